Context: an optimization exercise on an open-source flow, tuned for small area and a short achievable clock period. The choices shown serve that exercise and are no tape-out recipe.
Where RTL was checked, it was by simulation tests only, not by an equivalence proof against the original.
Runs are listed by start time; runs that overlapped did not see each other's results, and the first one shown may already differ from the original design.
The series may have gaps, and a smaller design here may also do less where the tests do not look.
For runs 5 to 10, 14, 15, 17, 19 to 21 and 26, only the layout was checked, not whether the RTL still works.

==> config.mk <==
export PLATFORM = sky130hd
export DESIGN_NAME = fir_direct_nom
export DESIGN_NICKNAME = fir_direct_nom
export VERILOG_FILES = /design/flow/design.v
export SDC_FILE = /design/flow/constraint.sdc
export NUM_CORES = 4
export LEC_CHECK = 0
export CAP_MARGIN = 20
export CORE_MARGIN = 2
export CORE_UTILIZATION = 40
export SLEW_MARGIN = 20
==> design.v <==
module mult #(
    parameter DATA_WIDTH      = 6,
    parameter TAP_COEFF_WIDTH = 6
)(
    input  signed [DATA_WIDTH-1:0]      in,
    output signed [DATA_WIDTH-1:0]      out,
    input  signed [TAP_COEFF_WIDTH-1:0] tap_coeff
);
logic signed [TAP_COEFF_WIDTH + DATA_WIDTH - 2 : 0] mult_out;  
assign mult_out = ($signed(in) * $signed(tap_coeff));
assign out = $signed(mult_out[TAP_COEFF_WIDTH + DATA_WIDTH - 2 : TAP_COEFF_WIDTH - 1]);
endmodule
module add_sat #(
    parameter DATA_WIDTH = 6,
    parameter NUM_TAPS   = 2
)(
    input         [NUM_TAPS-1:0][DATA_WIDTH-1:0] in,
    output signed [DATA_WIDTH-1:0] out
);
localparam PAD_WIDTH = $clog2(NUM_TAPS);
logic signed [PAD_WIDTH+DATA_WIDTH-1:0] sum;
logic signed [DATA_WIDTH-1:0] sum_sat;
always @(*) begin
	sum = '0;
	for (integer i=0; i<NUM_TAPS; i+=1) begin
		sum += $signed(in[i]);
	end  
end  
always @(*) begin
	if      (sum >= $signed(  'b1 << (DATA_WIDTH-1)))  sum_sat = $signed(~('b1 << (DATA_WIDTH-1)));
	else if (sum <  $signed(-('b1 << (DATA_WIDTH-1)))) sum_sat = $signed(  'b1 << (DATA_WIDTH-1) );
	else                                               sum_sat = $signed(sum[DATA_WIDTH-1:0]);
end  
assign out = sum_sat;
endmodule
module fir_direct_nom #(
    parameter DATA_WIDTH      = 5,
    parameter TAP_COEFF_WIDTH = 5,
    parameter NUM_TAPS        = 50
)(
    input                               clk,
    input                               rst,
    input  signed [DATA_WIDTH-1:0]      in,
    output signed [DATA_WIDTH-1:0]      out,
    input  [NUM_TAPS*TAP_COEFF_WIDTH-1:0] tap_coeffs
);
logic [NUM_TAPS-1:0][DATA_WIDTH-1:0] in_flopped;
logic [NUM_TAPS-1:0][DATA_WIDTH-1:0] mult_out;
logic signed [DATA_WIDTH-1:0] out_pre_flopped, out_flopped;
logic [NUM_TAPS-1:0][TAP_COEFF_WIDTH-1:0] tap_coeffs_flopped;
always @ (posedge clk or posedge rst) begin
    if (rst) begin
        out_flopped <= '0;
        for (integer i=0; i<NUM_TAPS; i+=1) begin
            tap_coeffs_flopped[i] <= '0;
            in_flopped[i]         <= '0;
        end  
    end  
    else begin
        in_flopped[0]         <= in;
        out_flopped           <= out_pre_flopped;
        tap_coeffs_flopped[0] <= tap_coeffs[0 +: TAP_COEFF_WIDTH];
        for (integer i=1; i<NUM_TAPS; i+=1) begin
            tap_coeffs_flopped[i] <= tap_coeffs[TAP_COEFF_WIDTH*i +: TAP_COEFF_WIDTH];
            in_flopped[i]         <= in_flopped[i-1];
        end  
    end  
end  
assign out = out_flopped;
genvar i;
for (i=0; i<NUM_TAPS; i=i+1) begin: mult
    mult #(
        .DATA_WIDTH(DATA_WIDTH),
        .TAP_COEFF_WIDTH(TAP_COEFF_WIDTH)
    ) mult (
        .in(in_flopped[i]),
        .out(mult_out[i]),
        .tap_coeff(tap_coeffs_flopped[i])
    );
end  
add_sat #(
    .DATA_WIDTH(DATA_WIDTH),
    .NUM_TAPS(NUM_TAPS)
) add_sat (
    .in(mult_out),
    .out(out_pre_flopped)
);
endmodule
==> constraint.sdc <==
create_clock -name core_clock -period 12.0 [get_ports {clk}]
set_input_delay 2.4000 -clock core_clock [delete_from_list [all_inputs] [get_ports {clk}]]
set_output_delay 2.4000 -clock core_clock [all_outputs]
set_load 0.01 [all_outputs]
==> run.sh <==
#!/bin/bash
# synth_recipe.tcl (not shown) runs the flow's synth.tcl, then flattens the netlist and writes it again
# the make line also repeats each setting of config.mk as NAME=value (left out here)
make -C /OpenROAD-flow-scripts/flow DESIGN_CONFIG=/design/flow/config.mk WORK_HOME=/design/flow/orfs CLKGATE_MAP_FILE= SYNTH_SCRIPT=/design/flow/synth_recipe.tcl finish
==> qor.csv, run 1 <==
metric;value;unit
final-layout fill cell count;13400;
gpl congestion;0.848;
TNS Setup;0;ns
Syn Std Cell Area;0.0575;mm^2
slew margin rel.;39.9;%
initial antenna violation count;1;
CP Max Fanout;6;
Die ar.;0.147;mm^2
total CTS buffers;70;
post-layout net count;7524;
1st-pass router iterations;7;
worst hold path class;reg -> reg;
# Post-CTS Setup Buffers;0;
H-tree depth;3;
TritonCTS clock tree;done;
root buf cell;clkbuf_16;
Max Fclk;87.2;MHz
largest net degree at the start of global routing;147;
I/O pin cnt;262;
WHS Path Cells;0;
Clock Skews;0.0314;ns
Ys Warns;2;
initial drt markers;1519;
Port Buf Inserts;261;
max-slew violation count;0;
Setup Crit Path Kind;reg -> reg;
min Tclk post-route;11.47;ns
sequential area share after synthesis;22.0;%
critical path's most frequent cell;fa_1;
CTS clk-pin slew, worst paths;0.06;ns
placed cells;7530;
register bit total from synthesis;505;
core outline area;0.143;mm^2
reg-to-reg slack, setup;0.53;ns
Cells after Synth;5361;
deepest clock path buffer count;3;
Vias/cell;4.72;
final core utilization;45.5;%
WP data required;12.56;ns
asr flop ratio synth;100;%
Non-Filler Instances;7659;
first-pass GRT wire length;211000;um
hpwl dp;106000;um
ranking of synthesized cells by area;fa_1, dfrtp_1, ha_1;
latest clock arrival within the worst-skew pair;0.67;ns
ratio of cells with drive above 1 in the final layout;2.59;%
Total Routing Usage GR;18.3;%
GR Overflow Total;0;
CP Launch Type;register;
Critical R2R Capture;out_flopped[2];
die height;383;um
post-synth top area cell;fa_1;
period utilization;95.6;%
r2r worst-path depth;34;
post-synth top area share;35.7;%
Top Family by Delay on Critical Path;adder cells;
final hold vios;0;
initial core utilization;40.2;%
Most used DFF post-synth;dfrtp_1;
Max-cap violations;0;
unrepaired setup endpoints after global routing;no;
Setup violations, final;0;
Net Count, Synth;7186;
Slowest cell on crit path;o311ai_1;
slowest stage delay, CP;0.68;ns
Mean Syn Cell Area;10.7;um^2
post-CTS sizing;0;
hold_buf cts;0;
number of synthesized flops with an enable pin;0;
vias in the first global route;39800;
pre-CTS setup slack;0.542;ns
Crit. End Element;register;
Setup WS post-layout;0.528;ns
DRT Wirelength;126000;um
status;timing/DRC/antenna clean;
most frequent cells in the layout;inv_1, fa_1, nand2_1;
Die X;383;um
clk sink count;505;
crit path DAT;12.03;ns
cell row count;139;
synth unique cells;48;
Final ANT Viol Nets;0;
Crit Reg-Reg Startpoint;in_flopped[3];
HP Start;in_flopped[240];
Residual DRC;0;
Worst-Margin Slew;0.901;ns
CP bufs+invs;7;
leading cell type in the layout, fill and taps excluded;inv_1;
Hold Path End;in_flopped[245];
post-detailed-route wirelength per cell;16.4;um
Layout area overhead;13.2;%
routed vias;36100;
[state kept, by name (all words and copies together) (netlist names)]
register / count
in_flopped: 250
tap_coeffs_flopped: 250
out_flopped: 5
[worst max path at each step]
stage	from	endpoint	slack (ns)	depth (start not counted)
2_1_floorplan	in_flopped[8]	out_flopped[0]	1.19	39
3_3_place_gp	in_flopped[8]	out_flopped[2]	0.69	39
3_5_place_dp	in_flopped[8]	out_flopped[2]	0.54	38
4_1_cts	in_flopped[8]	out_flopped[2]	0.53	39
5_1_grt	in_flopped[9]	out_flopped[2]	0.03	38
6_report	in_flopped[3]	out_flopped[2]	0.53	34
[area by class of cell]
cell class / instances / area (um^2) / area share (%)
repair buffers: 267 / 2680 / 4.12
inverters: 1098 / 4130 / 6.34
well taps: 1903 / 2380 / 3.66
flip-flops and latches: 505 / 12600 / 19.4
diodes: 1 / 2.50 / 0.00384
clock inverters: 43 / 588 / 0.903
clock buffers: 85 / 1920 / 2.95
multi-input cells: 3757 / 40800 / 62.6
[synthesized netlist by cell type (2+ instances only)]
cell / number
a211oi_1: 4
a21o_1: 89
a21oi_1: 157
a31o_2: 2
a41o_1: 10
and2_1: 396
and3b_1: 13
and4_1: 2
and4b_1: 2
dfrtp_1: 505
fa_1: 1025
ha_1: 543
inv_1: 1098
mux2_2: 3
mux2i_1: 2
nand2_1: 562
nand2b_1: 186
nand3_1: 12
nand4_1: 34
nor2_1: 48
nor2b_1: 10
nor3_1: 2
nor4_1: 4
o21ai_0: 103
o21bai_1: 3
or2_2: 3
xnor2_1: 427
xnor2_2: 2
xor2_1: 95
[routing by layer]
layer  track usage, %  up-vias  wire [um]
li1                 -    16900          -
met1             24.3    18600      54900
met2             30.5      523      61800
met3             2.73      161       4770
met4             5.93        0       4070
met5                0        -          0
[cell families (layout without fill, tap and decap cells)]
kind of cell | count (synthesis) | in the layout | synth area share (%)
adders and majority gates | 1568 | 1568 | 47.5
and+or+nand+nor | 1282 | 1282 | 11.4
buffers and inverters | 1099 | 1493 | 7.17
xor gates and xnor gates | 524 | 524 | 8.00
DFF | 505 | 505 | 22.0
AOI/OAI and AO/OA | 378 | 378 | 3.90
muxes | 5 | 5 | 0.0935
other | 0 | 1 | 0
[stage by stage]
| stage | area [um^2] | hold slack [ns] |
|---|---|---|
| final | 65100 | 0.443 |
| after global routing | 65100 | 0.458 |
| after CTS | 65100 | 0.437 |
| after detailed placement | 62600 | 0.429 |
| after global placement | 62600 | 0.424 |
| after floorplan | 57500 | 0.384 |
Power of run 1 is not shown: default switching activity piles up to over one toggle a cycle in this logic, so the estimate is an artifact.
--- run 2: outline of the changes from run 1 ---
design.v: 88 -> 7082 lines; modules unchanged: 0
  fir_direct_nom: edited, 53 -> 7082 lines, shown in part
  removed: mult, add_sat
==> module fir_direct_nom, changes in run 2, first 94 of 7133 lines <==
@@ -1,53 +1,7082 @@
-module fir_direct_nom #(
-    parameter DATA_WIDTH      = 5,
-    parameter TAP_COEFF_WIDTH = 5,
-    parameter NUM_TAPS        = 50
-)(
-    input                               clk,
-    input                               rst,
-    input  signed [DATA_WIDTH-1:0]      in,
-    output signed [DATA_WIDTH-1:0]      out,
-    input  [NUM_TAPS*TAP_COEFF_WIDTH-1:0] tap_coeffs
+module fir_direct_nom (
+    input              clk,
+    input              rst,
+    input  signed [4:0] in,
+    output signed [4:0] out,
+    input  [249:0]     tap_coeffs
 );
-logic [NUM_TAPS-1:0][DATA_WIDTH-1:0] in_flopped;
-logic [NUM_TAPS-1:0][DATA_WIDTH-1:0] mult_out;
-logic signed [DATA_WIDTH-1:0] out_pre_flopped, out_flopped;
-logic [NUM_TAPS-1:0][TAP_COEFF_WIDTH-1:0] tap_coeffs_flopped;
-always @ (posedge clk or posedge rst) begin
-    if (rst) begin
-        out_flopped <= '0;
-        for (integer i=0; i<NUM_TAPS; i+=1) begin
-            tap_coeffs_flopped[i] <= '0;
-            in_flopped[i]         <= '0;
-        end  
-    end  
+logic [48:0][4:0] sr;
+logic vld;   
+logic [110:0] ra, ra_d;
+logic [10:0] sum_a, sum_b, sum;
+wire n1;
+wire n2;
+wire n3;
+wire n4;
+wire n5;
+wire n6;
+wire n7;
+wire n8;
+wire n9;
+wire n10;
+wire n11;
+wire n12;
+wire n13;
+wire n14;
+wire n15;
+wire n16;
+wire n17;
+wire n18;
+wire n19;
+wire n20;
+wire n21;
+wire n22;
+wire n23;
+wire n24;
+wire n25;
+wire n26;
+wire n27;
+wire n28;
+wire n29;
+wire n30;
+wire n31;
+wire n32;
+wire n33;
+wire n34;
+wire n35;
+wire n36;
+wire n37;
+wire n38;
+wire n39;
+wire n40;
+wire n41;
+wire n42;
+wire n43;
+wire n44;
+wire n45;
+wire n46;
+wire n47;
+wire n48;
+wire n49;
+wire n50;
+wire n51;
+wire n52;
+wire n53;
+wire n54;
+wire n55;
+wire n56;
+wire n57;
+wire n58;
+wire n59;
+wire n60;
==> qor.csv, run 2 <==
metric;value;unit;change
status;timing/DRC/antenna clean;;unchanged
post-detailed-route wirelength per cell;26.2;um;was 16.4 um
Final ANT Viol Nets;0;;unchanged
worst hold path class;reg -> reg;;unchanged
most frequent cells in the layout;fa_1, inv_1, and2_1;;was inv_1, fa_1, nand2_1
# Post-CTS Setup Buffers;0;;unchanged
post-layout net count;5353;;was 7,524
asr flop ratio synth;100;%;unchanged
max-slew violation count;0;;unchanged
Net Count, Synth;5040;;was 7,186
CP Launch Type;input port;;was register
ranking of synthesized cells by area;fa_1, dfrtp_1, and2_1;;was fa_1, dfrtp_1, ha_1
Port Buf Inserts;261;;unchanged
routed vias;27500;;was 36,100
CP Max Fanout;6;;unchanged
Max-cap violations;0;;unchanged
initial core utilization;40.4;%;was 40.2%
clk sink count;367;;was 505
Layout area overhead;14.4;%;was 13.2%
min Tclk post-route;6.21;ns;was 11.47 ns
crit path DAT;6.79;ns;was 12.03 ns
1st-pass router iterations;7;;unchanged
Vias/cell;5.05;;was 4.72
deepest clock path buffer count;3;;unchanged
period utilization;51.8;%;was 95.6%
synth unique cells;35;;was 48
post-CTS sizing;0;;unchanged
hold_buf cts;0;;unchanged
initial antenna violation count;23;;was 1
post-synth top area share;51.5;%;was 35.7%
register area;0.00918;mm^2;was 0.0126 mm^2
Syn Std Cell Area;0.0419;mm^2;was 0.0575 mm^2
slew margin rel.;34.9;%;was 39.9%
unrepaired setup endpoints after global routing;no;;unchanged
DRT Wirelength;143000;um;was 126,000 um
number of synthesized flops with an enable pin;0;;unchanged
register bit total from synthesis;367;;was 505
leading cell type in the layout, fill and taps excluded;fa_1;;was inv_1
Max Fclk;161;MHz;was 87.2 MHz
Cells after Synth;3690;;was 5,361
H-tree depth;2;;was 3
final-layout fill cell count;9649;;was 13,400
Residual DRC;0;;unchanged
Top reg by flops;sr;;
Mean Syn Cell Area;11.4;um^2;was 10.7 um^2
cell row count;118;;was 139
Worst-Margin Slew;0.976;ns;was 0.901 ns
Crit. End Element;register;;unchanged
post-synth top area cell;fa_1;;unchanged
Die X;328;um;was 383 um
vias in the first global route;30800;;was 39,800
total CTS buffers;48;;was 70
Setup violations, final;0;;unchanged
Clock Skews;0.0286;ns;was 0.0314 ns
WP data required;12.57;ns;was 12.56 ns
multi-input logic area;0.0296;mm^2;was 0.0408 mm^2
Ys Warns;1;;was 2
sequential area share after synthesis;21.9;%;was 22.0%
Die ar.;0.107;mm^2;was 0.147 mm^2
initial drt markers;2397;;was 1,519
TritonCTS clock tree;done;;unchanged
largest net degree at the start of global routing;150;;was 147
max reg flops;245;;
Synth top cells by count;fa_1, inv_1, and2_1;;was inv_1, fa_1, nand2_1
final hold vios;0;;unchanged
root buf cell;clkbuf_16;;unchanged
die height;328;um;was 383 um
gpl congestion;1.00;;was 0.848
Setup Crit Path Kind;in -> reg;;was reg -> reg
CTS clk-pin slew, worst paths;0.06;ns;about the same
hpwl dp;124000;um;was 106,000 um
I/O pin cnt;262;;unchanged
most common cell in the netlist;fa_1;;was inv_1
ratio of cells with drive above 1 in the final layout;2.11;%;was 2.59%
Top Registers;sr (245), ra (111), sum_q (11);;was in_flopped (250), tap_coeffs_flopped (250), out_flopped (5)
latest clock arrival within the worst-skew pair;0.64;ns;was 0.67 ns
GR Overflow Total;0;;unchanged
first-pass GRT wire length;212000;um;was 211,000 um
Total Routing Usage GR;27.7;%;was 18.3%
core outline area;0.104;mm^2;was 0.143 mm^2
TNS Setup;0;ns;unchanged
Most used DFF post-synth;dfrtp_1;;unchanged
run 2: cell types whose count changed after synthesis, moves of 46 or more:
cell      previous run  this run
a21o_1              89         5
a21oi_1            157         4
and2_1             396       718
and3_1               0        46
dfrtp_1            505       367
fa_1              1025      1079
ha_1               543        14
inv_1             1098       822
nand2_1            562       398
nand2b_1           186         0
nor4_1               4        95
o21ai_0            103         1
xnor2_1            427         8
xor2_1              95         3
run 2: layout make-up:
cell class                 instances  share of cell area [%]
clock buffer                      66                    2.88
tap                             1380                    3.60
antenna                           15                  0.0782
clock inverter                    19                   0.563
multi-input combinational       2499                    61.8
inverter                         822                    6.44
timing repair buffer             265                    5.53
sequential                       367                    19.1
run 2: kinds of logic after synthesis:
logic type      after synthesis  synth area share, %
simple gates               1375                 18.2
fa+ha+maj                  1093                 51.9
buf+inv                     824                 7.39
flops                       367                 21.9
compound gates               18                0.325
xor+xnor                     11                0.230
mux                           2               0.0477
run 2: worst paths after layout:
kind,from,to,slack (ns),cells past startpoint
max,tap_coeffs[198],ra[31],5.79,10
min,sr[159],sr[164],0.46,0
max reg2reg,ra[79],sum_q[9],7.05,13
min reg2reg,sr[159],sr[164],0.46,0
max in group asynchronous,rst,sr[124],7.51,4
min in group asynchronous,rst,sr[240],2.22,2
run 2: critical path, cell delays in order:
cell and delay [ns]:
clkdlybuf4s50_1 0.52, and2_1 0.21, fa_1 0.54, inv_1 0.05
fa_1 0.43, nor4bb_1 0.48, fa_1 0.59, fa_1 0.54
fa_1 0.49, fa_1 0.54
run 2: per-layer routing:
layer	track usage, %	up-vias	wire length (um)
met5	0	-	107
met4	14.5	16	8930
met3	4.72	312	9460
met2	44.0	995	67400
met1	36.6	14700	56600
li1	-	11400	-
run 2: per-stage QoR:
stage | instance area, um^2 | hold WS (ns) | util [%] | worst slack [ns] | std cells
detailed placement | 46300 | 0.444 | 44.6 | 5.03 | 5333
floorplan | 41900 | 0.403 | - | 4.68 | 3690
global placement | 46300 | 0.446 | 44.6 | 5.04 | 5333
CTS | 48000 | 0.449 | 46.2 | 5.71 | 5418
finish | 48000 | 0.459 | 46.2 | 5.79 | 5433
global route | 48000 | 0.472 | 46.2 | 5.53 | 5432
Power of run 2 is not shown: the default activity estimate is doubtful for this run.
## Run 3: large edit since run 2, in outline
design.v: 7082 -> 6115 lines; modules unchanged: 0
  fa: new, 9 lines
  fir_direct_nom: edited, 7082 -> 6106 lines, shown in part
==> module fa as of run 3 <==
module fa (
    input  a,
    input  b,
    input  c,
    output s,
    output co
);
assign {co, s} = a + b + c;
endmodule
==> module fir_direct_nom, changes in run 3, first 80 of 5783 lines <==
@@ -5,10 +5,11 @@
     output signed [4:0] out,
     input  [249:0]     tap_coeffs
 );
-logic [48:0][4:0] sr;
-logic vld;   
-logic [110:0] ra, ra_d;
-logic [10:0] sum_a, sum_b, sum;
+logic [48:0][4:0] sr;     
+logic [133:0] ra, ra_d;  
+logic [10:0] sum_q;     
+logic v1, v2;              
+wire [10:0] sum_a, sum_b, sum;
 wire n1;
 wire n2;
 wire n3;
@@ -3481,3602 +3482,2625 @@
 wire n3470;
 wire n3471;
 wire n3472;
-assign n1 = in[0] & in[1] & tap_coeffs[0] & tap_coeffs[1];
-assign n2 = in[0] & tap_coeffs[2];
-assign n3 = in[1] & tap_coeffs[1];
-assign n4 = in[2] & tap_coeffs[0];
-assign n5 = in[0] & tap_coeffs[3];
-assign n6 = in[1] & tap_coeffs[2];
-assign n7 = in[2] & tap_coeffs[1];
-assign n8 = in[3] & tap_coeffs[0];
-assign n9 = (n2 & n3) | (n4 & (n2 ^ n3));
-assign n10 = n2 ^ n3 ^ n4;
-assign n11 = n1 & n10;
-assign n12 = (n5 & n6) | (n7 & (n5 ^ n6));
-assign n13 = n5 ^ n6 ^ n7;
-assign n14 = (n8 & n9) | (n13 & (n8 ^ n9));
-assign n15 = n8 ^ n9 ^ n13;
-assign n16 = n11 & n15;
+wire n3473;
+wire n3474;
+wire n3475;
+wire n3476;
+wire n3477;
+wire n3478;
+wire n3479;
+wire n3480;
+wire n3481;
+wire n3482;
+wire n3483;
+wire n3484;
+wire n3485;
+wire n3486;
+wire n3487;
+wire n3488;
+wire n3489;
+wire n3490;
+wire n3491;
+wire n3492;
+wire n3493;
+wire n3494;
+wire n3495;
+wire n3496;
+wire n3497;
+wire n3498;
+wire n3499;
+wire n3500;
+wire n3501;
+wire n3502;
+wire n3503;
+wire n3504;
+wire n3505;
+wire n3506;
+wire n3507;
+wire n3508;
+wire n3509;
+assign n1 = ~(in[0] & in[1] & tap_coeffs[0] & tap_coeffs[1]);
+assign n2 = ~(in[0] & tap_coeffs[2]);
+assign n3 = ~(in[1] & tap_coeffs[1]);
+assign n4 = ~(in[2] & tap_coeffs[0]);
+assign n5 = ~(in[0] & tap_coeffs[3]);
+assign n6 = ~(in[1] & tap_coeffs[2]);
+assign n7 = ~(in[2] & tap_coeffs[1]);
--- a/config.mk
+++ b/config.mk
@@ -9,3 +9,5 @@
 export CORE_MARGIN = 2
 export CORE_UTILIZATION = 40
 export SLEW_MARGIN = 20
+export SYNTH_HIERARCHICAL = 1
+export SYNTH_MINIMUM_KEEP_SIZE = 0
==> qor.csv, run 3 <==
metric;value;unit;change
core outline area;0.0918;mm^2;was 0.104 mm^2
number of synthesized flops with an enable pin;0;;unchanged
sequential area share after synthesis;24.4;%;was 21.9%
Synth top cells by count;nand2_1, fa_1, dfrtp_1;;was fa_1, inv_1, and2_1
Ys Warns;7;;was 1
Die ar.;0.0954;mm^2;was 0.107 mm^2
final-layout fill cell count;8335;;was 9,649
root buf cell;clkbuf_16;;unchanged
slew margin rel.;41.8;%;was 34.9%
post-synth top area cell;fa_1;;unchanged
max-slew violation count;0;;unchanged
WP data required;12.49;ns;was 12.57 ns
Setup Crit Path Kind;in -> reg;;unchanged
worst hold path class;reg -> reg;;unchanged
Slowest cell on crit path;fa_1;;unchanged
post-route cell area;0.0431;mm^2;was 0.0480 mm^2
deepest clock path buffer count;3;;unchanged
Non-Filler Instances;4567;;was 5,433
TritonCTS clock tree;done;;unchanged
Total Routing Usage GR;28.8;%;was 27.7%
CP Max Fanout;7;;was 6
1st-pass router iterations;7;;unchanged
vias in the first global route;28000;;was 30,800
crit path DAT;6.37;ns;was 6.79 ns
CTS clk-pin slew, worst paths;0.06;ns;about the same
register bit total from synthesis;392;;was 367
Cells after Synth;2968;;was 3,690
Area after DPL;0.0413;mm^2;was 0.0463 mm^2
Syn Std Cell Area;0.0372;mm^2;was 0.0419 mm^2
Setup violations, final;0;;unchanged
multi-input logic area;0.0278;mm^2;was 0.0296 mm^2
unrepaired setup endpoints after global routing;no;;unchanged
asr flop ratio synth;63.0;%;was 100%
post-layout net count;4634;;was 5,353
Net Count, Synth;4319;;was 5,040
CP Launch Type;input port;;unchanged
ratio of cells with drive above 1 in the final layout;2.77;%;was 2.11%
total CTS buffers;50;;was 48
Mean Syn Cell Area;12.5;um^2;was 11.4 um^2
Most used DFF post-synth;dfrtp_1;;unchanged
latest clock arrival within the worst-skew pair;0.63;ns;was 0.64 ns
post-detailed-route wirelength per cell;28.6;um;was 26.2 um
max reg flops;245;;unchanged
Port Buf Inserts;261;;unchanged
Final ANT Viol Nets;0;;unchanged
status;timing/DRC/antenna clean;;unchanged
Max-cap violations;0;;unchanged
CP Cell Sequence;clkdlybuf4s50_1 -> nor4_1 -> nand4_1 -> fa_1 -> fa_1 -> fa_1 -> fa_1 -> fa_1;;was clkdlybuf4s50_1 -> and2_1 -> fa_1 -> inv_1 -> fa_1 -> nor4bb_1 -> fa_1 -> fa_1 -> fa_1 -> fa_1
Top reg by flops;sr;;unchanged
GR Overflow Total;0;;unchanged
Worst-Margin Slew;0.874;ns;was 0.976 ns
initial core utilization;40.5;%;was 40.4%
first-pass GRT wire length;193000;um;was 212,000 um
post-CTS sizing;0;;unchanged
post-synth top area share;58.2;%;was 51.5%
Die X;309;um;was 328 um
placed cells;4474;;was 5,333
I/O pin cnt;262;;unchanged
die height;309;um;was 328 um
Crit. End Element;register;;unchanged
leading cell type in the layout, fill and taps excluded;nand2_1;;was fa_1
H-tree depth;2;;unchanged
routed vias;25300;;was 27,500
Top Registers;sr (245), ra (134), sum_q (11);;was sr (245), ra (111), sum_q (11)
Residual DRC;0;;unchanged
synth unique cells;39;;was 35
min Tclk post-route;5.88;ns;was 6.21 ns
Layout area overhead;15.9;%;was 14.4%
# Post-CTS Setup Buffers;0;;unchanged
initial antenna violation count;1;;was 23
initial drt markers;2776;;was 2,397
hpwl dp;115000;um;was 124,000 um
Clock Skews;0.0299;ns;was 0.0286 ns
gpl congestion;1.01;;was 1.00
Vias/cell;5.54;;was 5.05
ranking of synthesized cells by area;fa_1, dfrtp_1, nand2_1;;was fa_1, dfrtp_1, and2_1
cell row count;111;;was 118
largest net degree at the start of global routing;69;;was 150
hold_buf cts;0;;unchanged
most frequent cells in the layout;nand2_1, fa_1, clkdlybuf4s50_1;;was fa_1, inv_1, and2_1
DRT Wirelength;131000;um;was 143,000 um
critical path's most frequent cell;fa_1;;unchanged
Max Fclk;170;MHz;was 161 MHz
clk sink count;392;;was 367
final hold vios;0;;unchanged
most common cell in the netlist;nand2_1;;was fa_1
period utilization;49.0;%;was 51.8%
register area;0.00908;mm^2;was 0.00918 mm^2
slowest stage delay, CP;0.73;ns;was 0.59 ns
TNS Setup;0;ns;unchanged
==> run 3: cell count changes in the layout (fill, tap and decap cells not counted), moves of 10 or more <==
cell     change
nor3b_1     -10
and3_1      -45
and2_1     -716
diode_2     -14
nand2_1    +762
dfxtp_1    +145
dfrtp_1    -120
inv_1      -757
nor4_1      +56
nand4_1     +16
nand3_1     -13
nor2b_1     -33
==> run 3: cell type report <==
cell class	instances	area share, %
antenna	1	0.00581
clock inverter	15	0.383
timing repair buffer	264	6.12
clock buffer	77	3.62
sequential	392	21.1
tap	1243	3.61
inverter	65	0.584
multi-input combinational	2510	64.6
==> run 3: logic make-up (layout without fill, tap and decap cells) <==
kind of cell | after synthesis | after routing | share of synthesized area, %
and+or+nand+nor | 1381 | 1381 | 15.5
adders and majority gates | 1094 | 1094 | 58.7
DFF | 392 | 392 | 24.4
buffers and inverters | 66 | 421 | 0.687
AOI/OAI and AO/OA | 24 | 24 | 0.512
xor gates and xnor gates | 9 | 9 | 0.212
other | 1 | 2 | 0.0101
muxes | 1 | 1 | 0.0269
==> run 3: Yosys stat by module, one instance, submodules excluded <==
module          cell area (um^2)  flip-flops and latches  copies in the design  cells inside
fir_direct_nom             15500                     392                     1          1888
fa                          20.0                       0                  1080             1
==> run 3: path summary, 6_finish.rpt <==
path	from	to	slack, ns	cells after the start
max in group asynchronous	rst	sr[179]	7.78	4
min in group asynchronous	rst	sr[46]	2.19	2
worst min register to register	v1	v2	0.35	0
worst max register to register	ra[53]	sum_q[9]	6.82	15
worst max-delay path	in[2]	ra[109]	6.12	8
worst min-delay path	v1	v2	0.35	0
==> run 3: routing by layer <==
| layer | vias up | share of wire (%) | GRT usage [%] |
|---|---|---|---|
| met3 | 227 | 8.7 | 5.02 |
| met4 | 0 | 4.5 | 11.0 |
| li1 | 10000 | - | - |
| met1 | 13700 | 39 | 39.3 |
| met2 | 1315 | 48 | 46.2 |
| met5 | - | 0 | 0 |
==> run 3: metrics by stage <==
step                      hold slack [ns]  utilization, %  setup WS (ns)
after floorplan                     0.331               -           2.81
after global placement              0.333            45.0           5.50
after detailed placement            0.337            45.0           5.49
after CTS                           0.350            46.9           6.14
after global routing                0.367            46.9           6.01
final                               0.348            46.9           6.12
==> run 3: critical path, delay by kind of cell <==
| family | cells | cell delay (ns) |
|---|---|---|
| adder cells (fa/ha/maj) | 5 | 2.86 |
| buffers and inverters | 1 | 0.57 |
| AND/OR/NAND/NOR | 2 | 0.54 |
Power of run 3 is not shown: default switching activity piles up to over one toggle a cycle in this logic, so the estimate is an artifact.
==> run 4, diff against run 3 <==
==> flow/run.sh (new file) <==
#!/bin/bash
# Standard ORFS layout; only the port buffers are plain buf cells instead of
# the default delay buffers.
set -e
export BUFFER_PORTS_ARGS="-buffer_cell sky130_fd_sc_hd__buf_2"
bash standard.sh > standard.log 2>&1
==> standard.sh (new file) <==
#!/bin/bash
# synth_recipe.tcl (not shown) runs the flow's synth.tcl, then flattens the netlist and writes it again
# the make line also repeats each setting of config.mk as NAME=value (left out here)
make -C /OpenROAD-flow-scripts/flow DESIGN_CONFIG=/design/flow/config.mk WORK_HOME=/design/flow/orfs CLKGATE_MAP_FILE= SYNTH_SCRIPT=/design/flow/synth_recipe.tcl "${@:-finish}"
removed: run.sh
==> qor.csv, run 4 <==
metric;value;unit;change
die height;309;um;unchanged
root buf cell;clkbuf_16;;unchanged
deepest clock path buffer count;3;;unchanged
Max-cap violations;0;;unchanged
core outline area;0.0918;mm^2;unchanged
max reg flops;245;;unchanged
Worst-Margin Slew;0.890;ns;was 0.874 ns
critical path's most frequent cell;fa_1;;unchanged
clk sink count;392;;unchanged
ratio of cells with drive above 1 in the final layout;10.5;%;was 2.77%
CTS clk-pin slew, worst paths;0.06;ns;about the same
CP Launch Type;input port;;unchanged
crit path DAT;5.91;ns;was 6.37 ns
Most used DFF post-synth;dfrtp_1;;unchanged
sequential area share after synthesis;24.4;%;unchanged
leading cell type in the layout, fill and taps excluded;nand2_1;;unchanged
multi-input logic area;0.0278;mm^2;unchanged
1st-pass router iterations;5;;was 7
gpl congestion;1.00;;was 1.01
first-pass GRT wire length;193000;um;about the same
post-CTS sizing;0;;unchanged
Vias/cell;5.54;;about the same
Total Routing Usage GR;28.7;%;was 28.8%
post-synth top area cell;fa_1;;unchanged
Layout area overhead;12.1;%;was 15.9%
total CTS buffers;48;;was 50
CP Max Fanout;6;;was 7
Top Family by Delay on Critical Path;adder cells;;unchanged
CP bufs+invs;1;;unchanged
TNS Setup;0;ns;unchanged
Final ANT Viol Nets;0;;unchanged
slowest stage delay, CP;0.64;ns;was 0.73 ns
post-layout net count;4632;;was 4,634
max-slew violation count;0;;unchanged
Slowest cell on crit path;nor4_1;;was fa_1
post-synth top area share;58.2;%;unchanged
hold_buf cts;0;;unchanged
slew margin rel.;40.7;%;was 41.8%
Cells after Synth;2968;;unchanged
Crit. End Element;register;;unchanged
# Post-CTS Setup Buffers;0;;unchanged
routed vias;25300;;about the same
Net Count, Synth;4319;;unchanged
DRT Wirelength;130000;um;was 131,000 um
final-layout fill cell count;8429;;was 8,335
Top Registers;sr (245), ra (134), sum_q (11);;unchanged
Ys Warns;7;;unchanged
I/O pin cnt;262;;unchanged
number of synthesized flops with an enable pin;0;;unchanged
Max Fclk;184;MHz;was 170 MHz
Clock Skews;0.0166;ns;was 0.0299 ns
register area;0.00908;mm^2;unchanged
CP Cell Sequence;buf_2 -> nand2_1 -> fa_1 -> fa_1 -> nor4_1 -> fa_1 -> fa_1 -> fa_1;;was clkdlybuf4s50_1 -> nor4_1 -> nand4_1 -> fa_1 -> fa_1 -> fa_1 -> fa_1 -> fa_1
Syn Std Cell Area;0.0372;mm^2;unchanged
cell row count;111;;unchanged
H-tree depth;2;;unchanged
Port Buf Inserts;261;;unchanged
WP data required;12.49;ns;about the same
Setup Crit Path Kind;in -> reg;;unchanged
asr flop ratio synth;63.0;%;unchanged
min Tclk post-route;5.42;ns;was 5.88 ns
post-detailed-route wirelength per cell;28.6;um;about the same
Mean Syn Cell Area;12.5;um^2;unchanged
vias in the first global route;28400;;was 28,000
GR Overflow Total;0;;unchanged
Synth top cells by count;nand2_1, fa_1, dfrtp_1;;unchanged
most common cell in the netlist;nand2_1;;unchanged
Die X;309;um;unchanged
final hold vios;0;;unchanged
status;timing/DRC/antenna clean;;unchanged
most frequent cells in the layout;nand2_1, fa_1, buf_2;;was nand2_1, fa_1, clkdlybuf4s50_1
initial drt markers;2677;;was 2,776
Residual DRC;0;;unchanged
period utilization;45.2;%;was 49.0%
initial antenna violation count;3;;was 1
register bit total from synthesis;392;;unchanged
synth unique cells;39;;unchanged
initial core utilization;40.5;%;unchanged
largest net degree at the start of global routing;68;;was 69
TritonCTS clock tree;done;;unchanged
Top reg by flops;sr;;unchanged
hpwl dp;114000;um;was 115,000 um
unrepaired setup endpoints after global routing;no;;unchanged
Setup violations, final;0;;unchanged
Die ar.;0.0954;mm^2;unchanged
latest clock arrival within the worst-skew pair;0.62;ns;was 0.63 ns
ranking of synthesized cells by area;fa_1, dfrtp_1, nand2_1;;unchanged
worst hold path class;reg -> reg;;unchanged
run 4: cell counts after synthesis:
No cell type changed its count.
run 4: cell type report:
class	count	area share (%)
Sequential cell	392	21.8
Inverter	65	0.604
Tap cell	1243	3.73
Antenna cell	3	0.0180
Clock inverter	18	0.360
Timing Repair Buffer	264	3.19
Clock buffer	69	3.52
Multi-Input combinational cell	2510	66.8
run 4: worst reg2reg max path, delay by kind of cell, from the launching register on:
| family | cells | cell delay [ns] |
|---|---|---|
| buffers and inverters | 2 | 0.09 |
| DFF | 1 | 0.32 |
| xor gates and xnor gates | 1 | 0.13 |
| and+or+nand+nor | 2 | 0.29 |
| adders and majority gates | 8 | 3.82 |
| AOI/OAI and AO/OA | 1 | 0.35 |
run 4: stage by stage:
step | area, um^2 | hold slack (ns) | cells | util, % | setup WS, ns
after detailed placement | 40000 | 0.343 | 4474 | 43.6 | 5.99
after global placement | 40000 | 0.333 | 4474 | 43.6 | 6.02
after floorplan | 37200 | 0.331 | 2968 | - | 2.81
after CTS | 41700 | 0.357 | 4561 | 45.4 | 6.64
after global routing | 41700 | 0.359 | 4563 | 45.4 | 6.52
final | 41700 | 0.353 | 4564 | 45.4 | 6.58
run 4: worst paths after layout:
| kind | from | end | slack [ns] | depth (start not counted) |
|---|---|---|---|---|
| worst max-delay path | tap_coeffs[118] | ra[4] | 6.58 | 8 |
| worst min-delay path | v1 | v2 | 0.35 | 0 |
| worst max register to register | ra[57] | sum_q[9] | 6.89 | 14 |
| worst min register to register | v1 | v2 | 0.35 | 0 |
| max in group asynchronous | rst | sr[151] | 8.22 | 4 |
| min in group asynchronous | rst | sr[45] | 1.82 | 2 |
run 4: cells by family after synthesis:
kind of cell    Yosys count  share of synthesized area [%]
xor+xnor                  9                          0.212
other cells               1                         0.0101
flops                   392                           24.4
mux                       1                         0.0269
simple gates           1381                           15.5
fa+ha+maj              1094                           58.7
compound gates           24                          0.512
buf+inv                  66                          0.687
run 4: modules after synthesis, one instance, submodules excluded:
module | copies in the design | cells
fir_direct_nom | 1 | 1888
fa | 1080 | 1
run 4: routing by layer:
metal	share of wire [%]	global-route usage, %	wire length, um	up-vias
met4	5.5	13.1	7210	0
met3	7.7	4.87	10000	252
met1	39	38.7	50900	13800
li1	-	-	-	10000
met5	0	0	0	-
met2	48	46.0	62300	1236
Power of run 4 is left out for the same reason.
## Run 5: large edit since run 4, in outline
design.v: 6115 -> 6149 lines; modules unchanged: 1
  fir_direct_nom: edited, 6106 -> 6140 lines, shown in part
==> module fir_direct_nom, changes in run 5, first 40 of 1896 lines <==
@@ -6,7 +6,7 @@
     input  [249:0]     tap_coeffs
 );
 logic [48:0][4:0] sr;     
-logic [133:0] ra, ra_d;  
+logic [159:0] ra, ra_d;  
 logic [10:0] sum_q;     
 logic v1, v2;              
 wire [10:0] sum_a, sum_b, sum;
@@ -3519,6 +3519,10 @@
 wire n3507;
 wire n3508;
 wire n3509;
+wire n3510;
+wire n3511;
+wire n3512;
+wire n3513;
 assign n1 = ~(in[0] & in[1] & tap_coeffs[0] & tap_coeffs[1]);
 assign n2 = ~(in[0] & tap_coeffs[2]);
 assign n3 = ~(in[1] & tap_coeffs[1]);
@@ -5164,926 +5168,956 @@
 fa u_n1985 (.a(n1955), .b(n1957), .c(n1959), .s(n1985), .co(n1986));
 fa u_n1987 (.a(n1949), .b(n1965), .c(n1967), .s(n1987), .co(n1988));
 fa u_n1989 (.a(n1961), .b(n1963), .c(n1969), .s(n1989), .co(n1990));
-fa u_n1991 (.a(n1973), .b(n1975), .c(n1977), .s(n1991), .co(n1992));
-assign n1993 = ~n1971;
-fa u_n1994 (.a(n1993), .b(n1979), .c(n1981), .s(n1994), .co(n1995));
-fa u_n1996 (.a(n19), .b(n28), .c(n51), .s(n1996), .co(n1997));
-fa u_n1998 (.a(n60), .b(n83), .c(n92), .s(n1998), .co(n1999));
-fa u_n2000 (.a(n115), .b(n124), .c(n147), .s(n2000), .co(n2001));
-fa u_n2002 (.a(n156), .b(n179), .c(n188), .s(n2002), .co(n2003));
-fa u_n2004 (.a(n211), .b(n220), .c(n243), .s(n2004), .co(n2005));
-fa u_n2006 (.a(n252), .b(n275), .c(n284), .s(n2006), .co(n2007));
-fa u_n2008 (.a(n307), .b(n316), .c(n339), .s(n2008), .co(n2009));
-fa u_n2010 (.a(n348), .b(n371), .c(n380), .s(n2010), .co(n2011));
-fa u_n2012 (.a(n403), .b(n412), .c(n435), .s(n2012), .co(n2013));
-fa u_n2014 (.a(n444), .b(n467), .c(n476), .s(n2014), .co(n2015));
-fa u_n2016 (.a(n499), .b(n508), .c(n531), .s(n2016), .co(n2017));
-fa u_n2018 (.a(n540), .b(n563), .c(n572), .s(n2018), .co(n2019));
-fa u_n2020 (.a(n595), .b(n604), .c(n627), .s(n2020), .co(n2021));
==> qor.csv, run 5 <==
metric;value;unit;change
DRT Wirelength;132000;um;was 130,000 um
post-synth top area share;57.4;%;was 58.2%
Clock Skews;0.0240;ns;was 0.0166 ns
hold slack final;0.351;ns;was 0.353 ns
Final ANT Viol Nets;0;;unchanged
Mean Syn Cell Area;12.6;um^2;was 12.5 um^2
most frequent cells in the layout;nand2_1, fa_1, buf_2;;unchanged
HP Start;v1;;unchanged
number of synthesized flops with an enable pin;0;;unchanged
H-tree depth;2;;unchanged
ratio of cells with drive above 1 in the final layout;10.6;%;was 10.5%
CP Launch Type;register;;was input port
max reg flops;245;;unchanged
Die X;311;um;was 309 um
register bit total from synthesis;418;;was 392
Worst-Margin Slew;0.874;ns;was 0.890 ns
# Post-CTS Setup Buffers;0;;unchanged
GR Overflow Total;0;;unchanged
final hold vios;0;;unchanged
asr flop ratio synth;59.1;%;was 63.0%
CP Max Fanout;5;;was 6
Top reg by flops;sr;;unchanged
Syn Std Cell Area;0.0377;mm^2;was 0.0372 mm^2
post-CTS sizing;0;;unchanged
sequential area share after synthesis;25.5;%;was 24.4%
die height;311;um;was 309 um
Net Count, Synth;4352;;was 4,319
TritonCTS clock tree;done;;unchanged
TNS Setup;0;ns;unchanged
Top Registers;sr (245), ra (160), sum_q (11);;was sr (245), ra (134), sum_q (11)
worst hold path class;reg -> reg;;unchanged
cell row count;112;;was 111
first-pass GRT wire length;195000;um;was 193,000 um
Max-cap violations;0;;unchanged
Port Buf Inserts;261;;unchanged
post-synth top area cell;fa_1;;unchanged
Non-Filler Instances;4618;;was 4,564
gpl congestion;1.00;;about the same
hold_buf cts;0;;unchanged
placed cells;4518;;was 4,474
unrepaired setup endpoints after global routing;no;;unchanged
Setup violations, final;0;;unchanged
register area;0.00960;mm^2;was 0.00908 mm^2
post-layout net count;4669;;was 4,632
Setup Crit Path Kind;reg -> reg;;was in -> reg
met2 usage;45.6;%;was 46.0%
crit path DAT;5.97;ns;was 5.91 ns
CTS clk-pin slew, worst paths;0.06;ns;about the same
Synth top cells by count;nand2_1, fa_1, dfrtp_1;;unchanged
Crit. End Element;register;;unchanged
CP Launch Point;ra[96];;was tap_coeffs[118]
core outline area;0.0933;mm^2;was 0.0918 mm^2
I/O pin cnt;262;;unchanged
1st-pass router iterations;7;;was 5
ranking of synthesized cells by area;fa_1, dfrtp_1, nand2_1;;unchanged
Layout area overhead;12.2;%;was 12.1%
vias in the first global route;28300;;was 28,400
Total Routing Usage GR;28.1;%;was 28.7%
initial antenna violation count;9;;was 3
min Tclk post-route;5.47;ns;was 5.42 ns
post-detailed-route wirelength per cell;28.5;um;was 28.6 um
max-slew violation count;0;;unchanged
latest clock arrival within the worst-skew pair;0.63;ns;was 0.62 ns
Most used DFF post-synth;dfrtp_1;;unchanged
Residual DRC;0;;unchanged
Die ar.;0.0967;mm^2;was 0.0954 mm^2
most common cell in the netlist;nand2_1;;unchanged
WP data required;12.51;ns;was 12.49 ns
initial drt markers;2901;;was 2,677
Top Usage Layer GRT;met2;;unchanged
Ys Warns;7;;unchanged
slew margin rel.;41.7;%;was 40.7%
met3 GRT Util;5.17;%;was 4.87%
routed vias;25400;;was 25,300
deepest clock path buffer count;3;;unchanged
multi-input logic area;0.0278;mm^2;about the same
largest net degree at the start of global routing;65;;was 68
Cells after Synth;3001;;was 2,968
clk sink count;418;;was 392
Max Fclk;183;MHz;was 184 MHz
Vias/cell;5.49;;was 5.54
final-layout fill cell count;8676;;was 8,429
period utilization;45.6;%;was 45.2%
met1 GRT Util;37.4;%;was 38.7%
total CTS buffers;52;;was 48
status;timing/DRC/antenna clean;;unchanged
root buf cell;clkbuf_16;;unchanged
initial core utilization;40.4;%;was 40.5%
leading cell type in the layout, fill and taps excluded;nand2_1;;unchanged
synth unique cells;35;;was 39
hpwl dp;115000;um;was 114,000 um
Crit Reg-Reg Startpoint;ra[96];;was ra[57]
## run 5: cells by family (layout without fill, tap and decap cells)
logic type                 Yosys count  count (layout)  synth area share, %
buffers and inverters               76             435                0.777
xor gates and xnor gates             8               8                0.186
and+or+nand+nor                   1379            1379                 15.2
AOI/OAI and AO/OA                   24              24                0.501
muxes                                1               1               0.0398
other                                1               5              0.00995
DFF                                418             418                 25.5
adders and majority gates         1094            1094                 57.8
## run 5: per-module statistics from Yosys (local to each module, per instance)
module | times used | area (um^2)
fa | 1080 | 20.0
fir_direct_nom | 1 | 16100
## run 5: final timing paths
kind | depth (start not counted) | end | slack (ns)
worst max-delay path | 13 | sum_q[10] | 6.53
worst min-delay path | 0 | v2 | 0.35
worst max register to register | 13 | sum_q[10] | 6.53
worst min register to register | 0 | v2 | 0.35
max in group asynchronous | 4 | sr[121] | 8.10
min in group asynchronous | 2 | sr[35] | 1.83
## run 5: final cells by class
class	instances	share of cell area, %
multi-input cells	2507	65.7
clock inverters	20	0.317
flip-flops and latches	418	22.7
repair buffers	264	3.14
inverters	75	0.684
clock buffers	76	3.70
well taps	1254	3.71
diodes	4	0.0237
## run 5: worst max-delay path, stage by stage, from the launching register on
cell	delay [ns]
dfxtp_1	0.32
fa_1	0.49
fa_1	0.44
fa_1	0.46
fa_1	0.50
inv_1	0.06
fa_1	0.39
fa_1	0.49
fa_1	0.41
fa_1	0.39
xnor2_1	0.69
nor3_1	0.10
mux2_4	0.29
a211oi_2	0.32
## run 5: layer usage
| layer | vias up | wire length, um |
|---|---|---|
| met4 | 2 | 6530 |
| met1 | 13800 | 50200 |
| met3 | 219 | 10900 |
| li1 | 10100 | - |
| met2 | 1257 | 63900 |
| met5 | - | 13 |
## run 5: per-stage QoR
| stage | setup WS, ns | area [um^2] | utilization [%] |
|---|---|---|---|
| after global placement | 6.28 | 40600 | 43.5 |
| after CTS | 6.62 | 42300 | 45.3 |
| final | 6.53 | 42300 | 45.3 |
| after floorplan | 2.81 | 37700 | - |
| after global routing | 6.37 | 42300 | 45.3 |
| after detailed placement | 6.27 | 40600 | 43.5 |
Power of run 5 is left out for the same reason.
==> run 6, diff against run 5 <==
==> flow/run.sh (replaced) <==
#!/bin/bash
# Standard ORFS layout with plain buf_2 port buffers; timing repair aims at
# a setup slack margin so the resizer works on the critical paths.
set -e
export BUFFER_PORTS_ARGS="-buffer_cell sky130_fd_sc_hd__buf_2"
export SETUP_SLACK_MARGIN=${MARGIN:-6.9}
bash standard.sh > standard.log 2>&1
==> qor.csv, run 6 <==
metric;value;unit;change
first-pass GRT wire length;199000;um;was 195,000 um
complex-gate fraction of the synthesized area;0.501;%;unchanged
Residual DRC;0;;unchanged
unrepaired setup endpoints after global routing;yes;;was no
Cells after Synth;3001;;unchanged
CP Launch Type;register;;unchanged
Net Count, Synth;4352;;unchanged
gpl congestion;0.994;;was 1.00
1st-pass router iterations;7;;unchanged
CP Max Fanout;6;;was 5
most common cell in the netlist;nand2_1;;unchanged
Die X;311;um;unchanged
cell row count;112;;unchanged
Non-Filler Instances;4623;;was 4,618
crit path DAT;5.58;ns;was 5.97 ns
final hold vios;0;;unchanged
Critical R2R Capture;sum_q[10];;unchanged
HP Start;v1;;unchanged
WP data required;12.52;ns;was 12.51 ns
post-synth top area share;57.4;%;unchanged
leading cell type in the layout, fill and taps excluded;nand2_1;;unchanged
Clock Skews;0.0347;ns;was 0.0240 ns
WHS Path Cells;0;;unchanged
pre-CTS setup slack;6.35;ns;was 6.27 ns
die height;311;um;unchanged
max-slew violation count;0;;unchanged
Ys Warns;7;;unchanged
Setup violations, final;0;;unchanged
min Tclk post-route;5.06;ns;was 5.47 ns
placed cells;4519;;was 4,518
GR Overflow Total;0;;unchanged
Setup Crit Path Kind;reg -> reg;;unchanged
initial core utilization;40.4;%;unchanged
reg-to-reg slack, setup;6.94;ns;was 6.53 ns
Top reg by flops;sr;;unchanged
core outline area;0.0933;mm^2;unchanged
Final ANT Viol Nets;0;;unchanged
total CTS buffers;53;;was 52
Max Fclk;198;MHz;was 183 MHz
Max-cap violations;0;;unchanged
Die ar.;0.0967;mm^2;unchanged
DRT Wirelength;135000;um;was 132,000 um
adder-cell area share of the yosys netlist;57.8;%;unchanged
post-synthesis simple-gate area fraction;15.2;%;unchanged
final-layout fill cell count;8696;;was 8,676
Vias/cell;5.50;;was 5.49
Mean Syn Cell Area;12.6;um^2;unchanged
Synth top cells by count;nand2_1, fa_1, dfrtp_1;;unchanged
TritonCTS clock tree;done;;unchanged
multi-input logic area;0.0279;mm^2;was 0.0278 mm^2
I/O pin cnt;262;;unchanged
slew margin rel.;47.8;%;was 41.7%
Crit. End Element;register;;unchanged
r2r worst-path depth;13;;unchanged
H-tree depth;2;;unchanged
Top Registers;sr (245), ra (160), sum_q (11);;unchanged
CTS clk-pin slew, worst paths;0.06;ns;about the same
period utilization;42.2;%;was 45.6%
Layout area overhead;13.0;%;was 12.2%
register bit total from synthesis;418;;unchanged
status;timing/DRC/antenna clean;;unchanged
TNS Setup;0;ns;unchanged
Port Buf Inserts;261;;unchanged
worst hold path class;reg -> reg;;unchanged
latest clock arrival within the worst-skew pair;0.64;ns;was 0.63 ns
Most used DFF post-synth;dfrtp_1;;unchanged
largest net degree at the start of global routing;73;;was 65
root buf cell;clkbuf_16;;unchanged
max reg flops;245;;unchanged
Setup WS post-layout;6.94;ns;was 6.53 ns
deepest clock path buffer count;3;;unchanged
Total Routing Usage GR;28.8;%;was 28.1%
post-layout net count;4674;;was 4,669
largest family of logic cells by synthesized area;adder cells;;unchanged
post-synth top area cell;fa_1;;unchanged
asr flop ratio synth;59.1;%;unchanged
most frequent cells in the layout;nand2_1, fa_1, buf_2;;unchanged
number of synthesized flops with an enable pin;0;;unchanged
synth unique cells;35;;unchanged
post-synthesis mux area share;0.0398;%;unchanged
clk sink count;418;;unchanged
Crit Reg-Reg Startpoint;ra[122];;was ra[96]
initial drt markers;2755;;was 2,901
hold_buf cts;0;;unchanged
Synth Area in XOR/XNOR;0.186;%;unchanged
sequential area share after synthesis;25.5;%;unchanged
register area;0.00961;mm^2;was 0.00960 mm^2
hpwl dp;118000;um;was 115,000 um
post-detailed-route wirelength per cell;29.2;um;was 28.5 um
Syn Std Cell Area;0.0377;mm^2;unchanged
vias in the first global route;28300;;about the same
ranking of synthesized cells by area;fa_1, dfrtp_1, nand2_1;;unchanged
initial antenna violation count;7;;was 9
ratio of cells with drive above 1 in the final layout;11.8;%;was 10.6%
Hold Path End;v2;;unchanged
routed vias;25400;;about the same
Worst-Margin Slew;0.783;ns;was 0.874 ns
run 6: metal layers:
metal | vias up | global-route usage [%] | part of all wire (%)
li1 | 10100 | - | -
met1 | 13800 | 38.9 | 39
met2 | 1258 | 47.9 | 49
met3 | 215 | 4.62 | 7.6
met4 | 10 | 9.46 | 3.9
met5 | - | 0 | 0.041
run 6: area by class of cell:
| cell class | count | share of cell area, % |
|---|---|---|
| repair buffers | 268 | 3.24 |
| clock inverters | 23 | 0.620 |
| inverters | 75 | 0.670 |
| well taps | 1254 | 3.68 |
| clock buffers | 77 | 3.76 |
| multi-input cells | 2507 | 65.5 |
| flip-flops and latches | 418 | 22.6 |
| diodes | 1 | 0.00588 |
run 6: how the worst max path moves through the flow:
stage | slack, ns | from | depth (start not counted) | to
floorplan | 6.35 | rst | 1 | sr[0]
global placement | 6.37 | tap_coeffs[215] | 8 | ra[154]
detailed placement | 6.35 | tap_coeffs[185] | 8 | ra[154]
CTS | 6.90 | ra[95] | 13 | sum_q[10]
global route | 6.85 | ra[122] | 13 | sum_q[10]
finish | 6.94 | ra[122] | 13 | sum_q[10]
run 6: timing repair:
item / CTS / global route
setup buffers: 1 / 1
endpoints found under the hold margin: 0 / 0
pin swaps: 3 / 4
setup endpoints to repair: 2 / 4
resized for setup: 11 / 10
run 6: metrics by stage:
step	hold WS (ns)	util, %	area (um^2)
after floorplan	0.331	-	37700
after detailed placement	0.350	43.5	40600
after CTS	0.358	45.6	42500
after global routing	0.360	45.6	42600
after global placement	0.348	43.5	40600
final	0.361	45.6	42600
run 6: worst max-delay path: stages, from the launching register on:
cell and delay (ns):
dfxtp_1 0.32, fa_1 0.59, fa_2 0.46, fa_2 0.53, inv_1 0.08, fa_1 0.53
fa_1 0.43, fa_1 0.40, fa_1 0.51, inv_1 0.04, ha_2 0.40, nand3_2 0.13
a41o_2 0.30, a211oi_2 0.22
run 6: logic make-up after synthesis:
family | count (synthesis)
other | 1
AO/OA/AOI/OAI | 24
multiplexers | 1
buffers and inverters | 76
XOR/XNOR | 8
flip-flops | 418
AND/OR/NAND/NOR | 1379
adder cells (fa/ha/maj) | 1094
run 6: Yosys stat by module, one instance, submodules excluded:
module          cells  copies in the design
fir_direct_nom   1921                     1
fa                  1                  1080
Power of run 6 is left out for the same reason.
==> run 7, diff against run 6 <==
==> flow/run.sh (replaced) <==
#!/bin/bash
# Standard ORFS layout with plain buf_2 port buffers; timing repair aims at
# a setup slack margin so the resizer works on the critical paths.
set -e
export BUFFER_PORTS_ARGS="-buffer_cell sky130_fd_sc_hd__buf_2"
export SETUP_SLACK_MARGIN=7.4
bash standard.sh > standard.log 2>&1
==> qor.csv, run 7 <==
metric;value;unit;change
status;timing/DRC/antenna clean;;unchanged
Port Buf Inserts;261;;unchanged
total CTS buffers;52;;was 53
period utilization;42.0;%;was 42.2%
Crit Reg-Reg Startpoint;ra[126];;was ra[122]
most frequent cells in the layout;fa_2, nand2_1, nand2_2;;was nand2_1, fa_1, buf_2
Worst-Margin Slew;0.918;ns;was 0.783 ns
Layout area overhead;30.4;%;was 13.0%
ratio of cells with drive above 1 in the final layout;51.7;%;was 11.8%
Final ANT Viol Nets;0;;unchanged
largest net degree at the start of global routing;64;;was 73
DRT Wirelength;147000;um;was 135,000 um
Critical R2R Capture;sum_q[10];;unchanged
leading cell type in the layout, fill and taps excluded;fa_2;;was nand2_1
Die ar.;0.0967;mm^2;unchanged
routed vias;25800;;was 25,400
initial drt markers;2310;;was 2,755
slew margin rel.;38.8;%;was 47.8%
register bit total from synthesis;418;;unchanged
TritonCTS clock tree;done;;unchanged
hold_buf cts;0;;unchanged
Clock Skews;0.0302;ns;was 0.0347 ns
I/O pin cnt;262;;unchanged
TNS Setup;0;ns;unchanged
crit path DAT;5.58;ns;about the same
max-slew violation count;0;;unchanged
clk sink count;418;;unchanged
Vias/cell;5.55;;was 5.50
Crit. End Element;register;;unchanged
Residual DRC;0;;unchanged
most common cell in the netlist;nand2_1;;unchanged
post-synth top area share;57.4;%;unchanged
critical path endpoint;sum_q[10];;unchanged
initial core utilization;40.4;%;unchanged
Top reg by flops;sr;;unchanged
gpl congestion;1.03;;was 0.994
HP Start;v1;;unchanged
asr flop ratio synth;59.1;%;unchanged
Max-cap violations;0;;unchanged
root buf cell;clkbuf_16;;unchanged
reg-to-reg slack, setup;6.96;ns;was 6.94 ns
cell row count;112;;unchanged
WP data required;12.54;ns;was 12.52 ns
1st-pass router iterations;7;;unchanged
Syn Std Cell Area;0.0377;mm^2;unchanged
post-detailed-route wirelength per cell;31.6;um;was 29.2 um
H-tree depth;2;;unchanged
unrepaired setup endpoints after global routing;yes;;unchanged
Most used DFF post-synth;dfrtp_1;;unchanged
latest clock arrival within the worst-skew pair;0.64;ns;about the same
Top Registers;sr (245), ra (160), sum_q (11);;unchanged
ranking of synthesized cells by area;fa_1, dfrtp_1, nand2_1;;unchanged
Ys Warns;7;;unchanged
Non-Filler Instances;4639;;was 4,623
CTS clk-pin slew, worst paths;0.06;ns;about the same
deepest clock path buffer count;3;;unchanged
post-layout net count;4689;;was 4,674
vias in the first global route;28800;;was 28,300
number of synthesized flops with an enable pin;0;;unchanged
max reg flops;245;;unchanged
min Tclk post-route;5.04;ns;was 5.06 ns
placed cells;4519;;unchanged
CP Launch Type;register;;unchanged
Die X;311;um;unchanged
Setup violations, final;0;;unchanged
first-pass GRT wire length;210000;um;was 199,000 um
initial antenna violation count;5;;was 7
GR Overflow Total;0;;unchanged
sequential area share after synthesis;25.5;%;unchanged
Synth top cells by count;nand2_1, fa_1, dfrtp_1;;unchanged
final hold vios;0;;unchanged
synth unique cells;35;;unchanged
Max Fclk;198;MHz;about the same
post-synth top area cell;fa_1;;unchanged
Mean Syn Cell Area;12.6;um^2;unchanged
die height;311;um;unchanged
hpwl dp;128000;um;was 118,000 um
Cells after Synth;3001;;unchanged
r2r worst-path depth;14;;was 13
Net Count, Synth;4352;;unchanged
CP Launch Point;ra[126];;was ra[122]
CP Max Fanout;6;;unchanged
worst hold path class;reg -> reg;;unchanged
Setup Crit Path Kind;reg -> reg;;unchanged
core outline area;0.0933;mm^2;unchanged
Total Routing Usage GR;31.1;%;was 28.8%
==> run 7: cell counts after synthesis <==
No cell type changed its count.
==> run 7: final cells by class <==
type / instances / area [um^2]
Sequential cell: 418 / 9610
Tap cell: 1254 / 1570
Timing Repair Buffer: 284 / 3130
Inverter: 75 / 285
Antenna cell: 3 / 7.51
Multi-Input combinational cell: 2507 / 32700
Fill cell: 7847 / 44200
Clock inverter: 25 / 319
Clock buffer: 73 / 1500
==> run 7: cell families after synthesis <==
group	after synthesis	synth area share [%]
XOR/XNOR	8	0.186
flip-flops	418	25.5
AO/OA/AOI/OAI	24	0.501
multiplexers	1	0.0398
other	1	0.00995
buffers and inverters	76	0.777
adder cells (fa/ha/maj)	1094	57.8
AND/OR/NAND/NOR	1379	15.2
==> run 7: worst min-delay path by stage <==
stage | cells past startpoint | to | slack, ns
3_5_place_dp | 0 | v2 | 0.35
3_3_place_gp | 0 | v2 | 0.33
4_1_cts | 0 | v2 | 0.36
2_1_floorplan | 0 | v2 | 0.33
5_1_grt | 0 | v2 | 0.38
6_report | 0 | v2 | 0.37
==> run 7: metal layers <==
| layer | wire (um) | GRT usage (%) | vias to the layer above |
|---|---|---|---|
| li1 | - | - | 10200 |
| met1 | 56100 | 40.9 | 14100 |
| met2 | 69000 | 49.2 | 1201 |
| met3 | 13000 | 7.72 | 254 |
| met4 | 8520 | 13.8 | 6 |
| met5 | 42 | 0 | - |
==> run 7: Yosys stat by module, one instance, submodules excluded <==
module / flip-flops and latches / cells inside / area, um^2 / times used
fa: 0 / 1 / 20.0 / 1080
fir_direct_nom: 418 / 1921 / 16100 / 1
==> run 7: critical path, stage by stage (launching register included) <==
cell and delay, ns:
dfxtp_1 0.38, fa_1 0.47, fa_2 0.36, fa_1 0.55, fa_2 0.48, fa_2 0.40
fa_1 0.61, inv_1 0.09, fa_1 0.50, inv_1 0.07, ha_4 0.31, nand3_2 0.11
and3_1 0.15, mux2_4 0.26, a211oi_2 0.18
==> run 7: timing repair <==
item,in CTS,in global routing
setup buffers,9,10
setup endpoints to repair,83,51
pin swaps,389,313
hold endpoints to repair,0,0
gates resized for setup,723,344
==> run 7: through the flow <==
step                      setup WS [ns]  hold WS, ns  area, um^2  util [%]
after floorplan                    6.35        0.331       40700         -
after global placement             6.34        0.334       43600      46.8
after detailed placement           6.33        0.346       43600      46.8
after CTS                          7.00        0.364       47800      51.2
after global routing               6.92        0.379       49100      52.6
final                              6.96        0.370       49100      52.7
Power of run 7 is left out for the same reason.
==> run 8, diff against run 7 <==
==> flow/run.sh (replaced) <==
#!/bin/bash
# Standard ORFS layout with plain buf_2 port buffers; timing repair aims at
# a setup slack margin so the resizer works on the critical paths.
set -e
export BUFFER_PORTS_ARGS="-buffer_cell sky130_fd_sc_hd__buf_2"
export SETUP_SLACK_MARGIN=7.9
bash standard.sh > standard.log 2>&1
==> qor.csv, run 8 <==
metric;value;unit;change
status;timing/DRC/antenna clean;;unchanged
routed vias;25800;;about the same
GR Overflow Total;0;;unchanged
Setup WS post-layout;7.03;ns;was 6.96 ns
cell row count;112;;unchanged
post-synth top area cell;fa_1;;unchanged
Highest Signal Layer;met5;;unchanged
most common cell in the netlist;nand2_1;;unchanged
deepest clock path buffer count;3;;unchanged
max reg flops;245;;unchanged
Max-cap violations;0;;unchanged
TNS Setup;0;ns;unchanged
Non-Filler Instances;4663;;was 4,639
CP Max Fanout;4;;was 6
Most used DFF post-synth;dfrtp_1;;unchanged
latest clock arrival within the worst-skew pair;0.65;ns;was 0.64 ns
hold_buf cts;0;;unchanged
H-tree depth;2;;unchanged
total CTS buffers;54;;was 52
largest net degree at the start of global routing;129;;was 64
leading cell type in the layout, fill and taps excluded;fa_2;;unchanged
die height;311;um;unchanged
ratio of cells with drive above 1 in the final layout;55.5;%;was 51.7%
core outline area;0.0933;mm^2;unchanged
1st-pass router iterations;7;;unchanged
Total Routing Usage GR;31.4;%;was 31.1%
clk sink count;418;;unchanged
TritonCTS clock tree;done;;unchanged
initial antenna violation count;10;;was 5
WL met1;55200;um;was 56,100 um
slew margin rel.;37.1;%;was 38.8%
register bit total from synthesis;418;;unchanged
Residual DRC;0;;unchanged
Layout area overhead;33.5;%;was 30.4%
WP data required;12.56;ns;was 12.54 ns
worst hold path class;reg -> reg;;unchanged
I/O pin cnt;262;;unchanged
Mean Syn Cell Area;12.6;um^2;unchanged
Vias/cell;5.54;;was 5.55
Max Fclk;201;MHz;was 198 MHz
Die X;311;um;unchanged
DRT Wirelength;147000;um;about the same
crit path DAT;5.52;ns;was 5.58 ns
Crit. End Element;register;;unchanged
first-pass GRT wire length;213000;um;was 210,000 um
Syn Std Cell Area;0.0377;mm^2;unchanged
placed cells;4518;;was 4,519
gpl congestion;1.04;;was 1.03
Top reg by flops;sr;;unchanged
Port Buf Inserts;261;;unchanged
post-layout net count;4713;;was 4,689
post-synth top area share;57.4;%;unchanged
Setup violations, final;0;;unchanged
hpwl dp;128000;um;about the same
root buf cell;clkbuf_16;;unchanged
Worst-Margin Slew;0.943;ns;was 0.918 ns
period utilization;41.4;%;was 42.0%
min Tclk post-route;4.97;ns;was 5.04 ns
most frequent cells in the layout;fa_2, nand2_1, nand2_2;;unchanged
unrepaired setup endpoints after global routing;yes;;unchanged
met2 WL;69100;um;was 69,000 um
number of synthesized flops with an enable pin;0;;unchanged
asr flop ratio synth;59.1;%;unchanged
vias in the first global route;29600;;was 28,800
CP Launch Type;register;;unchanged
final hold vios;0;;unchanged
initial drt markers;2313;;was 2,310
Setup Crit Path Kind;reg -> reg;;unchanged
Cells after Synth;3001;;unchanged
Net Count, Synth;4352;;unchanged
post-detailed-route wirelength per cell;31.6;um;about the same
CTS clk-pin slew, worst paths;0.06;ns;about the same
Ys Warns;7;;unchanged
sequential area share after synthesis;25.5;%;unchanged
pre-CTS setup slack;6.28;ns;was 6.33 ns
ranking of synthesized cells by area;fa_1, dfrtp_1, nand2_1;;unchanged
Die ar.;0.0967;mm^2;unchanged
routed length on met3;13500;um;was 13,000 um
reg-to-reg slack, setup;7.03;ns;was 6.96 ns
Clock Skews;0.0306;ns;was 0.0302 ns
Top Registers;sr (245), ra (160), sum_q (11);;unchanged
max-slew violation count;0;;unchanged
Final ANT Viol Nets;0;;unchanged
synth unique cells;35;;unchanged
Synth top cells by count;nand2_1, fa_1, dfrtp_1;;unchanged
initial core utilization;40.4;%;unchanged
run 8: path summary, 6_finish.rpt:
kind / from / end / cells after the start
max: ra[123] / sum_q[10] / 13
min: v1 / v2 / 0
max reg2reg: ra[123] / sum_q[10] / 13
min reg2reg: v1 / v2 / 0
max in group asynchronous: rst / sr[225] / 4
min in group asynchronous: rst / sr[0] / 3
run 8: critical path, stage by stage (launching register included):
cell and delay (ns):
dfxtp_2 0.32, fa_1 0.57, fa_2 0.45, fa_1 0.54
inv_2 0.05, fa_1 0.53, fa_2 0.46, fa_2 0.56
inv_2 0.04, fa_2 0.56, nand3_2 0.10, o211ai_4 0.21
mux2_4 0.32, a211oi_2 0.18
run 8: cell families after synthesis:
family	Yosys count	synth area share, %
AO/OA/AOI/OAI	24	0.501
XOR/XNOR	8	0.186
adder cells (fa/ha/maj)	1094	57.8
buffers and inverters	76	0.777
flip-flops	418	25.5
multiplexers	1	0.0398
other	1	0.00995
AND/OR/NAND/NOR	1379	15.2
run 8: final cells by class:
type | instances | area [um^2]
Fill cell | 7781 | 43000
Clock inverter | 15 | 164
Sequential cell | 418 | 9610
Clock buffer | 82 | 1700
Multi-Input combinational cell | 2507 | 33300
Inverter | 75 | 289
Tap cell | 1254 | 1570
Antenna cell | 6 | 15.0
Timing Repair Buffer | 306 | 3660
run 8: Yosys stat by module, one instance, submodules excluded:
module          cells  cell area, um^2  flops+latches
fir_direct_nom   1921            16100            418
fa                  1             20.0              0
run 8: per-layer routing:
layer,vias to the layer above,GRT usage [%]
met5,-,0
met4,8,15.5
met3,326,8.36
met2,1201,49.7
met1,14100,40.1
li1,10300,-
run 8: repair_timing:
item	CTS	global route
endpoints found under the setup margin	171	169
cloned	0	0
pin swaps	484	298
resized for setup	903	282
setup buffers	20	22
run 8: stage by stage:
stage	hold WS, ns	instance area, um^2	util [%]
finish	0.347	50300	53.9
global route	0.354	50300	53.9
CTS	0.349	49100	52.6
detailed placement	0.335	44200	47.4
global placement	0.334	44200	47.4
floorplan	0.331	41300	-
Power of run 8 is left out for the same reason.
==> run 9, diff against run 8 <==
==> flow/run.sh (replaced) <==
#!/bin/bash
# ORFS layout (standard.sh) in three calls:
#  1. synthesis to placement as standard, with plain buf_2 port buffers;
#  2. CTS and 3. routing to finish, with timing repair aimed at a setup
#     slack margin and at the worst paths only.
set -e
export BUFFER_PORTS_ARGS="-buffer_cell sky130_fd_sc_hd__buf_2"
bash standard.sh synth floorplan place > standard_place.log 2>&1
export SETUP_SLACK_MARGIN=7.4
export TNS_END_PERCENT=0
bash standard.sh cts > standard_cts.log 2>&1
bash standard.sh > standard_finish.log 2>&1
==> qor.csv, run 9 <==
metric;value;unit;change
CP Max Fanout;6;;was 4
Mean Syn Cell Area;12.6;um^2;unchanged
number of synthesized flops with an enable pin;0;;unchanged
Max Fclk;198;MHz;was 201 MHz
Max-cap violations;0;;unchanged
hpwl dp;115000;um;was 128,000 um
cell row count;112;;unchanged
Top Family by Delay on Critical Path;adder cells;;unchanged
initial core utilization;40.4;%;unchanged
I/O pin cnt;262;;unchanged
worst hold path class;reg -> reg;;unchanged
Cells after Synth;3001;;unchanged
Total Routing Usage GR;28.2;%;was 31.4%
CTS clk-pin slew, worst paths;0.06;ns;about the same
leading cell type in the layout, fill and taps excluded;nand2_1;;was fa_2
H-tree depth;2;;unchanged
Die X;311;um;unchanged
Most used DFF post-synth;dfrtp_1;;unchanged
core outline area;0.0933;mm^2;unchanged
largest net degree at the start of global routing;65;;was 129
Die ar.;0.0967;mm^2;unchanged
Setup violations, final;0;;unchanged
total CTS buffers;52;;was 54
slew margin rel.;41.3;%;was 37.1%
period utilization;42.1;%;was 41.4%
sequential area share after synthesis;25.5;%;unchanged
Critical R2R Capture;sum_q[8];;was sum_q[10]
Vias/cell;5.51;;was 5.54
post-detailed-route wirelength per cell;28.5;um;was 31.6 um
latest clock arrival within the worst-skew pair;0.63;ns;was 0.65 ns
1st-pass router iterations;5;;was 7
Layout area overhead;12.7;%;was 33.5%
post-layout net count;4673;;was 4,713
placed cells;4518;;unchanged
CP Launch Type;input port;;was register
most frequent cells in the layout;nand2_1, fa_1, buf_2;;was fa_2, nand2_1, nand2_2
first-pass GRT wire length;195000;um;was 213,000 um
post-synth top area cell;fa_1;;unchanged
register bit total from synthesis;418;;unchanged
slowest stage delay, CP;0.76;ns;was 0.57 ns
HP Start;v1;;unchanged
post-synth top area share;57.4;%;unchanged
max-slew violation count;0;;unchanged
Net Count, Synth;4352;;unchanged
Clock Skews;0.0211;ns;was 0.0306 ns
unrepaired setup endpoints after global routing;yes;;unchanged
GR Overflow Total;0;;unchanged
Top reg by flops;sr;;unchanged
vias in the first global route;28400;;was 29,600
initial antenna violation count;9;;was 10
Setup Crit Path Kind;in -> reg;;was reg -> reg
Final ANT Viol Nets;0;;unchanged
Crit. End Element;register;;unchanged
ranking of synthesized cells by area;fa_1, dfrtp_1, nand2_1;;unchanged
DRT Wirelength;132000;um;was 147,000 um
die height;311;um;unchanged
Residual DRC;0;;unchanged
Synth top cells by count;nand2_1, fa_1, dfrtp_1;;unchanged
Non-Filler Instances;4623;;was 4,663
CP bufs+invs;1;;was 2
WHS Path Cells;0;;unchanged
Worst-Margin Slew;0.881;ns;was 0.943 ns
most common cell in the netlist;nand2_1;;unchanged
root buf cell;clkbuf_16;;unchanged
clk sink count;418;;unchanged
Ys Warns;7;;unchanged
Syn Std Cell Area;0.0377;mm^2;unchanged
Slowest cell on crit path;fa_1;;unchanged
status;timing/DRC/antenna clean;;unchanged
hold_buf cts;0;;unchanged
r2r worst-path depth;13;;unchanged
TritonCTS clock tree;done;;unchanged
initial drt markers;2765;;was 2,313
final core utilization;45.5;%;was 53.9%
asr flop ratio synth;59.1;%;unchanged
reg-to-reg slack, setup;6.96;ns;was 7.03 ns
CP Cell Sequence;buf_2 -> nand2_1 -> fa_1 -> fa_1 -> fa_1 -> fa_1 -> fa_1;;was fa_1 -> fa_2 -> fa_1 -> inv_2 -> fa_1 -> fa_2 -> fa_2 -> inv_2 -> fa_2 -> nand3_2 -> o211ai_4 -> mux2_4 -> a211oi_2
TNS Setup;0;ns;unchanged
synth unique cells;35;;unchanged
Hold Path End;v2;;unchanged
min Tclk post-route;5.06;ns;was 4.97 ns
ratio of cells with drive above 1 in the final layout;11.6;%;was 55.5%
max reg flops;245;;unchanged
Top Registers;sr (245), ra (160), sum_q (11);;unchanged
WP data required;12.50;ns;was 12.56 ns
routed vias;25500;;was 25,800
crit path DAT;5.55;ns;was 5.52 ns
Crit Reg-Reg Startpoint;ra[68];;was ra[123]
final hold vios;0;;unchanged
critical path's most frequent cell;fa_1;;was fa_2
deepest clock path buffer count;3;;unchanged
Port Buf Inserts;261;;unchanged
gpl congestion;1.00;;was 1.04
## run 9: logic make-up (layout without fill, tap and decap cells)
logic type	Yosys count	count (layout)	synth area share [%]
and+or+nand+nor	1379	1379	15.2
DFF	418	418	25.5
adders and majority gates	1094	1094	57.8
AOI/OAI and AO/OA	24	24	0.501
buffers and inverters	76	439	0.777
muxes	1	1	0.0398
other	1	6	0.00995
xor gates and xnor gates	8	8	0.186
## run 9: metal layers
metal | up-vias | share of wire [%] | global-route usage (%) | routed length, um
met4 | 4 | 5.3 | 12.3 | 6990
met3 | 251 | 7.9 | 4.92 | 10400
met1 | 13800 | 39 | 37.7 | 51000
met5 | - | 0.024 | 0 | 32
li1 | 10100 | - | - | -
met2 | 1281 | 48 | 45.5 | 63500
## run 9: area by class of cell
type                            instances  area [um^2]
Multi-Input combinational cell       2507        27900
Clock inverter                         20          134
Timing Repair Buffer                  268         1360
Sequential cell                       418         9610
Clock buffer                           76         1570
Tap cell                             1254         1570
Fill cell                            8658        50900
Antenna cell                            5         12.5
Inverter                               75          289
## run 9: worst max-delay path by stage
stage / to / depth (start not counted) / slack (ns) / start
6_report: ra[28] / 7 / 6.94 / tap_coeffs[3]
5_1_grt: sum_q[10] / 14 / 6.84 / ra[68]
4_1_cts: sum_q[10] / 13 / 7.00 / ra[123]
3_5_place_dp: ra[154] / 8 / 6.27 / tap_coeffs[180]
3_3_place_gp: ra[154] / 8 / 6.28 / in[0]
2_1_floorplan: sr[0] / 1 / 2.81 / rst
## run 9: stage by stage
| step | area, um^2 | worst slack, ns | hold WS [ns] |
|---|---|---|---|
| after global routing | 42500 | 6.84 | 0.374 |
| after CTS | 42400 | 7.00 | 0.354 |
| after detailed placement | 40600 | 6.27 | 0.342 |
| after global placement | 40600 | 6.28 | 0.337 |
| after floorplan | 37700 | 2.81 | 0.331 |
| final | 42500 | 6.94 | 0.351 |
## run 9: repair_timing
item	4_1_cts	5_1_grt
buffers inserted	4	0
setup endpoints to repair	144	150
resized for setup	22	15
pin swaps	8	12
## run 9: per-module statistics from Yosys (local to each module, per instance)
module,copies in the design,area [um^2],cells,flops+latches
fa,1080,20.0,1,0
fir_direct_nom,1,16100,1921,418
Power of run 9 is left out for the same reason.
==> run 10, diff against run 9 <==
--- a/config.mk
+++ b/config.mk
@@ -8,6 +8,9 @@
 export CAP_MARGIN = 20
 export CORE_MARGIN = 2
 export CORE_UTILIZATION = 40
+export CTS_BUF_LIST = sky130_fd_sc_hd__clkbuf_4 sky130_fd_sc_hd__clkbuf_8
+export CTS_CLUSTER_DIAMETER = 60
+export CTS_CLUSTER_SIZE = 20
 export SLEW_MARGIN = 20
 export SYNTH_HIERARCHICAL = 1
 export SYNTH_MINIMUM_KEEP_SIZE = 0
==> qor.csv, run 10 <==
metric;value;unit;change
WP data required;12.60;ns;was 12.50 ns
most common cell in the netlist;nand2_1;;unchanged
Final ANT Viol Nets;0;;unchanged
slowest stage delay, CP;0.59;ns;was 0.76 ns
hpwl dp;115000;um;unchanged
Slowest cell on crit path;fa_2;;was fa_1
min Tclk post-route;5.09;ns;was 5.06 ns
I/O pin cnt;262;;unchanged
met2 usage;45.6;%;was 45.5%
Layout area overhead;11.3;%;was 12.7%
Hold Path End;v2;;unchanged
sequential area share after synthesis;25.5;%;unchanged
HP Start;v1;;unchanged
slew margin rel.;42.2;%;was 41.3%
Non-Filler Instances;4618;;was 4,623
Clock Skews;0.0455;ns;was 0.0211 ns
register area;0.00960;mm^2;was 0.00961 mm^2
r2r worst-path depth;13;;unchanged
hold_buf cts;0;;unchanged
period utilization;42.5;%;was 42.1%
initial core utilization;40.4;%;unchanged
Critical R2R Capture;sum_q[10];;was sum_q[8]
worst hold path class;reg -> reg;;unchanged
gpl congestion;1.00;;unchanged
CP Launch Type;register;;was input port
post-route cell area;0.0419;mm^2;was 0.0425 mm^2
post-synth top area share;57.4;%;unchanged
clk sink count;418;;unchanged
cell row count;112;;unchanged
Top Usage Layer GRT;met2;;unchanged
leading cell type in the layout, fill and taps excluded;nand2_1;;unchanged
routed vias;25400;;was 25,500
Mean Syn Cell Area;12.6;um^2;unchanged
die height;311;um;unchanged
Setup violations, final;0;;unchanged
initial drt markers;2662;;was 2,765
1st-pass router iterations;5;;unchanged
Vias/cell;5.51;;about the same
core outline area;0.0933;mm^2;unchanged
crit path DAT;5.70;ns;was 5.55 ns
most frequent cells in the layout;nand2_1, fa_1, buf_2;;unchanged
CP Max Fanout;5;;was 6
TritonCTS clock tree;done;;unchanged
Residual DRC;0;;unchanged
Die ar.;0.0967;mm^2;unchanged
Port Buf Inserts;261;;unchanged
Crit. End Element;register;;unchanged
deepest clock path buffer count;3;;unchanged
WHS Path Cells;0;;unchanged
Ys Warns;7;;unchanged
register bit total from synthesis;418;;unchanged
DRT Wirelength;131000;um;was 132,000 um
vias in the first global route;28200;;was 28,400
Max-cap violations;0;;unchanged
Synth top cells by count;nand2_1, fa_1, dfrtp_1;;unchanged
initial antenna violation count;7;;was 9
final hold vios;0;;unchanged
critical path's most frequent cell;fa_1;;unchanged
H-tree depth;2;;unchanged
GR Overflow Total;0;;unchanged
met1 GRT Util;37.4;%;was 37.7%
reg-to-reg slack, setup;6.91;ns;was 6.96 ns
Total Routing Usage GR;28.1;%;was 28.2%
Top Registers;sr (245), ra (160), sum_q (11);;unchanged
Setup Crit Path Kind;reg -> reg;;was in -> reg
Cells after Synth;3001;;unchanged
Max Fclk;196;MHz;was 198 MHz
number of synthesized flops with an enable pin;0;;unchanged
hold slack final;0.356;ns;was 0.351 ns
latest clock arrival within the worst-skew pair;0.72;ns;was 0.63 ns
Crit Reg-Reg Startpoint;ra[123];;was ra[68]
total CTS buffers;49;;was 52
Die X;311;um;unchanged
post-detailed-route wirelength per cell;28.5;um;about the same
Syn Std Cell Area;0.0377;mm^2;unchanged
synth unique cells;35;;unchanged
max reg flops;245;;unchanged
post-layout net count;4669;;was 4,673
Worst-Margin Slew;0.867;ns;was 0.881 ns
ranking of synthesized cells by area;fa_1, dfrtp_1, nand2_1;;unchanged
final-layout fill cell count;8734;;was 8,658
TNS Setup;0;ns;unchanged
asr flop ratio synth;59.1;%;unchanged
CP Cell Sequence;fa_1 -> fa_2 -> fa_2 -> inv_1 -> fa_1 -> fa_1 -> fa_1 -> inv_1 -> fa_2 -> nand3_1 -> o211ai_2 -> mux2_4 -> a211oi_4;;was buf_2 -> nand2_1 -> fa_1 -> fa_1 -> fa_1 -> fa_1 -> fa_1
met3 GRT Util;5.16;%;was 4.92%
unrepaired setup endpoints after global routing;yes;;unchanged
placed cells;4518;;unchanged
Top reg by flops;sr;;unchanged
CTS clk-pin slew, worst paths;0.10;ns;was 0.06 ns
largest net degree at the start of global routing;65;;unchanged
first-pass GRT wire length;194000;um;was 195,000 um
status;timing/DRC/antenna clean;;unchanged
max-slew violation count;0;;unchanged
Net Count, Synth;4352;;unchanged
root buf cell;clkbuf_8;;was clkbuf_16
Most used DFF post-synth;dfrtp_1;;unchanged
ratio of cells with drive above 1 in the final layout;11.6;%;about the same
multi-input logic area;0.0279;mm^2;about the same
Area after DPL;0.0406;mm^2;unchanged
post-synth top area cell;fa_1;;unchanged
run 10: cell counts after synthesis:
No cell type changed its count.
run 10: layout make-up:
type                            instances  share of cell area (%)
Clock inverter                         36                    1.04
Inverter                               75                   0.689
Tap cell                             1254                    3.74
Sequential cell                       418                    22.9
Clock buffer                           56                    1.82
Timing Repair Buffer                  267                    3.22
Antenna cell                            5                  0.0298
Multi-Input combinational cell       2507                    66.6
run 10: layer usage:
layer	wire, um	up-vias
met1	50500	13900
met4	6500	2
met2	63800	1201
met5	13	-
li1	-	10100
met3	10700	218
run 10: metrics by stage:
stage                     util, %  setup WS (ns)
after floorplan                 -           2.81
after global placement       43.5           6.28
after detailed placement     43.5           6.27
after CTS                    44.9           6.96
after global routing         44.9           6.85
final                        44.9           6.91
run 10: kinds of logic (layout without fill, tap and decap cells):
kind of cell / after synthesis / count (layout) / share of synthesized area, %
fa+ha+maj: 1094 / 1094 / 57.8
simple gates: 1379 / 1379 / 15.2
xor+xnor: 8 / 8 / 0.186
compound gates: 24 / 24 / 0.501
buf+inv: 76 / 434 / 0.777
other cells: 1 / 6 / 0.00995
flops: 418 / 418 / 25.5
mux: 1 / 1 / 0.0398
run 10: timing repair:
item	CTS	global route
cloned	0	0
resized for setup	18	11
pin swaps	5	11
endpoints found under the setup margin	107	144
buffers inserted	3	0
run 10: modules after synthesis, one instance, submodules excluded:
module          cells inside  flip-flops and latches  times used
fa                         1                       0        1080
fir_direct_nom          1921                     418           1
run 10: worst max-delay path by stage:
stage | startpoint | to | slack (ns)
2_1_floorplan | rst | sr[0] | 2.81
3_3_place_gp | in[0] | ra[154] | 6.28
3_5_place_dp | tap_coeffs[180] | ra[154] | 6.27
4_1_cts | ra[123] | sum_q[10] | 6.96
5_1_grt | ra[68] | sum_q[10] | 6.85
6_report | ra[123] | sum_q[10] | 6.91
run 10: critical path: cells and delay by family (launching register included):
kind	cells	cell delay, ns
buf+inv	2	0.11
fa+ha+maj	7	3.64
flops	1	0.33
compound gates	2	0.48
simple gates	1	0.11
mux	1	0.33
Power of run 10 is left out for the same reason.
--- run 11: outline of the changes from run 10 ---
design.v: 6149 -> 5968 lines; modules unchanged: 1
  fir_direct_nom: edited, 6140 -> 5959 lines, shown in part
==> module fir_direct_nom as of run 11, first 157 of 5959 lines <==
module fir_direct_nom (
    input              clk,
    input              rst,
    input  signed [4:0] in,
    output signed [4:0] out,
    input  [249:0]     tap_coeffs
);
logic [48:0][4:0] sr;     
logic [129:0] ra, ra_d;  
logic [10:0] sum_q;     
logic v1, v2;              
wire [10:0] sum_a, sum_b, sum;
wire n1;
wire n2;
wire n3;
wire n4;
wire n5;
wire n6;
wire n7;
wire n8;
wire n9;
wire n10;
wire n11;
wire n12;
wire n13;
wire n14;
wire n15;
wire n16;
wire n17;
wire n18;
wire n19;
wire n20;
wire n21;
wire n22;
wire n23;
wire n24;
wire n25;
wire n26;
wire n27;
wire n28;
wire n29;
wire n30;
wire n31;
wire n32;
wire n33;
wire n34;
wire n35;
wire n36;
wire n37;
wire n38;
wire n39;
wire n40;
wire n41;
wire n42;
wire n43;
wire n44;
wire n45;
wire n46;
wire n47;
wire n48;
wire n49;
wire n50;
wire n51;
wire n52;
wire n53;
wire n54;
wire n55;
wire n56;
wire n57;
wire n58;
wire n59;
wire n60;
wire n61;
wire n62;
wire n63;
wire n64;
wire n65;
wire n66;
wire n67;
wire n68;
wire n69;
wire n70;
wire n71;
wire n72;
wire n73;
wire n74;
wire n75;
wire n76;
wire n77;
wire n78;
wire n79;
wire n80;
wire n81;
wire n82;
wire n83;
wire n84;
wire n85;
wire n86;
wire n87;
wire n88;
wire n89;
wire n90;
wire n91;
wire n92;
wire n93;
wire n94;
wire n95;
wire n96;
wire n97;
wire n98;
wire n99;
wire n100;
wire n101;
wire n102;
wire n103;
wire n104;
wire n105;
wire n106;
wire n107;
wire n108;
wire n109;
wire n110;
wire n111;
wire n112;
wire n113;
wire n114;
wire n115;
wire n116;
wire n117;
wire n118;
wire n119;
wire n120;
wire n121;
wire n122;
wire n123;
wire n124;
wire n125;
wire n126;
wire n127;
wire n128;
wire n129;
wire n130;
wire n131;
wire n132;
wire n133;
wire n134;
wire n135;
wire n136;
wire n137;
wire n138;
wire n139;
wire n140;
wire n141;
wire n142;
wire n143;
wire n144;
wire n145;
--- a/config.mk
+++ b/config.mk
@@ -8,7 +8,7 @@
 export CAP_MARGIN = 20
 export CORE_MARGIN = 2
 export CORE_UTILIZATION = 40
-export CTS_BUF_LIST = sky130_fd_sc_hd__clkbuf_4 sky130_fd_sc_hd__clkbuf_8
+export CTS_BUF_LIST = sky130_fd_sc_hd__clkbuf_8
 export CTS_CLUSTER_DIAMETER = 60
 export CTS_CLUSTER_SIZE = 20
 export SLEW_MARGIN = 20
==> qor.csv, run 11 <==
metric;value;unit;change
initial antenna violation count;4;;was 7
post-synth top area cell;fa_1;;unchanged
complex-gate fraction of the synthesized area;1.91;%;was 0.501%
register area;0.00900;mm^2;was 0.00960 mm^2
most common cell in the netlist;fa_1;;was nand2_1
post-layout net count;4514;;was 4,669
ranking of synthesized cells by area;fa_1, dfrtp_1, nand2_1;;unchanged
most frequent cells in the layout;fa_1, nand2_1, buf_2;;was nand2_1, fa_1, buf_2
CP Launch Type;input port;;was register
GR Overflow Total;0;;unchanged
hold slack final;0.362;ns;was 0.356 ns
Max Fclk;190;MHz;was 196 MHz
unrepaired setup endpoints after global routing;yes;;unchanged
TNS Setup;0;ns;unchanged
I/O pin cnt;262;;unchanged
latest clock arrival within the worst-skew pair;0.70;ns;was 0.72 ns
asr flop ratio synth;63.7;%;was 59.1%
Top reg by flops;sr;;unchanged
final hold vios;0;;unchanged
core outline area;0.0901;mm^2;was 0.0933 mm^2
Synth Area in XOR/XNOR;0.192;%;was 0.186%
first-pass GRT wire length;185000;um;was 194,000 um
DRT Wirelength;126000;um;was 131,000 um
Max-cap violations;0;;unchanged
sequential area share after synthesis;24.7;%;was 25.5%
Cells after Synth;2900;;was 3,001
Residual DRC;0;;unchanged
deepest clock path buffer count;3;;unchanged
worst hold path class;reg -> reg;;unchanged
CTS clk-pin slew, worst paths;0.09;ns;was 0.10 ns
TritonCTS clock tree;done;;unchanged
Clock Skews;0.0367;ns;was 0.0455 ns
post-synthesis mux area share;0.0275;%;was 0.0398%
Worst-Margin Slew;0.925;ns;was 0.867 ns
status;timing/DRC/antenna clean;;unchanged
Layout area overhead;11.7;%;was 11.3%
cell row count;110;;was 112
Critical R2R Capture;sum_q[10];;unchanged
clk sink count;388;;was 418
post-detailed-route wirelength per cell;28.4;um;was 28.5 um
r2r worst-path depth;12;;was 13
multi-input logic area;0.0274;mm^2;was 0.0279 mm^2
Most used DFF post-synth;dfrtp_1;;unchanged
CP Max Fanout;5;;unchanged
Crit Reg-Reg Startpoint;ra[55];;was ra[123]
initial drt markers;2551;;was 2,662
total CTS buffers;45;;was 49
root buf cell;clkbuf_8;;unchanged
Final ANT Viol Nets;0;;unchanged
adder-cell area share of the yosys netlist;57.0;%;was 57.8%
number of synthesized flops with an enable pin;0;;unchanged
Setup violations, final;0;;unchanged
post-synth top area share;56.7;%;was 57.4%
register bit total from synthesis;388;;was 418
period utilization;44.0;%;was 42.5%
Vias/cell;5.58;;was 5.51
routed vias;24700;;was 25,400
leading cell type in the layout, fill and taps excluded;fa_1;;was nand2_1
WP data required;12.57;ns;was 12.60 ns
Crit. End Element;register;;unchanged
Port Buf Inserts;261;;unchanged
min Tclk post-route;5.28;ns;was 5.09 ns
Synth top cells by count;fa_1, nand2_1, dfrtp_1;;was nand2_1, fa_1, dfrtp_1
post-synthesis simple-gate area fraction;15.5;%;was 15.2%
max reg flops;245;;unchanged
largest net degree at the start of global routing;68;;was 65
crit path DAT;5.84;ns;was 5.70 ns
synth unique cells;35;;unchanged
slew margin rel.;38.3;%;was 42.2%
Die X;306;um;was 311 um
Syn Std Cell Area;0.0364;mm^2;was 0.0377 mm^2
vias in the first global route;27400;;was 28,200
1st-pass router iterations;7;;was 5
hpwl dp;110000;um;was 115,000 um
ratio of cells with drive above 1 in the final layout;12.3;%;was 11.6%
Mean Syn Cell Area;12.6;um^2;about the same
initial core utilization;40.4;%;about the same
Setup Crit Path Kind;in -> reg;;was reg -> reg
WHS Path Cells;0;;unchanged
hold_buf cts;0;;unchanged
Net Count, Synth;4199;;was 4,352
reg-to-reg slack, setup;6.84;ns;was 6.91 ns
max-slew violation count;0;;unchanged
Ys Warns;7;;unchanged
largest family of logic cells by synthesized area;adder cells;;unchanged
CP Launch Point;tap_coeffs[125];;was ra[123]
gpl congestion;1.00;;about the same
die height;306;um;was 311 um
Top Registers;sr (245), ra (130), sum_q (11);;was sr (245), ra (160), sum_q (11)
Die ar.;0.0935;mm^2;was 0.0967 mm^2
H-tree depth;2;;unchanged
critical path endpoint;ra[94];;was sum_q[10]
Total Routing Usage GR;27.8;%;was 28.1%
final-layout fill cell count;8275;;was 8,734
==> run 11: layout make-up <==
| type | instances | share of cell area (%) |
|---|---|---|
| inverter | 59 | 0.563 |
| tap | 1176 | 3.62 |
| clock inverter | 30 | 0.886 |
| clock buffer | 54 | 1.83 |
| timing repair buffer | 269 | 3.49 |
| antenna | 2 | 0.0123 |
| sequential | 388 | 22.1 |
| multi-input combinational | 2452 | 67.5 |
==> run 11: cell families (layout without fill, tap and decap cells) <==
family,Yosys count,count (layout)
XOR/XNOR,8,8
AO/OA/AOI/OAI,126,126
adder cells (fa/ha/maj),1042,1042
buffers and inverters,60,412
AND/OR/NAND/NOR,1274,1274
multiplexers,1,1
other,1,3
flip-flops,388,388
==> run 11: per-layer routing <==
metal / global-route usage, % / vias to the layer above / wire length [um]
met1: 35.8 / 13400 / 47600
met3: 6.21 / 210 / 10500
met4: 10.5 / 2 / 5540
li1: - / 9971 / -
met5: 0 / - / 13
met2: 46.1 / 1134 / 62100
==> run 11: worst min-delay path by stage <==
stage               start  endpoint  slack [ns]
global route           v1        v2        0.38
global placement       v1        v2        0.33
floorplan              v1        v2        0.33
CTS                    v1        v2        0.37
detailed placement     v1        v2        0.35
finish                 v1        v2        0.36
==> run 11: repair_timing <==
action                     4_1_cts  5_1_grt
buffers inserted                 5        0
pin swaps                       23       27
gates cloned                     0        0
gates resized for setup         32       39
setup endpoints to repair      122      133
==> run 11: critical path: stages <==
cell	delay [ns]
buf_2	0.15
nor4_4	0.27
and4_4	0.27
nand3b_1	0.12
fa_1	0.45
fa_2	0.69
fa_2	0.53
fa_1	0.55
fa_1	0.41
==> run 11: through the flow <==
stage / cell area (um^2) / setup WS, ns / utilization (%) / cells
after global routing: 40700 / 6.67 / 45.1 / 4430
final: 40700 / 6.72 / 45.1 / 4430
after floorplan: 36400 / 2.81 / - / 2900
after global placement: 39200 / 5.82 / 43.5 / 4339
after detailed placement: 39200 / 5.85 / 43.5 / 4339
after CTS: 40500 / 6.78 / 44.9 / 4428
==> run 11: Yosys stat by module, one instance, submodules excluded <==
module	flops+latches	cells	copies in the design
fir_direct_nom	388	1869	1
fa	0	1	1031
Power of run 11 is left out for the same reason.
==> run 12, diff against run 11 <==
--- a/config.mk
+++ b/config.mk
@@ -8,9 +8,9 @@
 export CAP_MARGIN = 20
 export CORE_MARGIN = 2
 export CORE_UTILIZATION = 40
-export CTS_BUF_LIST = sky130_fd_sc_hd__clkbuf_8
-export CTS_CLUSTER_DIAMETER = 60
-export CTS_CLUSTER_SIZE = 20
+export CTS_BUF_LIST = sky130_fd_sc_hd__clkbuf_4 sky130_fd_sc_hd__clkbuf_8
+export CTS_CLUSTER_DIAMETER = 50
+export CTS_CLUSTER_SIZE = 16
 export SLEW_MARGIN = 20
 export SYNTH_HIERARCHICAL = 1
 export SYNTH_MINIMUM_KEEP_SIZE = 0
==> qor.csv, run 12 <==
metric;value;unit;change
core outline area;0.0901;mm^2;unchanged
DRT Wirelength;127000;um;was 126,000 um
Final ANT Viol Nets;0;;unchanged
hold_buf cts;0;;unchanged
max-slew violation count;0;;unchanged
WP data required;12.61;ns;was 12.57 ns
Syn Std Cell Area;0.0364;mm^2;unchanged
synth unique cells;35;;unchanged
Vias/cell;5.56;;was 5.58
ratio of cells with drive above 1 in the final layout;14.7;%;was 12.3%
die height;306;um;unchanged
Top reg by flops;sr;;unchanged
register bit total from synthesis;388;;unchanged
CP Launch Type;input port;;unchanged
initial drt markers;2343;;was 2,551
post-layout net count;4533;;was 4,514
Mean Syn Cell Area;12.6;um^2;unchanged
Layout area overhead;13.7;%;was 11.7%
TNS Setup;0;ns;unchanged
Worst-Margin Slew;0.921;ns;was 0.925 ns
Ys Warns;7;;unchanged
clk sink count;388;;unchanged
post-route cell area;0.0414;mm^2;was 0.0407 mm^2
crit path DAT;5.85;ns;was 5.84 ns
Setup Crit Path Kind;in -> reg;;unchanged
sequential area share after synthesis;24.7;%;unchanged
ranking of synthesized cells by area;fa_1, dfrtp_1, nand2_1;;unchanged
first-pass GRT wire length;186000;um;was 185,000 um
post-synth top area share;56.7;%;unchanged
gpl congestion;1.00;;unchanged
initial antenna violation count;5;;was 4
unrepaired setup endpoints after global routing;yes;;unchanged
Crit. End Element;register;;unchanged
reg-to-reg slack, setup;6.87;ns;was 6.84 ns
Cells after Synth;2900;;unchanged
hpwl dp;110000;um;unchanged
final hold vios;0;;unchanged
number of synthesized flops with an enable pin;0;;unchanged
total CTS buffers;57;;was 45
latest clock arrival within the worst-skew pair;0.74;ns;was 0.70 ns
Slowest cell on crit path;fa_2;;unchanged
vias in the first global route;27500;;was 27,400
period utilization;43.6;%;was 44.0%
hold slack final;0.361;ns;was 0.362 ns
leading cell type in the layout, fill and taps excluded;nand2_1;;was fa_1
post-synth top area cell;fa_1;;unchanged
CP Max Fanout;6;;was 5
most common cell in the netlist;fa_1;;unchanged
Synth top cells by count;fa_1, nand2_1, dfrtp_1;;unchanged
Total Routing Usage GR;27.9;%;was 27.8%
Max-cap violations;0;;unchanged
most frequent cells in the layout;nand2_1, fa_1, dfrtp_1;;was fa_1, nand2_1, buf_2
CTS clk-pin slew, worst paths;0.08;ns;was 0.09 ns
critical path's most frequent cell;fa_2;;was fa_1
largest net degree at the start of global routing;68;;unchanged
max reg flops;245;;unchanged
CP Cell Sequence;buf_2 -> nor4_1 -> and4_1 -> nand3b_1 -> fa_2 -> fa_2 -> fa_2 -> fa_1 -> fa_1;;was buf_2 -> nor4_4 -> and4_4 -> nand3b_1 -> fa_1 -> fa_2 -> fa_2 -> fa_1 -> fa_1
worst hold path class;reg -> reg;;unchanged
Residual DRC;0;;unchanged
slew margin rel.;38.6;%;was 38.3%
asr flop ratio synth;63.7;%;unchanged
Most used DFF post-synth;dfrtp_1;;unchanged
initial core utilization;40.4;%;unchanged
Top Registers;sr (245), ra (130), sum_q (11);;unchanged
I/O pin cnt;262;;unchanged
TritonCTS clock tree;done;;unchanged
GR Overflow Total;0;;unchanged
min Tclk post-route;5.24;ns;was 5.28 ns
status;timing/DRC/antenna clean;;unchanged
Clock Skews;0.0402;ns;was 0.0367 ns
Die ar.;0.0935;mm^2;unchanged
1st-pass router iterations;6;;was 7
post-detailed-route wirelength per cell;28.4;um;about the same
slowest stage delay, CP;0.66;ns;was 0.69 ns
Area after DPL;0.0392;mm^2;unchanged
cell row count;110;;unchanged
Net Count, Synth;4199;;unchanged
Die X;306;um;unchanged
root buf cell;clkbuf_8;;unchanged
Setup violations, final;0;;unchanged
Port Buf Inserts;261;;unchanged
routed vias;24800;;was 24,700
Max Fclk;191;MHz;was 190 MHz
deepest clock path buffer count;3;;unchanged
H-tree depth;2;;unchanged
==> run 12: cell counts after synthesis <==
Identical to the previous run, type by type.
==> run 12: per-module statistics from Yosys (local to each module, per instance) <==
module | copies in the design | flops+latches
fir_direct_nom | 1 | 388
fa | 1031 | 0
==> run 12: final cells by class <==
type / count / area, um^2
multi-input cells: 2452 / 27700
clock inverters: 42 / 514
repair buffers: 276 / 1590
flip-flops and latches: 388 / 9000
well taps: 1176 / 1470
inverters: 59 / 229
clock buffers: 65 / 857
diodes: 2 / 5.00
fillers: 8174 / 48700
==> run 12: final timing paths <==
kind | startpoint | endpoint | cells after the start
max | tap_coeffs[143] | ra[94] | 9
min in group asynchronous | rst | sr[43] | 2
min reg2reg | v1 | v2 | 0
min | v1 | v2 | 0
max in group asynchronous | rst | sr[134] | 4
max reg2reg | ra[55] | sum_q[10] | 13
==> run 12: cells by family after synthesis <==
group / after synthesis / share of synthesized area, %
AOI/OAI and AO/OA: 126 / 1.91
xor gates and xnor gates: 8 / 0.192
adders and majority gates: 1042 / 57.0
buffers and inverters: 60 / 0.622
DFF: 388 / 24.7
muxes: 1 / 0.0275
other: 1 / 0.0103
and+or+nand+nor: 1274 / 15.5
==> run 12: critical path, delay by kind of cell <==
| kind | cells | cell delay (ns) |
|---|---|---|
| fa+ha+maj | 5 | 2.65 |
| simple gates | 3 | 0.62 |
| buf+inv | 1 | 0.15 |
==> run 12: stage by stage <==
| stage | std cells | utilization (%) | worst slack [ns] |
|---|---|---|---|
| after floorplan | 2900 | - | 2.81 |
| after global placement | 4339 | 43.5 | 5.82 |
| after detailed placement | 4339 | 43.5 | 5.85 |
| after CTS | 4451 | 45.2 | 6.83 |
| after global routing | 4460 | 45.9 | 6.73 |
| final | 4460 | 45.9 | 6.76 |
==> run 12: layer usage <==
metal / routed length, um / track usage, % / vias up
li1: - / - / 10000
met3: 9830 / 6.06 / 242
met4: 6050 / 11.4 / 4
met2: 62100 / 46.0 / 1085
met5: 23 / 0 / -
met1: 48500 / 35.9 / 13400
==> run 12: repair_timing <==
action / CTS / global route
endpoints found under the hold margin: 0 / 0
setup buffers: 5 / 7
setup endpoints to repair: 118 / 133
pin swaps: 23 / 88
gates resized for setup: 41 / 140
Power of run 12 is left out for the same reason.
==> run 13, diff against run 12 <==
==> config.mk (replaced) <==
export PLATFORM = sky130hd
export DESIGN_NAME = fir_direct_nom
export DESIGN_NICKNAME = fir_direct_nom
export VERILOG_FILES = /design/flow/design.v
export SDC_FILE = /design/flow/constraint.sdc
export NUM_CORES = 4
export LEC_CHECK = 0
export CAP_MARGIN = 20
export CORE_MARGIN = 2
export CORE_UTILIZATION = 65
export CTS_BUF_LIST = sky130_fd_sc_hd__clkbuf_8
export CTS_CLUSTER_DIAMETER = 60
export CTS_CLUSTER_SIZE = 20
export SLEW_MARGIN = 20
export SYNTH_HIERARCHICAL = 1
export SYNTH_MINIMUM_KEEP_SIZE = 0
==> qor.csv, run 13 <==
metric;value;unit;change
TNS Setup;0;ns;unchanged
worst hold path class;reg -> reg;;unchanged
post-detailed-route wirelength per cell;30.1;um;was 28.4 um
Vias/cell;6.47;;was 5.56
die height;241;um;was 306 um
max reg flops;245;;unchanged
number of synthesized flops with an enable pin;0;;unchanged
Die X;241;um;was 306 um
latest clock arrival within the worst-skew pair;0.70;ns;was 0.74 ns
most frequent cells in the layout;nand2_1, fa_1, dfrtp_1;;unchanged
Setup WS post-layout;6.79;ns;was 6.76 ns
Cells after Synth;2900;;unchanged
TritonCTS clock tree;done;;unchanged
cell row count;86;;was 110
post-synth top area cell;fa_1;;unchanged
core outline area;0.0553;mm^2;was 0.0901 mm^2
sequential area share after synthesis;24.7;%;unchanged
hold_buf cts;0;;unchanged
Syn Std Cell Area;0.0364;mm^2;unchanged
period utilization;43.4;%;was 43.6%
vias in the first global route;27700;;was 27,500
Total Routing Usage GR;44.5;%;was 27.9%
GR Overflow Total;0;;unchanged
CP Max Fanout;5;;was 6
Net Count, Synth;4199;;unchanged
Max-cap violations;0;;unchanged
register bit total from synthesis;388;;unchanged
initial core utilization;65.9;%;was 40.4%
post-layout net count;4509;;was 4,533
Top Family by Delay on Critical Path;adder cells;;unchanged
reg-to-reg slack, setup;6.88;ns;was 6.87 ns
Port Buf Inserts;261;;unchanged
gpl congestion;1.05;;was 1.00
total CTS buffers;43;;was 57
CP Launch Type;input port;;unchanged
pre-CTS setup slack;5.88;ns;was 5.85 ns
ratio of cells with drive above 1 in the final layout;14.6;%;was 14.7%
Residual DRC;0;;unchanged
hpwl dp;105000;um;was 110,000 um
deepest clock path buffer count;3;;unchanged
Critical R2R Capture;sum_q[10];;unchanged
slew margin rel.;32.4;%;was 38.6%
Hold Path End;v2;;unchanged
Layout area overhead;10.9;%;was 13.7%
Die ar.;0.0580;mm^2;was 0.0935 mm^2
Non-Filler Instances;3993;;was 4,460
Clock Skews;0.0603;ns;was 0.0402 ns
final hold vios;0;;unchanged
Slowest cell on crit path;fa_2;;unchanged
WHS Path Cells;0;;unchanged
Crit. End Element;register;;unchanged
1st-pass router iterations;6;;unchanged
Top Registers;sr (245), ra (130), sum_q (11);;unchanged
CTS clk-pin slew, worst paths;0.12;ns;was 0.08 ns
unrepaired setup endpoints after global routing;yes;;unchanged
largest net degree at the start of global routing;72;;was 68
clk sink count;388;;unchanged
initial antenna violation count;3;;was 5
Crit Reg-Reg Startpoint;ra[84];;was ra[55]
H-tree depth;2;;unchanged
root buf cell;clkbuf_8;;unchanged
DRT Wirelength;120000;um;was 127,000 um
HP Start;v1;;unchanged
I/O pin cnt;262;;unchanged
status;timing/DRC/antenna clean;;unchanged
initial drt markers;3475;;was 2,343
Setup Crit Path Kind;in -> reg;;unchanged
placed cells;3911;;was 4,339
min Tclk post-route;5.21;ns;was 5.24 ns
Setup violations, final;0;;unchanged
max-slew violation count;0;;unchanged
Top reg by flops;sr;;unchanged
Ys Warns;7;;unchanged
r2r worst-path depth;13;;unchanged
Worst-Margin Slew;1.01;ns;was 0.921 ns
CP bufs+invs;1;;unchanged
routed vias;25800;;was 24,800
Mean Syn Cell Area;12.6;um^2;unchanged
synth unique cells;35;;unchanged
crit path DAT;5.80;ns;was 5.85 ns
Synth top cells by count;fa_1, nand2_1, dfrtp_1;;unchanged
asr flop ratio synth;63.7;%;unchanged
Max Fclk;192;MHz;was 191 MHz
Most used DFF post-synth;dfrtp_1;;unchanged
critical path's most frequent cell;fa_1;;was fa_2
WP data required;12.60;ns;was 12.61 ns
first-pass GRT wire length;179000;um;was 186,000 um
slowest stage delay, CP;0.69;ns;was 0.66 ns
most common cell in the netlist;fa_1;;unchanged
ranking of synthesized cells by area;fa_1, dfrtp_1, nand2_1;;unchanged
CP Cell Sequence;buf_2 -> nor4_1 -> and4_1 -> nand3b_1 -> fa_1 -> fa_2 -> fa_2 -> fa_1 -> fa_1;;was buf_2 -> nor4_1 -> and4_1 -> nand3b_1 -> fa_2 -> fa_2 -> fa_2 -> fa_1 -> fa_1
post-synth top area share;56.7;%;unchanged
leading cell type in the layout, fill and taps excluded;nand2_1;;unchanged
Final ANT Viol Nets;0;;unchanged
## run 13: cell counts after synthesis
Identical to the previous run, type by type.
## run 13: kinds of logic after synthesis
kind of cell / count (synthesis) / synth area share (%)
flip-flops: 388 / 24.7
other: 1 / 0.0103
multiplexers: 1 / 0.0275
buffers and inverters: 60 / 0.622
adder cells (fa/ha/maj): 1042 / 57.0
XOR/XNOR: 8 / 0.192
AND/OR/NAND/NOR: 1274 / 15.5
AO/OA/AOI/OAI: 126 / 1.91
## run 13: worst reg2reg max path: stages, from the launching register on
cell	delay, ns
dfxtp_1	0.36
fa_1	0.57
fa_1	0.43
fa_1	0.52
fa_1	0.47
fa_1	0.39
fa_1	0.50
fa_1	0.55
inv_1	0.06
ha_2	0.40
and3_4	0.23
a2111oi_1	0.05
a211oi_1	0.25
o311ai_0	0.18
## run 13: Yosys stat by module (local to each module, per instance)
module / area [um^2] / copies in the design / flip-flops and latches / cells inside
fir_direct_nom: 15800 / 1 / 388 / 1869
fa: 20.0 / 1031 / 0 / 1
## run 13: layer usage
layer	track usage [%]	routed length, um
met5	0	13
met4	22.0	7590
met3	9.24	13300
met2	69.2	56500
met1	61.2	43000
## run 13: stage by stage
stage | hold WS, ns | area [um^2] | util, %
final | 0.370 | 40400 | 73.0
after global routing | 0.379 | 40400 | 73.0
after CTS | 0.374 | 40300 | 72.9
after detailed placement | 0.346 | 38700 | 70.0
after global placement | 0.336 | 38700 | 70.0
after floorplan | 0.331 | 36400 | -
## run 13: area by class of cell
cell class / instances / area [um^2]
Clock buffer: 46 / 633
Clock inverter: 32 / 398
Fill cell: 3827 / 14900
Antenna cell: 2 / 5.00
Inverter: 59 / 229
Timing Repair Buffer: 266 / 1450
Tap cell: 748 / 936
Multi-Input combinational cell: 2452 / 27700
Sequential cell: 388 / 9000
## run 13: timing repair
| item | CTS | global route |
|---|---|---|
| pin swaps | 95 | 14 |
| setup endpoints to repair | 130 | 133 |
| gates resized for setup | 155 | 15 |
| buffers inserted | 2 | 0 |
## run 13: how the worst max path moves through the flow
| stage | end | from | slack (ns) | cells past startpoint |
|---|---|---|---|---|
| 6_report | ra[94] | tap_coeffs[80] | 6.79 | 9 |
| 3_3_place_gp | ra[85] | in[0] | 5.93 | 9 |
| 5_1_grt | ra[94] | tap_coeffs[80] | 6.73 | 9 |
| 4_1_cts | ra[94] | tap_coeffs[97] | 6.87 | 9 |
| 2_1_floorplan | sr[0] | rst | 2.81 | 1 |
| 3_5_place_dp | ra[85] | in[2] | 5.88 | 9 |
Power of run 13 is left out for the same reason.
## Run 14: large edit since run 13, in outline
design.v: 5968 -> 6015 lines; modules unchanged: 1
  fir_direct_nom: edited, 5959 -> 6006 lines, shown in part
==> module fir_direct_nom, changes in run 14, first 42 of 1445 lines <==
@@ -6,8 +6,9 @@
     input  [249:0]     tap_coeffs
 );
 logic [48:0][4:0] sr;     
-logic [129:0] ra, ra_d;  
-logic [10:0] sum_q;     
+logic [152:0] ra, ra_d;  
+logic [5:0] lo_q;         
+logic [5:0] x_q, g_q, o_q;  
 logic v1, v2;              
 wire [10:0] sum_a, sum_b, sum;
 wire n1;
@@ -3423,6 +3424,11 @@
 wire n3411;
 wire n3412;
 wire n3413;
+wire n3414;
+wire n3415;
+wire n3416;
+wire n3417;
+wire n3418;
 assign n1 = ~(in[0] & in[1] & tap_coeffs[0] & tap_coeffs[1]);
 assign n2 = ~(in[0] & tap_coeffs[2]);
 assign n3 = ~(in[1] & tap_coeffs[1]);
@@ -5252,410 +5258,386 @@
 fa u_n2353 (.a(n1972), .b(n2311), .c(n2313), .s(n2353), .co(n2354));
 fa u_n2355 (.a(n2315), .b(n2317), .c(n2319), .s(n2355), .co(n2356));
 fa u_n2357 (.a(n2307), .b(n2309), .c(n2323), .s(n2357), .co(n2358));
-fa u_n2359 (.a(n1974), .b(n1976), .c(n1978), .s(n2359), .co(n2360));
-fa u_n2361 (.a(n1980), .b(n1982), .c(n2327), .s(n2361), .co(n2362));
-fa u_n2363 (.a(n2329), .b(n2331), .c(n2333), .s(n2363), .co(n2364));
-fa u_n2365 (.a(n2321), .b(n2325), .c(n1984), .s(n2365), .co(n2366));
-fa u_n2367 (.a(n23), .b(n30), .c(n55), .s(n2367), .co(n2368));
-fa u_n2369 (.a(n62), .b(n87), .c(n94), .s(n2369), .co(n2370));
-fa u_n2371 (.a(n119), .b(n126), .c(n151), .s(n2371), .co(n2372));
-fa u_n2373 (.a(n158), .b(n183), .c(n190), .s(n2373), .co(n2374));
-fa u_n2375 (.a(n215), .b(n222), .c(n247), .s(n2375), .co(n2376));
-fa u_n2377 (.a(n254), .b(n279), .c(n286), .s(n2377), .co(n2378));
-fa u_n2379 (.a(n311), .b(n318), .c(n343), .s(n2379), .co(n2380));
-fa u_n2381 (.a(n350), .b(n375), .c(n382), .s(n2381), .co(n2382));
-fa u_n2383 (.a(n407), .b(n414), .c(n439), .s(n2383), .co(n2384));
-fa u_n2385 (.a(n446), .b(n471), .c(n478), .s(n2385), .co(n2386));
--- a/config.mk
+++ b/config.mk
@@ -7,10 +7,7 @@
 export LEC_CHECK = 0
 export CAP_MARGIN = 20
 export CORE_MARGIN = 2
-export CORE_UTILIZATION = 65
-export CTS_BUF_LIST = sky130_fd_sc_hd__clkbuf_8
-export CTS_CLUSTER_DIAMETER = 60
-export CTS_CLUSTER_SIZE = 20
+export CORE_UTILIZATION = 40
 export SLEW_MARGIN = 20
 export SYNTH_HIERARCHICAL = 1
 export SYNTH_MINIMUM_KEEP_SIZE = 0
==> qor.csv, run 14 <==
metric;value;unit;change
final-layout fill cell count;8417;;was 3,827
Port Buf Inserts;261;;unchanged
die height;308;um;was 241 um
I/O pin cnt;262;;unchanged
deepest clock path buffer count;3;;unchanged
vias in the first global route;27500;;was 27,700
CP Launch Type;input port;;unchanged
Cells after Synth;2930;;was 2,900
1st-pass router iterations;6;;unchanged
register bit total from synthesis;418;;was 388
Clock Skews;0.0184;ns;was 0.0603 ns
slew margin rel.;41.9;%;was 32.4%
sequential area share after synthesis;25.9;%;was 24.7%
TNS Setup;0;ns;unchanged
max-slew violation count;0;;unchanged
HP Start;v1;;unchanged
CTS clk-pin slew, worst paths;0.06;ns;was 0.12 ns
routed length on met3;10200;um;was 13,300 um
Critical R2R Capture;x_q[5];;was sum_q[10]
hpwl dp;111000;um;was 105,000 um
post-layout net count;4556;;was 4,509
Top reg by flops;sr;;unchanged
clk sink count;418;;was 388
hold slack final;0.359;ns;was 0.370 ns
DRT Wirelength;127000;um;was 120,000 um
Max Fclk;192;MHz;about the same
WL met1;48700;um;was 43,000 um
ratio of cells with drive above 1 in the final layout;13.4;%;was 14.6%
asr flop ratio synth;59.1;%;was 63.7%
latest clock arrival within the worst-skew pair;0.62;ns;was 0.70 ns
Crit Reg-Reg Startpoint;ra[98];;was ra[84]
H-tree depth;2;;unchanged
leading cell type in the layout, fill and taps excluded;nand2_1;;unchanged
min Tclk post-route;5.21;ns;about the same
Setup violations, final;0;;unchanged
post-synth top area cell;fa_1;;unchanged
Total Routing Usage GR;27.8;%;was 44.5%
worst hold path class;reg -> reg;;unchanged
Worst-Margin Slew;0.871;ns;was 1.01 ns
largest net degree at the start of global routing;65;;was 72
Hold Path End;v2;;unchanged
number of synthesized flops with an enable pin;0;;unchanged
most frequent cells in the layout;nand2_1, fa_1, buf_2;;was nand2_1, fa_1, dfrtp_1
Die X;308;um;was 241 um
Ys Warns;7;;unchanged
status;timing/DRC/antenna clean;;unchanged
Final ANT Viol Nets;0;;unchanged
Crit. End Element;register;;unchanged
Net Count, Synth;4233;;was 4,199
Layout area overhead;13.9;%;was 10.9%
cell row count;111;;was 86
Residual DRC;0;;unchanged
initial core utilization;40.4;%;was 65.9%
post-detailed-route wirelength per cell;28.3;um;was 30.1 um
unrepaired setup endpoints after global routing;yes;;unchanged
reg-to-reg slack, setup;7.45;ns;was 6.88 ns
WP data required;12.49;ns;was 12.60 ns
initial drt markers;2527;;was 3,475
Highest Signal Layer;met5;;unchanged
ranking of synthesized cells by area;fa_1, dfrtp_1, nand2_1;;unchanged
CP Max Fanout;5;;unchanged
max reg flops;245;;unchanged
Most used DFF post-synth;dfrtp_1;;unchanged
Syn Std Cell Area;0.0370;mm^2;was 0.0364 mm^2
Die ar.;0.0950;mm^2;was 0.0580 mm^2
crit path DAT;5.70;ns;was 5.80 ns
final hold vios;0;;unchanged
WHS Path Cells;0;;unchanged
core outline area;0.0917;mm^2;was 0.0553 mm^2
met2 WL;61600;um;was 56,500 um
initial antenna violation count;8;;was 3
synth unique cells;30;;was 35
Vias/cell;5.57;;was 6.47
gpl congestion;0.974;;was 1.05
Max-cap violations;0;;unchanged
Top Registers;sr (245), ra (153), lo_q (6);;was sr (245), ra (130), sum_q (11)
most common cell in the netlist;fa_1;;unchanged
routed vias;25000;;was 25,800
total CTS buffers;54;;was 43
Mean Syn Cell Area;12.6;um^2;about the same
post-synth top area share;55.8;%;was 56.7%
CP Launch Point;tap_coeffs[165];;was tap_coeffs[80]
Synth top cells by count;fa_1, nand2_1, dfrtp_1;;unchanged
root buf cell;clkbuf_16;;was clkbuf_8
TritonCTS clock tree;done;;unchanged
GR Overflow Total;0;;unchanged
Setup Crit Path Kind;in -> reg;;unchanged
first-pass GRT wire length;188000;um;was 179,000 um
r2r worst-path depth;9;;was 13
period utilization;43.4;%;about the same
[run 14: cell types whose count changed after synthesis, moves of 2 or more]
cell / change
and2_1: -2
inv_1: +13
nor2_1: -5
a21o_1: -3
a211oi_1: -2
ha_1: +4
nand3_1: +6
xor2_1: +3
dfxtp_1: +30
a31oi_1: -2
o21bai_1: -5
a21boi_0: -4
o221ai_1: +4
nand2_1: -2
[run 14: kinds of logic after synthesis]
group / share of synthesized area, %
compound gates: 1.64
xor+xnor: 0.260
fa+ha+maj: 56.3
buf+inv: 0.740
flops: 25.9
other cells: 0.0101
simple gates: 15.1
[run 14: repair_timing]
action                                  in CTS  in global routing
hold buffers                                 0                  0
resized for setup                           43                 53
endpoints found under the setup margin     143                146
pin swaps                                   36                 63
buffers inserted                             1                  3
[run 14: final cells by class]
type / count / area (um^2) / area share, %
multi-input combinational: 2439 / 27500 / 65.3
sequential: 418 / 9600 / 22.8
clock buffer: 76 / 1610 / 3.81
tap: 1186 / 1480 / 3.52
timing repair buffer: 268 / 1370 / 3.26
inverter: 72 / 278 / 0.659
clock inverter: 24 / 255 / 0.605
antenna: 6 / 15.0 / 0.0356
[run 14: how the worst max path moves through the flow]
stage	to	slack, ns	cells after the start
final	ra[135]	6.79	9
after CTS	ra[135]	6.84	9
after detailed placement	ra[134]	5.92	9
after floorplan	sr[0]	2.81	1
after global placement	ra[118]	5.92	9
after global routing	ra[118]	6.72	9
[run 14: per-module statistics from Yosys (local to each module, per instance)]
module,flip-flops and latches,copies in the design,cells inside
fa,0,1031,1
fir_direct_nom,418,1,1899
[run 14: per-stage QoR]
step / std cells / area [um^2] / utilization (%) / worst slack [ns]
4_1_cts: 4480 / 41900 / 45.7 / 6.84
3_3_place_gp: 4379 / 39800 / 43.5 / 5.92
3_5_place_dp: 4379 / 39800 / 43.5 / 5.92
6_report: 4489 / 42200 / 46.0 / 6.79
2_1_floorplan: 2930 / 37000 / - / 2.81
5_1_grt: 4487 / 42200 / 46.0 / 6.72
[run 14: layer usage]
layer | vias up | global-route usage, %
li1 | 10100 | -
met1 | 13400 | 36.8
met2 | 1226 | 45.4
met3 | 249 | 5.14
met4 | 4 | 11.2
met5 | - | 0
[run 14: worst max-delay path: stages]
cell      delay (ns)
buf_2           0.14
nor4_4          0.26
and4_1          0.27
nand3b_1        0.16
fa_2            0.48
fa_2            0.71
fa_2            0.47
fa_2            0.37
fa_1            0.44
Power of run 14 is not shown: the default activity estimate is doubtful for this run.
==> run 15, diff against run 14 <==
--- a/config.mk
+++ b/config.mk
@@ -7,7 +7,10 @@
 export LEC_CHECK = 0
 export CAP_MARGIN = 20
 export CORE_MARGIN = 2
-export CORE_UTILIZATION = 40
+export CORE_UTILIZATION = 60
+export CTS_BUF_LIST = sky130_fd_sc_hd__clkbuf_8
+export CTS_CLUSTER_DIAMETER = 40
+export CTS_CLUSTER_SIZE = 12
 export SLEW_MARGIN = 20
 export SYNTH_HIERARCHICAL = 1
 export SYNTH_MINIMUM_KEEP_SIZE = 0
==> qor.csv, run 15 <==
metric;value;unit;change
sequential area share after synthesis;25.9;%;unchanged
Vias/cell;6.21;;was 5.57
Critical R2R Capture;x_q[1];;was x_q[5]
Top Family by Delay on Critical Path;adder cells;;unchanged
routed vias;25700;;was 25,000
CP Max Fanout;5;;unchanged
die height;252;um;was 308 um
r2r worst-path depth;11;;was 9
HP Start;v1;;unchanged
Most used DFF post-synth;dfrtp_1;;unchanged
max reg flops;245;;unchanged
min Tclk post-route;5.13;ns;was 5.21 ns
status;timing/DRC/antenna clean;;unchanged
Ys Warns;7;;unchanged
number of synthesized flops with an enable pin;0;;unchanged
latest clock arrival within the worst-skew pair;0.71;ns;was 0.62 ns
GR Overflow Total;0;;unchanged
cell row count;91;;was 111
Total Routing Usage GR;42.1;%;was 27.8%
WHS Path Cells;0;;unchanged
most common cell in the netlist;fa_1;;unchanged
core outline area;0.0614;mm^2;was 0.0917 mm^2
initial core utilization;60.3;%;was 40.4%
TNS Setup;0;ns;unchanged
worst hold path class;reg -> reg;;unchanged
hold_buf cts;0;;unchanged
Final ANT Viol Nets;0;;unchanged
post-layout net count;4581;;was 4,556
leading cell type in the layout, fill and taps excluded;nand2_1;;unchanged
post-detailed-route wirelength per cell;30.4;um;was 28.3 um
Max Fclk;195;MHz;was 192 MHz
Residual DRC;0;;unchanged
Worst-Margin Slew;1.00;ns;was 0.871 ns
final-layout fill cell count;4509;;was 8,417
TritonCTS clock tree;done;;unchanged
clk sink count;418;;unchanged
Port Buf Inserts;261;;unchanged
largest net degree at the start of global routing;108;;was 65
Cells after Synth;2930;;unchanged
Die ar.;0.0637;mm^2;was 0.0950 mm^2
DRT Wirelength;126000;um;was 127,000 um
Syn Std Cell Area;0.0370;mm^2;unchanged
Clock Skews;0.0457;ns;was 0.0184 ns
reg-to-reg slack, setup;7.61;ns;was 7.45 ns
CP bufs+invs;1;;unchanged
gpl congestion;1.02;;was 0.974
vias in the first global route;28300;;was 27,500
initial antenna violation count;4;;was 8
Hold Path End;v2;;unchanged
max-slew violation count;0;;unchanged
I/O pin cnt;262;;unchanged
CP Cell Sequence;buf_2 -> nor4_1 -> and4_1 -> nand3b_1 -> fa_2 -> fa_2 -> fa_1 -> fa_1 -> fa_1;;was buf_2 -> nor4_4 -> and4_1 -> nand3b_1 -> fa_2 -> fa_2 -> fa_2 -> fa_2 -> fa_1
Setup violations, final;0;;unchanged
Slowest cell on crit path;fa_1;;was fa_2
hold slack final;0.362;ns;was 0.359 ns
register bit total from synthesis;418;;unchanged
unrepaired setup endpoints after global routing;yes;;unchanged
final hold vios;0;;unchanged
Max-cap violations;0;;unchanged
H-tree depth;3;;was 2
Die X;252;um;was 308 um
first-pass GRT wire length;188000;um;about the same
WP data required;12.58;ns;was 12.49 ns
ratio of cells with drive above 1 in the final layout;14.1;%;was 13.4%
hpwl dp;108000;um;was 111,000 um
CP Launch Type;input port;;unchanged
Setup Crit Path Kind;in -> reg;;unchanged
root buf cell;clkbuf_8;;was clkbuf_16
Top Registers;sr (245), ra (153), lo_q (6);;unchanged
critical path's most frequent cell;fa_1;;was fa_2
period utilization;42.8;%;was 43.4%
CTS clk-pin slew, worst paths;0.07;ns;was 0.06 ns
Crit Reg-Reg Startpoint;ra[38];;was ra[98]
Layout area overhead;12.2;%;was 13.9%
total CTS buffers;82;;was 54
CP Depth;9;;unchanged
1st-pass router iterations;9;;was 6
synth unique cells;30;;unchanged
Crit. End Element;register;;unchanged
Net Count, Synth;4233;;unchanged
deepest clock path buffer count;3;;unchanged
initial drt markers;3050;;was 2,527
crit path DAT;5.72;ns;was 5.70 ns
ranking of synthesized cells by area;fa_1, dfrtp_1, nand2_1;;unchanged
post-synth top area share;55.8;%;unchanged
Top reg by flops;sr;;unchanged
most frequent cells in the layout;nand2_1, fa_1, buf_2;;unchanged
post-synth top area cell;fa_1;;unchanged
slew margin rel.;33.4;%;was 41.9%
asr flop ratio synth;59.1;%;unchanged
Synth top cells by count;fa_1, nand2_1, dfrtp_1;;unchanged
slowest stage delay, CP;0.59;ns;was 0.71 ns
Mean Syn Cell Area;12.6;um^2;unchanged
[run 15: how the worst max path moves through the flow]
stage | from | to | slack (ns)
2_1_floorplan | rst | sr[0] | 2.81
3_3_place_gp | tap_coeffs[155] | ra[118] | 6.06
3_5_place_dp | tap_coeffs[65] | ra[118] | 5.99
4_1_cts | tap_coeffs[180] | ra[135] | 6.94
5_1_grt | tap_coeffs[173] | ra[135] | 6.78
6_report | tap_coeffs[210] | ra[135] | 6.87
[run 15: cell type report]
type | count | area (um^2) | share of cell area (%)
multi-input cells | 2439 | 27400 | 65.9
flip-flops and latches | 418 | 9600 | 23.1
repair buffers | 265 | 1360 | 3.27
clock buffers | 92 | 1270 | 3.05
well taps | 790 | 988 | 2.38
clock inverters | 59 | 643 | 1.55
inverters | 72 | 278 | 0.669
diodes | 3 | 7.51 | 0.0181
[run 15: stage by stage]
| stage | setup WS (ns) | area [um^2] | utilization, % | std cells |
|---|---|---|---|---|
| after global routing | 6.78 | 41500 | 67.7 | 4138 |
| after global placement | 6.06 | 39300 | 64.1 | 3982 |
| after floorplan | 2.81 | 37000 | - | 2930 |
| after detailed placement | 5.99 | 39300 | 64.1 | 3982 |
| final | 6.87 | 41500 | 67.7 | 4138 |
| after CTS | 6.94 | 41500 | 67.5 | 4133 |
[run 15: what timing repair did]
| item | CTS | global route |
|---|---|---|
| buffers inserted | 0 | 2 |
| setup endpoints to repair | 124 | 144 |
| gates resized for setup | 57 | 10 |
| pin swaps | 50 | 12 |
[run 15: per-layer routing]
| layer | share of wire, % | track usage (%) | up-vias |
|---|---|---|---|
| met2 | 48 | 65.9 | 1693 |
| met5 | 0 | 0 | - |
| met4 | 4.7 | 17.2 | 0 |
| met1 | 37 | 59.6 | 13600 |
| met3 | 9.9 | 7.70 | 273 |
| li1 | - | - | 10200 |
[run 15: kinds of logic after synthesis]
logic type | synth area share, %
xor+xnor | 0.260
other cells | 0.0101
simple gates | 15.1
compound gates | 1.64
flops | 25.9
fa+ha+maj | 56.3
buf+inv | 0.740
[run 15: Yosys stat by module (local to each module, per instance)]
module	area, um^2	flops+latches
fir_direct_nom	16400	418
fa	20.0	0
Power of run 15 is not shown: the default activity estimate is doubtful for this run.
==> run 16, diff against run 15 <==
--- a/design.v
+++ b/design.v
@@ -15,7 +15,7 @@
     input  [249:0]     tap_coeffs
 );
 logic [48:0][4:0] sr;     
-logic [152:0] ra, ra_d;  
+logic [160:0] ra, ra_d;  
 logic [5:0] lo_q;         
 logic [5:0] x_q, g_q, o_q;  
 logic v1, v2;              
@@ -3434,10 +3434,6 @@
 wire n3412;
 wire n3413;
 wire n3414;
-wire n3415;
-wire n3416;
-wire n3417;
-wire n3418;
 assign n1 = ~(in[0] & in[1] & tap_coeffs[0] & tap_coeffs[1]);
 assign n2 = ~(in[0] & tap_coeffs[2]);
 assign n3 = ~(in[1] & tap_coeffs[1]);
@@ -5475,24 +5471,24 @@
 fa u_n2764 (.a(n2450), .b(n2452), .c(n2454), .s(n2764), .co(n2765));
 assign n2766 = ~n2424;
 fa u_n2767 (.a(n2456), .b(n2459), .c(n2766), .s(n2767), .co(n2768));
-fa u_n2769 (.a(n2668), .b(n2670), .c(n2672), .s(n2769), .co(n2770));
-fa u_n2771 (.a(n2674), .b(n2676), .c(n2678), .s(n2771), .co(n2772));
-fa u_n2773 (.a(n2680), .b(n2682), .c(n2684), .s(n2773), .co(n2774));
-fa u_n2775 (.a(n2686), .b(n2688), .c(n2690), .s(n2775), .co(n2776));
-fa u_n2777 (.a(n2692), .b(n2694), .c(n2696), .s(n2777), .co(n2778));
-fa u_n2779 (.a(n2698), .b(n2700), .c(n2702), .s(n2779), .co(n2780));
-fa u_n2781 (.a(n2704), .b(n2706), .c(n2708), .s(n2781), .co(n2782));
-fa u_n2783 (.a(n2710), .b(n2712), .c(n2714), .s(n2783), .co(n2784));
-fa u_n2785 (.a(n2716), .b(n2718), .c(n2720), .s(n2785), .co(n2786));
-fa u_n2787 (.a(n2722), .b(n2724), .c(n2726), .s(n2787), .co(n2788));
-fa u_n2789 (.a(n2728), .b(n2730), .c(n2732), .s(n2789), .co(n2790));
-fa u_n2791 (.a(n2461), .b(n2463), .c(n2465), .s(n2791), .co(n2792));
-fa u_n2793 (.a(n2467), .b(n2469), .c(n2471), .s(n2793), .co(n2794));
-fa u_n2795 (.a(n2473), .b(n2475), .c(n2477), .s(n2795), .co(n2796));
-fa u_n2797 (.a(n2483), .b(n2485), .c(n2487), .s(n2797), .co(n2798));
-fa u_n2799 (.a(n2489), .b(n2491), .c(n2493), .s(n2799), .co(n2800));
-fa u_n2801 (.a(n2495), .b(n2497), .c(n2499), .s(n2801), .co(n2802));
-fa u_n2803 (.a(n2479), .b(n2481), .c(n2505), .s(n2803), .co(n2804));
+fa u_n2769 (.a(n2461), .b(n2463), .c(n2465), .s(n2769), .co(n2770));
+fa u_n2771 (.a(n2467), .b(n2469), .c(n2471), .s(n2771), .co(n2772));
+fa u_n2773 (.a(n2473), .b(n2475), .c(n2477), .s(n2773), .co(n2774));
+fa u_n2775 (.a(n2483), .b(n2485), .c(n2487), .s(n2775), .co(n2776));
+fa u_n2777 (.a(n2489), .b(n2491), .c(n2493), .s(n2777), .co(n2778));
+fa u_n2779 (.a(n2495), .b(n2497), .c(n2499), .s(n2779), .co(n2780));
+fa u_n2781 (.a(n2479), .b(n2481), .c(n2668), .s(n2781), .co(n2782));
+fa u_n2783 (.a(n2670), .b(n2672), .c(n2674), .s(n2783), .co(n2784));
+fa u_n2785 (.a(n2676), .b(n2678), .c(n2680), .s(n2785), .co(n2786));
+fa u_n2787 (.a(n2682), .b(n2684), .c(n2686), .s(n2787), .co(n2788));
+fa u_n2789 (.a(n2688), .b(n2690), .c(n2692), .s(n2789), .co(n2790));
+fa u_n2791 (.a(n2694), .b(n2696), .c(n2698), .s(n2791), .co(n2792));
+fa u_n2793 (.a(n2700), .b(n2702), .c(n2704), .s(n2793), .co(n2794));
+fa u_n2795 (.a(n2706), .b(n2708), .c(n2710), .s(n2795), .co(n2796));
+fa u_n2797 (.a(n2712), .b(n2714), .c(n2716), .s(n2797), .co(n2798));
+fa u_n2799 (.a(n2718), .b(n2720), .c(n2722), .s(n2799), .co(n2800));
+fa u_n2801 (.a(n2724), .b(n2726), .c(n2728), .s(n2801), .co(n2802));
+fa u_n2803 (.a(n2730), .b(n2732), .c(n2505), .s(n2803), .co(n2804));
 fa u_n2805 (.a(n2507), .b(n2509), .c(n2511), .s(n2805), .co(n2806));
 fa u_n2807 (.a(n2513), .b(n2515), .c(n2517), .s(n2807), .co(n2808));
 fa u_n2809 (.a(n2519), .b(n2521), .c(n2523), .s(n2809), .co(n2810));
@@ -5504,40 +5500,40 @@
 fa u_n2821 (.a(n2529), .b(n2531), .c(n2533), .s(n2821), .co(n2822));
 fa u_n2823 (.a(n2535), .b(n2756), .c(n2758), .s(n2823), .co(n2824));
 fa u_n2825 (.a(n2760), .b(n2762), .c(n2764), .s(n2825), .co(n2826));
-fa u_n2827 (.a(n2769), .b(n2771), .c(n2773), .s(n2827), .co(n2828));
-fa u_n2829 (.a(n2775), .b(n2777), .c(n2779), .s(n2829), .co(n2830));
-fa u_n2831 (.a(n2781), .b(n2783), .c(n2785), .s(n2831), .co(n2832));
-fa u_n2833 (.a(n2787), .b(n2789), .c(n2537), .s(n2833), .co(n2834));
-fa u_n2835 (.a(n2767), .b(n2543), .c(n2545), .s(n2835), .co(n2836));
-fa u_n2837 (.a(n2547), .b(n2549), .c(n2551), .s(n2837), .co(n2838));
-fa u_n2839 (.a(n2539), .b(n2541), .c(n2555), .s(n2839), .co(n2840));
-fa u_n2841 (.a(n2557), .b(n2559), .c(n2561), .s(n2841), .co(n2842));
-fa u_n2843 (.a(n2563), .b(n2565), .c(n2567), .s(n2843), .co(n2844));
-fa u_n2845 (.a(n2569), .b(n2791), .c(n2793), .s(n2845), .co(n2846));
-fa u_n2847 (.a(n2553), .b(n2571), .c(n2573), .s(n2847), .co(n2848));
-fa u_n2849 (.a(n2575), .b(n2577), .c(n2579), .s(n2849), .co(n2850));
-fa u_n2851 (.a(n2581), .b(n2583), .c(n2797), .s(n2851), .co(n2852));
-fa u_n2853 (.a(n2795), .b(n2585), .c(n2587), .s(n2853), .co(n2854));
+fa u_n2827 (.a(n2537), .b(n2539), .c(n2541), .s(n2827), .co(n2828));
+fa u_n2829 (.a(n2767), .b(n2543), .c(n2545), .s(n2829), .co(n2830));
+fa u_n2831 (.a(n2547), .b(n2549), .c(n2551), .s(n2831), .co(n2832));
+fa u_n2833 (.a(n2555), .b(n2557), .c(n2559), .s(n2833), .co(n2834));
+fa u_n2835 (.a(n2561), .b(n2563), .c(n2565), .s(n2835), .co(n2836));
+fa u_n2837 (.a(n2567), .b(n2569), .c(n2769), .s(n2837), .co(n2838));
+fa u_n2839 (.a(n2553), .b(n2571), .c(n2573), .s(n2839), .co(n2840));
+fa u_n2841 (.a(n2575), .b(n2577), .c(n2579), .s(n2841), .co(n2842));
+fa u_n2843 (.a(n2581), .b(n2583), .c(n2775), .s(n2843), .co(n2844));
+fa u_n2845 (.a(n2771), .b(n2773), .c(n2781), .s(n2845), .co(n2846));
+fa u_n2847 (.a(n2783), .b(n2785), .c(n2787), .s(n2847), .co(n2848));
+fa u_n2849 (.a(n2789), .b(n2791), .c(n2793), .s(n2849), .co(n2850));
+fa u_n2851 (.a(n2795), .b(n2797), .c(n2799), .s(n2851), .co(n2852));
+fa u_n2853 (.a(n2801), .b(n2585), .c(n2587), .s(n2853), .co(n2854));
 fa u_n2855 (.a(n2589), .b(n2803), .c(n2805), .s(n2855), .co(n2856));
 fa u_n2857 (.a(n2807), .b(n2809), .c(n2811), .s(n2857), .co(n2858));
 fa u_n2859 (.a(n2813), .b(n2815), .c(n2817), .s(n2859), .co(n2860));
-fa u_n2861 (.a(n2799), .b(n2801), .c(n2591), .s(n2861), .co(n2862));
+fa u_n2861 (.a(n2777), .b(n2779), .c(n2591), .s(n2861), .co(n2862));
 fa u_n2863 (.a(n2593), .b(n2819), .c(n2821), .s(n2863), .co(n2864));
 assign n2865 = ~n2823;
 assign n2866 = ~n2825;
 fa u_n2867 (.a(n2865), .b(n2866), .c(n2596), .s(n2867), .co(n2868));
-fa u_n2869 (.a(n2827), .b(n2829), .c(n2831), .s(n2869), .co(n2870));
-fa u_n2871 (.a(n2600), .b(n2602), .c(n2604), .s(n2871), .co(n2872));
-fa u_n2873 (.a(n2598), .b(n2606), .c(n2608), .s(n2873), .co(n2874));
-fa u_n2875 (.a(n2610), .b(n2612), .c(n2614), .s(n2875), .co(n2876));
-fa u_n2877 (.a(n2616), .b(n2835), .c(n2837), .s(n2877), .co(n2878));
-fa u_n2879 (.a(n2833), .b(n2618), .c(n2620), .s(n2879), .co(n2880));
-fa u_n2881 (.a(n2622), .b(n2624), .c(n2839), .s(n2881), .co(n2882));
-fa u_n2883 (.a(n2841), .b(n2843), .c(n2845), .s(n2883), .co(n2884));
-fa u_n2885 (.a(n2626), .b(n2628), .c(n2630), .s(n2885), .co(n2886));
-fa u_n2887 (.a(n2632), .b(n2847), .c(n2849), .s(n2887), .co(n2888));
+fa u_n2869 (.a(n2600), .b(n2602), .c(n2604), .s(n2869), .co(n2870));
+fa u_n2871 (.a(n2598), .b(n2606), .c(n2608), .s(n2871), .co(n2872));
+fa u_n2873 (.a(n2610), .b(n2612), .c(n2614), .s(n2873), .co(n2874));
+fa u_n2875 (.a(n2616), .b(n2829), .c(n2831), .s(n2875), .co(n2876));
+fa u_n2877 (.a(n2827), .b(n2618), .c(n2620), .s(n2877), .co(n2878));
+fa u_n2879 (.a(n2622), .b(n2624), .c(n2833), .s(n2879), .co(n2880));
+fa u_n2881 (.a(n2626), .b(n2628), .c(n2630), .s(n2881), .co(n2882));
+fa u_n2883 (.a(n2632), .b(n2839), .c(n2841), .s(n2883), .co(n2884));
+fa u_n2885 (.a(n2835), .b(n2837), .c(n2845), .s(n2885), .co(n2886));
+fa u_n2887 (.a(n2847), .b(n2849), .c(n2851), .s(n2887), .co(n2888));
 fa u_n2889 (.a(n2634), .b(n2853), .c(n2855), .s(n2889), .co(n2890));
-fa u_n2891 (.a(n2851), .b(n2861), .c(n2863), .s(n2891), .co(n2892));
+fa u_n2891 (.a(n2843), .b(n2861), .c(n2863), .s(n2891), .co(n2892));
 fa u_n2893 (.a(n2857), .b(n2859), .c(n2867), .s(n2893), .co(n2894));
 fa u_n2895 (.a(n32), .b(n64), .c(n96), .s(n2895), .co(n2896));
 fa u_n2897 (.a(n128), .b(n160), .c(n192), .s(n2897), .co(n2898));
@@ -5566,87 +5562,79 @@
 fa u_n2943 (.a(n2717), .b(n2719), .c(n2721), .s(n2943), .co(n2944));
 fa u_n2945 (.a(n2723), .b(n2725), .c(n2727), .s(n2945), .co(n2946));
 fa u_n2947 (.a(n2729), .b(n2731), .c(n2733), .s(n2947), .co(n2948));
-fa u_n2949 (.a(n1568), .b(n1600), .c(n2895), .s(n2949), .co(n2950));
-fa u_n2951 (.a(n2897), .b(n2899), .c(n2901), .s(n2951), .co(n2952));
-fa u_n2953 (.a(n2903), .b(n2905), .c(n2907), .s(n2953), .co(n2954));
-fa u_n2955 (.a(n2909), .b(n2911), .c(n2913), .s(n2955), .co(n2956));
-fa u_n2957 (.a(n2915), .b(n2917), .c(n2919), .s(n2957), .co(n2958));
-fa u_n2959 (.a(n2921), .b(n2923), .c(n2925), .s(n2959), .co(n2960));
-fa u_n2961 (.a(n2735), .b(n2737), .c(n2739), .s(n2961), .co(n2962));
-fa u_n2963 (.a(n2741), .b(n2743), .c(n2745), .s(n2963), .co(n2964));
-fa u_n2965 (.a(n2747), .b(n2749), .c(n2751), .s(n2965), .co(n2966));
-fa u_n2967 (.a(n2757), .b(n2759), .c(n2761), .s(n2967), .co(n2968));
-fa u_n2969 (.a(n2763), .b(n2765), .c(n2768), .s(n2969), .co(n2970));
+fa u_n2949 (.a(n2735), .b(n2737), .c(n2739), .s(n2949), .co(n2950));
+fa u_n2951 (.a(n2741), .b(n2743), .c(n2745), .s(n2951), .co(n2952));
+fa u_n2953 (.a(n2747), .b(n2749), .c(n2751), .s(n2953), .co(n2954));
+fa u_n2955 (.a(n1568), .b(n1600), .c(n2757), .s(n2955), .co(n2956));
+fa u_n2957 (.a(n2759), .b(n2761), .c(n2763), .s(n2957), .co(n2958));
+fa u_n2959 (.a(n2765), .b(n2768), .c(n2895), .s(n2959), .co(n2960));
+fa u_n2961 (.a(n2897), .b(n2899), .c(n2901), .s(n2961), .co(n2962));
+fa u_n2963 (.a(n2903), .b(n2905), .c(n2907), .s(n2963), .co(n2964));
+fa u_n2965 (.a(n2909), .b(n2911), .c(n2913), .s(n2965), .co(n2966));
+fa u_n2967 (.a(n2915), .b(n2917), .c(n2919), .s(n2967), .co(n2968));
+fa u_n2969 (.a(n2921), .b(n2923), .c(n2925), .s(n2969), .co(n2970));
 fa u_n2971 (.a(n2753), .b(n2755), .c(n2770), .s(n2971), .co(n2972));
-fa u_n2973 (.a(n2772), .b(n2774), .c(n2776), .s(n2973), .co(n2974));
-fa u_n2975 (.a(n2778), .b(n2780), .c(n2782), .s(n2975), .co(n2976));
+fa u_n2973 (.a(n2776), .b(n2778), .c(n2780), .s(n2973), .co(n2974));
+fa u_n2975 (.a(n2772), .b(n2774), .c(n2782), .s(n2975), .co(n2976));
 fa u_n2977 (.a(n2784), .b(n2786), .c(n2788), .s(n2977), .co(n2978));
-fa u_n2979 (.a(n2790), .b(n2927), .c(n2929), .s(n2979), .co(n2980));
-fa u_n2981 (.a(n2931), .b(n2933), .c(n2935), .s(n2981), .co(n2982));
-fa u_n2983 (.a(n2937), .b(n2939), .c(n2941), .s(n2983), .co(n2984));
-fa u_n2985 (.a(n2943), .b(n2945), .c(n2947), .s(n2985), .co(n2986));
-fa u_n2987 (.a(n2949), .b(n2951), .c(n2953), .s(n2987), .co(n2988));
-fa u_n2989 (.a(n2955), .b(n2957), .c(n2959), .s(n2989), .co(n2990));
-fa u_n2991 (.a(n2792), .b(n2794), .c(n2796), .s(n2991), .co(n2992));
-fa u_n2993 (.a(n2798), .b(n2800), .c(n2802), .s(n2993), .co(n2994));
-fa u_n2995 (.a(n2804), .b(n2806), .c(n2808), .s(n2995), .co(n2996));
-fa u_n2997 (.a(n2810), .b(n2812), .c(n2814), .s(n2997), .co(n2998));
-fa u_n2999 (.a(n2816), .b(n2818), .c(n2961), .s(n2999), .co(n3000));
-fa u_n3001 (.a(n2820), .b(n2822), .c(n2824), .s(n3001), .co(n3002));
-fa u_n3003 (.a(n2826), .b(n2967), .c(n2969), .s(n3003), .co(n3004));
-fa u_n3005 (.a(n2963), .b(n2965), .c(n2828), .s(n3005), .co(n3006));
-fa u_n3007 (.a(n2830), .b(n2832), .c(n2971), .s(n3007), .co(n3008));
-fa u_n3009 (.a(n2973), .b(n2975), .c(n2977), .s(n3009), .co(n3010));
-fa u_n3011 (.a(n2979), .b(n2981), .c(n2983), .s(n3011), .co(n3012));
-fa u_n3013 (.a(n2987), .b(n2989), .c(n2836), .s(n3013), .co(n3014));
-fa u_n3015 (.a(n2985), .b(n2834), .c(n2840), .s(n3015), .co(n3016));
-fa u_n3017 (.a(n2842), .b(n2844), .c(n2846), .s(n3017), .co(n3018));
-fa u_n3019 (.a(n2838), .b(n2848), .c(n2850), .s(n3019), .co(n3020));
-fa u_n3021 (.a(n2991), .b(n2854), .c(n2856), .s(n3021), .co(n3022));
-fa u_n3023 (.a(n2858), .b(n2860), .c(n2995), .s(n3023), .co(n3024));
-fa u_n3025 (.a(n2852), .b(n2993), .c(n2862), .s(n3025), .co(n3026));
-fa u_n3027 (.a(n2997), .b(n2999), .c(n2868), .s(n3027), .co(n3028));
-fa u_n3029 (.a(n2864), .b(n3001), .c(n3003), .s(n3029), .co(n3030));
-fa u_n3031 (.a(n2870), .b(n3005), .c(n3007), .s(n3031), .co(n3032));
-fa u_n3033 (.a(n2896), .b(n2898), .c(n2900), .s(n3033), .co(n3034));
-fa u_n3035 (.a(n2902), .b(n2904), .c(n2906), .s(n3035), .co(n3036));
-fa u_n3037 (.a(n2908), .b(n2910), .c(n2912), .s(n3037), .co(n3038));
-fa u_n3039 (.a(n2914), .b(n2916), .c(n2918), .s(n3039), .co(n3040));
-fa u_n3041 (.a(n2920), .b(n2922), .c(n2924), .s(n3041), .co(n3042));
-fa u_n3043 (.a(n2928), .b(n2930), .c(n2932), .s(n3043), .co(n3044));
-fa u_n3045 (.a(n2934), .b(n2936), .c(n2938), .s(n3045), .co(n3046));
-fa u_n3047 (.a(n2940), .b(n2942), .c(n2944), .s(n3047), .co(n3048));
-fa u_n3049 (.a(n2926), .b(n2950), .c(n2952), .s(n3049), .co(n3050));
-fa u_n3051 (.a(n2954), .b(n2956), .c(n2958), .s(n3051), .co(n3052));
-fa u_n3053 (.a(n2960), .b(n3033), .c(n3035), .s(n3053), .co(n3054));
-fa u_n3055 (.a(n3037), .b(n3039), .c(n3041), .s(n3055), .co(n3056));
-fa u_n3057 (.a(n2946), .b(n2948), .c(n2962), .s(n3057), .co(n3058));
-assign n3059 = ~n2968;
-fa u_n3060 (.a(n2964), .b(n2966), .c(n3059), .s(n3060), .co(n3061));
-fa u_n3062 (.a(n2972), .b(n2974), .c(n2976), .s(n3062), .co(n3063));
-fa u_n3064 (.a(n2978), .b(n2980), .c(n2982), .s(n3064), .co(n3065));
-fa u_n3066 (.a(n2984), .b(n2986), .c(n3043), .s(n3066), .co(n3067));
-fa u_n3068 (.a(n2970), .b(n2988), .c(n2990), .s(n3068), .co(n3069));
-fa u_n3070 (.a(n3049), .b(n3051), .c(n3053), .s(n3070), .co(n3071));
-fa u_n3072 (.a(n3045), .b(n3047), .c(n2992), .s(n3072), .co(n3073));
-fa u_n3074 (.a(n2996), .b(n2998), .c(n3000), .s(n3074), .co(n3075));
-fa u_n3076 (.a(n3055), .b(n2994), .c(n3002), .s(n3076), .co(n3077));
-assign n3078 = ~n3057;
-assign n3079 = ~n3060;
-fa u_n3080 (.a(n3078), .b(n3004), .c(n3079), .s(n3080), .co(n3081));
-fa u_n3082 (.a(n3006), .b(n3008), .c(n3010), .s(n3082), .co(n3083));
-fa u_n3084 (.a(n3012), .b(n3062), .c(n3064), .s(n3084), .co(n3085));
-fa u_n3086 (.a(n3068), .b(n3070), .c(n3014), .s(n3086), .co(n3087));
-fa u_n3088 (.a(n3034), .b(n3036), .c(n3038), .s(n3088), .co(n3089));
-fa u_n3090 (.a(n3044), .b(n3046), .c(n3048), .s(n3090), .co(n3091));
-fa u_n3092 (.a(n3040), .b(n3042), .c(n3050), .s(n3092), .co(n3093));
-fa u_n3094 (.a(n3052), .b(n3054), .c(n3056), .s(n3094), .co(n3095));
-assign n3096 = ~n3088;
-fa u_n3097 (.a(n3096), .b(n3058), .c(n3061), .s(n3097), .co(n3098));
-fa u_n3099 (.a(n3063), .b(n3065), .c(n3067), .s(n3099), .co(n3100));
-fa u_n3101 (.a(n3069), .b(n3071), .c(n3092), .s(n3101), .co(n3102));
-fa u_n3103 (.a(n3090), .b(n3073), .c(n3075), .s(n3103), .co(n3104));
-fa u_n3105 (.a(n3089), .b(n3093), .c(n3095), .s(n3105), .co(n3106));
+fa u_n2979 (.a(n2790), .b(n2792), .c(n2794), .s(n2979), .co(n2980));
+fa u_n2981 (.a(n2796), .b(n2798), .c(n2800), .s(n2981), .co(n2982));
+fa u_n2983 (.a(n2802), .b(n2927), .c(n2929), .s(n2983), .co(n2984));
+fa u_n2985 (.a(n2931), .b(n2933), .c(n2935), .s(n2985), .co(n2986));
+fa u_n2987 (.a(n2937), .b(n2939), .c(n2941), .s(n2987), .co(n2988));
+fa u_n2989 (.a(n2943), .b(n2945), .c(n2947), .s(n2989), .co(n2990));
+fa u_n2991 (.a(n2804), .b(n2806), .c(n2808), .s(n2991), .co(n2992));
+fa u_n2993 (.a(n2810), .b(n2812), .c(n2814), .s(n2993), .co(n2994));
+fa u_n2995 (.a(n2816), .b(n2818), .c(n2949), .s(n2995), .co(n2996));
+fa u_n2997 (.a(n2820), .b(n2822), .c(n2824), .s(n2997), .co(n2998));
+fa u_n2999 (.a(n2826), .b(n2955), .c(n2957), .s(n2999), .co(n3000));
+fa u_n3001 (.a(n2959), .b(n2961), .c(n2963), .s(n3001), .co(n3002));
+fa u_n3003 (.a(n2965), .b(n2967), .c(n2969), .s(n3003), .co(n3004));
+fa u_n3005 (.a(n2951), .b(n2953), .c(n2828), .s(n3005), .co(n3006));
+fa u_n3007 (.a(n2834), .b(n2836), .c(n2838), .s(n3007), .co(n3008));
+fa u_n3009 (.a(n2830), .b(n2832), .c(n2840), .s(n3009), .co(n3010));
+fa u_n3011 (.a(n2842), .b(n2844), .c(n2973), .s(n3011), .co(n3012));
+fa u_n3013 (.a(n2971), .b(n2846), .c(n2848), .s(n3013), .co(n3014));
+fa u_n3015 (.a(n2850), .b(n2852), .c(n2975), .s(n3015), .co(n3016));
+fa u_n3017 (.a(n2977), .b(n2979), .c(n2981), .s(n3017), .co(n3018));
+fa u_n3019 (.a(n2983), .b(n2985), .c(n2987), .s(n3019), .co(n3020));
+fa u_n3021 (.a(n2989), .b(n2854), .c(n2856), .s(n3021), .co(n3022));
+fa u_n3023 (.a(n2858), .b(n2860), .c(n2991), .s(n3023), .co(n3024));
+fa u_n3025 (.a(n2862), .b(n2864), .c(n2997), .s(n3025), .co(n3026));
+fa u_n3027 (.a(n2993), .b(n2995), .c(n2868), .s(n3027), .co(n3028));
+fa u_n3029 (.a(n2999), .b(n3001), .c(n3003), .s(n3029), .co(n3030));
+fa u_n3031 (.a(n2896), .b(n2898), .c(n2900), .s(n3031), .co(n3032));
+fa u_n3033 (.a(n2902), .b(n2904), .c(n2906), .s(n3033), .co(n3034));
+fa u_n3035 (.a(n2908), .b(n2910), .c(n2912), .s(n3035), .co(n3036));
+fa u_n3037 (.a(n2914), .b(n2916), .c(n2918), .s(n3037), .co(n3038));
+fa u_n3039 (.a(n2920), .b(n2922), .c(n2924), .s(n3039), .co(n3040));
+fa u_n3041 (.a(n2928), .b(n2930), .c(n2932), .s(n3041), .co(n3042));
+fa u_n3043 (.a(n2934), .b(n2936), .c(n2938), .s(n3043), .co(n3044));
+fa u_n3045 (.a(n2940), .b(n2942), .c(n2944), .s(n3045), .co(n3046));
+fa u_n3047 (.a(n2946), .b(n2948), .c(n2950), .s(n3047), .co(n3048));
+fa u_n3049 (.a(n2926), .b(n2956), .c(n2958), .s(n3049), .co(n3050));
+fa u_n3051 (.a(n2960), .b(n2962), .c(n2964), .s(n3051), .co(n3052));
+fa u_n3053 (.a(n2966), .b(n2968), .c(n2970), .s(n3053), .co(n3054));
+fa u_n3055 (.a(n3031), .b(n3033), .c(n3035), .s(n3055), .co(n3056));
+assign n3057 = ~n2952;
+assign n3058 = ~n2954;
+fa u_n3059 (.a(n3057), .b(n3058), .c(n3037), .s(n3059), .co(n3060));
+fa u_n3061 (.a(n2972), .b(n2976), .c(n2978), .s(n3061), .co(n3062));
+fa u_n3063 (.a(n2980), .b(n2982), .c(n2984), .s(n3063), .co(n3064));
+fa u_n3065 (.a(n2986), .b(n2988), .c(n2990), .s(n3065), .co(n3066));
+fa u_n3067 (.a(n3041), .b(n3043), .c(n3045), .s(n3067), .co(n3068));
+fa u_n3069 (.a(n2992), .b(n2994), .c(n2996), .s(n3069), .co(n3070));
+fa u_n3071 (.a(n3039), .b(n2974), .c(n2998), .s(n3071), .co(n3072));
+fa u_n3073 (.a(n3000), .b(n3049), .c(n3002), .s(n3073), .co(n3074));
+fa u_n3075 (.a(n3004), .b(n3051), .c(n3053), .s(n3075), .co(n3076));
+assign n3077 = ~n3047;
+fa u_n3078 (.a(n3077), .b(n3055), .c(n3059), .s(n3078), .co(n3079));
+fa u_n3080 (.a(n3032), .b(n3034), .c(n3036), .s(n3080), .co(n3081));
+fa u_n3082 (.a(n3042), .b(n3044), .c(n3046), .s(n3082), .co(n3083));
+fa u_n3084 (.a(n3038), .b(n3040), .c(n3050), .s(n3084), .co(n3085));
+fa u_n3086 (.a(n3052), .b(n3054), .c(n3056), .s(n3086), .co(n3087));
+assign n3088 = ~n3048;
+fa u_n3089 (.a(n3088), .b(n3060), .c(n3080), .s(n3089), .co(n3090));
 assign ra_d[0] = n1971;
 assign ra_d[1] = n1973;
 assign ra_d[2] = n1975;
@@ -5715,24 +5703,24 @@
 assign ra_d[65] = n2662;
 assign ra_d[66] = n2666;
 assign ra_d[67] = n2637;
-assign ra_d[68] = n2869;
-assign ra_d[69] = n2639;
-assign ra_d[70] = n2641;
-assign ra_d[71] = n2643;
-assign ra_d[72] = n2645;
-assign ra_d[73] = n2647;
-assign ra_d[74] = n2649;
-assign ra_d[75] = n2651;
-assign ra_d[76] = n2653;
-assign ra_d[77] = n2655;
+assign ra_d[68] = n2639;
+assign ra_d[69] = n2641;
+assign ra_d[70] = n2643;
+assign ra_d[71] = n2645;
+assign ra_d[72] = n2647;
+assign ra_d[73] = n2649;
+assign ra_d[74] = n2651;
+assign ra_d[75] = n2653;
+assign ra_d[76] = n2655;
+assign ra_d[77] = n2869;
 assign ra_d[78] = n2871;
 assign ra_d[79] = n2873;
 assign ra_d[80] = n2875;
-assign ra_d[81] = n2877;
-assign ra_d[82] = n2657;
-assign ra_d[83] = n2659;
-assign ra_d[84] = n2661;
-assign ra_d[85] = n2663;
+assign ra_d[81] = n2657;
+assign ra_d[82] = n2659;
+assign ra_d[83] = n2661;
+assign ra_d[84] = n2663;
+assign ra_d[85] = n2877;
 assign ra_d[86] = n2879;
 assign ra_d[87] = n2881;
 assign ra_d[88] = n2883;
@@ -5742,244 +5730,256 @@
 assign ra_d[92] = n2891;
 assign ra_d[93] = n2667;
 assign ra_d[94] = n2893;
-assign ra_d[95] = n3009;
-assign ra_d[96] = n3011;
-assign ra_d[97] = n2872;
-assign ra_d[98] = n2874;
-assign ra_d[99] = n2876;
+assign ra_d[95] = n2870;
+assign ra_d[96] = n2872;
+assign ra_d[97] = n2874;
+assign ra_d[98] = n2876;
+assign ra_d[99] = n3005;
 assign ra_d[100] = n2878;
-assign ra_d[101] = n3013;
-assign ra_d[102] = n2880;
-assign ra_d[103] = n2882;
-assign ra_d[104] = n2884;
-assign ra_d[105] = n2886;
-assign ra_d[106] = n2888;
-assign ra_d[107] = n3015;
-assign ra_d[108] = n3017;
-assign ra_d[109] = n3019;
-assign ra_d[110] = n2890;
-assign ra_d[111] = n2892;
-assign ra_d[112] = n3021;
-assign ra_d[113] = n3023;
-assign ra_d[114] = n3025;
-assign ra_d[115] = n2894;
-assign ra_d[116] = n3027;
-assign ra_d[117] = n3029;
-assign ra_d[118] = n3031;
-assign ra_d[119] = n3066;
-assign ra_d[120] = n3016;
-assign ra_d[121] = n3018;
-assign ra_d[122] = n3020;
-assign ra_d[123] = n3072;
-assign ra_d[124] = n3022;
-assign ra_d[125] = n3024;
-assign ra_d[126] = n3026;
-assign ra_d[127] = n3074;
-assign ra_d[128] = n3076;
-assign ra_d[129] = n3028;
-assign ra_d[130] = n3030;
-assign ra_d[131] = n3080;
-assign ra_d[132] = n3032;
-assign ra_d[133] = n3082;
-assign ra_d[134] = n3084;
-assign ra_d[135] = n3086;
-assign ra_d[136] = n3094;
-assign ra_d[137] = n3077;
-assign ra_d[138] = n3097;
-assign ra_d[139] = n3081;
-assign ra_d[140] = n3083;
-assign ra_d[141] = n3085;
-assign ra_d[142] = n3099;
-assign ra_d[143] = n3101;
-assign ra_d[144] = n3087;
-assign ra_d[145] = n3103;
-assign ra_d[146] = n3091;
-assign ra_d[147] = n3098;
-assign ra_d[148] = n3100;
-assign ra_d[149] = n3102;
-assign ra_d[150] = n3105;
-assign ra_d[151] = n3104;
-assign ra_d[152] = n3106;
-fa u_n3107 (.a(ra[1]), .b(ra[2]), .c(ra[3]), .s(n3107), .co(n3108));
-fa u_n3109 (.a(ra[4]), .b(ra[5]), .c(ra[8]), .s(n3109), .co(n3110));
-fa u_n3111 (.a(ra[0]), .b(ra[6]), .c(ra[7]), .s(n3111), .co(n3112));
-assign n3113 = ~ra[9];
-fa u_n3114 (.a(n3113), .b(n3107), .c(n3109), .s(n3114), .co(n3115));
-fa u_n3116 (.a(ra[12]), .b(ra[13]), .c(ra[14]), .s(n3116), .co(n3117));
-fa u_n3118 (.a(ra[15]), .b(ra[16]), .c(ra[17]), .s(n3118), .co(n3119));
-fa u_n3120 (.a(ra[18]), .b(ra[19]), .c(ra[20]), .s(n3120), .co(n3121));
-fa u_n3122 (.a(ra[21]), .b(ra[29]), .c(ra[31]), .s(n3122), .co(n3123));
-fa u_n3124 (.a(ra[10]), .b(ra[11]), .c(ra[22]), .s(n3124), .co(n3125));
-fa u_n3126 (.a(ra[23]), .b(ra[24]), .c(ra[25]), .s(n3126), .co(n3127));
-fa u_n3128 (.a(ra[26]), .b(ra[27]), .c(ra[28]), .s(n3128), .co(n3129));
-fa u_n3130 (.a(ra[30]), .b(ra[33]), .c(ra[34]), .s(n3130), .co(n3131));
-assign n3132 = ~ra[35];
-fa u_n3133 (.a(ra[32]), .b(ra[36]), .c(n3132), .s(n3133), .co(n3134));
-fa u_n3135 (.a(n3108), .b(n3110), .c(n3116), .s(n3135), .co(n3136));
-fa u_n3137 (.a(n3118), .b(n3120), .c(n3122), .s(n3137), .co(n3138));
-fa u_n3139 (.a(n3112), .b(n3124), .c(n3126), .s(n3139), .co(n3140));
-assign n3141 = ~n3128;
-assign n3142 = ~n3130;
-fa u_n3143 (.a(n3141), .b(n3142), .c(n3133), .s(n3143), .co(n3144));
-fa u_n3145 (.a(n3115), .b(n3135), .c(n3137), .s(n3145), .co(n3146));
-assign n3147 = ~n3139;
-fa u_n3148 (.a(n3143), .b(n3147), .c(n3145), .s(n3148), .co(n3149));
-fa u_n3150 (.a(ra[37]), .b(ra[38]), .c(ra[39]), .s(n3150), .co(n3151));
-fa u_n3152 (.a(ra[40]), .b(ra[41]), .c(ra[50]), .s(n3152), .co(n3153));
-fa u_n3154 (.a(ra[51]), .b(ra[55]), .c(ra[56]), .s(n3154), .co(n3155));
-fa u_n3156 (.a(ra[61]), .b(ra[62]), .c(ra[63]), .s(n3156), .co(n3157));
-fa u_n3158 (.a(ra[42]), .b(ra[43]), .c(ra[44]), .s(n3158), .co(n3159));
-fa u_n3160 (.a(ra[45]), .b(ra[46]), .c(ra[47]), .s(n3160), .co(n3161));
-fa u_n3162 (.a(ra[48]), .b(ra[49]), .c(ra[52]), .s(n3162), .co(n3163));
-fa u_n3164 (.a(ra[53]), .b(ra[54]), .c(ra[57]), .s(n3164), .co(n3165));
-fa u_n3166 (.a(ra[58]), .b(ra[59]), .c(ra[60]), .s(n3166), .co(n3167));
-fa u_n3168 (.a(ra[64]), .b(ra[65]), .c(ra[66]), .s(n3168), .co(n3169));
-assign n3170 = ~(n3117 ^ n3119);
-assign n3171 = n3117 | n3119;
-fa u_n3172 (.a(n3125), .b(n3127), .c(n3129), .s(n3172), .co(n3173));
-fa u_n3174 (.a(n3121), .b(n3123), .c(n3134), .s(n3174), .co(n3175));
-fa u_n3176 (.a(n3150), .b(n3152), .c(n3154), .s(n3176), .co(n3177));
-fa u_n3178 (.a(n3131), .b(n3158), .c(n3160), .s(n3178), .co(n3179));
-fa u_n3180 (.a(n3162), .b(n3164), .c(n3166), .s(n3180), .co(n3181));
-fa u_n3182 (.a(n3156), .b(n3136), .c(n3138), .s(n3182), .co(n3183));
-fa u_n3184 (.a(n3168), .b(n3140), .c(n3172), .s(n3184), .co(n3185));
-fa u_n3186 (.a(n3170), .b(n3144), .c(n3174), .s(n3186), .co(n3187));
-assign n3188 = ~n3176;
-fa u_n3189 (.a(n3178), .b(n3180), .c(n3188), .s(n3189), .co(n3190));
-fa u_n3191 (.a(n3146), .b(n3182), .c(n3186), .s(n3191), .co(n3192));
-assign n3193 = ~n3184;
-assign n3194 = ~n3189;
-fa u_n3195 (.a(n3193), .b(n3194), .c(n3149), .s(n3195), .co(n3196));
-fa u_n3197 (.a(ra[68]), .b(ra[72]), .c(ra[73]), .s(n3197), .co(n3198));
-fa u_n3199 (.a(ra[78]), .b(ra[82]), .c(ra[83]), .s(n3199), .co(n3200));
-fa u_n3201 (.a(ra[86]), .b(ra[87]), .c(ra[88]), .s(n3201), .co(n3202));
-fa u_n3203 (.a(ra[67]), .b(ra[69]), .c(ra[70]), .s(n3203), .co(n3204));
-fa u_n3205 (.a(ra[71]), .b(ra[74]), .c(ra[75]), .s(n3205), .co(n3206));
-fa u_n3207 (.a(ra[76]), .b(ra[77]), .c(ra[79]), .s(n3207), .co(n3208));
-fa u_n3209 (.a(ra[80]), .b(ra[81]), .c(ra[84]), .s(n3209), .co(n3210));
-fa u_n3211 (.a(ra[85]), .b(ra[89]), .c(ra[90]), .s(n3211), .co(n3212));
-assign n3213 = ~ra[91];
-fa u_n3214 (.a(ra[92]), .b(ra[93]), .c(n3213), .s(n3214), .co(n3215));
-fa u_n3216 (.a(ra[94]), .b(n3151), .c(n3153), .s(n3216), .co(n3217));
-fa u_n3218 (.a(n3159), .b(n3161), .c(n3163), .s(n3218), .co(n3219));
-fa u_n3220 (.a(n3165), .b(n3167), .c(n3169), .s(n3220), .co(n3221));
-fa u_n3222 (.a(n3155), .b(n3157), .c(n3197), .s(n3222), .co(n3223));
-fa u_n3224 (.a(n3203), .b(n3205), .c(n3207), .s(n3224), .co(n3225));
-fa u_n3226 (.a(n3209), .b(n3211), .c(n3214), .s(n3226), .co(n3227));
-fa u_n3228 (.a(n3199), .b(n3201), .c(n3171), .s(n3228), .co(n3229));
-fa u_n3230 (.a(n3175), .b(n3177), .c(n3216), .s(n3230), .co(n3231));
-fa u_n3232 (.a(n3173), .b(n3179), .c(n3181), .s(n3232), .co(n3233));
-fa u_n3234 (.a(n3218), .b(n3220), .c(n3224), .s(n3234), .co(n3235));
-fa u_n3236 (.a(n3222), .b(n3183), .c(n3228), .s(n3236), .co(n3237));
-fa u_n3238 (.a(n3226), .b(n3185), .c(n3232), .s(n3238), .co(n3239));
-assign n3240 = ~n3187;
-assign n3241 = ~n3230;
-fa u_n3242 (.a(n3240), .b(n3241), .c(n3190), .s(n3242), .co(n3243));
-fa u_n3244 (.a(n3234), .b(n3238), .c(n3242), .s(n3244), .co(n3245));
-fa u_n3246 (.a(n3236), .b(n3192), .c(n3196), .s(n3246), .co(n3247));
-fa u_n3248 (.a(ra[95]), .b(ra[96]), .c(ra[97]), .s(n3248), .co(n3249));
-fa u_n3250 (.a(ra[102]), .b(ra[103]), .c(ra[104]), .s(n3250), .co(n3251));
-fa u_n3252 (.a(ra[107]), .b(ra[108]), .c(ra[110]), .s(n3252), .co(n3253));
-fa u_n3254 (.a(ra[112]), .b(ra[113]), .c(ra[115]), .s(n3254), .co(n3255));
-fa u_n3256 (.a(ra[98]), .b(ra[99]), .c(ra[100]), .s(n3256), .co(n3257));
-fa u_n3258 (.a(ra[101]), .b(ra[105]), .c(ra[106]), .s(n3258), .co(n3259));
-fa u_n3260 (.a(ra[109]), .b(ra[111]), .c(ra[114]), .s(n3260), .co(n3261));
-assign n3262 = ~ra[117];
-fa u_n3263 (.a(ra[116]), .b(ra[118]), .c(n3262), .s(n3263), .co(n3264));
-fa u_n3265 (.a(n3198), .b(n3200), .c(n3202), .s(n3265), .co(n3266));
-fa u_n3267 (.a(n3204), .b(n3206), .c(n3208), .s(n3267), .co(n3268));
-fa u_n3269 (.a(n3210), .b(n3212), .c(n3215), .s(n3269), .co(n3270));
-fa u_n3271 (.a(n3248), .b(n3250), .c(n3252), .s(n3271), .co(n3272));
-fa u_n3273 (.a(n3256), .b(n3258), .c(n3260), .s(n3273), .co(n3274));
-fa u_n3275 (.a(n3254), .b(n3263), .c(n3217), .s(n3275), .co(n3276));
-fa u_n3277 (.a(n3219), .b(n3221), .c(n3225), .s(n3277), .co(n3278));
-fa u_n3279 (.a(n3267), .b(n3227), .c(n3269), .s(n3279), .co(n3280));
-fa u_n3281 (.a(n3223), .b(n3265), .c(n3271), .s(n3281), .co(n3282));
-fa u_n3283 (.a(n3229), .b(n3231), .c(n3275), .s(n3283), .co(n3284));
-fa u_n3285 (.a(n3273), .b(n3233), .c(n3235), .s(n3285), .co(n3286));
-assign n3287 = ~n3277;
-assign n3288 = ~n3279;
-fa u_n3289 (.a(n3287), .b(n3281), .c(n3288), .s(n3289), .co(n3290));
-fa u_n3291 (.a(n3239), .b(n3243), .c(n3285), .s(n3291), .co(n3292));
-fa u_n3293 (.a(n3237), .b(n3283), .c(n3289), .s(n3293), .co(n3294));
-assign n3295 = ~n3245;
-assign n3296 = ~n3291;
-fa u_n3297 (.a(n3295), .b(n3296), .c(n3293), .s(n3297), .co(n3298));
-fa u_n3299 (.a(ra[119]), .b(ra[120]), .c(ra[121]), .s(n3299), .co(n3300));
-fa u_n3301 (.a(ra[123]), .b(ra[124]), .c(ra[125]), .s(n3301), .co(n3302));
-fa u_n3303 (.a(ra[127]), .b(ra[129]), .c(ra[132]), .s(n3303), .co(n3304));
-assign n3305 = ~(ra[133] ^ ra[134]);
-assign n3306 = ra[133] | ra[134];
-fa u_n3307 (.a(ra[122]), .b(ra[126]), .c(ra[128]), .s(n3307), .co(n3308));
-fa u_n3309 (.a(ra[130]), .b(ra[131]), .c(ra[135]), .s(n3309), .co(n3310));
-fa u_n3311 (.a(n3249), .b(n3251), .c(n3253), .s(n3311), .co(n3312));
-fa u_n3313 (.a(n3257), .b(n3259), .c(n3261), .s(n3313), .co(n3314));
-fa u_n3315 (.a(n3255), .b(n3264), .c(n3299), .s(n3315), .co(n3316));
-fa u_n3317 (.a(n3301), .b(n3303), .c(n3305), .s(n3317), .co(n3318));
-fa u_n3319 (.a(n3307), .b(n3309), .c(n3268), .s(n3319), .co(n3320));
-fa u_n3321 (.a(n3266), .b(n3272), .c(n3311), .s(n3321), .co(n3322));
-fa u_n3323 (.a(n3270), .b(n3274), .c(n3313), .s(n3323), .co(n3324));
-fa u_n3325 (.a(n3315), .b(n3317), .c(n3276), .s(n3325), .co(n3326));
-fa u_n3327 (.a(n3278), .b(n3319), .c(n3280), .s(n3327), .co(n3328));
-assign n3329 = ~n3323;
-fa u_n3330 (.a(n3282), .b(n3321), .c(n3329), .s(n3330), .co(n3331));
-assign n3332 = ~n3284;
-assign n3333 = ~n3325;
-fa u_n3334 (.a(n3332), .b(n3333), .c(n3286), .s(n3334), .co(n3335));
-assign n3336 = ~n3327;
-fa u_n3337 (.a(n3336), .b(n3290), .c(n3330), .s(n3337), .co(n3338));
-assign n3339 = ~n3292;
-assign n3340 = ~n3334;
-fa u_n3341 (.a(n3339), .b(n3340), .c(n3294), .s(n3341), .co(n3342));
-fa u_n3343 (.a(n3337), .b(n3298), .c(n3341), .s(n3343), .co(n3344));
-fa u_n3345 (.a(ra[138]), .b(ra[140]), .c(ra[141]), .s(n3345), .co(n3346));
-fa u_n3347 (.a(ra[136]), .b(ra[137]), .c(ra[139]), .s(n3347), .co(n3348));
-assign n3349 = ~ra[142];
-fa u_n3350 (.a(ra[143]), .b(ra[144]), .c(n3349), .s(n3350), .co(n3351));
-fa u_n3352 (.a(ra[145]), .b(n3300), .c(n3302), .s(n3352), .co(n3353));
-fa u_n3354 (.a(n3304), .b(n3306), .c(n3345), .s(n3354), .co(n3355));
-fa u_n3356 (.a(n3308), .b(n3310), .c(n3347), .s(n3356), .co(n3357));
-fa u_n3358 (.a(n3312), .b(n3316), .c(n3318), .s(n3358), .co(n3359));
-fa u_n3360 (.a(n3350), .b(n3314), .c(n3356), .s(n3360), .co(n3361));
-fa u_n3362 (.a(n3352), .b(n3354), .c(n3322), .s(n3362), .co(n3363));
-fa u_n3364 (.a(n3320), .b(n3324), .c(n3360), .s(n3364), .co(n3365));
-fa u_n3366 (.a(n3358), .b(n3326), .c(n3362), .s(n3366), .co(n3367));
-assign n3368 = ~n3331;
-fa u_n3369 (.a(n3328), .b(n3368), .c(n3364), .s(n3369), .co(n3370));
-assign n3371 = ~n3335;
-fa u_n3372 (.a(n3371), .b(n3366), .c(n3338), .s(n3372), .co(n3373));
-assign n3374 = ~n3369;
-fa u_n3375 (.a(n3374), .b(n3342), .c(n3372), .s(n3375), .co(n3376));
-fa u_n3377 (.a(ra[146]), .b(ra[147]), .c(ra[148]), .s(n3377), .co(n3378));
-assign n3379 = ~ra[151];
-fa u_n3380 (.a(ra[149]), .b(ra[150]), .c(n3379), .s(n3380), .co(n3381));
-fa u_n3382 (.a(n3348), .b(n3351), .c(n3380), .s(n3382), .co(n3383));
-fa u_n3384 (.a(n3346), .b(n3377), .c(n3353), .s(n3384), .co(n3385));
-assign n3386 = ~n3355;
-fa u_n3387 (.a(n3357), .b(n3386), .c(n3382), .s(n3387), .co(n3388));
-assign n3389 = ~n3359;
-assign n3390 = ~n3384;
-fa u_n3391 (.a(n3389), .b(n3390), .c(n3361), .s(n3391), .co(n3392));
-fa u_n3393 (.a(n3387), .b(n3365), .c(n3391), .s(n3393), .co(n3394));
-assign n3395 = ~n3363;
-assign n3396 = ~n3367;
-fa u_n3397 (.a(n3395), .b(n3396), .c(n3370), .s(n3397), .co(n3398));
-assign n3399 = ~n3373;
-fa u_n3400 (.a(n3393), .b(n3399), .c(n3397), .s(n3400), .co(n3401));
-assign n3402 = ~n3378;
-fa u_n3403 (.a(ra[152]), .b(n3402), .c(n3381), .s(n3403), .co(n3404));
-assign n3405 = ~n3383;
-assign n3406 = ~n3403;
-fa u_n3407 (.a(n3405), .b(n3406), .c(n3385), .s(n3407), .co(n3408));
-assign n3409 = ~n3407;
-fa u_n3410 (.a(n3388), .b(n3409), .c(n3392), .s(n3410), .co(n3411));
-fa u_n3412 (.a(n3394), .b(n3410), .c(n3398), .s(n3412), .co(n3413));
-assign n3414 = ~(~n3404 ^ n3408);
-assign n3415 = ~n3404 | n3408;
-assign n3416 = ~n3414;
-fa u_n3417 (.a(n3416), .b(n3411), .c(n3413), .s(n3417), .co(n3418));
-assign sum_a = {n3415, ~n3417, ~n3401, n3376, n3344, n3343, n3247, ~n3244, n3191, n3148, ~n3111};
-assign sum_b = {~n3418, 1'b0, ~n3412, ~n3400, n3375, 1'b0, n3297, n3246, n3195, 1'b0, n3114};
+assign ra_d[101] = n2880;
+assign ra_d[102] = n2882;
+assign ra_d[103] = n2884;
+assign ra_d[104] = n3007;
+assign ra_d[105] = n3009;
+assign ra_d[106] = n3011;
+assign ra_d[107] = n2886;
+assign ra_d[108] = n2888;
+assign ra_d[109] = n3013;
+assign ra_d[110] = n3015;
+assign ra_d[111] = n3017;
+assign ra_d[112] = n3019;
+assign ra_d[113] = n2890;
+assign ra_d[114] = n2892;
+assign ra_d[115] = n3021;
+assign ra_d[116] = n3023;
+assign ra_d[117] = n3025;
+assign ra_d[118] = n2894;
+assign ra_d[119] = n3027;
+assign ra_d[120] = n3029;
+assign ra_d[121] = n3006;
+assign ra_d[122] = n3008;
+assign ra_d[123] = n3010;
+assign ra_d[124] = n3012;
+assign ra_d[125] = n3014;
+assign ra_d[126] = n3016;
+assign ra_d[127] = n3018;
+assign ra_d[128] = n3020;
+assign ra_d[129] = n3061;
+assign ra_d[130] = n3063;
+assign ra_d[131] = n3065;
+assign ra_d[132] = n3067;
+assign ra_d[133] = n3022;
+assign ra_d[134] = n3024;
+assign ra_d[135] = n3026;
+assign ra_d[136] = n3069;
+assign ra_d[137] = n3071;
+assign ra_d[138] = n3028;
+assign ra_d[139] = n3030;
+assign ra_d[140] = n3073;
+assign ra_d[141] = n3075;
+assign ra_d[142] = n3078;
+assign ra_d[143] = n3062;
+assign ra_d[144] = n3064;
+assign ra_d[145] = n3066;
+assign ra_d[146] = n3068;
+assign ra_d[147] = n3082;
+assign ra_d[148] = n3070;
+assign ra_d[149] = n3072;
+assign ra_d[150] = n3084;
+assign ra_d[151] = n3074;
+assign ra_d[152] = n3076;
+assign ra_d[153] = n3079;
+assign ra_d[154] = n3086;
+assign ra_d[155] = n3089;
+assign ra_d[156] = n3081;
+assign ra_d[157] = n3083;
+assign ra_d[158] = n3085;
+assign ra_d[159] = n3087;
+assign ra_d[160] = n3090;
+fa u_n3091 (.a(ra[1]), .b(ra[2]), .c(ra[3]), .s(n3091), .co(n3092));
+fa u_n3093 (.a(ra[4]), .b(ra[5]), .c(ra[8]), .s(n3093), .co(n3094));
+fa u_n3095 (.a(ra[0]), .b(ra[6]), .c(ra[7]), .s(n3095), .co(n3096));
+assign n3097 = ~ra[9];
+fa u_n3098 (.a(n3097), .b(n3091), .c(n3093), .s(n3098), .co(n3099));
+fa u_n3100 (.a(ra[12]), .b(ra[13]), .c(ra[14]), .s(n3100), .co(n3101));
+fa u_n3102 (.a(ra[15]), .b(ra[16]), .c(ra[17]), .s(n3102), .co(n3103));
+fa u_n3104 (.a(ra[18]), .b(ra[19]), .c(ra[20]), .s(n3104), .co(n3105));
+fa u_n3106 (.a(ra[21]), .b(ra[29]), .c(ra[31]), .s(n3106), .co(n3107));
+fa u_n3108 (.a(ra[10]), .b(ra[11]), .c(ra[22]), .s(n3108), .co(n3109));
+fa u_n3110 (.a(ra[23]), .b(ra[24]), .c(ra[25]), .s(n3110), .co(n3111));
+fa u_n3112 (.a(ra[26]), .b(ra[27]), .c(ra[28]), .s(n3112), .co(n3113));
+fa u_n3114 (.a(ra[30]), .b(ra[33]), .c(ra[34]), .s(n3114), .co(n3115));
+assign n3116 = ~ra[35];
+fa u_n3117 (.a(ra[32]), .b(ra[36]), .c(n3116), .s(n3117), .co(n3118));
+fa u_n3119 (.a(n3092), .b(n3094), .c(n3100), .s(n3119), .co(n3120));
+fa u_n3121 (.a(n3102), .b(n3104), .c(n3106), .s(n3121), .co(n3122));
+fa u_n3123 (.a(n3096), .b(n3108), .c(n3110), .s(n3123), .co(n3124));
+assign n3125 = ~n3112;
+assign n3126 = ~n3114;
+fa u_n3127 (.a(n3125), .b(n3126), .c(n3117), .s(n3127), .co(n3128));
+fa u_n3129 (.a(n3099), .b(n3119), .c(n3121), .s(n3129), .co(n3130));
+assign n3131 = ~n3123;
+fa u_n3132 (.a(n3127), .b(n3131), .c(n3129), .s(n3132), .co(n3133));
+fa u_n3134 (.a(ra[37]), .b(ra[38]), .c(ra[39]), .s(n3134), .co(n3135));
+fa u_n3136 (.a(ra[40]), .b(ra[41]), .c(ra[50]), .s(n3136), .co(n3137));
+fa u_n3138 (.a(ra[51]), .b(ra[55]), .c(ra[56]), .s(n3138), .co(n3139));
+fa u_n3140 (.a(ra[61]), .b(ra[62]), .c(ra[63]), .s(n3140), .co(n3141));
+fa u_n3142 (.a(ra[42]), .b(ra[43]), .c(ra[44]), .s(n3142), .co(n3143));
+fa u_n3144 (.a(ra[45]), .b(ra[46]), .c(ra[47]), .s(n3144), .co(n3145));
+fa u_n3146 (.a(ra[48]), .b(ra[49]), .c(ra[52]), .s(n3146), .co(n3147));
+fa u_n3148 (.a(ra[53]), .b(ra[54]), .c(ra[57]), .s(n3148), .co(n3149));
+fa u_n3150 (.a(ra[58]), .b(ra[59]), .c(ra[60]), .s(n3150), .co(n3151));
+fa u_n3152 (.a(ra[64]), .b(ra[65]), .c(ra[66]), .s(n3152), .co(n3153));
+assign n3154 = ~(n3101 ^ n3103);
+assign n3155 = n3101 | n3103;
+fa u_n3156 (.a(n3109), .b(n3111), .c(n3113), .s(n3156), .co(n3157));
+fa u_n3158 (.a(n3105), .b(n3107), .c(n3118), .s(n3158), .co(n3159));
+fa u_n3160 (.a(n3134), .b(n3136), .c(n3138), .s(n3160), .co(n3161));
+fa u_n3162 (.a(n3115), .b(n3142), .c(n3144), .s(n3162), .co(n3163));
+fa u_n3164 (.a(n3146), .b(n3148), .c(n3150), .s(n3164), .co(n3165));
+fa u_n3166 (.a(n3140), .b(n3120), .c(n3122), .s(n3166), .co(n3167));
+fa u_n3168 (.a(n3152), .b(n3124), .c(n3156), .s(n3168), .co(n3169));
+fa u_n3170 (.a(n3154), .b(n3128), .c(n3158), .s(n3170), .co(n3171));
+assign n3172 = ~n3160;
+fa u_n3173 (.a(n3162), .b(n3164), .c(n3172), .s(n3173), .co(n3174));
+fa u_n3175 (.a(n3130), .b(n3166), .c(n3170), .s(n3175), .co(n3176));
+assign n3177 = ~n3168;
+assign n3178 = ~n3173;
+fa u_n3179 (.a(n3177), .b(n3178), .c(n3133), .s(n3179), .co(n3180));
+fa u_n3181 (.a(ra[71]), .b(ra[72]), .c(ra[77]), .s(n3181), .co(n3182));
+fa u_n3183 (.a(ra[81]), .b(ra[82]), .c(ra[85]), .s(n3183), .co(n3184));
+fa u_n3185 (.a(ra[86]), .b(ra[89]), .c(ra[90]), .s(n3185), .co(n3186));
+fa u_n3187 (.a(ra[67]), .b(ra[68]), .c(ra[69]), .s(n3187), .co(n3188));
+fa u_n3189 (.a(ra[70]), .b(ra[73]), .c(ra[74]), .s(n3189), .co(n3190));
+fa u_n3191 (.a(ra[75]), .b(ra[76]), .c(ra[78]), .s(n3191), .co(n3192));
+fa u_n3193 (.a(ra[79]), .b(ra[80]), .c(ra[83]), .s(n3193), .co(n3194));
+fa u_n3195 (.a(ra[84]), .b(ra[87]), .c(ra[88]), .s(n3195), .co(n3196));
+assign n3197 = ~ra[91];
+fa u_n3198 (.a(ra[92]), .b(ra[93]), .c(n3197), .s(n3198), .co(n3199));
+fa u_n3200 (.a(ra[94]), .b(n3135), .c(n3137), .s(n3200), .co(n3201));
+fa u_n3202 (.a(n3143), .b(n3145), .c(n3147), .s(n3202), .co(n3203));
+fa u_n3204 (.a(n3149), .b(n3151), .c(n3153), .s(n3204), .co(n3205));
+fa u_n3206 (.a(n3139), .b(n3141), .c(n3181), .s(n3206), .co(n3207));
+fa u_n3208 (.a(n3187), .b(n3189), .c(n3191), .s(n3208), .co(n3209));
+fa u_n3210 (.a(n3193), .b(n3195), .c(n3198), .s(n3210), .co(n3211));
+fa u_n3212 (.a(n3183), .b(n3185), .c(n3155), .s(n3212), .co(n3213));
+fa u_n3214 (.a(n3159), .b(n3161), .c(n3200), .s(n3214), .co(n3215));
+fa u_n3216 (.a(n3157), .b(n3163), .c(n3165), .s(n3216), .co(n3217));
+fa u_n3218 (.a(n3202), .b(n3204), .c(n3208), .s(n3218), .co(n3219));
+fa u_n3220 (.a(n3206), .b(n3167), .c(n3212), .s(n3220), .co(n3221));
+fa u_n3222 (.a(n3210), .b(n3169), .c(n3216), .s(n3222), .co(n3223));
+assign n3224 = ~n3171;
+assign n3225 = ~n3214;
+fa u_n3226 (.a(n3224), .b(n3225), .c(n3174), .s(n3226), .co(n3227));
+fa u_n3228 (.a(n3218), .b(n3222), .c(n3226), .s(n3228), .co(n3229));
+fa u_n3230 (.a(n3220), .b(n3176), .c(n3180), .s(n3230), .co(n3231));
+fa u_n3232 (.a(ra[95]), .b(ra[99]), .c(ra[100]), .s(n3232), .co(n3233));
+fa u_n3234 (.a(ra[101]), .b(ra[104]), .c(ra[107]), .s(n3234), .co(n3235));
+fa u_n3236 (.a(ra[108]), .b(ra[109]), .c(ra[110]), .s(n3236), .co(n3237));
+fa u_n3238 (.a(ra[111]), .b(ra[112]), .c(ra[113]), .s(n3238), .co(n3239));
+fa u_n3240 (.a(ra[115]), .b(ra[116]), .c(ra[118]), .s(n3240), .co(n3241));
+fa u_n3242 (.a(ra[96]), .b(ra[97]), .c(ra[98]), .s(n3242), .co(n3243));
+fa u_n3244 (.a(ra[102]), .b(ra[103]), .c(ra[105]), .s(n3244), .co(n3245));
+fa u_n3246 (.a(ra[106]), .b(ra[114]), .c(ra[117]), .s(n3246), .co(n3247));
+fa u_n3248 (.a(ra[119]), .b(n3182), .c(n3184), .s(n3248), .co(n3249));
+fa u_n3250 (.a(ra[120]), .b(n3188), .c(n3190), .s(n3250), .co(n3251));
+fa u_n3252 (.a(n3192), .b(n3194), .c(n3196), .s(n3252), .co(n3253));
+fa u_n3254 (.a(n3186), .b(n3232), .c(n3234), .s(n3254), .co(n3255));
+fa u_n3256 (.a(n3236), .b(n3238), .c(n3240), .s(n3256), .co(n3257));
+fa u_n3258 (.a(n3199), .b(n3242), .c(n3244), .s(n3258), .co(n3259));
+fa u_n3260 (.a(n3246), .b(n3203), .c(n3205), .s(n3260), .co(n3261));
+fa u_n3262 (.a(n3201), .b(n3207), .c(n3248), .s(n3262), .co(n3263));
+fa u_n3264 (.a(n3209), .b(n3250), .c(n3252), .s(n3264), .co(n3265));
+assign n3266 = ~n3211;
+fa u_n3267 (.a(n3254), .b(n3256), .c(n3266), .s(n3267), .co(n3268));
+fa u_n3269 (.a(n3258), .b(n3217), .c(n3260), .s(n3269), .co(n3270));
+fa u_n3271 (.a(n3213), .b(n3215), .c(n3262), .s(n3271), .co(n3272));
+assign n3273 = ~n3219;
+assign n3274 = ~n3264;
+fa u_n3275 (.a(n3273), .b(n3274), .c(n3267), .s(n3275), .co(n3276));
+fa u_n3277 (.a(n3223), .b(n3269), .c(n3227), .s(n3277), .co(n3278));
+fa u_n3279 (.a(n3221), .b(n3271), .c(n3275), .s(n3279), .co(n3280));
+assign n3281 = ~n3229;
+assign n3282 = ~n3277;
+fa u_n3283 (.a(n3281), .b(n3282), .c(n3279), .s(n3283), .co(n3284));
+fa u_n3285 (.a(ra[121]), .b(ra[122]), .c(ra[125]), .s(n3285), .co(n3286));
+fa u_n3287 (.a(ra[126]), .b(ra[127]), .c(ra[128]), .s(n3287), .co(n3288));
+fa u_n3289 (.a(ra[129]), .b(ra[130]), .c(ra[131]), .s(n3289), .co(n3290));
+fa u_n3291 (.a(ra[132]), .b(ra[133]), .c(ra[134]), .s(n3291), .co(n3292));
+assign n3293 = ~(ra[136] ^ ra[138]);
+assign n3294 = ra[136] | ra[138];
+fa u_n3295 (.a(ra[123]), .b(ra[124]), .c(ra[135]), .s(n3295), .co(n3296));
+fa u_n3297 (.a(ra[137]), .b(ra[139]), .c(ra[140]), .s(n3297), .co(n3298));
+fa u_n3299 (.a(n3233), .b(n3235), .c(n3237), .s(n3299), .co(n3300));
+fa u_n3301 (.a(ra[141]), .b(ra[142]), .c(n3243), .s(n3301), .co(n3302));
+fa u_n3303 (.a(n3239), .b(n3241), .c(n3285), .s(n3303), .co(n3304));
+fa u_n3305 (.a(n3287), .b(n3289), .c(n3291), .s(n3305), .co(n3306));
+fa u_n3307 (.a(n3245), .b(n3247), .c(n3295), .s(n3307), .co(n3308));
+fa u_n3309 (.a(n3297), .b(n3251), .c(n3253), .s(n3309), .co(n3310));
+fa u_n3311 (.a(n3293), .b(n3249), .c(n3255), .s(n3311), .co(n3312));
+fa u_n3313 (.a(n3257), .b(n3299), .c(n3303), .s(n3313), .co(n3314));
+fa u_n3315 (.a(n3259), .b(n3301), .c(n3307), .s(n3315), .co(n3316));
+fa u_n3317 (.a(n3261), .b(n3265), .c(n3309), .s(n3317), .co(n3318));
+fa u_n3319 (.a(n3305), .b(n3263), .c(n3311), .s(n3319), .co(n3320));
+assign n3321 = ~n3315;
+fa u_n3322 (.a(n3268), .b(n3313), .c(n3321), .s(n3322), .co(n3323));
+assign n3324 = ~n3272;
+fa u_n3325 (.a(n3270), .b(n3317), .c(n3324), .s(n3325), .co(n3326));
+fa u_n3327 (.a(n3319), .b(n3276), .c(n3322), .s(n3327), .co(n3328));
+assign n3329 = ~n3278;
+assign n3330 = ~n3325;
+fa u_n3331 (.a(n3329), .b(n3280), .c(n3330), .s(n3331), .co(n3332));
+fa u_n3333 (.a(n3327), .b(n3284), .c(n3331), .s(n3333), .co(n3334));
+fa u_n3335 (.a(ra[143]), .b(ra[144]), .c(ra[145]), .s(n3335), .co(n3336));
+fa u_n3337 (.a(ra[146]), .b(ra[147]), .c(ra[148]), .s(n3337), .co(n3338));
+fa u_n3339 (.a(ra[149]), .b(ra[150]), .c(ra[151]), .s(n3339), .co(n3340));
+fa u_n3341 (.a(ra[152]), .b(ra[153]), .c(ra[154]), .s(n3341), .co(n3342));
+fa u_n3343 (.a(n3286), .b(n3288), .c(n3290), .s(n3343), .co(n3344));
+fa u_n3345 (.a(ra[155]), .b(n3296), .c(n3298), .s(n3345), .co(n3346));
+fa u_n3347 (.a(n3292), .b(n3294), .c(n3335), .s(n3347), .co(n3348));
+assign n3349 = ~n3337;
+fa u_n3350 (.a(n3339), .b(n3341), .c(n3349), .s(n3350), .co(n3351));
+fa u_n3352 (.a(n3300), .b(n3304), .c(n3306), .s(n3352), .co(n3353));
+fa u_n3354 (.a(n3302), .b(n3308), .c(n3345), .s(n3354), .co(n3355));
+assign n3356 = ~n3343;
+assign n3357 = ~n3347;
+fa u_n3358 (.a(n3356), .b(n3350), .c(n3357), .s(n3358), .co(n3359));
+fa u_n3360 (.a(n3312), .b(n3314), .c(n3352), .s(n3360), .co(n3361));
+fa u_n3362 (.a(n3310), .b(n3316), .c(n3354), .s(n3362), .co(n3363));
+fa u_n3364 (.a(n3358), .b(n3318), .c(n3362), .s(n3364), .co(n3365));
+fa u_n3366 (.a(n3320), .b(n3360), .c(n3323), .s(n3366), .co(n3367));
+assign n3368 = ~n3326;
+assign n3369 = ~n3364;
+fa u_n3370 (.a(n3368), .b(n3369), .c(n3328), .s(n3370), .co(n3371));
+fa u_n3372 (.a(n3366), .b(n3332), .c(n3370), .s(n3372), .co(n3373));
+fa u_n3374 (.a(ra[156]), .b(ra[158]), .c(ra[159]), .s(n3374), .co(n3375));
+fa u_n3376 (.a(ra[157]), .b(n3336), .c(n3338), .s(n3376), .co(n3377));
+fa u_n3378 (.a(ra[160]), .b(n3340), .c(n3342), .s(n3378), .co(n3379));
+fa u_n3380 (.a(n3344), .b(n3348), .c(n3376), .s(n3380), .co(n3381));
+fa u_n3382 (.a(n3374), .b(n3346), .c(n3378), .s(n3382), .co(n3383));
+fa u_n3384 (.a(n3351), .b(n3355), .c(n3382), .s(n3384), .co(n3385));
+assign n3386 = ~n3353;
+assign n3387 = ~n3380;
+fa u_n3388 (.a(n3386), .b(n3387), .c(n3359), .s(n3388), .co(n3389));
+fa u_n3390 (.a(n3363), .b(n3384), .c(n3388), .s(n3390), .co(n3391));
+assign n3392 = ~n3365;
+fa u_n3393 (.a(n3361), .b(n3392), .c(n3367), .s(n3393), .co(n3394));
+assign n3395 = ~n3390;
+fa u_n3396 (.a(n3395), .b(n3371), .c(n3393), .s(n3396), .co(n3397));
+assign n3398 = ~n3377;
+fa u_n3399 (.a(n3375), .b(n3379), .c(n3398), .s(n3399), .co(n3400));
+assign n3401 = ~n3381;
+fa u_n3402 (.a(n3383), .b(n3401), .c(n3399), .s(n3402), .co(n3403));
+fa u_n3404 (.a(n3385), .b(n3389), .c(n3402), .s(n3404), .co(n3405));
+assign n3406 = ~n3391;
+assign n3407 = ~n3404;
+fa u_n3408 (.a(n3406), .b(n3407), .c(n3394), .s(n3408), .co(n3409));
+assign n3410 = ~(~n3400 ^ ~n3403);
+assign n3411 = ~n3400 | ~n3403;
+assign n3412 = ~n3405;
+fa u_n3413 (.a(n3410), .b(n3412), .c(n3409), .s(n3413), .co(n3414));
+assign sum_a = {n3411, n3413, n3397, n3373, n3334, n3333, n3231, ~n3228, n3175, n3132, ~n3095};
+assign sum_b = {n3414, 1'b0, n3408, n3396, n3372, 1'b0, n3283, n3230, n3179, 1'b0, n3098};
 assign sum = {6'b0, {1'b0, sum_a[4:0]} + {1'b0, sum_b[4:0]}};
 always @(posedge clk or posedge rst) begin
     if (rst) begin
--- a/config.mk
+++ b/config.mk
@@ -7,10 +7,7 @@
 export LEC_CHECK = 0
 export CAP_MARGIN = 20
 export CORE_MARGIN = 2
-export CORE_UTILIZATION = 60
-export CTS_BUF_LIST = sky130_fd_sc_hd__clkbuf_8
-export CTS_CLUSTER_DIAMETER = 40
-export CTS_CLUSTER_SIZE = 12
+export CORE_UTILIZATION = 40
 export SLEW_MARGIN = 20
 export SYNTH_HIERARCHICAL = 1
 export SYNTH_MINIMUM_KEEP_SIZE = 0
==> qor.csv, run 16 <==
metric;value;unit;change
worst hold path class;reg -> reg;;unchanged
Total Routing Usage GR;28.2;%;was 42.1%
leading cell type in the layout, fill and taps excluded;nand2_1;;unchanged
I/O pin cnt;262;;unchanged
die height;309;um;was 252 um
Ys Warns;7;;unchanged
Vias/cell;5.53;;was 6.21
number of synthesized flops with an enable pin;0;;unchanged
Setup violations, final;0;;unchanged
1st-pass router iterations;6;;was 9
asr flop ratio synth;58.0;%;was 59.1%
register bit total from synthesis;426;;was 418
post-layout net count;4564;;was 4,581
first-pass GRT wire length;191000;um;was 188,000 um
core outline area;0.0919;mm^2;was 0.0614 mm^2
unrepaired setup endpoints after global routing;yes;;unchanged
Max Fclk;206;MHz;was 195 MHz
Final ANT Viol Nets;0;;unchanged
WP data required;12.50;ns;was 12.58 ns
Top reg by flops;sr;;unchanged
vias in the first global route;27600;;was 28,300
largest net degree at the start of global routing;68;;was 108
initial core utilization;40.4;%;was 60.3%
post-synth top area cell;fa_1;;unchanged
reg-to-reg slack, setup;7.61;ns;about the same
root buf cell;clkbuf_16;;was clkbuf_8
most common cell in the netlist;fa_1;;unchanged
initial drt markers;2374;;was 3,050
TNS Setup;0;ns;unchanged
Area after DPL;0.0401;mm^2;was 0.0393 mm^2
Synth top cells by count;fa_1, nand2_1, dfrtp_1;;unchanged
GR Overflow Total;0;;unchanged
H-tree depth;2;;was 3
crit path DAT;5.36;ns;was 5.72 ns
Max-cap violations;0;;unchanged
status;timing/DRC/antenna clean;;unchanged
min Tclk post-route;4.86;ns;was 5.13 ns
Top Registers;sr (245), ra (161), lo_q (6);;was sr (245), ra (153), lo_q (6)
post-synth top area share;55.5;%;was 55.8%
Mean Syn Cell Area;12.7;um^2;was 12.6 um^2
CTS clk-pin slew, worst paths;0.06;ns;was 0.07 ns
final core utilization;46.9;%;was 67.7%
hpwl dp;112000;um;was 108,000 um
Crit. End Element;register;;unchanged
Port Buf Inserts;261;;unchanged
DRT Wirelength;130000;um;was 126,000 um
Clock Skews;0.0454;ns;was 0.0457 ns
latest clock arrival within the worst-skew pair;0.64;ns;was 0.71 ns
gpl congestion;1.04;;was 1.02
Die ar.;0.0954;mm^2;was 0.0637 mm^2
Die X;309;um;was 252 um
Most used DFF post-synth;dfrtp_1;;unchanged
Net Count, Synth;4237;;was 4,233
post-route cell area;0.0431;mm^2;was 0.0415 mm^2
cell row count;111;;was 91
TritonCTS clock tree;done;;unchanged
ratio of cells with drive above 1 in the final layout;18.8;%;was 14.1%
total CTS buffers;53;;was 82
clk sink count;426;;was 418
period utilization;40.5;%;was 42.8%
most frequent cells in the layout;nand2_1, fa_1, dfrtp_1;;was nand2_1, fa_1, buf_2
slew margin rel.;40.4;%;was 33.4%
Layout area overhead;16.0;%;was 12.2%
initial antenna violation count;4;;unchanged
sequential area share after synthesis;26.3;%;was 25.9%
ranking of synthesized cells by area;fa_1, dfrtp_1, nand2_1;;unchanged
CP Max Fanout;5;;unchanged
final hold vios;0;;unchanged
synth unique cells;30;;unchanged
Syn Std Cell Area;0.0372;mm^2;was 0.0370 mm^2
max-slew violation count;0;;unchanged
Cells after Synth;2934;;was 2,930
routed vias;25200;;was 25,700
CP Launch Type;input port;;unchanged
deepest clock path buffer count;3;;unchanged
Worst-Margin Slew;0.894;ns;was 1.00 ns
Residual DRC;0;;unchanged
Setup Crit Path Kind;in -> reg;;unchanged
post-detailed-route wirelength per cell;28.5;um;was 30.4 um
max reg flops;245;;unchanged
## run 16: final timing paths
| path | startpoint | endpoint | depth (start not counted) |
|---|---|---|---|
| min in group asynchronous | rst | sr[35] | 2 |
| max reg2reg | ra[113] | x_q[5] | 9 |
| min reg2reg | v1 | v2 | 0 |
| max in group asynchronous | rst | sr[151] | 4 |
| max | tap_coeffs[136] | ra[90] | 8 |
| min | v1 | v2 | 0 |
## run 16: final cells by class
cell class,instances,area [um^2]
Sequential cell,426,9760
Clock buffer,78,1570
Fill cell,8355,48800
Antenna cell,3,7.51
Timing Repair Buffer,273,1660
Clock inverter,20,191
Tap cell,1243,1560
Multi-Input combinational cell,2439,28100
Inverter,68,263
## run 16: kinds of logic after synthesis
group           synth area share (%)
simple gates                    15.1
fa+ha+maj                       56.0
flops                           26.3
compound gates                  1.64
buf+inv                        0.697
xor+xnor                       0.259
other cells                   0.0101
## run 16: metrics by stage
step	hold slack, ns	worst slack, ns	instances
2_1_floorplan	0.331	2.81	2934
3_3_place_gp	0.334	6.23	4440
3_5_place_dp	0.338	6.26	4440
4_1_cts	0.351	7.24	4544
5_1_grt	0.363	7.14	4548
6_report	0.349	7.14	4550
## run 16: per-module statistics from Yosys (local to each module, per instance)
module | cells | area (um^2)
fir_direct_nom | 1903 | 16500
fa | 1 | 20.0
## run 16: worst max-delay path, stage by stage
cell and delay (ns):
buf_2 0.16, nor4_4 0.21, and4_1 0.29, a21oi_2 0.06
fa_1 0.61, fa_2 0.51, fa_2 0.67, fa_2 0.45
## run 16: layer usage
layer | up-vias | GRT usage [%] | wire length (um)
met5 | - | 0 | 0
met1 | 13700 | 38.4 | 50900
met3 | 233 | 4.25 | 9410
met2 | 1167 | 46.1 | 63100
li1 | 10100 | - | -
met4 | 0 | 11.0 | 6150
## run 16: timing repair
item / CTS / global route
endpoints found under the setup margin: 139 / 145
gates resized for setup: 218 / 156
pin swaps: 111 / 115
hold buffers: 0 / 0
buffers inserted: 6 / 3
Power of run 16 is not shown: the default activity estimate is doubtful for this run.
==> run 17, diff against run 16 <==
--- a/design.v
+++ b/design.v
@@ -3434,6 +3434,29 @@
 wire n3412;
 wire n3413;
 wire n3414;
+wire n3415;
+wire n3416;
+wire n3417;
+wire n3418;
+wire n3419;
+wire n3420;
+wire n3421;
+wire n3422;
+wire n3423;
+wire n3424;
+wire n3425;
+wire n3426;
+wire n3427;
+wire n3428;
+wire n3429;
+wire n3430;
+wire n3431;
+wire n3432;
+wire n3433;
+wire n3434;
+wire n3435;
+wire n3436;
+wire n3437;
 assign n1 = ~(in[0] & in[1] & tap_coeffs[0] & tap_coeffs[1]);
 assign n2 = ~(in[0] & tap_coeffs[2]);
 assign n3 = ~(in[1] & tap_coeffs[1]);
@@ -5796,190 +5819,215 @@
 assign ra_d[158] = n3085;
 assign ra_d[159] = n3087;
 assign ra_d[160] = n3090;
-fa u_n3091 (.a(ra[1]), .b(ra[2]), .c(ra[3]), .s(n3091), .co(n3092));
-fa u_n3093 (.a(ra[4]), .b(ra[5]), .c(ra[8]), .s(n3093), .co(n3094));
-fa u_n3095 (.a(ra[0]), .b(ra[6]), .c(ra[7]), .s(n3095), .co(n3096));
-assign n3097 = ~ra[9];
-fa u_n3098 (.a(n3097), .b(n3091), .c(n3093), .s(n3098), .co(n3099));
-fa u_n3100 (.a(ra[12]), .b(ra[13]), .c(ra[14]), .s(n3100), .co(n3101));
-fa u_n3102 (.a(ra[15]), .b(ra[16]), .c(ra[17]), .s(n3102), .co(n3103));
-fa u_n3104 (.a(ra[18]), .b(ra[19]), .c(ra[20]), .s(n3104), .co(n3105));
-fa u_n3106 (.a(ra[21]), .b(ra[29]), .c(ra[31]), .s(n3106), .co(n3107));
-fa u_n3108 (.a(ra[10]), .b(ra[11]), .c(ra[22]), .s(n3108), .co(n3109));
-fa u_n3110 (.a(ra[23]), .b(ra[24]), .c(ra[25]), .s(n3110), .co(n3111));
-fa u_n3112 (.a(ra[26]), .b(ra[27]), .c(ra[28]), .s(n3112), .co(n3113));
-fa u_n3114 (.a(ra[30]), .b(ra[33]), .c(ra[34]), .s(n3114), .co(n3115));
-assign n3116 = ~ra[35];
-fa u_n3117 (.a(ra[32]), .b(ra[36]), .c(n3116), .s(n3117), .co(n3118));
-fa u_n3119 (.a(n3092), .b(n3094), .c(n3100), .s(n3119), .co(n3120));
-fa u_n3121 (.a(n3102), .b(n3104), .c(n3106), .s(n3121), .co(n3122));
-fa u_n3123 (.a(n3096), .b(n3108), .c(n3110), .s(n3123), .co(n3124));
-assign n3125 = ~n3112;
-assign n3126 = ~n3114;
-fa u_n3127 (.a(n3125), .b(n3126), .c(n3117), .s(n3127), .co(n3128));
-fa u_n3129 (.a(n3099), .b(n3119), .c(n3121), .s(n3129), .co(n3130));
-assign n3131 = ~n3123;
-fa u_n3132 (.a(n3127), .b(n3131), .c(n3129), .s(n3132), .co(n3133));
-fa u_n3134 (.a(ra[37]), .b(ra[38]), .c(ra[39]), .s(n3134), .co(n3135));
-fa u_n3136 (.a(ra[40]), .b(ra[41]), .c(ra[50]), .s(n3136), .co(n3137));
-fa u_n3138 (.a(ra[51]), .b(ra[55]), .c(ra[56]), .s(n3138), .co(n3139));
-fa u_n3140 (.a(ra[61]), .b(ra[62]), .c(ra[63]), .s(n3140), .co(n3141));
-fa u_n3142 (.a(ra[42]), .b(ra[43]), .c(ra[44]), .s(n3142), .co(n3143));
-fa u_n3144 (.a(ra[45]), .b(ra[46]), .c(ra[47]), .s(n3144), .co(n3145));
-fa u_n3146 (.a(ra[48]), .b(ra[49]), .c(ra[52]), .s(n3146), .co(n3147));
-fa u_n3148 (.a(ra[53]), .b(ra[54]), .c(ra[57]), .s(n3148), .co(n3149));
-fa u_n3150 (.a(ra[58]), .b(ra[59]), .c(ra[60]), .s(n3150), .co(n3151));
-fa u_n3152 (.a(ra[64]), .b(ra[65]), .c(ra[66]), .s(n3152), .co(n3153));
-assign n3154 = ~(n3101 ^ n3103);
-assign n3155 = n3101 | n3103;
-fa u_n3156 (.a(n3109), .b(n3111), .c(n3113), .s(n3156), .co(n3157));
-fa u_n3158 (.a(n3105), .b(n3107), .c(n3118), .s(n3158), .co(n3159));
-fa u_n3160 (.a(n3134), .b(n3136), .c(n3138), .s(n3160), .co(n3161));
-fa u_n3162 (.a(n3115), .b(n3142), .c(n3144), .s(n3162), .co(n3163));
-fa u_n3164 (.a(n3146), .b(n3148), .c(n3150), .s(n3164), .co(n3165));
-fa u_n3166 (.a(n3140), .b(n3120), .c(n3122), .s(n3166), .co(n3167));
-fa u_n3168 (.a(n3152), .b(n3124), .c(n3156), .s(n3168), .co(n3169));
-fa u_n3170 (.a(n3154), .b(n3128), .c(n3158), .s(n3170), .co(n3171));
-assign n3172 = ~n3160;
-fa u_n3173 (.a(n3162), .b(n3164), .c(n3172), .s(n3173), .co(n3174));
-fa u_n3175 (.a(n3130), .b(n3166), .c(n3170), .s(n3175), .co(n3176));
-assign n3177 = ~n3168;
-assign n3178 = ~n3173;
-fa u_n3179 (.a(n3177), .b(n3178), .c(n3133), .s(n3179), .co(n3180));
-fa u_n3181 (.a(ra[71]), .b(ra[72]), .c(ra[77]), .s(n3181), .co(n3182));
-fa u_n3183 (.a(ra[81]), .b(ra[82]), .c(ra[85]), .s(n3183), .co(n3184));
-fa u_n3185 (.a(ra[86]), .b(ra[89]), .c(ra[90]), .s(n3185), .co(n3186));
-fa u_n3187 (.a(ra[67]), .b(ra[68]), .c(ra[69]), .s(n3187), .co(n3188));
-fa u_n3189 (.a(ra[70]), .b(ra[73]), .c(ra[74]), .s(n3189), .co(n3190));
-fa u_n3191 (.a(ra[75]), .b(ra[76]), .c(ra[78]), .s(n3191), .co(n3192));
-fa u_n3193 (.a(ra[79]), .b(ra[80]), .c(ra[83]), .s(n3193), .co(n3194));
-fa u_n3195 (.a(ra[84]), .b(ra[87]), .c(ra[88]), .s(n3195), .co(n3196));
-assign n3197 = ~ra[91];
-fa u_n3198 (.a(ra[92]), .b(ra[93]), .c(n3197), .s(n3198), .co(n3199));
-fa u_n3200 (.a(ra[94]), .b(n3135), .c(n3137), .s(n3200), .co(n3201));
-fa u_n3202 (.a(n3143), .b(n3145), .c(n3147), .s(n3202), .co(n3203));
-fa u_n3204 (.a(n3149), .b(n3151), .c(n3153), .s(n3204), .co(n3205));
-fa u_n3206 (.a(n3139), .b(n3141), .c(n3181), .s(n3206), .co(n3207));
-fa u_n3208 (.a(n3187), .b(n3189), .c(n3191), .s(n3208), .co(n3209));
-fa u_n3210 (.a(n3193), .b(n3195), .c(n3198), .s(n3210), .co(n3211));
-fa u_n3212 (.a(n3183), .b(n3185), .c(n3155), .s(n3212), .co(n3213));
-fa u_n3214 (.a(n3159), .b(n3161), .c(n3200), .s(n3214), .co(n3215));
-fa u_n3216 (.a(n3157), .b(n3163), .c(n3165), .s(n3216), .co(n3217));
-fa u_n3218 (.a(n3202), .b(n3204), .c(n3208), .s(n3218), .co(n3219));
-fa u_n3220 (.a(n3206), .b(n3167), .c(n3212), .s(n3220), .co(n3221));
-fa u_n3222 (.a(n3210), .b(n3169), .c(n3216), .s(n3222), .co(n3223));
-assign n3224 = ~n3171;
-assign n3225 = ~n3214;
-fa u_n3226 (.a(n3224), .b(n3225), .c(n3174), .s(n3226), .co(n3227));
-fa u_n3228 (.a(n3218), .b(n3222), .c(n3226), .s(n3228), .co(n3229));
-fa u_n3230 (.a(n3220), .b(n3176), .c(n3180), .s(n3230), .co(n3231));
-fa u_n3232 (.a(ra[95]), .b(ra[99]), .c(ra[100]), .s(n3232), .co(n3233));
-fa u_n3234 (.a(ra[101]), .b(ra[104]), .c(ra[107]), .s(n3234), .co(n3235));
-fa u_n3236 (.a(ra[108]), .b(ra[109]), .c(ra[110]), .s(n3236), .co(n3237));
-fa u_n3238 (.a(ra[111]), .b(ra[112]), .c(ra[113]), .s(n3238), .co(n3239));
-fa u_n3240 (.a(ra[115]), .b(ra[116]), .c(ra[118]), .s(n3240), .co(n3241));
-fa u_n3242 (.a(ra[96]), .b(ra[97]), .c(ra[98]), .s(n3242), .co(n3243));
-fa u_n3244 (.a(ra[102]), .b(ra[103]), .c(ra[105]), .s(n3244), .co(n3245));
-fa u_n3246 (.a(ra[106]), .b(ra[114]), .c(ra[117]), .s(n3246), .co(n3247));
-fa u_n3248 (.a(ra[119]), .b(n3182), .c(n3184), .s(n3248), .co(n3249));
-fa u_n3250 (.a(ra[120]), .b(n3188), .c(n3190), .s(n3250), .co(n3251));
-fa u_n3252 (.a(n3192), .b(n3194), .c(n3196), .s(n3252), .co(n3253));
-fa u_n3254 (.a(n3186), .b(n3232), .c(n3234), .s(n3254), .co(n3255));
-fa u_n3256 (.a(n3236), .b(n3238), .c(n3240), .s(n3256), .co(n3257));
-fa u_n3258 (.a(n3199), .b(n3242), .c(n3244), .s(n3258), .co(n3259));
-fa u_n3260 (.a(n3246), .b(n3203), .c(n3205), .s(n3260), .co(n3261));
-fa u_n3262 (.a(n3201), .b(n3207), .c(n3248), .s(n3262), .co(n3263));
-fa u_n3264 (.a(n3209), .b(n3250), .c(n3252), .s(n3264), .co(n3265));
-assign n3266 = ~n3211;
-fa u_n3267 (.a(n3254), .b(n3256), .c(n3266), .s(n3267), .co(n3268));
-fa u_n3269 (.a(n3258), .b(n3217), .c(n3260), .s(n3269), .co(n3270));
-fa u_n3271 (.a(n3213), .b(n3215), .c(n3262), .s(n3271), .co(n3272));
-assign n3273 = ~n3219;
-assign n3274 = ~n3264;
-fa u_n3275 (.a(n3273), .b(n3274), .c(n3267), .s(n3275), .co(n3276));
-fa u_n3277 (.a(n3223), .b(n3269), .c(n3227), .s(n3277), .co(n3278));
-fa u_n3279 (.a(n3221), .b(n3271), .c(n3275), .s(n3279), .co(n3280));
-assign n3281 = ~n3229;
-assign n3282 = ~n3277;
-fa u_n3283 (.a(n3281), .b(n3282), .c(n3279), .s(n3283), .co(n3284));
-fa u_n3285 (.a(ra[121]), .b(ra[122]), .c(ra[125]), .s(n3285), .co(n3286));
-fa u_n3287 (.a(ra[126]), .b(ra[127]), .c(ra[128]), .s(n3287), .co(n3288));
-fa u_n3289 (.a(ra[129]), .b(ra[130]), .c(ra[131]), .s(n3289), .co(n3290));
-fa u_n3291 (.a(ra[132]), .b(ra[133]), .c(ra[134]), .s(n3291), .co(n3292));
-assign n3293 = ~(ra[136] ^ ra[138]);
-assign n3294 = ra[136] | ra[138];
-fa u_n3295 (.a(ra[123]), .b(ra[124]), .c(ra[135]), .s(n3295), .co(n3296));
-fa u_n3297 (.a(ra[137]), .b(ra[139]), .c(ra[140]), .s(n3297), .co(n3298));
-fa u_n3299 (.a(n3233), .b(n3235), .c(n3237), .s(n3299), .co(n3300));
-fa u_n3301 (.a(ra[141]), .b(ra[142]), .c(n3243), .s(n3301), .co(n3302));
-fa u_n3303 (.a(n3239), .b(n3241), .c(n3285), .s(n3303), .co(n3304));
-fa u_n3305 (.a(n3287), .b(n3289), .c(n3291), .s(n3305), .co(n3306));
-fa u_n3307 (.a(n3245), .b(n3247), .c(n3295), .s(n3307), .co(n3308));
-fa u_n3309 (.a(n3297), .b(n3251), .c(n3253), .s(n3309), .co(n3310));
-fa u_n3311 (.a(n3293), .b(n3249), .c(n3255), .s(n3311), .co(n3312));
-fa u_n3313 (.a(n3257), .b(n3299), .c(n3303), .s(n3313), .co(n3314));
-fa u_n3315 (.a(n3259), .b(n3301), .c(n3307), .s(n3315), .co(n3316));
-fa u_n3317 (.a(n3261), .b(n3265), .c(n3309), .s(n3317), .co(n3318));
-fa u_n3319 (.a(n3305), .b(n3263), .c(n3311), .s(n3319), .co(n3320));
-assign n3321 = ~n3315;
-fa u_n3322 (.a(n3268), .b(n3313), .c(n3321), .s(n3322), .co(n3323));
-assign n3324 = ~n3272;
-fa u_n3325 (.a(n3270), .b(n3317), .c(n3324), .s(n3325), .co(n3326));
-fa u_n3327 (.a(n3319), .b(n3276), .c(n3322), .s(n3327), .co(n3328));
-assign n3329 = ~n3278;
-assign n3330 = ~n3325;
-fa u_n3331 (.a(n3329), .b(n3280), .c(n3330), .s(n3331), .co(n3332));
-fa u_n3333 (.a(n3327), .b(n3284), .c(n3331), .s(n3333), .co(n3334));
-fa u_n3335 (.a(ra[143]), .b(ra[144]), .c(ra[145]), .s(n3335), .co(n3336));
-fa u_n3337 (.a(ra[146]), .b(ra[147]), .c(ra[148]), .s(n3337), .co(n3338));
-fa u_n3339 (.a(ra[149]), .b(ra[150]), .c(ra[151]), .s(n3339), .co(n3340));
-fa u_n3341 (.a(ra[152]), .b(ra[153]), .c(ra[154]), .s(n3341), .co(n3342));
-fa u_n3343 (.a(n3286), .b(n3288), .c(n3290), .s(n3343), .co(n3344));
-fa u_n3345 (.a(ra[155]), .b(n3296), .c(n3298), .s(n3345), .co(n3346));
-fa u_n3347 (.a(n3292), .b(n3294), .c(n3335), .s(n3347), .co(n3348));
-assign n3349 = ~n3337;
-fa u_n3350 (.a(n3339), .b(n3341), .c(n3349), .s(n3350), .co(n3351));
-fa u_n3352 (.a(n3300), .b(n3304), .c(n3306), .s(n3352), .co(n3353));
-fa u_n3354 (.a(n3302), .b(n3308), .c(n3345), .s(n3354), .co(n3355));
-assign n3356 = ~n3343;
-assign n3357 = ~n3347;
-fa u_n3358 (.a(n3356), .b(n3350), .c(n3357), .s(n3358), .co(n3359));
-fa u_n3360 (.a(n3312), .b(n3314), .c(n3352), .s(n3360), .co(n3361));
-fa u_n3362 (.a(n3310), .b(n3316), .c(n3354), .s(n3362), .co(n3363));
-fa u_n3364 (.a(n3358), .b(n3318), .c(n3362), .s(n3364), .co(n3365));
-fa u_n3366 (.a(n3320), .b(n3360), .c(n3323), .s(n3366), .co(n3367));
-assign n3368 = ~n3326;
-assign n3369 = ~n3364;
-fa u_n3370 (.a(n3368), .b(n3369), .c(n3328), .s(n3370), .co(n3371));
-fa u_n3372 (.a(n3366), .b(n3332), .c(n3370), .s(n3372), .co(n3373));
-fa u_n3374 (.a(ra[156]), .b(ra[158]), .c(ra[159]), .s(n3374), .co(n3375));
-fa u_n3376 (.a(ra[157]), .b(n3336), .c(n3338), .s(n3376), .co(n3377));
-fa u_n3378 (.a(ra[160]), .b(n3340), .c(n3342), .s(n3378), .co(n3379));
-fa u_n3380 (.a(n3344), .b(n3348), .c(n3376), .s(n3380), .co(n3381));
-fa u_n3382 (.a(n3374), .b(n3346), .c(n3378), .s(n3382), .co(n3383));
-fa u_n3384 (.a(n3351), .b(n3355), .c(n3382), .s(n3384), .co(n3385));
-assign n3386 = ~n3353;
-assign n3387 = ~n3380;
-fa u_n3388 (.a(n3386), .b(n3387), .c(n3359), .s(n3388), .co(n3389));
-fa u_n3390 (.a(n3363), .b(n3384), .c(n3388), .s(n3390), .co(n3391));
-assign n3392 = ~n3365;
-fa u_n3393 (.a(n3361), .b(n3392), .c(n3367), .s(n3393), .co(n3394));
-assign n3395 = ~n3390;
-fa u_n3396 (.a(n3395), .b(n3371), .c(n3393), .s(n3396), .co(n3397));
-assign n3398 = ~n3377;
-fa u_n3399 (.a(n3375), .b(n3379), .c(n3398), .s(n3399), .co(n3400));
-assign n3401 = ~n3381;
-fa u_n3402 (.a(n3383), .b(n3401), .c(n3399), .s(n3402), .co(n3403));
-fa u_n3404 (.a(n3385), .b(n3389), .c(n3402), .s(n3404), .co(n3405));
-assign n3406 = ~n3391;
-assign n3407 = ~n3404;
-fa u_n3408 (.a(n3406), .b(n3407), .c(n3394), .s(n3408), .co(n3409));
-assign n3410 = ~(~n3400 ^ ~n3403);
-assign n3411 = ~n3400 | ~n3403;
-assign n3412 = ~n3405;
-fa u_n3413 (.a(n3410), .b(n3412), .c(n3409), .s(n3413), .co(n3414));
-assign sum_a = {n3411, n3413, n3397, n3373, n3334, n3333, n3231, ~n3228, n3175, n3132, ~n3095};
-assign sum_b = {n3414, 1'b0, n3408, n3396, n3372, 1'b0, n3283, n3230, n3179, 1'b0, n3098};
+fa u_n3091 (.a(ra[37]), .b(ra[38]), .c(ra[39]), .s(n3091), .co(n3092));
+assign n3093 = ra[40] ^ ra[41];
+assign n3094 = ra[40] & ra[41];
+fa u_n3095 (.a(ra[71]), .b(ra[72]), .c(ra[77]), .s(n3095), .co(n3096));
+fa u_n3097 (.a(ra[12]), .b(ra[13]), .c(ra[14]), .s(n3097), .co(n3098));
+fa u_n3099 (.a(ra[15]), .b(ra[16]), .c(ra[17]), .s(n3099), .co(n3100));
+fa u_n3101 (.a(ra[18]), .b(ra[19]), .c(ra[20]), .s(n3101), .co(n3102));
+fa u_n3103 (.a(ra[21]), .b(ra[29]), .c(ra[31]), .s(n3103), .co(n3104));
+fa u_n3105 (.a(ra[50]), .b(ra[51]), .c(ra[55]), .s(n3105), .co(n3106));
+fa u_n3107 (.a(ra[56]), .b(ra[61]), .c(ra[62]), .s(n3107), .co(n3108));
+fa u_n3109 (.a(ra[42]), .b(ra[43]), .c(ra[44]), .s(n3109), .co(n3110));
+fa u_n3111 (.a(ra[45]), .b(ra[46]), .c(ra[47]), .s(n3111), .co(n3112));
+fa u_n3113 (.a(ra[48]), .b(ra[49]), .c(ra[52]), .s(n3113), .co(n3114));
+fa u_n3115 (.a(ra[53]), .b(ra[54]), .c(ra[57]), .s(n3115), .co(n3116));
+assign n3117 = ~ra[58] ^ ~ra[59];
+assign n3118 = ~ra[58] & ~ra[59];
+fa u_n3119 (.a(ra[81]), .b(ra[82]), .c(ra[85]), .s(n3119), .co(n3120));
+fa u_n3121 (.a(ra[86]), .b(ra[89]), .c(ra[90]), .s(n3121), .co(n3122));
+fa u_n3123 (.a(ra[67]), .b(ra[68]), .c(ra[69]), .s(n3123), .co(n3124));
+fa u_n3125 (.a(ra[70]), .b(ra[73]), .c(ra[74]), .s(n3125), .co(n3126));
+fa u_n3127 (.a(ra[75]), .b(ra[76]), .c(ra[78]), .s(n3127), .co(n3128));
+fa u_n3129 (.a(ra[79]), .b(ra[80]), .c(ra[83]), .s(n3129), .co(n3130));
+fa u_n3131 (.a(ra[84]), .b(ra[87]), .c(ra[88]), .s(n3131), .co(n3132));
+assign n3133 = ~ra[91];
+fa u_n3134 (.a(ra[92]), .b(ra[93]), .c(n3133), .s(n3134), .co(n3135));
+fa u_n3136 (.a(ra[95]), .b(ra[99]), .c(ra[100]), .s(n3136), .co(n3137));
+fa u_n3138 (.a(ra[101]), .b(ra[104]), .c(ra[107]), .s(n3138), .co(n3139));
+fa u_n3140 (.a(ra[108]), .b(ra[109]), .c(ra[110]), .s(n3140), .co(n3141));
+fa u_n3142 (.a(ra[111]), .b(ra[112]), .c(ra[113]), .s(n3142), .co(n3143));
+fa u_n3144 (.a(ra[115]), .b(ra[116]), .c(ra[118]), .s(n3144), .co(n3145));
+fa u_n3146 (.a(ra[96]), .b(ra[97]), .c(ra[98]), .s(n3146), .co(n3147));
+fa u_n3148 (.a(ra[102]), .b(ra[103]), .c(ra[105]), .s(n3148), .co(n3149));
+fa u_n3150 (.a(ra[106]), .b(ra[114]), .c(ra[117]), .s(n3150), .co(n3151));
+fa u_n3152 (.a(ra[121]), .b(ra[122]), .c(ra[125]), .s(n3152), .co(n3153));
+fa u_n3154 (.a(ra[126]), .b(ra[127]), .c(ra[128]), .s(n3154), .co(n3155));
+fa u_n3156 (.a(ra[129]), .b(ra[130]), .c(ra[131]), .s(n3156), .co(n3157));
+fa u_n3158 (.a(ra[132]), .b(ra[133]), .c(ra[134]), .s(n3158), .co(n3159));
+assign n3160 = ~(ra[136] ^ ra[138]);
+assign n3161 = ra[136] | ra[138];
+fa u_n3162 (.a(ra[123]), .b(ra[124]), .c(ra[135]), .s(n3162), .co(n3163));
+fa u_n3164 (.a(ra[10]), .b(ra[11]), .c(ra[22]), .s(n3164), .co(n3165));
+fa u_n3166 (.a(ra[23]), .b(ra[24]), .c(ra[25]), .s(n3166), .co(n3167));
+fa u_n3168 (.a(ra[26]), .b(ra[27]), .c(ra[28]), .s(n3168), .co(n3169));
+fa u_n3170 (.a(ra[60]), .b(ra[64]), .c(ra[65]), .s(n3170), .co(n3171));
+assign n3172 = ~(ra[63] ^ ~ra[66]);
+assign n3173 = ra[63] | ~ra[66];
+fa u_n3174 (.a(n3117), .b(n3093), .c(n3098), .s(n3174), .co(n3175));
+fa u_n3176 (.a(n3100), .b(n3102), .c(n3104), .s(n3176), .co(n3177));
+assign n3178 = n3105 ^ n3107;
+assign n3179 = n3105 & n3107;
+fa u_n3180 (.a(ra[94]), .b(n3118), .c(n3094), .s(n3180), .co(n3181));
+fa u_n3182 (.a(n3106), .b(n3108), .c(n3092), .s(n3182), .co(n3183));
+fa u_n3184 (.a(n3110), .b(n3112), .c(n3114), .s(n3184), .co(n3185));
+fa u_n3186 (.a(n3119), .b(n3121), .c(n3095), .s(n3186), .co(n3187));
+fa u_n3188 (.a(n3116), .b(n3123), .c(n3125), .s(n3188), .co(n3189));
+assign n3190 = ~n3127 ^ ~n3129;
+assign n3191 = ~n3127 & ~n3129;
+fa u_n3192 (.a(ra[119]), .b(n3120), .c(n3122), .s(n3192), .co(n3193));
+fa u_n3194 (.a(ra[120]), .b(n3124), .c(n3126), .s(n3194), .co(n3195));
+fa u_n3196 (.a(n3128), .b(n3130), .c(n3132), .s(n3196), .co(n3197));
+fa u_n3198 (.a(n3096), .b(n3136), .c(n3138), .s(n3198), .co(n3199));
+fa u_n3200 (.a(n3140), .b(n3142), .c(n3144), .s(n3200), .co(n3201));
+fa u_n3202 (.a(n3135), .b(n3146), .c(n3148), .s(n3202), .co(n3203));
+fa u_n3204 (.a(ra[137]), .b(ra[139]), .c(ra[140]), .s(n3204), .co(n3205));
+fa u_n3206 (.a(n3137), .b(n3139), .c(n3141), .s(n3206), .co(n3207));
+fa u_n3208 (.a(ra[141]), .b(ra[142]), .c(n3147), .s(n3208), .co(n3209));
+fa u_n3210 (.a(n3143), .b(n3145), .c(n3152), .s(n3210), .co(n3211));
+fa u_n3212 (.a(n3154), .b(n3156), .c(n3158), .s(n3212), .co(n3213));
+fa u_n3214 (.a(n3149), .b(n3151), .c(n3162), .s(n3214), .co(n3215));
+fa u_n3216 (.a(ra[143]), .b(ra[144]), .c(ra[145]), .s(n3216), .co(n3217));
+fa u_n3218 (.a(ra[146]), .b(ra[147]), .c(ra[148]), .s(n3218), .co(n3219));
+fa u_n3220 (.a(ra[149]), .b(ra[150]), .c(ra[151]), .s(n3220), .co(n3221));
+fa u_n3222 (.a(ra[152]), .b(ra[153]), .c(ra[154]), .s(n3222), .co(n3223));
+fa u_n3224 (.a(n3153), .b(n3155), .c(n3157), .s(n3224), .co(n3225));
+assign n3226 = ~ra[155];
+fa u_n3227 (.a(n3226), .b(n3159), .c(n3161), .s(n3227), .co(n3228));
+assign n3229 = ~ra[0] ^ ra[1];
+assign n3230 = ~ra[0] & ra[1];
+fa u_n3231 (.a(ra[30]), .b(ra[33]), .c(ra[34]), .s(n3231), .co(n3232));
+assign n3233 = ~ra[35];
+fa u_n3234 (.a(ra[32]), .b(ra[36]), .c(n3233), .s(n3234), .co(n3235));
+assign n3236 = ~n3164 ^ ~n3166;
+assign n3237 = ~n3164 & ~n3166;
+fa u_n3238 (.a(n3165), .b(n3167), .c(n3169), .s(n3238), .co(n3239));
+fa u_n3240 (.a(n3170), .b(n3109), .c(n3111), .s(n3240), .co(n3241));
+assign n3242 = ~n3172;
+fa u_n3243 (.a(n3113), .b(n3115), .c(n3242), .s(n3243), .co(n3244));
+assign n3245 = n3091 ^ n3178;
+assign n3246 = n3091 & n3178;
+fa u_n3247 (.a(n3171), .b(n3131), .c(n3134), .s(n3247), .co(n3248));
+fa u_n3249 (.a(n3173), .b(n3179), .c(n3180), .s(n3249), .co(n3250));
+fa u_n3251 (.a(n3190), .b(n3175), .c(n3177), .s(n3251), .co(n3252));
+assign n3253 = ~n3184;
+fa u_n3254 (.a(n3182), .b(n3253), .c(n3186), .s(n3254), .co(n3255));
+assign n3256 = ~n3150;
+fa u_n3257 (.a(n3256), .b(n3181), .c(n3191), .s(n3257), .co(n3258));
+fa u_n3259 (.a(n3183), .b(n3187), .c(n3192), .s(n3259), .co(n3260));
+fa u_n3261 (.a(n3185), .b(n3189), .c(n3194), .s(n3261), .co(n3262));
+assign n3263 = ~n3196;
+fa u_n3264 (.a(n3263), .b(n3198), .c(n3200), .s(n3264), .co(n3265));
+fa u_n3266 (.a(n3204), .b(n3195), .c(n3197), .s(n3266), .co(n3267));
+fa u_n3268 (.a(n3160), .b(n3193), .c(n3199), .s(n3268), .co(n3269));
+fa u_n3270 (.a(n3201), .b(n3206), .c(n3210), .s(n3270), .co(n3271));
+fa u_n3272 (.a(n3203), .b(n3208), .c(n3214), .s(n3272), .co(n3273));
+fa u_n3274 (.a(n3205), .b(n3163), .c(n3220), .s(n3274), .co(n3275));
+assign n3276 = ~n3222;
+fa u_n3277 (.a(n3216), .b(n3218), .c(n3276), .s(n3277), .co(n3278));
+fa u_n3279 (.a(n3207), .b(n3211), .c(n3213), .s(n3279), .co(n3280));
+assign n3281 = ~n3224;
+fa u_n3282 (.a(n3209), .b(n3215), .c(n3281), .s(n3282), .co(n3283));
+fa u_n3284 (.a(ra[156]), .b(ra[158]), .c(ra[159]), .s(n3284), .co(n3285));
+fa u_n3286 (.a(ra[157]), .b(n3217), .c(n3219), .s(n3286), .co(n3287));
+fa u_n3288 (.a(ra[160]), .b(n3221), .c(n3223), .s(n3288), .co(n3289));
+fa u_n3290 (.a(ra[2]), .b(ra[3]), .c(ra[4]), .s(n3290), .co(n3291));
+assign n3292 = ra[5] ^ ~ra[6];
+assign n3293 = ra[5] & ~ra[6];
+fa u_n3294 (.a(n3230), .b(n3097), .c(n3099), .s(n3294), .co(n3295));
+fa u_n3296 (.a(n3101), .b(n3103), .c(n3234), .s(n3296), .co(n3297));
+assign n3298 = ~n3231 ^ ~n3168;
+assign n3299 = ~n3231 & ~n3168;
+assign n3300 = ~n3232;
+fa u_n3301 (.a(n3300), .b(n3235), .c(n3237), .s(n3301), .co(n3302));
+assign n3303 = ~n3238;
+fa u_n3304 (.a(n3174), .b(n3176), .c(n3303), .s(n3304), .co(n3305));
+assign n3306 = ~n3240;
+assign n3307 = ~n3243;
+fa u_n3308 (.a(n3306), .b(n3245), .c(n3307), .s(n3308), .co(n3309));
+fa u_n3310 (.a(n3239), .b(n3241), .c(n3244), .s(n3310), .co(n3311));
+assign n3312 = ~n3188;
+assign n3313 = ~n3247;
+fa u_n3314 (.a(n3312), .b(n3246), .c(n3313), .s(n3314), .co(n3315));
+fa u_n3316 (.a(n3249), .b(n3251), .c(n3254), .s(n3316), .co(n3317));
+assign n3318 = ~n3248;
+assign n3319 = ~n3202;
+fa u_n3320 (.a(n3318), .b(n3319), .c(n3250), .s(n3320), .co(n3321));
+fa u_n3322 (.a(n3257), .b(n3252), .c(n3255), .s(n3322), .co(n3323));
+assign n3324 = ~n3261;
+fa u_n3325 (.a(n3259), .b(n3324), .c(n3264), .s(n3325), .co(n3326));
+fa u_n3327 (.a(n3212), .b(n3258), .c(n3260), .s(n3327), .co(n3328));
+fa u_n3329 (.a(n3265), .b(n3268), .c(n3270), .s(n3329), .co(n3330));
+fa u_n3331 (.a(n3262), .b(n3266), .c(n3272), .s(n3331), .co(n3332));
+assign n3333 = ~n3274;
+fa u_n3334 (.a(n3227), .b(n3277), .c(n3333), .s(n3334), .co(n3335));
+fa u_n3336 (.a(n3269), .b(n3271), .c(n3279), .s(n3336), .co(n3337));
+fa u_n3338 (.a(n3267), .b(n3273), .c(n3282), .s(n3338), .co(n3339));
+fa u_n3340 (.a(n3225), .b(n3228), .c(n3286), .s(n3340), .co(n3341));
+fa u_n3342 (.a(n3284), .b(n3275), .c(n3288), .s(n3342), .co(n3343));
+assign n3344 = ~n3278;
+assign n3345 = ~n3280;
+fa u_n3346 (.a(n3344), .b(n3283), .c(n3345), .s(n3346), .co(n3347));
+assign n3348 = ~ra[8];
+fa u_n3349 (.a(ra[7]), .b(ra[9]), .c(n3348), .s(n3349), .co(n3350));
+fa u_n3351 (.a(n3293), .b(n3291), .c(n3298), .s(n3351), .co(n3352));
+assign n3353 = n3236 ^ n3294;
+assign n3354 = n3236 & n3294;
+fa u_n3355 (.a(n3299), .b(n3295), .c(n3297), .s(n3355), .co(n3356));
+fa u_n3357 (.a(n3301), .b(n3304), .c(n3308), .s(n3357), .co(n3358));
+fa u_n3359 (.a(n3302), .b(n3305), .c(n3309), .s(n3359), .co(n3360));
+assign n3361 = ~n3310;
+fa u_n3362 (.a(n3361), .b(n3314), .c(n3316), .s(n3362), .co(n3363));
+assign n3364 = ~n3311;
+fa u_n3365 (.a(n3364), .b(n3315), .c(n3320), .s(n3365), .co(n3366));
+fa u_n3367 (.a(n3317), .b(n3322), .c(n3325), .s(n3367), .co(n3368));
+fa u_n3369 (.a(n3321), .b(n3323), .c(n3327), .s(n3369), .co(n3370));
+assign n3371 = ~n3331;
+fa u_n3372 (.a(n3326), .b(n3329), .c(n3371), .s(n3372), .co(n3373));
+fa u_n3374 (.a(n3334), .b(n3328), .c(n3330), .s(n3374), .co(n3375));
+assign n3376 = ~n3336;
+fa u_n3377 (.a(n3332), .b(n3338), .c(n3376), .s(n3377), .co(n3378));
+assign n3379 = ~n3342;
+fa u_n3380 (.a(n3340), .b(n3379), .c(n3335), .s(n3380), .co(n3381));
+assign n3382 = ~n3337;
+fa u_n3383 (.a(n3339), .b(n3382), .c(n3346), .s(n3383), .co(n3384));
+assign n3385 = ~n3287;
+fa u_n3386 (.a(n3285), .b(n3289), .c(n3385), .s(n3386), .co(n3387));
+assign n3388 = ~n3341;
+fa u_n3389 (.a(n3343), .b(n3388), .c(n3347), .s(n3389), .co(n3390));
+assign n3391 = n3292 ^ n3229;
+assign n3392 = n3292 & n3229;
+fa u_n3393 (.a(n3296), .b(n3351), .c(n3353), .s(n3393), .co(n3394));
+fa u_n3395 (.a(n3352), .b(n3354), .c(n3355), .s(n3395), .co(n3396));
+fa u_n3397 (.a(n3356), .b(n3358), .c(n3359), .s(n3397), .co(n3398));
+fa u_n3399 (.a(n3360), .b(n3365), .c(n3363), .s(n3399), .co(n3400));
+fa u_n3401 (.a(n3366), .b(n3369), .c(n3368), .s(n3401), .co(n3402));
+fa u_n3403 (.a(n3370), .b(n3374), .c(n3373), .s(n3403), .co(n3404));
+assign n3405 = ~n3380;
+assign n3406 = ~n3375;
+fa u_n3407 (.a(n3405), .b(n3406), .c(n3378), .s(n3407), .co(n3408));
+fa u_n3409 (.a(n3386), .b(n3384), .c(n3389), .s(n3409), .co(n3410));
+assign n3411 = 1'b1 ^ ~n3387;
+assign n3412 = 1'b1 & ~n3387;
+assign n3413 = n3290 ^ ~n3349;
+assign n3414 = n3290 & ~n3349;
+assign n3415 = ~n3350;
+fa u_n3416 (.a(n3415), .b(n3392), .c(n3393), .s(n3416), .co(n3417));
+fa u_n3418 (.a(n3394), .b(n3395), .c(n3357), .s(n3418), .co(n3419));
+fa u_n3420 (.a(n3396), .b(n3362), .c(n3397), .s(n3420), .co(n3421));
+fa u_n3422 (.a(n3398), .b(n3367), .c(n3399), .s(n3422), .co(n3423));
+fa u_n3424 (.a(n3372), .b(n3400), .c(n3401), .s(n3424), .co(n3425));
+assign n3426 = ~n3377;
+fa u_n3427 (.a(n3426), .b(n3402), .c(n3403), .s(n3427), .co(n3428));
+assign n3429 = ~n3404;
+fa u_n3430 (.a(n3383), .b(n3407), .c(n3429), .s(n3430), .co(n3431));
+assign n3432 = ~n3381;
+fa u_n3433 (.a(n3432), .b(n3408), .c(n3409), .s(n3433), .co(n3434));
+assign n3435 = ~n3411;
+fa u_n3436 (.a(n3435), .b(n3390), .c(n3410), .s(n3436), .co(n3437));
+assign sum_a = {n3412, ~n3434, ~n3433, n3428, n3425, n3423, n3421, n3419, n3417, n3414, n3391};
+assign sum_b = {~n3437, ~n3436, ~n3431, ~n3430, n3427, n3424, n3422, n3420, n3418, n3416, n3413};
 assign sum = {6'b0, {1'b0, sum_a[4:0]} + {1'b0, sum_b[4:0]}};
 always @(posedge clk or posedge rst) begin
     if (rst) begin
==> qor.csv, run 17 <==
metric;value;unit;change
register area;0.00985;mm^2;was 0.00976 mm^2
Setup Crit Path Kind;in -> reg;;unchanged
Max Fclk;204;MHz;was 206 MHz
multi-input logic area;0.0281;mm^2;about the same
period utilization;40.8;%;was 40.5%
post-synth top area share;54.8;%;was 55.5%
1st-pass router iterations;7;;was 6
Non-Filler Instances;4605;;was 4,550
WHS Path Cells;0;;unchanged
final hold vios;0;;unchanged
max-slew violation count;0;;unchanged
DRT Wirelength;132000;um;was 130,000 um
ratio of cells with drive above 1 in the final layout;15.7;%;was 18.8%
post-detailed-route wirelength per cell;28.6;um;was 28.5 um
Ys Warns;7;;unchanged
leading cell type in the layout, fill and taps excluded;nand2_1;;unchanged
synth unique cells;32;;was 30
Crit. End Element;register;;unchanged
CP Launch Type;input port;;unchanged
Setup violations, final;0;;unchanged
status;timing/DRC/antenna clean;;unchanged
most common cell in the netlist;fa_1;;unchanged
Die ar.;0.0965;mm^2;was 0.0954 mm^2
Top reg by flops;sr;;unchanged
Setup WS post-layout;7.11;ns;was 7.14 ns
Total Routing Usage GR;28.1;%;was 28.2%
initial core utilization;40.3;%;was 40.4%
H-tree depth;2;;unchanged
Residual DRC;0;;unchanged
CTS clk-pin slew, worst paths;0.06;ns;about the same
Net Count, Synth;4303;;was 4,237
initial antenna violation count;4;;unchanged
largest net degree at the start of global routing;71;;was 68
root buf cell;clkbuf_16;;unchanged
min Tclk post-route;4.89;ns;was 4.86 ns
core outline area;0.0933;mm^2;was 0.0919 mm^2
clk sink count;430;;was 426
Final ANT Viol Nets;0;;unchanged
vias in the first global route;28200;;was 27,600
r2r worst-path depth;9;;unchanged
TNS Setup;0;ns;unchanged
die height;311;um;was 309 um
Port Buf Inserts;261;;unchanged
Worst-Margin Slew;0.973;ns;was 0.894 ns
post-synth top area cell;fa_1;;unchanged
Mean Syn Cell Area;12.6;um^2;was 12.7 um^2
Top Registers;sr (245), ra (161);;was sr (245), ra (161), lo_q (6)
initial drt markers;2523;;was 2,374
placed cells;4502;;was 4,440
hpwl dp;114000;um;was 112,000 um
total CTS buffers;52;;was 53
Max-cap violations;0;;unchanged
CP Max Fanout;5;;unchanged
post-layout net count;4623;;was 4,564
CP Cell Sequence;buf_4 -> nor4_1 -> and4_2 -> a21oi_2 -> fa_1 -> fa_1 -> fa_2 -> fa_2;;was buf_2 -> nor4_4 -> and4_1 -> a21oi_2 -> fa_1 -> fa_2 -> fa_2 -> fa_2
GR Overflow Total;0;;unchanged
worst hold path class;reg -> reg;;unchanged
slowest stage delay, CP;0.73;ns;was 0.67 ns
deepest clock path buffer count;3;;unchanged
most frequent cells in the layout;nand2_1, fa_1, dfrtp_1;;unchanged
I/O pin cnt;262;;unchanged
TritonCTS clock tree;done;;unchanged
Syn Std Cell Area;0.0376;mm^2;was 0.0372 mm^2
gpl congestion;0.973;;was 1.04
sequential area share after synthesis;26.2;%;was 26.3%
routed vias;25400;;was 25,200
Most used DFF post-synth;dfrtp_1;;unchanged
Cells after Synth;2986;;was 2,934
unrepaired setup endpoints after global routing;yes;;unchanged
asr flop ratio synth;57.4;%;was 58.0%
latest clock arrival within the worst-skew pair;0.62;ns;was 0.64 ns
cell row count;112;;was 111
WP data required;12.49;ns;was 12.50 ns
Clock Skews;0.0213;ns;was 0.0454 ns
Slowest cell on crit path;fa_2;;unchanged
Layout area overhead;14.7;%;was 16.0%
Synth top cells by count;fa_1, nand2_1, dfrtp_1;;unchanged
pre-CTS setup slack;6.31;ns;was 6.26 ns
first-pass GRT wire length;195000;um;was 191,000 um
slew margin rel.;35.1;%;was 40.4%
max reg flops;245;;unchanged
number of synthesized flops with an enable pin;0;;unchanged
ranking of synthesized cells by area;fa_1, dfrtp_1, nand2_1;;unchanged
register bit total from synthesis;430;;was 426
Vias/cell;5.52;;was 5.53
Die X;311;um;was 309 um
crit path DAT;5.38;ns;was 5.36 ns
final-layout fill cell count;8588;;was 8,355
==> run 17: cell types whose count changed after synthesis, moves of 2 or more <==
cell,previous run,this run
inv_1,68,86
ha_1,15,30
nand3b_1,50,58
nand3_1,6,1
xnor2_1,6,11
a21oi_1,103,107
dfxtp_1,179,183
nor2_1,0,4
a21o_1,1,3
xor2_1,5,3
==> run 17: timing repair <==
action | CTS | global route
setup buffers | 2 | 2
hold endpoints to repair | 0 | 0
pin swaps | 77 | 56
hold buffers | 0 | 0
cloned | 0 | 0
gates resized for setup | 157 | 80
setup endpoints to repair | 138 | 151
==> run 17: cell type report <==
class	count	share of cell area [%]
antenna	3	0.0174
timing repair buffer	268	3.48
sequential	430	22.8
tap	1254	3.64
clock inverter	22	0.479
clock buffer	74	3.69
multi-input combinational	2468	65.1
inverter	86	0.766
==> run 17: worst paths after layout <==
kind / start / endpoint / slack, ns
setup / recovery: tap_coeffs[71] / ra[90] / 7.11
hold / removal: v1 / v2 / 0.35
setup reg to reg: ra[90] / lo_q[5] / 7.51
hold reg to reg: v1 / v2 / 0.35
max in group asynchronous: rst / sr[161] / 8.10
min in group asynchronous: rst / sr[35] / 1.78
==> run 17: cell families (layout without fill, tap and decap cells) <==
group / count (synthesis) / in the layout / share of synthesized area, %
AOI/OAI and AO/OA: 120 / 120 / 1.74
xor gates and xnor gates: 14 / 14 / 0.326
adders and majority gates: 1060 / 1060 / 55.8
buffers and inverters: 88 / 450 / 0.891
DFF: 430 / 430 / 26.2
other: 1 / 4 / 0.00997
and+or+nand+nor: 1273 / 1273 / 15.1
==> run 17: stage by stage <==
step / area, um^2 / hold slack, ns / util, %
final: 43100 / 0.350 / 46.2
after global routing: 43100 / 0.361 / 46.2
after CTS: 42800 / 0.352 / 45.9
after detailed placement: 40500 / 0.337 / 43.4
after global placement: 40500 / 0.333 / 43.4
after floorplan: 37600 / 0.331 / -
==> run 17: metal layers <==
metal / part of all wire [%] / up-vias / GRT usage (%)
met4: 4.5 / 0 / 10.5
met2: 49 / 1114 / 46.2
met1: 39 / 13800 / 37.4
met5: 0 / - / 0
met3: 7.4 / 239 / 5.13
li1: - / 10300 / -
==> run 17: modules after synthesis (local to each module, per instance) <==
module / cells / times used
fa: 1 / 1029
fir_direct_nom: 1957 / 1
==> run 17: worst max-delay path: cells and delay by family <==
family / cells / cell delay [ns]
AO/OA/AOI/OAI: 1 / 0.05
buffers and inverters: 1 / 0.14
AND/OR/NAND/NOR: 2 / 0.51
adder cells (fa/ha/maj): 4 / 2.28
Power of run 17 is not shown: the default activity estimate is doubtful for this run.
==> run 18, diff against run 17 <==
==> design.v: back to that of run 16 <==
--- a/config.mk
+++ b/config.mk
@@ -8,6 +8,9 @@
 export CAP_MARGIN = 20
 export CORE_MARGIN = 2
 export CORE_UTILIZATION = 40
+export CTS_BUF_LIST = sky130_fd_sc_hd__clkbuf_8
+export CTS_CLUSTER_DIAMETER = 50
+export CTS_CLUSTER_SIZE = 16
 export SLEW_MARGIN = 20
 export SYNTH_HIERARCHICAL = 1
 export SYNTH_MINIMUM_KEEP_SIZE = 0
==> qor.csv, run 18 <==
metric;value;unit;change
largest family of logic cells by synthesized area;adder cells;;unchanged
most frequent cells in the layout;nand2_1, fa_1, buf_2;;was nand2_1, fa_1, dfrtp_1
synth unique cells;30;;was 32
CP Launch Type;input port;;unchanged
most common cell in the netlist;fa_1;;unchanged
slew margin rel.;39.6;%;was 35.1%
crit path DAT;5.38;ns;about the same
Most used DFF post-synth;dfrtp_1;;unchanged
Worst-Margin Slew;0.906;ns;was 0.973 ns
Vias/cell;5.49;;was 5.52
Non-Filler Instances;4574;;was 4,605
final-layout fill cell count;8512;;was 8,588
cell row count;111;;was 112
root buf cell;clkbuf_8;;was clkbuf_16
Ys Warns;7;;unchanged
Top reg by flops;sr;;unchanged
I/O pin cnt;262;;unchanged
Crit Reg-Reg Startpoint;ra[111];;was ra[90]
register bit total from synthesis;426;;was 430
initial core utilization;40.4;%;was 40.3%
Max Fclk;208;MHz;was 204 MHz
post-layout net count;4578;;was 4,623
Setup Crit Path Kind;in -> reg;;unchanged
final hold vios;0;;unchanged
Top Family by Delay on Critical Path;adder cells;;unchanged
ranking of synthesized cells by area;fa_1, dfrtp_1, nand2_1;;unchanged
Port Buf Inserts;261;;unchanged
vias in the first global route;27600;;was 28,200
Residual DRC;0;;unchanged
Synth top cells by count;fa_1, nand2_1, dfrtp_1;;unchanged
GR Overflow Total;0;;unchanged
sequential area share after synthesis;26.3;%;was 26.2%
Clock Skews;0.0535;ns;was 0.0213 ns
HP Start;v1;;unchanged
H-tree depth;3;;was 2
CTS clk-pin slew, worst paths;0.07;ns;was 0.06 ns
Total Routing Usage GR;28.2;%;was 28.1%
Slowest cell on crit path;fa_2;;unchanged
clk sink count;426;;was 430
complex-gate fraction of the synthesized area;1.64;%;was 1.74%
number of synthesized flops with an enable pin;0;;unchanged
post-synthesis mux area share;0;%;unchanged
leading cell type in the layout, fill and taps excluded;nand2_1;;unchanged
CP Launch Point;tap_coeffs[120];;was tap_coeffs[71]
Net Count, Synth;4237;;was 4,303
placed cells;4440;;was 4,502
min Tclk post-route;4.82;ns;was 4.89 ns
register area;0.00977;mm^2;was 0.00985 mm^2
max-slew violation count;0;;unchanged
largest net degree at the start of global routing;68;;was 71
multi-input logic area;0.0276;mm^2;was 0.0281 mm^2
post-detailed-route wirelength per cell;28.2;um;was 28.6 um
Layout area overhead;13.6;%;was 14.7%
post-synthesis simple-gate area fraction;15.1;%;about the same
final core utilization;45.9;%;was 46.2%
routed vias;25100;;was 25,400
max reg flops;245;;unchanged
period utilization;40.1;%;was 40.8%
TritonCTS clock tree;done;;unchanged
TNS Setup;0;ns;unchanged
CP Cell Sequence;buf_2 -> nor4_1 -> and4_1 -> a21oi_1 -> fa_1 -> fa_1 -> fa_2 -> fa_2;;was buf_4 -> nor4_1 -> and4_2 -> a21oi_2 -> fa_1 -> fa_1 -> fa_2 -> fa_2
CP Max Fanout;5;;unchanged
die height;309;um;was 311 um
hpwl dp;112000;um;was 114,000 um
hold slack final;0.358;ns;was 0.350 ns
slowest stage delay, CP;0.64;ns;was 0.73 ns
deepest clock path buffer count;3;;unchanged
reg-to-reg slack, setup;7.66;ns;was 7.51 ns
Setup violations, final;0;;unchanged
initial antenna violation count;5;;was 4
Die ar.;0.0954;mm^2;was 0.0965 mm^2
1st-pass router iterations;7;;unchanged
unrepaired setup endpoints after global routing;yes;;unchanged
initial drt markers;2567;;was 2,523
Crit. End Element;register;;unchanged
Synth Area in XOR/XNOR;0.259;%;was 0.326%
ratio of cells with drive above 1 in the final layout;15.1;%;was 15.7%
Final ANT Viol Nets;0;;unchanged
Syn Std Cell Area;0.0372;mm^2;was 0.0376 mm^2
core outline area;0.0919;mm^2;was 0.0933 mm^2
WP data required;12.57;ns;was 12.49 ns
Top Registers;sr (245), ra (161), lo_q (6);;was sr (245), ra (161)
Cells after Synth;2934;;was 2,986
post-synth top area share;55.5;%;was 54.8%
adder-cell area share of the yosys netlist;56.0;%;was 55.8%
Mean Syn Cell Area;12.7;um^2;was 12.6 um^2
Die X;309;um;was 311 um
CP bufs+invs;1;;unchanged
DRT Wirelength;129000;um;was 132,000 um
asr flop ratio synth;58.0;%;was 57.4%
gpl congestion;1.04;;was 0.973
latest clock arrival within the worst-skew pair;0.72;ns;was 0.62 ns
Max-cap violations;0;;unchanged
worst hold path class;reg -> reg;;unchanged
total CTS buffers;69;;was 52
status;timing/DRC/antenna clean;;unchanged
post-synth top area cell;fa_1;;unchanged
first-pass GRT wire length;190000;um;was 195,000 um
run 18: cell count changes after synthesis, sizes merged, moves of 2 or more:
| cell | before | now |
|---|---|---|
| inv | 86 | 68 |
| ha | 30 | 15 |
| nand3b | 58 | 50 |
| nand3 | 1 | 6 |
| xnor2 | 11 | 6 |
| a21oi | 107 | 103 |
| dfxtp | 183 | 179 |
| nor2 | 4 | 0 |
| a21o | 3 | 1 |
| xor2 | 3 | 5 |
run 18: worst register-to-register path, cell delays in order, from the launching register on:
cell and delay, ns:
dfxtp_1 0.35, fa_1 0.58, fa_1 0.48, fa_1 0.48, fa_1 0.48, fa_1 0.40
fa_1 0.40, fa_1 0.39, fa_1 0.39, xnor2_1 0.28
run 18: kinds of logic after synthesis:
group                      after synthesis
AOI/OAI and AO/OA                      114
other                                    1
buffers and inverters                   69
and+or+nand+nor                       1267
xor gates and xnor gates                11
adders and majority gates             1046
DFF                                    426
run 18: cell type report:
class / count / area share (%)
multi-input cells: 2439 / 65.4
inverters: 68 / 0.622
flip-flops and latches: 426 / 23.1
diodes: 3 / 0.0178
clock buffers: 77 / 2.51
clock inverters: 47 / 1.20
well taps: 1243 / 3.68
repair buffers: 271 / 3.45
run 18: layer usage:
layer | share of wire (%) | routed length, um | GRT usage [%]
met3 | 7.9 | 10200 | 5.23
met2 | 49 | 62700 | 45.9
met1 | 39 | 50400 | 37.8
met5 | 0 | 0 | 0
met4 | 4.5 | 5760 | 11.0
run 18: metrics by stage:
step	instance area [um^2]	worst slack [ns]
2_1_floorplan	37200	2.81
3_3_place_gp	40100	6.23
3_5_place_dp	40100	6.26
4_1_cts	41800	7.25
5_1_grt	42200	7.16
6_report	42200	7.18
run 18: worst paths after layout:
check,to,depth (start not counted)
setup / recovery,ra[90],8
hold / removal,v2,0
setup reg to reg,x_q[5],9
hold reg to reg,v2,0
max in group asynchronous,sr[153],4
min in group asynchronous,sr[35],2
run 18: repair_timing:
action / CTS / global route
hold buffers: 0 / 0
endpoints found under the setup margin: 117 / 143
gates resized for setup: 49 / 104
setup buffers: 4 / 3
pin swaps: 21 / 44
run 18: modules after synthesis (local to each module, per instance):
module | copies in the design | cell area [um^2]
fir_direct_nom | 1 | 16500
fa | 1031 | 20.0
Power of run 18 is not shown: the default activity estimate is doubtful for this run.
--- run 19: outline of the changes from run 18 ---
design.v: 6015 -> 6022 lines; modules unchanged: 1
  fir_direct_nom: edited, 6006 -> 6013 lines, shown in part
==> module fir_direct_nom, changes in run 19, first 43 of 1866 lines <==
@@ -6,7 +6,7 @@
     input  [249:0]     tap_coeffs
 );
 logic [48:0][4:0] sr;     
-logic [160:0] ra, ra_d;  
+logic [183:0] ra, ra_d;  
 logic [5:0] lo_q;         
 logic [5:0] x_q, g_q, o_q;  
 logic v1, v2;              
@@ -3417,14 +3417,6 @@
 wire n3404;
 wire n3405;
 wire n3406;
-wire n3407;
-wire n3408;
-wire n3409;
-wire n3410;
-wire n3411;
-wire n3412;
-wire n3413;
-wire n3414;
 assign n1 = ~(in[0] & in[1] & tap_coeffs[0] & tap_coeffs[1]);
 assign n2 = ~(in[0] & tap_coeffs[2]);
 assign n3 = ~(in[1] & tap_coeffs[1]);
@@ -5061,916 +5053,931 @@
 fa u_n1967 (.a(n1901), .b(n1903), .c(n1905), .s(n1967), .co(n1968));
 fa u_n1969 (.a(n1897), .b(n1907), .c(n1909), .s(n1969), .co(n1970));
 fa u_n1971 (.a(n1911), .b(n1913), .c(n1915), .s(n1971), .co(n1972));
-fa u_n1973 (.a(n1919), .b(n1921), .c(n1923), .s(n1973), .co(n1974));
-fa u_n1975 (.a(n1925), .b(n1927), .c(n1929), .s(n1975), .co(n1976));
-fa u_n1977 (.a(n1931), .b(n1933), .c(n1935), .s(n1977), .co(n1978));
-fa u_n1979 (.a(n1937), .b(n1939), .c(n1941), .s(n1979), .co(n1980));
-fa u_n1981 (.a(n1943), .b(n1945), .c(n1947), .s(n1981), .co(n1982));
-fa u_n1983 (.a(n1917), .b(n1951), .c(n1953), .s(n1983), .co(n1984));
-fa u_n1985 (.a(n1955), .b(n1957), .c(n1959), .s(n1985), .co(n1986));
-fa u_n1987 (.a(n1949), .b(n1965), .c(n1967), .s(n1987), .co(n1988));
-fa u_n1989 (.a(n1961), .b(n1963), .c(n1969), .s(n1989), .co(n1990));
-fa u_n1991 (.a(n20), .b(n29), .c(n52), .s(n1991), .co(n1992));
-fa u_n1993 (.a(n61), .b(n84), .c(n93), .s(n1993), .co(n1994));
-fa u_n1995 (.a(n116), .b(n125), .c(n148), .s(n1995), .co(n1996));
-fa u_n1997 (.a(n157), .b(n180), .c(n189), .s(n1997), .co(n1998));
-fa u_n1999 (.a(n212), .b(n221), .c(n244), .s(n1999), .co(n2000));
-fa u_n2001 (.a(n253), .b(n276), .c(n285), .s(n2001), .co(n2002));
==> qor.csv, run 19 <==
metric;value;unit;change
slew margin rel.;40.6;%;was 39.6%
core outline area;0.0932;mm^2;was 0.0919 mm^2
cell row count;112;;was 111
met1 GRT Util;35.2;%;was 37.8%
Vias/cell;5.45;;was 5.49
most frequent cells in the layout;fa_1, nand2_1, buf_2;;was nand2_1, fa_1, buf_2
clk sink count;449;;was 426
root buf cell;clkbuf_8;;unchanged
final-layout fill cell count;8561;;was 8,512
GR Overflow Total;0;;unchanged
Ys Warns;7;;unchanged
largest net degree at the start of global routing;69;;was 68
I/O pin cnt;262;;unchanged
Setup violations, final;0;;unchanged
Residual DRC;0;;unchanged
hold_buf cts;0;;unchanged
Top Registers;sr (245), ra (184), lo_q (6);;was sr (245), ra (161), lo_q (6)
initial drt markers;2263;;was 2,567
Setup Crit Path Kind;in -> reg;;unchanged
latest clock arrival within the worst-skew pair;0.74;ns;was 0.72 ns
H-tree depth;3;;unchanged
min Tclk post-route;4.83;ns;was 4.82 ns
unrepaired setup endpoints after global routing;yes;;unchanged
period utilization;40.2;%;was 40.1%
worst hold path class;reg -> reg;;unchanged
vias in the first global route;28100;;was 27,600
ranking of synthesized cells by area;fa_1, dfrtp_1, dfxtp_1;;was fa_1, dfrtp_1, nand2_1
gpl congestion;1.04;;about the same
complex-gate fraction of the synthesized area;1.62;%;was 1.64%
adder-cell area share of the yosys netlist;55.4;%;was 56.0%
CP Launch Type;input port;;unchanged
Total Routing Usage GR;27.4;%;was 28.2%
Syn Std Cell Area;0.0376;mm^2;was 0.0372 mm^2
CP Max Fanout;6;;was 5
Cells after Synth;2951;;was 2,934
post-synth top area cell;fa_1;;unchanged
WP data required;12.56;ns;was 12.57 ns
Worst-Margin Slew;0.891;ns;was 0.906 ns
initial antenna violation count;6;;was 5
total CTS buffers;69;;unchanged
post-synthesis simple-gate area fraction;14.9;%;was 15.1%
number of synthesized flops with an enable pin;0;;unchanged
Layout area overhead;12.6;%;was 13.6%
met2 usage;44.4;%;was 45.9%
Port Buf Inserts;261;;unchanged
leading cell type in the layout, fill and taps excluded;fa_1;;was nand2_1
Max-cap violations;0;;unchanged
initial core utilization;40.4;%;about the same
most common cell in the netlist;fa_1;;unchanged
post-synth top area share;54.9;%;was 55.5%
ratio of cells with drive above 1 in the final layout;12.4;%;was 15.1%
register bit total from synthesis;449;;was 426
Mean Syn Cell Area;12.7;um^2;about the same
Crit Reg-Reg Startpoint;ra[69];;was ra[111]
Die X;311;um;was 309 um
CTS clk-pin slew, worst paths;0.07;ns;about the same
status;timing/DRC/antenna clean;;unchanged
Top Usage Layer GRT;met2;;unchanged
CP Launch Point;tap_coeffs[202];;was tap_coeffs[120]
Max Fclk;207;MHz;was 208 MHz
die height;311;um;was 309 um
post-synthesis mux area share;0;%;unchanged
Most used DFF post-synth;dfrtp_1;;unchanged
final hold vios;0;;unchanged
Final ANT Viol Nets;0;;unchanged
final core utilization;45.4;%;was 45.9%
sequential area share after synthesis;27.2;%;was 26.3%
deepest clock path buffer count;3;;unchanged
max-slew violation count;0;;unchanged
Synth top cells by count;fa_1, nand2_1, dfrtp_1;;unchanged
hpwl dp;112000;um;about the same
synth unique cells;30;;unchanged
post-detailed-route wirelength per cell;27.9;um;was 28.2 um
Critical R2R Capture;x_q[1];;was x_q[5]
Synth Area in XOR/XNOR;0.256;%;was 0.259%
TNS Setup;0;ns;unchanged
TritonCTS clock tree;done;;unchanged
first-pass GRT wire length;190000;um;about the same
DRT Wirelength;128000;um;was 129,000 um
Net Count, Synth;4254;;was 4,237
routed vias;25100;;about the same
largest family of logic cells by synthesized area;adder cells;;unchanged
crit path DAT;5.39;ns;was 5.38 ns
Die ar.;0.0965;mm^2;was 0.0954 mm^2
max reg flops;245;;unchanged
post-layout net count;4591;;was 4,578
met3 GRT Util;6.45;%;was 5.23%
Clock Skews;0.0817;ns;was 0.0535 ns
1st-pass router iterations;6;;was 7
r2r worst-path depth;11;;was 9
critical path endpoint;ra[119];;was ra[90]
asr flop ratio synth;55.0;%;was 58.0%
Top reg by flops;sr;;unchanged
Crit. End Element;register;;unchanged
reg-to-reg slack, setup;7.32;ns;was 7.66 ns
-- run 19: changes by cell type after synthesis, sizes merged --
cell / change
dfxtp: +23
inv: -6
xnor2: -1
xor2: +1
-- run 19: worst min path at each step --
stage               startpoint  endpoint  depth (start not counted)
finish                      v1        v2                          0
global route                v1        v2                          0
CTS                         v1        v2                          0
detailed placement          v1        v2                          0
global placement            v1        v2                          0
floorplan                   v1        v2                          0
-- run 19: timing repair --
| item | in CTS | in global routing |
|---|---|---|
| pin swaps | 5 | 1 |
| cloned | 0 | 0 |
| buffers inserted | 3 | 0 |
| resized for setup | 20 | 12 |
| setup endpoints to repair | 60 | 104 |
-- run 19: cell families (layout without fill, tap and decap cells) --
kind of cell,Yosys count,count (layout)
DFF,449,449
xor gates and xnor gates,11,11
other,1,4
AOI/OAI and AO/OA,114,114
adders and majority gates,1046,1046
buffers and inverters,63,453
and+or+nand+nor,1267,1267
-- run 19: cell type report --
cell class                 count  area [um^2]  area share, %
antenna                        3         7.51         0.0177
clock buffer                  79         1090           2.57
timing repair buffer         267         1360           3.22
tap                         1254         1570           3.71
inverter                      62          240          0.568
multi-input combinational   2439        27300           64.5
clock inverter                45          527           1.24
sequential                   449        10200           24.2
-- run 19: worst max-delay path, cell delays in order --
cell,delay (ns)
buf_2,0.15
nand2_1,0.11
fa_1,0.53
fa_1,0.57
fa_1,0.51
fa_1,0.65
fa_1,0.45
-- run 19: Yosys stat by module, one instance, submodules excluded --
module,area [um^2],copies in the design,cells,flip-flops and latches
fir_direct_nom,17000,1,1920,449
fa,20.0,1031,1,0
-- run 19: metal layers --
| layer | up-vias | share of wire, % |
|---|---|---|
| li1 | 10200 | - |
| met1 | 13400 | 38 |
| met2 | 1195 | 48 |
| met3 | 229 | 8.5 |
| met4 | 4 | 4.9 |
| met5 | - | 0.016 |
-- run 19: metrics by stage --
step | cells | hold WS [ns] | area, um^2 | setup WS (ns)
after floorplan | 2951 | 0.331 | 37600 | 2.81
after global placement | 4468 | 0.338 | 40500 | 6.40
after detailed placement | 4468 | 0.340 | 40500 | 6.41
after CTS | 4595 | 0.366 | 42300 | 7.20
after global routing | 4598 | 0.383 | 42300 | 7.15
final | 4598 | 0.360 | 42300 | 7.17
Power of run 19 is not shown: default switching activity piles up to over one toggle a cycle in this logic, so the estimate is an artifact.
==> run 20, diff against run 19 <==
--- a/design.v
+++ b/design.v
@@ -17,7 +17,10 @@
 logic [48:0][4:0] sr;     
 logic [183:0] ra, ra_d;  
 logic [5:0] lo_q;         
-logic [5:0] x_q, g_q, o_q;  
+logic x0_q;                
+logic [5:1] ez_q, eo_q;  
+logic sg0_q, sg1_q;        
+wire [5:0] xh, gh, oh;
 logic v1, v2;              
 wire [10:0] sum_a, sum_b, sum;
 wire n1;
@@ -5988,6 +5991,17 @@
 assign sum_a = {n3403, ~n3405, ~n3400, ~n3368, ~n3367, ~n3327, ~n3274, n3165, n3160, n3110, ~n3065};
 assign sum_b = {~n3406, 1'b0, ~n3391, ~n3390, ~n3328, 1'b0, ~n3278, ~n3224, n3164, 1'b0, n3068};
 assign sum = {6'b0, {1'b0, sum_a[4:0]} + {1'b0, sum_b[4:0]}};
+wire [5:0] hs0 = sum_a[10:5] + sum_b[10:5];
+wire [5:0] hs1 = sum_a[10:5] + sum_b[10:5] + 1'b1;
+assign xh = sum_a[10:5] ^ sum_b[10:5];
+assign gh = sum_a[10:5] & sum_b[10:5];
+assign oh = sum_a[10:5] | sum_b[10:5];
+wire [5:0] cg;   
+assign cg[0] = 1'b0;
+genvar gi;
+for (gi = 1; gi < 6; gi = gi + 1) begin : g_cg
+    assign cg[gi] = gh[gi-1] | (xh[gi-1] & cg[gi-1]);
+end
 always @(posedge clk or posedge rst) begin
     if (rst) begin
         sr <= '0;
@@ -6002,19 +6016,15 @@
 always @(posedge clk) begin
     ra <= ra_d;
     lo_q <= sum[5:0];
-    x_q <= sum_a[10:5] ^ sum_b[10:5];
-    g_q <= sum_a[10:5] & sum_b[10:5];
-    o_q <= sum_a[10:5] | sum_b[10:5];
-end
-wire hz = (x_q[0] == lo_q[5]) && (x_q[5:1] == o_q[4:0]);
-wire ho = (x_q[0] != lo_q[5]) && (&(x_q[5:1] ^ g_q[4:0]));
-wire [6:0] c;   
-assign c[0] = lo_q[5];
-genvar gi;
-for (gi = 0; gi < 6; gi = gi + 1) begin : g_c
-    assign c[gi+1] = g_q[gi] | (x_q[gi] & c[gi]);
+    x0_q <= xh[0];
+    ez_q <= xh[5:1] ~^ oh[4:0];
+    eo_q <= xh[5:1] ^ gh[4:0];
+    sg0_q <= hs0[5];
+    sg1_q <= hs1[5];
 end
-wire sgn = x_q[5] ^ c[5];
+wire hz = (&ez_q) && (x0_q == lo_q[5]);
+wire ho = (&eo_q) && (x0_q != lo_q[5]);
+wire sgn = lo_q[5] ? sg1_q : sg0_q;
 wire lz = ~|lo_q[4:4];
 wire lo1 = &lo_q[4:4];
 wire inr = (hz && lz) || (ho && lo1);
==> qor.csv, run 20 <==
metric;value;unit;change
initial core utilization;40.3;%;was 40.4%
root buf cell;clkbuf_8;;unchanged
Vias/cell;5.44;;was 5.45
final hold vios;0;;unchanged
Ys Warns;7;;unchanged
Mean Syn Cell Area;12.8;um^2;was 12.7 um^2
GR Overflow Total;0;;unchanged
Crit. End Element;register;;unchanged
ratio of cells with drive above 1 in the final layout;13.5;%;was 12.4%
largest net degree at the start of global routing;68;;was 69
TNS Setup;0;ns;unchanged
post-layout net count;4590;;was 4,591
CP Max Fanout;2;;was 6
Top Registers;sr (245), ra (184), lo_q (6);;unchanged
max reg flops;245;;unchanged
number of synthesized flops with an enable pin;0;;unchanged
Syn Std Cell Area;0.0376;mm^2;about the same
slew margin rel.;41.0;%;was 40.6%
Setup violations, final;0;;unchanged
I/O pin cnt;262;;unchanged
Residual DRC;0;;unchanged
Slowest cell on crit path;fa_1;;unchanged
deepest clock path buffer count;3;;unchanged
1st-pass router iterations;5;;was 6
CTS clk-pin slew, worst paths;0.08;ns;was 0.07 ns
latest clock arrival within the worst-skew pair;0.74;ns;about the same
post-synth top area share;54.9;%;about the same
Final ANT Viol Nets;0;;unchanged
critical path's most frequent cell;fa_1;;unchanged
register bit total from synthesis;450;;was 449
reg-to-reg slack, setup;6.77;ns;was 7.32 ns
post-detailed-route wirelength per cell;28.1;um;was 27.9 um
DRT Wirelength;129000;um;was 128,000 um
Net Count, Synth;4251;;was 4,254
Top reg by flops;sr;;unchanged
Max Fclk;191;MHz;was 207 MHz
slowest stage delay, CP;0.56;ns;was 0.65 ns
hpwl dp;113000;um;was 112,000 um
cell row count;112;;unchanged
first-pass GRT wire length;191000;um;was 190,000 um
Total Routing Usage GR;27.7;%;was 27.4%
core outline area;0.0933;mm^2;was 0.0932 mm^2
CP Launch Type;register;;was input port
CP Cell Sequence;fa_2 -> fa_1 -> fa_1 -> fa_1 -> inv_1 -> fa_1 -> fa_2 -> fa_1 -> inv_2 -> ha_4 -> fa_2 -> nand2_1 -> nor4_2 -> xor2_1;;was buf_2 -> nand2_1 -> fa_1 -> fa_1 -> fa_1 -> fa_1 -> fa_1
Most used DFF post-synth;dfrtp_1;;unchanged
most frequent cells in the layout;nand2_1, fa_1, buf_2;;was fa_1, nand2_1, buf_2
ranking of synthesized cells by area;fa_1, dfrtp_1, dfxtp_1;;unchanged
unrepaired setup endpoints after global routing;yes;;unchanged
status;timing/DRC/antenna clean;;unchanged
min Tclk post-route;5.23;ns;was 4.83 ns
worst hold path class;reg -> reg;;unchanged
leading cell type in the layout, fill and taps excluded;nand2_1;;was fa_1
sequential area share after synthesis;27.2;%;about the same
asr flop ratio synth;54.9;%;was 55.0%
# Post-CTS Setup Buffers;0;;was 3
Max-cap violations;0;;unchanged
TritonCTS clock tree;done;;unchanged
routed vias;25000;;was 25,100
initial drt markers;2274;;was 2,263
synth unique cells;27;;was 30
Synth top cells by count;fa_1, nand2_1, dfrtp_1;;unchanged
most common cell in the netlist;fa_1;;unchanged
Layout area overhead;12.6;%;about the same
Worst-Margin Slew;0.885;ns;was 0.891 ns
H-tree depth;3;;unchanged
Port Buf Inserts;261;;unchanged
total CTS buffers;73;;was 69
Die X;311;um;about the same
max-slew violation count;0;;unchanged
clk sink count;450;;was 449
period utilization;43.6;%;was 40.2%
Setup Crit Path Kind;reg -> reg;;was in -> reg
WP data required;12.65;ns;was 12.56 ns
Cells after Synth;2946;;was 2,951
gpl congestion;0.981;;was 1.04
initial antenna violation count;10;;was 6
vias in the first global route;28100;;about the same
Die ar.;0.0966;mm^2;was 0.0965 mm^2
Clock Skews;0.0777;ns;was 0.0817 ns
post-synth top area cell;fa_1;;unchanged
crit path DAT;5.88;ns;was 5.39 ns
die height;311;um;about the same
run 20: cell types whose count changed after synthesis, sizes merged, moves of 4 or more:
cell	change
a21o	+4
inv	-4
o221ai	-4
nand3	-6
run 20: cell families (layout without fill, tap and decap cells):
logic type               after synthesis  after routing  share of synthesized area, %
buffers and inverters                 58            455                         0.578
other                                  1              9                       0.00996
AO/OA/AOI/OAI                        112            112                          1.55
XOR/XNOR                              14             14                         0.326
AND/OR/NAND/NOR                     1262           1262                          14.9
adder cells (fa/ha/maj)             1048           1048                          55.4
flip-flops                           450            450                          27.2
multiplexers                           1              1                        0.0266
run 20: final timing paths:
path	start	end	depth (start not counted)
min reg2reg	v1	v2	0
min	v1	v2	0
max reg2reg	ra[154]	sg1_q	14
max	ra[154]	sg1_q	14
min in group asynchronous	rst	sr[38]	2
max in group asynchronous	rst	sr[170]	4
run 20: metrics by stage:
step | util [%] | cell area, um^2 | setup WS [ns] | instances | hold WS, ns
final | 45.4 | 42400 | 6.77 | 4605 | 0.356
after global routing | 45.4 | 42400 | 6.63 | 4601 | 0.371
after CTS | 45.4 | 42300 | 6.78 | 4597 | 0.363
after detailed placement | 43.4 | 40500 | 6.34 | 4464 | 0.336
after global placement | 43.4 | 40500 | 6.37 | 4464 | 0.335
after floorplan | - | 37600 | 2.81 | 2946 | 0.331
run 20: cell type report:
cell class | count | area (um^2)
clock inverters | 52 | 578
clock buffers | 81 | 1110
multi-input cells | 2438 | 27300
well taps | 1254 | 1570
repair buffers | 264 | 1330
flip-flops and latches | 450 | 10300
inverters | 58 | 225
diodes | 8 | 20.0
fillers | 8615 | 50900
run 20: Yosys stat by module, one instance, submodules excluded:
module | cells | flops+latches | area (um^2)
fa | 1 | 0 | 20.0
fir_direct_nom | 1915 | 450 | 17000
run 20: repair_timing:
item                       in CTS  in global routing
hold buffers                    0                  0
setup endpoints to repair      77                105
gates cloned                    0                  0
pin swaps                      20                 11
resized for setup              39                 18
run 20: critical path: cells and delay by family (launching register included):
kind                       cells  cell delay (ns)
xor gates and xnor gates       1             0.15
adders and majority gates      9             4.18
buffers and inverters          2             0.13
DFF                            1             0.37
and+or+nand+nor                2             0.33
run 20: layer usage:
layer	up-vias	track usage [%]	share of wire, %
li1	10200	-	-
met1	13600	36.0	39
met2	1065	45.5	49
met3	239	5.76	7.3
met4	8	11.4	4.6
met5	-	0	0.047
Power of run 20 is left out for the same reason.
==> run 21, diff against run 20 <==
--- a/design.v
+++ b/design.v
@@ -17,10 +17,7 @@
 logic [48:0][4:0] sr;     
 logic [183:0] ra, ra_d;  
 logic [5:0] lo_q;         
-logic x0_q;                
-logic [5:1] ez_q, eo_q;  
-logic sg0_q, sg1_q;        
-wire [5:0] xh, gh, oh;
+logic [5:0] x_q, g_q, o_q;  
 logic v1, v2;              
 wire [10:0] sum_a, sum_b, sum;
 wire n1;
@@ -5991,17 +5988,6 @@
 assign sum_a = {n3403, ~n3405, ~n3400, ~n3368, ~n3367, ~n3327, ~n3274, n3165, n3160, n3110, ~n3065};
 assign sum_b = {~n3406, 1'b0, ~n3391, ~n3390, ~n3328, 1'b0, ~n3278, ~n3224, n3164, 1'b0, n3068};
 assign sum = {6'b0, {1'b0, sum_a[4:0]} + {1'b0, sum_b[4:0]}};
-wire [5:0] hs0 = sum_a[10:5] + sum_b[10:5];
-wire [5:0] hs1 = sum_a[10:5] + sum_b[10:5] + 1'b1;
-assign xh = sum_a[10:5] ^ sum_b[10:5];
-assign gh = sum_a[10:5] & sum_b[10:5];
-assign oh = sum_a[10:5] | sum_b[10:5];
-wire [5:0] cg;   
-assign cg[0] = 1'b0;
-genvar gi;
-for (gi = 1; gi < 6; gi = gi + 1) begin : g_cg
-    assign cg[gi] = gh[gi-1] | (xh[gi-1] & cg[gi-1]);
-end
 always @(posedge clk or posedge rst) begin
     if (rst) begin
         sr <= '0;
@@ -6016,15 +6002,19 @@
 always @(posedge clk) begin
     ra <= ra_d;
     lo_q <= sum[5:0];
-    x0_q <= xh[0];
-    ez_q <= xh[5:1] ~^ oh[4:0];
-    eo_q <= xh[5:1] ^ gh[4:0];
-    sg0_q <= hs0[5];
-    sg1_q <= hs1[5];
+    x_q <= sum_a[10:5] ^ sum_b[10:5];
+    g_q <= sum_a[10:5] & sum_b[10:5];
+    o_q <= sum_a[10:5] | sum_b[10:5];
+end
+wire hz = (x_q[0] == lo_q[5]) && (x_q[5:1] == o_q[4:0]);
+wire ho = (x_q[0] != lo_q[5]) && (&(x_q[5:1] ^ g_q[4:0]));
+wire [6:0] c;   
+assign c[0] = lo_q[5];
+genvar gi;
+for (gi = 0; gi < 6; gi = gi + 1) begin : g_c
+    assign c[gi+1] = g_q[gi] | (x_q[gi] & c[gi]);
 end
-wire hz = (&ez_q) && (x0_q == lo_q[5]);
-wire ho = (&eo_q) && (x0_q != lo_q[5]);
-wire sgn = lo_q[5] ? sg1_q : sg0_q;
+wire sgn = x_q[5] ^ c[5];
 wire lz = ~|lo_q[4:4];
 wire lo1 = &lo_q[4:4];
 wire inr = (hz && lz) || (ho && lo1);
--- a/flow/run.sh
+++ b/flow/run.sh
@@ -6,7 +6,7 @@
 set -e
 export BUFFER_PORTS_ARGS="-buffer_cell sky130_fd_sc_hd__buf_2"
 bash standard.sh synth floorplan place > standard_place.log 2>&1
-export SETUP_SLACK_MARGIN=7.4
+export SETUP_SLACK_MARGIN=7.7
 export TNS_END_PERCENT=0
 bash standard.sh cts > standard_cts.log 2>&1
 bash standard.sh > standard_finish.log 2>&1
==> qor.csv, run 21 <==
metric;value;unit;change
status;timing/DRC/antenna clean;;unchanged
Setup violations, final;0;;unchanged
Mean Syn Cell Area;12.7;um^2;was 12.8 um^2
Total Routing Usage GR;27.4;%;was 27.7%
adder-cell area share of the yosys netlist;55.4;%;about the same
final-layout fill cell count;8561;;was 8,615
final hold vios;0;;unchanged
Crit. End Element;register;;unchanged
core outline area;0.0932;mm^2;was 0.0933 mm^2
Hold Path End;v2;;unchanged
Layout area overhead;12.6;%;about the same
CP Cell Sequence;buf_2 -> nand2_1 -> fa_1 -> fa_1 -> fa_1 -> fa_1 -> fa_1;;was fa_2 -> fa_1 -> fa_1 -> fa_1 -> inv_1 -> fa_1 -> fa_2 -> fa_1 -> inv_2 -> ha_4 -> fa_2 -> nand2_1 -> nor4_2 -> xor2_1
post-synthesis simple-gate area fraction;14.9;%;about the same
Synth Area in XOR/XNOR;0.256;%;was 0.326%
vias in the first global route;28100;;about the same
r2r worst-path depth;11;;was 14
initial drt markers;2263;;was 2,274
post-layout net count;4591;;was 4,590
total CTS buffers;69;;was 73
Top Usage Layer GRT;met2;;unchanged
die height;311;um;about the same
post-synthesis mux area share;0;%;was 0.0266%
Cells after Synth;2951;;was 2,946
complex-gate fraction of the synthesized area;1.62;%;was 1.55%
register bit total from synthesis;449;;was 450
Clock Skews;0.0817;ns;was 0.0777 ns
Syn Std Cell Area;0.0376;mm^2;about the same
Max-cap violations;0;;unchanged
sequential area share after synthesis;27.2;%;about the same
routed vias;25100;;was 25,000
Final ANT Viol Nets;0;;unchanged
DRT Wirelength;128000;um;was 129,000 um
asr flop ratio synth;55.0;%;was 54.9%
critical path's most frequent cell;fa_1;;unchanged
most frequent cells in the layout;fa_1, nand2_1, buf_2;;was nand2_1, fa_1, buf_2
largest family of logic cells by synthesized area;adder cells;;unchanged
largest net degree at the start of global routing;69;;was 68
ratio of cells with drive above 1 in the final layout;12.4;%;was 13.5%
synth unique cells;30;;was 27
WP data required;12.56;ns;was 12.65 ns
unrepaired setup endpoints after global routing;yes;;unchanged
Setup Crit Path Kind;in -> reg;;was reg -> reg
Slowest cell on crit path;fa_1;;unchanged
WHS Path Cells;0;;unchanged
Synth top cells by count;fa_1, nand2_1, dfrtp_1;;unchanged
HP Start;v1;;unchanged
clk sink count;449;;was 450
cell row count;112;;unchanged
post-detailed-route wirelength per cell;27.9;um;was 28.1 um
Top Registers;sr (245), ra (184), lo_q (6);;unchanged
number of synthesized flops with an enable pin;0;;unchanged
crit path DAT;5.39;ns;was 5.88 ns
met1 GRT Util;35.2;%;was 36.0%
I/O pin cnt;262;;unchanged
CTS clk-pin slew, worst paths;0.07;ns;was 0.08 ns
slew margin rel.;40.6;%;was 41.0%
CP Launch Type;input port;;was register
first-pass GRT wire length;190000;um;was 191,000 um
ranking of synthesized cells by area;fa_1, dfrtp_1, dfxtp_1;;unchanged
leading cell type in the layout, fill and taps excluded;fa_1;;was nand2_1
hpwl dp;112000;um;was 113,000 um
Max Fclk;207;MHz;was 191 MHz
post-synth top area cell;fa_1;;unchanged
Critical R2R Capture;x_q[1];;was sg1_q
period utilization;40.2;%;was 43.6%
initial antenna violation count;6;;was 10
Vias/cell;5.45;;was 5.44
Crit Reg-Reg Startpoint;ra[69];;was ra[154]
gpl congestion;1.04;;was 0.981
Most used DFF post-synth;dfrtp_1;;unchanged
Residual DRC;0;;unchanged
slowest stage delay, CP;0.65;ns;was 0.56 ns
GR Overflow Total;0;;unchanged
H-tree depth;3;;unchanged
Top reg by flops;sr;;unchanged
most common cell in the netlist;fa_1;;unchanged
root buf cell;clkbuf_8;;unchanged
initial core utilization;40.4;%;was 40.3%
latest clock arrival within the worst-skew pair;0.74;ns;about the same
Die X;311;um;about the same
CP Max Fanout;6;;was 2
TritonCTS clock tree;done;;unchanged
1st-pass router iterations;6;;was 5
min Tclk post-route;4.83;ns;was 5.23 ns
Worst-Margin Slew;0.891;ns;was 0.885 ns
post-synth top area share;54.9;%;about the same
met2 usage;44.4;%;was 45.5%
reg-to-reg slack, setup;7.32;ns;was 6.77 ns
met3 GRT Util;6.45;%;was 5.76%
TNS Setup;0;ns;unchanged
worst hold path class;reg -> reg;;unchanged
max-slew violation count;0;;unchanged
Port Buf Inserts;261;;unchanged
Ys Warns;7;;unchanged
Net Count, Synth;4254;;was 4,251
Die ar.;0.0965;mm^2;was 0.0966 mm^2
deepest clock path buffer count;3;;unchanged
max reg flops;245;;unchanged
run 21: worst max-delay path by stage:
stage                         start       to  slack [ns]  cells after the start
CTS                          o_q[0]   out[0]        7.20                      7
floorplan                       rst    sr[0]        2.81                      1
finish              tap_coeffs[202]  ra[119]        7.17                      7
detailed placement    tap_coeffs[5]  ra[139]        6.41                      8
global placement      tap_coeffs[5]  ra[151]        6.40                      8
global route                 o_q[0]   out[0]        7.15                      8
run 21: critical path: cells and delay by family:
family	cells	cell delay [ns]
adders and majority gates	5	2.71
buffers and inverters	1	0.15
and+or+nand+nor	1	0.11
run 21: cell families after synthesis:
kind of cell | after synthesis
simple gates | 1267
fa+ha+maj | 1046
flops | 449
compound gates | 114
buf+inv | 63
xor+xnor | 11
other cells | 1
run 21: cell type report:
type	count	area [um^2]	share of cell area [%]
Tap cell	1254	1570	3.71
Clock buffer	79	1090	2.57
Clock inverter	45	527	1.24
Sequential cell	449	10200	24.2
Multi-Input combinational cell	2439	27300	64.5
Timing Repair Buffer	267	1360	3.22
Antenna cell	3	7.51	0.0177
Inverter	62	240	0.568
run 21: metrics by stage:
stage / worst slack (ns) / std cells / util (%) / area, um^2 / hold WS [ns]
floorplan: 2.81 / 2951 / - / 37600 / 0.331
global placement: 6.40 / 4468 / 43.5 / 40500 / 0.338
detailed placement: 6.41 / 4468 / 43.5 / 40500 / 0.340
CTS: 7.20 / 4595 / 45.4 / 42300 / 0.366
global route: 7.15 / 4598 / 45.4 / 42300 / 0.383
finish: 7.17 / 4598 / 45.4 / 42300 / 0.360
run 21: timing repair:
item,4_1_cts,5_1_grt
gates cloned,0,0
setup buffers,3,0
gates resized for setup,20,12
pin swaps,5,1
hold buffers,0,0
setup endpoints to repair,130,151
run 21: modules after synthesis, one instance, submodules excluded:
module / cells / area, um^2 / copies in the design
fa: 1 / 20.0 / 1031
fir_direct_nom: 1920 / 17000 / 1
run 21: routing by layer:
layer | vias up | share of wire, %
li1 | 10200 | -
met1 | 13400 | 38
met2 | 1195 | 48
met3 | 229 | 8.5
met4 | 4 | 4.9
met5 | - | 0.016
Power of run 21 is left out for the same reason.
--- run 22: outline of the changes from run 21 ---
design.v: 6022 -> 6015 lines; modules unchanged: 1
  fir_direct_nom: edited, 6013 -> 6006 lines, shown in part
==> module fir_direct_nom, changes in run 22, first 46 of 1907 lines <==
@@ -6,9 +6,9 @@
     input  [249:0]     tap_coeffs
 );
 logic [48:0][4:0] sr;     
-logic [183:0] ra, ra_d;  
-logic [5:0] lo_q;         
-logic [5:0] x_q, g_q, o_q;  
+logic [160:0] ra, ra_d;  
+logic [6:0] lo_q;         
+logic [4:0] x_q, g_q, o_q;  
 logic v1, v2;              
 wire [10:0] sum_a, sum_b, sum;
 wire n1;
@@ -3417,6 +3417,14 @@
 wire n3404;
 wire n3405;
 wire n3406;
+wire n3407;
+wire n3408;
+wire n3409;
+wire n3410;
+wire n3411;
+wire n3412;
+wire n3413;
+wire n3414;
 assign n1 = ~(in[0] & in[1] & tap_coeffs[0] & tap_coeffs[1]);
 assign n2 = ~(in[0] & tap_coeffs[2]);
 assign n3 = ~(in[1] & tap_coeffs[1]);
@@ -5053,932 +5061,917 @@
 fa u_n1967 (.a(n1901), .b(n1903), .c(n1905), .s(n1967), .co(n1968));
 fa u_n1969 (.a(n1897), .b(n1907), .c(n1909), .s(n1969), .co(n1970));
 fa u_n1971 (.a(n1911), .b(n1913), .c(n1915), .s(n1971), .co(n1972));
-fa u_n1973 (.a(n20), .b(n29), .c(n52), .s(n1973), .co(n1974));
-fa u_n1975 (.a(n61), .b(n84), .c(n93), .s(n1975), .co(n1976));
-fa u_n1977 (.a(n116), .b(n125), .c(n148), .s(n1977), .co(n1978));
-fa u_n1979 (.a(n157), .b(n180), .c(n189), .s(n1979), .co(n1980));
-fa u_n1981 (.a(n212), .b(n221), .c(n244), .s(n1981), .co(n1982));
-fa u_n1983 (.a(n253), .b(n276), .c(n285), .s(n1983), .co(n1984));
-fa u_n1985 (.a(n308), .b(n317), .c(n340), .s(n1985), .co(n1986));
-fa u_n1987 (.a(n349), .b(n372), .c(n381), .s(n1987), .co(n1988));
-fa u_n1989 (.a(n404), .b(n413), .c(n436), .s(n1989), .co(n1990));
-fa u_n1991 (.a(n445), .b(n468), .c(n477), .s(n1991), .co(n1992));
-fa u_n1993 (.a(n500), .b(n509), .c(n532), .s(n1993), .co(n1994));
-fa u_n1995 (.a(n541), .b(n564), .c(n573), .s(n1995), .co(n1996));
-fa u_n1997 (.a(n596), .b(n605), .c(n628), .s(n1997), .co(n1998));
-fa u_n1999 (.a(n637), .b(n660), .c(n669), .s(n1999), .co(n2000));
--- a/flow/run.sh
+++ b/flow/run.sh
@@ -6,7 +6,7 @@
 set -e
 export BUFFER_PORTS_ARGS="-buffer_cell sky130_fd_sc_hd__buf_2"
 bash standard.sh synth floorplan place > standard_place.log 2>&1
-export SETUP_SLACK_MARGIN=7.7
+export SETUP_SLACK_MARGIN=7.4
 export TNS_END_PERCENT=0
 bash standard.sh cts > standard_cts.log 2>&1
 bash standard.sh > standard_finish.log 2>&1
==> qor.csv, run 22 <==
metric;value;unit;change
unrepaired setup endpoints after global routing;yes;;unchanged
Residual DRC;0;;unchanged
adder-cell area share of the yosys netlist;56.0;%;was 55.4%
Layout area overhead;12.4;%;was 12.6%
min Tclk post-route;4.87;ns;was 4.83 ns
Setup WS post-layout;7.13;ns;was 7.17 ns
WL met1;49400;um;was 49,100 um
ratio of cells with drive above 1 in the final layout;12.5;%;was 12.4%
Die ar.;0.0954;mm^2;was 0.0965 mm^2
max-slew violation count;0;;unchanged
cell row count;111;;was 112
core outline area;0.0919;mm^2;was 0.0932 mm^2
worst hold path class;reg -> reg;;unchanged
register bit total from synthesis;426;;was 449
H-tree depth;3;;unchanged
Cells after Synth;2935;;was 2,951
CP Max Fanout;6;;unchanged
status;timing/DRC/antenna clean;;unchanged
first-pass GRT wire length;190000;um;about the same
latest clock arrival within the worst-skew pair;0.71;ns;was 0.74 ns
Clock Skews;0.0486;ns;was 0.0817 ns
period utilization;40.6;%;was 40.2%
leading cell type in the layout, fill and taps excluded;fa_1;;unchanged
I/O pin cnt;262;;unchanged
asr flop ratio synth;58.0;%;was 55.0%
post-synthesis simple-gate area fraction;15.1;%;was 14.9%
post-layout net count;4572;;was 4,591
root buf cell;clkbuf_8;;unchanged
Highest Signal Layer;met4;;was met5
routed vias;25200;;was 25,100
number of synthesized flops with an enable pin;0;;unchanged
CP Launch Type;input port;;unchanged
synth unique cells;32;;was 30
gpl congestion;0.999;;was 1.04
Mean Syn Cell Area;12.7;um^2;about the same
# Post-CTS Setup Buffers;0;;was 3
Syn Std Cell Area;0.0372;mm^2;was 0.0376 mm^2
Vias/cell;5.51;;was 5.45
post-synth top area cell;fa_1;;unchanged
Crit. End Element;register;;unchanged
most frequent cells in the layout;fa_1, nand2_1, buf_2;;unchanged
DRT Wirelength;128000;um;about the same
Most used DFF post-synth;dfrtp_1;;unchanged
Max-cap violations;0;;unchanged
multi-input logic area;0.0272;mm^2;was 0.0273 mm^2
pre-CTS setup slack;6.27;ns;was 6.41 ns
Ys Warns;7;;unchanged
CTS clk-pin slew, worst paths;0.08;ns;was 0.07 ns
most common cell in the netlist;fa_1;;unchanged
die height;309;um;was 311 um
crit path DAT;5.51;ns;was 5.39 ns
Synth Area in XOR/XNOR;0.236;%;was 0.256%
total CTS buffers;69;;unchanged
TNS Setup;0;ns;unchanged
Setup violations, final;0;;unchanged
Final ANT Viol Nets;0;;unchanged
Net Count, Synth;4238;;was 4,254
post-synth top area share;55.5;%;was 54.9%
initial drt markers;2564;;was 2,263
deepest clock path buffer count;3;;unchanged
post-detailed-route wirelength per cell;28.1;um;was 27.9 um
Max Fclk;205;MHz;was 207 MHz
GR Overflow Total;0;;unchanged
1st-pass router iterations;5;;was 6
clk sink count;426;;was 449
TritonCTS clock tree;done;;unchanged
Top reg by flops;sr;;unchanged
slew margin rel.;38.4;%;was 40.6%
vias in the first global route;28000;;was 28,100
post-synthesis mux area share;0.108;%;was 0%
Total Routing Usage GR;28.1;%;was 27.4%
WP data required;12.64;ns;was 12.56 ns
sequential area share after synthesis;26.3;%;was 27.2%
routed length on met3;10900;um;about the same
final-layout fill cell count;8585;;was 8,561
max reg flops;245;;unchanged
Synth top cells by count;fa_1, nand2_1, dfrtp_1;;unchanged
Setup Crit Path Kind;in -> reg;;unchanged
largest family of logic cells by synthesized area;adder cells;;unchanged
ranking of synthesized cells by area;fa_1, dfrtp_1, nand2_1;;was fa_1, dfrtp_1, dfxtp_1
Die X;309;um;was 311 um
hpwl dp;112000;um;about the same
register area;0.00977;mm^2;was 0.0102 mm^2
initial core utilization;40.4;%;about the same
Port Buf Inserts;261;;unchanged
initial antenna violation count;6;;unchanged
met2 WL;62000;um;was 62,100 um
largest net degree at the start of global routing;113;;was 69
complex-gate fraction of the synthesized area;1.62;%;about the same
Top Registers;sr (245), ra (161), lo_q (7);;was sr (245), ra (184), lo_q (6)
final hold vios;0;;unchanged
Worst-Margin Slew;0.924;ns;was 0.891 ns
## run 22: routing by layer
layer / GRT usage [%] / vias to the layer above
li1: - / 10100
met1: 37.3 / 13700
met2: 45.9 / 1182
met3: 5.12 / 232
met4: 11.6 / 0
met5: 0 / -
## run 22: metrics by stage
step | instances | util, % | hold slack [ns] | area, um^2
final | 4573 | 45.4 | 0.355 | 41800
after global routing | 4570 | 45.4 | 0.370 | 41800
after CTS | 4568 | 45.4 | 0.355 | 41700
after detailed placement | 4441 | 43.6 | 0.345 | 40100
after global placement | 4441 | 43.6 | 0.334 | 40100
after floorplan | 2935 | - | 0.331 | 37200
## run 22: cell families (layout without fill, tap and decap cells)
| family | Yosys count | after routing |
|---|---|---|
| AO/OA/AOI/OAI | 114 | 114 |
| XOR/XNOR | 10 | 10 |
| adder cells (fa/ha/maj) | 1046 | 1046 |
| buffers and inverters | 68 | 458 |
| flip-flops | 426 | 426 |
| multiplexers | 4 | 4 |
| other | 1 | 6 |
| AND/OR/NAND/NOR | 1266 | 1266 |
## run 22: area by class of cell
type	count	share of cell area [%]
clock inverters	53	1.39
repair buffers	263	3.23
multi-input cells	2441	65.2
flip-flops and latches	426	23.4
well taps	1243	3.72
clock buffers	74	2.44
inverters	68	0.629
diodes	5	0.0299
## run 22: per-module statistics from Yosys, one instance, submodules excluded
module	cell area, um^2	flops+latches	times used
fir_direct_nom	16500	426	1
fa	20.0	0	1031
## run 22: repair_timing
item,4_1_cts,5_1_grt
hold buffers,0,0
resized for setup,12,29
pin swaps,5,15
endpoints found under the setup margin,108,142
## run 22: path summary, 6_finish.rpt
kind | from | slack [ns] | depth (start not counted) | to
max in group asynchronous | rst | 8.58 | 3 | sr[154]
worst max register to register | ra[115] | 7.44 | 9 | x_q[4]
worst max-delay path | tap_coeffs[34] | 7.13 | 8 | ra[66]
worst min register to register | v1 | 0.36 | 0 | v2
worst min-delay path | v1 | 0.36 | 0 | v2
min in group asynchronous | rst | 1.87 | 2 | sr[30]
## run 22: worst max-delay path, cell delays in order
cell      delay (ns)
clkbuf_4        0.14
nand2_1         0.08
fa_1            0.54
fa_2            0.64
fa_2            0.51
fa_1            0.62
inv_2           0.05
fa_2            0.51
Power of run 22 is not shown: the default activity estimate is doubtful for this run.
==> run 23, diff against run 22 <==
--- a/design.v
+++ b/design.v
@@ -16,8 +16,8 @@
 );
 logic [48:0][4:0] sr;     
 logic [160:0] ra, ra_d;  
-logic [6:0] lo_q;         
-logic [4:0] x_q, g_q, o_q;  
+logic [5:0] lo_q;         
+logic [5:0] x_q, g_q, o_q;  
 logic v1, v2;              
 wire [10:0] sum_a, sum_b, sum;
 wire n1;
@@ -5980,7 +5980,7 @@
 fa u_n3413 (.a(n3410), .b(n3412), .c(n3409), .s(n3413), .co(n3414));
 assign sum_a = {n3411, n3413, n3397, n3373, n3334, n3333, n3231, ~n3228, n3175, n3132, ~n3095};
 assign sum_b = {n3414, 1'b0, n3408, n3396, n3372, 1'b0, n3283, n3230, n3179, 1'b0, n3098};
-assign sum = {5'b0, {1'b0, sum_a[5:0]} + {1'b0, sum_b[5:0]}};
+assign sum = {6'b0, {1'b0, sum_a[4:0]} + {1'b0, sum_b[4:0]}};
 always @(posedge clk or posedge rst) begin
     if (rst) begin
         sr <= '0;
@@ -5994,22 +5994,22 @@
 end
 always @(posedge clk) begin
     ra <= ra_d;
-    lo_q <= sum[6:0];
-    x_q <= sum_a[10:6] ^ sum_b[10:6];
-    g_q <= sum_a[10:6] & sum_b[10:6];
-    o_q <= sum_a[10:6] | sum_b[10:6];
+    lo_q <= sum[5:0];
+    x_q <= sum_a[10:5] ^ sum_b[10:5];
+    g_q <= sum_a[10:5] & sum_b[10:5];
+    o_q <= sum_a[10:5] | sum_b[10:5];
 end
-wire hz = (x_q[0] == lo_q[6]) && (x_q[4:1] == o_q[3:0]);
-wire ho = (x_q[0] != lo_q[6]) && (&(x_q[4:1] ^ g_q[3:0]));
-wire [5:0] c;   
-assign c[0] = lo_q[6];
+wire hz = (x_q[0] == lo_q[5]) && (x_q[5:1] == o_q[4:0]);
+wire ho = (x_q[0] != lo_q[5]) && (&(x_q[5:1] ^ g_q[4:0]));
+wire [6:0] c;   
+assign c[0] = lo_q[5];
 genvar gi;
-for (gi = 0; gi < 5; gi = gi + 1) begin : g_c
+for (gi = 0; gi < 6; gi = gi + 1) begin : g_c
     assign c[gi+1] = g_q[gi] | (x_q[gi] & c[gi]);
 end
-wire sgn = x_q[4] ^ c[4];
-wire lz = ~|lo_q[5:4];
-wire lo1 = &lo_q[5:4];
+wire sgn = x_q[5] ^ c[5];
+wire lz = ~|lo_q[4:4];
+wire lo1 = &lo_q[4:4];
 wire inr = (hz && lz) || (ho && lo1);
 assign out = !v2 ? 5'sd0 : inr ? lo_q[4:0] : sgn ? -5'sd16 : 5'sd15;
 endmodule
--- a/flow/run.sh
+++ b/flow/run.sh
@@ -7,6 +7,6 @@
 export BUFFER_PORTS_ARGS="-buffer_cell sky130_fd_sc_hd__buf_2"
 bash standard.sh synth floorplan place > standard_place.log 2>&1
 export SETUP_SLACK_MARGIN=7.4
-export TNS_END_PERCENT=0
+export TNS_END_PERCENT=100
 bash standard.sh cts > standard_cts.log 2>&1
 bash standard.sh > standard_finish.log 2>&1
==> qor.csv, run 23 <==
metric;value;unit;change
WHS Path Cells;0;;unchanged
initial core utilization;40.4;%;about the same
CP Launch Point;tap_coeffs[141];;was tap_coeffs[34]
period utilization;40.0;%;was 40.6%
post-layout net count;4590;;was 4,572
cell row count;111;;unchanged
WP data required;12.56;ns;was 12.64 ns
Setup Crit Path Kind;in -> reg;;unchanged
leading cell type in the layout, fill and taps excluded;nand2_1;;was fa_1
Die X;309;um;about the same
largest family of logic cells by synthesized area;adder cells;;unchanged
Syn Std Cell Area;0.0372;mm^2;about the same
post-detailed-route wirelength per cell;28.5;um;was 28.1 um
clk sink count;426;;unchanged
Clock Skews;0.0504;ns;was 0.0486 ns
post-synth top area share;55.5;%;about the same
synth unique cells;30;;was 32
initial antenna violation count;1;;was 6
die height;309;um;about the same
Port Buf Inserts;261;;unchanged
max-slew violation count;0;;unchanged
placed cells;4440;;was 4,441
Max-cap violations;0;;unchanged
root buf cell;clkbuf_8;;unchanged
most common cell in the netlist;fa_1;;unchanged
CTS clk-pin slew, worst paths;0.07;ns;was 0.08 ns
final core utilization;49.6;%;was 45.4%
Net Count, Synth;4237;;was 4,238
Max Fclk;209;MHz;was 205 MHz
Synth Area in XOR/XNOR;0.259;%;was 0.236%
max reg flops;245;;unchanged
Crit. End Element;register;;unchanged
vias in the first global route;27800;;was 28,000
Worst-Margin Slew;0.907;ns;was 0.924 ns
Top reg by flops;sr;;unchanged
unrepaired setup endpoints after global routing;yes;;unchanged
critical path's most frequent cell;fa_2;;unchanged
sequential area share after synthesis;26.3;%;about the same
register bit total from synthesis;426;;unchanged
slew margin rel.;39.6;%;was 38.4%
Most used DFF post-synth;dfrtp_1;;unchanged
CP Launch Type;input port;;unchanged
Cells after Synth;2934;;was 2,935
ratio of cells with drive above 1 in the final layout;35.7;%;was 12.5%
post-synthesis simple-gate area fraction;15.1;%;about the same
Synth top cells by count;fa_1, nand2_1, dfrtp_1;;unchanged
hold_buf cts;0;;unchanged
most frequent cells in the layout;nand2_1, fa_1, fa_2;;was fa_1, nand2_1, buf_2
core outline area;0.0919;mm^2;unchanged
adder-cell area share of the yosys netlist;56.0;%;about the same
number of synthesized flops with an enable pin;0;;unchanged
Setup violations, final;0;;unchanged
CP Max Fanout;5;;was 6
crit path DAT;5.35;ns;was 5.51 ns
Top Registers;sr (245), ra (161), lo_q (6);;was sr (245), ra (161), lo_q (7)
Die ar.;0.0954;mm^2;about the same
gpl congestion;1.04;;was 0.999
Critical R2R Capture;x_q[5];;was x_q[4]
1st-pass router iterations;5;;unchanged
status;timing/DRC/antenna clean;;unchanged
DRT Wirelength;131000;um;was 128,000 um
slowest stage delay, CP;0.66;ns;was 0.64 ns
complex-gate fraction of the synthesized area;1.64;%;was 1.62%
Final ANT Viol Nets;0;;unchanged
largest net degree at the start of global routing;68;;was 113
H-tree depth;3;;unchanged
Total Routing Usage GR;28.4;%;was 28.1%
post-synthesis mux area share;0;%;was 0.108%
min Tclk post-route;4.80;ns;was 4.87 ns
CP bufs+invs;1;;was 2
GR Overflow Total;0;;unchanged
latest clock arrival within the worst-skew pair;0.71;ns;about the same
Vias/cell;5.52;;was 5.51
worst hold path class;reg -> reg;;unchanged
Crit Reg-Reg Startpoint;ra[111];;was ra[115]
asr flop ratio synth;58.0;%;unchanged
deepest clock path buffer count;3;;unchanged
total CTS buffers;69;;unchanged
CP Cell Sequence;buf_6 -> nor4_4 -> and4_4 -> a21oi_2 -> fa_2 -> fa_2 -> fa_2 -> fa_2;;was clkbuf_4 -> nand2_1 -> fa_1 -> fa_2 -> fa_2 -> fa_1 -> inv_2 -> fa_2
Non-Filler Instances;4584;;was 4,573
reg-to-reg slack, setup;7.62;ns;was 7.44 ns
ranking of synthesized cells by area;fa_1, dfrtp_1, nand2_1;;unchanged
TNS Setup;0;ns;unchanged
CP Depth;8;;unchanged
Top Family by Delay on Critical Path;adder cells;;unchanged
critical path endpoint;ra[90];;was ra[66]
Layout area overhead;22.7;%;was 12.4%
routed vias;25300;;was 25,200
Slowest cell on crit path;fa_2;;unchanged
Residual DRC;0;;unchanged
I/O pin cnt;262;;unchanged
Mean Syn Cell Area;12.7;um^2;about the same
HP Start;v1;;unchanged
r2r worst-path depth;9;;unchanged
final-layout fill cell count;8094;;was 8,585
TritonCTS clock tree;done;;unchanged
first-pass GRT wire length;191000;um;was 190,000 um
initial drt markers;2352;;was 2,564
post-synth top area cell;fa_1;;unchanged
Ys Warns;7;;unchanged
final hold vios;0;;unchanged
hpwl dp;112000;um;about the same
==> run 23: final cells by class <==
class | instances | area, um^2 | share of cell area [%]
Clock buffer | 77 | 1060 | 2.32
Tap cell | 1243 | 1560 | 3.41
Clock inverter | 47 | 507 | 1.11
Multi-Input combinational cell | 2439 | 30000 | 65.7
Sequential cell | 426 | 9770 | 21.4
Timing Repair Buffer | 283 | 2470 | 5.43
Antenna cell | 1 | 2.50 | 0.00549
Inverter | 68 | 263 | 0.576
==> run 23: kinds of logic after synthesis <==
logic type | count (synthesis)
flops | 426
fa+ha+maj | 1046
compound gates | 114
simple gates | 1267
buf+inv | 69
xor+xnor | 11
other cells | 1
==> run 23: through the flow <==
stage	worst slack, ns	instance area (um^2)	hold WS [ns]
2_1_floorplan	2.81	37200	0.331
3_3_place_gp	6.23	40100	0.334
3_5_place_dp	6.26	40100	0.338
4_1_cts	7.30	43500	0.360
5_1_grt	7.20	45600	0.376
6_report	7.20	45600	0.358
==> run 23: routing by layer <==
layer	share of wire (%)	global-route usage [%]	vias up	wire length, um
met3	7.7	4.99	270	10100
met4	5.3	11.8	0	6900
met5	0	0	-	0
li1	-	-	10200	-
met1	39	38.0	13700	50500
met2	48	46.1	1165	63300
==> run 23: worst min-delay path by stage <==
stage                     endpoint  slack [ns]
after global routing            v2        0.38
after CTS                       v2        0.36
final                           v2        0.36
after global placement          v2        0.33
after detailed placement        v2        0.34
after floorplan                 v2        0.33
==> run 23: modules after synthesis (local to each module, per instance) <==
module / cells inside / cell area [um^2] / flip-flops and latches
fa: 1 / 20.0 / 0
fir_direct_nom: 1903 / 16500 / 426
==> run 23: timing repair <==
item / CTS / global route
gates resized for setup: 567 / 676
endpoints found under the setup margin: 117 / 104
buffers inserted: 14 / 5
pin swaps: 296 / 368
Power of run 23 is not shown: the default activity estimate is doubtful for this run.
==> run 24, diff against run 23 <==
--- a/flow/run.sh
+++ b/flow/run.sh
@@ -7,6 +7,6 @@
 export BUFFER_PORTS_ARGS="-buffer_cell sky130_fd_sc_hd__buf_2"
 bash standard.sh synth floorplan place > standard_place.log 2>&1
 export SETUP_SLACK_MARGIN=7.4
-export TNS_END_PERCENT=100
+export TNS_END_PERCENT=0
 bash standard.sh cts > standard_cts.log 2>&1
 bash standard.sh > standard_finish.log 2>&1
--- a/config.mk
+++ b/config.mk
@@ -7,7 +7,7 @@
 export LEC_CHECK = 0
 export CAP_MARGIN = 20
 export CORE_MARGIN = 2
-export CORE_UTILIZATION = 40
+export CORE_UTILIZATION = 55
 export CTS_BUF_LIST = sky130_fd_sc_hd__clkbuf_8
 export CTS_CLUSTER_DIAMETER = 50
 export CTS_CLUSTER_SIZE = 16
==> qor.csv, run 24 <==
metric;value;unit;change
status;timing/DRC/antenna clean;;unchanged
Worst-Margin Slew;0.993;ns;was 0.907 ns
number of synthesized flops with an enable pin;0;;unchanged
CP bufs+invs;1;;unchanged
Vias/cell;6.05;;was 5.52
CP Launch Type;input port;;unchanged
max-slew violation count;0;;unchanged
latest clock arrival within the worst-skew pair;0.70;ns;was 0.71 ns
vias in the first global route;28600;;was 27,800
Die X;264;um;was 309 um
ratio of cells with drive above 1 in the final layout;22.7;%;was 35.7%
Max-cap violations;0;;unchanged
DRT Wirelength;129000;um;was 131,000 um
Port Buf Inserts;261;;unchanged
Top reg by flops;sr;;unchanged
Syn Std Cell Area;0.0372;mm^2;unchanged
Ys Warns;7;;unchanged
post-detailed-route wirelength per cell;30.8;um;was 28.5 um
post-layout net count;4575;;was 4,590
routed vias;25400;;was 25,300
Synth top cells by count;fa_1, nand2_1, dfrtp_1;;unchanged
critical path's most frequent cell;fa_1;;was fa_2
Net Count, Synth;4237;;unchanged
worst hold path class;reg -> reg;;unchanged
Residual DRC;0;;unchanged
slew margin rel.;33.8;%;was 39.6%
first-pass GRT wire length;191000;um;about the same
period utilization;39.9;%;was 40.0%
Crit. End Element;register;;unchanged
Non-Filler Instances;4198;;was 4,584
asr flop ratio synth;58.0;%;unchanged
TNS Setup;0;ns;unchanged
synth unique cells;30;;unchanged
max reg flops;245;;unchanged
Total Routing Usage GR;39.0;%;was 28.4%
initial core utilization;55.4;%;was 40.4%
post-synth top area share;55.5;%;unchanged
final hold vios;0;;unchanged
min Tclk post-route;4.79;ns;was 4.80 ns
Top Family by Delay on Critical Path;adder cells;;unchanged
CTS clk-pin slew, worst paths;0.10;ns;was 0.07 ns
hpwl dp;111000;um;was 112,000 um
Top Registers;sr (245), ra (161), lo_q (6);;unchanged
total CTS buffers;67;;was 69
final-layout fill cell count;5236;;was 8,094
cell row count;95;;was 111
CP Cell Sequence;buf_2 -> nand2_1 -> fa_1 -> fa_1 -> fa_2 -> fa_1 -> fa_1;;was buf_6 -> nor4_4 -> and4_4 -> a21oi_2 -> fa_2 -> fa_2 -> fa_2 -> fa_2
Most used DFF post-synth;dfrtp_1;;unchanged
Setup violations, final;0;;unchanged
gpl congestion;1.03;;was 1.04
most frequent cells in the layout;nand2_1, fa_1, dfrtp_1;;was nand2_1, fa_1, fa_2
Layout area overhead;15.2;%;was 22.7%
Die ar.;0.0697;mm^2;was 0.0954 mm^2
Clock Skews;0.0533;ns;was 0.0504 ns
slowest stage delay, CP;0.65;ns;was 0.66 ns
most common cell in the netlist;fa_1;;unchanged
TritonCTS clock tree;done;;unchanged
1st-pass router iterations;6;;was 5
Setup Crit Path Kind;in -> reg;;unchanged
die height;264;um;was 309 um
Mean Syn Cell Area;12.7;um^2;unchanged
ranking of synthesized cells by area;fa_1, dfrtp_1, nand2_1;;unchanged
clk sink count;426;;unchanged
GR Overflow Total;0;;unchanged
initial drt markers;2526;;was 2,352
H-tree depth;3;;unchanged
Final ANT Viol Nets;0;;unchanged
sequential area share after synthesis;26.3;%;unchanged
Max Fclk;209;MHz;about the same
leading cell type in the layout, fill and taps excluded;nand2_1;;unchanged
placed cells;4070;;was 4,440
largest net degree at the start of global routing;71;;was 68
crit path DAT;5.35;ns;about the same
unrepaired setup endpoints after global routing;yes;;unchanged
I/O pin cnt;262;;unchanged
register bit total from synthesis;426;;unchanged
core outline area;0.0670;mm^2;was 0.0919 mm^2
Slowest cell on crit path;fa_2;;unchanged
post-synth top area cell;fa_1;;unchanged
CP Max Fanout;6;;was 5
Cells after Synth;2934;;unchanged
WP data required;12.56;ns;about the same
root buf cell;clkbuf_8;;unchanged
deepest clock path buffer count;3;;unchanged
initial antenna violation count;2;;was 1
## run 24: cell types whose count changed in the layout (fill, tap and decap cells not counted), sizes merged
cell and change:
bufinv -1, inv +8, clkinvlp -3, clkbuf -15, clkinv -5
## run 24: worst paths after layout
kind | from | to | slack [ns] | cells past startpoint
setup / recovery | tap_coeffs[232] | ra[94] | 7.21 | 7
hold / removal | v1 | v2 | 0.36 | 0
setup reg to reg | ra[95] | x_q[5] | 7.32 | 9
hold reg to reg | v1 | v2 | 0.36 | 0
max in group asynchronous | rst | sr[182] | 8.10 | 4
min in group asynchronous | rst | sr[30] | 1.74 | 2
## run 24: area by class of cell
class	instances	area, um^2	share of cell area (%)
inverters	68	263	0.614
clock buffers	75	1030	2.41
well taps	873	1090	2.55
clock inverters	46	449	1.05
repair buffers	270	1750	4.08
multi-input cells	2439	28500	66.5
flip-flops and latches	426	9770	22.8
diodes	1	2.50	0.00584
## run 24: timing repair
item,CTS,global route
setup buffers,5,1
resized for setup,337,202
hold buffers,0,0
pin swaps,200,159
setup endpoints to repair,131,128
## run 24: cells by family after synthesis
group,count (synthesis),synth area share (%)
AOI/OAI and AO/OA,114,1.64
xor gates and xnor gates,11,0.259
adders and majority gates,1046,56.0
buffers and inverters,69,0.697
DFF,426,26.3
other,1,0.0101
and+or+nand+nor,1267,15.1
## run 24: Yosys stat by module (local to each module, per instance)
module          cells  times used
fa                  1        1031
fir_direct_nom   1903           1
## run 24: metal layers
metal  GRT usage (%)  up-vias  routed length, um
li1                -    10100                  -
met3            9.62      270              11900
met5               0        -                  0
met2            62.5     1314              62000
met4            15.0        0               6300
met1            52.1    13700              49200
## run 24: stage by stage
step	setup WS [ns]	hold slack, ns	area (um^2)	util, %
after floorplan	2.81	0.331	37200	-
after global placement	6.33	0.338	39600	59.1
after detailed placement	6.33	0.342	39600	59.1
after CTS	7.31	0.364	42100	62.8
after global routing	7.20	0.377	42800	63.9
final	7.21	0.361	42800	63.9
Power of run 24 is not shown: the default activity estimate is doubtful for this run.
==> run 25, diff against run 24 <==
--- a/config.mk
+++ b/config.mk
@@ -7,10 +7,11 @@
 export LEC_CHECK = 0
 export CAP_MARGIN = 20
 export CORE_MARGIN = 2
-export CORE_UTILIZATION = 55
+export CORE_UTILIZATION = 40
 export CTS_BUF_LIST = sky130_fd_sc_hd__clkbuf_8
 export CTS_CLUSTER_DIAMETER = 50
 export CTS_CLUSTER_SIZE = 16
+export PLACE_DENSITY = 0.7
 export SLEW_MARGIN = 20
 export SYNTH_HIERARCHICAL = 1
 export SYNTH_MINIMUM_KEEP_SIZE = 0
==> qor.csv, run 25 <==
metric;value;unit;change
status;timing/DRC/antenna clean;;unchanged
sequential area share after synthesis;26.3;%;unchanged
root buf cell;clkbuf_8;;unchanged
CP Max Fanout;6;;unchanged
final hold vios;0;;unchanged
Top reg by flops;sr;;unchanged
post-detailed-route wirelength per cell;28.0;um;was 30.8 um
max-slew violation count;0;;unchanged
Final ANT Viol Nets;0;;unchanged
initial antenna violation count;8;;was 2
Non-Filler Instances;4571;;was 4,198
first-pass GRT wire length;189000;um;was 191,000 um
GR Overflow Total;0;;unchanged
CTS clk-pin slew, worst paths;0.09;ns;was 0.10 ns
Top Registers;sr (245), ra (161), lo_q (6);;unchanged
Setup WS post-layout;7.23;ns;was 7.21 ns
Port Buf Inserts;261;;unchanged
slew margin rel.;35.0;%;was 33.8%
ratio of cells with drive above 1 in the final layout;17.9;%;was 22.7%
hold_buf cts;0;;unchanged
post-layout net count;4574;;was 4,575
1st-pass router iterations;6;;unchanged
Total Routing Usage GR;27.8;%;was 39.0%
leading cell type in the layout, fill and taps excluded;nand2_1;;unchanged
Max Fclk;210;MHz;was 209 MHz
Ys Warns;7;;unchanged
pre-CTS setup slack;6.35;ns;was 6.33 ns
vias in the first global route;28200;;was 28,600
hpwl dp;110000;um;was 111,000 um
TNS Setup;0;ns;unchanged
core outline area;0.0919;mm^2;was 0.0670 mm^2
met2 usage;45.1;%;was 62.5%
Top Usage Layer GRT;met2;;unchanged
latest clock arrival within the worst-skew pair;0.72;ns;was 0.70 ns
period utilization;39.7;%;was 39.9%
post-synth top area share;55.5;%;unchanged
H-tree depth;3;;unchanged
Clock Skews;0.0335;ns;was 0.0533 ns
initial core utilization;40.4;%;was 55.4%
Net Count, Synth;4237;;unchanged
worst hold path class;reg -> reg;;unchanged
placed cells;4439;;was 4,070
Synth top cells by count;fa_1, nand2_1, dfrtp_1;;unchanged
Worst-Margin Slew;0.975;ns;was 0.993 ns
routed vias;26000;;was 25,400
initial drt markers;3374;;was 2,526
Die ar.;0.0954;mm^2;was 0.0697 mm^2
Die X;309;um;was 264 um
min Tclk post-route;4.77;ns;was 4.79 ns
DRT Wirelength;128000;um;was 129,000 um
unrepaired setup endpoints after global routing;yes;;unchanged
Crit. End Element;register;;unchanged
Vias/cell;5.68;;was 6.05
largest net degree at the start of global routing;113;;was 71
synth unique cells;30;;unchanged
Mean Syn Cell Area;12.7;um^2;unchanged
cell row count;111;;was 95
met3 GRT Util;5.89;%;was 9.62%
met1 GRT Util;35.9;%;was 52.1%
TritonCTS clock tree;done;;unchanged
register bit total from synthesis;426;;unchanged
gpl congestion;1.08;;was 1.03
ranking of synthesized cells by area;fa_1, dfrtp_1, nand2_1;;unchanged
deepest clock path buffer count;3;;unchanged
die height;309;um;was 264 um
total CTS buffers;66;;was 67
crit path DAT;5.34;ns;was 5.35 ns
post-synth top area cell;fa_1;;unchanged
number of synthesized flops with an enable pin;0;;unchanged
Syn Std Cell Area;0.0372;mm^2;unchanged
Layout area overhead;14.8;%;was 15.2%
Residual DRC;0;;unchanged
asr flop ratio synth;58.0;%;unchanged
CP Launch Type;input port;;unchanged
Max-cap violations;0;;unchanged
most frequent cells in the layout;nand2_1, fa_1, dfrtp_1;;unchanged
most common cell in the netlist;fa_1;;unchanged
Setup violations, final;0;;unchanged
WP data required;12.57;ns;was 12.56 ns
Cells after Synth;2934;;unchanged
max reg flops;245;;unchanged
Setup Crit Path Kind;in -> reg;;unchanged
I/O pin cnt;262;;unchanged
Most used DFF post-synth;dfrtp_1;;unchanged
clk sink count;426;;unchanged
[run 25: cell types whose count changed in the layout (fill, tap and decap cells not counted), moves of 14 or more]
cell     previous run  this run
a21oi_2            17         3
a21oi_1            81       100
fa_1              808       915
nor4_2             37        20
nor4_1            100       128
buf_4              61        39
buf_2             166       195
fa_2              223       116
and4_1             32        47
[run 25: final timing paths]
path,startpoint,end,slack (ns),cells after the start
max,tap_coeffs[62],ra[66],7.23,8
min,v1,v2,0.36,0
max reg2reg,ra[93],x_q[5],7.53,10
min reg2reg,v1,v2,0.36,0
max in group asynchronous,rst,sr[128],8.55,3
min in group asynchronous,rst,sr[18],1.89,2
[run 25: critical path, stage by stage]
cell and delay (ns):
buf_6 0.10, nand2_2 0.06, fa_1 0.51, fa_1 0.62, fa_2 0.55, fa_1 0.60
inv_2 0.05, fa_1 0.45
[run 25: what timing repair did]
action	4_1_cts	5_1_grt
setup buffers	5	2
resized for setup	182	140
hold endpoints to repair	0	0
endpoints found under the setup margin	109	136
pin swaps	72	88
[run 25: stage by stage]
step	hold WS, ns	utilization, %	instance area, um^2
final	0.365	46.4	42700
after global routing	0.384	46.4	42700
after CTS	0.370	45.9	42200
after detailed placement	0.343	43.6	40000
after global placement	0.338	43.6	40000
after floorplan	0.331	-	37200
[run 25: layout make-up]
class / count / area, um^2
fillers: 8295 / 49300
diodes: 4 / 10.0
well taps: 1243 / 1560
inverters: 68 / 263
clock inverters: 48 / 549
multi-input cells: 2439 / 27800
repair buffers: 270 / 1700
flip-flops and latches: 426 / 9770
clock buffers: 73 / 1000
[run 25: modules after synthesis (local to each module, per instance)]
module          times used  cells inside
fa                    1031             1
fir_direct_nom           1          1903
[run 25: per-layer routing]
layer / vias to the layer above / part of all wire, %
met4: 6 / 5.8
met5: - / 0.028
li1: 10100 / -
met1: 13900 / 36
met2: 1610 / 48
met3: 352 / 9.7
[run 25: cell families (layout without fill, tap and decap cells)]
group | Yosys count | after routing | synth area share [%]
adders and majority gates | 1046 | 1046 | 56.0
other | 1 | 5 | 0.0101
DFF | 426 | 426 | 26.3
AOI/OAI and AO/OA | 114 | 114 | 1.64
and+or+nand+nor | 1267 | 1267 | 15.1
xor gates and xnor gates | 11 | 11 | 0.259
buffers and inverters | 69 | 459 | 0.697
Power of run 25 is not shown: the default activity estimate is doubtful for this run.
==> run 26, diff against run 25 <==
--- a/design.v
+++ b/design.v
@@ -3433,7 +3433,6 @@
 wire n3411;
 wire n3412;
 wire n3413;
-wire n3414;
 assign n1 = ~(in[0] & in[1] & tap_coeffs[0] & tap_coeffs[1]);
 assign n2 = ~(in[0] & tap_coeffs[2]);
 assign n3 = ~(in[1] & tap_coeffs[1]);
@@ -5470,25 +5469,25 @@
 fa u_n2762 (.a(n2444), .b(n2446), .c(n2448), .s(n2762), .co(n2763));
 fa u_n2764 (.a(n2450), .b(n2452), .c(n2454), .s(n2764), .co(n2765));
 assign n2766 = ~n2424;
-fa u_n2767 (.a(n2456), .b(n2459), .c(n2766), .s(n2767), .co(n2768));
-fa u_n2769 (.a(n2461), .b(n2463), .c(n2465), .s(n2769), .co(n2770));
-fa u_n2771 (.a(n2467), .b(n2469), .c(n2471), .s(n2771), .co(n2772));
-fa u_n2773 (.a(n2473), .b(n2475), .c(n2477), .s(n2773), .co(n2774));
-fa u_n2775 (.a(n2483), .b(n2485), .c(n2487), .s(n2775), .co(n2776));
-fa u_n2777 (.a(n2489), .b(n2491), .c(n2493), .s(n2777), .co(n2778));
-fa u_n2779 (.a(n2495), .b(n2497), .c(n2499), .s(n2779), .co(n2780));
-fa u_n2781 (.a(n2479), .b(n2481), .c(n2668), .s(n2781), .co(n2782));
-fa u_n2783 (.a(n2670), .b(n2672), .c(n2674), .s(n2783), .co(n2784));
-fa u_n2785 (.a(n2676), .b(n2678), .c(n2680), .s(n2785), .co(n2786));
-fa u_n2787 (.a(n2682), .b(n2684), .c(n2686), .s(n2787), .co(n2788));
-fa u_n2789 (.a(n2688), .b(n2690), .c(n2692), .s(n2789), .co(n2790));
-fa u_n2791 (.a(n2694), .b(n2696), .c(n2698), .s(n2791), .co(n2792));
-fa u_n2793 (.a(n2700), .b(n2702), .c(n2704), .s(n2793), .co(n2794));
-fa u_n2795 (.a(n2706), .b(n2708), .c(n2710), .s(n2795), .co(n2796));
-fa u_n2797 (.a(n2712), .b(n2714), .c(n2716), .s(n2797), .co(n2798));
-fa u_n2799 (.a(n2718), .b(n2720), .c(n2722), .s(n2799), .co(n2800));
-fa u_n2801 (.a(n2724), .b(n2726), .c(n2728), .s(n2801), .co(n2802));
-fa u_n2803 (.a(n2730), .b(n2732), .c(n2505), .s(n2803), .co(n2804));
+fa u_n2767 (.a(n2456), .b(n2766), .c(n2459), .s(n2767), .co(n2768));
+fa u_n2769 (.a(n2668), .b(n2670), .c(n2672), .s(n2769), .co(n2770));
+fa u_n2771 (.a(n2674), .b(n2676), .c(n2678), .s(n2771), .co(n2772));
+fa u_n2773 (.a(n2680), .b(n2682), .c(n2684), .s(n2773), .co(n2774));
+fa u_n2775 (.a(n2686), .b(n2688), .c(n2690), .s(n2775), .co(n2776));
+fa u_n2777 (.a(n2692), .b(n2694), .c(n2696), .s(n2777), .co(n2778));
+fa u_n2779 (.a(n2698), .b(n2700), .c(n2702), .s(n2779), .co(n2780));
+fa u_n2781 (.a(n2704), .b(n2706), .c(n2708), .s(n2781), .co(n2782));
+fa u_n2783 (.a(n2710), .b(n2712), .c(n2714), .s(n2783), .co(n2784));
+fa u_n2785 (.a(n2716), .b(n2718), .c(n2720), .s(n2785), .co(n2786));
+fa u_n2787 (.a(n2722), .b(n2724), .c(n2726), .s(n2787), .co(n2788));
+fa u_n2789 (.a(n2728), .b(n2730), .c(n2732), .s(n2789), .co(n2790));
+fa u_n2791 (.a(n2461), .b(n2463), .c(n2465), .s(n2791), .co(n2792));
+fa u_n2793 (.a(n2467), .b(n2469), .c(n2471), .s(n2793), .co(n2794));
+fa u_n2795 (.a(n2473), .b(n2475), .c(n2477), .s(n2795), .co(n2796));
+fa u_n2797 (.a(n2483), .b(n2485), .c(n2487), .s(n2797), .co(n2798));
+fa u_n2799 (.a(n2489), .b(n2491), .c(n2493), .s(n2799), .co(n2800));
+fa u_n2801 (.a(n2495), .b(n2497), .c(n2499), .s(n2801), .co(n2802));
+fa u_n2803 (.a(n2479), .b(n2481), .c(n2505), .s(n2803), .co(n2804));
 fa u_n2805 (.a(n2507), .b(n2509), .c(n2511), .s(n2805), .co(n2806));
 fa u_n2807 (.a(n2513), .b(n2515), .c(n2517), .s(n2807), .co(n2808));
 fa u_n2809 (.a(n2519), .b(n2521), .c(n2523), .s(n2809), .co(n2810));
@@ -5503,21 +5502,21 @@
 fa u_n2827 (.a(n2537), .b(n2539), .c(n2541), .s(n2827), .co(n2828));
 fa u_n2829 (.a(n2767), .b(n2543), .c(n2545), .s(n2829), .co(n2830));
 fa u_n2831 (.a(n2547), .b(n2549), .c(n2551), .s(n2831), .co(n2832));
-fa u_n2833 (.a(n2555), .b(n2557), .c(n2559), .s(n2833), .co(n2834));
-fa u_n2835 (.a(n2561), .b(n2563), .c(n2565), .s(n2835), .co(n2836));
-fa u_n2837 (.a(n2567), .b(n2569), .c(n2769), .s(n2837), .co(n2838));
-fa u_n2839 (.a(n2553), .b(n2571), .c(n2573), .s(n2839), .co(n2840));
-fa u_n2841 (.a(n2575), .b(n2577), .c(n2579), .s(n2841), .co(n2842));
-fa u_n2843 (.a(n2581), .b(n2583), .c(n2775), .s(n2843), .co(n2844));
-fa u_n2845 (.a(n2771), .b(n2773), .c(n2781), .s(n2845), .co(n2846));
-fa u_n2847 (.a(n2783), .b(n2785), .c(n2787), .s(n2847), .co(n2848));
-fa u_n2849 (.a(n2789), .b(n2791), .c(n2793), .s(n2849), .co(n2850));
-fa u_n2851 (.a(n2795), .b(n2797), .c(n2799), .s(n2851), .co(n2852));
-fa u_n2853 (.a(n2801), .b(n2585), .c(n2587), .s(n2853), .co(n2854));
+fa u_n2833 (.a(n2769), .b(n2771), .c(n2773), .s(n2833), .co(n2834));
+fa u_n2835 (.a(n2775), .b(n2777), .c(n2779), .s(n2835), .co(n2836));
+fa u_n2837 (.a(n2781), .b(n2783), .c(n2785), .s(n2837), .co(n2838));
+fa u_n2839 (.a(n2787), .b(n2789), .c(n2555), .s(n2839), .co(n2840));
+fa u_n2841 (.a(n2557), .b(n2559), .c(n2561), .s(n2841), .co(n2842));
+fa u_n2843 (.a(n2563), .b(n2565), .c(n2567), .s(n2843), .co(n2844));
+fa u_n2845 (.a(n2569), .b(n2791), .c(n2793), .s(n2845), .co(n2846));
+fa u_n2847 (.a(n2553), .b(n2571), .c(n2573), .s(n2847), .co(n2848));
+fa u_n2849 (.a(n2575), .b(n2577), .c(n2579), .s(n2849), .co(n2850));
+fa u_n2851 (.a(n2581), .b(n2583), .c(n2797), .s(n2851), .co(n2852));
+fa u_n2853 (.a(n2795), .b(n2585), .c(n2587), .s(n2853), .co(n2854));
 fa u_n2855 (.a(n2589), .b(n2803), .c(n2805), .s(n2855), .co(n2856));
 fa u_n2857 (.a(n2807), .b(n2809), .c(n2811), .s(n2857), .co(n2858));
 fa u_n2859 (.a(n2813), .b(n2815), .c(n2817), .s(n2859), .co(n2860));
-fa u_n2861 (.a(n2777), .b(n2779), .c(n2591), .s(n2861), .co(n2862));
+fa u_n2861 (.a(n2799), .b(n2801), .c(n2591), .s(n2861), .co(n2862));
 fa u_n2863 (.a(n2593), .b(n2819), .c(n2821), .s(n2863), .co(n2864));
 assign n2865 = ~n2823;
 assign n2866 = ~n2825;
@@ -5526,14 +5525,14 @@
 fa u_n2871 (.a(n2598), .b(n2606), .c(n2608), .s(n2871), .co(n2872));
 fa u_n2873 (.a(n2610), .b(n2612), .c(n2614), .s(n2873), .co(n2874));
 fa u_n2875 (.a(n2616), .b(n2829), .c(n2831), .s(n2875), .co(n2876));
-fa u_n2877 (.a(n2827), .b(n2618), .c(n2620), .s(n2877), .co(n2878));
-fa u_n2879 (.a(n2622), .b(n2624), .c(n2833), .s(n2879), .co(n2880));
-fa u_n2881 (.a(n2626), .b(n2628), .c(n2630), .s(n2881), .co(n2882));
-fa u_n2883 (.a(n2632), .b(n2839), .c(n2841), .s(n2883), .co(n2884));
-fa u_n2885 (.a(n2835), .b(n2837), .c(n2845), .s(n2885), .co(n2886));
-fa u_n2887 (.a(n2847), .b(n2849), .c(n2851), .s(n2887), .co(n2888));
+fa u_n2877 (.a(n2827), .b(n2833), .c(n2835), .s(n2877), .co(n2878));
+fa u_n2879 (.a(n2837), .b(n2618), .c(n2620), .s(n2879), .co(n2880));
+fa u_n2881 (.a(n2622), .b(n2624), .c(n2839), .s(n2881), .co(n2882));
+fa u_n2883 (.a(n2841), .b(n2843), .c(n2845), .s(n2883), .co(n2884));
+fa u_n2885 (.a(n2626), .b(n2628), .c(n2630), .s(n2885), .co(n2886));
+fa u_n2887 (.a(n2632), .b(n2847), .c(n2849), .s(n2887), .co(n2888));
 fa u_n2889 (.a(n2634), .b(n2853), .c(n2855), .s(n2889), .co(n2890));
-fa u_n2891 (.a(n2843), .b(n2861), .c(n2863), .s(n2891), .co(n2892));
+fa u_n2891 (.a(n2851), .b(n2861), .c(n2863), .s(n2891), .co(n2892));
 fa u_n2893 (.a(n2857), .b(n2859), .c(n2867), .s(n2893), .co(n2894));
 fa u_n2895 (.a(n32), .b(n64), .c(n96), .s(n2895), .co(n2896));
 fa u_n2897 (.a(n128), .b(n160), .c(n192), .s(n2897), .co(n2898));
@@ -5562,47 +5561,47 @@
 fa u_n2943 (.a(n2717), .b(n2719), .c(n2721), .s(n2943), .co(n2944));
 fa u_n2945 (.a(n2723), .b(n2725), .c(n2727), .s(n2945), .co(n2946));
 fa u_n2947 (.a(n2729), .b(n2731), .c(n2733), .s(n2947), .co(n2948));
-fa u_n2949 (.a(n2735), .b(n2737), .c(n2739), .s(n2949), .co(n2950));
-fa u_n2951 (.a(n2741), .b(n2743), .c(n2745), .s(n2951), .co(n2952));
-fa u_n2953 (.a(n2747), .b(n2749), .c(n2751), .s(n2953), .co(n2954));
-fa u_n2955 (.a(n1568), .b(n1600), .c(n2757), .s(n2955), .co(n2956));
-fa u_n2957 (.a(n2759), .b(n2761), .c(n2763), .s(n2957), .co(n2958));
-fa u_n2959 (.a(n2765), .b(n2768), .c(n2895), .s(n2959), .co(n2960));
-fa u_n2961 (.a(n2897), .b(n2899), .c(n2901), .s(n2961), .co(n2962));
-fa u_n2963 (.a(n2903), .b(n2905), .c(n2907), .s(n2963), .co(n2964));
-fa u_n2965 (.a(n2909), .b(n2911), .c(n2913), .s(n2965), .co(n2966));
-fa u_n2967 (.a(n2915), .b(n2917), .c(n2919), .s(n2967), .co(n2968));
-fa u_n2969 (.a(n2921), .b(n2923), .c(n2925), .s(n2969), .co(n2970));
+fa u_n2949 (.a(n1568), .b(n1600), .c(n2895), .s(n2949), .co(n2950));
+fa u_n2951 (.a(n2897), .b(n2899), .c(n2901), .s(n2951), .co(n2952));
+fa u_n2953 (.a(n2903), .b(n2905), .c(n2907), .s(n2953), .co(n2954));
+fa u_n2955 (.a(n2909), .b(n2911), .c(n2913), .s(n2955), .co(n2956));
+fa u_n2957 (.a(n2915), .b(n2917), .c(n2919), .s(n2957), .co(n2958));
+fa u_n2959 (.a(n2921), .b(n2923), .c(n2925), .s(n2959), .co(n2960));
+fa u_n2961 (.a(n2735), .b(n2737), .c(n2739), .s(n2961), .co(n2962));
+fa u_n2963 (.a(n2741), .b(n2743), .c(n2745), .s(n2963), .co(n2964));
+fa u_n2965 (.a(n2747), .b(n2749), .c(n2751), .s(n2965), .co(n2966));
+fa u_n2967 (.a(n2757), .b(n2759), .c(n2761), .s(n2967), .co(n2968));
+fa u_n2969 (.a(n2763), .b(n2765), .c(n2768), .s(n2969), .co(n2970));
 fa u_n2971 (.a(n2753), .b(n2755), .c(n2770), .s(n2971), .co(n2972));
-fa u_n2973 (.a(n2776), .b(n2778), .c(n2780), .s(n2973), .co(n2974));
-fa u_n2975 (.a(n2772), .b(n2774), .c(n2782), .s(n2975), .co(n2976));
+fa u_n2973 (.a(n2772), .b(n2774), .c(n2776), .s(n2973), .co(n2974));
+fa u_n2975 (.a(n2778), .b(n2780), .c(n2782), .s(n2975), .co(n2976));
 fa u_n2977 (.a(n2784), .b(n2786), .c(n2788), .s(n2977), .co(n2978));
-fa u_n2979 (.a(n2790), .b(n2792), .c(n2794), .s(n2979), .co(n2980));
-fa u_n2981 (.a(n2796), .b(n2798), .c(n2800), .s(n2981), .co(n2982));
-fa u_n2983 (.a(n2802), .b(n2927), .c(n2929), .s(n2983), .co(n2984));
-fa u_n2985 (.a(n2931), .b(n2933), .c(n2935), .s(n2985), .co(n2986));
-fa u_n2987 (.a(n2937), .b(n2939), .c(n2941), .s(n2987), .co(n2988));
-fa u_n2989 (.a(n2943), .b(n2945), .c(n2947), .s(n2989), .co(n2990));
-fa u_n2991 (.a(n2804), .b(n2806), .c(n2808), .s(n2991), .co(n2992));
-fa u_n2993 (.a(n2810), .b(n2812), .c(n2814), .s(n2993), .co(n2994));
-fa u_n2995 (.a(n2816), .b(n2818), .c(n2949), .s(n2995), .co(n2996));
-fa u_n2997 (.a(n2820), .b(n2822), .c(n2824), .s(n2997), .co(n2998));
-fa u_n2999 (.a(n2826), .b(n2955), .c(n2957), .s(n2999), .co(n3000));
-fa u_n3001 (.a(n2959), .b(n2961), .c(n2963), .s(n3001), .co(n3002));
-fa u_n3003 (.a(n2965), .b(n2967), .c(n2969), .s(n3003), .co(n3004));
-fa u_n3005 (.a(n2951), .b(n2953), .c(n2828), .s(n3005), .co(n3006));
+fa u_n2979 (.a(n2790), .b(n2927), .c(n2929), .s(n2979), .co(n2980));
+fa u_n2981 (.a(n2931), .b(n2933), .c(n2935), .s(n2981), .co(n2982));
+fa u_n2983 (.a(n2937), .b(n2939), .c(n2941), .s(n2983), .co(n2984));
+fa u_n2985 (.a(n2943), .b(n2945), .c(n2947), .s(n2985), .co(n2986));
+fa u_n2987 (.a(n2792), .b(n2794), .c(n2796), .s(n2987), .co(n2988));
+fa u_n2989 (.a(n2798), .b(n2800), .c(n2802), .s(n2989), .co(n2990));
+fa u_n2991 (.a(n2949), .b(n2951), .c(n2953), .s(n2991), .co(n2992));
+fa u_n2993 (.a(n2955), .b(n2957), .c(n2959), .s(n2993), .co(n2994));
+fa u_n2995 (.a(n2804), .b(n2806), .c(n2808), .s(n2995), .co(n2996));
+fa u_n2997 (.a(n2810), .b(n2812), .c(n2814), .s(n2997), .co(n2998));
+fa u_n2999 (.a(n2816), .b(n2818), .c(n2961), .s(n2999), .co(n3000));
+fa u_n3001 (.a(n2820), .b(n2822), .c(n2824), .s(n3001), .co(n3002));
+fa u_n3003 (.a(n2826), .b(n2967), .c(n2969), .s(n3003), .co(n3004));
+fa u_n3005 (.a(n2963), .b(n2965), .c(n2828), .s(n3005), .co(n3006));
 fa u_n3007 (.a(n2834), .b(n2836), .c(n2838), .s(n3007), .co(n3008));
-fa u_n3009 (.a(n2830), .b(n2832), .c(n2840), .s(n3009), .co(n3010));
-fa u_n3011 (.a(n2842), .b(n2844), .c(n2973), .s(n3011), .co(n3012));
-fa u_n3013 (.a(n2971), .b(n2846), .c(n2848), .s(n3013), .co(n3014));
-fa u_n3015 (.a(n2850), .b(n2852), .c(n2975), .s(n3015), .co(n3016));
-fa u_n3017 (.a(n2977), .b(n2979), .c(n2981), .s(n3017), .co(n3018));
-fa u_n3019 (.a(n2983), .b(n2985), .c(n2987), .s(n3019), .co(n3020));
-fa u_n3021 (.a(n2989), .b(n2854), .c(n2856), .s(n3021), .co(n3022));
-fa u_n3023 (.a(n2858), .b(n2860), .c(n2991), .s(n3023), .co(n3024));
-fa u_n3025 (.a(n2862), .b(n2864), .c(n2997), .s(n3025), .co(n3026));
-fa u_n3027 (.a(n2993), .b(n2995), .c(n2868), .s(n3027), .co(n3028));
-fa u_n3029 (.a(n2999), .b(n3001), .c(n3003), .s(n3029), .co(n3030));
+fa u_n3009 (.a(n2971), .b(n2973), .c(n2975), .s(n3009), .co(n3010));
+fa u_n3011 (.a(n2977), .b(n2979), .c(n2981), .s(n3011), .co(n3012));
+fa u_n3013 (.a(n2983), .b(n2985), .c(n2840), .s(n3013), .co(n3014));
+fa u_n3015 (.a(n2842), .b(n2844), .c(n2846), .s(n3015), .co(n3016));
+fa u_n3017 (.a(n2830), .b(n2832), .c(n2848), .s(n3017), .co(n3018));
+fa u_n3019 (.a(n2850), .b(n2852), .c(n2989), .s(n3019), .co(n3020));
+fa u_n3021 (.a(n2987), .b(n2854), .c(n2856), .s(n3021), .co(n3022));
+fa u_n3023 (.a(n2858), .b(n2860), .c(n2995), .s(n3023), .co(n3024));
+fa u_n3025 (.a(n2991), .b(n2993), .c(n2862), .s(n3025), .co(n3026));
+fa u_n3027 (.a(n2997), .b(n2999), .c(n2868), .s(n3027), .co(n3028));
+fa u_n3029 (.a(n2864), .b(n3001), .c(n3003), .s(n3029), .co(n3030));
 fa u_n3031 (.a(n2896), .b(n2898), .c(n2900), .s(n3031), .co(n3032));
 fa u_n3033 (.a(n2902), .b(n2904), .c(n2906), .s(n3033), .co(n3034));
 fa u_n3035 (.a(n2908), .b(n2910), .c(n2912), .s(n3035), .co(n3036));
@@ -5611,30 +5610,29 @@
 fa u_n3041 (.a(n2928), .b(n2930), .c(n2932), .s(n3041), .co(n3042));
 fa u_n3043 (.a(n2934), .b(n2936), .c(n2938), .s(n3043), .co(n3044));
 fa u_n3045 (.a(n2940), .b(n2942), .c(n2944), .s(n3045), .co(n3046));
-fa u_n3047 (.a(n2946), .b(n2948), .c(n2950), .s(n3047), .co(n3048));
-fa u_n3049 (.a(n2926), .b(n2956), .c(n2958), .s(n3049), .co(n3050));
-fa u_n3051 (.a(n2960), .b(n2962), .c(n2964), .s(n3051), .co(n3052));
-fa u_n3053 (.a(n2966), .b(n2968), .c(n2970), .s(n3053), .co(n3054));
-fa u_n3055 (.a(n3031), .b(n3033), .c(n3035), .s(n3055), .co(n3056));
-assign n3057 = ~n2952;
-assign n3058 = ~n2954;
-fa u_n3059 (.a(n3057), .b(n3058), .c(n3037), .s(n3059), .co(n3060));
-fa u_n3061 (.a(n2972), .b(n2976), .c(n2978), .s(n3061), .co(n3062));
-fa u_n3063 (.a(n2980), .b(n2982), .c(n2984), .s(n3063), .co(n3064));
-fa u_n3065 (.a(n2986), .b(n2988), .c(n2990), .s(n3065), .co(n3066));
-fa u_n3067 (.a(n3041), .b(n3043), .c(n3045), .s(n3067), .co(n3068));
-fa u_n3069 (.a(n2992), .b(n2994), .c(n2996), .s(n3069), .co(n3070));
-fa u_n3071 (.a(n3039), .b(n2974), .c(n2998), .s(n3071), .co(n3072));
-fa u_n3073 (.a(n3000), .b(n3049), .c(n3002), .s(n3073), .co(n3074));
-fa u_n3075 (.a(n3004), .b(n3051), .c(n3053), .s(n3075), .co(n3076));
-assign n3077 = ~n3047;
-fa u_n3078 (.a(n3077), .b(n3055), .c(n3059), .s(n3078), .co(n3079));
-fa u_n3080 (.a(n3032), .b(n3034), .c(n3036), .s(n3080), .co(n3081));
-fa u_n3082 (.a(n3042), .b(n3044), .c(n3046), .s(n3082), .co(n3083));
-fa u_n3084 (.a(n3038), .b(n3040), .c(n3050), .s(n3084), .co(n3085));
-fa u_n3086 (.a(n3052), .b(n3054), .c(n3056), .s(n3086), .co(n3087));
-assign n3088 = ~n3048;
-fa u_n3089 (.a(n3088), .b(n3060), .c(n3080), .s(n3089), .co(n3090));
+fa u_n3047 (.a(n2926), .b(n2950), .c(n2952), .s(n3047), .co(n3048));
+fa u_n3049 (.a(n2954), .b(n2956), .c(n2958), .s(n3049), .co(n3050));
+fa u_n3051 (.a(n2960), .b(n3031), .c(n3033), .s(n3051), .co(n3052));
+fa u_n3053 (.a(n3035), .b(n3037), .c(n3039), .s(n3053), .co(n3054));
+fa u_n3055 (.a(n2946), .b(n2948), .c(n2962), .s(n3055), .co(n3056));
+assign n3057 = ~n2968;
+fa u_n3058 (.a(n2964), .b(n2966), .c(n3057), .s(n3058), .co(n3059));
+fa u_n3060 (.a(n2972), .b(n2974), .c(n2976), .s(n3060), .co(n3061));
+fa u_n3062 (.a(n2978), .b(n2980), .c(n2982), .s(n3062), .co(n3063));
+fa u_n3064 (.a(n2984), .b(n2986), .c(n3041), .s(n3064), .co(n3065));
+fa u_n3066 (.a(n3043), .b(n3045), .c(n2988), .s(n3066), .co(n3067));
+fa u_n3068 (.a(n2970), .b(n2990), .c(n2992), .s(n3068), .co(n3069));
+fa u_n3070 (.a(n2994), .b(n3047), .c(n3049), .s(n3070), .co(n3071));
+fa u_n3072 (.a(n2996), .b(n2998), .c(n3000), .s(n3072), .co(n3073));
+fa u_n3074 (.a(n3051), .b(n3053), .c(n3002), .s(n3074), .co(n3075));
+assign n3076 = ~n3004;
+fa u_n3077 (.a(n3055), .b(n3058), .c(n3076), .s(n3077), .co(n3078));
+fa u_n3079 (.a(n3032), .b(n3034), .c(n3036), .s(n3079), .co(n3080));
+fa u_n3081 (.a(n3042), .b(n3044), .c(n3046), .s(n3081), .co(n3082));
+fa u_n3083 (.a(n3038), .b(n3040), .c(n3048), .s(n3083), .co(n3084));
+fa u_n3085 (.a(n3050), .b(n3052), .c(n3054), .s(n3085), .co(n3086));
+assign n3087 = ~n3079;
+fa u_n3088 (.a(n3056), .b(n3087), .c(n3059), .s(n3088), .co(n3089));
 assign ra_d[0] = n1971;
 assign ra_d[1] = n1973;
 assign ra_d[2] = n1975;
@@ -5716,11 +5714,11 @@
 assign ra_d[78] = n2871;
 assign ra_d[79] = n2873;
 assign ra_d[80] = n2875;
-assign ra_d[81] = n2657;
-assign ra_d[82] = n2659;
-assign ra_d[83] = n2661;
-assign ra_d[84] = n2663;
-assign ra_d[85] = n2877;
+assign ra_d[81] = n2877;
+assign ra_d[82] = n2657;
+assign ra_d[83] = n2659;
+assign ra_d[84] = n2661;
+assign ra_d[85] = n2663;
 assign ra_d[86] = n2879;
 assign ra_d[87] = n2881;
 assign ra_d[88] = n2883;
@@ -5736,12 +5734,12 @@
 assign ra_d[98] = n2876;
 assign ra_d[99] = n3005;
 assign ra_d[100] = n2878;
-assign ra_d[101] = n2880;
-assign ra_d[102] = n2882;
-assign ra_d[103] = n2884;
-assign ra_d[104] = n3007;
-assign ra_d[105] = n3009;
-assign ra_d[106] = n3011;
+assign ra_d[101] = n3007;
+assign ra_d[102] = n3009;
+assign ra_d[103] = n3011;
+assign ra_d[104] = n2880;
+assign ra_d[105] = n2882;
+assign ra_d[106] = n2884;
 assign ra_d[107] = n2886;
 assign ra_d[108] = n2888;
 assign ra_d[109] = n3013;
@@ -5760,226 +5758,226 @@
 assign ra_d[122] = n3008;
 assign ra_d[123] = n3010;
 assign ra_d[124] = n3012;
-assign ra_d[125] = n3014;
-assign ra_d[126] = n3016;
-assign ra_d[127] = n3018;
-assign ra_d[128] = n3020;
-assign ra_d[129] = n3061;
-assign ra_d[130] = n3063;
-assign ra_d[131] = n3065;
-assign ra_d[132] = n3067;
-assign ra_d[133] = n3022;
-assign ra_d[134] = n3024;
-assign ra_d[135] = n3026;
-assign ra_d[136] = n3069;
-assign ra_d[137] = n3071;
-assign ra_d[138] = n3028;
-assign ra_d[139] = n3030;
-assign ra_d[140] = n3073;
-assign ra_d[141] = n3075;
-assign ra_d[142] = n3078;
-assign ra_d[143] = n3062;
-assign ra_d[144] = n3064;
-assign ra_d[145] = n3066;
-assign ra_d[146] = n3068;
-assign ra_d[147] = n3082;
-assign ra_d[148] = n3070;
-assign ra_d[149] = n3072;
-assign ra_d[150] = n3084;
-assign ra_d[151] = n3074;
-assign ra_d[152] = n3076;
-assign ra_d[153] = n3079;
-assign ra_d[154] = n3086;
-assign ra_d[155] = n3089;
-assign ra_d[156] = n3081;
-assign ra_d[157] = n3083;
-assign ra_d[158] = n3085;
-assign ra_d[159] = n3087;
-assign ra_d[160] = n3090;
-fa u_n3091 (.a(ra[1]), .b(ra[2]), .c(ra[3]), .s(n3091), .co(n3092));
-fa u_n3093 (.a(ra[4]), .b(ra[5]), .c(ra[8]), .s(n3093), .co(n3094));
-fa u_n3095 (.a(ra[0]), .b(ra[6]), .c(ra[7]), .s(n3095), .co(n3096));
-assign n3097 = ~ra[9];
-fa u_n3098 (.a(n3097), .b(n3091), .c(n3093), .s(n3098), .co(n3099));
-fa u_n3100 (.a(ra[12]), .b(ra[13]), .c(ra[14]), .s(n3100), .co(n3101));
-fa u_n3102 (.a(ra[15]), .b(ra[16]), .c(ra[17]), .s(n3102), .co(n3103));
-fa u_n3104 (.a(ra[18]), .b(ra[19]), .c(ra[20]), .s(n3104), .co(n3105));
-fa u_n3106 (.a(ra[21]), .b(ra[29]), .c(ra[31]), .s(n3106), .co(n3107));
-fa u_n3108 (.a(ra[10]), .b(ra[11]), .c(ra[22]), .s(n3108), .co(n3109));
-fa u_n3110 (.a(ra[23]), .b(ra[24]), .c(ra[25]), .s(n3110), .co(n3111));
-fa u_n3112 (.a(ra[26]), .b(ra[27]), .c(ra[28]), .s(n3112), .co(n3113));
-fa u_n3114 (.a(ra[30]), .b(ra[33]), .c(ra[34]), .s(n3114), .co(n3115));
-assign n3116 = ~ra[35];
-fa u_n3117 (.a(ra[32]), .b(ra[36]), .c(n3116), .s(n3117), .co(n3118));
-fa u_n3119 (.a(n3092), .b(n3094), .c(n3100), .s(n3119), .co(n3120));
-fa u_n3121 (.a(n3102), .b(n3104), .c(n3106), .s(n3121), .co(n3122));
-fa u_n3123 (.a(n3096), .b(n3108), .c(n3110), .s(n3123), .co(n3124));
-assign n3125 = ~n3112;
-assign n3126 = ~n3114;
-fa u_n3127 (.a(n3125), .b(n3126), .c(n3117), .s(n3127), .co(n3128));
-fa u_n3129 (.a(n3099), .b(n3119), .c(n3121), .s(n3129), .co(n3130));
-assign n3131 = ~n3123;
-fa u_n3132 (.a(n3127), .b(n3131), .c(n3129), .s(n3132), .co(n3133));
-fa u_n3134 (.a(ra[37]), .b(ra[38]), .c(ra[39]), .s(n3134), .co(n3135));
-fa u_n3136 (.a(ra[40]), .b(ra[41]), .c(ra[50]), .s(n3136), .co(n3137));
-fa u_n3138 (.a(ra[51]), .b(ra[55]), .c(ra[56]), .s(n3138), .co(n3139));
-fa u_n3140 (.a(ra[61]), .b(ra[62]), .c(ra[63]), .s(n3140), .co(n3141));
-fa u_n3142 (.a(ra[42]), .b(ra[43]), .c(ra[44]), .s(n3142), .co(n3143));
-fa u_n3144 (.a(ra[45]), .b(ra[46]), .c(ra[47]), .s(n3144), .co(n3145));
-fa u_n3146 (.a(ra[48]), .b(ra[49]), .c(ra[52]), .s(n3146), .co(n3147));
-fa u_n3148 (.a(ra[53]), .b(ra[54]), .c(ra[57]), .s(n3148), .co(n3149));
-fa u_n3150 (.a(ra[58]), .b(ra[59]), .c(ra[60]), .s(n3150), .co(n3151));
-fa u_n3152 (.a(ra[64]), .b(ra[65]), .c(ra[66]), .s(n3152), .co(n3153));
-assign n3154 = ~(n3101 ^ n3103);
-assign n3155 = n3101 | n3103;
-fa u_n3156 (.a(n3109), .b(n3111), .c(n3113), .s(n3156), .co(n3157));
-fa u_n3158 (.a(n3105), .b(n3107), .c(n3118), .s(n3158), .co(n3159));
-fa u_n3160 (.a(n3134), .b(n3136), .c(n3138), .s(n3160), .co(n3161));
-fa u_n3162 (.a(n3115), .b(n3142), .c(n3144), .s(n3162), .co(n3163));
-fa u_n3164 (.a(n3146), .b(n3148), .c(n3150), .s(n3164), .co(n3165));
-fa u_n3166 (.a(n3140), .b(n3120), .c(n3122), .s(n3166), .co(n3167));
-fa u_n3168 (.a(n3152), .b(n3124), .c(n3156), .s(n3168), .co(n3169));
-fa u_n3170 (.a(n3154), .b(n3128), .c(n3158), .s(n3170), .co(n3171));
-assign n3172 = ~n3160;
-fa u_n3173 (.a(n3162), .b(n3164), .c(n3172), .s(n3173), .co(n3174));
-fa u_n3175 (.a(n3130), .b(n3166), .c(n3170), .s(n3175), .co(n3176));
-assign n3177 = ~n3168;
-assign n3178 = ~n3173;
-fa u_n3179 (.a(n3177), .b(n3178), .c(n3133), .s(n3179), .co(n3180));
-fa u_n3181 (.a(ra[71]), .b(ra[72]), .c(ra[77]), .s(n3181), .co(n3182));
-fa u_n3183 (.a(ra[81]), .b(ra[82]), .c(ra[85]), .s(n3183), .co(n3184));
-fa u_n3185 (.a(ra[86]), .b(ra[89]), .c(ra[90]), .s(n3185), .co(n3186));
-fa u_n3187 (.a(ra[67]), .b(ra[68]), .c(ra[69]), .s(n3187), .co(n3188));
-fa u_n3189 (.a(ra[70]), .b(ra[73]), .c(ra[74]), .s(n3189), .co(n3190));
-fa u_n3191 (.a(ra[75]), .b(ra[76]), .c(ra[78]), .s(n3191), .co(n3192));
-fa u_n3193 (.a(ra[79]), .b(ra[80]), .c(ra[83]), .s(n3193), .co(n3194));
-fa u_n3195 (.a(ra[84]), .b(ra[87]), .c(ra[88]), .s(n3195), .co(n3196));
-assign n3197 = ~ra[91];
-fa u_n3198 (.a(ra[92]), .b(ra[93]), .c(n3197), .s(n3198), .co(n3199));
-fa u_n3200 (.a(ra[94]), .b(n3135), .c(n3137), .s(n3200), .co(n3201));
-fa u_n3202 (.a(n3143), .b(n3145), .c(n3147), .s(n3202), .co(n3203));
-fa u_n3204 (.a(n3149), .b(n3151), .c(n3153), .s(n3204), .co(n3205));
-fa u_n3206 (.a(n3139), .b(n3141), .c(n3181), .s(n3206), .co(n3207));
-fa u_n3208 (.a(n3187), .b(n3189), .c(n3191), .s(n3208), .co(n3209));
-fa u_n3210 (.a(n3193), .b(n3195), .c(n3198), .s(n3210), .co(n3211));
-fa u_n3212 (.a(n3183), .b(n3185), .c(n3155), .s(n3212), .co(n3213));
-fa u_n3214 (.a(n3159), .b(n3161), .c(n3200), .s(n3214), .co(n3215));
-fa u_n3216 (.a(n3157), .b(n3163), .c(n3165), .s(n3216), .co(n3217));
-fa u_n3218 (.a(n3202), .b(n3204), .c(n3208), .s(n3218), .co(n3219));
-fa u_n3220 (.a(n3206), .b(n3167), .c(n3212), .s(n3220), .co(n3221));
-fa u_n3222 (.a(n3210), .b(n3169), .c(n3216), .s(n3222), .co(n3223));
-assign n3224 = ~n3171;
-assign n3225 = ~n3214;
-fa u_n3226 (.a(n3224), .b(n3225), .c(n3174), .s(n3226), .co(n3227));
-fa u_n3228 (.a(n3218), .b(n3222), .c(n3226), .s(n3228), .co(n3229));
-fa u_n3230 (.a(n3220), .b(n3176), .c(n3180), .s(n3230), .co(n3231));
-fa u_n3232 (.a(ra[95]), .b(ra[99]), .c(ra[100]), .s(n3232), .co(n3233));
-fa u_n3234 (.a(ra[101]), .b(ra[104]), .c(ra[107]), .s(n3234), .co(n3235));
-fa u_n3236 (.a(ra[108]), .b(ra[109]), .c(ra[110]), .s(n3236), .co(n3237));
-fa u_n3238 (.a(ra[111]), .b(ra[112]), .c(ra[113]), .s(n3238), .co(n3239));
-fa u_n3240 (.a(ra[115]), .b(ra[116]), .c(ra[118]), .s(n3240), .co(n3241));
-fa u_n3242 (.a(ra[96]), .b(ra[97]), .c(ra[98]), .s(n3242), .co(n3243));
-fa u_n3244 (.a(ra[102]), .b(ra[103]), .c(ra[105]), .s(n3244), .co(n3245));
-fa u_n3246 (.a(ra[106]), .b(ra[114]), .c(ra[117]), .s(n3246), .co(n3247));
-fa u_n3248 (.a(ra[119]), .b(n3182), .c(n3184), .s(n3248), .co(n3249));
-fa u_n3250 (.a(ra[120]), .b(n3188), .c(n3190), .s(n3250), .co(n3251));
-fa u_n3252 (.a(n3192), .b(n3194), .c(n3196), .s(n3252), .co(n3253));
-fa u_n3254 (.a(n3186), .b(n3232), .c(n3234), .s(n3254), .co(n3255));
-fa u_n3256 (.a(n3236), .b(n3238), .c(n3240), .s(n3256), .co(n3257));
-fa u_n3258 (.a(n3199), .b(n3242), .c(n3244), .s(n3258), .co(n3259));
-fa u_n3260 (.a(n3246), .b(n3203), .c(n3205), .s(n3260), .co(n3261));
-fa u_n3262 (.a(n3201), .b(n3207), .c(n3248), .s(n3262), .co(n3263));
-fa u_n3264 (.a(n3209), .b(n3250), .c(n3252), .s(n3264), .co(n3265));
-assign n3266 = ~n3211;
-fa u_n3267 (.a(n3254), .b(n3256), .c(n3266), .s(n3267), .co(n3268));
-fa u_n3269 (.a(n3258), .b(n3217), .c(n3260), .s(n3269), .co(n3270));
-fa u_n3271 (.a(n3213), .b(n3215), .c(n3262), .s(n3271), .co(n3272));
-assign n3273 = ~n3219;
-assign n3274 = ~n3264;
-fa u_n3275 (.a(n3273), .b(n3274), .c(n3267), .s(n3275), .co(n3276));
-fa u_n3277 (.a(n3223), .b(n3269), .c(n3227), .s(n3277), .co(n3278));
-fa u_n3279 (.a(n3221), .b(n3271), .c(n3275), .s(n3279), .co(n3280));
-assign n3281 = ~n3229;
-assign n3282 = ~n3277;
-fa u_n3283 (.a(n3281), .b(n3282), .c(n3279), .s(n3283), .co(n3284));
-fa u_n3285 (.a(ra[121]), .b(ra[122]), .c(ra[125]), .s(n3285), .co(n3286));
-fa u_n3287 (.a(ra[126]), .b(ra[127]), .c(ra[128]), .s(n3287), .co(n3288));
-fa u_n3289 (.a(ra[129]), .b(ra[130]), .c(ra[131]), .s(n3289), .co(n3290));
-fa u_n3291 (.a(ra[132]), .b(ra[133]), .c(ra[134]), .s(n3291), .co(n3292));
-assign n3293 = ~(ra[136] ^ ra[138]);
-assign n3294 = ra[136] | ra[138];
-fa u_n3295 (.a(ra[123]), .b(ra[124]), .c(ra[135]), .s(n3295), .co(n3296));
-fa u_n3297 (.a(ra[137]), .b(ra[139]), .c(ra[140]), .s(n3297), .co(n3298));
-fa u_n3299 (.a(n3233), .b(n3235), .c(n3237), .s(n3299), .co(n3300));
-fa u_n3301 (.a(ra[141]), .b(ra[142]), .c(n3243), .s(n3301), .co(n3302));
-fa u_n3303 (.a(n3239), .b(n3241), .c(n3285), .s(n3303), .co(n3304));
-fa u_n3305 (.a(n3287), .b(n3289), .c(n3291), .s(n3305), .co(n3306));
-fa u_n3307 (.a(n3245), .b(n3247), .c(n3295), .s(n3307), .co(n3308));
-fa u_n3309 (.a(n3297), .b(n3251), .c(n3253), .s(n3309), .co(n3310));
-fa u_n3311 (.a(n3293), .b(n3249), .c(n3255), .s(n3311), .co(n3312));
-fa u_n3313 (.a(n3257), .b(n3299), .c(n3303), .s(n3313), .co(n3314));
-fa u_n3315 (.a(n3259), .b(n3301), .c(n3307), .s(n3315), .co(n3316));
-fa u_n3317 (.a(n3261), .b(n3265), .c(n3309), .s(n3317), .co(n3318));
-fa u_n3319 (.a(n3305), .b(n3263), .c(n3311), .s(n3319), .co(n3320));
-assign n3321 = ~n3315;
-fa u_n3322 (.a(n3268), .b(n3313), .c(n3321), .s(n3322), .co(n3323));
-assign n3324 = ~n3272;
-fa u_n3325 (.a(n3270), .b(n3317), .c(n3324), .s(n3325), .co(n3326));
-fa u_n3327 (.a(n3319), .b(n3276), .c(n3322), .s(n3327), .co(n3328));
-assign n3329 = ~n3278;
-assign n3330 = ~n3325;
-fa u_n3331 (.a(n3329), .b(n3280), .c(n3330), .s(n3331), .co(n3332));
-fa u_n3333 (.a(n3327), .b(n3284), .c(n3331), .s(n3333), .co(n3334));
-fa u_n3335 (.a(ra[143]), .b(ra[144]), .c(ra[145]), .s(n3335), .co(n3336));
-fa u_n3337 (.a(ra[146]), .b(ra[147]), .c(ra[148]), .s(n3337), .co(n3338));
-fa u_n3339 (.a(ra[149]), .b(ra[150]), .c(ra[151]), .s(n3339), .co(n3340));
-fa u_n3341 (.a(ra[152]), .b(ra[153]), .c(ra[154]), .s(n3341), .co(n3342));
-fa u_n3343 (.a(n3286), .b(n3288), .c(n3290), .s(n3343), .co(n3344));
-fa u_n3345 (.a(ra[155]), .b(n3296), .c(n3298), .s(n3345), .co(n3346));
-fa u_n3347 (.a(n3292), .b(n3294), .c(n3335), .s(n3347), .co(n3348));
-assign n3349 = ~n3337;
-fa u_n3350 (.a(n3339), .b(n3341), .c(n3349), .s(n3350), .co(n3351));
-fa u_n3352 (.a(n3300), .b(n3304), .c(n3306), .s(n3352), .co(n3353));
-fa u_n3354 (.a(n3302), .b(n3308), .c(n3345), .s(n3354), .co(n3355));
-assign n3356 = ~n3343;
-assign n3357 = ~n3347;
-fa u_n3358 (.a(n3356), .b(n3350), .c(n3357), .s(n3358), .co(n3359));
-fa u_n3360 (.a(n3312), .b(n3314), .c(n3352), .s(n3360), .co(n3361));
-fa u_n3362 (.a(n3310), .b(n3316), .c(n3354), .s(n3362), .co(n3363));
-fa u_n3364 (.a(n3358), .b(n3318), .c(n3362), .s(n3364), .co(n3365));
-fa u_n3366 (.a(n3320), .b(n3360), .c(n3323), .s(n3366), .co(n3367));
-assign n3368 = ~n3326;
-assign n3369 = ~n3364;
-fa u_n3370 (.a(n3368), .b(n3369), .c(n3328), .s(n3370), .co(n3371));
-fa u_n3372 (.a(n3366), .b(n3332), .c(n3370), .s(n3372), .co(n3373));
+assign ra_d[125] = n3060;
+assign ra_d[126] = n3062;
+assign ra_d[127] = n3064;
+assign ra_d[128] = n3014;
+assign ra_d[129] = n3016;
+assign ra_d[130] = n3018;
+assign ra_d[131] = n3020;
+assign ra_d[132] = n3066;
+assign ra_d[133] = n3068;
+assign ra_d[134] = n3070;
+assign ra_d[135] = n3022;
+assign ra_d[136] = n3024;
+assign ra_d[137] = n3026;
+assign ra_d[138] = n3072;
+assign ra_d[139] = n3074;
+assign ra_d[140] = n3028;
+assign ra_d[141] = n3030;
+assign ra_d[142] = n3077;
+assign ra_d[143] = n3061;
+assign ra_d[144] = n3063;
+assign ra_d[145] = n3065;
+assign ra_d[146] = n3081;
+assign ra_d[147] = n3067;
+assign ra_d[148] = n3069;
+assign ra_d[149] = n3071;
+assign ra_d[150] = n3083;
+assign ra_d[151] = n3085;
+assign ra_d[152] = n3073;
+assign ra_d[153] = n3075;
+assign ra_d[154] = n3088;
+assign ra_d[155] = n3078;
+assign ra_d[156] = n3080;
+assign ra_d[157] = n3082;
+assign ra_d[158] = n3084;
+assign ra_d[159] = n3086;
+assign ra_d[160] = n3089;
+fa u_n3090 (.a(ra[1]), .b(ra[2]), .c(ra[3]), .s(n3090), .co(n3091));
+fa u_n3092 (.a(ra[4]), .b(ra[5]), .c(ra[8]), .s(n3092), .co(n3093));
+fa u_n3094 (.a(ra[0]), .b(ra[6]), .c(ra[7]), .s(n3094), .co(n3095));
+assign n3096 = ~ra[9];
+fa u_n3097 (.a(n3096), .b(n3090), .c(n3092), .s(n3097), .co(n3098));
+fa u_n3099 (.a(ra[12]), .b(ra[13]), .c(ra[14]), .s(n3099), .co(n3100));
+fa u_n3101 (.a(ra[15]), .b(ra[16]), .c(ra[17]), .s(n3101), .co(n3102));
+fa u_n3103 (.a(ra[18]), .b(ra[19]), .c(ra[20]), .s(n3103), .co(n3104));
+fa u_n3105 (.a(ra[21]), .b(ra[29]), .c(ra[31]), .s(n3105), .co(n3106));
+fa u_n3107 (.a(ra[10]), .b(ra[11]), .c(ra[22]), .s(n3107), .co(n3108));
+fa u_n3109 (.a(ra[23]), .b(ra[24]), .c(ra[25]), .s(n3109), .co(n3110));
+fa u_n3111 (.a(ra[26]), .b(ra[27]), .c(ra[28]), .s(n3111), .co(n3112));
+fa u_n3113 (.a(ra[30]), .b(ra[33]), .c(ra[34]), .s(n3113), .co(n3114));
+assign n3115 = ~ra[35];
+fa u_n3116 (.a(ra[32]), .b(ra[36]), .c(n3115), .s(n3116), .co(n3117));
+fa u_n3118 (.a(n3091), .b(n3093), .c(n3099), .s(n3118), .co(n3119));
+fa u_n3120 (.a(n3101), .b(n3103), .c(n3105), .s(n3120), .co(n3121));
+fa u_n3122 (.a(n3095), .b(n3107), .c(n3109), .s(n3122), .co(n3123));
+assign n3124 = ~n3111;
+assign n3125 = ~n3113;
+fa u_n3126 (.a(n3116), .b(n3124), .c(n3125), .s(n3126), .co(n3127));
+fa u_n3128 (.a(n3098), .b(n3118), .c(n3120), .s(n3128), .co(n3129));
+assign n3130 = ~n3122;
+fa u_n3131 (.a(n3130), .b(n3126), .c(n3128), .s(n3131), .co(n3132));
+fa u_n3133 (.a(ra[37]), .b(ra[38]), .c(ra[39]), .s(n3133), .co(n3134));
+fa u_n3135 (.a(ra[40]), .b(ra[41]), .c(ra[50]), .s(n3135), .co(n3136));
+fa u_n3137 (.a(ra[51]), .b(ra[55]), .c(ra[56]), .s(n3137), .co(n3138));
+fa u_n3139 (.a(ra[61]), .b(ra[62]), .c(ra[63]), .s(n3139), .co(n3140));
+fa u_n3141 (.a(ra[42]), .b(ra[43]), .c(ra[44]), .s(n3141), .co(n3142));
+fa u_n3143 (.a(ra[45]), .b(ra[46]), .c(ra[47]), .s(n3143), .co(n3144));
+fa u_n3145 (.a(ra[48]), .b(ra[49]), .c(ra[52]), .s(n3145), .co(n3146));
+fa u_n3147 (.a(ra[53]), .b(ra[54]), .c(ra[57]), .s(n3147), .co(n3148));
+fa u_n3149 (.a(ra[58]), .b(ra[59]), .c(ra[60]), .s(n3149), .co(n3150));
+fa u_n3151 (.a(ra[64]), .b(ra[65]), .c(ra[66]), .s(n3151), .co(n3152));
+assign n3153 = ~(n3100 ^ n3102);
+assign n3154 = n3100 | n3102;
+fa u_n3155 (.a(n3108), .b(n3110), .c(n3112), .s(n3155), .co(n3156));
+fa u_n3157 (.a(n3104), .b(n3106), .c(n3133), .s(n3157), .co(n3158));
+fa u_n3159 (.a(n3135), .b(n3137), .c(n3139), .s(n3159), .co(n3160));
+fa u_n3161 (.a(n3114), .b(n3141), .c(n3143), .s(n3161), .co(n3162));
+fa u_n3163 (.a(n3145), .b(n3147), .c(n3149), .s(n3163), .co(n3164));
+fa u_n3165 (.a(n3117), .b(n3119), .c(n3121), .s(n3165), .co(n3166));
+fa u_n3167 (.a(n3151), .b(n3123), .c(n3155), .s(n3167), .co(n3168));
+fa u_n3169 (.a(n3153), .b(n3157), .c(n3159), .s(n3169), .co(n3170));
+assign n3171 = ~n3161;
+assign n3172 = ~n3163;
+fa u_n3173 (.a(n3127), .b(n3171), .c(n3172), .s(n3173), .co(n3174));
+fa u_n3175 (.a(n3129), .b(n3165), .c(n3169), .s(n3175), .co(n3176));
+fa u_n3177 (.a(n3173), .b(n3132), .c(n3175), .s(n3177), .co(n3178));
+fa u_n3179 (.a(ra[71]), .b(ra[72]), .c(ra[77]), .s(n3179), .co(n3180));
+fa u_n3181 (.a(ra[81]), .b(ra[82]), .c(ra[83]), .s(n3181), .co(n3182));
+fa u_n3183 (.a(ra[86]), .b(ra[87]), .c(ra[88]), .s(n3183), .co(n3184));
+fa u_n3185 (.a(ra[67]), .b(ra[68]), .c(ra[69]), .s(n3185), .co(n3186));
+fa u_n3187 (.a(ra[70]), .b(ra[73]), .c(ra[74]), .s(n3187), .co(n3188));
+fa u_n3189 (.a(ra[75]), .b(ra[76]), .c(ra[78]), .s(n3189), .co(n3190));
+fa u_n3191 (.a(ra[79]), .b(ra[80]), .c(ra[84]), .s(n3191), .co(n3192));
+fa u_n3193 (.a(ra[85]), .b(ra[89]), .c(ra[90]), .s(n3193), .co(n3194));
+assign n3195 = ~ra[91];
+fa u_n3196 (.a(ra[92]), .b(ra[93]), .c(n3195), .s(n3196), .co(n3197));
+fa u_n3198 (.a(ra[94]), .b(n3134), .c(n3136), .s(n3198), .co(n3199));
+fa u_n3200 (.a(n3142), .b(n3144), .c(n3146), .s(n3200), .co(n3201));
+fa u_n3202 (.a(n3148), .b(n3150), .c(n3152), .s(n3202), .co(n3203));
+fa u_n3204 (.a(n3138), .b(n3140), .c(n3179), .s(n3204), .co(n3205));
+fa u_n3206 (.a(n3185), .b(n3187), .c(n3189), .s(n3206), .co(n3207));
+fa u_n3208 (.a(n3191), .b(n3193), .c(n3196), .s(n3208), .co(n3209));
+fa u_n3210 (.a(n3181), .b(n3183), .c(n3154), .s(n3210), .co(n3211));
+fa u_n3212 (.a(n3158), .b(n3160), .c(n3198), .s(n3212), .co(n3213));
+fa u_n3214 (.a(n3156), .b(n3162), .c(n3164), .s(n3214), .co(n3215));
+fa u_n3216 (.a(n3200), .b(n3202), .c(n3206), .s(n3216), .co(n3217));
+fa u_n3218 (.a(n3204), .b(n3166), .c(n3210), .s(n3218), .co(n3219));
+fa u_n3220 (.a(n3208), .b(n3168), .c(n3214), .s(n3220), .co(n3221));
+fa u_n3222 (.a(n3170), .b(n3212), .c(n3174), .s(n3222), .co(n3223));
+fa u_n3224 (.a(n3218), .b(n3176), .c(n3222), .s(n3224), .co(n3225));
+assign n3226 = ~n3216;
+assign n3227 = ~n3220;
+fa u_n3228 (.a(n3226), .b(n3227), .c(n3178), .s(n3228), .co(n3229));
+fa u_n3230 (.a(ra[95]), .b(ra[99]), .c(ra[100]), .s(n3230), .co(n3231));
+fa u_n3232 (.a(ra[101]), .b(ra[102]), .c(ra[103]), .s(n3232), .co(n3233));
+fa u_n3234 (.a(ra[104]), .b(ra[105]), .c(ra[106]), .s(n3234), .co(n3235));
+fa u_n3236 (.a(ra[109]), .b(ra[110]), .c(ra[113]), .s(n3236), .co(n3237));
+fa u_n3238 (.a(ra[115]), .b(ra[116]), .c(ra[118]), .s(n3238), .co(n3239));
+fa u_n3240 (.a(ra[96]), .b(ra[97]), .c(ra[98]), .s(n3240), .co(n3241));
+fa u_n3242 (.a(ra[107]), .b(ra[108]), .c(ra[111]), .s(n3242), .co(n3243));
+fa u_n3244 (.a(ra[112]), .b(ra[114]), .c(ra[117]), .s(n3244), .co(n3245));
+fa u_n3246 (.a(ra[119]), .b(n3180), .c(n3182), .s(n3246), .co(n3247));
+fa u_n3248 (.a(ra[120]), .b(n3186), .c(n3188), .s(n3248), .co(n3249));
+fa u_n3250 (.a(n3190), .b(n3192), .c(n3194), .s(n3250), .co(n3251));
+fa u_n3252 (.a(n3184), .b(n3230), .c(n3232), .s(n3252), .co(n3253));
+fa u_n3254 (.a(n3234), .b(n3236), .c(n3238), .s(n3254), .co(n3255));
+fa u_n3256 (.a(n3240), .b(n3242), .c(n3244), .s(n3256), .co(n3257));
+fa u_n3258 (.a(n3197), .b(n3201), .c(n3203), .s(n3258), .co(n3259));
+fa u_n3260 (.a(n3199), .b(n3205), .c(n3246), .s(n3260), .co(n3261));
+fa u_n3262 (.a(n3207), .b(n3248), .c(n3250), .s(n3262), .co(n3263));
+assign n3264 = ~n3256;
+fa u_n3265 (.a(n3252), .b(n3254), .c(n3264), .s(n3265), .co(n3266));
+fa u_n3267 (.a(n3209), .b(n3215), .c(n3258), .s(n3267), .co(n3268));
+fa u_n3269 (.a(n3211), .b(n3213), .c(n3260), .s(n3269), .co(n3270));
+assign n3271 = ~n3217;
+assign n3272 = ~n3262;
+fa u_n3273 (.a(n3271), .b(n3272), .c(n3265), .s(n3273), .co(n3274));
+fa u_n3275 (.a(n3219), .b(n3269), .c(n3223), .s(n3275), .co(n3276));
+assign n3277 = ~n3221;
+assign n3278 = ~n3267;
+fa u_n3279 (.a(n3277), .b(n3278), .c(n3273), .s(n3279), .co(n3280));
+fa u_n3281 (.a(n3225), .b(n3275), .c(n3279), .s(n3281), .co(n3282));
+fa u_n3283 (.a(ra[121]), .b(ra[122]), .c(ra[123]), .s(n3283), .co(n3284));
+fa u_n3285 (.a(ra[124]), .b(ra[125]), .c(ra[126]), .s(n3285), .co(n3286));
+fa u_n3287 (.a(ra[127]), .b(ra[128]), .c(ra[129]), .s(n3287), .co(n3288));
+fa u_n3289 (.a(ra[132]), .b(ra[135]), .c(ra[136]), .s(n3289), .co(n3290));
+fa u_n3291 (.a(ra[138]), .b(ra[140]), .c(ra[142]), .s(n3291), .co(n3292));
+fa u_n3293 (.a(ra[130]), .b(ra[131]), .c(ra[133]), .s(n3293), .co(n3294));
+fa u_n3295 (.a(ra[134]), .b(ra[137]), .c(ra[139]), .s(n3295), .co(n3296));
+assign n3297 = ~(n3231 ^ n3233);
+assign n3298 = n3231 | n3233;
+fa u_n3299 (.a(n3235), .b(n3237), .c(n3239), .s(n3299), .co(n3300));
+fa u_n3301 (.a(ra[141]), .b(n3241), .c(n3243), .s(n3301), .co(n3302));
+fa u_n3303 (.a(n3283), .b(n3285), .c(n3287), .s(n3303), .co(n3304));
+fa u_n3305 (.a(n3245), .b(n3293), .c(n3295), .s(n3305), .co(n3306));
+fa u_n3307 (.a(n3289), .b(n3291), .c(n3247), .s(n3307), .co(n3308));
+fa u_n3309 (.a(n3253), .b(n3255), .c(n3297), .s(n3309), .co(n3310));
+fa u_n3311 (.a(n3249), .b(n3251), .c(n3257), .s(n3311), .co(n3312));
+assign n3313 = ~n3301;
+fa u_n3314 (.a(n3299), .b(n3303), .c(n3313), .s(n3314), .co(n3315));
+fa u_n3316 (.a(n3305), .b(n3259), .c(n3263), .s(n3316), .co(n3317));
+fa u_n3318 (.a(n3261), .b(n3307), .c(n3309), .s(n3318), .co(n3319));
+assign n3320 = ~n3311;
+fa u_n3321 (.a(n3320), .b(n3266), .c(n3314), .s(n3321), .co(n3322));
+fa u_n3323 (.a(n3270), .b(n3318), .c(n3274), .s(n3323), .co(n3324));
+assign n3325 = ~n3268;
+assign n3326 = ~n3316;
+fa u_n3327 (.a(n3325), .b(n3326), .c(n3321), .s(n3327), .co(n3328));
+fa u_n3329 (.a(n3276), .b(n3280), .c(n3323), .s(n3329), .co(n3330));
+fa u_n3331 (.a(n3327), .b(n3282), .c(n3329), .s(n3331), .co(n3332));
+fa u_n3333 (.a(ra[143]), .b(ra[144]), .c(ra[145]), .s(n3333), .co(n3334));
+fa u_n3335 (.a(ra[146]), .b(ra[147]), .c(ra[152]), .s(n3335), .co(n3336));
+fa u_n3337 (.a(ra[148]), .b(ra[149]), .c(ra[150]), .s(n3337), .co(n3338));
+assign n3339 = ~ra[154];
+fa u_n3340 (.a(ra[151]), .b(ra[153]), .c(n3339), .s(n3340), .co(n3341));
+fa u_n3342 (.a(ra[155]), .b(n3284), .c(n3286), .s(n3342), .co(n3343));
+fa u_n3344 (.a(n3288), .b(n3290), .c(n3292), .s(n3344), .co(n3345));
+fa u_n3346 (.a(n3294), .b(n3296), .c(n3337), .s(n3346), .co(n3347));
+assign n3348 = ~n3333;
+assign n3349 = ~n3335;
+fa u_n3350 (.a(n3340), .b(n3348), .c(n3349), .s(n3350), .co(n3351));
+fa u_n3352 (.a(n3298), .b(n3300), .c(n3304), .s(n3352), .co(n3353));
+fa u_n3354 (.a(n3302), .b(n3306), .c(n3346), .s(n3354), .co(n3355));
+assign n3356 = ~n3342;
+assign n3357 = ~n3344;
+fa u_n3358 (.a(n3356), .b(n3357), .c(n3350), .s(n3358), .co(n3359));
+fa u_n3360 (.a(n3308), .b(n3310), .c(n3352), .s(n3360), .co(n3361));
+fa u_n3362 (.a(n3312), .b(n3354), .c(n3358), .s(n3362), .co(n3363));
+fa u_n3364 (.a(n3315), .b(n3319), .c(n3360), .s(n3364), .co(n3365));
+assign n3366 = ~n3322;
+fa u_n3367 (.a(n3317), .b(n3366), .c(n3362), .s(n3367), .co(n3368));
+fa u_n3369 (.a(n3364), .b(n3324), .c(n3328), .s(n3369), .co(n3370));
+assign n3371 = ~n3367;
+fa u_n3372 (.a(n3371), .b(n3330), .c(n3369), .s(n3372), .co(n3373));
 fa u_n3374 (.a(ra[156]), .b(ra[158]), .c(ra[159]), .s(n3374), .co(n3375));
-fa u_n3376 (.a(ra[157]), .b(n3336), .c(n3338), .s(n3376), .co(n3377));
-fa u_n3378 (.a(ra[160]), .b(n3340), .c(n3342), .s(n3378), .co(n3379));
-fa u_n3380 (.a(n3344), .b(n3348), .c(n3376), .s(n3380), .co(n3381));
-fa u_n3382 (.a(n3374), .b(n3346), .c(n3378), .s(n3382), .co(n3383));
-fa u_n3384 (.a(n3351), .b(n3355), .c(n3382), .s(n3384), .co(n3385));
-assign n3386 = ~n3353;
-assign n3387 = ~n3380;
-fa u_n3388 (.a(n3386), .b(n3387), .c(n3359), .s(n3388), .co(n3389));
-fa u_n3390 (.a(n3363), .b(n3384), .c(n3388), .s(n3390), .co(n3391));
-assign n3392 = ~n3365;
-fa u_n3393 (.a(n3361), .b(n3392), .c(n3367), .s(n3393), .co(n3394));
-assign n3395 = ~n3390;
-fa u_n3396 (.a(n3395), .b(n3371), .c(n3393), .s(n3396), .co(n3397));
+fa u_n3376 (.a(ra[157]), .b(ra[160]), .c(n3334), .s(n3376), .co(n3377));
+fa u_n3378 (.a(n3338), .b(n3374), .c(n3341), .s(n3378), .co(n3379));
+fa u_n3380 (.a(n3336), .b(n3343), .c(n3345), .s(n3380), .co(n3381));
+fa u_n3382 (.a(n3347), .b(n3351), .c(n3378), .s(n3382), .co(n3383));
+fa u_n3384 (.a(n3376), .b(n3353), .c(n3380), .s(n3384), .co(n3385));
+fa u_n3386 (.a(n3355), .b(n3359), .c(n3382), .s(n3386), .co(n3387));
+assign n3388 = ~n3361;
+assign n3389 = ~n3384;
+fa u_n3390 (.a(n3388), .b(n3389), .c(n3363), .s(n3390), .co(n3391));
+fa u_n3392 (.a(n3386), .b(n3368), .c(n3390), .s(n3392), .co(n3393));
+assign n3394 = ~n3365;
+assign n3395 = ~n3370;
+fa u_n3396 (.a(n3394), .b(n3395), .c(n3392), .s(n3396), .co(n3397));
 assign n3398 = ~n3377;
-fa u_n3399 (.a(n3375), .b(n3379), .c(n3398), .s(n3399), .co(n3400));
+fa u_n3399 (.a(n3375), .b(n3398), .c(n3379), .s(n3399), .co(n3400));
 assign n3401 = ~n3381;
-fa u_n3402 (.a(n3383), .b(n3401), .c(n3399), .s(n3402), .co(n3403));
-fa u_n3404 (.a(n3385), .b(n3389), .c(n3402), .s(n3404), .co(n3405));
-assign n3406 = ~n3391;
-assign n3407 = ~n3404;
-fa u_n3408 (.a(n3406), .b(n3407), .c(n3394), .s(n3408), .co(n3409));
-assign n3410 = ~(~n3400 ^ ~n3403);
-assign n3411 = ~n3400 | ~n3403;
-assign n3412 = ~n3405;
-fa u_n3413 (.a(n3410), .b(n3412), .c(n3409), .s(n3413), .co(n3414));
-assign sum_a = {n3411, n3413, n3397, n3373, n3334, n3333, n3231, ~n3228, n3175, n3132, ~n3095};
-assign sum_b = {n3414, 1'b0, n3408, n3396, n3372, 1'b0, n3283, n3230, n3179, 1'b0, n3098};
+fa u_n3402 (.a(n3401), .b(n3383), .c(n3399), .s(n3402), .co(n3403));
+assign n3404 = ~n3385;
+fa u_n3405 (.a(n3404), .b(n3387), .c(n3402), .s(n3405), .co(n3406));
+fa u_n3407 (.a(n3391), .b(n3405), .c(n3393), .s(n3407), .co(n3408));
+assign n3409 = ~(~n3400 ^ ~n3403);
+assign n3410 = ~n3400 | ~n3403;
+assign n3411 = ~n3409;
+fa u_n3412 (.a(n3406), .b(n3411), .c(n3408), .s(n3412), .co(n3413));
+assign sum_a = {n3410, ~n3412, ~n3397, n3373, n3332, n3331, n3229, n3224, ~n3167, n3131, ~n3094};
+assign sum_b = {~n3413, 1'b0, ~n3407, ~n3396, n3372, 1'b0, n3281, n3228, n3177, 1'b0, n3097};
 assign sum = {6'b0, {1'b0, sum_a[4:0]} + {1'b0, sum_b[4:0]}};
 always @(posedge clk or posedge rst) begin
     if (rst) begin
--- a/config.mk
+++ b/config.mk
@@ -11,7 +11,6 @@
 export CTS_BUF_LIST = sky130_fd_sc_hd__clkbuf_8
 export CTS_CLUSTER_DIAMETER = 50
 export CTS_CLUSTER_SIZE = 16
-export PLACE_DENSITY = 0.7
 export SLEW_MARGIN = 20
 export SYNTH_HIERARCHICAL = 1
 export SYNTH_MINIMUM_KEEP_SIZE = 0
==> qor.csv, run 26 <==
metric;value;unit;change
Mean Syn Cell Area;12.7;um^2;about the same
max-slew violation count;0;;unchanged
unrepaired setup endpoints after global routing;yes;;unchanged
Top reg by flops;sr;;unchanged
Crit. End Element;register;;unchanged
reg-to-reg slack, setup;7.49;ns;was 7.53 ns
CTS clk-pin slew, worst paths;0.09;ns;about the same
largest net degree at the start of global routing;71;;was 113
clk sink count;426;;unchanged
Critical R2R Capture;x_q[5];;unchanged
Max Fclk;210;MHz;about the same
crit path DAT;5.32;ns;was 5.34 ns
Crit Reg-Reg Startpoint;ra[143];;was ra[93]
gpl congestion;0.997;;was 1.08
core outline area;0.0918;mm^2;was 0.0919 mm^2
cell row count;111;;unchanged
max reg flops;245;;unchanged
Ys Warns;7;;unchanged
Die ar.;0.0954;mm^2;about the same
Layout area overhead;15.2;%;was 14.8%
Cells after Synth;2932;;was 2,934
slew margin rel.;36.9;%;was 35.0%
min Tclk post-route;4.76;ns;was 4.77 ns
post-layout net count;4579;;was 4,574
post-synth top area share;55.5;%;about the same
TritonCTS clock tree;done;;unchanged
leading cell type in the layout, fill and taps excluded;nand2_1;;unchanged
routed vias;25400;;was 26,000
Vias/cell;5.54;;was 5.68
status;timing/DRC/antenna clean;;unchanged
total CTS buffers;70;;was 66
H-tree depth;3;;unchanged
WP data required;12.56;ns;was 12.57 ns
GR Overflow Total;0;;unchanged
period utilization;39.7;%;about the same
deepest clock path buffer count;3;;unchanged
Setup Crit Path Kind;in -> reg;;unchanged
initial antenna violation count;4;;was 8
ranking of synthesized cells by area;fa_1, dfrtp_1, nand2_1;;unchanged
ratio of cells with drive above 1 in the final layout;18.7;%;was 17.9%
1st-pass router iterations;5;;was 6
Residual DRC;0;;unchanged
vias in the first global route;28000;;was 28,200
post-synth top area cell;fa_1;;unchanged
die height;309;um;about the same
Net Count, Synth;4235;;was 4,237
most common cell in the netlist;fa_1;;unchanged
initial core utilization;40.5;%;was 40.4%
Top Registers;sr (245), ra (161), lo_q (6);;unchanged
register bit total from synthesis;426;;unchanged
Synth top cells by count;fa_1, nand2_1, dfrtp_1;;unchanged
DRT Wirelength;128000;um;about the same
TNS Setup;0;ns;unchanged
root buf cell;clkbuf_8;;unchanged
Port Buf Inserts;261;;unchanged
sequential area share after synthesis;26.3;%;about the same
Final ANT Viol Nets;0;;unchanged
asr flop ratio synth;58.0;%;unchanged
Worst-Margin Slew;0.947;ns;was 0.975 ns
first-pass GRT wire length;190000;um;was 189,000 um
synth unique cells;30;;unchanged
Max-cap violations;0;;unchanged
Syn Std Cell Area;0.0372;mm^2;about the same
Total Routing Usage GR;28.2;%;was 27.8%
HP Start;v1;;unchanged
initial drt markers;2602;;was 3,374
most frequent cells in the layout;nand2_1, fa_1, dfrtp_1;;unchanged
latest clock arrival within the worst-skew pair;0.73;ns;was 0.72 ns
post-detailed-route wirelength per cell;28.0;um;about the same
r2r worst-path depth;10;;unchanged
Setup violations, final;0;;unchanged
Most used DFF post-synth;dfrtp_1;;unchanged
final hold vios;0;;unchanged
I/O pin cnt;262;;unchanged
Clock Skews;0.0615;ns;was 0.0335 ns
worst hold path class;reg -> reg;;unchanged
WHS Path Cells;0;;unchanged
final-layout fill cell count;8308;;was 8,295
Hold Path End;v2;;unchanged
CP Max Fanout;6;;unchanged
hpwl dp;112000;um;was 110,000 um
Die X;309;um;about the same
CP Launch Type;input port;;unchanged
number of synthesized flops with an enable pin;0;;unchanged
hold_buf cts;0;;unchanged
run 26: changes by cell type in the layout (fill, tap and decap cells not counted), sizes merged:
cell	previous run	this run
buf	260	271
clkbuf	83	77
clkinv	14	19
diode	4	2
xnor2	6	5
xor2	5	6
run 26: routing by layer:
metal / up-vias / track usage, % / share of wire (%)
met5: - / 0 / 0.010
met4: 2 / 12.0 / 5.0
met3: 249 / 4.75 / 7.8
met2: 1284 / 46.1 / 49
met1: 13700 / 37.3 / 39
li1: 10100 / - / -
run 26: logic make-up after synthesis:
family | synth area share [%]
buffers and inverters | 0.677
adder cells (fa/ha/maj) | 56.0
flip-flops | 26.3
AND/OR/NAND/NOR | 15.1
other | 0.0101
AO/OA/AOI/OAI | 1.64
XOR/XNOR | 0.259
run 26: final cells by class:
cell class / count / area, um^2 / share of cell area, %
diodes: 2 / 5.00 / 0.0117
clock buffers: 75 / 1030 / 2.41
clock inverters: 55 / 572 / 1.34
inverters: 66 / 255 / 0.596
multi-input cells: 2439 / 27900 / 65.3
flip-flops and latches: 426 / 9770 / 22.8
well taps: 1243 / 1560 / 3.63
repair buffers: 273 / 1680 / 3.92
run 26: worst max path at each step:
| stage | end | depth (start not counted) | startpoint | slack (ns) |
|---|---|---|---|---|
| finish | ra[92] | 7 | tap_coeffs[178] | 7.24 |
| detailed placement | ra[117] | 8 | tap_coeffs[20] | 6.39 |
| floorplan | sr[0] | 1 | rst | 2.81 |
| CTS | ra[117] | 8 | tap_coeffs[227] | 7.33 |
| global placement | ra[117] | 8 | tap_coeffs[20] | 6.41 |
| global route | ra[117] | 8 | tap_coeffs[56] | 7.20 |
run 26: worst max-delay path: stages:
cell and delay [ns]:
buf_2 0.15, nand2_1 0.09, fa_1 0.62, fa_2 0.55, fa_2 0.43, fa_2 0.64
fa_1 0.44
run 26: modules after synthesis, one instance, submodules excluded:
| module | flip-flops and latches | area [um^2] | copies in the design |
|---|---|---|---|
| fir_direct_nom | 426 | 16500 | 1 |
| fa | 0 | 20.0 | 1031 |
run 26: repair_timing:
item / 4_1_cts / 5_1_grt
setup endpoints to repair: 112 / 134
buffers inserted: 5 / 4
pin swaps: 115 / 66
gates resized for setup: 253 / 76
run 26: per-stage QoR:
step	hold slack [ns]	instances	setup slack (ns)	area, um^2	util (%)
CTS	0.365	4573	7.33	42500	46.2
floorplan	0.331	2932	2.81	37200	-
global placement	0.336	4438	6.41	40000	43.6
finish	0.366	4579	7.24	42800	46.6
detailed placement	0.344	4438	6.39	40000	43.6
global route	0.378	4578	7.20	42800	46.6
Power of run 26 is not shown: the default activity estimate is doubtful for this run.
==> run 27, diff against run 26 <==
==> design.v: back to that of run 16 <==
--- a/flow/run.sh
+++ b/flow/run.sh
@@ -6,7 +6,7 @@
 set -e
 export BUFFER_PORTS_ARGS="-buffer_cell sky130_fd_sc_hd__buf_2"
 bash standard.sh synth floorplan place > standard_place.log 2>&1
-export SETUP_SLACK_MARGIN=7.4
+export SETUP_SLACK_MARGIN=7.1
 export TNS_END_PERCENT=0
 bash standard.sh cts > standard_cts.log 2>&1
 bash standard.sh > standard_finish.log 2>&1
==> qor.csv, run 27 <==
metric;value;unit;change
status;timing/DRC/antenna clean;;unchanged
CP Launch Point;tap_coeffs[15];;was tap_coeffs[178]
Synth top cells by count;fa_1, nand2_1, dfrtp_1;;unchanged
Worst-Margin Slew;0.914;ns;was 0.947 ns
routed vias;25100;;was 25,400
initial antenna violation count;5;;was 4
CP Launch Type;input port;;unchanged
Mean Syn Cell Area;12.7;um^2;about the same
ranking of synthesized cells by area;fa_1, dfrtp_1, nand2_1;;unchanged
final hold vios;0;;unchanged
total CTS buffers;69;;was 70
initial drt markers;2480;;was 2,602
Net Count, Synth;4237;;was 4,235
Top Registers;sr (245), ra (161), lo_q (6);;unchanged
vias in the first global route;27600;;was 28,000
Max Fclk;204;MHz;was 210 MHz
Residual DRC;0;;unchanged
1st-pass router iterations;7;;was 5
Total Routing Usage GR;28.2;%;about the same
cell row count;111;;unchanged
Die ar.;0.0954;mm^2;about the same
ratio of cells with drive above 1 in the final layout;11.7;%;was 18.7%
Setup Crit Path Kind;in -> reg;;unchanged
Die X;309;um;about the same
post-synth top area cell;fa_1;;unchanged
Crit. End Element;register;;unchanged
leading cell type in the layout, fill and taps excluded;fa_1;;was nand2_1
DRT Wirelength;129000;um;was 128,000 um
min Tclk post-route;4.91;ns;was 4.76 ns
Most used DFF post-synth;dfrtp_1;;unchanged
first-pass GRT wire length;190000;um;about the same
TNS Setup;0;ns;unchanged
Vias/cell;5.49;;was 5.54
sequential area share after synthesis;26.3;%;about the same
deepest clock path buffer count;3;;unchanged
final-layout fill cell count;8565;;was 8,308
hpwl dp;112000;um;about the same
r2r worst-path depth;9;;was 10
Clock Skews;0.0494;ns;was 0.0615 ns
number of synthesized flops with an enable pin;0;;unchanged
register bit total from synthesis;426;;unchanged
I/O pin cnt;262;;unchanged
asr flop ratio synth;58.0;%;unchanged
most common cell in the netlist;fa_1;;unchanged
worst hold path class;reg -> reg;;unchanged
Setup violations, final;0;;unchanged
clk sink count;426;;unchanged
Port Buf Inserts;261;;unchanged
H-tree depth;3;;unchanged
Syn Std Cell Area;0.0372;mm^2;about the same
Cells after Synth;2934;;was 2,932
post-layout net count;4573;;was 4,579
Final ANT Viol Nets;0;;unchanged
max-slew violation count;0;;unchanged
post-synth top area share;55.5;%;about the same
Top reg by flops;sr;;unchanged
Ys Warns;7;;unchanged
period utilization;40.9;%;was 39.7%
die height;309;um;about the same
crit path DAT;5.47;ns;was 5.32 ns
post-detailed-route wirelength per cell;28.2;um;was 28.0 um
max reg flops;245;;unchanged
CP Max Fanout;5;;was 6
Critical R2R Capture;x_q[5];;unchanged
hold_buf cts;0;;unchanged
TritonCTS clock tree;done;;unchanged
largest net degree at the start of global routing;68;;was 71
Layout area overhead;12.1;%;was 15.2%
Max-cap violations;0;;unchanged
core outline area;0.0919;mm^2;was 0.0918 mm^2
most frequent cells in the layout;fa_1, nand2_1, buf_2;;was nand2_1, fa_1, dfrtp_1
synth unique cells;30;;unchanged
WP data required;12.56;ns;about the same
latest clock arrival within the worst-skew pair;0.71;ns;was 0.73 ns
CTS clk-pin slew, worst paths;0.07;ns;was 0.09 ns
GR Overflow Total;0;;unchanged
slew margin rel.;39.1;%;was 36.9%
critical path endpoint;ra[90];;was ra[92]
final core utilization;45.3;%;was 46.6%
reg-to-reg slack, setup;7.59;ns;was 7.49 ns
unrepaired setup endpoints after global routing;yes;;unchanged
initial core utilization;40.4;%;was 40.5%
Crit Reg-Reg Startpoint;ra[111];;was ra[143]
root buf cell;clkbuf_8;;unchanged
gpl congestion;1.04;;was 0.997
run 27: cell types whose count changed in the layout (fill, tap and decap cells not counted), sizes merged:
cell | previous run | this run
buf | 271 | 266
clkinv | 19 | 15
inv | 93 | 90
clkinvlp | 4 | 5
xnor2 | 5 | 6
xor2 | 6 | 5
run 27: kinds of logic (layout without fill, tap and decap cells):
kind of cell               Yosys count  after routing  share of synthesized area (%)
and+or+nand+nor                   1267           1267                           15.1
adders and majority gates         1046           1046                           56.0
DFF                                426            426                           26.3
AOI/OAI and AO/OA                  114            114                           1.64
buffers and inverters               69            458                          0.697
xor gates and xnor gates            11             11                          0.259
other                                1              3                         0.0101
run 27: how the worst min path moves through the flow:
stage	end	slack, ns	start	cells past startpoint
after global routing	v2	0.38	v1	0
after global placement	v2	0.33	v1	0
final	v2	0.36	v1	0
after detailed placement	v2	0.34	v1	0
after CTS	v2	0.36	v1	0
after floorplan	v2	0.33	v1	0
run 27: cell type report:
class / count / area, um^2 / area share [%]
Antenna cell: 2 / 5.00 / 0.0120
Clock inverter: 47 / 507 / 1.22
Tap cell: 1243 / 1560 / 3.73
Clock buffer: 77 / 1060 / 2.54
Sequential cell: 426 / 9760 / 23.4
Inverter: 68 / 263 / 0.630
Multi-Input combinational cell: 2439 / 27200 / 65.2
Timing Repair Buffer: 266 / 1360 / 3.25
run 27: timing repair:
action                     4_1_cts  5_1_grt
pin swaps                        1        3
buffers inserted                 0        2
gates resized for setup          3        3
setup endpoints to repair        7       16
hold endpoints to repair         0        0
run 27: Yosys stat by module (local to each module, per instance):
module	flip-flops and latches	area, um^2
fir_direct_nom	426	16500
fa	0	20.0
run 27: per-layer routing:
| metal | track usage [%] | part of all wire [%] | up-vias |
|---|---|---|---|
| met3 | 5.15 | 7.6 | 220 |
| li1 | - | - | 10100 |
| met2 | 45.9 | 49 | 1083 |
| met5 | 0 | 0 | - |
| met4 | 11.0 | 4.2 | 0 |
| met1 | 37.8 | 39 | 13600 |
run 27: critical path, stage by stage:
cell,delay (ns)
buf_2,0.13
nor4_1,0.32
and4_1,0.29
a21oi_1,0.07
fa_1,0.60
fa_1,0.49
fa_2,0.70
fa_2,0.46
run 27: stage by stage:
step / worst slack, ns / hold slack, ns / std cells / cell area, um^2
2_1_floorplan: 2.81 / 0.331 / 2934 / 37200
3_3_place_gp: 6.23 / 0.334 / 4440 / 40100
3_5_place_dp: 6.26 / 0.338 / 4440 / 40100
4_1_cts: 7.06 / 0.360 / 4564 / 41600
5_1_grt: 7.00 / 0.375 / 4568 / 41700
6_report: 7.09 / 0.361 / 4568 / 41700
Power of run 27 is not shown: the default activity estimate is doubtful for this run.
==> run 28, diff against run 27 <==
--- a/design.v
+++ b/design.v
@@ -16,8 +16,8 @@
 );
 logic [48:0][4:0] sr;     
 logic [160:0] ra, ra_d;  
-logic [5:0] lo_q;         
-logic [5:0] x_q, g_q, o_q;  
+logic [6:0] lo_q;         
+logic [4:0] x_q, g_q, o_q;  
 logic v1, v2;              
 wire [10:0] sum_a, sum_b, sum;
 wire n1;
@@ -5980,7 +5980,7 @@
 fa u_n3413 (.a(n3410), .b(n3412), .c(n3409), .s(n3413), .co(n3414));
 assign sum_a = {n3411, n3413, n3397, n3373, n3334, n3333, n3231, ~n3228, n3175, n3132, ~n3095};
 assign sum_b = {n3414, 1'b0, n3408, n3396, n3372, 1'b0, n3283, n3230, n3179, 1'b0, n3098};
-assign sum = {6'b0, {1'b0, sum_a[4:0]} + {1'b0, sum_b[4:0]}};
+assign sum = {5'b0, {1'b0, sum_a[5:0]} + {1'b0, sum_b[5:0]}};
 always @(posedge clk or posedge rst) begin
     if (rst) begin
         sr <= '0;
@@ -5994,22 +5994,22 @@
 end
 always @(posedge clk) begin
     ra <= ra_d;
-    lo_q <= sum[5:0];
-    x_q <= sum_a[10:5] ^ sum_b[10:5];
-    g_q <= sum_a[10:5] & sum_b[10:5];
-    o_q <= sum_a[10:5] | sum_b[10:5];
+    lo_q <= sum[6:0];
+    x_q <= sum_a[10:6] ^ sum_b[10:6];
+    g_q <= sum_a[10:6] & sum_b[10:6];
+    o_q <= sum_a[10:6] | sum_b[10:6];
 end
-wire hz = (x_q[0] == lo_q[5]) && (x_q[5:1] == o_q[4:0]);
-wire ho = (x_q[0] != lo_q[5]) && (&(x_q[5:1] ^ g_q[4:0]));
-wire [6:0] c;   
-assign c[0] = lo_q[5];
+wire hz = (x_q[0] == lo_q[6]) && (x_q[4:1] == o_q[3:0]);
+wire ho = (x_q[0] != lo_q[6]) && (&(x_q[4:1] ^ g_q[3:0]));
+wire [5:0] c;   
+assign c[0] = lo_q[6];
 genvar gi;
-for (gi = 0; gi < 6; gi = gi + 1) begin : g_c
+for (gi = 0; gi < 5; gi = gi + 1) begin : g_c
     assign c[gi+1] = g_q[gi] | (x_q[gi] & c[gi]);
 end
-wire sgn = x_q[5] ^ c[5];
-wire lz = ~|lo_q[4:4];
-wire lo1 = &lo_q[4:4];
+wire sgn = x_q[4] ^ c[4];
+wire lz = ~|lo_q[5:4];
+wire lo1 = &lo_q[5:4];
 wire inr = (hz && lz) || (ho && lo1);
 assign out = !v2 ? 5'sd0 : inr ? lo_q[4:0] : sgn ? -5'sd16 : 5'sd15;
 endmodule
==> qor.csv, run 28 <==
metric;value;unit;change
Residual DRC;0;;unchanged
routed vias;25200;;was 25,100
TritonCTS clock tree;done;;unchanged
worst hold path class;reg -> reg;;unchanged
CTS clk-pin slew, worst paths;0.08;ns;was 0.07 ns
leading cell type in the layout, fill and taps excluded;fa_1;;unchanged
Max Fclk;202;MHz;was 204 MHz
Final ANT Viol Nets;0;;unchanged
most frequent cells in the layout;fa_1, nand2_1, buf_2;;unchanged
Total Routing Usage GR;28.1;%;was 28.2%
Port Buf Inserts;261;;unchanged
Crit. End Element;register;;unchanged
register area;0.00976;mm^2;unchanged
unrepaired setup endpoints after global routing;yes;;unchanged
initial antenna violation count;6;;was 5
pre-CTS setup slack;6.27;ns;was 6.26 ns
register bit total from synthesis;426;;unchanged
die height;309;um;about the same
Syn Std Cell Area;0.0372;mm^2;about the same
CP Max Fanout;6;;was 5
Setup Crit Path Kind;in -> reg;;unchanged
Net Count, Synth;4238;;was 4,237
WP data required;12.56;ns;about the same
initial drt markers;2426;;was 2,480
post-synth top area cell;fa_1;;unchanged
Cells after Synth;2935;;was 2,934
deepest clock path buffer count;3;;unchanged
number of synthesized flops with an enable pin;0;;unchanged
ranking of synthesized cells by area;fa_1, dfrtp_1, nand2_1;;unchanged
# Post-CTS Setup Buffers;0;;unchanged
Setup violations, final;0;;unchanged
Setup WS post-layout;7.05;ns;was 7.09 ns
H-tree depth;3;;unchanged
DRT Wirelength;128000;um;was 129,000 um
synth unique cells;32;;was 30
most common cell in the netlist;fa_1;;unchanged
Clock Skews;0.0513;ns;was 0.0494 ns
Synth top cells by count;fa_1, nand2_1, dfrtp_1;;unchanged
max-slew violation count;0;;unchanged
post-synth top area share;55.5;%;about the same
1st-pass router iterations;5;;was 7
latest clock arrival within the worst-skew pair;0.71;ns;about the same
final-layout fill cell count;8591;;was 8,565
multi-input logic area;0.0272;mm^2;about the same
largest net degree at the start of global routing;113;;was 68
I/O pin cnt;262;;unchanged
vias in the first global route;28000;;was 27,600
hpwl dp;112000;um;about the same
root buf cell;clkbuf_8;;unchanged
Die ar.;0.0954;mm^2;about the same
asr flop ratio synth;58.0;%;unchanged
status;timing/DRC/antenna clean;;unchanged
post-layout net count;4572;;was 4,573
core outline area;0.0919;mm^2;unchanged
CP Launch Type;input port;;unchanged
initial core utilization;40.4;%;about the same
period utilization;41.3;%;was 40.9%
final hold vios;0;;unchanged
clk sink count;426;;unchanged
Die X;309;um;about the same
slew margin rel.;38.3;%;was 39.1%
hold slack final;0.355;ns;was 0.361 ns
GR Overflow Total;0;;unchanged
gpl congestion;0.999;;was 1.04
total CTS buffers;69;;unchanged
Ys Warns;7;;unchanged
Most used DFF post-synth;dfrtp_1;;unchanged
min Tclk post-route;4.95;ns;was 4.91 ns
Max-cap violations;0;;unchanged
Top reg by flops;sr;;unchanged
Top Registers;sr (245), ra (161), lo_q (7);;was sr (245), ra (161), lo_q (6)
Mean Syn Cell Area;12.7;um^2;about the same
sequential area share after synthesis;26.3;%;about the same
Layout area overhead;12.2;%;was 12.1%
post-detailed-route wirelength per cell;28.1;um;was 28.2 um
Worst-Margin Slew;0.926;ns;was 0.914 ns
Vias/cell;5.52;;was 5.49
ratio of cells with drive above 1 in the final layout;11.9;%;was 11.7%
first-pass GRT wire length;190000;um;about the same
crit path DAT;5.51;ns;was 5.47 ns
cell row count;111;;unchanged
max reg flops;245;;unchanged
TNS Setup;0;ns;unchanged
[run 28: changes by cell type after synthesis, sizes merged, moves of 2 or more]
| cell | previous run | this run |
|---|---|---|
| o221ai | 4 | 0 |
| nand3 | 6 | 1 |
| xor2 | 5 | 3 |
| o211ai | 0 | 2 |
| nor3b | 0 | 2 |
| mux2i | 0 | 4 |
| o21ai | 1 | 3 |
[run 28: area by class of cell]
type	instances	area share [%]
clock buffer	74	2.44
timing repair buffer	263	3.17
multi-input combinational	2441	65.2
clock inverter	53	1.40
tap	1243	3.73
antenna	4	0.0240
sequential	426	23.4
inverter	68	0.630
[run 28: per-module statistics from Yosys (local to each module, per instance)]
module	copies in the design	flops+latches
fa	1031	0
fir_direct_nom	1	426
[run 28: layer usage]
metal / vias to the layer above / wire length, um / GRT usage (%)
li1: 10100 / - / -
met1: 13700 / 49300 / 36.9
met2: 1163 / 62100 / 45.8
met3: 230 / 10900 / 5.66
met4: 0 / 5960 / 11.8
met5: - / 0 / 0
[run 28: kinds of logic after synthesis]
logic type,after synthesis,share of synthesized area (%)
AO/OA/AOI/OAI,114,1.62
buffers and inverters,68,0.687
other,1,0.0101
XOR/XNOR,10,0.236
flip-flops,426,26.3
adder cells (fa/ha/maj),1046,56.0
AND/OR/NAND/NOR,1266,15.1
multiplexers,4,0.108
[run 28: stage by stage]
step,cells,area [um^2],util [%]
6_report,4572,41700,45.4
5_1_grt,4570,41700,45.4
4_1_cts,4568,41700,45.3
3_5_place_dp,4441,40100,43.6
3_3_place_gp,4441,40100,43.6
2_1_floorplan,2935,37200,-
[run 28: critical path, stage by stage]
cell and delay (ns):
buf_2 0.14, nand2_1 0.10, fa_1 0.54, fa_1 0.66
fa_2 0.53, fa_1 0.57, inv_1 0.07, fa_1 0.49
[run 28: worst paths after layout]
path / startpoint / slack [ns] / to / cells past startpoint
setup / recovery: tap_coeffs[49] / 7.05 / ra[93] / 8
hold / removal: v1 / 0.36 / v2 / 0
setup reg to reg: ra[115] / 7.48 / x_q[4] / 9
hold reg to reg: v1 / 0.36 / v2 / 0
max in group asynchronous: rst / 8.58 / sr[154] / 3
min in group asynchronous: rst / 1.87 / sr[30] / 2
[run 28: repair_timing]
item | in CTS | in global routing
hold buffers | 0 | 0
gates resized for setup | 7 | 1
setup endpoints to repair | 7 | 16
pin swaps | 3 | 1
Power of run 28 is not shown: the default activity estimate is doubtful for this run.
==> run 29, diff against run 28 <==
--- a/flow/run.sh
+++ b/flow/run.sh
@@ -6,7 +6,7 @@
 set -e
 export BUFFER_PORTS_ARGS="-buffer_cell sky130_fd_sc_hd__buf_2"
 bash standard.sh synth floorplan place > standard_place.log 2>&1
-export SETUP_SLACK_MARGIN=7.1
+export SETUP_SLACK_MARGIN=7.4
 export TNS_END_PERCENT=0
 bash standard.sh cts > standard_cts.log 2>&1
 bash standard.sh > standard_finish.log 2>&1
--- a/config.mk
+++ b/config.mk
@@ -11,6 +11,7 @@
 export CTS_BUF_LIST = sky130_fd_sc_hd__clkbuf_8
 export CTS_CLUSTER_DIAMETER = 50
 export CTS_CLUSTER_SIZE = 16
+export PLACE_DENSITY = 0.7
 export SLEW_MARGIN = 20
 export SYNTH_HIERARCHICAL = 1
 export SYNTH_MINIMUM_KEEP_SIZE = 0
==> qor.csv, run 29 <==
metric;value;unit;change
status;timing/DRC/antenna clean;;unchanged
TritonCTS clock tree;done;;unchanged
slew margin rel.;38.5;%;was 38.3%
1st-pass router iterations;6;;was 5
Setup Crit Path Kind;in -> reg;;unchanged
largest net degree at the start of global routing;72;;was 113
Ys Warns;7;;unchanged
die height;309;um;unchanged
Residual DRC;0;;unchanged
min Tclk post-route;4.86;ns;was 4.95 ns
ranking of synthesized cells by area;fa_1, dfrtp_1, nand2_1;;unchanged
Syn Std Cell Area;0.0372;mm^2;unchanged
sequential area share after synthesis;26.3;%;unchanged
I/O pin cnt;262;;unchanged
Final ANT Viol Nets;0;;unchanged
synth unique cells;32;;unchanged
asr flop ratio synth;58.0;%;unchanged
Mean Syn Cell Area;12.7;um^2;unchanged
final-layout fill cell count;8464;;was 8,591
Cells after Synth;2935;;unchanged
hold_buf cts;0;;unchanged
ratio of cells with drive above 1 in the final layout;11.7;%;was 11.9%
post-layout net count;4565;;was 4,572
max reg flops;245;;unchanged
Total Routing Usage GR;27.6;%;was 28.1%
Top Registers;sr (245), ra (161), lo_q (7);;unchanged
vias in the first global route;28000;;about the same
CTS clk-pin slew, worst paths;0.09;ns;was 0.08 ns
cell row count;111;;unchanged
crit path DAT;5.47;ns;was 5.51 ns
Top reg by flops;sr;;unchanged
Clock Skews;0.0524;ns;was 0.0513 ns
Die X;309;um;unchanged
leading cell type in the layout, fill and taps excluded;fa_1;;unchanged
most common cell in the netlist;fa_1;;unchanged
Max Fclk;206;MHz;was 202 MHz
post-detailed-route wirelength per cell;27.7;um;was 28.1 um
TNS Setup;0;ns;unchanged
Worst-Margin Slew;0.923;ns;was 0.926 ns
Most used DFF post-synth;dfrtp_1;;unchanged
max-slew violation count;0;;unchanged
Crit. End Element;register;;unchanged
worst hold path class;reg -> reg;;unchanged
total CTS buffers;60;;was 69
Die ar.;0.0954;mm^2;unchanged
clk sink count;426;;unchanged
Synth top cells by count;fa_1, nand2_1, dfrtp_1;;unchanged
Layout area overhead;11.6;%;was 12.2%
core outline area;0.0919;mm^2;unchanged
register bit total from synthesis;426;;unchanged
most frequent cells in the layout;fa_1, nand2_1, buf_2;;unchanged
Vias/cell;5.61;;was 5.52
deepest clock path buffer count;3;;unchanged
Setup violations, final;0;;unchanged
WP data required;12.61;ns;was 12.56 ns
Max-cap violations;0;;unchanged
initial antenna violation count;9;;was 6
gpl congestion;1.06;;was 0.999
DRT Wirelength;126000;um;was 128,000 um
CP Max Fanout;6;;unchanged
number of synthesized flops with an enable pin;0;;unchanged
unrepaired setup endpoints after global routing;yes;;unchanged
initial drt markers;2996;;was 2,426
Net Count, Synth;4238;;unchanged
initial core utilization;40.4;%;unchanged
latest clock arrival within the worst-skew pair;0.75;ns;was 0.71 ns
Port Buf Inserts;261;;unchanged
final hold vios;0;;unchanged
period utilization;40.5;%;was 41.3%
root buf cell;clkbuf_8;;unchanged
GR Overflow Total;0;;unchanged
post-synth top area share;55.5;%;unchanged
routed vias;25600;;was 25,200
post-synth top area cell;fa_1;;unchanged
first-pass GRT wire length;187000;um;was 190,000 um
H-tree depth;2;;was 3
hpwl dp;110000;um;was 112,000 um
CP Launch Type;input port;;unchanged
[run 29: cell counts after synthesis]
No cell type changed its count.
[run 29: final cells by class]
| cell class | count | area (um^2) | area share [%] |
|---|---|---|---|
| multi-input cells | 2441 | 27200 | 65.6 |
| diodes | 5 | 12.5 | 0.0302 |
| well taps | 1243 | 1560 | 3.75 |
| inverters | 68 | 263 | 0.633 |
| clock buffers | 62 | 853 | 2.06 |
| flip-flops and latches | 426 | 9770 | 23.5 |
| repair buffers | 265 | 1340 | 3.22 |
| clock inverters | 52 | 498 | 1.20 |
[run 29: worst max-delay path, stage by stage]
cell	delay (ns)
buf_2	0.18
nand2_1	0.10
fa_1	0.46
fa_1	0.59
fa_1	0.78
fa_1	0.50
fa_1	0.46
[run 29: what timing repair did]
item	in CTS	in global routing
pin swaps	3	1
setup buffers	1	0
gates resized for setup	5	6
endpoints found under the setup margin	88	132
hold endpoints to repair	0	0
[run 29: per-stage QoR]
step / setup slack, ns / area [um^2] / std cells / hold WS (ns) / util (%)
after floorplan: 2.81 / 37200 / 2935 / 0.331 / -
after global placement: 6.36 / 40100 / 4442 / 0.332 / 43.6
after detailed placement: 6.32 / 40100 / 4442 / 0.336 / 43.6
after CTS: 7.18 / 41500 / 4557 / 0.358 / 45.1
after global routing: 7.10 / 41500 / 4561 / 0.390 / 45.1
final: 7.14 / 41500 / 4562 / 0.360 / 45.1
[run 29: cells by family (layout without fill, tap and decap cells)]
group	after synthesis	count (layout)	synth area share (%)
AO/OA/AOI/OAI	114	114	1.62
XOR/XNOR	10	10	0.236
adder cells (fa/ha/maj)	1046	1046	56.0
buffers and inverters	68	447	0.687
flip-flops	426	426	26.3
multiplexers	4	4	0.108
other	1	6	0.0101
AND/OR/NAND/NOR	1266	1266	15.1
[run 29: path summary, 6_finish.rpt]
| kind | from | to | slack, ns | cells after the start |
|---|---|---|---|---|
| max in group asynchronous | rst | sr[170] | 8.37 | 4 |
| max | tap_coeffs[93] | ra[9] | 7.14 | 7 |
| min in group asynchronous | rst | sr[40] | 1.67 | 2 |
| min reg2reg | v1 | v2 | 0.36 | 0 |
| min | v1 | v2 | 0.36 | 0 |
| max reg2reg | ra[95] | x_q[4] | 7.34 | 9 |
[run 29: per-module statistics from Yosys (local to each module, per instance)]
module | flops+latches | cells
fa | 0 | 1
fir_direct_nom | 426 | 1904
[run 29: per-layer routing]
layer / vias to the layer above / GRT usage, % / routed length (um)
met1: 13600 / 35.2 / 45400
met3: 322 / 7.29 / 13300
met5: - / 0 / 34
met2: 1559 / 44.8 / 61000
li1: 10100 / - / -
met4: 4 / 11.8 / 6670
Power of run 29 is not shown: the default activity estimate is doubtful for this run.
==> run 30, diff against run 29 <==
--- a/config.mk
+++ b/config.mk
@@ -9,8 +9,8 @@
 export CORE_MARGIN = 2
 export CORE_UTILIZATION = 40
 export CTS_BUF_LIST = sky130_fd_sc_hd__clkbuf_8
-export CTS_CLUSTER_DIAMETER = 50
-export CTS_CLUSTER_SIZE = 16
+export CTS_CLUSTER_DIAMETER = 60
+export CTS_CLUSTER_SIZE = 20
 export PLACE_DENSITY = 0.7
 export SLEW_MARGIN = 20
 export SYNTH_HIERARCHICAL = 1
==> qor.csv, run 30 <==
metric;value;unit;change
Most used DFF post-synth;dfrtp_1;;unchanged
deepest clock path buffer count;3;;unchanged
H-tree depth;2;;unchanged
max-slew violation count;0;;unchanged
Top Registers;sr (245), ra (161), lo_q (7);;unchanged
largest net degree at the start of global routing;72;;unchanged
Worst-Margin Slew;0.938;ns;was 0.923 ns
Vias/cell;5.63;;was 5.61
CP bufs+invs;1;;unchanged
met1 GRT Util;35.4;%;was 35.2%
Crit Reg-Reg Startpoint;ra[95];;unchanged
WHS Path Cells;0;;unchanged
worst hold path class;reg -> reg;;unchanged
period utilization;40.7;%;was 40.5%
final-layout fill cell count;8433;;was 8,464
post-synth top area share;55.5;%;unchanged
CP Max Fanout;6;;unchanged
Hold Path End;v2;;unchanged
synth unique cells;32;;unchanged
post-detailed-route wirelength per cell;27.8;um;was 27.7 um
Max Fclk;205;MHz;was 206 MHz
Residual DRC;0;;unchanged
Syn Std Cell Area;0.0372;mm^2;unchanged
TNS Setup;0;ns;unchanged
Cells after Synth;2935;;unchanged
slew margin rel.;37.5;%;was 38.5%
Crit. End Element;register;;unchanged
Die ar.;0.0954;mm^2;unchanged
core outline area;0.0919;mm^2;unchanged
most frequent cells in the layout;fa_1, nand2_1, buf_2;;unchanged
root buf cell;clkbuf_8;;unchanged
Non-Filler Instances;4536;;was 4,562
Max-cap violations;0;;unchanged
register bit total from synthesis;426;;unchanged
clk sink count;426;;unchanged
max reg flops;245;;unchanged
met2 usage;44.5;%;was 44.8%
sequential area share after synthesis;26.3;%;unchanged
vias in the first global route;27900;;was 28,000
total CTS buffers;46;;was 60
placed cells;4442;;unchanged
asr flop ratio synth;58.0;%;unchanged
reg-to-reg slack, setup;7.30;ns;was 7.34 ns
GR Overflow Total;0;;unchanged
CP Launch Type;input port;;unchanged
WP data required;12.57;ns;was 12.61 ns
most common cell in the netlist;fa_1;;unchanged
final hold vios;0;;unchanged
CTS clk-pin slew, worst paths;0.12;ns;was 0.09 ns
ranking of synthesized cells by area;fa_1, dfrtp_1, nand2_1;;unchanged
TritonCTS clock tree;done;;unchanged
Port Buf Inserts;261;;unchanged
cell row count;111;;unchanged
first-pass GRT wire length;187000;um;about the same
met3 GRT Util;6.76;%;was 7.29%
I/O pin cnt;262;;unchanged
hold_buf cts;0;;unchanged
die height;309;um;unchanged
initial drt markers;3135;;was 2,996
Top Usage Layer GRT;met2;;unchanged
HP Start;v1;;unchanged
number of synthesized flops with an enable pin;0;;unchanged
Slowest cell on crit path;fa_2;;was fa_1
status;timing/DRC/antenna clean;;unchanged
unrepaired setup endpoints after global routing;yes;;unchanged
Die X;309;um;unchanged
initial antenna violation count;10;;was 9
min Tclk post-route;4.89;ns;was 4.86 ns
Setup Crit Path Kind;in -> reg;;unchanged
Ys Warns;7;;unchanged
gpl congestion;1.06;;unchanged
initial core utilization;40.4;%;unchanged
Total Routing Usage GR;27.5;%;was 27.6%
Top Family by Delay on Critical Path;adder cells;;unchanged
post-synth top area cell;fa_1;;unchanged
r2r worst-path depth;9;;unchanged
Critical R2R Capture;x_q[4];;unchanged
Top reg by flops;sr;;unchanged
Synth top cells by count;fa_1, nand2_1, dfrtp_1;;unchanged
routed vias;25500;;was 25,600
crit path DAT;5.46;ns;was 5.47 ns
leading cell type in the layout, fill and taps excluded;fa_1;;unchanged
Setup violations, final;0;;unchanged
Clock Skews;0.0580;ns;was 0.0524 ns
final core utilization;45.0;%;was 45.1%
1st-pass router iterations;5;;was 6
hpwl dp;110000;um;unchanged
latest clock arrival within the worst-skew pair;0.71;ns;was 0.75 ns
ratio of cells with drive above 1 in the final layout;11.7;%;about the same
Net Count, Synth;4238;;unchanged
critical path's most frequent cell;fa_2;;was fa_1
DRT Wirelength;126000;um;about the same
Layout area overhead;11.3;%;was 11.6%
slowest stage delay, CP;0.72;ns;was 0.78 ns
Mean Syn Cell Area;12.7;um^2;unchanged
Final ANT Viol Nets;0;;unchanged
post-layout net count;4553;;was 4,565
CP Cell Sequence;buf_2 -> nor4_1 -> and4_1 -> a21oi_2 -> fa_1 -> fa_2 -> fa_2 -> fa_2;;was buf_2 -> nand2_1 -> fa_1 -> fa_1 -> fa_1 -> fa_1 -> fa_1
[run 30: cell counts after synthesis]
No cell type changed its count.
[run 30: logic make-up after synthesis]
family                   Yosys count  synth area share (%)
flip-flops                       426                  26.3
XOR/XNOR                          10                 0.236
AO/OA/AOI/OAI                    114                  1.62
AND/OR/NAND/NOR                 1266                  15.1
other                              1                0.0101
adder cells (fa/ha/maj)         1046                  56.0
buffers and inverters             68                 0.687
multiplexers                       4                 0.108
[run 30: layer usage]
metal	wire, um	up-vias
met1	44600	13500
met3	13800	303
li1	-	10100
met5	34	-
met2	60600	1618
met4	6870	4
[run 30: worst max path at each step]
stage                  start  endpoint  slack, ns  depth (start not counted)
4_1_cts               x_q[0]    out[3]       7.20                          6
3_5_place_dp   tap_coeffs[5]    ra[90]       6.32                          8
2_1_floorplan            rst     sr[0]       2.81                          1
3_3_place_gp   tap_coeffs[5]   ra[108]       6.36                          8
5_1_grt        tap_coeffs[8]    ra[90]       7.11                          8
6_report       tap_coeffs[8]    ra[90]       7.11                          8
[run 30: layout make-up]
type / instances / area (um^2) / share of cell area (%)
Antenna cell: 6 / 15.0 / 0.0363
Inverter: 68 / 263 / 0.635
Sequential cell: 426 / 9770 / 23.6
Timing Repair Buffer: 267 / 1350 / 3.27
Tap cell: 1243 / 1560 / 3.76
Clock buffer: 47 / 647 / 1.56
Clock inverter: 38 / 509 / 1.23
Multi-Input combinational cell: 2441 / 27300 / 65.9
[run 30: metrics by stage]
step	worst slack [ns]	instance area, um^2	hold slack (ns)
final	7.11	41400	0.362
after global routing	7.11	41400	0.396
after floorplan	2.81	37200	0.331
after global placement	6.36	40100	0.332
after CTS	7.20	41300	0.364
after detailed placement	6.32	40100	0.336
[run 30: what timing repair did]
action / in CTS / in global routing
resized for setup: 15 / 18
pin swaps: 10 / 9
endpoints found under the setup margin: 107 / 139
buffers inserted: 2 / 1
[run 30: worst register-to-register path, stage by stage (launching register included)]
cell and delay, ns:
dfxtp_1 0.34, fa_1 0.52, fa_1 0.49, fa_1 0.60
fa_1 0.46, fa_1 0.44, fa_1 0.45, fa_1 0.40
fa_1 0.41, xnor2_2 0.45
[run 30: Yosys stat by module, one instance, submodules excluded]
module,area [um^2],cells inside
fir_direct_nom,16500,1904
fa,20.0,1
Power of run 30 is not shown: the default activity estimate is doubtful for this run.
==> run 31, diff against run 30 <==
--- a/config.mk
+++ b/config.mk
@@ -5,12 +5,13 @@
 export SDC_FILE = /design/flow/constraint.sdc
 export NUM_CORES = 4
 export LEC_CHECK = 0
+export ABC_AREA = 1
 export CAP_MARGIN = 20
 export CORE_MARGIN = 2
 export CORE_UTILIZATION = 40
 export CTS_BUF_LIST = sky130_fd_sc_hd__clkbuf_8
-export CTS_CLUSTER_DIAMETER = 60
-export CTS_CLUSTER_SIZE = 20
+export CTS_CLUSTER_DIAMETER = 50
+export CTS_CLUSTER_SIZE = 16
 export PLACE_DENSITY = 0.7
 export SLEW_MARGIN = 20
 export SYNTH_HIERARCHICAL = 1
==> qor.csv, run 31 <==
metric;value;unit;change
clk sink count;426;;unchanged
worst hold path class;reg -> reg;;unchanged
Die X;311;um;was 309 um
Setup Crit Path Kind;in -> reg;;unchanged
post-layout net count;4745;;was 4,553
Crit Reg-Reg Startpoint;ra[108];;was ra[95]
Top reg by flops;sr;;unchanged
post-synth top area cell;fa_1;;unchanged
cell row count;112;;was 111
hpwl dp;111000;um;was 110,000 um
Crit. End Element;register;;unchanged
Layout area overhead;14.9;%;was 11.3%
Vias/cell;5.50;;was 5.63
TritonCTS clock tree;done;;unchanged
final-layout fill cell count;8358;;was 8,433
multi-input logic area;0.0285;mm^2;was 0.0273 mm^2
ranking of synthesized cells by area;fa_1, dfrtp_1, nand2_1;;unchanged
Max-cap violations;0;;unchanged
deepest clock path buffer count;3;;unchanged
period utilization;40.0;%;was 40.7%
asr flop ratio synth;58.0;%;unchanged
CP Launch Type;input port;;unchanged
total CTS buffers;66;;was 46
Critical R2R Capture;x_q[4];;unchanged
Synth top cells by count;nand2_1, fa_1, dfrtp_1;;was fa_1, nand2_1, dfrtp_1
die height;311;um;was 309 um
H-tree depth;3;;was 2
HP Start;v1;;unchanged
Final ANT Viol Nets;0;;unchanged
sequential area share after synthesis;25.8;%;was 26.3%
routed vias;26100;;was 25,500
pre-CTS setup slack;6.25;ns;was 6.32 ns
initial core utilization;40.4;%;about the same
Port Buf Inserts;261;;unchanged
most common cell in the netlist;nand2_1;;was fa_1
Clock Skews;0.0485;ns;was 0.0580 ns
leading cell type in the layout, fill and taps excluded;nand2_1;;was fa_1
Mean Syn Cell Area;12.2;um^2;was 12.7 um^2
DRT Wirelength;128000;um;was 126,000 um
WP data required;12.56;ns;was 12.57 ns
WHS Path Cells;0;;unchanged
max-slew violation count;0;;unchanged
number of synthesized flops with an enable pin;0;;unchanged
Most used DFF post-synth;dfrtp_1;;unchanged
Cells after Synth;3107;;was 2,935
1st-pass router iterations;11;;was 5
root buf cell;clkbuf_8;;unchanged
Max Fclk;208;MHz;was 205 MHz
Setup violations, final;0;;unchanged
Net Count, Synth;4410;;was 4,238
slowest stage delay, CP;0.68;ns;was 0.72 ns
latest clock arrival within the worst-skew pair;0.70;ns;was 0.71 ns
Die ar.;0.0969;mm^2;was 0.0954 mm^2
ratio of cells with drive above 1 in the final layout;17.5;%;was 11.7%
status;timing/DRC/antenna clean;;unchanged
post-synth top area share;54.6;%;was 55.5%
CP Max Fanout;6;;unchanged
Total Routing Usage GR;27.3;%;was 27.5%
initial drt markers;2845;;was 3,135
Setup WS post-layout;7.20;ns;was 7.11 ns
Top Registers;sr (245), ra (161), lo_q (7);;unchanged
register area;0.00976;mm^2;was 0.00977 mm^2
CTS clk-pin slew, worst paths;0.09;ns;was 0.12 ns
Worst-Margin Slew;0.981;ns;was 0.938 ns
Ys Warns;7;;unchanged
Syn Std Cell Area;0.0378;mm^2;was 0.0372 mm^2
initial antenna violation count;13;;was 10
Hold Path End;v2;;unchanged
Slowest cell on crit path;fa_2;;unchanged
GR Overflow Total;0;;unchanged
Residual DRC;0;;unchanged
crit path DAT;5.36;ns;was 5.46 ns
vias in the first global route;28600;;was 27,900
most frequent cells in the layout;nand2_1, fa_1, dfrtp_1;;was fa_1, nand2_1, buf_2
largest net degree at the start of global routing;108;;was 72
final hold vios;0;;unchanged
register bit total from synthesis;426;;unchanged
r2r worst-path depth;9;;unchanged
I/O pin cnt;262;;unchanged
TNS Setup;0;ns;unchanged
min Tclk post-route;4.80;ns;was 4.89 ns
first-pass GRT wire length;190000;um;was 187,000 um
core outline area;0.0935;mm^2;was 0.0919 mm^2
synth unique cells;28;;was 32
CP Cell Sequence;buf_2 -> or2_4 -> nor4_4 -> or2_1 -> fa_2 -> fa_2 -> fa_1 -> fa_1;;was buf_2 -> nor4_1 -> and4_1 -> a21oi_2 -> fa_1 -> fa_2 -> fa_2 -> fa_2
post-detailed-route wirelength per cell;26.9;um;was 27.8 um
gpl congestion;1.04;;was 1.06
unrepaired setup endpoints after global routing;yes;;unchanged
reg-to-reg slack, setup;7.29;ns;was 7.30 ns
slew margin rel.;34.6;%;was 37.5%
max reg flops;245;;unchanged
-- run 31: cell types whose count changed after synthesis, sizes merged, moves of 8 or more --
cell,before,now
and4,50,0
inv,68,81
nor4,150,100
nor3,2,10
nor2,1,104
nand3b,50,1
or2,0,89
nand2,1004,1079
nand4,1,41
and3,1,9
-- run 31: critical path: cells and delay by family --
family | cells | cell delay [ns]
adder cells (fa/ha/maj) | 4 | 2.08
AND/OR/NAND/NOR | 3 | 0.72
buffers and inverters | 1 | 0.15
-- run 31: layer usage --
metal  wire [um]  vias up  share of wire (%)  track usage [%]
met5          70        -              0.055                0
met4        6860       14                5.4             12.9
met3       13000      312                 10             6.58
met2       62300     1503                 49             44.4
met1       45700    13900                 36             34.5
li1            -    10400                  -                -
-- run 31: cells by family after synthesis --
| group | synth area share, % |
|---|---|
| adder cells (fa/ha/maj) | 55.1 |
| AND/OR/NAND/NOR | 16.7 |
| buffers and inverters | 0.805 |
| other | 0.00993 |
| AO/OA/AOI/OAI | 1.47 |
| XOR/XNOR | 0.0927 |
| flip-flops | 25.8 |
-- run 31: per-module statistics from Yosys, one instance, submodules excluded --
| module | flip-flops and latches | cells | area, um^2 |
|---|---|---|---|
| fir_direct_nom | 426 | 2076 | 17100 |
| fa | 0 | 1 | 20.0 |
-- run 31: through the flow --
stage / utilization (%) / cells / hold WS [ns] / area, um^2
final: 46.4 / 4754 / 0.366 / 43400
after global placement: 43.5 / 4624 / 0.335 / 40700
after floorplan: - / 3107 / 0.331 / 37800
after detailed placement: 43.5 / 4624 / 0.353 / 40700
after CTS: 45.8 / 4747 / 0.351 / 42800
after global routing: 46.4 / 4754 / 0.364 / 43400
-- run 31: final cells by class --
| cell class | count | area share (%) |
|---|---|---|
| diodes | 6 | 0.0346 |
| clock buffers | 73 | 2.31 |
| clock inverters | 47 | 1.22 |
| inverters | 81 | 0.718 |
| multi-input cells | 2600 | 65.7 |
| flip-flops and latches | 426 | 22.5 |
| well taps | 1254 | 3.61 |
| repair buffers | 267 | 3.90 |
-- run 31: repair_timing --
item	CTS	global route
setup buffers	3	1
setup endpoints to repair	118	144
cloned	0	0
pin swaps	134	168
hold buffers	0	0
gates resized for setup	175	192
-- run 31: how the worst max path moves through the flow --
stage	start	to	slack [ns]	depth (start not counted)
after floorplan	rst	sr[0]	2.81	1
after global placement	tap_coeffs[8]	ra[90]	6.26	8
after detailed placement	tap_coeffs[8]	ra[90]	6.25	8
after CTS	tap_coeffs[221]	ra[120]	7.28	9
after global routing	tap_coeffs[80]	ra[90]	7.16	9
final	tap_coeffs[208]	ra[120]	7.20	8
Power of run 31 is not shown: the default activity estimate is doubtful for this run.

[afterwards: timing with drivers on the ports]
The flow's constraints put no driver on any port. The routed layouts listed below were extracted and timed again, unchanged, in two steps.
Step 1, drivers: a clkbuf_16 drives clk and a buf_2 each remaining input, both assumed.
Step 2, shift: input delay + t, output delay - t, t = (earliest + latest rising clock arrival at the registers) / 2. This alone moves slack from input paths to output paths.
Slacks: ideal ports / drivers / drivers and shift; pairs: ideal ports / drivers.
run	t (ns)	setup WS [ns]	latest minus earliest clock arrival (ns)	worst register clock-pin slew, ns	worst data-port slew with drivers (ns)
run 1	0.740	0.528 / 0.528 / 0.528	0.043 / 0.043	0.06 / 0.06	0.07
run 2	0.701	5.786 / 5.832 / 5.131	0.029 / 0.029	0.07 / 0.07	0.11
run 3	0.693	6.117 / 6.171 / 5.478	0.030 / 0.030	0.07 / 0.07	0.09
run 4	0.681	6.575 / 6.627 / 5.946	0.016 / 0.017	0.07 / 0.07	0.10
run 5	0.686	6.534 / 6.534 / 6.201	0.025 / 0.025	0.06 / 0.06	0.09
run 6	0.700	6.938 / 6.938 / 6.317	0.036 / 0.036	0.07 / 0.07	0.08
run 7	0.695	6.960 / 6.960 / 6.452	0.030 / 0.030	0.07 / 0.07	0.12
run 8	0.704	7.034 / 7.034 / 6.383	0.031 / 0.031	0.07 / 0.07	0.12
run 9	0.689	6.943 / 6.959 / 6.305	0.022 / 0.022	0.07 / 0.07	0.10
run 10	0.757	6.905 / 6.905 / 6.275	0.054 / 0.054	0.12 / 0.12	0.10
run 11	0.740	6.724 / 6.761 / 6.020	0.040 / 0.039	0.11 / 0.11	0.08
run 12	0.780	6.763 / 6.804 / 6.024	0.041 / 0.041	0.09 / 0.09	0.09
run 13	0.734	6.791 / 6.825 / 6.091	0.061 / 0.061	0.12 / 0.12	0.08
run 14	0.683	6.794 / 6.823 / 6.139	0.019 / 0.019	0.06 / 0.06	0.11
run 15	0.754	6.866 / 6.910 / 6.156	0.047 / 0.046	0.08 / 0.08	0.08
run 16	0.684	7.135 / 7.174 / 6.490	0.045 / 0.046	0.07 / 0.07	0.08
run 17	0.683	7.108 / 7.133 / 6.449	0.025 / 0.025	0.07 / 0.07	0.10
run 18	0.760	7.184 / 7.223 / 6.470	0.054 / 0.054	0.10 / 0.10	0.09
run 19	0.761	7.172 / 7.171 / 6.447	0.082 / 0.082	0.09 / 0.09	0.08
run 20	0.775	6.771 / 6.771 / 6.265	0.080 / 0.080	0.10 / 0.10	0.09
run 21	0.761	7.172 / 7.171 / 6.447	0.082 / 0.082	0.09 / 0.09	0.08
run 22	0.754	7.130 / 7.085 / 6.393	0.049 / 0.049	0.09 / 0.09	0.08
run 23	0.750	7.205 / 7.233 / 6.483	0.051 / 0.051	0.10 / 0.10	0.13
run 24	0.738	7.210 / 7.245 / 6.507	0.053 / 0.053	0.10 / 0.10	0.07
run 25	0.760	7.232 / 7.214 / 6.454	0.039 / 0.039	0.09 / 0.09	0.10
run 26	0.758	7.239 / 7.211 / 6.453	0.061 / 0.062	0.10 / 0.10	0.08
run 27	0.752	7.094 / 7.111 / 6.359	0.050 / 0.049	0.10 / 0.10	0.09
run 28	0.760	7.050 / 7.052 / 6.310	0.051 / 0.052	0.09 / 0.09	0.08
run 29	0.787	7.141 / 7.122 / 6.388	0.053 / 0.053	0.10 / 0.10	0.08
run 30	0.751	7.111 / 7.157 / 6.406	0.059 / 0.058	0.12 / 0.12	0.10
run 31	0.737	7.199 / 7.197 / 6.460	0.048 / 0.048	0.10 / 0.10	0.11
After both steps every run listed still meets setup and hold. For run 26, which loses most, drivers alone change the setup slack by -0.028 ns; drivers and shift together by -0.786 ns.
